This design comes from an exercise in tuning for small area and a short achievable clock period on the open sky130 flow, not from production work. At most, simulation tests tie the RTL to the original design; equivalence was not proved. Runs are listed by start time; runs that overlapped did not see each other's results, and the first one shown may already differ from the original design. Not every run is shown, and edits may drop behaviour that the tests do not exercise. Only the layout flow was run in run 2; the RTL was not checked for function there. Power and IR drop assume default switching activity.

File: design.v
`timescale 1ns / 10ps
`timescale 1ns / 1ps
`timescale 1ns / 10ps
module pipelined_4stage(clk, rst, imem_addr, imem_data, aluout);
input clk;										
input rst;
output [9:0] imem_addr;			 
input [32-1:0] imem_data;	 
output [32-1:0] aluout;
wire [32-1:0]inst_addr;
wire [32-1:0] inst_out;
wire [32-1:0] inst_in;
assign imem_addr = inst_addr[9:0];
assign inst_out = imem_data;
datapath_mux DP(
	.clk(clk),
	.rst(rst),
	.inst(inst_out),
	.WB_aluout(aluout)
);
PC1 pc(
	.clk(clk),
	.rst(rst),
	.currPC(inst_addr),
	.nextPC(inst_addr)
);
IF_ID_stage IIS(
	.clk(clk),
	.rst(rst), 
	.instout(inst_out), 
	.instin(inst_in)
);
endmodule
`timescale 1ns / 10ps
`timescale 1ns / 1ps
module datapath_mux (
	clk,
	rst,
	inst,
	WB_aluout
);
input		  clk;
input		  rst;
input  [32-1:0] inst;
output  [32-1:0] WB_aluout;
wire [32-1:0] inst_out;
wire [2:0]	aluop_in;
wire [2:0]	aluop_out;
wire alusrc_in;
wire alusrc_out;
wire regDST;
wire wen;
wire [32-1:0] rdata1_in;
wire [32-1:0] rdata2_in;
wire [32-1:0] rdata1_out;
wire [32-1:0] rdata2_out;
wire [32-1:0] wdata_out;
wire [5-1:0] waddr_out;
wire [32-1:0] aluout;
wire [5-1:0] WB_muxout;
wire [32-1:0]rdata2_imm=alusrc_out ? {16'b0,inst_out[15:0]} : rdata2_out; 
wire [5-1:0]waddr_regDST=regDST ? inst[15:11] : inst[20:16]; 
control CO (
    .inst_cntrl(inst[31:26]),
    .wen_cntrl(wen),
    .alusrc_cntrl(alusrc_in),
    .regdst_cntrl(regDST),
    .aluop_cntrl(aluop_in)
);
regfile RFO (
    .clk(clk),
    .rst(rst),
    .wen(wen),
    .raddr1(inst[25:21]),
    .raddr2(inst[20:16]),
    .waddr(WB_muxout),
    .wdata(WB_aluout),
    .rdata1(rdata1_in),
    .rdata2(rdata2_in)
);
ID_EXE_stage IXS(
    .clk(clk),  
    .rst(rst), 
    .aluop_in(aluop_in), 
    .alusrc_in(alusrc_in), 
    .rdata1_in(rdata1_in), 
    .rdata2_in(rdata2_in),
    .inst_in(inst),
    .wregdst_in(waddr_regDST),
    .aluop_out(aluop_out),
    .alusrc_out(alusrc_out), 
    .rdata1_out(rdata1_out), 
    .rdata2_out(rdata2_out), 
    .inst_out(inst_out),
    .wregdst_out(waddr_out)
);
alu ALU0 (
    .a(rdata1_out),
    .b(rdata2_imm),
    .op(aluop_out),
    .out(aluout)
);
EXE_WBstage EWS(
	.clk(clk),
	.rst(rst),
	.aluin(aluout),
	.aluout(WB_aluout),
	.muxin(waddr_out),
	.muxout(WB_muxout)	
);
endmodule  
`timescale 1ns / 10ps
module PC1(clk,rst,nextPC,currPC);
		 input clk,rst;		 
		 input [32 - 1:0]nextPC;		  
		 output reg [32 - 1:0]currPC;
always @(posedge clk)
  begin
    if(rst)
      begin
	currPC <= 0;
      end
    else
      begin
        currPC <= nextPC + 1;
      end
  end
endmodule	
`timescale 1ns / 10ps
module IF_ID_stage (
	clk,  rst, instout, instin
);
input clk, rst;
input [32 - 1:0]instout;
output reg [32 - 1:0]instin;
always @(posedge clk)
  begin
    if(rst)
      begin
	instin <= 0;
      end
    else
      begin
        instin <= instout;
      end
  end
endmodule
`timescale 1ns / 10ps
module ID_EXE_stage (
	clk,  rst, aluop_in, alusrc_in, rdata1_in, rdata2_in, inst_in, wregdst_in,
	aluop_out, alusrc_out, rdata1_out, rdata2_out, inst_out, wregdst_out
);
input clk, rst, alusrc_in;
input [2:0] aluop_in;
input [32-1:0] rdata1_in;
input [32-1:0] rdata2_in;
input [32-1:0] inst_in;
input [5-1:0] wregdst_in;
output reg alusrc_out;
output reg[2:0] aluop_out;
output reg [32-1:0] rdata1_out;
output reg [32-1:0] rdata2_out;
output reg [32-1:0] inst_out;
output reg [5-1:0] wregdst_out;
always @(posedge clk)
  begin
    if(rst)
      begin
	aluop_out <= 0; 
	alusrc_out <= 0; 
	rdata1_out <= 0; 
	rdata2_out <= 0; 
	inst_out <= 0;
	wregdst_out <= 0;
      end
    else
      begin
        aluop_out <= aluop_in; 
	alusrc_out <= alusrc_in; 
	rdata1_out <= rdata1_in; 
	rdata2_out <= rdata2_in; 
	inst_out <= inst_in;
	wregdst_out <= wregdst_in;
      end
  end
endmodule
`timescale 1ns / 10ps
module EXE_WBstage (
	clk,  rst, aluin, aluout,
	muxin, muxout             
);
input clk, rst;
input [32-1:0]aluin;
input [5-1:0]muxin;
output reg[5-1:0]muxout;
output reg [32-1:0]aluout;
always @(posedge clk)
  begin
    if(rst)
      begin
	aluout <= 0;
	muxout <= 0;
      end
    else
      begin
        aluout <= aluin;
	muxout <= muxin;
      end
  end
endmodule
`timescale 1ns / 10ps
module alu(
   a,    
   b,    
   op,    
   out    
   );
   input [32-1:0] a, b;
   input [2:0] op;
   output reg [32-1:0] out;
always @(a or b or op )
begin
   case(op)
       6'b000000: out = a+b;
       6'b000001: out = a - b;
       6'b000010: out = a & b;
       6'b000011:  out = a^b;
       6'b000100: out = a<=b;
       6'b000101: out = a*b;
       6'b000110: out = a+b;
default: out = 0;  
   endcase
end
endmodule
`timescale 1ns / 10ps
module control(
  input [5:0] inst_cntrl, 
  output reg wen_cntrl,
  output reg alusrc_cntrl,
  output reg regdst_cntrl,
  output reg [2:0] aluop_cntrl
  );
  always@(inst_cntrl)
  begin
    case(inst_cntrl)
			6'b000000: begin
					wen_cntrl=1;
					alusrc_cntrl=0;
					regdst_cntrl=1;
					aluop_cntrl=inst_cntrl[2:0];
			end
        6'b000001: begin
                wen_cntrl=1;
					 alusrc_cntrl=0;
					 regdst_cntrl=1;
                aluop_cntrl=inst_cntrl[2:0];
        end
        6'b000010: begin
                wen_cntrl=1;
					 alusrc_cntrl=0;
					 regdst_cntrl=1;
                aluop_cntrl=inst_cntrl[2:0];
        end
        6'b000011: begin
                wen_cntrl=1;
					 alusrc_cntrl=0;
					 regdst_cntrl=1;
                aluop_cntrl=inst_cntrl[2:0];
        end
        6'b000100: begin
                wen_cntrl=1;
					 alusrc_cntrl=0;
					 regdst_cntrl=1;
                aluop_cntrl=inst_cntrl[2:0];
        end
        6'b000101: begin
                wen_cntrl=1;
					 alusrc_cntrl=0;
					 regdst_cntrl=1;
                aluop_cntrl=inst_cntrl[2:0];
			end
		6'b000110: begin
                wen_cntrl=1;
					 alusrc_cntrl=1;
					 regdst_cntrl=0;
                aluop_cntrl=inst_cntrl[2:0];
        end
		default: begin
				wen_cntrl=1; 
				alusrc_cntrl=0;
				regdst_cntrl=1;
				aluop_cntrl=inst_cntrl[2:0];
		end	
    endcase
  end
endmodule
`timescale 1ns / 10ps
`timescale 1ns / 1ps
module regfile (
	clk,
	rst,
	wen,
	raddr1, 
	raddr2, 
	waddr, 
	wdata, 
	rdata1,
	rdata2
	);
	input clk;
	input rst;
	input wen;
	input [5-1:0] raddr1; 
	input [5-1:0] raddr2; 
	input [5-1:0] waddr; 
	input [32-1:0] wdata; 
	output [32-1:0] rdata1;
	output [32-1:0] rdata2;
	reg [32-1:0] regdata [0:32-1];
integer i;
	always@(posedge clk)
		begin
			if(rst)
				begin
					for (i=0; i<32; i=i+1)
					regdata[i] <=0;
					regdata[8] <=5; 
					regdata[3] <=2;
				end
			else
				regdata[waddr] <= (wen == 1) ? wdata : regdata[waddr]; 
		end
	assign rdata1 = ((wen) && (waddr == raddr1)) ? wdata : regdata[raddr1]; 
	assign rdata2 = ((wen) && (waddr == raddr2)) ? wdata : regdata[raddr2];
endmodule 
File: run.sh
#!/bin/bash
# synth_recipe.tcl (not shown) runs the flow's synth.tcl, then flattens the netlist and writes it again
# the make line also repeats each setting of config.mk as NAME=value (left out here)
make -C /OpenROAD-flow-scripts/flow DESIGN_CONFIG=/design/flow/config.mk WORK_HOME=/design/flow/orfs CLKGATE_MAP_FILE= SYNTH_SCRIPT=/design/flow/synth_recipe.tcl finish
File: config.mk
export PLATFORM = sky130hd
export DESIGN_NAME = pipelined_4stage
export DESIGN_NICKNAME = pipelined_4stage
export VERILOG_FILES = /design/flow/design.v
export SDC_FILE = /design/flow/constraint.sdc
export NUM_CORES = 4
export LEC_CHECK = 0
export CAP_MARGIN = 20
export CORE_MARGIN = 2
export CORE_UTILIZATION = 40
export SLEW_MARGIN = 20
File: constraint.sdc
create_clock -name core_clock -period 8.0 [get_ports {clk}]
set_input_delay 1.6000 -clock core_clock [delete_from_list [all_inputs] [get_ports {clk}]]
set_output_delay 1.6000 -clock core_clock [all_outputs]
set_load 0.01 [all_outputs]
==> results of run 1 <==
==> synth_stat cells (all sizes together) (16+ instances only) <==
cell	n
a211oi	79
a21o	22
a21oi	89
a31oi	17
and2	277
buf	164
clkbuf	337
dfxtp	136
edfxtp	1024
fa	410
ha	188
inv	452
mux2i	97
mux4	641
nand2	304
nand2b	78
nand3	20
nor2	1210
nor2b	52
nor3	33
o21a	16
o21ai	64
o21bai	20
xnor2	92
xor2	32
==> sequential cells by signal, summed over array words and instances (netlist names) <==
register / flops
DP.EWS.aluout: 32
DP.EWS.muxout: 5
DP.IXS.aluop_out: 3
DP.IXS.alusrc_out: 1
DP.IXS.inst_out: 16
DP.IXS.rdata1_out: 32
DP.IXS.rdata2_out: 32
DP.IXS.wregdst_out: 5
DP.RFO.regdata: 1024
pc.currPC: 10
==> metal layers <==
| layer | global-route usage, % | vias to the layer above | routed length (um) | share of wire, % |
|---|---|---|---|---|
| met1 | 34.80 | 26650 | 95810 | 36 |
| met4 | 13.46 | 8 | 14840 | 5.6 |
| met2 | 45.46 | 3044 | 128700 | 48 |
| met3 | 4.862 | 681 | 25990 | 9.8 |
| li1 | - | 21300 | - | - |
| met5 | 0 | - | 47 | 0.018 |
==> worst min path at each step <==
stage                             endpoint  slack, ns  cells after the start
2_1_floorplan  DP.EWS.muxout[0]$_SDFF_PP0_       0.41                      1
5_1_grt        DP.EWS.muxout[1]$_SDFF_PP0_       0.46                      1
4_1_cts        DP.EWS.muxout[1]$_SDFF_PP0_       0.44                      1
3_5_place_dp   DP.EWS.muxout[3]$_SDFF_PP0_       0.42                      1
3_3_place_gp   DP.EWS.muxout[1]$_SDFF_PP0_       0.42                      1
6_report       DP.EWS.muxout[1]$_SDFF_PP0_       0.45                      1
==> final cells by class <==
| class | instances | area, um2 |
|---|---|---|
| diodes | 6 | 15.01 |
| clock buffers | 153 | 3292 |
| clock inverters | 68 | 654.4 |
| fillers | 17070 | 105100 |
| inverters | 454 | 1704 |
| multi-input cells | 3917 | 39340 |
| flip-flops and latches | 1160 | 33480 |
| well taps | 2511 | 3142 |
| repair buffers | 330 | 2894 |
==> kinds of logic after synthesis <==
logic type,Yosys count,share of synthesized area (%)
buf+inv,955,4.749
simple gates,2035,11.74
fa+ha+maj,598,13.88
xor+xnor,129,1.575
mux,744,20.35
flops,1160,43.99
compound gates,411,3.721
==> through the flow <==
stage	instance area [um2]	total power, mW
2_1_floorplan	76090	10.02
3_3_place_gp	80440	11.79
4_1_cts	84410	17.51
6_report	84520	17.52
3_5_place_dp	80450	11.81
5_1_grt	84510	18.12
==> power by group through the flow <==
| stage | clock network, mW | registers, mW | logic, mW |
|---|---|---|---|
| finish | 5.72 | 7.13 | 4.66 |
| global route | 5.97 | 7.16 | 4.99 |
| CTS | 5.77 | 7.13 | 4.61 |
| detailed placement | 0 | 7.26 | 4.56 |
| global placement | 0 | 7.24 | 4.55 |
| floorplan | 0 | 7.10 | 2.92 |
==> timing repair <==
item                                    in CTS  in global routing
gates resized for setup                      2                 19
pin swaps                                    0                  1
buffers inserted                             0                  3
endpoints found under the setup margin       4                 10
endpoints found under the hold margin        0                  0
==> impl_metrics.env, run 1 <==
export IMPL_drt_wirelength_per_cell_um=30.86
export IMPL_ys_flop_type="edfxtp_1"
export IMPL_fp_dieH_um=440.2
export IMPL_outcome="finished clean"
export IMPL_critPathLaunchType="register"
export IMPL_slowest_delay_ns=0.56
export IMPL_start_util_pct=40.14
export IMPL_fin_nets=6613
export IMPL_intPower_mw=11.95
export IMPL_hp_start="DP.IXS.wregdst_out[1]$_SDFF_PP0_"
export IMPL_grt_usage_pct=27.45
export IMPL_die_w_um=440.2
export IMPL_holdWs_ns=0.4468
export IMPL_ys_ff_latch=1160
export IMPL_synth_area_top_cells="edfxtp_1 40%, mux4_2 19%, fa_1 11%"
export IMPL_antenna_found_initial=8
export IMPL_final_util_pct=44.58
export IMPL_final_period_utilization_pct=96.09
export IMPL_setup_slack_ns=0.3129
export IMPL_clkLatencyLatePin_ns=0.77
export IMPL_pre_cts_slack_ns=-0.09886
export IMPL_wl_um=265400
export IMPL_power_share_sequential_pct=40.7
export IMPL_io_buffers=75
export IMPL_drc_errors=0
export IMPL_grt_max_degree=119
export IMPL_layout_common_cells="1,208 x nor2_1, 1,024 x edfxtp_1, 641 x mux4_2"
export IMPL_tns_ns=0
export IMPL_io_pins=76
export IMPL_clock_sinks=1160
export IMPL_hold_viol=0
export IMPL_critPathCaptureType="register"
export IMPL_drv_cap=0
export IMPL_ctsHoldBuffers=0
export IMPL_final_common_cell="nor2_1"
export IMPL_cp_arrival_ns=8.30
export IMPL_path_buf_inv=8
export IMPL_ant_nets=0
export IMPL_r2r_end="DP.EWS.aluout[29]$_SDFF_PP0_"
export IMPL_numCtsBuffers=118
export IMPL_cp_depth=26
export IMPL_synth_edff_count=1024
export IMPL_clock_path_buffers=3
export IMPL_setup_viol=0
export IMPL_placement_rows=160
export IMPL_cts_tree="yes"
export IMPL_async_flop_share_pct=0
export IMPL_crit_start="DP.IXS.alusrc_out$_SDFF_PP0_"
export IMPL_clock_fmax_mhz=130.1
export IMPL_crit_path_top_delay_cell="fa_1"
export IMPL_reg2reg_depth=26
export IMPL_fin_skew_ns=0.04838
export IMPL_htreeDepth=3
export IMPL_p_leak_nw=31.19
export IMPL_worst_pin_slew_ns=1.201
export IMPL_dr_pass1_iters=8
export IMPL_r2r_start="DP.IXS.alusrc_out$_SDFF_PP0_"
export IMPL_vias=51680
export IMPL_netlist_area_mm2=0.07609
export IMPL_cts_root_buf="clkbuf_16"
export IMPL_crit_type="reg2reg"
export IMPL_drive_above_1_share_pct=19.80
export IMPL_viasPerCell=6.010
export IMPL_synthCells=6032
export IMPL_gp_congestion=0.9879
export IMPL_first_iter_violations=6719
export IMPL_dieArea_mm2=0.1937
export IMPL_grt_pass1_wl_um=379600
export IMPL_dp_cells=8369
export IMPL_share_comb_of_total_power_pct=26.6
export IMPL_dp_hpwl_um=171400
export IMPL_power_density_mw_per_mm2=207.3
export IMPL_crit_path_max_fanout=18
export IMPL_power_switching_mw=5.570
export IMPL_drv_slew=0
export IMPL_p_clk_share_pct=32.7
export IMPL_cp_top_family="adder cells"
export IMPL_overflow=0
export IMPL_netlist_area_leader_share_pct=40.41
export IMPL_first_global_vias=53080
export IMPL_syn_avg_cell_area_um2=12.61
export IMPL_vdd_ir_drop_worst_uv=187.2
export IMPL_cp_endpoint="DP.EWS.aluout[29]$_SDFF_PP0_"
export IMPL_maxSlewHeadroom_pct=19.93
export IMPL_min_path_type="reg2reg"
export IMPL_area_growth_pct=11.07
export IMPL_yosysSeqAreaShare_pct=43.99
export IMPL_clk_pin_slew_ns=0.07
export IMPL_yosysTopAreaCell="edfxtp_1"
export IMPL_required_ns=8.61
export IMPL_r2r_slack_ns=0.31
export IMPL_stdcell_count=8599
export IMPL_min_period_ns=7.687
export IMPL_cpMostUsedCell="fa_1"
export IMPL_synth_cell_types=89
export IMPL_synth_warnings=7
export IMPL_placeableCoreArea_mm2=0.1896
export IMPL_p_sw_share_pct=31.80
==> run 2, diff against run 1 <==
==> design.v (replaced) <==
`timescale 1ns / 10ps
`timescale 1ns / 1ps
`timescale 1ns / 10ps
module pipelined_4stage(clk, rst, imem_addr, imem_data, aluout);
input clk;
input rst;
output [9:0] imem_addr;			 
input [32-1:0] imem_data;	 
output [32-1:0] aluout;
reg [9:0] pc;
always @(posedge clk)
  if (rst) pc <= 10'd0;
  else pc <= pc + 10'd1;
assign imem_addr = pc;
reg [31:0] regdata [0:31];    
reg [291-1:0] ex_r;          
reg [4:0] ex_waddr;
reg ex_valid;                 
reg [31:0] wb_x, wb_y;        
wire [31:0] wb_aluout = wb_x + wb_y;
reg [4:0] wb_waddr;
wire [31:0] wsel = 32'd1 << wb_waddr;
wire [31:0] wload = wsel | {32{rst}};
wire [31:0] wd0 = rst ? 32'd0 : wb_aluout;
wire [31:0] wd3 = rst ? 32'd2 : wb_aluout;
wire [31:0] wd8 = rst ? 32'd5 : wb_aluout;
genvar g, h;
generate
  for (g = 0; g < 32; g = g + 1) begin : RF
    wire [31:0] d = g == 8 ? wd8 : g == 3 ? wd3 : wd0;
    wire [31:0] next;
    for (h = 0; h < 32; h = h + 1) begin : B
      rf_hold H (.load(wload[g]), .hold(~wload[g]), .d(d[h]), .q(regdata[g][h]),
                 .next(next[h]));
    end
    always @(posedge clk)
      regdata[g] <= next;
  end
endgenerate
wire [5:0] opcode = imem_data[31:26];
wire [4:0] rs = imem_data[25:21];
wire [4:0] rt = imem_data[20:16];
wire [2:0] aluop = opcode[2:0];
wire alusrc = opcode == 6'b000110;
wire [4:0] waddr_id = alusrc ? rt : imem_data[15:11];
wire [31:0] sel1, sel2;
rf_dec DEC1 (.addr(rs), .keep(~wsel), .sel(sel1));
rf_dec DEC2 (.addr(rt), .keep(~wsel), .sel(sel2));
wire fwd1 = rs == wb_waddr;
wire fwd2 = rt == wb_waddr;
wire [1023:0] rflat;
generate
  for (g = 0; g < 32; g = g + 1) begin : RFLAT
    assign rflat[32*g +: 32] = regdata[g];
  end
endgenerate
wire [31:0] opa, opb;
rf_read RD1 (.sel({fwd1, sel1}), .d({wb_aluout, rflat}), .q(opa));
rf_read RD2 (.sel({fwd2, sel2}), .d({wb_aluout, rflat}), .q(opb));
wire [291-1:0] r_id;
alu_id ALUID (
  .a(opa), .b(opb), .imm(imem_data[15:0]), .alusrc(alusrc),
  .op_add(aluop == 3'd0 || aluop == 3'd6),
  .op_sub(aluop == 3'd1),
  .op_and(aluop == 3'd2),
  .op_xor(aluop == 3'd3),
  .op_com(aluop == 3'd4),
  .op_mul(aluop == 3'd5),
  .r(r_id)
);
always @(posedge clk) begin
  ex_r <= r_id;
  if (rst) begin
    ex_waddr <= 5'd0;
    ex_valid <= 1'b0;
  end else begin
    ex_waddr <= waddr_id;
    ex_valid <= 1'b1;
  end
end
wire [31:0] ex_x, ex_y;
alu_ex ALUEX (.r(ex_r), .x(ex_x), .y(ex_y));
always @(posedge clk)
  if (rst || !ex_valid) begin
    wb_x <= 32'd0;
    wb_y <= 32'd0;
    wb_waddr <= 5'd0;
  end else begin
    wb_x <= ex_x;
    wb_y <= ex_y;
    wb_waddr <= ex_waddr;
  end
assign aluout = wb_aluout;
endmodule
`timescale 1ns / 10ps
module alu_id (
  input  [31:0] a,
  input  [31:0] b,        
  input  [15:0] imm,
  input         alusrc,   
  input         op_add,   
  input         op_sub,
  input         op_and,
  input         op_xor,
  input         op_com,
  input         op_mul,
  output [290:0] r
);
  wire gt0_0, eq0_0;
  cmp_bit C0_0 (.a(a[0]), .b(b[0]), .gt(gt0_0), .eq(eq0_0));
  wire gt0_1, eq0_1;
  cmp_bit C0_1 (.a(a[1]), .b(b[1]), .gt(gt0_1), .eq(eq0_1));
  wire gt0_2, eq0_2;
  cmp_bit C0_2 (.a(a[2]), .b(b[2]), .gt(gt0_2), .eq(eq0_2));
  wire gt0_3, eq0_3;
  cmp_bit C0_3 (.a(a[3]), .b(b[3]), .gt(gt0_3), .eq(eq0_3));
  wire gt0_4, eq0_4;
  cmp_bit C0_4 (.a(a[4]), .b(b[4]), .gt(gt0_4), .eq(eq0_4));
  wire gt0_5, eq0_5;
  cmp_bit C0_5 (.a(a[5]), .b(b[5]), .gt(gt0_5), .eq(eq0_5));
  wire gt0_6, eq0_6;
  cmp_bit C0_6 (.a(a[6]), .b(b[6]), .gt(gt0_6), .eq(eq0_6));
  wire gt0_7, eq0_7;
  cmp_bit C0_7 (.a(a[7]), .b(b[7]), .gt(gt0_7), .eq(eq0_7));
  wire gt0_8, eq0_8;
  cmp_bit C0_8 (.a(a[8]), .b(b[8]), .gt(gt0_8), .eq(eq0_8));
  wire gt0_9, eq0_9;
  cmp_bit C0_9 (.a(a[9]), .b(b[9]), .gt(gt0_9), .eq(eq0_9));
  wire gt0_10, eq0_10;
  cmp_bit C0_10 (.a(a[10]), .b(b[10]), .gt(gt0_10), .eq(eq0_10));
  wire gt0_11, eq0_11;
  cmp_bit C0_11 (.a(a[11]), .b(b[11]), .gt(gt0_11), .eq(eq0_11));
  wire gt0_12, eq0_12;
  cmp_bit C0_12 (.a(a[12]), .b(b[12]), .gt(gt0_12), .eq(eq0_12));
  wire gt0_13, eq0_13;
  cmp_bit C0_13 (.a(a[13]), .b(b[13]), .gt(gt0_13), .eq(eq0_13));
  wire gt0_14, eq0_14;
  cmp_bit C0_14 (.a(a[14]), .b(b[14]), .gt(gt0_14), .eq(eq0_14));
  wire gt0_15, eq0_15;
  cmp_bit C0_15 (.a(a[15]), .b(b[15]), .gt(gt0_15), .eq(eq0_15));
  wire gt0_16, eq0_16;
  cmp_bit C0_16 (.a(a[16]), .b(b[16]), .gt(gt0_16), .eq(eq0_16));
  wire gt0_17, eq0_17;
  cmp_bit C0_17 (.a(a[17]), .b(b[17]), .gt(gt0_17), .eq(eq0_17));
  wire gt0_18, eq0_18;
  cmp_bit C0_18 (.a(a[18]), .b(b[18]), .gt(gt0_18), .eq(eq0_18));
  wire gt0_19, eq0_19;
  cmp_bit C0_19 (.a(a[19]), .b(b[19]), .gt(gt0_19), .eq(eq0_19));
  wire gt0_20, eq0_20;
  cmp_bit C0_20 (.a(a[20]), .b(b[20]), .gt(gt0_20), .eq(eq0_20));
  wire gt0_21, eq0_21;
  cmp_bit C0_21 (.a(a[21]), .b(b[21]), .gt(gt0_21), .eq(eq0_21));
  wire gt0_22, eq0_22;
  cmp_bit C0_22 (.a(a[22]), .b(b[22]), .gt(gt0_22), .eq(eq0_22));
  wire gt0_23, eq0_23;
  cmp_bit C0_23 (.a(a[23]), .b(b[23]), .gt(gt0_23), .eq(eq0_23));
  wire gt0_24, eq0_24;
  cmp_bit C0_24 (.a(a[24]), .b(b[24]), .gt(gt0_24), .eq(eq0_24));
  wire gt0_25, eq0_25;
  cmp_bit C0_25 (.a(a[25]), .b(b[25]), .gt(gt0_25), .eq(eq0_25));
  wire gt0_26, eq0_26;
  cmp_bit C0_26 (.a(a[26]), .b(b[26]), .gt(gt0_26), .eq(eq0_26));
  wire gt0_27, eq0_27;
  cmp_bit C0_27 (.a(a[27]), .b(b[27]), .gt(gt0_27), .eq(eq0_27));
  wire gt0_28, eq0_28;
  cmp_bit C0_28 (.a(a[28]), .b(b[28]), .gt(gt0_28), .eq(eq0_28));
  wire gt0_29, eq0_29;
  cmp_bit C0_29 (.a(a[29]), .b(b[29]), .gt(gt0_29), .eq(eq0_29));
  wire gt0_30, eq0_30;
  cmp_bit C0_30 (.a(a[30]), .b(b[30]), .gt(gt0_30), .eq(eq0_30));
  wire gt0_31, eq0_31;
  cmp_bit C0_31 (.a(a[31]), .b(b[31]), .gt(gt0_31), .eq(eq0_31));
  wire gt1_0, eq1_0;
  cmp_node C1_0 (.gh(gt0_1), .eh(eq0_1), .gl(gt0_0), .el(eq0_0), .g(gt1_0), .e(eq1_0));
  wire gt1_1, eq1_1;
  cmp_node C1_1 (.gh(gt0_3), .eh(eq0_3), .gl(gt0_2), .el(eq0_2), .g(gt1_1), .e(eq1_1));
  wire gt1_2, eq1_2;
  cmp_node C1_2 (.gh(gt0_5), .eh(eq0_5), .gl(gt0_4), .el(eq0_4), .g(gt1_2), .e(eq1_2));
  wire gt1_3, eq1_3;
  cmp_node C1_3 (.gh(gt0_7), .eh(eq0_7), .gl(gt0_6), .el(eq0_6), .g(gt1_3), .e(eq1_3));
  wire gt1_4, eq1_4;
  cmp_node C1_4 (.gh(gt0_9), .eh(eq0_9), .gl(gt0_8), .el(eq0_8), .g(gt1_4), .e(eq1_4));
  wire gt1_5, eq1_5;
  cmp_node C1_5 (.gh(gt0_11), .eh(eq0_11), .gl(gt0_10), .el(eq0_10), .g(gt1_5), .e(eq1_5));
  wire gt1_6, eq1_6;
  cmp_node C1_6 (.gh(gt0_13), .eh(eq0_13), .gl(gt0_12), .el(eq0_12), .g(gt1_6), .e(eq1_6));
  wire gt1_7, eq1_7;
  cmp_node C1_7 (.gh(gt0_15), .eh(eq0_15), .gl(gt0_14), .el(eq0_14), .g(gt1_7), .e(eq1_7));
  wire gt1_8, eq1_8;
  cmp_node C1_8 (.gh(gt0_17), .eh(eq0_17), .gl(gt0_16), .el(eq0_16), .g(gt1_8), .e(eq1_8));
  wire gt1_9, eq1_9;
  cmp_node C1_9 (.gh(gt0_19), .eh(eq0_19), .gl(gt0_18), .el(eq0_18), .g(gt1_9), .e(eq1_9));
  wire gt1_10, eq1_10;
  cmp_node C1_10 (.gh(gt0_21), .eh(eq0_21), .gl(gt0_20), .el(eq0_20), .g(gt1_10), .e(eq1_10));
  wire gt1_11, eq1_11;
  cmp_node C1_11 (.gh(gt0_23), .eh(eq0_23), .gl(gt0_22), .el(eq0_22), .g(gt1_11), .e(eq1_11));
  wire gt1_12, eq1_12;
  cmp_node C1_12 (.gh(gt0_25), .eh(eq0_25), .gl(gt0_24), .el(eq0_24), .g(gt1_12), .e(eq1_12));
  wire gt1_13, eq1_13;
  cmp_node C1_13 (.gh(gt0_27), .eh(eq0_27), .gl(gt0_26), .el(eq0_26), .g(gt1_13), .e(eq1_13));
  wire gt1_14, eq1_14;
  cmp_node C1_14 (.gh(gt0_29), .eh(eq0_29), .gl(gt0_28), .el(eq0_28), .g(gt1_14), .e(eq1_14));
  wire gt1_15, eq1_15;
  cmp_node C1_15 (.gh(gt0_31), .eh(eq0_31), .gl(gt0_30), .el(eq0_30), .g(gt1_15), .e(eq1_15));
  wire gt2_0, eq2_0;
  cmp_node C2_0 (.gh(gt1_1), .eh(eq1_1), .gl(gt1_0), .el(eq1_0), .g(gt2_0), .e(eq2_0));
  wire gt2_1, eq2_1;
  cmp_node C2_1 (.gh(gt1_3), .eh(eq1_3), .gl(gt1_2), .el(eq1_2), .g(gt2_1), .e(eq2_1));
  wire gt2_2, eq2_2;
  cmp_node C2_2 (.gh(gt1_5), .eh(eq1_5), .gl(gt1_4), .el(eq1_4), .g(gt2_2), .e(eq2_2));
  wire gt2_3, eq2_3;
  cmp_node C2_3 (.gh(gt1_7), .eh(eq1_7), .gl(gt1_6), .el(eq1_6), .g(gt2_3), .e(eq2_3));
  wire gt2_4, eq2_4;
  cmp_node C2_4 (.gh(gt1_9), .eh(eq1_9), .gl(gt1_8), .el(eq1_8), .g(gt2_4), .e(eq2_4));
  wire gt2_5, eq2_5;
  cmp_node C2_5 (.gh(gt1_11), .eh(eq1_11), .gl(gt1_10), .el(eq1_10), .g(gt2_5), .e(eq2_5));
  wire gt2_6, eq2_6;
  cmp_node C2_6 (.gh(gt1_13), .eh(eq1_13), .gl(gt1_12), .el(eq1_12), .g(gt2_6), .e(eq2_6));
  wire gt2_7, eq2_7;
  cmp_node C2_7 (.gh(gt1_15), .eh(eq1_15), .gl(gt1_14), .el(eq1_14), .g(gt2_7), .e(eq2_7));
  wire gt3_0, eq3_0;
  cmp_node C3_0 (.gh(gt2_1), .eh(eq2_1), .gl(gt2_0), .el(eq2_0), .g(gt3_0), .e(eq3_0));
  wire gt3_1, eq3_1;
  cmp_node C3_1 (.gh(gt2_3), .eh(eq2_3), .gl(gt2_2), .el(eq2_2), .g(gt3_1), .e(eq3_1));
  wire gt3_2, eq3_2;
  cmp_node C3_2 (.gh(gt2_5), .eh(eq2_5), .gl(gt2_4), .el(eq2_4), .g(gt3_2), .e(eq3_2));
  wire gt3_3, eq3_3;
  cmp_node C3_3 (.gh(gt2_7), .eh(eq2_7), .gl(gt2_6), .el(eq2_6), .g(gt3_3), .e(eq3_3));
  wire gt4_0, eq4_0;
  cmp_node C4_0 (.gh(gt3_1), .eh(eq3_1), .gl(gt3_0), .el(eq3_0), .g(gt4_0), .e(eq4_0));
  wire gt4_1, eq4_1;
  cmp_node C4_1 (.gh(gt3_3), .eh(eq3_3), .gl(gt3_2), .el(eq3_2), .g(gt4_1), .e(eq4_1));
  wire gt5_0;
  cmp_top C5_0 (.gh(gt4_1), .eh(eq4_1), .gl(gt4_0), .g(gt5_0));
  assign le = ~gt5_0;
  wire le;
  wire com = op_com & le;
  wire [31:0] b2 = alusrc ? {16'b0, imm} : b;
  wire [31:0] inj_x = ({32{op_add | op_sub}} & a)
                    | ({32{op_and}} & (a & b))
                    | ({32{op_xor}} & (a ^ b));
  wire [31:0] inj_y = ({32{op_add}} & b2) | ({32{op_sub}} & ~b);
  wire inj_c = op_sub;
  wire one0 = op_mul & (b[0] ^ 1'b0);
  wire two0 = op_mul & ((b[1] & ~b[0] & ~1'b0) | (~b[1] & b[0] & 1'b0));
  wire neg0 = op_mul & b[1];
  wire one1 = op_mul & (b[2] ^ b[1]);
  wire two1 = op_mul & ((b[3] & ~b[2] & ~b[1]) | (~b[3] & b[2] & b[1]));
  wire neg1 = op_mul & b[3];
  wire one2 = op_mul & (b[4] ^ b[3]);
  wire two2 = op_mul & ((b[5] & ~b[4] & ~b[3]) | (~b[5] & b[4] & b[3]));
  wire neg2 = op_mul & b[5];
  wire one3 = op_mul & (b[6] ^ b[5]);
  wire two3 = op_mul & ((b[7] & ~b[6] & ~b[5]) | (~b[7] & b[6] & b[5]));
  wire neg3 = op_mul & b[7];
  wire one4 = op_mul & (b[8] ^ b[7]);
  wire two4 = op_mul & ((b[9] & ~b[8] & ~b[7]) | (~b[9] & b[8] & b[7]));
  wire neg4 = op_mul & b[9];
  wire one5 = op_mul & (b[10] ^ b[9]);
  wire two5 = op_mul & ((b[11] & ~b[10] & ~b[9]) | (~b[11] & b[10] & b[9]));
  wire neg5 = op_mul & b[11];
  wire one6 = op_mul & (b[12] ^ b[11]);
  wire two6 = op_mul & ((b[13] & ~b[12] & ~b[11]) | (~b[13] & b[12] & b[11]));
  wire neg6 = op_mul & b[13];
  wire one7 = op_mul & (b[14] ^ b[13]);
  wire two7 = op_mul & ((b[15] & ~b[14] & ~b[13]) | (~b[15] & b[14] & b[13]));
  wire neg7 = op_mul & b[15];
  wire one8 = op_mul & (b[16] ^ b[15]);
  wire two8 = op_mul & ((b[17] & ~b[16] & ~b[15]) | (~b[17] & b[16] & b[15]));
  wire neg8 = op_mul & b[17];
  wire one9 = op_mul & (b[18] ^ b[17]);
  wire two9 = op_mul & ((b[19] & ~b[18] & ~b[17]) | (~b[19] & b[18] & b[17]));
  wire neg9 = op_mul & b[19];
  wire one10 = op_mul & (b[20] ^ b[19]);
  wire two10 = op_mul & ((b[21] & ~b[20] & ~b[19]) | (~b[21] & b[20] & b[19]));
  wire neg10 = op_mul & b[21];
  wire one11 = op_mul & (b[22] ^ b[21]);
  wire two11 = op_mul & ((b[23] & ~b[22] & ~b[21]) | (~b[23] & b[22] & b[21]));
  wire neg11 = op_mul & b[23];
  wire one12 = op_mul & (b[24] ^ b[23]);
  wire two12 = op_mul & ((b[25] & ~b[24] & ~b[23]) | (~b[25] & b[24] & b[23]));
  wire neg12 = op_mul & b[25];
  wire one13 = op_mul & (b[26] ^ b[25]);
  wire two13 = op_mul & ((b[27] & ~b[26] & ~b[25]) | (~b[27] & b[26] & b[25]));
  wire neg13 = op_mul & b[27];
  wire one14 = op_mul & (b[28] ^ b[27]);
  wire two14 = op_mul & ((b[29] & ~b[28] & ~b[27]) | (~b[29] & b[28] & b[27]));
  wire neg14 = op_mul & b[29];
  wire one15 = op_mul & (b[30] ^ b[29]);
  wire two15 = op_mul & ((b[31] & ~b[30] & ~b[29]) | (~b[31] & b[30] & b[29]));
  wire neg15 = op_mul & b[31];
  wire pp0_0;
  booth_ppi P0_0 (.one(one0), .two(two0), .neg(neg0), .a(a[0]), .am1(1'b0), .i(inj_x[0]), .pp(pp0_0));
  wire pp0_1;
  booth_ppi P0_1 (.one(one0), .two(two0), .neg(neg0), .a(a[1]), .am1(a[0]), .i(inj_x[1]), .pp(pp0_1));
  wire pp0_2;
  booth_ppi P0_2 (.one(one0), .two(two0), .neg(neg0), .a(a[2]), .am1(a[1]), .i(inj_x[2]), .pp(pp0_2));
  wire pp0_3;
  booth_ppi P0_3 (.one(one0), .two(two0), .neg(neg0), .a(a[3]), .am1(a[2]), .i(inj_x[3]), .pp(pp0_3));
  wire pp0_4;
  booth_ppi P0_4 (.one(one0), .two(two0), .neg(neg0), .a(a[4]), .am1(a[3]), .i(inj_x[4]), .pp(pp0_4));
  wire pp0_5;
  booth_ppi P0_5 (.one(one0), .two(two0), .neg(neg0), .a(a[5]), .am1(a[4]), .i(inj_x[5]), .pp(pp0_5));
  wire pp0_6;
  booth_ppi P0_6 (.one(one0), .two(two0), .neg(neg0), .a(a[6]), .am1(a[5]), .i(inj_x[6]), .pp(pp0_6));
  wire pp0_7;
  booth_ppi P0_7 (.one(one0), .two(two0), .neg(neg0), .a(a[7]), .am1(a[6]), .i(inj_x[7]), .pp(pp0_7));
  wire pp0_8;
  booth_ppi P0_8 (.one(one0), .two(two0), .neg(neg0), .a(a[8]), .am1(a[7]), .i(inj_x[8]), .pp(pp0_8));
  wire pp0_9;
  booth_ppi P0_9 (.one(one0), .two(two0), .neg(neg0), .a(a[9]), .am1(a[8]), .i(inj_x[9]), .pp(pp0_9));
  wire pp0_10;
  booth_ppi P0_10 (.one(one0), .two(two0), .neg(neg0), .a(a[10]), .am1(a[9]), .i(inj_x[10]), .pp(pp0_10));
  wire pp0_11;
  booth_ppi P0_11 (.one(one0), .two(two0), .neg(neg0), .a(a[11]), .am1(a[10]), .i(inj_x[11]), .pp(pp0_11));
  wire pp0_12;
  booth_ppi P0_12 (.one(one0), .two(two0), .neg(neg0), .a(a[12]), .am1(a[11]), .i(inj_x[12]), .pp(pp0_12));
  wire pp0_13;
  booth_ppi P0_13 (.one(one0), .two(two0), .neg(neg0), .a(a[13]), .am1(a[12]), .i(inj_x[13]), .pp(pp0_13));
  wire pp0_14;
  booth_ppi P0_14 (.one(one0), .two(two0), .neg(neg0), .a(a[14]), .am1(a[13]), .i(inj_x[14]), .pp(pp0_14));
  wire pp0_15;
  booth_ppi P0_15 (.one(one0), .two(two0), .neg(neg0), .a(a[15]), .am1(a[14]), .i(inj_x[15]), .pp(pp0_15));
  wire pp0_16;
  booth_ppi P0_16 (.one(one0), .two(two0), .neg(neg0), .a(a[16]), .am1(a[15]), .i(inj_x[16]), .pp(pp0_16));
  wire pp0_17;
  booth_ppi P0_17 (.one(one0), .two(two0), .neg(neg0), .a(a[17]), .am1(a[16]), .i(inj_x[17]), .pp(pp0_17));
  wire pp0_18;
  booth_ppi P0_18 (.one(one0), .two(two0), .neg(neg0), .a(a[18]), .am1(a[17]), .i(inj_x[18]), .pp(pp0_18));
  wire pp0_19;
  booth_ppi P0_19 (.one(one0), .two(two0), .neg(neg0), .a(a[19]), .am1(a[18]), .i(inj_x[19]), .pp(pp0_19));
  wire pp0_20;
  booth_ppi P0_20 (.one(one0), .two(two0), .neg(neg0), .a(a[20]), .am1(a[19]), .i(inj_x[20]), .pp(pp0_20));
  wire pp0_21;
  booth_ppi P0_21 (.one(one0), .two(two0), .neg(neg0), .a(a[21]), .am1(a[20]), .i(inj_x[21]), .pp(pp0_21));
  wire pp0_22;
  booth_ppi P0_22 (.one(one0), .two(two0), .neg(neg0), .a(a[22]), .am1(a[21]), .i(inj_x[22]), .pp(pp0_22));
  wire pp0_23;
  booth_ppi P0_23 (.one(one0), .two(two0), .neg(neg0), .a(a[23]), .am1(a[22]), .i(inj_x[23]), .pp(pp0_23));
  wire pp0_24;
  booth_ppi P0_24 (.one(one0), .two(two0), .neg(neg0), .a(a[24]), .am1(a[23]), .i(inj_x[24]), .pp(pp0_24));
  wire pp0_25;
  booth_ppi P0_25 (.one(one0), .two(two0), .neg(neg0), .a(a[25]), .am1(a[24]), .i(inj_x[25]), .pp(pp0_25));
  wire pp0_26;
  booth_ppi P0_26 (.one(one0), .two(two0), .neg(neg0), .a(a[26]), .am1(a[25]), .i(inj_x[26]), .pp(pp0_26));
  wire pp0_27;
  booth_ppi P0_27 (.one(one0), .two(two0), .neg(neg0), .a(a[27]), .am1(a[26]), .i(inj_x[27]), .pp(pp0_27));
  wire pp0_28;
  booth_ppi P0_28 (.one(one0), .two(two0), .neg(neg0), .a(a[28]), .am1(a[27]), .i(inj_x[28]), .pp(pp0_28));
  wire pp0_29;
  booth_ppi P0_29 (.one(one0), .two(two0), .neg(neg0), .a(a[29]), .am1(a[28]), .i(inj_x[29]), .pp(pp0_29));
  wire pp0_30;
  booth_ppi P0_30 (.one(one0), .two(two0), .neg(neg0), .a(a[30]), .am1(a[29]), .i(inj_x[30]), .pp(pp0_30));
  wire pp0_31;
  booth_ppi P0_31 (.one(one0), .two(two0), .neg(neg0), .a(a[31]), .am1(a[30]), .i(inj_x[31]), .pp(pp0_31));
  wire n0 = neg0 | inj_y[0];
  wire pp1_0;
  booth_ppi P1_0 (.one(one1), .two(two1), .neg(neg1), .a(a[0]), .am1(1'b0), .i(inj_y[2]), .pp(pp1_0));
  wire pp1_1;
  booth_ppi P1_1 (.one(one1), .two(two1), .neg(neg1), .a(a[1]), .am1(a[0]), .i(inj_y[3]), .pp(pp1_1));
  wire pp1_2;
  booth_ppi P1_2 (.one(one1), .two(two1), .neg(neg1), .a(a[2]), .am1(a[1]), .i(inj_y[4]), .pp(pp1_2));
  wire pp1_3;
  booth_ppi P1_3 (.one(one1), .two(two1), .neg(neg1), .a(a[3]), .am1(a[2]), .i(inj_y[5]), .pp(pp1_3));
  wire pp1_4;
  booth_ppi P1_4 (.one(one1), .two(two1), .neg(neg1), .a(a[4]), .am1(a[3]), .i(inj_y[6]), .pp(pp1_4));
  wire pp1_5;
  booth_ppi P1_5 (.one(one1), .two(two1), .neg(neg1), .a(a[5]), .am1(a[4]), .i(inj_y[7]), .pp(pp1_5));
  wire pp1_6;
  booth_ppi P1_6 (.one(one1), .two(two1), .neg(neg1), .a(a[6]), .am1(a[5]), .i(inj_y[8]), .pp(pp1_6));
  wire pp1_7;
  booth_ppi P1_7 (.one(one1), .two(two1), .neg(neg1), .a(a[7]), .am1(a[6]), .i(inj_y[9]), .pp(pp1_7));
  wire pp1_8;
  booth_ppi P1_8 (.one(one1), .two(two1), .neg(neg1), .a(a[8]), .am1(a[7]), .i(inj_y[10]), .pp(pp1_8));
  wire pp1_9;
  booth_ppi P1_9 (.one(one1), .two(two1), .neg(neg1), .a(a[9]), .am1(a[8]), .i(inj_y[11]), .pp(pp1_9));
  wire pp1_10;
  booth_ppi P1_10 (.one(one1), .two(two1), .neg(neg1), .a(a[10]), .am1(a[9]), .i(inj_y[12]), .pp(pp1_10));
  wire pp1_11;
  booth_ppi P1_11 (.one(one1), .two(two1), .neg(neg1), .a(a[11]), .am1(a[10]), .i(inj_y[13]), .pp(pp1_11));
  wire pp1_12;
  booth_ppi P1_12 (.one(one1), .two(two1), .neg(neg1), .a(a[12]), .am1(a[11]), .i(inj_y[14]), .pp(pp1_12));
  wire pp1_13;
  booth_ppi P1_13 (.one(one1), .two(two1), .neg(neg1), .a(a[13]), .am1(a[12]), .i(inj_y[15]), .pp(pp1_13));
  wire pp1_14;
  booth_ppi P1_14 (.one(one1), .two(two1), .neg(neg1), .a(a[14]), .am1(a[13]), .i(inj_y[16]), .pp(pp1_14));
  wire pp1_15;
  booth_ppi P1_15 (.one(one1), .two(two1), .neg(neg1), .a(a[15]), .am1(a[14]), .i(inj_y[17]), .pp(pp1_15));
  wire pp1_16;
  booth_ppi P1_16 (.one(one1), .two(two1), .neg(neg1), .a(a[16]), .am1(a[15]), .i(inj_y[18]), .pp(pp1_16));
  wire pp1_17;
  booth_ppi P1_17 (.one(one1), .two(two1), .neg(neg1), .a(a[17]), .am1(a[16]), .i(inj_y[19]), .pp(pp1_17));
  wire pp1_18;
  booth_ppi P1_18 (.one(one1), .two(two1), .neg(neg1), .a(a[18]), .am1(a[17]), .i(inj_y[20]), .pp(pp1_18));
  wire pp1_19;
  booth_ppi P1_19 (.one(one1), .two(two1), .neg(neg1), .a(a[19]), .am1(a[18]), .i(inj_y[21]), .pp(pp1_19));
  wire pp1_20;
  booth_ppi P1_20 (.one(one1), .two(two1), .neg(neg1), .a(a[20]), .am1(a[19]), .i(inj_y[22]), .pp(pp1_20));
  wire pp1_21;
  booth_ppi P1_21 (.one(one1), .two(two1), .neg(neg1), .a(a[21]), .am1(a[20]), .i(inj_y[23]), .pp(pp1_21));
  wire pp1_22;
  booth_ppi P1_22 (.one(one1), .two(two1), .neg(neg1), .a(a[22]), .am1(a[21]), .i(inj_y[24]), .pp(pp1_22));
  wire pp1_23;
  booth_ppi P1_23 (.one(one1), .two(two1), .neg(neg1), .a(a[23]), .am1(a[22]), .i(inj_y[25]), .pp(pp1_23));
  wire pp1_24;
  booth_ppi P1_24 (.one(one1), .two(two1), .neg(neg1), .a(a[24]), .am1(a[23]), .i(inj_y[26]), .pp(pp1_24));
  wire pp1_25;
  booth_ppi P1_25 (.one(one1), .two(two1), .neg(neg1), .a(a[25]), .am1(a[24]), .i(inj_y[27]), .pp(pp1_25));
  wire pp1_26;
  booth_ppi P1_26 (.one(one1), .two(two1), .neg(neg1), .a(a[26]), .am1(a[25]), .i(inj_y[28]), .pp(pp1_26));
  wire pp1_27;
  booth_ppi P1_27 (.one(one1), .two(two1), .neg(neg1), .a(a[27]), .am1(a[26]), .i(inj_y[29]), .pp(pp1_27));
  wire pp1_28;
  booth_ppi P1_28 (.one(one1), .two(two1), .neg(neg1), .a(a[28]), .am1(a[27]), .i(inj_y[30]), .pp(pp1_28));
  wire pp1_29;
  booth_ppi P1_29 (.one(one1), .two(two1), .neg(neg1), .a(a[29]), .am1(a[28]), .i(inj_y[31]), .pp(pp1_29));
  wire pp2_0;
  booth_pp P2_0 (.one(one2), .two(two2), .neg(neg2), .a(a[0]), .am1(1'b0), .pp(pp2_0));
  wire pp2_1;
  booth_pp P2_1 (.one(one2), .two(two2), .neg(neg2), .a(a[1]), .am1(a[0]), .pp(pp2_1));
  wire pp2_2;
  booth_pp P2_2 (.one(one2), .two(two2), .neg(neg2), .a(a[2]), .am1(a[1]), .pp(pp2_2));
  wire pp2_3;
  booth_pp P2_3 (.one(one2), .two(two2), .neg(neg2), .a(a[3]), .am1(a[2]), .pp(pp2_3));
  wire pp2_4;
  booth_pp P2_4 (.one(one2), .two(two2), .neg(neg2), .a(a[4]), .am1(a[3]), .pp(pp2_4));
  wire pp2_5;
  booth_pp P2_5 (.one(one2), .two(two2), .neg(neg2), .a(a[5]), .am1(a[4]), .pp(pp2_5));
  wire pp2_6;
  booth_pp P2_6 (.one(one2), .two(two2), .neg(neg2), .a(a[6]), .am1(a[5]), .pp(pp2_6));
  wire pp2_7;
  booth_pp P2_7 (.one(one2), .two(two2), .neg(neg2), .a(a[7]), .am1(a[6]), .pp(pp2_7));
  wire pp2_8;
  booth_pp P2_8 (.one(one2), .two(two2), .neg(neg2), .a(a[8]), .am1(a[7]), .pp(pp2_8));
  wire pp2_9;
  booth_pp P2_9 (.one(one2), .two(two2), .neg(neg2), .a(a[9]), .am1(a[8]), .pp(pp2_9));
  wire pp2_10;
  booth_pp P2_10 (.one(one2), .two(two2), .neg(neg2), .a(a[10]), .am1(a[9]), .pp(pp2_10));
  wire pp2_11;
  booth_pp P2_11 (.one(one2), .two(two2), .neg(neg2), .a(a[11]), .am1(a[10]), .pp(pp2_11));
  wire pp2_12;
  booth_pp P2_12 (.one(one2), .two(two2), .neg(neg2), .a(a[12]), .am1(a[11]), .pp(pp2_12));
  wire pp2_13;
  booth_pp P2_13 (.one(one2), .two(two2), .neg(neg2), .a(a[13]), .am1(a[12]), .pp(pp2_13));
  wire pp2_14;
  booth_pp P2_14 (.one(one2), .two(two2), .neg(neg2), .a(a[14]), .am1(a[13]), .pp(pp2_14));
  wire pp2_15;
  booth_pp P2_15 (.one(one2), .two(two2), .neg(neg2), .a(a[15]), .am1(a[14]), .pp(pp2_15));
  wire pp2_16;
  booth_pp P2_16 (.one(one2), .two(two2), .neg(neg2), .a(a[16]), .am1(a[15]), .pp(pp2_16));
  wire pp2_17;
  booth_pp P2_17 (.one(one2), .two(two2), .neg(neg2), .a(a[17]), .am1(a[16]), .pp(pp2_17));
  wire pp2_18;
  booth_pp P2_18 (.one(one2), .two(two2), .neg(neg2), .a(a[18]), .am1(a[17]), .pp(pp2_18));
  wire pp2_19;
  booth_pp P2_19 (.one(one2), .two(two2), .neg(neg2), .a(a[19]), .am1(a[18]), .pp(pp2_19));
  wire pp2_20;
  booth_pp P2_20 (.one(one2), .two(two2), .neg(neg2), .a(a[20]), .am1(a[19]), .pp(pp2_20));
  wire pp2_21;
  booth_pp P2_21 (.one(one2), .two(two2), .neg(neg2), .a(a[21]), .am1(a[20]), .pp(pp2_21));
  wire pp2_22;
  booth_pp P2_22 (.one(one2), .two(two2), .neg(neg2), .a(a[22]), .am1(a[21]), .pp(pp2_22));
  wire pp2_23;
  booth_pp P2_23 (.one(one2), .two(two2), .neg(neg2), .a(a[23]), .am1(a[22]), .pp(pp2_23));
  wire pp2_24;
  booth_pp P2_24 (.one(one2), .two(two2), .neg(neg2), .a(a[24]), .am1(a[23]), .pp(pp2_24));
  wire pp2_25;
  booth_pp P2_25 (.one(one2), .two(two2), .neg(neg2), .a(a[25]), .am1(a[24]), .pp(pp2_25));
  wire pp2_26;
  booth_pp P2_26 (.one(one2), .two(two2), .neg(neg2), .a(a[26]), .am1(a[25]), .pp(pp2_26));
  wire pp2_27;
  booth_pp P2_27 (.one(one2), .two(two2), .neg(neg2), .a(a[27]), .am1(a[26]), .pp(pp2_27));
  wire pp3_0;
  booth_pp P3_0 (.one(one3), .two(two3), .neg(neg3), .a(a[0]), .am1(1'b0), .pp(pp3_0));
  wire pp3_1;
  booth_pp P3_1 (.one(one3), .two(two3), .neg(neg3), .a(a[1]), .am1(a[0]), .pp(pp3_1));
  wire pp3_2;
  booth_pp P3_2 (.one(one3), .two(two3), .neg(neg3), .a(a[2]), .am1(a[1]), .pp(pp3_2));
  wire pp3_3;
  booth_pp P3_3 (.one(one3), .two(two3), .neg(neg3), .a(a[3]), .am1(a[2]), .pp(pp3_3));
  wire pp3_4;
  booth_pp P3_4 (.one(one3), .two(two3), .neg(neg3), .a(a[4]), .am1(a[3]), .pp(pp3_4));
  wire pp3_5;
  booth_pp P3_5 (.one(one3), .two(two3), .neg(neg3), .a(a[5]), .am1(a[4]), .pp(pp3_5));
  wire pp3_6;
  booth_pp P3_6 (.one(one3), .two(two3), .neg(neg3), .a(a[6]), .am1(a[5]), .pp(pp3_6));
  wire pp3_7;
  booth_pp P3_7 (.one(one3), .two(two3), .neg(neg3), .a(a[7]), .am1(a[6]), .pp(pp3_7));
  wire pp3_8;
  booth_pp P3_8 (.one(one3), .two(two3), .neg(neg3), .a(a[8]), .am1(a[7]), .pp(pp3_8));
  wire pp3_9;
  booth_pp P3_9 (.one(one3), .two(two3), .neg(neg3), .a(a[9]), .am1(a[8]), .pp(pp3_9));
  wire pp3_10;
  booth_pp P3_10 (.one(one3), .two(two3), .neg(neg3), .a(a[10]), .am1(a[9]), .pp(pp3_10));
  wire pp3_11;
  booth_pp P3_11 (.one(one3), .two(two3), .neg(neg3), .a(a[11]), .am1(a[10]), .pp(pp3_11));
  wire pp3_12;
  booth_pp P3_12 (.one(one3), .two(two3), .neg(neg3), .a(a[12]), .am1(a[11]), .pp(pp3_12));
  wire pp3_13;
  booth_pp P3_13 (.one(one3), .two(two3), .neg(neg3), .a(a[13]), .am1(a[12]), .pp(pp3_13));
  wire pp3_14;
  booth_pp P3_14 (.one(one3), .two(two3), .neg(neg3), .a(a[14]), .am1(a[13]), .pp(pp3_14));
  wire pp3_15;
  booth_pp P3_15 (.one(one3), .two(two3), .neg(neg3), .a(a[15]), .am1(a[14]), .pp(pp3_15));
  wire pp3_16;
  booth_pp P3_16 (.one(one3), .two(two3), .neg(neg3), .a(a[16]), .am1(a[15]), .pp(pp3_16));
  wire pp3_17;
  booth_pp P3_17 (.one(one3), .two(two3), .neg(neg3), .a(a[17]), .am1(a[16]), .pp(pp3_17));
  wire pp3_18;
  booth_pp P3_18 (.one(one3), .two(two3), .neg(neg3), .a(a[18]), .am1(a[17]), .pp(pp3_18));
  wire pp3_19;
  booth_pp P3_19 (.one(one3), .two(two3), .neg(neg3), .a(a[19]), .am1(a[18]), .pp(pp3_19));
  wire pp3_20;
  booth_pp P3_20 (.one(one3), .two(two3), .neg(neg3), .a(a[20]), .am1(a[19]), .pp(pp3_20));
  wire pp3_21;
  booth_pp P3_21 (.one(one3), .two(two3), .neg(neg3), .a(a[21]), .am1(a[20]), .pp(pp3_21));
  wire pp3_22;
  booth_pp P3_22 (.one(one3), .two(two3), .neg(neg3), .a(a[22]), .am1(a[21]), .pp(pp3_22));
  wire pp3_23;
  booth_pp P3_23 (.one(one3), .two(two3), .neg(neg3), .a(a[23]), .am1(a[22]), .pp(pp3_23));
  wire pp3_24;
  booth_pp P3_24 (.one(one3), .two(two3), .neg(neg3), .a(a[24]), .am1(a[23]), .pp(pp3_24));
  wire pp3_25;
  booth_pp P3_25 (.one(one3), .two(two3), .neg(neg3), .a(a[25]), .am1(a[24]), .pp(pp3_25));
  wire pp4_0;
  booth_pp P4_0 (.one(one4), .two(two4), .neg(neg4), .a(a[0]), .am1(1'b0), .pp(pp4_0));
  wire pp4_1;
  booth_pp P4_1 (.one(one4), .two(two4), .neg(neg4), .a(a[1]), .am1(a[0]), .pp(pp4_1));
  wire pp4_2;
  booth_pp P4_2 (.one(one4), .two(two4), .neg(neg4), .a(a[2]), .am1(a[1]), .pp(pp4_2));
  wire pp4_3;
  booth_pp P4_3 (.one(one4), .two(two4), .neg(neg4), .a(a[3]), .am1(a[2]), .pp(pp4_3));
  wire pp4_4;
  booth_pp P4_4 (.one(one4), .two(two4), .neg(neg4), .a(a[4]), .am1(a[3]), .pp(pp4_4));
  wire pp4_5;
  booth_pp P4_5 (.one(one4), .two(two4), .neg(neg4), .a(a[5]), .am1(a[4]), .pp(pp4_5));
  wire pp4_6;
  booth_pp P4_6 (.one(one4), .two(two4), .neg(neg4), .a(a[6]), .am1(a[5]), .pp(pp4_6));
  wire pp4_7;
  booth_pp P4_7 (.one(one4), .two(two4), .neg(neg4), .a(a[7]), .am1(a[6]), .pp(pp4_7));
  wire pp4_8;
  booth_pp P4_8 (.one(one4), .two(two4), .neg(neg4), .a(a[8]), .am1(a[7]), .pp(pp4_8));
  wire pp4_9;
  booth_pp P4_9 (.one(one4), .two(two4), .neg(neg4), .a(a[9]), .am1(a[8]), .pp(pp4_9));
  wire pp4_10;
  booth_pp P4_10 (.one(one4), .two(two4), .neg(neg4), .a(a[10]), .am1(a[9]), .pp(pp4_10));
  wire pp4_11;
  booth_pp P4_11 (.one(one4), .two(two4), .neg(neg4), .a(a[11]), .am1(a[10]), .pp(pp4_11));
  wire pp4_12;
  booth_pp P4_12 (.one(one4), .two(two4), .neg(neg4), .a(a[12]), .am1(a[11]), .pp(pp4_12));
  wire pp4_13;
  booth_pp P4_13 (.one(one4), .two(two4), .neg(neg4), .a(a[13]), .am1(a[12]), .pp(pp4_13));
  wire pp4_14;
  booth_pp P4_14 (.one(one4), .two(two4), .neg(neg4), .a(a[14]), .am1(a[13]), .pp(pp4_14));
  wire pp4_15;
  booth_pp P4_15 (.one(one4), .two(two4), .neg(neg4), .a(a[15]), .am1(a[14]), .pp(pp4_15));
  wire pp4_16;
  booth_pp P4_16 (.one(one4), .two(two4), .neg(neg4), .a(a[16]), .am1(a[15]), .pp(pp4_16));
  wire pp4_17;
  booth_pp P4_17 (.one(one4), .two(two4), .neg(neg4), .a(a[17]), .am1(a[16]), .pp(pp4_17));
  wire pp4_18;
  booth_pp P4_18 (.one(one4), .two(two4), .neg(neg4), .a(a[18]), .am1(a[17]), .pp(pp4_18));
  wire pp4_19;
  booth_pp P4_19 (.one(one4), .two(two4), .neg(neg4), .a(a[19]), .am1(a[18]), .pp(pp4_19));
  wire pp4_20;
  booth_pp P4_20 (.one(one4), .two(two4), .neg(neg4), .a(a[20]), .am1(a[19]), .pp(pp4_20));
  wire pp4_21;
  booth_pp P4_21 (.one(one4), .two(two4), .neg(neg4), .a(a[21]), .am1(a[20]), .pp(pp4_21));
  wire pp4_22;
  booth_pp P4_22 (.one(one4), .two(two4), .neg(neg4), .a(a[22]), .am1(a[21]), .pp(pp4_22));
  wire pp4_23;
  booth_pp P4_23 (.one(one4), .two(two4), .neg(neg4), .a(a[23]), .am1(a[22]), .pp(pp4_23));
  wire pp5_0;
  booth_pp P5_0 (.one(one5), .two(two5), .neg(neg5), .a(a[0]), .am1(1'b0), .pp(pp5_0));
  wire pp5_1;
  booth_pp P5_1 (.one(one5), .two(two5), .neg(neg5), .a(a[1]), .am1(a[0]), .pp(pp5_1));
  wire pp5_2;
  booth_pp P5_2 (.one(one5), .two(two5), .neg(neg5), .a(a[2]), .am1(a[1]), .pp(pp5_2));
  wire pp5_3;
  booth_pp P5_3 (.one(one5), .two(two5), .neg(neg5), .a(a[3]), .am1(a[2]), .pp(pp5_3));
  wire pp5_4;
  booth_pp P5_4 (.one(one5), .two(two5), .neg(neg5), .a(a[4]), .am1(a[3]), .pp(pp5_4));
  wire pp5_5;
  booth_pp P5_5 (.one(one5), .two(two5), .neg(neg5), .a(a[5]), .am1(a[4]), .pp(pp5_5));
  wire pp5_6;
  booth_pp P5_6 (.one(one5), .two(two5), .neg(neg5), .a(a[6]), .am1(a[5]), .pp(pp5_6));
  wire pp5_7;
  booth_pp P5_7 (.one(one5), .two(two5), .neg(neg5), .a(a[7]), .am1(a[6]), .pp(pp5_7));
  wire pp5_8;
  booth_pp P5_8 (.one(one5), .two(two5), .neg(neg5), .a(a[8]), .am1(a[7]), .pp(pp5_8));
  wire pp5_9;
  booth_pp P5_9 (.one(one5), .two(two5), .neg(neg5), .a(a[9]), .am1(a[8]), .pp(pp5_9));
  wire pp5_10;
  booth_pp P5_10 (.one(one5), .two(two5), .neg(neg5), .a(a[10]), .am1(a[9]), .pp(pp5_10));
  wire pp5_11;
  booth_pp P5_11 (.one(one5), .two(two5), .neg(neg5), .a(a[11]), .am1(a[10]), .pp(pp5_11));
  wire pp5_12;
  booth_pp P5_12 (.one(one5), .two(two5), .neg(neg5), .a(a[12]), .am1(a[11]), .pp(pp5_12));
  wire pp5_13;
  booth_pp P5_13 (.one(one5), .two(two5), .neg(neg5), .a(a[13]), .am1(a[12]), .pp(pp5_13));
  wire pp5_14;
  booth_pp P5_14 (.one(one5), .two(two5), .neg(neg5), .a(a[14]), .am1(a[13]), .pp(pp5_14));
  wire pp5_15;
  booth_pp P5_15 (.one(one5), .two(two5), .neg(neg5), .a(a[15]), .am1(a[14]), .pp(pp5_15));
  wire pp5_16;
  booth_pp P5_16 (.one(one5), .two(two5), .neg(neg5), .a(a[16]), .am1(a[15]), .pp(pp5_16));
  wire pp5_17;
  booth_pp P5_17 (.one(one5), .two(two5), .neg(neg5), .a(a[17]), .am1(a[16]), .pp(pp5_17));
  wire pp5_18;
  booth_pp P5_18 (.one(one5), .two(two5), .neg(neg5), .a(a[18]), .am1(a[17]), .pp(pp5_18));
  wire pp5_19;
  booth_pp P5_19 (.one(one5), .two(two5), .neg(neg5), .a(a[19]), .am1(a[18]), .pp(pp5_19));
  wire pp5_20;
  booth_pp P5_20 (.one(one5), .two(two5), .neg(neg5), .a(a[20]), .am1(a[19]), .pp(pp5_20));
  wire pp5_21;
  booth_pp P5_21 (.one(one5), .two(two5), .neg(neg5), .a(a[21]), .am1(a[20]), .pp(pp5_21));
  wire pp6_0;
  booth_pp P6_0 (.one(one6), .two(two6), .neg(neg6), .a(a[0]), .am1(1'b0), .pp(pp6_0));
  wire pp6_1;
  booth_pp P6_1 (.one(one6), .two(two6), .neg(neg6), .a(a[1]), .am1(a[0]), .pp(pp6_1));
  wire pp6_2;
  booth_pp P6_2 (.one(one6), .two(two6), .neg(neg6), .a(a[2]), .am1(a[1]), .pp(pp6_2));
  wire pp6_3;
  booth_pp P6_3 (.one(one6), .two(two6), .neg(neg6), .a(a[3]), .am1(a[2]), .pp(pp6_3));
  wire pp6_4;
  booth_pp P6_4 (.one(one6), .two(two6), .neg(neg6), .a(a[4]), .am1(a[3]), .pp(pp6_4));
  wire pp6_5;
  booth_pp P6_5 (.one(one6), .two(two6), .neg(neg6), .a(a[5]), .am1(a[4]), .pp(pp6_5));
  wire pp6_6;
  booth_pp P6_6 (.one(one6), .two(two6), .neg(neg6), .a(a[6]), .am1(a[5]), .pp(pp6_6));
  wire pp6_7;
  booth_pp P6_7 (.one(one6), .two(two6), .neg(neg6), .a(a[7]), .am1(a[6]), .pp(pp6_7));
  wire pp6_8;
  booth_pp P6_8 (.one(one6), .two(two6), .neg(neg6), .a(a[8]), .am1(a[7]), .pp(pp6_8));
  wire pp6_9;
  booth_pp P6_9 (.one(one6), .two(two6), .neg(neg6), .a(a[9]), .am1(a[8]), .pp(pp6_9));
  wire pp6_10;
  booth_pp P6_10 (.one(one6), .two(two6), .neg(neg6), .a(a[10]), .am1(a[9]), .pp(pp6_10));
  wire pp6_11;
  booth_pp P6_11 (.one(one6), .two(two6), .neg(neg6), .a(a[11]), .am1(a[10]), .pp(pp6_11));
  wire pp6_12;
  booth_pp P6_12 (.one(one6), .two(two6), .neg(neg6), .a(a[12]), .am1(a[11]), .pp(pp6_12));
  wire pp6_13;
  booth_pp P6_13 (.one(one6), .two(two6), .neg(neg6), .a(a[13]), .am1(a[12]), .pp(pp6_13));
  wire pp6_14;
  booth_pp P6_14 (.one(one6), .two(two6), .neg(neg6), .a(a[14]), .am1(a[13]), .pp(pp6_14));
  wire pp6_15;
  booth_pp P6_15 (.one(one6), .two(two6), .neg(neg6), .a(a[15]), .am1(a[14]), .pp(pp6_15));
  wire pp6_16;
  booth_pp P6_16 (.one(one6), .two(two6), .neg(neg6), .a(a[16]), .am1(a[15]), .pp(pp6_16));
  wire pp6_17;
  booth_pp P6_17 (.one(one6), .two(two6), .neg(neg6), .a(a[17]), .am1(a[16]), .pp(pp6_17));
  wire pp6_18;
  booth_pp P6_18 (.one(one6), .two(two6), .neg(neg6), .a(a[18]), .am1(a[17]), .pp(pp6_18));
  wire pp6_19;
  booth_pp P6_19 (.one(one6), .two(two6), .neg(neg6), .a(a[19]), .am1(a[18]), .pp(pp6_19));
  wire pp7_0;
  booth_pp P7_0 (.one(one7), .two(two7), .neg(neg7), .a(a[0]), .am1(1'b0), .pp(pp7_0));
  wire pp7_1;
  booth_pp P7_1 (.one(one7), .two(two7), .neg(neg7), .a(a[1]), .am1(a[0]), .pp(pp7_1));
  wire pp7_2;
  booth_pp P7_2 (.one(one7), .two(two7), .neg(neg7), .a(a[2]), .am1(a[1]), .pp(pp7_2));
  wire pp7_3;
  booth_pp P7_3 (.one(one7), .two(two7), .neg(neg7), .a(a[3]), .am1(a[2]), .pp(pp7_3));
  wire pp7_4;
  booth_pp P7_4 (.one(one7), .two(two7), .neg(neg7), .a(a[4]), .am1(a[3]), .pp(pp7_4));
  wire pp7_5;
  booth_pp P7_5 (.one(one7), .two(two7), .neg(neg7), .a(a[5]), .am1(a[4]), .pp(pp7_5));
  wire pp7_6;
  booth_pp P7_6 (.one(one7), .two(two7), .neg(neg7), .a(a[6]), .am1(a[5]), .pp(pp7_6));
  wire pp7_7;
  booth_pp P7_7 (.one(one7), .two(two7), .neg(neg7), .a(a[7]), .am1(a[6]), .pp(pp7_7));
  wire pp7_8;
  booth_pp P7_8 (.one(one7), .two(two7), .neg(neg7), .a(a[8]), .am1(a[7]), .pp(pp7_8));
  wire pp7_9;
  booth_pp P7_9 (.one(one7), .two(two7), .neg(neg7), .a(a[9]), .am1(a[8]), .pp(pp7_9));
  wire pp7_10;
  booth_pp P7_10 (.one(one7), .two(two7), .neg(neg7), .a(a[10]), .am1(a[9]), .pp(pp7_10));
  wire pp7_11;
  booth_pp P7_11 (.one(one7), .two(two7), .neg(neg7), .a(a[11]), .am1(a[10]), .pp(pp7_11));
  wire pp7_12;
  booth_pp P7_12 (.one(one7), .two(two7), .neg(neg7), .a(a[12]), .am1(a[11]), .pp(pp7_12));
  wire pp7_13;
  booth_pp P7_13 (.one(one7), .two(two7), .neg(neg7), .a(a[13]), .am1(a[12]), .pp(pp7_13));
  wire pp7_14;
  booth_pp P7_14 (.one(one7), .two(two7), .neg(neg7), .a(a[14]), .am1(a[13]), .pp(pp7_14));
  wire pp7_15;
  booth_pp P7_15 (.one(one7), .two(two7), .neg(neg7), .a(a[15]), .am1(a[14]), .pp(pp7_15));
  wire pp7_16;
  booth_pp P7_16 (.one(one7), .two(two7), .neg(neg7), .a(a[16]), .am1(a[15]), .pp(pp7_16));
  wire pp7_17;
  booth_pp P7_17 (.one(one7), .two(two7), .neg(neg7), .a(a[17]), .am1(a[16]), .pp(pp7_17));
  wire pp8_0;
  booth_pp P8_0 (.one(one8), .two(two8), .neg(neg8), .a(a[0]), .am1(1'b0), .pp(pp8_0));
  wire pp8_1;
  booth_pp P8_1 (.one(one8), .two(two8), .neg(neg8), .a(a[1]), .am1(a[0]), .pp(pp8_1));
  wire pp8_2;
  booth_pp P8_2 (.one(one8), .two(two8), .neg(neg8), .a(a[2]), .am1(a[1]), .pp(pp8_2));
  wire pp8_3;
  booth_pp P8_3 (.one(one8), .two(two8), .neg(neg8), .a(a[3]), .am1(a[2]), .pp(pp8_3));
  wire pp8_4;
  booth_pp P8_4 (.one(one8), .two(two8), .neg(neg8), .a(a[4]), .am1(a[3]), .pp(pp8_4));
  wire pp8_5;
  booth_pp P8_5 (.one(one8), .two(two8), .neg(neg8), .a(a[5]), .am1(a[4]), .pp(pp8_5));
  wire pp8_6;
  booth_pp P8_6 (.one(one8), .two(two8), .neg(neg8), .a(a[6]), .am1(a[5]), .pp(pp8_6));
  wire pp8_7;
  booth_pp P8_7 (.one(one8), .two(two8), .neg(neg8), .a(a[7]), .am1(a[6]), .pp(pp8_7));
  wire pp8_8;
  booth_pp P8_8 (.one(one8), .two(two8), .neg(neg8), .a(a[8]), .am1(a[7]), .pp(pp8_8));
  wire pp8_9;
  booth_pp P8_9 (.one(one8), .two(two8), .neg(neg8), .a(a[9]), .am1(a[8]), .pp(pp8_9));
  wire pp8_10;
  booth_pp P8_10 (.one(one8), .two(two8), .neg(neg8), .a(a[10]), .am1(a[9]), .pp(pp8_10));
  wire pp8_11;
  booth_pp P8_11 (.one(one8), .two(two8), .neg(neg8), .a(a[11]), .am1(a[10]), .pp(pp8_11));
  wire pp8_12;
  booth_pp P8_12 (.one(one8), .two(two8), .neg(neg8), .a(a[12]), .am1(a[11]), .pp(pp8_12));
  wire pp8_13;
  booth_pp P8_13 (.one(one8), .two(two8), .neg(neg8), .a(a[13]), .am1(a[12]), .pp(pp8_13));
  wire pp8_14;
  booth_pp P8_14 (.one(one8), .two(two8), .neg(neg8), .a(a[14]), .am1(a[13]), .pp(pp8_14));
  wire pp8_15;
  booth_pp P8_15 (.one(one8), .two(two8), .neg(neg8), .a(a[15]), .am1(a[14]), .pp(pp8_15));
  wire pp9_0;
  booth_pp P9_0 (.one(one9), .two(two9), .neg(neg9), .a(a[0]), .am1(1'b0), .pp(pp9_0));
  wire pp9_1;
  booth_pp P9_1 (.one(one9), .two(two9), .neg(neg9), .a(a[1]), .am1(a[0]), .pp(pp9_1));
  wire pp9_2;
  booth_pp P9_2 (.one(one9), .two(two9), .neg(neg9), .a(a[2]), .am1(a[1]), .pp(pp9_2));
  wire pp9_3;
  booth_pp P9_3 (.one(one9), .two(two9), .neg(neg9), .a(a[3]), .am1(a[2]), .pp(pp9_3));
  wire pp9_4;
  booth_pp P9_4 (.one(one9), .two(two9), .neg(neg9), .a(a[4]), .am1(a[3]), .pp(pp9_4));
  wire pp9_5;
  booth_pp P9_5 (.one(one9), .two(two9), .neg(neg9), .a(a[5]), .am1(a[4]), .pp(pp9_5));
  wire pp9_6;
  booth_pp P9_6 (.one(one9), .two(two9), .neg(neg9), .a(a[6]), .am1(a[5]), .pp(pp9_6));
  wire pp9_7;
  booth_pp P9_7 (.one(one9), .two(two9), .neg(neg9), .a(a[7]), .am1(a[6]), .pp(pp9_7));
  wire pp9_8;
  booth_pp P9_8 (.one(one9), .two(two9), .neg(neg9), .a(a[8]), .am1(a[7]), .pp(pp9_8));
  wire pp9_9;
  booth_pp P9_9 (.one(one9), .two(two9), .neg(neg9), .a(a[9]), .am1(a[8]), .pp(pp9_9));
  wire pp9_10;
  booth_pp P9_10 (.one(one9), .two(two9), .neg(neg9), .a(a[10]), .am1(a[9]), .pp(pp9_10));
  wire pp9_11;
  booth_pp P9_11 (.one(one9), .two(two9), .neg(neg9), .a(a[11]), .am1(a[10]), .pp(pp9_11));
  wire pp9_12;
  booth_pp P9_12 (.one(one9), .two(two9), .neg(neg9), .a(a[12]), .am1(a[11]), .pp(pp9_12));
  wire pp9_13;
  booth_pp P9_13 (.one(one9), .two(two9), .neg(neg9), .a(a[13]), .am1(a[12]), .pp(pp9_13));
  wire pp10_0;
  booth_pp P10_0 (.one(one10), .two(two10), .neg(neg10), .a(a[0]), .am1(1'b0), .pp(pp10_0));
  wire pp10_1;
  booth_pp P10_1 (.one(one10), .two(two10), .neg(neg10), .a(a[1]), .am1(a[0]), .pp(pp10_1));
  wire pp10_2;
  booth_pp P10_2 (.one(one10), .two(two10), .neg(neg10), .a(a[2]), .am1(a[1]), .pp(pp10_2));
  wire pp10_3;
  booth_pp P10_3 (.one(one10), .two(two10), .neg(neg10), .a(a[3]), .am1(a[2]), .pp(pp10_3));
  wire pp10_4;
  booth_pp P10_4 (.one(one10), .two(two10), .neg(neg10), .a(a[4]), .am1(a[3]), .pp(pp10_4));
  wire pp10_5;
  booth_pp P10_5 (.one(one10), .two(two10), .neg(neg10), .a(a[5]), .am1(a[4]), .pp(pp10_5));
  wire pp10_6;
  booth_pp P10_6 (.one(one10), .two(two10), .neg(neg10), .a(a[6]), .am1(a[5]), .pp(pp10_6));
  wire pp10_7;
  booth_pp P10_7 (.one(one10), .two(two10), .neg(neg10), .a(a[7]), .am1(a[6]), .pp(pp10_7));
  wire pp10_8;
  booth_pp P10_8 (.one(one10), .two(two10), .neg(neg10), .a(a[8]), .am1(a[7]), .pp(pp10_8));
  wire pp10_9;
  booth_pp P10_9 (.one(one10), .two(two10), .neg(neg10), .a(a[9]), .am1(a[8]), .pp(pp10_9));
  wire pp10_10;
  booth_pp P10_10 (.one(one10), .two(two10), .neg(neg10), .a(a[10]), .am1(a[9]), .pp(pp10_10));
  wire pp10_11;
  booth_pp P10_11 (.one(one10), .two(two10), .neg(neg10), .a(a[11]), .am1(a[10]), .pp(pp10_11));
  wire pp11_0;
  booth_pp P11_0 (.one(one11), .two(two11), .neg(neg11), .a(a[0]), .am1(1'b0), .pp(pp11_0));
  wire pp11_1;
  booth_pp P11_1 (.one(one11), .two(two11), .neg(neg11), .a(a[1]), .am1(a[0]), .pp(pp11_1));
  wire pp11_2;
  booth_pp P11_2 (.one(one11), .two(two11), .neg(neg11), .a(a[2]), .am1(a[1]), .pp(pp11_2));
  wire pp11_3;
  booth_pp P11_3 (.one(one11), .two(two11), .neg(neg11), .a(a[3]), .am1(a[2]), .pp(pp11_3));
  wire pp11_4;
  booth_pp P11_4 (.one(one11), .two(two11), .neg(neg11), .a(a[4]), .am1(a[3]), .pp(pp11_4));
  wire pp11_5;
  booth_pp P11_5 (.one(one11), .two(two11), .neg(neg11), .a(a[5]), .am1(a[4]), .pp(pp11_5));
  wire pp11_6;
  booth_pp P11_6 (.one(one11), .two(two11), .neg(neg11), .a(a[6]), .am1(a[5]), .pp(pp11_6));
  wire pp11_7;
  booth_pp P11_7 (.one(one11), .two(two11), .neg(neg11), .a(a[7]), .am1(a[6]), .pp(pp11_7));
  wire pp11_8;
  booth_pp P11_8 (.one(one11), .two(two11), .neg(neg11), .a(a[8]), .am1(a[7]), .pp(pp11_8));
  wire pp11_9;
  booth_pp P11_9 (.one(one11), .two(two11), .neg(neg11), .a(a[9]), .am1(a[8]), .pp(pp11_9));
  wire pp12_0;
  booth_pp P12_0 (.one(one12), .two(two12), .neg(neg12), .a(a[0]), .am1(1'b0), .pp(pp12_0));
  wire pp12_1;
  booth_pp P12_1 (.one(one12), .two(two12), .neg(neg12), .a(a[1]), .am1(a[0]), .pp(pp12_1));
  wire pp12_2;
  booth_pp P12_2 (.one(one12), .two(two12), .neg(neg12), .a(a[2]), .am1(a[1]), .pp(pp12_2));
  wire pp12_3;
  booth_pp P12_3 (.one(one12), .two(two12), .neg(neg12), .a(a[3]), .am1(a[2]), .pp(pp12_3));
  wire pp12_4;
  booth_pp P12_4 (.one(one12), .two(two12), .neg(neg12), .a(a[4]), .am1(a[3]), .pp(pp12_4));
  wire pp12_5;
  booth_pp P12_5 (.one(one12), .two(two12), .neg(neg12), .a(a[5]), .am1(a[4]), .pp(pp12_5));
  wire pp12_6;
  booth_pp P12_6 (.one(one12), .two(two12), .neg(neg12), .a(a[6]), .am1(a[5]), .pp(pp12_6));
  wire pp12_7;
  booth_pp P12_7 (.one(one12), .two(two12), .neg(neg12), .a(a[7]), .am1(a[6]), .pp(pp12_7));
  wire pp13_0;
  booth_pp P13_0 (.one(one13), .two(two13), .neg(neg13), .a(a[0]), .am1(1'b0), .pp(pp13_0));
  wire pp13_1;
  booth_pp P13_1 (.one(one13), .two(two13), .neg(neg13), .a(a[1]), .am1(a[0]), .pp(pp13_1));
  wire pp13_2;
  booth_pp P13_2 (.one(one13), .two(two13), .neg(neg13), .a(a[2]), .am1(a[1]), .pp(pp13_2));
  wire pp13_3;
  booth_pp P13_3 (.one(one13), .two(two13), .neg(neg13), .a(a[3]), .am1(a[2]), .pp(pp13_3));
  wire pp13_4;
  booth_pp P13_4 (.one(one13), .two(two13), .neg(neg13), .a(a[4]), .am1(a[3]), .pp(pp13_4));
  wire pp13_5;
  booth_pp P13_5 (.one(one13), .two(two13), .neg(neg13), .a(a[5]), .am1(a[4]), .pp(pp13_5));
  wire pp14_0;
  booth_pp P14_0 (.one(one14), .two(two14), .neg(neg14), .a(a[0]), .am1(1'b0), .pp(pp14_0));
  wire pp14_1;
  booth_pp P14_1 (.one(one14), .two(two14), .neg(neg14), .a(a[1]), .am1(a[0]), .pp(pp14_1));
  wire pp14_2;
  booth_pp P14_2 (.one(one14), .two(two14), .neg(neg14), .a(a[2]), .am1(a[1]), .pp(pp14_2));
  wire pp14_3;
  booth_pp P14_3 (.one(one14), .two(two14), .neg(neg14), .a(a[3]), .am1(a[2]), .pp(pp14_3));
  wire pp15_0;
  booth_pp P15_0 (.one(one15), .two(two15), .neg(neg15), .a(a[0]), .am1(1'b0), .pp(pp15_0));
  wire pp15_1;
  booth_pp P15_1 (.one(one15), .two(two15), .neg(neg15), .a(a[1]), .am1(a[0]), .pp(pp15_1));
  assign r[0] = inj_c;
  assign r[1] = com;
  assign r[2] = n0;
  assign r[3] = pp0_0;
  assign r[4] = inj_y[1];
  assign r[5] = pp0_1;
  assign r[6] = neg1;
  assign r[7] = pp0_2;
  assign r[8] = pp1_0;
  assign r[9] = pp0_3;
  assign r[10] = pp1_1;
  assign r[11] = neg2;
  assign r[12] = pp0_4;
  assign r[13] = pp1_2;
  assign r[14] = pp2_0;
  assign r[15] = pp0_5;
  assign r[16] = pp1_3;
  assign r[17] = pp2_1;
  assign r[18] = neg3;
  assign r[19] = pp0_6;
  assign r[20] = pp1_4;
  assign r[21] = pp2_2;
  assign r[22] = pp3_0;
  assign r[23] = pp0_7;
  assign r[24] = pp1_5;
  assign r[25] = pp2_3;
  assign r[26] = pp3_1;
  assign r[27] = neg4;
  assign r[28] = pp0_8;
  assign r[29] = pp1_6;
  assign r[30] = pp2_4;
  assign r[31] = pp3_2;
  assign r[32] = pp4_0;
  assign r[33] = pp0_9;
  assign r[34] = pp1_7;
  assign r[35] = pp2_5;
  assign r[36] = pp3_3;
  assign r[37] = pp4_1;
  assign r[38] = neg5;
  assign r[39] = pp0_10;
  assign r[40] = pp1_8;
  assign r[41] = pp2_6;
  assign r[42] = pp3_4;
  assign r[43] = pp4_2;
  assign r[44] = pp5_0;
  assign r[45] = pp0_11;
  assign r[46] = pp1_9;
  assign r[47] = pp2_7;
  assign r[48] = pp3_5;
  assign r[49] = pp4_3;
  assign r[50] = pp5_1;
  assign r[51] = neg6;
  assign r[52] = pp0_12;
  assign r[53] = pp1_10;
  assign r[54] = pp2_8;
  assign r[55] = pp3_6;
  assign r[56] = pp4_4;
  assign r[57] = pp5_2;
  assign r[58] = pp6_0;
  assign r[59] = pp0_13;
  assign r[60] = pp1_11;
  assign r[61] = pp2_9;
  assign r[62] = pp3_7;
  assign r[63] = pp4_5;
  assign r[64] = pp5_3;
  assign r[65] = pp6_1;
  assign r[66] = neg7;
  assign r[67] = pp0_14;
  assign r[68] = pp1_12;
  assign r[69] = pp2_10;
  assign r[70] = pp3_8;
  assign r[71] = pp4_6;
  assign r[72] = pp5_4;
  assign r[73] = pp6_2;
  assign r[74] = pp7_0;
  assign r[75] = pp0_15;
  assign r[76] = pp1_13;
  assign r[77] = pp2_11;
  assign r[78] = pp3_9;
  assign r[79] = pp4_7;
  assign r[80] = pp5_5;
  assign r[81] = pp6_3;
  assign r[82] = pp7_1;
  assign r[83] = neg8;
  assign r[84] = pp0_16;
  assign r[85] = pp1_14;
  assign r[86] = pp2_12;
  assign r[87] = pp3_10;
  assign r[88] = pp4_8;
  assign r[89] = pp5_6;
  assign r[90] = pp6_4;
  assign r[91] = pp7_2;
  assign r[92] = pp8_0;
  assign r[93] = pp0_17;
  assign r[94] = pp1_15;
  assign r[95] = pp2_13;
  assign r[96] = pp3_11;
  assign r[97] = pp4_9;
  assign r[98] = pp5_7;
  assign r[99] = pp6_5;
  assign r[100] = pp7_3;
  assign r[101] = pp8_1;
  assign r[102] = neg9;
  assign r[103] = pp0_18;
  assign r[104] = pp1_16;
  assign r[105] = pp2_14;
  assign r[106] = pp3_12;
  assign r[107] = pp4_10;
  assign r[108] = pp5_8;
  assign r[109] = pp6_6;
  assign r[110] = pp7_4;
  assign r[111] = pp8_2;
  assign r[112] = pp9_0;
  assign r[113] = pp0_19;
  assign r[114] = pp1_17;
  assign r[115] = pp2_15;
  assign r[116] = pp3_13;
  assign r[117] = pp4_11;
  assign r[118] = pp5_9;
  assign r[119] = pp6_7;
  assign r[120] = pp7_5;
  assign r[121] = pp8_3;
  assign r[122] = pp9_1;
  assign r[123] = neg10;
  assign r[124] = pp0_20;
  assign r[125] = pp1_18;
  assign r[126] = pp2_16;
  assign r[127] = pp3_14;
  assign r[128] = pp4_12;
  assign r[129] = pp5_10;
  assign r[130] = pp6_8;
  assign r[131] = pp7_6;
  assign r[132] = pp8_4;
  assign r[133] = pp9_2;
  assign r[134] = pp10_0;
  assign r[135] = pp0_21;
  assign r[136] = pp1_19;
  assign r[137] = pp2_17;
  assign r[138] = pp3_15;
  assign r[139] = pp4_13;
  assign r[140] = pp5_11;
  assign r[141] = pp6_9;
  assign r[142] = pp7_7;
  assign r[143] = pp8_5;
  assign r[144] = pp9_3;
  assign r[145] = pp10_1;
  assign r[146] = neg11;
  assign r[147] = pp0_22;
  assign r[148] = pp1_20;
  assign r[149] = pp2_18;
  assign r[150] = pp3_16;
  assign r[151] = pp4_14;
  assign r[152] = pp5_12;
  assign r[153] = pp6_10;
  assign r[154] = pp7_8;
  assign r[155] = pp8_6;
  assign r[156] = pp9_4;
  assign r[157] = pp10_2;
  assign r[158] = pp11_0;
  assign r[159] = pp0_23;
  assign r[160] = pp1_21;
  assign r[161] = pp2_19;
  assign r[162] = pp3_17;
  assign r[163] = pp4_15;
  assign r[164] = pp5_13;
  assign r[165] = pp6_11;
  assign r[166] = pp7_9;
  assign r[167] = pp8_7;
  assign r[168] = pp9_5;
  assign r[169] = pp10_3;
  assign r[170] = pp11_1;
  assign r[171] = neg12;
  assign r[172] = pp0_24;
  assign r[173] = pp1_22;
  assign r[174] = pp2_20;
  assign r[175] = pp3_18;
  assign r[176] = pp4_16;
  assign r[177] = pp5_14;
  assign r[178] = pp6_12;
  assign r[179] = pp7_10;
  assign r[180] = pp8_8;
  assign r[181] = pp9_6;
  assign r[182] = pp10_4;
  assign r[183] = pp11_2;
  assign r[184] = pp12_0;
  assign r[185] = pp0_25;
  assign r[186] = pp1_23;
  assign r[187] = pp2_21;
  assign r[188] = pp3_19;
  assign r[189] = pp4_17;
  assign r[190] = pp5_15;
  assign r[191] = pp6_13;
  assign r[192] = pp7_11;
  assign r[193] = pp8_9;
  assign r[194] = pp9_7;
  assign r[195] = pp10_5;
  assign r[196] = pp11_3;
  assign r[197] = pp12_1;
  assign r[198] = neg13;
  assign r[199] = pp0_26;
  assign r[200] = pp1_24;
  assign r[201] = pp2_22;
  assign r[202] = pp3_20;
  assign r[203] = pp4_18;
  assign r[204] = pp5_16;
  assign r[205] = pp6_14;
  assign r[206] = pp7_12;
  assign r[207] = pp8_10;
  assign r[208] = pp9_8;
  assign r[209] = pp10_6;
  assign r[210] = pp11_4;
  assign r[211] = pp12_2;
  assign r[212] = pp13_0;
  assign r[213] = pp0_27;
  assign r[214] = pp1_25;
  assign r[215] = pp2_23;
  assign r[216] = pp3_21;
  assign r[217] = pp4_19;
  assign r[218] = pp5_17;
  assign r[219] = pp6_15;
  assign r[220] = pp7_13;
  assign r[221] = pp8_11;
  assign r[222] = pp9_9;
  assign r[223] = pp10_7;
  assign r[224] = pp11_5;
  assign r[225] = pp12_3;
  assign r[226] = pp13_1;
  assign r[227] = neg14;
  assign r[228] = pp0_28;
  assign r[229] = pp1_26;
  assign r[230] = pp2_24;
  assign r[231] = pp3_22;
  assign r[232] = pp4_20;
  assign r[233] = pp5_18;
  assign r[234] = pp6_16;
  assign r[235] = pp7_14;
  assign r[236] = pp8_12;
  assign r[237] = pp9_10;
  assign r[238] = pp10_8;
  assign r[239] = pp11_6;
  assign r[240] = pp12_4;
  assign r[241] = pp13_2;
  assign r[242] = pp14_0;
  assign r[243] = pp0_29;
  assign r[244] = pp1_27;
  assign r[245] = pp2_25;
  assign r[246] = pp3_23;
  assign r[247] = pp4_21;
  assign r[248] = pp5_19;
  assign r[249] = pp6_17;
  assign r[250] = pp7_15;
  assign r[251] = pp8_13;
  assign r[252] = pp9_11;
  assign r[253] = pp10_9;
  assign r[254] = pp11_7;
  assign r[255] = pp12_5;
  assign r[256] = pp13_3;
  assign r[257] = pp14_1;
  assign r[258] = neg15;
  assign r[259] = pp0_30;
  assign r[260] = pp1_28;
  assign r[261] = pp2_26;
  assign r[262] = pp3_24;
  assign r[263] = pp4_22;
  assign r[264] = pp5_20;
  assign r[265] = pp6_18;
  assign r[266] = pp7_16;
  assign r[267] = pp8_14;
  assign r[268] = pp9_12;
  assign r[269] = pp10_10;
  assign r[270] = pp11_8;
  assign r[271] = pp12_6;
  assign r[272] = pp13_4;
  assign r[273] = pp14_2;
  assign r[274] = pp15_0;
  assign r[275] = pp0_31;
  assign r[276] = pp1_29;
  assign r[277] = pp2_27;
  assign r[278] = pp3_25;
  assign r[279] = pp4_23;
  assign r[280] = pp5_21;
  assign r[281] = pp6_19;
  assign r[282] = pp7_17;
  assign r[283] = pp8_15;
  assign r[284] = pp9_13;
  assign r[285] = pp10_11;
  assign r[286] = pp11_9;
  assign r[287] = pp12_7;
  assign r[288] = pp13_5;
  assign r[289] = pp14_3;
  assign r[290] = pp15_1;
endmodule
module alu_ex (
  input  [290:0] r,
  output [31:0] x,
  output [31:0] y
);
  wire se1, ce1;
  ha He1 (.a(r[171]), .b(r[172]), .s(se1), .co(ce1));
  wire se2, ce2;
  ha He2 (.a(r[185]), .b(r[186]), .s(se2), .co(ce2));
  wire se3, ce3;
  fa Fe3 (.a(r[198]), .b(r[199]), .c(r[200]), .s(se3), .co(ce3));
  wire se4, ce4;
  ha He4 (.a(r[201]), .b(r[202]), .s(se4), .co(ce4));
  wire se5, ce5;
  fa Fe5 (.a(r[213]), .b(r[214]), .c(r[215]), .s(se5), .co(ce5));
  wire se6, ce6;
  ha He6 (.a(r[216]), .b(r[217]), .s(se6), .co(ce6));
  wire se7, ce7;
  fa Fe7 (.a(r[227]), .b(r[228]), .c(r[229]), .s(se7), .co(ce7));
  wire se8, ce8;
  fa Fe8 (.a(r[230]), .b(r[231]), .c(r[232]), .s(se8), .co(ce8));
  wire se9, ce9;
  ha He9 (.a(r[233]), .b(r[234]), .s(se9), .co(ce9));
  wire se10, ce10;
  fa Fe10 (.a(r[243]), .b(r[244]), .c(r[245]), .s(se10), .co(ce10));
  wire se11, ce11;
  fa Fe11 (.a(r[246]), .b(r[247]), .c(r[248]), .s(se11), .co(ce11));
  wire se12, ce12;
  ha He12 (.a(r[249]), .b(r[250]), .s(se12), .co(ce12));
  wire se13, ce13;
  fa Fe13 (.a(r[258]), .b(r[259]), .c(r[260]), .s(se13), .co(ce13));
  wire se14, ce14;
  fa Fe14 (.a(r[261]), .b(r[262]), .c(r[263]), .s(se14), .co(ce14));
  wire se15, ce15;
  fa Fe15 (.a(r[264]), .b(r[265]), .c(r[266]), .s(se15), .co(ce15));
  wire se16, ce16;
  ha He16 (.a(r[267]), .b(r[268]), .s(se16), .co(ce16));
  wire se17, ce17;
  fa Fe17 (.a(r[275]), .b(r[276]), .c(r[277]), .s(se17), .co(ce17));
  wire se18, ce18;
  fa Fe18 (.a(r[278]), .b(r[279]), .c(r[280]), .s(se18), .co(ce18));
  wire se19, ce19;
  fa Fe19 (.a(r[281]), .b(r[282]), .c(r[283]), .s(se19), .co(ce19));
  wire se20, ce20;
  ha He20 (.a(r[284]), .b(r[285]), .s(se20), .co(ce20));
  wire se21, ce21;
  ha He21 (.a(r[83]), .b(r[84]), .s(se21), .co(ce21));
  wire se22, ce22;
  ha He22 (.a(r[93]), .b(r[94]), .s(se22), .co(ce22));
  wire se23, ce23;
  fa Fe23 (.a(r[102]), .b(r[103]), .c(r[104]), .s(se23), .co(ce23));
  wire se24, ce24;
  ha He24 (.a(r[105]), .b(r[106]), .s(se24), .co(ce24));
  wire se25, ce25;
  fa Fe25 (.a(r[113]), .b(r[114]), .c(r[115]), .s(se25), .co(ce25));
  wire se26, ce26;
  ha He26 (.a(r[116]), .b(r[117]), .s(se26), .co(ce26));
  wire se27, ce27;
  fa Fe27 (.a(r[123]), .b(r[124]), .c(r[125]), .s(se27), .co(ce27));
  wire se28, ce28;
  fa Fe28 (.a(r[126]), .b(r[127]), .c(r[128]), .s(se28), .co(ce28));
  wire se29, ce29;
  ha He29 (.a(r[129]), .b(r[130]), .s(se29), .co(ce29));
  wire se30, ce30;
  fa Fe30 (.a(r[135]), .b(r[136]), .c(r[137]), .s(se30), .co(ce30));
  wire se31, ce31;
  fa Fe31 (.a(r[138]), .b(r[139]), .c(r[140]), .s(se31), .co(ce31));
  wire se32, ce32;
  ha He32 (.a(r[141]), .b(r[142]), .s(se32), .co(ce32));
  wire se33, ce33;
  fa Fe33 (.a(r[146]), .b(r[147]), .c(r[148]), .s(se33), .co(ce33));
  wire se34, ce34;
  fa Fe34 (.a(r[149]), .b(r[150]), .c(r[151]), .s(se34), .co(ce34));
  wire se35, ce35;
  fa Fe35 (.a(r[152]), .b(r[153]), .c(r[154]), .s(se35), .co(ce35));
  wire se36, ce36;
  ha He36 (.a(r[155]), .b(r[156]), .s(se36), .co(ce36));
  wire se37, ce37;
  fa Fe37 (.a(r[159]), .b(r[160]), .c(r[161]), .s(se37), .co(ce37));
  wire se38, ce38;
  fa Fe38 (.a(r[162]), .b(r[163]), .c(r[164]), .s(se38), .co(ce38));
  wire se39, ce39;
  fa Fe39 (.a(r[165]), .b(r[166]), .c(r[167]), .s(se39), .co(ce39));
  wire se40, ce40;
  ha He40 (.a(r[168]), .b(r[169]), .s(se40), .co(ce40));
  wire se41, ce41;
  fa Fe41 (.a(r[173]), .b(r[174]), .c(r[175]), .s(se41), .co(ce41));
  wire se42, ce42;
  fa Fe42 (.a(r[176]), .b(r[177]), .c(r[178]), .s(se42), .co(ce42));
  wire se43, ce43;
  fa Fe43 (.a(r[179]), .b(r[180]), .c(r[181]), .s(se43), .co(ce43));
  wire se44, ce44;
  fa Fe44 (.a(r[182]), .b(r[183]), .c(r[184]), .s(se44), .co(ce44));
  wire se45, ce45;
  fa Fe45 (.a(r[187]), .b(r[188]), .c(r[189]), .s(se45), .co(ce45));
  wire se46, ce46;
  fa Fe46 (.a(r[190]), .b(r[191]), .c(r[192]), .s(se46), .co(ce46));
  wire se47, ce47;
  fa Fe47 (.a(r[193]), .b(r[194]), .c(r[195]), .s(se47), .co(ce47));
  wire se48, ce48;
  fa Fe48 (.a(r[196]), .b(r[197]), .c(ce1), .s(se48), .co(ce48));
  wire se49, ce49;
  fa Fe49 (.a(r[203]), .b(r[204]), .c(r[205]), .s(se49), .co(ce49));
  wire se50, ce50;
  fa Fe50 (.a(r[206]), .b(r[207]), .c(r[208]), .s(se50), .co(ce50));
  wire se51, ce51;
  fa Fe51 (.a(r[209]), .b(r[210]), .c(r[211]), .s(se51), .co(ce51));
  wire se52, ce52;
  fa Fe52 (.a(r[212]), .b(ce2), .c(se4), .s(se52), .co(ce52));
  wire se53, ce53;
  fa Fe53 (.a(r[218]), .b(r[219]), .c(r[220]), .s(se53), .co(ce53));
  wire se54, ce54;
  fa Fe54 (.a(r[221]), .b(r[222]), .c(r[223]), .s(se54), .co(ce54));
  wire se55, ce55;
  fa Fe55 (.a(r[224]), .b(r[225]), .c(r[226]), .s(se55), .co(ce55));
  wire se56, ce56;
  fa Fe56 (.a(ce4), .b(se6), .c(ce3), .s(se56), .co(ce56));
  wire se57, ce57;
  fa Fe57 (.a(r[235]), .b(r[236]), .c(r[237]), .s(se57), .co(ce57));
  wire se58, ce58;
  fa Fe58 (.a(r[238]), .b(r[239]), .c(r[240]), .s(se58), .co(ce58));
  wire se59, ce59;
  fa Fe59 (.a(r[241]), .b(r[242]), .c(ce6), .s(se59), .co(ce59));
  wire se60, ce60;
  fa Fe60 (.a(se9), .b(ce5), .c(se7), .s(se60), .co(ce60));
  wire se61, ce61;
  fa Fe61 (.a(r[251]), .b(r[252]), .c(r[253]), .s(se61), .co(ce61));
  wire se62, ce62;
  fa Fe62 (.a(r[254]), .b(r[255]), .c(r[256]), .s(se62), .co(ce62));
  wire se63, ce63;
  fa Fe63 (.a(r[257]), .b(ce9), .c(se12), .s(se63), .co(ce63));
  wire se64, ce64;
  fa Fe64 (.a(ce7), .b(ce8), .c(se10), .s(se64), .co(ce64));
  wire se65, ce65;
  fa Fe65 (.a(r[269]), .b(r[270]), .c(r[271]), .s(se65), .co(ce65));
  wire se66, ce66;
  fa Fe66 (.a(r[272]), .b(r[273]), .c(r[274]), .s(se66), .co(ce66));
  wire se67, ce67;
  fa Fe67 (.a(ce12), .b(se16), .c(ce10), .s(se67), .co(ce67));
  wire se68, ce68;
  fa Fe68 (.a(ce11), .b(se13), .c(se14), .s(se68), .co(ce68));
  wire se69, ce69;
  fa Fe69 (.a(r[286]), .b(r[287]), .c(r[288]), .s(se69), .co(ce69));
  wire se70, ce70;
  fa Fe70 (.a(r[289]), .b(r[290]), .c(ce16), .s(se70), .co(ce70));
  wire se71, ce71;
  fa Fe71 (.a(se20), .b(ce13), .c(ce14), .s(se71), .co(ce71));
  wire se72, ce72;
  fa Fe72 (.a(ce15), .b(se17), .c(se18), .s(se72), .co(ce72));
  wire se73, ce73;
  ha He73 (.a(r[38]), .b(r[39]), .s(se73), .co(ce73));
  wire se74, ce74;
  ha He74 (.a(r[45]), .b(r[46]), .s(se74), .co(ce74));
  wire se75, ce75;
  fa Fe75 (.a(r[51]), .b(r[52]), .c(r[53]), .s(se75), .co(ce75));
  wire se76, ce76;
  ha He76 (.a(r[54]), .b(r[55]), .s(se76), .co(ce76));
  wire se77, ce77;
  fa Fe77 (.a(r[59]), .b(r[60]), .c(r[61]), .s(se77), .co(ce77));
  wire se78, ce78;
  ha He78 (.a(r[62]), .b(r[63]), .s(se78), .co(ce78));
  wire se79, ce79;
  fa Fe79 (.a(r[66]), .b(r[67]), .c(r[68]), .s(se79), .co(ce79));
  wire se80, ce80;
  fa Fe80 (.a(r[69]), .b(r[70]), .c(r[71]), .s(se80), .co(ce80));
  wire se81, ce81;
  ha He81 (.a(r[72]), .b(r[73]), .s(se81), .co(ce81));
  wire se82, ce82;
  fa Fe82 (.a(r[75]), .b(r[76]), .c(r[77]), .s(se82), .co(ce82));
  wire se83, ce83;
  fa Fe83 (.a(r[78]), .b(r[79]), .c(r[80]), .s(se83), .co(ce83));
  wire se84, ce84;
  ha He84 (.a(r[81]), .b(r[82]), .s(se84), .co(ce84));
  wire se85, ce85;
  fa Fe85 (.a(r[85]), .b(r[86]), .c(r[87]), .s(se85), .co(ce85));
  wire se86, ce86;
  fa Fe86 (.a(r[88]), .b(r[89]), .c(r[90]), .s(se86), .co(ce86));
  wire se87, ce87;
  fa Fe87 (.a(r[91]), .b(r[92]), .c(se21), .s(se87), .co(ce87));
  wire se88, ce88;
  fa Fe88 (.a(r[95]), .b(r[96]), .c(r[97]), .s(se88), .co(ce88));
  wire se89, ce89;
  fa Fe89 (.a(r[98]), .b(r[99]), .c(r[100]), .s(se89), .co(ce89));
  wire se90, ce90;
  fa Fe90 (.a(r[101]), .b(ce21), .c(se22), .s(se90), .co(ce90));
  wire se91, ce91;
  fa Fe91 (.a(r[107]), .b(r[108]), .c(r[109]), .s(se91), .co(ce91));
  wire se92, ce92;
  fa Fe92 (.a(r[110]), .b(r[111]), .c(r[112]), .s(se92), .co(ce92));
  wire se93, ce93;
  fa Fe93 (.a(ce22), .b(se24), .c(se23), .s(se93), .co(ce93));
  wire se94, ce94;
  fa Fe94 (.a(r[118]), .b(r[119]), .c(r[120]), .s(se94), .co(ce94));
  wire se95, ce95;
  fa Fe95 (.a(r[121]), .b(r[122]), .c(ce24), .s(se95), .co(ce95));
  wire se96, ce96;
  fa Fe96 (.a(se26), .b(ce23), .c(se25), .s(se96), .co(ce96));
  wire se97, ce97;
  fa Fe97 (.a(r[131]), .b(r[132]), .c(r[133]), .s(se97), .co(ce97));
  wire se98, ce98;
  fa Fe98 (.a(r[134]), .b(ce26), .c(se29), .s(se98), .co(ce98));
  wire se99, ce99;
  fa Fe99 (.a(ce25), .b(se27), .c(se28), .s(se99), .co(ce99));
  wire se100, ce100;
  fa Fe100 (.a(r[143]), .b(r[144]), .c(r[145]), .s(se100), .co(ce100));
  wire se101, ce101;
  fa Fe101 (.a(ce29), .b(se32), .c(ce27), .s(se101), .co(ce101));
  wire se102, ce102;
  fa Fe102 (.a(ce28), .b(se30), .c(se31), .s(se102), .co(ce102));
  wire se103, ce103;
  fa Fe103 (.a(r[157]), .b(r[158]), .c(ce32), .s(se103), .co(ce103));
  wire se104, ce104;
  fa Fe104 (.a(se36), .b(ce30), .c(ce31), .s(se104), .co(ce104));
  wire se105, ce105;
  fa Fe105 (.a(se33), .b(se34), .c(se35), .s(se105), .co(ce105));
  wire se106, ce106;
  fa Fe106 (.a(r[170]), .b(ce36), .c(se40), .s(se106), .co(ce106));
  wire se107, ce107;
  fa Fe107 (.a(ce33), .b(ce34), .c(ce35), .s(se107), .co(ce107));
  wire se108, ce108;
  fa Fe108 (.a(se37), .b(se38), .c(se39), .s(se108), .co(ce108));
  wire se109, ce109;
  fa Fe109 (.a(ce40), .b(se1), .c(ce37), .s(se109), .co(ce109));
  wire se110, ce110;
  fa Fe110 (.a(ce38), .b(ce39), .c(se41), .s(se110), .co(ce110));
  wire se111, ce111;
  fa Fe111 (.a(se42), .b(se43), .c(se44), .s(se111), .co(ce111));
  wire se112, ce112;
  fa Fe112 (.a(se2), .b(ce41), .c(ce42), .s(se112), .co(ce112));
  wire se113, ce113;
  fa Fe113 (.a(ce43), .b(ce44), .c(se45), .s(se113), .co(ce113));
  wire se114, ce114;
  fa Fe114 (.a(se46), .b(se47), .c(se48), .s(se114), .co(ce114));
  wire se115, ce115;
  fa Fe115 (.a(ce45), .b(ce46), .c(ce47), .s(se115), .co(ce115));
  wire se116, ce116;
  fa Fe116 (.a(se49), .b(se50), .c(se51), .s(se116), .co(ce116));
  wire se117, ce117;
  fa Fe117 (.a(se3), .b(ce48), .c(se52), .s(se117), .co(ce117));
  wire se118, ce118;
  fa Fe118 (.a(ce49), .b(ce50), .c(ce51), .s(se118), .co(ce118));
  wire se119, ce119;
  fa Fe119 (.a(se53), .b(se54), .c(se55), .s(se119), .co(ce119));
  wire se120, ce120;
  fa Fe120 (.a(se5), .b(ce52), .c(se56), .s(se120), .co(ce120));
  wire se121, ce121;
  fa Fe121 (.a(ce53), .b(ce54), .c(ce55), .s(se121), .co(ce121));
  wire se122, ce122;
  fa Fe122 (.a(se57), .b(se58), .c(se8), .s(se122), .co(ce122));
  wire se123, ce123;
  fa Fe123 (.a(se59), .b(ce56), .c(se60), .s(se123), .co(ce123));
  wire se124, ce124;
  fa Fe124 (.a(ce57), .b(ce58), .c(se61), .s(se124), .co(ce124));
  wire se125, ce125;
  fa Fe125 (.a(se62), .b(se11), .c(ce59), .s(se125), .co(ce125));
  wire se126, ce126;
  fa Fe126 (.a(se63), .b(ce60), .c(se64), .s(se126), .co(ce126));
  wire se127, ce127;
  fa Fe127 (.a(ce61), .b(ce62), .c(se65), .s(se127), .co(ce127));
  wire se128, ce128;
  fa Fe128 (.a(se66), .b(se15), .c(ce63), .s(se128), .co(ce128));
  wire se129, ce129;
  fa Fe129 (.a(ce64), .b(se67), .c(se68), .s(se129), .co(ce129));
  wire se130, ce130;
  fa Fe130 (.a(ce65), .b(ce66), .c(se69), .s(se130), .co(ce130));
  wire se131, ce131;
  fa Fe131 (.a(se19), .b(se70), .c(ce67), .s(se131), .co(ce131));
  wire se132, ce132;
  fa Fe132 (.a(ce68), .b(se71), .c(se72), .s(se132), .co(ce132));
  wire se133, ce133;
  ha He133 (.a(r[18]), .b(r[19]), .s(se133), .co(ce133));
  wire se134, ce134;
  ha He134 (.a(r[23]), .b(r[24]), .s(se134), .co(ce134));
  wire se135, ce135;
  fa Fe135 (.a(r[27]), .b(r[28]), .c(r[29]), .s(se135), .co(ce135));
  wire se136, ce136;
  ha He136 (.a(r[30]), .b(r[31]), .s(se136), .co(ce136));
  wire se137, ce137;
  fa Fe137 (.a(r[33]), .b(r[34]), .c(r[35]), .s(se137), .co(ce137));
  wire se138, ce138;
  ha He138 (.a(r[36]), .b(r[37]), .s(se138), .co(ce138));
  wire se139, ce139;
  fa Fe139 (.a(r[40]), .b(r[41]), .c(r[42]), .s(se139), .co(ce139));
  wire se140, ce140;
  fa Fe140 (.a(r[43]), .b(r[44]), .c(se73), .s(se140), .co(ce140));
  wire se141, ce141;
  fa Fe141 (.a(r[47]), .b(r[48]), .c(r[49]), .s(se141), .co(ce141));
  wire se142, ce142;
  fa Fe142 (.a(r[50]), .b(ce73), .c(se74), .s(se142), .co(ce142));
  wire se143, ce143;
  fa Fe143 (.a(r[56]), .b(r[57]), .c(r[58]), .s(se143), .co(ce143));
  wire se144, ce144;
  fa Fe144 (.a(ce74), .b(se76), .c(se75), .s(se144), .co(ce144));
  wire se145, ce145;
  fa Fe145 (.a(r[64]), .b(r[65]), .c(ce76), .s(se145), .co(ce145));
  wire se146, ce146;
  fa Fe146 (.a(se78), .b(ce75), .c(se77), .s(se146), .co(ce146));
  wire se147, ce147;
  fa Fe147 (.a(r[74]), .b(ce78), .c(se81), .s(se147), .co(ce147));
  wire se148, ce148;
  fa Fe148 (.a(ce77), .b(se79), .c(se80), .s(se148), .co(ce148));
  wire se149, ce149;
  fa Fe149 (.a(ce81), .b(se84), .c(ce79), .s(se149), .co(ce149));
  wire se150, ce150;
  fa Fe150 (.a(ce80), .b(se82), .c(se83), .s(se150), .co(ce150));
  wire se151, ce151;
  fa Fe151 (.a(ce84), .b(ce82), .c(ce83), .s(se151), .co(ce151));
  wire se152, ce152;
  fa Fe152 (.a(se85), .b(se86), .c(se87), .s(se152), .co(ce152));
  wire se153, ce153;
  fa Fe153 (.a(ce85), .b(ce86), .c(se88), .s(se153), .co(ce153));
  wire se154, ce154;
  fa Fe154 (.a(se89), .b(ce87), .c(se90), .s(se154), .co(ce154));
  wire se155, ce155;
  fa Fe155 (.a(ce88), .b(ce89), .c(se91), .s(se155), .co(ce155));
  wire se156, ce156;
  fa Fe156 (.a(se92), .b(ce90), .c(se93), .s(se156), .co(ce156));
  wire se157, ce157;
  fa Fe157 (.a(ce91), .b(ce92), .c(se94), .s(se157), .co(ce157));
  wire se158, ce158;
  fa Fe158 (.a(se95), .b(ce93), .c(se96), .s(se158), .co(ce158));
  wire se159, ce159;
  fa Fe159 (.a(ce94), .b(se97), .c(ce95), .s(se159), .co(ce159));
  wire se160, ce160;
  fa Fe160 (.a(se98), .b(ce96), .c(se99), .s(se160), .co(ce160));
  wire se161, ce161;
  fa Fe161 (.a(ce97), .b(se100), .c(ce98), .s(se161), .co(ce161));
  wire se162, ce162;
  fa Fe162 (.a(ce99), .b(se101), .c(se102), .s(se162), .co(ce162));
  wire se163, ce163;
  fa Fe163 (.a(ce100), .b(se103), .c(ce101), .s(se163), .co(ce163));
  wire se164, ce164;
  fa Fe164 (.a(ce102), .b(se104), .c(se105), .s(se164), .co(ce164));
  wire se165, ce165;
  fa Fe165 (.a(ce103), .b(se106), .c(ce104), .s(se165), .co(ce165));
  wire se166, ce166;
  fa Fe166 (.a(ce105), .b(se107), .c(se108), .s(se166), .co(ce166));
  wire se167, ce167;
  fa Fe167 (.a(ce106), .b(ce107), .c(ce108), .s(se167), .co(ce167));
  wire se168, ce168;
  fa Fe168 (.a(se109), .b(se110), .c(se111), .s(se168), .co(ce168));
  wire se169, ce169;
  fa Fe169 (.a(ce109), .b(ce110), .c(ce111), .s(se169), .co(ce169));
  wire se170, ce170;
  fa Fe170 (.a(se112), .b(se113), .c(se114), .s(se170), .co(ce170));
  wire se171, ce171;
  fa Fe171 (.a(ce112), .b(ce113), .c(se115), .s(se171), .co(ce171));
  wire se172, ce172;
  fa Fe172 (.a(se116), .b(ce114), .c(se117), .s(se172), .co(ce172));
  wire se173, ce173;
  fa Fe173 (.a(ce115), .b(ce116), .c(se118), .s(se173), .co(ce173));
  wire se174, ce174;
  fa Fe174 (.a(se119), .b(ce117), .c(se120), .s(se174), .co(ce174));
  wire se175, ce175;
  fa Fe175 (.a(ce118), .b(ce119), .c(se121), .s(se175), .co(ce175));
  wire se176, ce176;
  fa Fe176 (.a(se122), .b(ce120), .c(se123), .s(se176), .co(ce176));
  wire se177, ce177;
  fa Fe177 (.a(ce121), .b(ce122), .c(se124), .s(se177), .co(ce177));
  wire se178, ce178;
  fa Fe178 (.a(se125), .b(ce123), .c(se126), .s(se178), .co(ce178));
  wire se179, ce179;
  fa Fe179 (.a(ce124), .b(se127), .c(ce125), .s(se179), .co(ce179));
  wire se180, ce180;
  fa Fe180 (.a(se128), .b(ce126), .c(se129), .s(se180), .co(ce180));
  wire se181, ce181;
  fa Fe181 (.a(ce127), .b(se130), .c(ce128), .s(se181), .co(ce181));
  wire se182, ce182;
  fa Fe182 (.a(se131), .b(ce129), .c(se132), .s(se182), .co(ce182));
  wire se183, ce183;
  ha He183 (.a(r[0]), .b(r[1]), .s(se183), .co(ce183));
  wire se184, ce184;
  ha He184 (.a(r[11]), .b(r[12]), .s(se184), .co(ce184));
  wire se185, ce185;
  ha He185 (.a(r[15]), .b(r[16]), .s(se185), .co(ce185));
  wire se186, ce186;
  fa Fe186 (.a(r[20]), .b(r[21]), .c(r[22]), .s(se186), .co(ce186));
  wire se187, ce187;
  fa Fe187 (.a(r[25]), .b(r[26]), .c(ce133), .s(se187), .co(ce187));
  wire se188, ce188;
  fa Fe188 (.a(r[32]), .b(ce134), .c(se136), .s(se188), .co(ce188));
  wire se189, ce189;
  fa Fe189 (.a(ce136), .b(se138), .c(ce135), .s(se189), .co(ce189));
  wire se190, ce190;
  fa Fe190 (.a(ce138), .b(ce137), .c(se139), .s(se190), .co(ce190));
  wire se191, ce191;
  fa Fe191 (.a(ce139), .b(se141), .c(ce140), .s(se191), .co(ce191));
  wire se192, ce192;
  fa Fe192 (.a(ce141), .b(se143), .c(ce142), .s(se192), .co(ce192));
  wire se193, ce193;
  fa Fe193 (.a(ce143), .b(se145), .c(ce144), .s(se193), .co(ce193));
  wire se194, ce194;
  fa Fe194 (.a(ce145), .b(se147), .c(ce146), .s(se194), .co(ce194));
  wire se195, ce195;
  fa Fe195 (.a(ce147), .b(ce148), .c(se149), .s(se195), .co(ce195));
  wire se196, ce196;
  fa Fe196 (.a(ce149), .b(ce150), .c(se151), .s(se196), .co(ce196));
  wire se197, ce197;
  fa Fe197 (.a(ce151), .b(se153), .c(ce152), .s(se197), .co(ce197));
  wire se198, ce198;
  fa Fe198 (.a(ce153), .b(se155), .c(ce154), .s(se198), .co(ce198));
  wire se199, ce199;
  fa Fe199 (.a(ce155), .b(se157), .c(ce156), .s(se199), .co(ce199));
  wire se200, ce200;
  fa Fe200 (.a(ce157), .b(se159), .c(ce158), .s(se200), .co(ce200));
  wire se201, ce201;
  fa Fe201 (.a(ce159), .b(se161), .c(ce160), .s(se201), .co(ce201));
  wire se202, ce202;
  fa Fe202 (.a(ce161), .b(se163), .c(ce162), .s(se202), .co(ce202));
  wire se203, ce203;
  fa Fe203 (.a(ce163), .b(se165), .c(ce164), .s(se203), .co(ce203));
  wire se204, ce204;
  fa Fe204 (.a(ce165), .b(ce166), .c(se167), .s(se204), .co(ce204));
  wire se205, ce205;
  fa Fe205 (.a(ce167), .b(ce168), .c(se169), .s(se205), .co(ce205));
  wire se206, ce206;
  fa Fe206 (.a(ce169), .b(se171), .c(ce170), .s(se206), .co(ce206));
  wire se207, ce207;
  fa Fe207 (.a(ce171), .b(se173), .c(ce172), .s(se207), .co(ce207));
  wire se208, ce208;
  fa Fe208 (.a(ce173), .b(se175), .c(ce174), .s(se208), .co(ce208));
  wire se209, ce209;
  fa Fe209 (.a(ce175), .b(se177), .c(ce176), .s(se209), .co(ce209));
  wire se210, ce210;
  fa Fe210 (.a(ce177), .b(se179), .c(ce178), .s(se210), .co(ce210));
  wire se211, ce211;
  fa Fe211 (.a(ce179), .b(se181), .c(ce180), .s(se211), .co(ce211));
  wire se212, ce212;
  ha He212 (.a(r[2]), .b(r[3]), .s(se212), .co(ce212));
  wire se213, ce213;
  fa Fe213 (.a(r[4]), .b(r[5]), .c(ce183), .s(se213), .co(ce213));
  wire se214, ce214;
  fa Fe214 (.a(r[6]), .b(r[7]), .c(r[8]), .s(se214), .co(ce214));
  wire se215, ce215;
  ha He215 (.a(r[9]), .b(r[10]), .s(se215), .co(ce215));
  wire se216, ce216;
  fa Fe216 (.a(r[13]), .b(r[14]), .c(se184), .s(se216), .co(ce216));
  wire se217, ce217;
  fa Fe217 (.a(r[17]), .b(ce184), .c(se185), .s(se217), .co(ce217));
  wire se218, ce218;
  fa Fe218 (.a(ce185), .b(se133), .c(se186), .s(se218), .co(ce218));
  wire se219, ce219;
  fa Fe219 (.a(se134), .b(ce186), .c(se187), .s(se219), .co(ce219));
  wire se220, ce220;
  fa Fe220 (.a(se135), .b(ce187), .c(se188), .s(se220), .co(ce220));
  wire se221, ce221;
  fa Fe221 (.a(se137), .b(ce188), .c(se189), .s(se221), .co(ce221));
  wire se222, ce222;
  fa Fe222 (.a(se140), .b(ce189), .c(se190), .s(se222), .co(ce222));
  wire se223, ce223;
  fa Fe223 (.a(se142), .b(ce190), .c(se191), .s(se223), .co(ce223));
  wire se224, ce224;
  fa Fe224 (.a(se144), .b(ce191), .c(se192), .s(se224), .co(ce224));
  wire se225, ce225;
  fa Fe225 (.a(se146), .b(ce192), .c(se193), .s(se225), .co(ce225));
  wire se226, ce226;
  fa Fe226 (.a(se148), .b(ce193), .c(se194), .s(se226), .co(ce226));
  wire se227, ce227;
  fa Fe227 (.a(se150), .b(ce194), .c(se195), .s(se227), .co(ce227));
  wire se228, ce228;
  fa Fe228 (.a(se152), .b(ce195), .c(se196), .s(se228), .co(ce228));
  wire se229, ce229;
  fa Fe229 (.a(se154), .b(ce196), .c(se197), .s(se229), .co(ce229));
  wire se230, ce230;
  fa Fe230 (.a(se156), .b(ce197), .c(se198), .s(se230), .co(ce230));
  wire se231, ce231;
  fa Fe231 (.a(se158), .b(ce198), .c(se199), .s(se231), .co(ce231));
  wire se232, ce232;
  fa Fe232 (.a(se160), .b(ce199), .c(se200), .s(se232), .co(ce232));
  wire se233, ce233;
  fa Fe233 (.a(se162), .b(ce200), .c(se201), .s(se233), .co(ce233));
  wire se234, ce234;
  fa Fe234 (.a(se164), .b(ce201), .c(se202), .s(se234), .co(ce234));
  wire se235, ce235;
  fa Fe235 (.a(se166), .b(ce202), .c(se203), .s(se235), .co(ce235));
  wire se236, ce236;
  fa Fe236 (.a(se168), .b(ce203), .c(se204), .s(se236), .co(ce236));
  wire se237, ce237;
  fa Fe237 (.a(se170), .b(ce204), .c(se205), .s(se237), .co(ce237));
  wire se238, ce238;
  fa Fe238 (.a(se172), .b(ce205), .c(se206), .s(se238), .co(ce238));
  wire se239, ce239;
  fa Fe239 (.a(se174), .b(ce206), .c(se207), .s(se239), .co(ce239));
  wire se240, ce240;
  fa Fe240 (.a(se176), .b(ce207), .c(se208), .s(se240), .co(ce240));
  wire se241, ce241;
  fa Fe241 (.a(se178), .b(ce208), .c(se209), .s(se241), .co(ce241));
  wire se242, ce242;
  fa Fe242 (.a(se180), .b(ce209), .c(se210), .s(se242), .co(ce242));
  wire se243, ce243;
  fa Fe243 (.a(se182), .b(ce210), .c(se211), .s(se243), .co(ce243));
  assign x[0] = se212;
  assign y[0] = se183;
  assign x[1] = ce212;
  assign y[1] = se213;
  assign x[2] = ce213;
  assign y[2] = se214;
  assign x[3] = ce214;
  assign y[3] = se215;
  assign x[4] = ce215;
  assign y[4] = se216;
  assign x[5] = ce216;
  assign y[5] = se217;
  assign x[6] = ce217;
  assign y[6] = se218;
  assign x[7] = ce218;
  assign y[7] = se219;
  assign x[8] = ce219;
  assign y[8] = se220;
  assign x[9] = ce220;
  assign y[9] = se221;
  assign x[10] = ce221;
  assign y[10] = se222;
  assign x[11] = ce222;
  assign y[11] = se223;
  assign x[12] = ce223;
  assign y[12] = se224;
  assign x[13] = ce224;
  assign y[13] = se225;
  assign x[14] = ce225;
  assign y[14] = se226;
  assign x[15] = ce226;
  assign y[15] = se227;
  assign x[16] = ce227;
  assign y[16] = se228;
  assign x[17] = ce228;
  assign y[17] = se229;
  assign x[18] = ce229;
  assign y[18] = se230;
  assign x[19] = ce230;
  assign y[19] = se231;
  assign x[20] = ce231;
  assign y[20] = se232;
  assign x[21] = ce232;
  assign y[21] = se233;
  assign x[22] = ce233;
  assign y[22] = se234;
  assign x[23] = ce234;
  assign y[23] = se235;
  assign x[24] = ce235;
  assign y[24] = se236;
  assign x[25] = ce236;
  assign y[25] = se237;
  assign x[26] = ce237;
  assign y[26] = se238;
  assign x[27] = ce238;
  assign y[27] = se239;
  assign x[28] = ce239;
  assign y[28] = se240;
  assign x[29] = ce240;
  assign y[29] = se241;
  assign x[30] = ce241;
  assign y[30] = se242;
  assign x[31] = ce242;
  assign y[31] = se243;
endmodule
module cmp_bit (
  input  a,
  input  b,
  output gt,
  output eq
);
  assign gt = a & ~b;
  assign eq = ~(a ^ b);
endmodule
module cmp_node (
  input  gh,
  input  eh,
  input  gl,
  input  el,
  output g,
  output e
);
  assign g = gh | (eh & gl);
  assign e = eh & el;
endmodule
module cmp_top (
  input  gh,
  input  eh,
  input  gl,
  output g
);
  assign g = gh | (eh & gl);
endmodule
module booth_ppi (
  input  one,
  input  two,
  input  neg,
  input  a,
  input  am1,
  input  i,
  output pp
);
  wire m;
  booth_seli S (.one(one), .two(two), .a(a), .am1(am1), .i(i), .m(m));
  bit_xor X (.a(m), .b(neg), .y(pp));
endmodule
module booth_seli (
  input  one,
  input  two,
  input  a,
  input  am1,
  input  i,
  output m
);
  assign m = (one & a) | (two & am1) | i;
endmodule
module fa (
  input  a,
  input  b,
  input  c,
  output s,
  output co
);
  assign s = a ^ b ^ c;
  assign co = (a & b) | (a & c) | (b & c);
endmodule
module ha (
  input  a,
  input  b,
  output s,
  output co
);
  assign s = a ^ b;
  assign co = a & b;
endmodule
module booth_pp (
  input  one,
  input  two,
  input  neg,
  input  a,
  input  am1,
  output pp
);
  wire m;
  booth_sel S (.one(one), .two(two), .a(a), .am1(am1), .m(m));
  bit_xor X (.a(m), .b(neg), .y(pp));
endmodule
module booth_sel (
  input  one,
  input  two,
  input  a,
  input  am1,
  output m
);
  assign m = (one & a) | (two & am1);
endmodule
module bit_xor (
  input  a,
  input  b,
  output y
);
  assign y = a ^ b;
endmodule
`timescale 1ns / 10ps
module rf_hold (
  input  load,
  input  hold,
  input  d,
  input  q,
  output next
);
  assign next = (load & d) | (hold & q);
endmodule
module rf_dec (
  input  [4:0]  addr,
  input  [31:0] keep,
  output [31:0] sel
);
  wire [3:0] lo = 4'd1 << addr[1:0];
  wire [7:0] hi = 8'd1 << addr[4:2];
  genvar i;
  generate
    for (i = 0; i < 32; i = i + 1) begin : S
      assign sel[i] = lo[i % 4] & hi[i / 4] & keep[i];
    end
  endgenerate
endmodule
module rf_read (
  input  [32:0]   sel,
  input  [1055:0] d,
  output [31:0]   q
);
  reg [31:0] r;
  integer i;
  always @(*) begin
    r = 32'b0;
    for (i = 0; i < 33; i = i + 1)
      r = r | ({32{sel[i]}} & d[32*i +: 32]);
  end
  assign q = r;
endmodule
--- a/config.mk
+++ b/config.mk
@@ -7,5 +7,8 @@
 export LEC_CHECK = 0
 export CAP_MARGIN = 20
 export CORE_MARGIN = 2
-export CORE_UTILIZATION = 40
+export CORE_UTILIZATION = 35
+export PLACE_DENSITY = 0.45
+export SETUP_SLACK_MARGIN = 3.4
 export SLEW_MARGIN = 20
+export SYNTH_HIERARCHICAL = 1
==> impl_metrics.env, run 2 <==
export IMPL_fillers=18210
export IMPL_cp_arrival_ns=3.56
export IMPL_regMostFlops="regdata"
export IMPL_dp_hpwl_um=227000
export IMPL_die_w_um=444
export IMPL_intPower_mw=12.26
export IMPL_dieArea_mm2=0.1971
export IMPL_dr_pass1_iters=11
export IMPL_htreeDepth=4
export IMPL_gp_congestion=0.9782
export IMPL_drive_above_1_share_pct=20.33
export IMPL_drv_cap=0
export IMPL_grt_pass1_wl_um=515300
export IMPL_power_share_sequential_pct=43.3
export IMPL_cpMostUsedCell="buf_6"
export IMPL_share_comb_of_total_power_pct=10.1
export IMPL_clock_fmax_mhz=193.7
export IMPL_power_switching_mw=4.709
export IMPL_worst_pin_slew_ns=1.145
export IMPL_critPathCaptureType="output pin"
export IMPL_vdd_ir_drop_worst_uv=208.4
export IMPL_placeableCoreArea_mm2=0.1924
export IMPL_p_sw_share_pct=27.75
export IMPL_stdcell_count=9154
export IMPL_first_global_vias=59340
export IMPL_met1_usage_pct=47.13
export IMPL_fp_dieH_um=444
export IMPL_clock_path_buffers=3
export IMPL_grt_usage_pct=37.56
export IMPL_final_util_pct=42.03
export IMPL_crit_type="reg2out"
export IMPL_p_clk_share_pct=46.6
export IMPL_seqCellArea_mm2=0.02803
export IMPL_gr_usage_met3_pct=14.09
export IMPL_p_leak_nw=33.78
export IMPL_post_dp_cell_area_mm2=0.07019
export IMPL_path_buf_inv=4
export IMPL_crit_chain="ha_2 > inv_2 > fa_2 > and2b_2 > o2111a_2 > o2111ai_2 > nor3b_4 > buf_6 > a311o_2 > xnor2_1 > buf_4 > buf_6"
export IMPL_drc_errors=0
export IMPL_fin_skew_ns=0.05041
export IMPL_numCtsBuffers=163
export IMPL_slowest_delay_ns=0.36
export IMPL_clkLatencyLatePin_ns=0.86
export IMPL_final_period_utilization_pct=64.54
export IMPL_vias=64210
export IMPL_final_common_cell="dfxtp_1"
export IMPL_io_buffers=75
export IMPL_drv_slew=0
export IMPL_outcome="finished clean"
export IMPL_fin_nets=6840
export IMPL_globalRouteMet2Util_pct=52.60
export IMPL_cts_tree="yes"
export IMPL_clk_pin_slew_ns=0.06
export IMPL_reg2reg_depth=22
export IMPL_setup_viol=0
export IMPL_maxSlewHeadroom_pct=23.66
export IMPL_min_path_type="reg2reg"
export IMPL_ant_nets=0
export IMPL_dp_cells=8581
export IMPL_min_period_ns=5.163
export IMPL_viasPerCell=7.014
export IMPL_hold_depth=1
export IMPL_antenna_found_initial=41
export IMPL_io_pins=76
export IMPL_netlist_area_mm2=0.06776
export IMPL_multi_input_area_mm2=0.03833
export IMPL_tns_ns=0
export IMPL_syn_avg_cell_area_um2=10.75
export IMPL_reg_top3="regdata x1024, ex_r x291"
export IMPL_cp_depth=12
export IMPL_synthCells=6305
export IMPL_final_area_mm2=0.08085
export IMPL_crit_path_top_delay_cell="a311o_2"
export IMPL_area_growth_pct=19.32
export IMPL_top_usage_layer="met2"
export IMPL_first_iter_violations=10770
export IMPL_cp_top_family="compound AO/OA/AOI/OAI gates"
export IMPL_cts_root_buf="clkbuf_16"
export IMPL_power_density_mw_per_mm2=209.9
export IMPL_synth_warnings=10
export IMPL_crit_path_max_fanout=3
export IMPL_overflow=0
export IMPL_start_util_pct=35.22
export IMPL_layout_common_cells="1,395 x dfxtp_1, 1,234 x a22o_1, 969 x a22oi_1"
export IMPL_hold_viol=0
export IMPL_wl_um=390100
export IMPL_clock_sinks=1400
export IMPL_holdWs_ns=0.4240
export IMPL_required_ns=6.40
export IMPL_grt_max_degree=70
export IMPL_drt_wirelength_per_cell_um=42.62
export IMPL_critPathLaunchType="register"
export IMPL_largest_register_ffs=1024
export IMPL_rsz0062_at_grt="true"
export IMPL_placement_rows=161
[run 2: area by class of cell]
class | instances | area share, %
tap | 2526 | 3.909
antenna | 32 | 0.09904
timing repair buffer | 582 | 6.704
clock buffer | 237 | 5.953
inverter | 76 | 0.3621
sequential | 1400 | 34.67
clock inverter | 58 | 0.8898
multi-input combinational | 4243 | 47.41
[run 2: through the flow]
stage | worst slack, ns | power (mW)
global route | 2.735 | 17.23
floorplan | 3.408 | 8.170
finish | 2.837 | 16.97
global placement | 1.361 | 8.935
CTS | 2.802 | 16.81
detailed placement | 1.340 | 8.937
[run 2: worst paths after layout]
| check | startpoint | endpoint | slack (ns) |
|---|---|---|---|
| setup reg to reg | wb_y[0]$_SDFF_PP0_ | ex_r[250]$_DFF_P_ | 2.98 |
| hold / removal | ex_waddr[2]$_SDFF_PP0_ | wb_waddr[2]$_SDFF_PP0_ | 0.42 |
| setup / recovery | wb_y[0]$_SDFF_PP0_ | aluout[28] | 2.84 |
| hold reg to reg | ex_waddr[2]$_SDFF_PP0_ | wb_waddr[2]$_SDFF_PP0_ | 0.42 |
[run 2: power by group through the flow]
stage	Sequential [mW]	Clock [mW]	Combinational, mW
3_5_place_dp	7.49	0	1.45
6_report	7.35	7.91	1.71
4_1_cts	7.34	7.92	1.55
3_3_place_gp	7.49	0	1.44
2_1_floorplan	7.44	0	0.731
5_1_grt	7.37	8.18	1.69
[run 2: layer usage]
metal	routed length [um]	part of all wire [%]
met5	736	0.19
met4	33630	8.6
met3	51710	13
met2	155500	40
met1	148500	38
[run 2: repair_timing]
action | 4_1_cts | 5_1_grt
gates cloned | 12 | 10
resized for setup | 547 | 219
endpoints found under the setup margin | 313 | 296
pin swaps | 106 | 93
hold buffers | 0 | 0
setup buffers | 152 | 72
==> run 3, diff against run 2 <==
--- a/design.v
+++ b/design.v
@@ -16,8 +16,13 @@
 reg [291-1:0] ex_r;          
 reg [4:0] ex_waddr;
 reg ex_valid;                 
-reg [31:0] wb_x, wb_y;        
-wire [31:0] wb_aluout = wb_x + wb_y;
+reg [20-1:0] wb_lo;         
+reg wb_c;                     
+reg [12-1:0] wb_xh, wb_yh;  
+wire [12-1:0] hi_out, hi_int;
+add12 ADDO (.a(wb_xh), .b(wb_yh), .ci(wb_c), .s(hi_out), .co());
+add12 ADDI (.a(wb_xh), .b(wb_yh), .ci(wb_c), .s(hi_int), .co());
+wire [31:0] wb_aluout = {hi_int, wb_lo};
 reg [4:0] wb_waddr;
 wire [31:0] wsel = 32'd1 << wb_waddr;
 wire [31:0] wload = wsel | {32{rst}};
@@ -78,19 +83,25 @@
     ex_valid <= 1'b1;
   end
 end
-wire [31:0] ex_x, ex_y;
-alu_ex ALUEX (.r(ex_r), .x(ex_x), .y(ex_y));
+wire [20-1:0] ex_lo;
+wire ex_c;
+wire [12-1:0] ex_xh, ex_yh;
+alu_ex ALUEX (.r(ex_r), .lo(ex_lo), .clo(ex_c), .xh(ex_xh), .yh(ex_yh));
 always @(posedge clk)
   if (rst || !ex_valid) begin
-    wb_x <= 32'd0;
-    wb_y <= 32'd0;
+    wb_lo <= 0;
+    wb_c <= 1'b0;
+    wb_xh <= 0;
+    wb_yh <= 0;
     wb_waddr <= 5'd0;
   end else begin
-    wb_x <= ex_x;
-    wb_y <= ex_y;
+    wb_lo <= ex_lo;
+    wb_c <= ex_c;
+    wb_xh <= ex_xh;
+    wb_yh <= ex_yh;
     wb_waddr <= ex_waddr;
   end
-assign aluout = wb_aluout;
+assign aluout = {hi_out, wb_lo};
 endmodule
 `timescale 1ns / 10ps
 module alu_id (
@@ -1128,8 +1139,10 @@
 endmodule
 module alu_ex (
   input  [290:0] r,
-  output [31:0] x,
-  output [31:0] y
+  output [19:0] lo,      
+  output        clo,     
+  output [11:0] xh,      
+  output [11:0] yh
 );
   wire se1, ce1;
   ha He1 (.a(r[171]), .b(r[172]), .s(se1), .co(ce1));
@@ -1617,6 +1630,7 @@
   fa Fe242 (.a(se180), .b(ce209), .c(se210), .s(se242), .co(ce242));
   wire se243, ce243;
   fa Fe243 (.a(se182), .b(ce210), .c(se211), .s(se243), .co(ce243));
+  wire [31:0] x, y;
   assign x[0] = se212;
   assign y[0] = se183;
   assign x[1] = ce212;
@@ -1681,6 +1695,350 @@
   assign y[30] = se242;
   assign x[31] = ce242;
   assign y[31] = se243;
+  add20 ADDLO (.a(x[19:0]), .b(y[19:0]), .ci(1'b0), .s(lo), .co(clo));
+  assign xh = x[31:20];
+  assign yh = y[31:20];
+endmodule
+module add20 (
+  input  [19:0] a,
+  input  [19:0] b,
+  input  ci,
+  output [19:0] s,
+  output co
+);
+  wire g0_0, p0_0;
+  ha B0 (.a(a[0]), .b(b[0]), .s(p0_0), .co(g0_0));
+  wire g0_1, p0_1;
+  ha B1 (.a(a[1]), .b(b[1]), .s(p0_1), .co(g0_1));
+  wire g0_2, p0_2;
+  ha B2 (.a(a[2]), .b(b[2]), .s(p0_2), .co(g0_2));
+  wire g0_3, p0_3;
+  ha B3 (.a(a[3]), .b(b[3]), .s(p0_3), .co(g0_3));
+  wire g0_4, p0_4;
+  ha B4 (.a(a[4]), .b(b[4]), .s(p0_4), .co(g0_4));
+  wire g0_5, p0_5;
+  ha B5 (.a(a[5]), .b(b[5]), .s(p0_5), .co(g0_5));
+  wire g0_6, p0_6;
+  ha B6 (.a(a[6]), .b(b[6]), .s(p0_6), .co(g0_6));
+  wire g0_7, p0_7;
+  ha B7 (.a(a[7]), .b(b[7]), .s(p0_7), .co(g0_7));
+  wire g0_8, p0_8;
+  ha B8 (.a(a[8]), .b(b[8]), .s(p0_8), .co(g0_8));
+  wire g0_9, p0_9;
+  ha B9 (.a(a[9]), .b(b[9]), .s(p0_9), .co(g0_9));
+  wire g0_10, p0_10;
+  ha B10 (.a(a[10]), .b(b[10]), .s(p0_10), .co(g0_10));
+  wire g0_11, p0_11;
+  ha B11 (.a(a[11]), .b(b[11]), .s(p0_11), .co(g0_11));
+  wire g0_12, p0_12;
+  ha B12 (.a(a[12]), .b(b[12]), .s(p0_12), .co(g0_12));
+  wire g0_13, p0_13;
+  ha B13 (.a(a[13]), .b(b[13]), .s(p0_13), .co(g0_13));
+  wire g0_14, p0_14;
+  ha B14 (.a(a[14]), .b(b[14]), .s(p0_14), .co(g0_14));
+  wire g0_15, p0_15;
+  ha B15 (.a(a[15]), .b(b[15]), .s(p0_15), .co(g0_15));
+  wire g0_16, p0_16;
+  ha B16 (.a(a[16]), .b(b[16]), .s(p0_16), .co(g0_16));
+  wire g0_17, p0_17;
+  ha B17 (.a(a[17]), .b(b[17]), .s(p0_17), .co(g0_17));
+  wire g0_18, p0_18;
+  ha B18 (.a(a[18]), .b(b[18]), .s(p0_18), .co(g0_18));
+  wire g0_19, p0_19;
+  ha B19 (.a(a[19]), .b(b[19]), .s(p0_19), .co(g0_19));
+  wire gc_0;
+  pfx_g C0 (.gh(g0_0), .ph(p0_0), .gl(ci), .g(gc_0));
+  wire g1_1;
+  pfx_g X1_1 (.gh(g0_1), .ph(p0_1), .gl(gc_0), .g(g1_1));
+  wire g1_2, p1_2;
+  pfx X1_2 (.gh(g0_2), .ph(p0_2), .gl(g0_1), .pl(p0_1), .g(g1_2), .p(p1_2));
+  wire g1_3, p1_3;
+  pfx X1_3 (.gh(g0_3), .ph(p0_3), .gl(g0_2), .pl(p0_2), .g(g1_3), .p(p1_3));
+  wire g1_4, p1_4;
+  pfx X1_4 (.gh(g0_4), .ph(p0_4), .gl(g0_3), .pl(p0_3), .g(g1_4), .p(p1_4));
+  wire g1_5, p1_5;
+  pfx X1_5 (.gh(g0_5), .ph(p0_5), .gl(g0_4), .pl(p0_4), .g(g1_5), .p(p1_5));
+  wire g1_6, p1_6;
+  pfx X1_6 (.gh(g0_6), .ph(p0_6), .gl(g0_5), .pl(p0_5), .g(g1_6), .p(p1_6));
+  wire g1_7, p1_7;
+  pfx X1_7 (.gh(g0_7), .ph(p0_7), .gl(g0_6), .pl(p0_6), .g(g1_7), .p(p1_7));
+  wire g1_8, p1_8;
+  pfx X1_8 (.gh(g0_8), .ph(p0_8), .gl(g0_7), .pl(p0_7), .g(g1_8), .p(p1_8));
+  wire g1_9, p1_9;
+  pfx X1_9 (.gh(g0_9), .ph(p0_9), .gl(g0_8), .pl(p0_8), .g(g1_9), .p(p1_9));
+  wire g1_10, p1_10;
+  pfx X1_10 (.gh(g0_10), .ph(p0_10), .gl(g0_9), .pl(p0_9), .g(g1_10), .p(p1_10));
+  wire g1_11, p1_11;
+  pfx X1_11 (.gh(g0_11), .ph(p0_11), .gl(g0_10), .pl(p0_10), .g(g1_11), .p(p1_11));
+  wire g1_12, p1_12;
+  pfx X1_12 (.gh(g0_12), .ph(p0_12), .gl(g0_11), .pl(p0_11), .g(g1_12), .p(p1_12));
+  wire g1_13, p1_13;
+  pfx X1_13 (.gh(g0_13), .ph(p0_13), .gl(g0_12), .pl(p0_12), .g(g1_13), .p(p1_13));
+  wire g1_14, p1_14;
+  pfx X1_14 (.gh(g0_14), .ph(p0_14), .gl(g0_13), .pl(p0_13), .g(g1_14), .p(p1_14));
+  wire g1_15, p1_15;
+  pfx X1_15 (.gh(g0_15), .ph(p0_15), .gl(g0_14), .pl(p0_14), .g(g1_15), .p(p1_15));
+  wire g1_16, p1_16;
+  pfx X1_16 (.gh(g0_16), .ph(p0_16), .gl(g0_15), .pl(p0_15), .g(g1_16), .p(p1_16));
+  wire g1_17, p1_17;
+  pfx X1_17 (.gh(g0_17), .ph(p0_17), .gl(g0_16), .pl(p0_16), .g(g1_17), .p(p1_17));
+  wire g1_18, p1_18;
+  pfx X1_18 (.gh(g0_18), .ph(p0_18), .gl(g0_17), .pl(p0_17), .g(g1_18), .p(p1_18));
+  wire g1_19, p1_19;
+  pfx X1_19 (.gh(g0_19), .ph(p0_19), .gl(g0_18), .pl(p0_18), .g(g1_19), .p(p1_19));
+  wire g2_2;
+  pfx_g X2_2 (.gh(g1_2), .ph(p1_2), .gl(gc_0), .g(g2_2));
+  wire g2_3;
+  pfx_g X2_3 (.gh(g1_3), .ph(p1_3), .gl(g1_1), .g(g2_3));
+  wire g2_4, p2_4;
+  pfx X2_4 (.gh(g1_4), .ph(p1_4), .gl(g1_2), .pl(p1_2), .g(g2_4), .p(p2_4));
+  wire g2_5, p2_5;
+  pfx X2_5 (.gh(g1_5), .ph(p1_5), .gl(g1_3), .pl(p1_3), .g(g2_5), .p(p2_5));
+  wire g2_6, p2_6;
+  pfx X2_6 (.gh(g1_6), .ph(p1_6), .gl(g1_4), .pl(p1_4), .g(g2_6), .p(p2_6));
+  wire g2_7, p2_7;
+  pfx X2_7 (.gh(g1_7), .ph(p1_7), .gl(g1_5), .pl(p1_5), .g(g2_7), .p(p2_7));
+  wire g2_8, p2_8;
+  pfx X2_8 (.gh(g1_8), .ph(p1_8), .gl(g1_6), .pl(p1_6), .g(g2_8), .p(p2_8));
+  wire g2_9, p2_9;
+  pfx X2_9 (.gh(g1_9), .ph(p1_9), .gl(g1_7), .pl(p1_7), .g(g2_9), .p(p2_9));
+  wire g2_10, p2_10;
+  pfx X2_10 (.gh(g1_10), .ph(p1_10), .gl(g1_8), .pl(p1_8), .g(g2_10), .p(p2_10));
+  wire g2_11, p2_11;
+  pfx X2_11 (.gh(g1_11), .ph(p1_11), .gl(g1_9), .pl(p1_9), .g(g2_11), .p(p2_11));
+  wire g2_12, p2_12;
+  pfx X2_12 (.gh(g1_12), .ph(p1_12), .gl(g1_10), .pl(p1_10), .g(g2_12), .p(p2_12));
+  wire g2_13, p2_13;
+  pfx X2_13 (.gh(g1_13), .ph(p1_13), .gl(g1_11), .pl(p1_11), .g(g2_13), .p(p2_13));
+  wire g2_14, p2_14;
+  pfx X2_14 (.gh(g1_14), .ph(p1_14), .gl(g1_12), .pl(p1_12), .g(g2_14), .p(p2_14));
+  wire g2_15, p2_15;
+  pfx X2_15 (.gh(g1_15), .ph(p1_15), .gl(g1_13), .pl(p1_13), .g(g2_15), .p(p2_15));
+  wire g2_16, p2_16;
+  pfx X2_16 (.gh(g1_16), .ph(p1_16), .gl(g1_14), .pl(p1_14), .g(g2_16), .p(p2_16));
+  wire g2_17, p2_17;
+  pfx X2_17 (.gh(g1_17), .ph(p1_17), .gl(g1_15), .pl(p1_15), .g(g2_17), .p(p2_17));
+  wire g2_18, p2_18;
+  pfx X2_18 (.gh(g1_18), .ph(p1_18), .gl(g1_16), .pl(p1_16), .g(g2_18), .p(p2_18));
+  wire g2_19, p2_19;
+  pfx X2_19 (.gh(g1_19), .ph(p1_19), .gl(g1_17), .pl(p1_17), .g(g2_19), .p(p2_19));
+  wire g3_4;
+  pfx_g X3_4 (.gh(g2_4), .ph(p2_4), .gl(gc_0), .g(g3_4));
+  wire g3_5;
+  pfx_g X3_5 (.gh(g2_5), .ph(p2_5), .gl(g1_1), .g(g3_5));
+  wire g3_6;
+  pfx_g X3_6 (.gh(g2_6), .ph(p2_6), .gl(g2_2), .g(g3_6));
+  wire g3_7;
+  pfx_g X3_7 (.gh(g2_7), .ph(p2_7), .gl(g2_3), .g(g3_7));
+  wire g3_8, p3_8;
+  pfx X3_8 (.gh(g2_8), .ph(p2_8), .gl(g2_4), .pl(p2_4), .g(g3_8), .p(p3_8));
+  wire g3_9, p3_9;
+  pfx X3_9 (.gh(g2_9), .ph(p2_9), .gl(g2_5), .pl(p2_5), .g(g3_9), .p(p3_9));
+  wire g3_10, p3_10;
+  pfx X3_10 (.gh(g2_10), .ph(p2_10), .gl(g2_6), .pl(p2_6), .g(g3_10), .p(p3_10));
+  wire g3_11, p3_11;
+  pfx X3_11 (.gh(g2_11), .ph(p2_11), .gl(g2_7), .pl(p2_7), .g(g3_11), .p(p3_11));
+  wire g3_12, p3_12;
+  pfx X3_12 (.gh(g2_12), .ph(p2_12), .gl(g2_8), .pl(p2_8), .g(g3_12), .p(p3_12));
+  wire g3_13, p3_13;
+  pfx X3_13 (.gh(g2_13), .ph(p2_13), .gl(g2_9), .pl(p2_9), .g(g3_13), .p(p3_13));
+  wire g3_14, p3_14;
+  pfx X3_14 (.gh(g2_14), .ph(p2_14), .gl(g2_10), .pl(p2_10), .g(g3_14), .p(p3_14));
+  wire g3_15, p3_15;
+  pfx X3_15 (.gh(g2_15), .ph(p2_15), .gl(g2_11), .pl(p2_11), .g(g3_15), .p(p3_15));
+  wire g3_16, p3_16;
+  pfx X3_16 (.gh(g2_16), .ph(p2_16), .gl(g2_12), .pl(p2_12), .g(g3_16), .p(p3_16));
+  wire g3_17, p3_17;
+  pfx X3_17 (.gh(g2_17), .ph(p2_17), .gl(g2_13), .pl(p2_13), .g(g3_17), .p(p3_17));
+  wire g3_18, p3_18;
+  pfx X3_18 (.gh(g2_18), .ph(p2_18), .gl(g2_14), .pl(p2_14), .g(g3_18), .p(p3_18));
+  wire g3_19, p3_19;
+  pfx X3_19 (.gh(g2_19), .ph(p2_19), .gl(g2_15), .pl(p2_15), .g(g3_19), .p(p3_19));
+  wire g4_8;
+  pfx_g X4_8 (.gh(g3_8), .ph(p3_8), .gl(gc_0), .g(g4_8));
+  wire g4_9;
+  pfx_g X4_9 (.gh(g3_9), .ph(p3_9), .gl(g1_1), .g(g4_9));
+  wire g4_10;
+  pfx_g X4_10 (.gh(g3_10), .ph(p3_10), .gl(g2_2), .g(g4_10));
+  wire g4_11;
+  pfx_g X4_11 (.gh(g3_11), .ph(p3_11), .gl(g2_3), .g(g4_11));
+  wire g4_12;
+  pfx_g X4_12 (.gh(g3_12), .ph(p3_12), .gl(g3_4), .g(g4_12));
+  wire g4_13;
+  pfx_g X4_13 (.gh(g3_13), .ph(p3_13), .gl(g3_5), .g(g4_13));
+  wire g4_14;
+  pfx_g X4_14 (.gh(g3_14), .ph(p3_14), .gl(g3_6), .g(g4_14));
+  wire g4_15;
+  pfx_g X4_15 (.gh(g3_15), .ph(p3_15), .gl(g3_7), .g(g4_15));
+  wire g4_16, p4_16;
+  pfx X4_16 (.gh(g3_16), .ph(p3_16), .gl(g3_8), .pl(p3_8), .g(g4_16), .p(p4_16));
+  wire g4_17, p4_17;
+  pfx X4_17 (.gh(g3_17), .ph(p3_17), .gl(g3_9), .pl(p3_9), .g(g4_17), .p(p4_17));
+  wire g4_18, p4_18;
+  pfx X4_18 (.gh(g3_18), .ph(p3_18), .gl(g3_10), .pl(p3_10), .g(g4_18), .p(p4_18));
+  wire g4_19, p4_19;
+  pfx X4_19 (.gh(g3_19), .ph(p3_19), .gl(g3_11), .pl(p3_11), .g(g4_19), .p(p4_19));
+  wire g5_16;
+  pfx_g X5_16 (.gh(g4_16), .ph(p4_16), .gl(gc_0), .g(g5_16));
+  wire g5_17;
+  pfx_g X5_17 (.gh(g4_17), .ph(p4_17), .gl(g1_1), .g(g5_17));
+  wire g5_18;
+  pfx_g X5_18 (.gh(g4_18), .ph(p4_18), .gl(g2_2), .g(g5_18));
+  wire g5_19;
+  pfx_g X5_19 (.gh(g4_19), .ph(p4_19), .gl(g2_3), .g(g5_19));
+  bit_xor S0 (.a(p0_0), .b(ci), .y(s[0]));
+  bit_xor S1 (.a(p0_1), .b(gc_0), .y(s[1]));
+  bit_xor S2 (.a(p0_2), .b(g1_1), .y(s[2]));
+  bit_xor S3 (.a(p0_3), .b(g2_2), .y(s[3]));
+  bit_xor S4 (.a(p0_4), .b(g2_3), .y(s[4]));
+  bit_xor S5 (.a(p0_5), .b(g3_4), .y(s[5]));
+  bit_xor S6 (.a(p0_6), .b(g3_5), .y(s[6]));
+  bit_xor S7 (.a(p0_7), .b(g3_6), .y(s[7]));
+  bit_xor S8 (.a(p0_8), .b(g3_7), .y(s[8]));
+  bit_xor S9 (.a(p0_9), .b(g4_8), .y(s[9]));
+  bit_xor S10 (.a(p0_10), .b(g4_9), .y(s[10]));
+  bit_xor S11 (.a(p0_11), .b(g4_10), .y(s[11]));
+  bit_xor S12 (.a(p0_12), .b(g4_11), .y(s[12]));
+  bit_xor S13 (.a(p0_13), .b(g4_12), .y(s[13]));
+  bit_xor S14 (.a(p0_14), .b(g4_13), .y(s[14]));
+  bit_xor S15 (.a(p0_15), .b(g4_14), .y(s[15]));
+  bit_xor S16 (.a(p0_16), .b(g4_15), .y(s[16]));
+  bit_xor S17 (.a(p0_17), .b(g5_16), .y(s[17]));
+  bit_xor S18 (.a(p0_18), .b(g5_17), .y(s[18]));
+  bit_xor S19 (.a(p0_19), .b(g5_18), .y(s[19]));
+  assign co = g5_19;
+endmodule
+module add12 (
+  input  [11:0] a,
+  input  [11:0] b,
+  input  ci,
+  output [11:0] s,
+  output co
+);
+  wire g0_0, p0_0;
+  ha B0 (.a(a[0]), .b(b[0]), .s(p0_0), .co(g0_0));
+  wire g0_1, p0_1;
+  ha B1 (.a(a[1]), .b(b[1]), .s(p0_1), .co(g0_1));
+  wire g0_2, p0_2;
+  ha B2 (.a(a[2]), .b(b[2]), .s(p0_2), .co(g0_2));
+  wire g0_3, p0_3;
+  ha B3 (.a(a[3]), .b(b[3]), .s(p0_3), .co(g0_3));
+  wire g0_4, p0_4;
+  ha B4 (.a(a[4]), .b(b[4]), .s(p0_4), .co(g0_4));
+  wire g0_5, p0_5;
+  ha B5 (.a(a[5]), .b(b[5]), .s(p0_5), .co(g0_5));
+  wire g0_6, p0_6;
+  ha B6 (.a(a[6]), .b(b[6]), .s(p0_6), .co(g0_6));
+  wire g0_7, p0_7;
+  ha B7 (.a(a[7]), .b(b[7]), .s(p0_7), .co(g0_7));
+  wire g0_8, p0_8;
+  ha B8 (.a(a[8]), .b(b[8]), .s(p0_8), .co(g0_8));
+  wire g0_9, p0_9;
+  ha B9 (.a(a[9]), .b(b[9]), .s(p0_9), .co(g0_9));
+  wire g0_10, p0_10;
+  ha B10 (.a(a[10]), .b(b[10]), .s(p0_10), .co(g0_10));
+  wire g0_11, p0_11;
+  ha B11 (.a(a[11]), .b(b[11]), .s(p0_11), .co(g0_11));
+  wire gc_0;
+  pfx_g C0 (.gh(g0_0), .ph(p0_0), .gl(ci), .g(gc_0));
+  wire g1_1;
+  pfx_g X1_1 (.gh(g0_1), .ph(p0_1), .gl(gc_0), .g(g1_1));
+  wire g1_2, p1_2;
+  pfx X1_2 (.gh(g0_2), .ph(p0_2), .gl(g0_1), .pl(p0_1), .g(g1_2), .p(p1_2));
+  wire g1_3, p1_3;
+  pfx X1_3 (.gh(g0_3), .ph(p0_3), .gl(g0_2), .pl(p0_2), .g(g1_3), .p(p1_3));
+  wire g1_4, p1_4;
+  pfx X1_4 (.gh(g0_4), .ph(p0_4), .gl(g0_3), .pl(p0_3), .g(g1_4), .p(p1_4));
+  wire g1_5, p1_5;
+  pfx X1_5 (.gh(g0_5), .ph(p0_5), .gl(g0_4), .pl(p0_4), .g(g1_5), .p(p1_5));
+  wire g1_6, p1_6;
+  pfx X1_6 (.gh(g0_6), .ph(p0_6), .gl(g0_5), .pl(p0_5), .g(g1_6), .p(p1_6));
+  wire g1_7, p1_7;
+  pfx X1_7 (.gh(g0_7), .ph(p0_7), .gl(g0_6), .pl(p0_6), .g(g1_7), .p(p1_7));
+  wire g1_8, p1_8;
+  pfx X1_8 (.gh(g0_8), .ph(p0_8), .gl(g0_7), .pl(p0_7), .g(g1_8), .p(p1_8));
+  wire g1_9, p1_9;
+  pfx X1_9 (.gh(g0_9), .ph(p0_9), .gl(g0_8), .pl(p0_8), .g(g1_9), .p(p1_9));
+  wire g1_10, p1_10;
+  pfx X1_10 (.gh(g0_10), .ph(p0_10), .gl(g0_9), .pl(p0_9), .g(g1_10), .p(p1_10));
+  wire g1_11, p1_11;
+  pfx X1_11 (.gh(g0_11), .ph(p0_11), .gl(g0_10), .pl(p0_10), .g(g1_11), .p(p1_11));
+  wire g2_2;
+  pfx_g X2_2 (.gh(g1_2), .ph(p1_2), .gl(gc_0), .g(g2_2));
+  wire g2_3;
+  pfx_g X2_3 (.gh(g1_3), .ph(p1_3), .gl(g1_1), .g(g2_3));
+  wire g2_4, p2_4;
+  pfx X2_4 (.gh(g1_4), .ph(p1_4), .gl(g1_2), .pl(p1_2), .g(g2_4), .p(p2_4));
+  wire g2_5, p2_5;
+  pfx X2_5 (.gh(g1_5), .ph(p1_5), .gl(g1_3), .pl(p1_3), .g(g2_5), .p(p2_5));
+  wire g2_6, p2_6;
+  pfx X2_6 (.gh(g1_6), .ph(p1_6), .gl(g1_4), .pl(p1_4), .g(g2_6), .p(p2_6));
+  wire g2_7, p2_7;
+  pfx X2_7 (.gh(g1_7), .ph(p1_7), .gl(g1_5), .pl(p1_5), .g(g2_7), .p(p2_7));
+  wire g2_8, p2_8;
+  pfx X2_8 (.gh(g1_8), .ph(p1_8), .gl(g1_6), .pl(p1_6), .g(g2_8), .p(p2_8));
+  wire g2_9, p2_9;
+  pfx X2_9 (.gh(g1_9), .ph(p1_9), .gl(g1_7), .pl(p1_7), .g(g2_9), .p(p2_9));
+  wire g2_10, p2_10;
+  pfx X2_10 (.gh(g1_10), .ph(p1_10), .gl(g1_8), .pl(p1_8), .g(g2_10), .p(p2_10));
+  wire g2_11, p2_11;
+  pfx X2_11 (.gh(g1_11), .ph(p1_11), .gl(g1_9), .pl(p1_9), .g(g2_11), .p(p2_11));
+  wire g3_4;
+  pfx_g X3_4 (.gh(g2_4), .ph(p2_4), .gl(gc_0), .g(g3_4));
+  wire g3_5;
+  pfx_g X3_5 (.gh(g2_5), .ph(p2_5), .gl(g1_1), .g(g3_5));
+  wire g3_6;
+  pfx_g X3_6 (.gh(g2_6), .ph(p2_6), .gl(g2_2), .g(g3_6));
+  wire g3_7;
+  pfx_g X3_7 (.gh(g2_7), .ph(p2_7), .gl(g2_3), .g(g3_7));
+  wire g3_8, p3_8;
+  pfx X3_8 (.gh(g2_8), .ph(p2_8), .gl(g2_4), .pl(p2_4), .g(g3_8), .p(p3_8));
+  wire g3_9, p3_9;
+  pfx X3_9 (.gh(g2_9), .ph(p2_9), .gl(g2_5), .pl(p2_5), .g(g3_9), .p(p3_9));
+  wire g3_10, p3_10;
+  pfx X3_10 (.gh(g2_10), .ph(p2_10), .gl(g2_6), .pl(p2_6), .g(g3_10), .p(p3_10));
+  wire g3_11, p3_11;
+  pfx X3_11 (.gh(g2_11), .ph(p2_11), .gl(g2_7), .pl(p2_7), .g(g3_11), .p(p3_11));
+  wire g4_8;
+  pfx_g X4_8 (.gh(g3_8), .ph(p3_8), .gl(gc_0), .g(g4_8));
+  wire g4_9;
+  pfx_g X4_9 (.gh(g3_9), .ph(p3_9), .gl(g1_1), .g(g4_9));
+  wire g4_10;
+  pfx_g X4_10 (.gh(g3_10), .ph(p3_10), .gl(g2_2), .g(g4_10));
+  wire g4_11;
+  pfx_g X4_11 (.gh(g3_11), .ph(p3_11), .gl(g2_3), .g(g4_11));
+  bit_xor S0 (.a(p0_0), .b(ci), .y(s[0]));
+  bit_xor S1 (.a(p0_1), .b(gc_0), .y(s[1]));
+  bit_xor S2 (.a(p0_2), .b(g1_1), .y(s[2]));
+  bit_xor S3 (.a(p0_3), .b(g2_2), .y(s[3]));
+  bit_xor S4 (.a(p0_4), .b(g2_3), .y(s[4]));
+  bit_xor S5 (.a(p0_5), .b(g3_4), .y(s[5]));
+  bit_xor S6 (.a(p0_6), .b(g3_5), .y(s[6]));
+  bit_xor S7 (.a(p0_7), .b(g3_6), .y(s[7]));
+  bit_xor S8 (.a(p0_8), .b(g3_7), .y(s[8]));
+  bit_xor S9 (.a(p0_9), .b(g4_8), .y(s[9]));
+  bit_xor S10 (.a(p0_10), .b(g4_9), .y(s[10]));
+  bit_xor S11 (.a(p0_11), .b(g4_10), .y(s[11]));
+  assign co = g4_11;
+endmodule
+module pfx (
+  input  gh,
+  input  ph,
+  input  gl,
+  input  pl,
+  output g,
+  output p
+);
+  assign g = gh | (ph & gl);
+  assign p = ph & pl;
+endmodule
+module pfx_g (
+  input  gh,
+  input  ph,
+  input  gl,
+  output g
+);
+  assign g = gh | (ph & gl);
 endmodule
 module cmp_bit (
   input  a,
--- a/config.mk
+++ b/config.mk
@@ -9,6 +9,6 @@
 export CORE_MARGIN = 2
 export CORE_UTILIZATION = 35
 export PLACE_DENSITY = 0.45
-export SETUP_SLACK_MARGIN = 3.4
+export SETUP_SLACK_MARGIN = 3.6
 export SLEW_MARGIN = 20
 export SYNTH_HIERARCHICAL = 1
==> impl_metrics.env, run 3 <==
export IMPL_final_period_utilization_pct=57.83
export IMPL_syn_avg_cell_area_um2=10.82
export IMPL_p_sw_share_pct=28.26
export IMPL_r2r_start="wb_waddr[3]$_SDFF_PP0_"
export IMPL_ant_nets=0
export IMPL_vdd_ir_drop_worst_uv=254.5
export IMPL_synthCells=6237
export IMPL_power_switching_mw=4.755
export IMPL_io_pins=76
export IMPL_overflow=0
export IMPL_p_leak_nw=35.20
export IMPL_required_ns=8.76
export IMPL_drc_errors=0
export IMPL_fin_skew_ns=0.05502
export IMPL_numCtsBuffers=162
export IMPL_crit_path_max_fanout=17
export IMPL_drive_above_1_share_pct=19.26
export IMPL_htreeDepth=4
export IMPL_start_util_pct=35.15
export IMPL_share_comb_of_total_power_pct=10.8
export IMPL_largest_register_ffs=1024
export IMPL_wl_um=400900
export IMPL_critPathCaptureType="register"
export IMPL_dr_pass1_iters=12
export IMPL_cpMostUsedCell="a21o_1"
export IMPL_pre_cts_slack_ns=1.391
export IMPL_drv_slew=0
export IMPL_crit_chain="nor2b_2 > buf_8 > nand2_2 > and3_4 > buf_12 > a22oi_2 > nand4_1 > nor4_4 > nand2_1 > buf_6 > ha_1 > a21o_1 > a21o_1 > a21o_1 > a21o_1 > a21o_1 > nor2b_1"
export IMPL_critPathLaunchType="register"
export IMPL_first_iter_violations=12350
export IMPL_grt_max_degree=51
export IMPL_final_common_cell="dfxtp_1"
export IMPL_intPower_mw=12.07
export IMPL_cts_tree="yes"
export IMPL_grt_usage_pct=39.17
export IMPL_fin_nets=6890
export IMPL_area_growth_pct=20.11
export IMPL_cts_root_buf="clkbuf_16"
export IMPL_min_period_ns=4.626
export IMPL_min_path_type="reg2reg"
export IMPL_grt_pass1_wl_um=532900
export IMPL_reg_top3="regdata x1024, ex_r x291, wb_lo x20"
export IMPL_regMostFlops="regdata"
export IMPL_rsz0062_at_grt="true"
export IMPL_outcome="finished clean"
export IMPL_maxSlewHeadroom_pct=10.33
export IMPL_setup_slack_ns=3.374
export IMPL_drt_wirelength_per_cell_um=43.64
export IMPL_clock_sinks=1381
export IMPL_setup_viol=0
export IMPL_drv_cap=0
export IMPL_hp_start="ex_waddr[3]$_SDFF_PP0_"
export IMPL_clock_path_buffers=3
export IMPL_clk_pin_slew_ns=0.06
export IMPL_first_global_vias=60500
export IMPL_vias=65100
export IMPL_crit_start="wb_waddr[3]$_SDFF_PP0_"
export IMPL_crit_type="reg2reg"
export IMPL_io_buffers=75
export IMPL_slowest_delay_ns=0.74
export IMPL_dieArea_mm2=0.1963
export IMPL_placeableCoreArea_mm2=0.1920
export IMPL_fp_dieH_um=443.1
export IMPL_cp_arrival_ns=5.38
export IMPL_gp_congestion=0.9384
export IMPL_p_clk_share_pct=45.8
export IMPL_antenna_found_initial=42
export IMPL_hold_viol=0
export IMPL_die_w_um=443.1
export IMPL_power_density_mw_per_mm2=207.6
export IMPL_power_share_sequential_pct=43.4
export IMPL_tns_ns=0
export IMPL_dp_hpwl_um=215300
export IMPL_viasPerCell=7.087
export IMPL_crit_path_top_delay_cell="nor4_4"
export IMPL_synth_warnings=10
export IMPL_netlist_area_mm2=0.06748
export IMPL_clock_fmax_mhz=216.2
export IMPL_worst_pin_slew_ns=1.339
export IMPL_layout_common_cells="1,370 x dfxtp_1, 1,234 x a22o_1, 969 x a22oi_1"
export IMPL_placement_rows=161
export IMPL_clkLatencyLatePin_ns=0.86
==> run 3: changes by cell type in the layout (fill, tap and decap cells not counted), sizes merged, moves of 28 or more <==
cell | previous run | this run
and2 | 150 | 200
nor2 | 53 | 14
nand2 | 207 | 134
a21o | 39 | 165
buf | 526 | 554
xor2 | 306 | 338
==> run 3: metrics by stage <==
step	hold WS [ns]	std cells	total power, mW	utilization, %	cell area, um2
2_1_floorplan	0.4057	6253	8.134	-	67700
3_3_place_gp	0.4116	8540	8.978	36.78	70610
3_5_place_dp	0.4142	8540	8.983	36.78	70620
4_1_cts	0.4290	9027	16.64	41.06	78830
5_1_grt	0.4481	9167	17.10	42.20	81010
6_report	0.4268	9186	16.83	42.22	81060
==> run 3: layout make-up <==
cell class	instances	area (um2)
fill	18210	110900
multi-input combinational	4271	38530
sequential	1381	27670
timing repair buffer	623	5995
clock buffer	236	4770
tap	2526	3161
clock inverter	56	623.1
inverter	65	247.7
antenna	28	70.07
==> run 3: what timing repair did <==
action / 4_1_cts / 5_1_grt
resized for setup: 300 / 207
buffers inserted: 166 / 122
pin swaps: 35 / 75
setup endpoints to repair: 298 / 262
hold buffers: 0 / 0
cloned: 29 / 7
==> run 3: final timing paths <==
kind         cells past startpoint  slack [ns]                     end
min                              1        0.43  wb_waddr[3]$_SDFF_PP0_
max                             17        3.37         ex_r[1]$_DFF_P_
max reg2reg                     17        3.37         ex_r[1]$_DFF_P_
min reg2reg                      1        0.43  wb_waddr[3]$_SDFF_PP0_
==> run 3: routing by layer <==
metal | global-route usage (%) | wire, um | vias to the layer above
met5 | 1.465 | 674 | -
met4 | 28.84 | 37000 | 28
met3 | 16.80 | 57520 | 1891
met2 | 52.73 | 154600 | 5945
met1 | 49.09 | 151100 | 32150
li1 | - | - | 25090
==> run 3: power by group through the flow <==
stage	registers [mW]	clock network (mW)	logic, mW
finish	7.30	7.71	1.82
global route	7.32	7.99	1.79
CTS	7.29	7.71	1.64
detailed placement	7.43	0	1.55
global placement	7.44	0	1.54
floorplan	7.37	0	0.764
==> run 3: critical path: cells and delay by family (launching register included) <==
kind | cells | cell delay [ns]
flops | 1 | 0.44
buf+inv | 3 | 0.59
compound gates | 6 | 0.98
fa+ha+maj | 1 | 0.29
simple gates | 7 | 2.17
==> run 4: too many edits to list; what changed since run 3 <==
design.v: 2178 -> 2171 lines; modules unchanged: 15
  pipelined_4stage: edited, 102 -> 112 lines
  alu_id: edited, 1033 -> 887 lines, not shown
  alu_ex: edited, 562 -> 700 lines, shown in part
  add20: edited, 209 -> 206 lines
  addpg12: new, 93 lines
  booth_enc: new, 14 lines
  removed: add12
==> module pipelined_4stage, changes in run 4 <==
@@ -10,15 +10,16 @@
   else pc <= pc + 10'd1;
 assign imem_addr = pc;
 reg [31:0] regdata [0:31];    
-reg [291-1:0] ex_r;          
+reg [290-1:0] ex_r;          
 reg [4:0] ex_waddr;
 reg ex_valid;                 
+reg ex_com;                   
 reg [20-1:0] wb_lo;         
 reg wb_c;                     
-reg [12-1:0] wb_xh, wb_yh;  
+reg [12-1:0] wb_ph, wb_gh;  
 wire [12-1:0] hi_out, hi_int;
-add12 ADDO (.a(wb_xh), .b(wb_yh), .ci(wb_c), .s(hi_out), .co());
-add12 ADDI (.a(wb_xh), .b(wb_yh), .ci(wb_c), .s(hi_int), .co());
+addpg12 ADDOUT (.p(wb_ph), .g(wb_gh), .ci(wb_c), .s(hi_out));
+addpg12 ADDINT (.p(wb_ph), .g(wb_gh), .ci(wb_c), .s(hi_int));
 wire [31:0] wb_aluout = {hi_int, wb_lo};
 reg [4:0] wb_waddr;
 wire [31:0] wsel = 32'd1 << wb_waddr;
@@ -59,7 +60,7 @@
 wire [31:0] opa, opb;
 rf_read RD1 (.sel({fwd1, sel1}), .d({wb_aluout, rflat}), .q(opa));
 rf_read RD2 (.sel({fwd2, sel2}), .d({wb_aluout, rflat}), .q(opb));
-wire [291-1:0] r_id;
+wire [290-1:0] r_id;
 alu_id ALUID (
   .a(opa), .b(opb), .imm(imem_data[15:0]), .alusrc(alusrc),
   .op_add(aluop == 3'd0 || aluop == 3'd6),
@@ -75,27 +76,36 @@
   if (rst) begin
     ex_waddr <= 5'd0;
     ex_valid <= 1'b0;
+    ex_com <= 1'b0;
   end else begin
     ex_waddr <= waddr_id;
     ex_valid <= 1'b1;
+    ex_com <= aluop == 3'd4;
   end
 end
 wire [20-1:0] ex_lo;
 wire ex_c;
-wire [12-1:0] ex_xh, ex_yh;
-alu_ex ALUEX (.r(ex_r), .lo(ex_lo), .clo(ex_c), .xh(ex_xh), .yh(ex_yh));
+wire [12-1:0] ex_ph, ex_gh;
+wire ex_le;
+alu_ex ALUEX (.r(ex_r), .lo(ex_lo), .clo(ex_c), .ph(ex_ph), .gh(ex_gh), .le(ex_le));
 always @(posedge clk)
   if (rst || !ex_valid) begin
     wb_lo <= 0;
     wb_c <= 1'b0;
-    wb_xh <= 0;
-    wb_yh <= 0;
+    wb_ph <= 0;
+    wb_gh <= 0;
     wb_waddr <= 5'd0;
+  end else if (ex_com) begin
+    wb_lo <= {{(20-1){1'b0}}, ex_le};
+    wb_c <= 1'b0;
+    wb_ph <= 0;
+    wb_gh <= 0;
+    wb_waddr <= ex_waddr;
   end else begin
     wb_lo <= ex_lo;
     wb_c <= ex_c;
-    wb_xh <= ex_xh;
-    wb_yh <= ex_yh;
+    wb_ph <= ex_ph;
+    wb_gh <= ex_gh;
     wb_waddr <= ex_waddr;
   end
 assign aluout = {hi_out, wb_lo};
==> module alu_ex, changes in run 4, first 44 of 828 lines <==
@@ -1,222 +1,223 @@
 module alu_ex (
-  input  [290:0] r,
+  input  [289:0] r,
   output [19:0] lo,      
   output        clo,     
-  output [11:0] xh,      
-  output [11:0] yh
+  output [11:0] ph,      
+  output [11:0] gh,      
+  output        le       
 );
   wire se1, ce1;
-  ha He1 (.a(r[171]), .b(r[172]), .s(se1), .co(ce1));
+  ha He1 (.a(r[170]), .b(r[171]), .s(se1), .co(ce1));
   wire se2, ce2;
-  ha He2 (.a(r[185]), .b(r[186]), .s(se2), .co(ce2));
+  ha He2 (.a(r[184]), .b(r[185]), .s(se2), .co(ce2));
   wire se3, ce3;
-  fa Fe3 (.a(r[198]), .b(r[199]), .c(r[200]), .s(se3), .co(ce3));
+  fa Fe3 (.a(r[197]), .b(r[198]), .c(r[199]), .s(se3), .co(ce3));
   wire se4, ce4;
-  ha He4 (.a(r[201]), .b(r[202]), .s(se4), .co(ce4));
+  ha He4 (.a(r[200]), .b(r[201]), .s(se4), .co(ce4));
   wire se5, ce5;
-  fa Fe5 (.a(r[213]), .b(r[214]), .c(r[215]), .s(se5), .co(ce5));
+  fa Fe5 (.a(r[212]), .b(r[213]), .c(r[214]), .s(se5), .co(ce5));
   wire se6, ce6;
-  ha He6 (.a(r[216]), .b(r[217]), .s(se6), .co(ce6));
+  ha He6 (.a(r[215]), .b(r[216]), .s(se6), .co(ce6));
   wire se7, ce7;
-  fa Fe7 (.a(r[227]), .b(r[228]), .c(r[229]), .s(se7), .co(ce7));
+  fa Fe7 (.a(r[226]), .b(r[227]), .c(r[228]), .s(se7), .co(ce7));
   wire se8, ce8;
-  fa Fe8 (.a(r[230]), .b(r[231]), .c(r[232]), .s(se8), .co(ce8));
+  fa Fe8 (.a(r[229]), .b(r[230]), .c(r[231]), .s(se8), .co(ce8));
   wire se9, ce9;
-  ha He9 (.a(r[233]), .b(r[234]), .s(se9), .co(ce9));
+  ha He9 (.a(r[232]), .b(r[233]), .s(se9), .co(ce9));
   wire se10, ce10;
-  fa Fe10 (.a(r[243]), .b(r[244]), .c(r[245]), .s(se10), .co(ce10));
+  fa Fe10 (.a(r[242]), .b(r[243]), .c(r[244]), .s(se10), .co(ce10));
   wire se11, ce11;
-  fa Fe11 (.a(r[246]), .b(r[247]), .c(r[248]), .s(se11), .co(ce11));
==> module add20, changes in run 4 <==
@@ -1,7 +1,6 @@
 module add20 (
   input  [19:0] a,
   input  [19:0] b,
-  input  ci,
   output [19:0] s,
   output co
 );
@@ -45,10 +44,8 @@
   ha B18 (.a(a[18]), .b(b[18]), .s(p0_18), .co(g0_18));
   wire g0_19, p0_19;
   ha B19 (.a(a[19]), .b(b[19]), .s(p0_19), .co(g0_19));
-  wire gc_0;
-  pfx_g C0 (.gh(g0_0), .ph(p0_0), .gl(ci), .g(gc_0));
   wire g1_1;
-  pfx_g X1_1 (.gh(g0_1), .ph(p0_1), .gl(gc_0), .g(g1_1));
+  pfx_g X1_1 (.gh(g0_1), .ph(p0_1), .gl(g0_0), .g(g1_1));
   wire g1_2, p1_2;
   pfx X1_2 (.gh(g0_2), .ph(p0_2), .gl(g0_1), .pl(p0_1), .g(g1_2), .p(p1_2));
   wire g1_3, p1_3;
@@ -86,7 +83,7 @@
   wire g1_19, p1_19;
   pfx X1_19 (.gh(g0_19), .ph(p0_19), .gl(g0_18), .pl(p0_18), .g(g1_19), .p(p1_19));
   wire g2_2;
-  pfx_g X2_2 (.gh(g1_2), .ph(p1_2), .gl(gc_0), .g(g2_2));
+  pfx_g X2_2 (.gh(g1_2), .ph(p1_2), .gl(g0_0), .g(g2_2));
   wire g2_3;
   pfx_g X2_3 (.gh(g1_3), .ph(p1_3), .gl(g1_1), .g(g2_3));
   wire g2_4, p2_4;
@@ -122,7 +119,7 @@
   wire g2_19, p2_19;
   pfx X2_19 (.gh(g1_19), .ph(p1_19), .gl(g1_17), .pl(p1_17), .g(g2_19), .p(p2_19));
   wire g3_4;
-  pfx_g X3_4 (.gh(g2_4), .ph(p2_4), .gl(gc_0), .g(g3_4));
+  pfx_g X3_4 (.gh(g2_4), .ph(p2_4), .gl(g0_0), .g(g3_4));
   wire g3_5;
   pfx_g X3_5 (.gh(g2_5), .ph(p2_5), .gl(g1_1), .g(g3_5));
   wire g3_6;
@@ -154,7 +151,7 @@
   wire g3_19, p3_19;
   pfx X3_19 (.gh(g2_19), .ph(p2_19), .gl(g2_15), .pl(p2_15), .g(g3_19), .p(p3_19));
   wire g4_8;
-  pfx_g X4_8 (.gh(g3_8), .ph(p3_8), .gl(gc_0), .g(g4_8));
+  pfx_g X4_8 (.gh(g3_8), .ph(p3_8), .gl(g0_0), .g(g4_8));
   wire g4_9;
   pfx_g X4_9 (.gh(g3_9), .ph(p3_9), .gl(g1_1), .g(g4_9));
   wire g4_10;
@@ -178,15 +175,15 @@
   wire g4_19, p4_19;
   pfx X4_19 (.gh(g3_19), .ph(p3_19), .gl(g3_11), .pl(p3_11), .g(g4_19), .p(p4_19));
   wire g5_16;
-  pfx_g X5_16 (.gh(g4_16), .ph(p4_16), .gl(gc_0), .g(g5_16));
+  pfx_g X5_16 (.gh(g4_16), .ph(p4_16), .gl(g0_0), .g(g5_16));
   wire g5_17;
   pfx_g X5_17 (.gh(g4_17), .ph(p4_17), .gl(g1_1), .g(g5_17));
   wire g5_18;
   pfx_g X5_18 (.gh(g4_18), .ph(p4_18), .gl(g2_2), .g(g5_18));
   wire g5_19;
   pfx_g X5_19 (.gh(g4_19), .ph(p4_19), .gl(g2_3), .g(g5_19));
-  bit_xor S0 (.a(p0_0), .b(ci), .y(s[0]));
-  bit_xor S1 (.a(p0_1), .b(gc_0), .y(s[1]));
+  assign s[0] = p0_0;
+  bit_xor S1 (.a(p0_1), .b(g0_0), .y(s[1]));
   bit_xor S2 (.a(p0_2), .b(g1_1), .y(s[2]));
   bit_xor S3 (.a(p0_3), .b(g2_2), .y(s[3]));
   bit_xor S4 (.a(p0_4), .b(g2_3), .y(s[4]));
==> module addpg12 as of run 4 <==
module addpg12 (
  input  [11:0] p,
  input  [11:0] g,
  input  ci,
  output [11:0] s
);
  wire g1_1;
  pfx_g X1_1 (.gh(g[0]), .ph(p[0]), .gl(ci), .g(g1_1));
  wire g1_2, p1_2;
  pfx X1_2 (.gh(g[1]), .ph(p[1]), .gl(g[0]), .pl(p[0]), .g(g1_2), .p(p1_2));
  wire g1_3, p1_3;
  pfx X1_3 (.gh(g[2]), .ph(p[2]), .gl(g[1]), .pl(p[1]), .g(g1_3), .p(p1_3));
  wire g1_4, p1_4;
  pfx X1_4 (.gh(g[3]), .ph(p[3]), .gl(g[2]), .pl(p[2]), .g(g1_4), .p(p1_4));
  wire g1_5, p1_5;
  pfx X1_5 (.gh(g[4]), .ph(p[4]), .gl(g[3]), .pl(p[3]), .g(g1_5), .p(p1_5));
  wire g1_6, p1_6;
  pfx X1_6 (.gh(g[5]), .ph(p[5]), .gl(g[4]), .pl(p[4]), .g(g1_6), .p(p1_6));
  wire g1_7, p1_7;
  pfx X1_7 (.gh(g[6]), .ph(p[6]), .gl(g[5]), .pl(p[5]), .g(g1_7), .p(p1_7));
  wire g1_8, p1_8;
  pfx X1_8 (.gh(g[7]), .ph(p[7]), .gl(g[6]), .pl(p[6]), .g(g1_8), .p(p1_8));
  wire g1_9, p1_9;
  pfx X1_9 (.gh(g[8]), .ph(p[8]), .gl(g[7]), .pl(p[7]), .g(g1_9), .p(p1_9));
  wire g1_10, p1_10;
  pfx X1_10 (.gh(g[9]), .ph(p[9]), .gl(g[8]), .pl(p[8]), .g(g1_10), .p(p1_10));
  wire g1_11, p1_11;
  pfx X1_11 (.gh(g[10]), .ph(p[10]), .gl(g[9]), .pl(p[9]), .g(g1_11), .p(p1_11));
  wire g1_12, p1_12;
  pfx X1_12 (.gh(g[11]), .ph(p[11]), .gl(g[10]), .pl(p[10]), .g(g1_12), .p(p1_12));
  wire g2_2;
  pfx_g X2_2 (.gh(g1_2), .ph(p1_2), .gl(ci), .g(g2_2));
  wire g2_3;
  pfx_g X2_3 (.gh(g1_3), .ph(p1_3), .gl(g1_1), .g(g2_3));
  wire g2_4, p2_4;
  pfx X2_4 (.gh(g1_4), .ph(p1_4), .gl(g1_2), .pl(p1_2), .g(g2_4), .p(p2_4));
  wire g2_5, p2_5;
  pfx X2_5 (.gh(g1_5), .ph(p1_5), .gl(g1_3), .pl(p1_3), .g(g2_5), .p(p2_5));
  wire g2_6, p2_6;
  pfx X2_6 (.gh(g1_6), .ph(p1_6), .gl(g1_4), .pl(p1_4), .g(g2_6), .p(p2_6));
  wire g2_7, p2_7;
  pfx X2_7 (.gh(g1_7), .ph(p1_7), .gl(g1_5), .pl(p1_5), .g(g2_7), .p(p2_7));
  wire g2_8, p2_8;
  pfx X2_8 (.gh(g1_8), .ph(p1_8), .gl(g1_6), .pl(p1_6), .g(g2_8), .p(p2_8));
  wire g2_9, p2_9;
  pfx X2_9 (.gh(g1_9), .ph(p1_9), .gl(g1_7), .pl(p1_7), .g(g2_9), .p(p2_9));
  wire g2_10, p2_10;
  pfx X2_10 (.gh(g1_10), .ph(p1_10), .gl(g1_8), .pl(p1_8), .g(g2_10), .p(p2_10));
  wire g2_11, p2_11;
  pfx X2_11 (.gh(g1_11), .ph(p1_11), .gl(g1_9), .pl(p1_9), .g(g2_11), .p(p2_11));
  wire g2_12, p2_12;
  pfx X2_12 (.gh(g1_12), .ph(p1_12), .gl(g1_10), .pl(p1_10), .g(g2_12), .p(p2_12));
  wire g3_4;
  pfx_g X3_4 (.gh(g2_4), .ph(p2_4), .gl(ci), .g(g3_4));
  wire g3_5;
  pfx_g X3_5 (.gh(g2_5), .ph(p2_5), .gl(g1_1), .g(g3_5));
  wire g3_6;
  pfx_g X3_6 (.gh(g2_6), .ph(p2_6), .gl(g2_2), .g(g3_6));
  wire g3_7;
  pfx_g X3_7 (.gh(g2_7), .ph(p2_7), .gl(g2_3), .g(g3_7));
  wire g3_8, p3_8;
  pfx X3_8 (.gh(g2_8), .ph(p2_8), .gl(g2_4), .pl(p2_4), .g(g3_8), .p(p3_8));
  wire g3_9, p3_9;
  pfx X3_9 (.gh(g2_9), .ph(p2_9), .gl(g2_5), .pl(p2_5), .g(g3_9), .p(p3_9));
  wire g3_10, p3_10;
  pfx X3_10 (.gh(g2_10), .ph(p2_10), .gl(g2_6), .pl(p2_6), .g(g3_10), .p(p3_10));
  wire g3_11, p3_11;
  pfx X3_11 (.gh(g2_11), .ph(p2_11), .gl(g2_7), .pl(p2_7), .g(g3_11), .p(p3_11));
  wire g3_12, p3_12;
  pfx X3_12 (.gh(g2_12), .ph(p2_12), .gl(g2_8), .pl(p2_8), .g(g3_12), .p(p3_12));
  wire g4_8;
  pfx_g X4_8 (.gh(g3_8), .ph(p3_8), .gl(ci), .g(g4_8));
  wire g4_9;
  pfx_g X4_9 (.gh(g3_9), .ph(p3_9), .gl(g1_1), .g(g4_9));
  wire g4_10;
  pfx_g X4_10 (.gh(g3_10), .ph(p3_10), .gl(g2_2), .g(g4_10));
  wire g4_11;
  pfx_g X4_11 (.gh(g3_11), .ph(p3_11), .gl(g2_3), .g(g4_11));
  wire g4_12;
  pfx_g X4_12 (.gh(g3_12), .ph(p3_12), .gl(g3_4), .g(g4_12));
  bit_xor S0 (.a(p[0]), .b(ci), .y(s[0]));
  bit_xor S1 (.a(p[1]), .b(g1_1), .y(s[1]));
  bit_xor S2 (.a(p[2]), .b(g2_2), .y(s[2]));
  bit_xor S3 (.a(p[3]), .b(g2_3), .y(s[3]));
  bit_xor S4 (.a(p[4]), .b(g3_4), .y(s[4]));
  bit_xor S5 (.a(p[5]), .b(g3_5), .y(s[5]));
  bit_xor S6 (.a(p[6]), .b(g3_6), .y(s[6]));
  bit_xor S7 (.a(p[7]), .b(g3_7), .y(s[7]));
  bit_xor S8 (.a(p[8]), .b(g4_8), .y(s[8]));
  bit_xor S9 (.a(p[9]), .b(g4_9), .y(s[9]));
  bit_xor S10 (.a(p[10]), .b(g4_10), .y(s[10]));
  bit_xor S11 (.a(p[11]), .b(g4_11), .y(s[11]));
endmodule
==> module booth_enc as of run 4 <==
module booth_enc (
  input  b1,
  input  b0,
  input  bm1,
  input  mul,
  output one,
  output two,
  output neg
);
  wire x0 = b0 ^ bm1;
  assign one = mul & x0;
  assign two = mul & ~x0 & (b1 ^ b0);
  assign neg = mul & b1;
endmodule
--- a/config.mk
+++ b/config.mk
@@ -8,6 +8,8 @@
 export CAP_MARGIN = 20
 export CORE_MARGIN = 2
 export CORE_UTILIZATION = 35
+export CTS_CLUSTER_DIAMETER = 90
+export CTS_CLUSTER_SIZE = 20
 export PLACE_DENSITY = 0.45
 export SETUP_SLACK_MARGIN = 3.6
 export SLEW_MARGIN = 20
==> impl_metrics.env, run 4 <==
export IMPL_outcome="finished clean"
export IMPL_rsz0062_at_grt="true"
export IMPL_clk_pin_slew_ns=0.08
export IMPL_fillers=18280
export IMPL_drv_cap=0
export IMPL_drive_above_1_share_pct=15.81
export IMPL_worst_pin_slew_ns=1.223
export IMPL_power_total_mw=14.16
export IMPL_start_util_pct=35.21
export IMPL_r2r_start="wb_waddr[4]$_SDFF_PP0_"
export IMPL_min_period_ns=4.483
export IMPL_critPathCaptureType="register"
export IMPL_r2r_slack_ns=3.59
export IMPL_dieArea_mm2=0.1948
export IMPL_grt_pass1_wl_um=508700
export IMPL_cts_root_buf="clkbuf_16"
export IMPL_io_buffers=75
export IMPL_power_density_mw_per_mm2=184.1
export IMPL_dp_cells=8554
export IMPL_placement_rows=160
export IMPL_grt_usage_pct=37.65
export IMPL_htreeDepth=3
export IMPL_r2r_end="ex_r[6]$_DFF_P_"
export IMPL_fin_skew_ns=0.05780
export IMPL_clock_fmax_mhz=223.1
export IMPL_clock_sinks=1380
export IMPL_area_growth_pct=14.84
export IMPL_fp_dieH_um=441.4
export IMPL_min_path_type="reg2reg"
export IMPL_vdd_ir_drop_worst_uv=150.2
export IMPL_cp_arrival_ns=5.10
export IMPL_clkLatencyLatePin_ns=0.79
export IMPL_grt_max_degree=44
export IMPL_final_common_cell="dfxtp_1"
export IMPL_p_leak_nw=33.48
export IMPL_layout_common_cells="1,367 x dfxtp_1, 1,234 x a22o_1, 952 x a22oi_1"
export IMPL_setup_viol=0
export IMPL_dp_hpwl_um=230700
export IMPL_vias=62540
export IMPL_hold_viol=0
export IMPL_hold_depth=1
export IMPL_synthCells=6193
export IMPL_regMostFlops="regdata"
export IMPL_clock_path_buffers=3
export IMPL_drc_errors=0
export IMPL_drt_wirelength_per_cell_um=43.06
export IMPL_reg_top3="regdata x1024, ex_r x290, wb_lo x20"
export IMPL_gp_congestion=0.9541
export IMPL_stdcell_count=8893
export IMPL_wl_um=382900
export IMPL_ant_nets=0
export IMPL_required_ns=8.62
export IMPL_dr_pass1_iters=10
export IMPL_whs_endpoint="wb_waddr[0]$_SDFF_PP0_"
export IMPL_crit_type="in2reg"
export IMPL_numCtsBuffers=90
export IMPL_hp_start="ex_waddr[0]$_SDFF_PP0_"
export IMPL_synth_warnings=10
export IMPL_first_global_vias=57970
export IMPL_syn_avg_cell_area_um2=10.81
export IMPL_placeableCoreArea_mm2=0.1902
export IMPL_fin_nets=6687
export IMPL_netlist_area_mm2=0.06696
export IMPL_first_iter_violations=10580
export IMPL_cts_tree="yes"
export IMPL_antenna_found_initial=21
export IMPL_largest_register_ffs=1024
export IMPL_overflow=0
export IMPL_viasPerCell=7.032
export IMPL_reg2reg_depth=14
export IMPL_die_w_um=441.4
export IMPL_final_period_utilization_pct=56.04
export IMPL_maxSlewHeadroom_pct=18.44
export IMPL_critPathLaunchType="input port"
export IMPL_tns_ns=0
export IMPL_drv_slew=0
export IMPL_io_pins=76
export IMPL_crit_path_max_fanout=16
run 4: changes by cell type in the layout (fill, tap and decap cells not counted), moves of 22 or more:
cell,change
o21ai_0,-27
clkinv_2,-28
buf_4,-59
clkbuf_8,-25
clkbuf_16,-80
clkbuf_1,-35
a222oi_1,+32
inv_1,+43
nand2_1,-22
and3_4,-27
run 4: layout make-up:
type                            instances  area (um2)  area share (%)
Inverter                              113       439.2          0.5711
Clock inverter                         36       476.7          0.6199
Timing Repair Buffer                  535        4992           6.492
Antenna cell                           24       60.06         0.07810
Sequential cell                      1380       27650           35.96
Tap cell                             2511        3142           4.086
Clock buffer                          100        2381           3.096
Multi-Input combinational cell       4194       37750           49.10
run 4: worst max-delay path by stage:
| stage | start | slack (ns) | cells after the start | end |
|---|---|---|---|---|
| after detailed placement | imem_data[18] | 1.23 | 12 | ex_r[139]$_DFF_P_ |
| after CTS | wb_ph[3]$_SDFF_PP0_ | 3.57 | 5 | aluout[24] |
| after global routing | imem_data[18] | 3.57 | 14 | ex_r[171]$_DFF_P_ |
| after global placement | imem_data[18] | 1.28 | 12 | ex_r[176]$_DFF_P_ |
| after floorplan | rst | 3.54 | 5 | regdata[27][0]$_DFF_P_ |
| final | imem_data[21] | 3.52 | 14 | ex_r[6]$_DFF_P_ |
run 4: worst max-delay path, cell delays in order:
cell      delay [ns]
clkbuf_4        0.18
nor2b_2         0.23
and3_4          0.26
buf_4           0.28
a22oi_2         0.22
nand4_1         0.17
nor4_4          0.76
nand2_4         0.11
buf_12          0.21
ha_1            0.30
a222oi_1        0.25
inv_1           0.07
a221o_1         0.28
xor2_1          0.14
run 4: repair_timing:
item / in CTS / in global routing
pin swaps: 74 / 59
gates cloned: 9 / 5
setup endpoints to repair: 298 / 272
hold buffers: 0 / 0
setup buffers: 110 / 54
resized for setup: 330 / 122
run 4: power breakdown:
part,internal [mW],total [mW],leakage [nW],switching (mW)
clock,2.35,5.16,1.40,2.81
sequential,7.07,7.28,11.2,0.206
combinational,0.478,1.71,20.9,1.23
run 4: per-stage QoR:
stage | setup WS [ns] | hold slack, ns | util (%) | cell area [um2]
floorplan | 3.536 | 0.4057 | - | 67170
global placement | 1.276 | 0.4130 | 37.08 | 70520
detailed placement | 1.233 | 0.4147 | 37.09 | 70540
CTS | 3.566 | 0.4439 | 39.83 | 75750
global route | 3.566 | 0.4662 | 40.40 | 76840
finish | 3.517 | 0.4453 | 40.43 | 76900
run 4: per-layer routing:
layer | routed length (um) | vias to the layer above | part of all wire (%) | track usage (%)
met5 | 198 | - | 0.052 | 0
met4 | 33780 | 14 | 8.8 | 25.90
met3 | 46430 | 1604 | 12 | 11.90
met2 | 159500 | 5130 | 42 | 55.65
met1 | 143000 | 31220 | 37 | 46.60
li1 | - | 24580 | - | -
==> run 5, diff against run 4 <==
--- a/config.mk
+++ b/config.mk
@@ -11,6 +11,6 @@
 export CTS_CLUSTER_DIAMETER = 90
 export CTS_CLUSTER_SIZE = 20
 export PLACE_DENSITY = 0.45
-export SETUP_SLACK_MARGIN = 3.6
+export SETUP_SLACK_MARGIN = 3.3
 export SLEW_MARGIN = 20
 export SYNTH_HIERARCHICAL = 1
==> impl_metrics.env, run 5 <==
export IMPL_outcome="finished clean"
export IMPL_drv_slew=0
export IMPL_multi_input_area_mm2=0.03694
export IMPL_dp_cells=8566
export IMPL_dr_pass1_iters=12
export IMPL_area_growth_pct=12.13
export IMPL_largest_register_ffs=1024
export IMPL_intPower_mw=9.819
export IMPL_rsz0062_at_grt="false"
export IMPL_setup_viol=0
export IMPL_io_buffers=75
export IMPL_die_w_um=441.4
export IMPL_fin_nets=6608
export IMPL_seqCellArea_mm2=0.02763
export IMPL_fp_dieH_um=441.4
export IMPL_clock_fmax_mhz=210.3
export IMPL_synth_warnings=10
export IMPL_final_area_mm2=0.07508
export IMPL_p_leak_nw=32.74
export IMPL_critPathLaunchType="input port"
export IMPL_highest_signal_layer="met5"
export IMPL_wl_met3_um=43540
export IMPL_drv_cap=0
export IMPL_wl_met2_um=159700
export IMPL_hold_viol=0
export IMPL_wl_um=376500
export IMPL_crit_path_max_fanout=17
export IMPL_stdcell_count=8804
export IMPL_io_pins=76
export IMPL_pre_cts_slack_ns=1.272
export IMPL_post_dp_cell_area_mm2=0.07073
export IMPL_regMostFlops="regdata"
export IMPL_overflow=0
export IMPL_first_iter_violations=10010
export IMPL_viasPerCell=6.986
export IMPL_clk_pin_slew_ns=0.09
export IMPL_drt_met1_wl_um=142200
export IMPL_netlist_area_mm2=0.06696
export IMPL_cp_arrival_ns=5.39
export IMPL_grt_pass1_wl_um=504100
export IMPL_clkLatencyLatePin_ns=0.80
export IMPL_cts_root_buf="clkbuf_16"
export IMPL_min_period_ns=4.756
export IMPL_drive_above_1_share_pct=13.30
export IMPL_antenna_found_initial=20
export IMPL_ant_nets=0
export IMPL_grt_usage_pct=37.16
export IMPL_worst_pin_slew_ns=1.247
export IMPL_gp_congestion=0.9572
export IMPL_placeableCoreArea_mm2=0.1902
export IMPL_grt_max_degree=49
export IMPL_vias=61510
export IMPL_fillers=18440
export IMPL_drt_wirelength_per_cell_um=42.77
export IMPL_first_global_vias=58180
export IMPL_tns_ns=0
export IMPL_final_common_cell="dfxtp_1"
export IMPL_cts_tree="yes"
export IMPL_clock_sinks=1380
export IMPL_power_share_sequential_pct=52.0
export IMPL_required_ns=8.64
export IMPL_syn_avg_cell_area_um2=10.81
export IMPL_dp_hpwl_um=235500
export IMPL_crit_type="in2reg"
export IMPL_placement_rows=160
export IMPL_clock_path_buffers=3
export IMPL_layout_common_cells="1,374 x dfxtp_1, 1,234 x a22o_1, 956 x a22oi_1"
export IMPL_reg_top3="regdata x1024, ex_r x290, wb_lo x20"
export IMPL_setup_slack_ns=3.244
export IMPL_min_path_type="reg2reg"
export IMPL_htreeDepth=3
export IMPL_power_density_mw_per_mm2=186.4
export IMPL_synthCells=6193
export IMPL_fin_skew_ns=0.05730
export IMPL_share_comb_of_total_power_pct=11.8
export IMPL_dieArea_mm2=0.1948
export IMPL_p_sw_share_pct=29.83
export IMPL_start_util_pct=35.21
export IMPL_critPathCaptureType="register"
export IMPL_power_switching_mw=4.174
export IMPL_maxSlewHeadroom_pct=16.86
export IMPL_vdd_ir_drop_worst_uv=166.2
export IMPL_drc_errors=0
export IMPL_numCtsBuffers=88
export IMPL_p_clk_share_pct=36.2
export IMPL_final_period_utilization_pct=59.45
[run 5: changes by cell type in the layout (fill, tap and decap cells not counted), sizes merged, moves of 5 or more]
cell / change
and3: -9
buf: -69
clkbuf: +6
clkdlybuf4s50: +5
diode: -10
dlygate4sd2: -5
inv: -7
[run 5: what timing repair did]
| item | in CTS | in global routing |
|---|---|---|
| pin swaps | 27 | 21 |
| hold endpoints to repair | 0 | 0 |
| endpoints found under the setup margin | 283 | 235 |
| gates resized for setup | 144 | 80 |
| buffers inserted | 60 | 27 |
| hold buffers | 0 | 0 |
| cloned | 0 | 3 |
[run 5: path summary, 6_finish.rpt]
path	start	slack, ns	end	cells after the start
setup reg to reg	wb_waddr[0]$_SDFF_PP0_	3.39	ex_r[92]$_DFF_P_	15
hold / removal	ex_waddr[1]$_SDFF_PP0_	0.45	wb_waddr[1]$_SDFF_PP0_	1
hold reg to reg	ex_waddr[1]$_SDFF_PP0_	0.45	wb_waddr[1]$_SDFF_PP0_	1
setup / recovery	imem_data[23]	3.24	ex_r[92]$_DFF_P_	14
[run 5: layout make-up]
type | instances | share of cell area [%]
Clock inverter | 31 | 0.4833
Antenna cell | 14 | 0.04666
Multi-Input combinational cell | 4183 | 49.20
Timing Repair Buffer | 469 | 5.511
Clock buffer | 103 | 3.186
Inverter | 113 | 0.5849
Sequential cell | 1380 | 36.81
Tap cell | 2511 | 4.185
[run 5: through the flow]
step | hold WS (ns) | util, % | power [mW]
after detailed placement | 0.4135 | 37.19 | 8.949
after CTS | 0.4457 | 39.20 | 13.89
after floorplan | 0.4057 | - | 8.085
after global placement | 0.4136 | 37.18 | 8.948
after global routing | 0.4728 | 39.46 | 14.26
final | 0.4471 | 39.48 | 13.99
[run 5: power by group through the flow]
stage               logic [mW]  registers [mW]  clock network (mW)
floorplan                0.727            7.36                   0
global placement          1.52            7.43                   0
detailed placement        1.52            7.43                   0
CTS                       1.55            7.27                5.08
global route              1.65            7.30                5.31
finish                    1.65            7.28                5.07
[run 5: critical path, stage by stage]
cell      delay, ns
buf_2          0.22
and3b_1        0.27
and3_4         0.33
buf_6          0.26
a22oi_1        0.19
nand4_1        0.27
nor4_4         0.72
nand2_1        0.21
buf_12         0.22
ha_1           0.29
a222oi_1       0.27
inv_1          0.07
a221o_1        0.27
xor2_1         0.14
[run 5: per-layer routing]
layer | up-vias | GRT usage, %
li1 | 24370 | -
met1 | 31110 | 45.73
met2 | 4578 | 56.01
met3 | 1430 | 11.80
met4 | 22 | 23.60
met5 | - | 0.8309
==> run 6, diff against run 5 <==
--- a/design.v
+++ b/design.v
@@ -49,20 +49,23 @@
 wire [2:0] aluop = opcode[2:0];
 wire alusrc = opcode == 6'b000110;
 wire [4:0] waddr_id = alusrc ? rt : imem_data[15:11];
-wire [31:0] sel1, sel2;
-rf_dec DEC1 (.addr(rs), .keep(~wsel), .sel(sel1));
-rf_dec DEC2 (.addr(rt), .keep(~wsel), .sel(sel2));
-wire fwd1 = rs == wb_waddr;
-wire fwd2 = rt == wb_waddr;
-wire [1023:0] rflat;
+wire [31:0] opa, opb;
+genvar hf;
 generate
-  for (g = 0; g < 32; g = g + 1) begin : RFLAT
-    assign rflat[32*g +: 32] = regdata[g];
+  for (hf = 0; hf < 2; hf = hf + 1) begin : RD
+    wire [31:0] sel1, sel2;
+    wire fwd1, fwd2;
+    rf_dec DEC1 (.addr(rs), .keep(~wsel), .waddr(wb_waddr), .sel(sel1), .fwd(fwd1));
+    rf_dec DEC2 (.addr(rt), .keep(~wsel), .waddr(wb_waddr), .sel(sel2), .fwd(fwd2));
+    wire [527:0] d;
+    assign d[16*32 +: 16] = wb_aluout[16*hf +: 16];
+    for (g = 0; g < 32; g = g + 1) begin : D
+      assign d[16*g +: 16] = regdata[g][16*hf +: 16];
+    end
+    rf_read16 RD1 (.sel({fwd1, sel1}), .d(d), .q(opa[16*hf +: 16]));
+    rf_read16 RD2 (.sel({fwd2, sel2}), .d(d), .q(opb[16*hf +: 16]));
   end
 endgenerate
-wire [31:0] opa, opb;
-rf_read RD1 (.sel({fwd1, sel1}), .d({wb_aluout, rflat}), .q(opa));
-rf_read RD2 (.sel({fwd2, sel2}), .d({wb_aluout, rflat}), .q(opb));
 wire [290-1:0] r_id;
 alu_id ALUID (
   .a(opa), .b(opb), .imm(imem_data[15:0]), .alusrc(alusrc),
@@ -2144,8 +2147,11 @@
 module rf_dec (
   input  [4:0]  addr,
   input  [31:0] keep,
-  output [31:0] sel
+  input  [4:0]  waddr,
+  output [31:0] sel,
+  output        fwd
 );
+  assign fwd = addr == waddr;
   wire [3:0] lo = 4'd1 << addr[1:0];
   wire [7:0] hi = 8'd1 << addr[4:2];
   genvar i;
@@ -2155,17 +2161,17 @@
     end
   endgenerate
 endmodule
-module rf_read (
-  input  [32:0]   sel,
-  input  [1055:0] d,
-  output [31:0]   q
+module rf_read16 (
+  input  [32:0]  sel,
+  input  [527:0] d,
+  output [15:0]  q
 );
-  reg [31:0] r;
+  reg [15:0] r;
   integer i;
   always @(*) begin
-    r = 32'b0;
+    r = 16'b0;
     for (i = 0; i < 33; i = i + 1)
-      r = r | ({32{sel[i]}} & d[32*i +: 32]);
+      r = r | ({16{sel[i]}} & d[16*i +: 16]);
   end
   assign q = r;
 endmodule
--- a/config.mk
+++ b/config.mk
@@ -11,6 +11,6 @@
 export CTS_CLUSTER_DIAMETER = 90
 export CTS_CLUSTER_SIZE = 20
 export PLACE_DENSITY = 0.45
-export SETUP_SLACK_MARGIN = 3.3
+export SETUP_SLACK_MARGIN = 3.6
 export SLEW_MARGIN = 20
 export SYNTH_HIERARCHICAL = 1
==> impl_metrics.env, run 6 <==
export IMPL_ant_nets=0
export IMPL_fp_dieH_um=449.3
export IMPL_drv_slew=0
export IMPL_synthCells=6388
export IMPL_clkLatencyLatePin_ns=0.78
export IMPL_holdWs_ns=0.4404
export IMPL_synth_warnings=10
export IMPL_seqCellArea_mm2=0.02765
export IMPL_first_global_vias=57470
export IMPL_final_common_cell="dfxtp_1"
export IMPL_critPathCaptureType="register"
export IMPL_first_iter_violations=8946
export IMPL_antenna_found_initial=15
export IMPL_area_growth_pct=12.16
export IMPL_dp_hpwl_um=234400
export IMPL_min_path_type="reg2reg"
export IMPL_clk_pin_slew_ns=0.08
export IMPL_r2r_start="wb_waddr[4]$_SDFF_PP0_"
export IMPL_largest_register_ffs=1024
export IMPL_io_buffers=75
export IMPL_clock_sinks=1380
export IMPL_min_period_ns=4.526
export IMPL_maxSlewHeadroom_pct=17.49
export IMPL_fin_nets=6761
export IMPL_crit_start="imem_data[25]"
export IMPL_reg2reg_depth=14
export IMPL_syn_avg_cell_area_um2=10.86
export IMPL_clock_path_buffers=3
export IMPL_wl_met2_um=156400
export IMPL_cts_tree="yes"
export IMPL_crit_type="in2reg"
export IMPL_start_util_pct=35.19
export IMPL_drive_above_1_share_pct=16.57
export IMPL_final_period_utilization_pct=56.57
export IMPL_r2r_slack_ns=3.51
export IMPL_wl_um=363200
export IMPL_io_pins=76
export IMPL_dr_pass1_iters=14
export IMPL_placeableCoreArea_mm2=0.1972
export IMPL_placement_rows=163
export IMPL_post_dp_cell_area_mm2=0.07207
export IMPL_netlist_area_mm2=0.06940
export IMPL_highest_signal_layer="met5"
export IMPL_vdd_ir_drop_worst_uv=167.0
export IMPL_outcome="finished clean"
export IMPL_hold_viol=0
export IMPL_layout_common_cells="1,369 x dfxtp_1, 1,234 x a22o_1, 896 x a22oi_1"
export IMPL_drt_met1_wl_um=146500
export IMPL_setup_slack_ns=3.474
export IMPL_fillers=19140
export IMPL_drc_errors=0
export IMPL_grt_pass1_wl_um=487200
export IMPL_die_w_um=449.3
export IMPL_multi_input_area_mm2=0.03874
export IMPL_crit_path_max_fanout=5
export IMPL_reg_top3="regdata x1024, ex_r x290, wb_lo x20"
export IMPL_stdcell_count=9085
export IMPL_p_leak_nw=33.83
export IMPL_setup_viol=0
export IMPL_clock_fmax_mhz=221.0
export IMPL_tns_ns=0
export IMPL_ctsHoldBuffers=0
export IMPL_pre_cts_slack_ns=0.9751
export IMPL_power_density_mw_per_mm2=180.0
export IMPL_grt_max_degree=35
export IMPL_critPathLaunchType="input port"
export IMPL_fin_skew_ns=0.05090
export IMPL_cts_root_buf="clkbuf_16"
export IMPL_wl_met3_um=40840
export IMPL_drv_cap=0
export IMPL_numCtsBuffers=89
export IMPL_dieArea_mm2=0.2019
export IMPL_overflow=0
export IMPL_rsz0062_at_grt="true"
export IMPL_cp_arrival_ns=5.16
export IMPL_worst_pin_slew_ns=1.236
export IMPL_gp_congestion=0.9980
export IMPL_r2r_end="ex_r[11]$_DFF_P_"
export IMPL_htreeDepth=3
export IMPL_regMostFlops="regdata"
export IMPL_dp_cells=8819
export IMPL_viasPerCell=6.715
export IMPL_final_area_mm2=0.07784
export IMPL_required_ns=8.63
export IMPL_vias=61010
export IMPL_drt_wirelength_per_cell_um=39.98
export IMPL_cp_endpoint="ex_r[11]$_DFF_P_"
export IMPL_grt_usage_pct=34.03
[run 6: metrics by stage]
stage          util, %  total power [mW]
3_3_place_gp     36.50             8.913
2_1_floorplan        -             8.157
6_report         39.47             14.01
3_5_place_dp     36.54             8.919
5_1_grt          39.46             14.33
4_1_cts          38.42             13.92
[run 6: what timing repair did]
item / in CTS / in global routing
buffers inserted: 16 / 85
hold endpoints to repair: 0 / 0
setup endpoints to repair: 292 / 265
gates cloned: 4 / 13
resized for setup: 281 / 269
pin swaps: 42 / 104
[run 6: final cells by class]
cell class	count	share of cell area [%]
multi-input cells	4286	49.77
flip-flops and latches	1380	35.53
repair buffers	517	6.267
well taps	2640	4.244
clock buffers	100	2.993
clock inverters	35	0.5867
inverters	114	0.5674
diodes	13	0.04179
[run 6: worst max-delay path: stages]
cell       delay [ns]
clkbuf_16        0.14
and3b_2          0.24
and3_4           0.23
buf_4            0.16
a22oi_1          0.19
nand4_1          0.42
nor4_2           0.99
nand2_4          0.16
ha_4             0.20
a222oi_1         0.30
inv_1            0.07
a221o_1          0.27
xor2_1           0.16
[run 6: power by group]
part / switching [mW] / internal (mW)
sequential: 0.209 / 7.07
clock: 2.79 / 2.30
combinational: 1.14 / 0.499
[run 6: worst min path at each step]
stage                                start                endpoint  slack (ns)  cells past startpoint
floorplan           ex_waddr[0]$_SDFF_PP0_  wb_waddr[0]$_SDFF_PP0_        0.41                      1
global placement    ex_waddr[0]$_SDFF_PP0_  wb_waddr[0]$_SDFF_PP0_        0.41                      1
detailed placement  ex_waddr[0]$_SDFF_PP0_  wb_waddr[0]$_SDFF_PP0_        0.42                      1
CTS                 ex_waddr[3]$_SDFF_PP0_  wb_waddr[3]$_SDFF_PP0_        0.44                      1
global route        ex_waddr[0]$_SDFF_PP0_  wb_waddr[0]$_SDFF_PP0_        0.47                      1
finish              ex_waddr[3]$_SDFF_PP0_  wb_waddr[3]$_SDFF_PP0_        0.44                      1
[run 6: layer usage]
metal	up-vias	GRT usage, %
li1	24860	-
met1	31010	44.76
met2	4114	51.40
met3	1011	9.826
met4	8	15.35
met5	-	0
==> run 7, diff against run 6 <==
--- a/config.mk
+++ b/config.mk
@@ -11,6 +11,6 @@
 export CTS_CLUSTER_DIAMETER = 90
 export CTS_CLUSTER_SIZE = 20
 export PLACE_DENSITY = 0.45
-export SETUP_SLACK_MARGIN = 3.6
+export SETUP_SLACK_MARGIN = 3.8
 export SLEW_MARGIN = 20
 export SYNTH_HIERARCHICAL = 1
==> impl_metrics.env, run 7 <==
export IMPL_cts_root_buf="clkbuf_16"
export IMPL_io_pins=76
export IMPL_cp_arrival_ns=5.13
export IMPL_grt_max_degree=44
export IMPL_fin_nets=7005
export IMPL_synthCells=6388
export IMPL_post_dp_cell_area_mm2=0.07252
export IMPL_syn_avg_cell_area_um2=10.86
export IMPL_r2r_slack_ns=3.63
export IMPL_io_buffers=75
export IMPL_clock_path_buffers=3
export IMPL_fin_skew_ns=0.05318
export IMPL_vdd_ir_drop_worst_uv=177.0
export IMPL_clk_pin_slew_ns=0.09
export IMPL_start_util_pct=35.19
export IMPL_maxSlewHeadroom_pct=19.77
export IMPL_clock_fmax_mhz=223.2
export IMPL_htreeDepth=3
export IMPL_largest_register_ffs=1024
export IMPL_placement_rows=163
export IMPL_cts_tree="yes"
export IMPL_dr_pass1_iters=9
export IMPL_crit_type="in2reg"
export IMPL_gp_congestion=0.9953
export IMPL_clock_sinks=1380
export IMPL_overflow=0
export IMPL_power_density_mw_per_mm2=174.1
export IMPL_layout_common_cells="1,359 x dfxtp_1, 1,234 x a22o_1, 796 x a22oi_1"
export IMPL_viasPerCell=6.696
export IMPL_critPathCaptureType="register"
export IMPL_ctsHoldBuffers=0
export IMPL_p_leak_nw=35.31
export IMPL_final_period_utilization_pct=56.00
export IMPL_rsz0062_at_grt="true"
export IMPL_first_iter_violations=9324
export IMPL_critPathLaunchType="input port"
export IMPL_placeableCoreArea_mm2=0.1972
export IMPL_fp_dieH_um=449.3
export IMPL_grt_usage_pct=34.58
export IMPL_worst_pin_slew_ns=1.203
export IMPL_required_ns=8.65
export IMPL_drive_above_1_share_pct=22.51
export IMPL_dieArea_mm2=0.2019
export IMPL_fillers=18860
export IMPL_numCtsBuffers=89
export IMPL_dp_hpwl_um=232600
export IMPL_netlist_area_mm2=0.06940
export IMPL_drv_cap=0
export IMPL_hold_viol=0
export IMPL_wl_um=370000
export IMPL_area_growth_pct=17.78
export IMPL_setup_viol=0
export IMPL_min_period_ns=4.480
export IMPL_final_util_pct=41.45
export IMPL_crit_path_max_fanout=5
export IMPL_regMostFlops="regdata"
export IMPL_drc_errors=0
export IMPL_vias=62420
export IMPL_clkLatencyLatePin_ns=0.77
export IMPL_grt_pass1_wl_um=494800
export IMPL_antenna_found_initial=15
export IMPL_min_path_type="reg2reg"
export IMPL_reg_top3="regdata x1024, ex_r x290, wb_lo x20"
export IMPL_final_area_mm2=0.08174
export IMPL_synth_warnings=10
export IMPL_ant_nets=0
export IMPL_tns_ns=0
export IMPL_die_w_um=449.3
export IMPL_drt_wirelength_per_cell_um=39.69
export IMPL_outcome="finished clean"
export IMPL_final_common_cell="dfxtp_1"
export IMPL_first_global_vias=58020
export IMPL_drv_slew=0
## run 7: cell types whose count changed in the layout (fill, tap and decap cells not counted), moves of 18 or more
| cell | before | now |
|---|---|---|
| buf_12 | 25 | 57 |
| a22oi_2 | 64 | 164 |
| buf_4 | 361 | 502 |
| and3_4 | 72 | 90 |
| and3_1 | 39 | 17 |
| buf_6 | 37 | 76 |
| a22oi_1 | 896 | 796 |
| and2_4 | 12 | 34 |
## run 7: critical path: stages
cell      delay (ns)
buf_16          0.10
buf_12          0.12
and3b_2         0.23
and3_4          0.19
buf_4           0.15
a22oi_2         0.18
nand4_1         0.49
nor4_4          0.83
nand2_4         0.15
ha_4            0.24
a222oi_1        0.31
inv_1           0.07
a221o_1         0.28
xor2_1          0.16
## run 7: final timing paths
kind	start	end	cells past startpoint
hold reg to reg	ex_waddr[3]$_SDFF_PP0_	wb_waddr[3]$_SDFF_PP0_	1
setup reg to reg	wb_waddr[2]$_SDFF_PP0_	ex_r[41]$_DFF_P_	16
hold / removal	ex_waddr[3]$_SDFF_PP0_	wb_waddr[3]$_SDFF_PP0_	1
setup / recovery	imem_data[25]	ex_r[83]$_DFF_P_	14
## run 7: per-layer routing
metal | track usage (%) | up-vias | routed length (um)
met1 | 45.26 | 31680 | 147600
met3 | 10.23 | 1026 | 42850
met5 | 0 | - | 79
met2 | 51.39 | 4351 | 157200
li1 | - | 25350 | -
met4 | 17.64 | 14 | 22350
## run 7: power by group
| part | switching, mW | internal [mW] |
|---|---|---|
| Clock | 2.79 | 2.41 |
| Combinational | 1.18 | 0.565 |
| Sequential | 0.211 | 7.07 |
| Total | 4.18 | 10.1 |
## run 7: what timing repair did
action	4_1_cts	5_1_grt
buffers inserted	123	185
cloned	23	25
endpoints found under the hold margin	0	0
pin swaps	131	274
setup endpoints to repair	300	280
resized for setup	519	287
## run 7: through the flow
step / hold WS, ns / worst slack, ns / instances / power (mW)
floorplan: 0.4057 / 3.528 / 6406 / 8.171
global placement: 0.4211 / 0.9823 / 8823 / 8.921
detailed placement: 0.4200 / 1.199 / 8824 / 8.925
CTS: 0.4470 / 3.645 / 9103 / 14.09
global route: 0.4670 / 3.475 / 9320 / 14.53
finish: 0.4471 / 3.520 / 9322 / 14.23
## run 7: cell type report
type	count	area [um2]	share of cell area, %
clock inverters	32	451.7	0.5526
diodes	8	20.02	0.02449
clock buffers	101	2397	2.933
flip-flops and latches	1380	27670	33.85
multi-input cells	4300	40040	48.98
repair buffers	746	7396	9.048
inverters	114	455.4	0.5572
well taps	2640	3303	4.041
repair inverters	1	7.507	0.009185
## Run 8: large edit since run 7, in outline
design.v: 2177 -> 2752 lines; modules unchanged: 16
  pipelined_4stage: edited, 115 -> 115 lines
  alu_id: edited, 887 -> 920 lines, not shown
  alu_ex: edited, 700 -> 1245 lines, shown in part
  rf_dec: edited, 17 -> 14 lines
  rf_read: new, 14 lines
  removed: rf_read16
==> module pipelined_4stage, changes in run 8 <==
@@ -11,6 +11,7 @@
 assign imem_addr = pc;
 reg [31:0] regdata [0:31];    
 reg [290-1:0] ex_r;          
+reg [32-1:0] ex_ng;         
 reg [4:0] ex_waddr;
 reg ex_valid;                 
 reg ex_com;                   
@@ -46,24 +47,22 @@
 wire [2:0] aluop = opcode[2:0];
 wire alusrc = opcode == 6'b000110;
 wire [4:0] waddr_id = alusrc ? rt : imem_data[15:11];
-wire [31:0] opa, opb;
-genvar hf;
+wire [31:0] sel1, sel2;
+rf_dec DEC1 (.addr(rs), .keep(~wsel), .sel(sel1));
+rf_dec DEC2 (.addr(rt), .keep(~wsel), .sel(sel2));
+wire fwd1 = rs == wb_waddr;
+wire fwd2 = rt == wb_waddr;
+wire [1023:0] rflat;
 generate
-  for (hf = 0; hf < 2; hf = hf + 1) begin : RD
-    wire [31:0] sel1, sel2;
-    wire fwd1, fwd2;
-    rf_dec DEC1 (.addr(rs), .keep(~wsel), .waddr(wb_waddr), .sel(sel1), .fwd(fwd1));
-    rf_dec DEC2 (.addr(rt), .keep(~wsel), .waddr(wb_waddr), .sel(sel2), .fwd(fwd2));
-    wire [527:0] d;
-    assign d[16*32 +: 16] = wb_aluout[16*hf +: 16];
-    for (g = 0; g < 32; g = g + 1) begin : D
-      assign d[16*g +: 16] = regdata[g][16*hf +: 16];
-    end
-    rf_read16 RD1 (.sel({fwd1, sel1}), .d(d), .q(opa[16*hf +: 16]));
-    rf_read16 RD2 (.sel({fwd2, sel2}), .d(d), .q(opb[16*hf +: 16]));
+  for (g = 0; g < 32; g = g + 1) begin : RFLAT
+    assign rflat[32*g +: 32] = regdata[g];
   end
 endgenerate
+wire [31:0] opa, opb;
+rf_read RD1 (.sel({fwd1, sel1}), .d({wb_aluout, rflat}), .q(opa));
+rf_read RD2 (.sel({fwd2, sel2}), .d({wb_aluout, rflat}), .q(opb));
 wire [290-1:0] r_id;
+wire [32-1:0] ng_id;
 alu_id ALUID (
   .a(opa), .b(opb), .imm(imem_data[15:0]), .alusrc(alusrc),
   .op_add(aluop == 3'd0 || aluop == 3'd6),
@@ -72,10 +71,11 @@
   .op_xor(aluop == 3'd3),
   .op_com(aluop == 3'd4),
   .op_mul(aluop == 3'd5),
-  .r(r_id)
+  .r(r_id), .ng(ng_id)
 );
 always @(posedge clk) begin
   ex_r <= r_id;
+  ex_ng <= ng_id;
   if (rst) begin
     ex_waddr <= 5'd0;
     ex_valid <= 1'b0;
@@ -90,7 +90,7 @@
 wire ex_c;
 wire [12-1:0] ex_ph, ex_gh;
 wire ex_le;
-alu_ex ALUEX (.r(ex_r), .lo(ex_lo), .clo(ex_c), .ph(ex_ph), .gh(ex_gh), .le(ex_le));
+alu_ex ALUEX (.r(ex_r), .ng(ex_ng), .lo(ex_lo), .clo(ex_c), .ph(ex_ph), .gh(ex_gh), .le(ex_le));
 always @(posedge clk)
   if (rst || !ex_valid) begin
     wb_lo <= 0;
==> module alu_ex, changes in run 8, first 58 of 961 lines <==
@@ -1,223 +1,768 @@
 module alu_ex (
   input  [289:0] r,
+  input  [31:0] ng,
   output [19:0] lo,      
   output        clo,     
   output [11:0] ph,      
   output [11:0] gh,      
   output        le       
 );
+  wire pp0_0;
+  bit_xor X0_0 (.a(r[2]), .b(ng[0]), .y(pp0_0));
+  wire pp0_1;
+  bit_xor X0_1 (.a(r[4]), .b(ng[0]), .y(pp0_1));
+  wire pp0_2;
+  bit_xor X0_2 (.a(r[6]), .b(ng[0]), .y(pp0_2));
+  wire pp1_0;
+  bit_xor X1_0 (.a(r[7]), .b(ng[2]), .y(pp1_0));
+  wire pp0_3;
+  bit_xor X0_3 (.a(r[8]), .b(ng[0]), .y(pp0_3));
+  wire pp1_1;
+  bit_xor X1_1 (.a(r[9]), .b(ng[2]), .y(pp1_1));
+  wire pp0_4;
+  bit_xor X0_4 (.a(r[11]), .b(ng[0]), .y(pp0_4));
+  wire pp1_2;
+  bit_xor X1_2 (.a(r[12]), .b(ng[2]), .y(pp1_2));
+  wire pp2_0;
+  bit_xor X2_0 (.a(r[13]), .b(ng[4]), .y(pp2_0));
+  wire pp0_5;
+  bit_xor X0_5 (.a(r[14]), .b(ng[0]), .y(pp0_5));
+  wire pp1_3;
+  bit_xor X1_3 (.a(r[15]), .b(ng[2]), .y(pp1_3));
+  wire pp2_1;
+  bit_xor X2_1 (.a(r[16]), .b(ng[4]), .y(pp2_1));
+  wire pp0_6;
+  bit_xor X0_6 (.a(r[18]), .b(ng[0]), .y(pp0_6));
+  wire pp1_4;
+  bit_xor X1_4 (.a(r[19]), .b(ng[2]), .y(pp1_4));
+  wire pp2_2;
+  bit_xor X2_2 (.a(r[20]), .b(ng[4]), .y(pp2_2));
+  wire pp3_0;
+  bit_xor X3_0 (.a(r[21]), .b(ng[6]), .y(pp3_0));
+  wire pp0_7;
+  bit_xor X0_7 (.a(r[22]), .b(ng[0]), .y(pp0_7));
+  wire pp1_5;
+  bit_xor X1_5 (.a(r[23]), .b(ng[2]), .y(pp1_5));
+  wire pp2_3;
+  bit_xor X2_3 (.a(r[24]), .b(ng[4]), .y(pp2_3));
+  wire pp3_1;
+  bit_xor X3_1 (.a(r[25]), .b(ng[6]), .y(pp3_1));
+  wire pp0_8;
+  bit_xor X0_8 (.a(r[27]), .b(ng[0]), .y(pp0_8));
+  wire pp1_6;
+  bit_xor X1_6 (.a(r[28]), .b(ng[2]), .y(pp1_6));
+  wire pp2_4;
+  bit_xor X2_4 (.a(r[29]), .b(ng[4]), .y(pp2_4));
+  wire pp3_2;
+  bit_xor X3_2 (.a(r[30]), .b(ng[6]), .y(pp3_2));
==> module rf_dec as of run 8 <==
module rf_dec (
  input  [4:0]  addr,
  input  [31:0] keep,
  output [31:0] sel
);
  wire [3:0] lo = 4'd1 << addr[1:0];
  wire [7:0] hi = 8'd1 << addr[4:2];
  genvar i;
  generate
    for (i = 0; i < 32; i = i + 1) begin : S
      assign sel[i] = lo[i % 4] & hi[i / 4] & keep[i];
    end
  endgenerate
endmodule
==> module rf_read as of run 8 <==
module rf_read (
  input  [32:0]   sel,
  input  [1055:0] d,
  output [31:0]   q
);
  reg [31:0] r;
  integer i;
  always @(*) begin
    r = 32'b0;
    for (i = 0; i < 33; i = i + 1)
      r = r | ({32{sel[i]}} & d[32*i +: 32]);
  end
  assign q = r;
endmodule
--- a/config.mk
+++ b/config.mk
@@ -11,6 +11,6 @@
 export CTS_CLUSTER_DIAMETER = 90
 export CTS_CLUSTER_SIZE = 20
 export PLACE_DENSITY = 0.45
-export SETUP_SLACK_MARGIN = 3.8
+export SETUP_SLACK_MARGIN = 3.6
 export SLEW_MARGIN = 20
 export SYNTH_HIERARCHICAL = 1
==> impl_metrics.env, run 8 <==
export IMPL_outcome="finished clean"
export IMPL_tns_ns=0
export IMPL_reg_top3="regdata x1024, ex_r x290, ex_ng x32"
export IMPL_r2r_slack_ns=3.57
export IMPL_drv_cap=0
export IMPL_drv_slew=0
export IMPL_hold_viol=0
export IMPL_setup_viol=0
export IMPL_synth_warnings=10
export IMPL_critPathCaptureType="register"
export IMPL_clkLatencyLatePin_ns=0.82
export IMPL_fillers=18660
export IMPL_viasPerCell=6.978
export IMPL_drive_above_1_share_pct=15.35
export IMPL_io_buffers=75
export IMPL_syn_avg_cell_area_um2=10.84
export IMPL_grt_max_degree=49
export IMPL_p_leak_nw=33.30
export IMPL_gp_congestion=0.9920
export IMPL_setup_slack_ns=3.517
export IMPL_final_common_cell="dfxtp_1"
export IMPL_cp_endpoint="ex_r[92]$_DFF_P_"
export IMPL_min_path_type="reg2reg"
export IMPL_clk_pin_slew_ns=0.09
export IMPL_cts_tree="yes"
export IMPL_rsz0062_at_grt="true"
export IMPL_fp_dieH_um=444.3
export IMPL_r2r_start="ex_ng[1]$_DFF_P_"
export IMPL_cp_arrival_ns=5.17
export IMPL_ant_nets=0
export IMPL_io_pins=76
export IMPL_clock_fmax_mhz=223.1
export IMPL_multi_input_area_mm2=0.03755
export IMPL_dieArea_mm2=0.1974
export IMPL_power_density_mw_per_mm2=189.0
export IMPL_clock_path_buffers=3
export IMPL_min_period_ns=4.483
export IMPL_area_growth_pct=12.97
export IMPL_fin_nets=6667
export IMPL_seqCellArea_mm2=0.02834
export IMPL_cts_root_buf="clkbuf_16"
export IMPL_maxSlewHeadroom_pct=16.36
export IMPL_critPathLaunchType="input port"
export IMPL_placement_rows=161
export IMPL_numCtsBuffers=94
export IMPL_required_ns=8.69
export IMPL_fin_skew_ns=0.07241
export IMPL_clock_sinks=1412
export IMPL_drc_errors=0
export IMPL_crit_path_max_fanout=14
export IMPL_placeableCoreArea_mm2=0.1926
export IMPL_largest_register_ffs=1024
export IMPL_drt_wirelength_per_cell_um=43.34
export IMPL_reg2reg_depth=15
export IMPL_crit_type="in2reg"
export IMPL_r2r_end="wb_lo[19]$_SDFF_PP0_"
export IMPL_netlist_area_mm2=0.06784
export IMPL_first_global_vias=58250
export IMPL_worst_pin_slew_ns=1.252
export IMPL_pre_cts_slack_ns=1.506
export IMPL_dr_pass1_iters=10
export IMPL_dp_hpwl_um=249200
export IMPL_htreeDepth=3
export IMPL_start_util_pct=35.23
export IMPL_regMostFlops="regdata"
export IMPL_antenna_found_initial=37
export IMPL_grt_usage_pct=37.65
export IMPL_vias=61980
export IMPL_holdWs_ns=0.4318
export IMPL_wl_um=384900
export IMPL_layout_common_cells="1,378 x dfxtp_1, 1,234 x a22o_1, 956 x a22oi_1"
export IMPL_die_w_um=444.3
export IMPL_overflow=0
export IMPL_first_iter_violations=10100
export IMPL_final_period_utilization_pct=56.04
export IMPL_crit_start="imem_data[18]"
export IMPL_power_total_mw=14.49
export IMPL_vdd_ir_drop_worst_uv=186.3
export IMPL_synthCells=6257
export IMPL_grt_pass1_wl_um=517200
==> run 8: layout make-up <==
| class | count | share of cell area (%) |
|---|---|---|
| well taps | 2526 | 4.124 |
| clock inverters | 41 | 0.6922 |
| diodes | 16 | 0.05224 |
| inverters | 113 | 0.5567 |
| clock buffers | 100 | 3.179 |
| repair buffers | 489 | 5.419 |
| flip-flops and latches | 1412 | 36.98 |
| multi-input cells | 4184 | 49.00 |
==> run 8: worst min path at each step <==
stage                            from                     end  slack, ns  depth (start not counted)
2_1_floorplan  ex_waddr[0]$_SDFF_PP0_  wb_waddr[0]$_SDFF_PP0_       0.41                          1
3_3_place_gp   ex_waddr[3]$_SDFF_PP0_  wb_waddr[3]$_SDFF_PP0_       0.41                          1
3_5_place_dp   ex_waddr[3]$_SDFF_PP0_  wb_waddr[3]$_SDFF_PP0_       0.41                          1
4_1_cts        ex_waddr[3]$_SDFF_PP0_  wb_waddr[3]$_SDFF_PP0_       0.43                          1
5_1_grt        ex_waddr[1]$_SDFF_PP0_  wb_waddr[1]$_SDFF_PP0_       0.44                          1
6_report       ex_waddr[3]$_SDFF_PP0_  wb_waddr[3]$_SDFF_PP0_       0.43                          1
==> run 8: what timing repair did <==
| action | 4_1_cts | 5_1_grt |
|---|---|---|
| hold endpoints to repair | 0 | 0 |
| hold buffers | 0 | 0 |
| gates resized for setup | 290 | 106 |
| gates cloned | 3 | 0 |
| setup buffers | 44 | 48 |
| setup endpoints to repair | 334 | 206 |
| pin swaps | 57 | 58 |
==> run 8: where the power goes <==
part	internal [mW]	switching, mW	total [mW]
clock	2.42	2.93	5.35
combinational	0.472	1.22	1.69
sequential	7.22	0.228	7.45
==> run 8: per-stage QoR <==
| stage | instance area, um2 | instances | util [%] |
|---|---|---|---|
| floorplan | 67980 | 6275 | - |
| global placement | 71300 | 8628 | 37.02 |
| detailed placement | 71350 | 8629 | 37.05 |
| CTS | 75820 | 8817 | 39.37 |
| global route | 76610 | 8871 | 39.78 |
| finish | 76640 | 8881 | 39.80 |
==> run 8: per-layer routing <==
| metal | track usage [%] | part of all wire (%) |
|---|---|---|
| met1 | 46.92 | 38 |
| met2 | 55.65 | 42 |
| met3 | 12.20 | 12 |
| met4 | 24.48 | 8.0 |
| met5 | 0.1465 | 0.050 |
==> run 8: critical path, stage by stage <==
cell and delay, ns:
buf_2 0.22, and3b_1 0.26, and3_4 0.35, buf_4 0.33
a22oi_1 0.22, nand4_1 0.17, nor4_2 0.61, nand2_2 0.34
ha_1 0.37, a222oi_1 0.32, inv_1 0.07, a221o_1 0.25
==> run 9: too many edits to list; what changed since run 8 <==
design.v: 2752 -> 1809 lines; modules unchanged: 16
  pipelined_4stage: edited, 115 -> 115 lines
  alu_id: edited, 920 -> 24 lines
  alu_ex: edited, 1245 -> 1258 lines, shown in part
  add18: new, 128 lines, not shown
  addpg14: new, 111 lines
  removed: add20, addpg12
==> module pipelined_4stage as of run 9 <==
module pipelined_4stage(clk, rst, imem_addr, imem_data, aluout);
input clk;
input rst;
output [9:0] imem_addr;			 
input [32-1:0] imem_data;	 
output [32-1:0] aluout;
reg [9:0] pc;
always @(posedge clk)
  if (rst) pc <= 10'd0;
  else pc <= pc + 10'd1;
assign imem_addr = pc;
reg [31:0] regdata [0:31];    
reg [31:0] ex_a, ex_b;        
reg [15:0] ex_one, ex_two, ex_neg;   
reg ex_add, ex_sub, ex_and, ex_xor;
reg [4:0] ex_waddr;
reg ex_valid;                 
reg ex_com;                   
reg [18-1:0] wb_lo;         
reg wb_c;                     
reg [14-1:0] wb_ph, wb_gh;  
wire [14-1:0] hi_out, hi_int;
addpg14 ADDOUT (.p(wb_ph), .g(wb_gh), .ci(wb_c), .s(hi_out));
addpg14 ADDINT (.p(wb_ph), .g(wb_gh), .ci(wb_c), .s(hi_int));
wire [31:0] wb_aluout = {hi_int, wb_lo};
reg [4:0] wb_waddr;
wire [31:0] wsel = 32'd1 << wb_waddr;
wire [31:0] wload = wsel | {32{rst}};
wire [31:0] wd0 = rst ? 32'd0 : wb_aluout;
wire [31:0] wd3 = rst ? 32'd2 : wb_aluout;
wire [31:0] wd8 = rst ? 32'd5 : wb_aluout;
genvar g, h;
generate
  for (g = 0; g < 32; g = g + 1) begin : RF
    wire [31:0] d = g == 8 ? wd8 : g == 3 ? wd3 : wd0;
    wire [31:0] next;
    for (h = 0; h < 32; h = h + 1) begin : B
      rf_hold H (.load(wload[g]), .hold(~wload[g]), .d(d[h]), .q(regdata[g][h]),
                 .next(next[h]));
    end
    always @(posedge clk)
      regdata[g] <= next;
  end
endgenerate
wire [5:0] opcode = imem_data[31:26];
wire [4:0] rs = imem_data[25:21];
wire [4:0] rt = imem_data[20:16];
wire [2:0] aluop = opcode[2:0];
wire alusrc = opcode == 6'b000110;
wire [4:0] waddr_id = alusrc ? rt : imem_data[15:11];
wire [31:0] sel1, sel2;
rf_dec DEC1 (.addr(rs), .keep(~wsel), .sel(sel1));
rf_dec DEC2 (.addr(rt), .keep(~wsel), .sel(sel2));
wire fwd1 = rs == wb_waddr;
wire fwd2 = rt == wb_waddr;
wire [1023:0] rflat;
generate
  for (g = 0; g < 32; g = g + 1) begin : RFLAT
    assign rflat[32*g +: 32] = regdata[g];
  end
endgenerate
wire [31:0] opa, opb;
rf_read RD1 (.sel({fwd1, sel1}), .d({wb_aluout, rflat}), .q(opa));
rf_read RD2 (.sel({fwd2, sel2}), .d({wb_aluout, rflat}), .q(opb));
wire [15:0] one_id, two_id, neg_id;
alu_id ALUID (.b(opb), .op_mul(aluop == 3'd5), .one(one_id), .two(two_id), .neg(neg_id));
always @(posedge clk) begin
  ex_a <= opa;
  ex_b <= alusrc ? {16'b0, imem_data[15:0]} : opb;
  ex_one <= one_id;
  ex_two <= two_id;
  ex_neg <= neg_id;
  ex_add <= aluop == 3'd0 || aluop == 3'd6;
  ex_sub <= aluop == 3'd1;
  ex_and <= aluop == 3'd2;
  ex_xor <= aluop == 3'd3;
  if (rst) begin
    ex_waddr <= 5'd0;
    ex_valid <= 1'b0;
    ex_com <= 1'b0;
  end else begin
    ex_waddr <= waddr_id;
    ex_valid <= 1'b1;
    ex_com <= aluop == 3'd4;
  end
end
wire [18-1:0] ex_lo;
wire ex_c;
wire [14-1:0] ex_ph, ex_gh;
wire ex_le;
alu_ex ALUEX (.a(ex_a), .b(ex_b), .one(ex_one), .two(ex_two), .neg(ex_neg),
  .op_add(ex_add), .op_sub(ex_sub), .op_and(ex_and), .op_xor(ex_xor), .op_com(ex_com),
  .lo(ex_lo), .clo(ex_c), .ph(ex_ph), .gh(ex_gh), .le(ex_le));
always @(posedge clk)
  if (rst || !ex_valid) begin
    wb_lo <= 0;
    wb_c <= 1'b0;
    wb_ph <= 0;
    wb_gh <= 0;
    wb_waddr <= 5'd0;
  end else if (ex_com) begin
    wb_lo <= {{(18-1){1'b0}}, ex_le};
    wb_c <= 1'b0;
    wb_ph <= 0;
    wb_gh <= 0;
    wb_waddr <= ex_waddr;
  end else begin
    wb_lo <= ex_lo;
    wb_c <= ex_c;
    wb_ph <= ex_ph;
    wb_gh <= ex_gh;
    wb_waddr <= ex_waddr;
  end
assign aluout = {hi_out, wb_lo};
endmodule
==> module alu_id as of run 9 <==
module alu_id (
  input  [31:0] b,
  input         op_mul,
  output [15:0] one,
  output [15:0] two,
  output [15:0] neg
);
  booth_enc E0 (.b1(b[1]), .b0(b[0]), .bm1(1'b0), .mul(op_mul), .one(one[0]), .two(two[0]), .neg(neg[0]));
  booth_enc E1 (.b1(b[3]), .b0(b[2]), .bm1(b[1]), .mul(op_mul), .one(one[1]), .two(two[1]), .neg(neg[1]));
  booth_enc E2 (.b1(b[5]), .b0(b[4]), .bm1(b[3]), .mul(op_mul), .one(one[2]), .two(two[2]), .neg(neg[2]));
  booth_enc E3 (.b1(b[7]), .b0(b[6]), .bm1(b[5]), .mul(op_mul), .one(one[3]), .two(two[3]), .neg(neg[3]));
  booth_enc E4 (.b1(b[9]), .b0(b[8]), .bm1(b[7]), .mul(op_mul), .one(one[4]), .two(two[4]), .neg(neg[4]));
  booth_enc E5 (.b1(b[11]), .b0(b[10]), .bm1(b[9]), .mul(op_mul), .one(one[5]), .two(two[5]), .neg(neg[5]));
  booth_enc E6 (.b1(b[13]), .b0(b[12]), .bm1(b[11]), .mul(op_mul), .one(one[6]), .two(two[6]), .neg(neg[6]));
  booth_enc E7 (.b1(b[15]), .b0(b[14]), .bm1(b[13]), .mul(op_mul), .one(one[7]), .two(two[7]), .neg(neg[7]));
  booth_enc E8 (.b1(b[17]), .b0(b[16]), .bm1(b[15]), .mul(op_mul), .one(one[8]), .two(two[8]), .neg(neg[8]));
  booth_enc E9 (.b1(b[19]), .b0(b[18]), .bm1(b[17]), .mul(op_mul), .one(one[9]), .two(two[9]), .neg(neg[9]));
  booth_enc E10 (.b1(b[21]), .b0(b[20]), .bm1(b[19]), .mul(op_mul), .one(one[10]), .two(two[10]), .neg(neg[10]));
  booth_enc E11 (.b1(b[23]), .b0(b[22]), .bm1(b[21]), .mul(op_mul), .one(one[11]), .two(two[11]), .neg(neg[11]));
  booth_enc E12 (.b1(b[25]), .b0(b[24]), .bm1(b[23]), .mul(op_mul), .one(one[12]), .two(two[12]), .neg(neg[12]));
  booth_enc E13 (.b1(b[27]), .b0(b[26]), .bm1(b[25]), .mul(op_mul), .one(one[13]), .two(two[13]), .neg(neg[13]));
  booth_enc E14 (.b1(b[29]), .b0(b[28]), .bm1(b[27]), .mul(op_mul), .one(one[14]), .two(two[14]), .neg(neg[14]));
  booth_enc E15 (.b1(b[31]), .b0(b[30]), .bm1(b[29]), .mul(op_mul), .one(one[15]), .two(two[15]), .neg(neg[15]));
endmodule
==> module alu_ex, changes in run 9, first 49 of 1233 lines <==
@@ -1,562 +1,575 @@
 module alu_ex (
-  input  [289:0] r,
-  input  [31:0] ng,
-  output [19:0] lo,      
+  input  [31:0] a,
+  input  [31:0] b,        
+  input  [15:0] one,
+  input  [15:0] two,
+  input  [15:0] neg,
+  input         op_add,   
+  input         op_sub,
+  input         op_and,
+  input         op_xor,
+  input         op_com,
+  output [17:0] lo,      
   output        clo,     
-  output [11:0] ph,      
-  output [11:0] gh,      
+  output [13:0] ph,      
+  output [13:0] gh,      
   output        le       
 );
+  wire [31:0] inj_x = ({32{op_add | op_sub}} & a)
+                    | ({32{op_and}} & (a & b))
+                    | ({32{op_xor}} & (a ^ b));
+  wire [31:0] inj_y = ({32{op_add}} & b) | ({32{op_sub}} & ~b);
   wire pp0_0;
-  bit_xor X0_0 (.a(r[2]), .b(ng[0]), .y(pp0_0));
+  booth_ppi P0_0 (.one(one[0]), .two(two[0]), .neg(neg[0]), .a(a[0]), .am1(1'b0), .i(inj_x[0]), .pp(pp0_0));
   wire pp0_1;
-  bit_xor X0_1 (.a(r[4]), .b(ng[0]), .y(pp0_1));
+  booth_ppi P0_1 (.one(one[0]), .two(two[0]), .neg(neg[0]), .a(a[1]), .am1(a[0]), .i(inj_x[1]), .pp(pp0_1));
   wire pp0_2;
-  bit_xor X0_2 (.a(r[6]), .b(ng[0]), .y(pp0_2));
-  wire pp1_0;
-  bit_xor X1_0 (.a(r[7]), .b(ng[2]), .y(pp1_0));
+  booth_ppi P0_2 (.one(one[0]), .two(two[0]), .neg(neg[0]), .a(a[2]), .am1(a[1]), .i(inj_x[2]), .pp(pp0_2));
   wire pp0_3;
-  bit_xor X0_3 (.a(r[8]), .b(ng[0]), .y(pp0_3));
-  wire pp1_1;
-  bit_xor X1_1 (.a(r[9]), .b(ng[2]), .y(pp1_1));
+  booth_ppi P0_3 (.one(one[0]), .two(two[0]), .neg(neg[0]), .a(a[3]), .am1(a[2]), .i(inj_x[3]), .pp(pp0_3));
   wire pp0_4;
-  bit_xor X0_4 (.a(r[11]), .b(ng[0]), .y(pp0_4));
-  wire pp1_2;
-  bit_xor X1_2 (.a(r[12]), .b(ng[2]), .y(pp1_2));
-  wire pp2_0;
-  bit_xor X2_0 (.a(r[13]), .b(ng[4]), .y(pp2_0));
==> module addpg14 as of run 9 <==
module addpg14 (
  input  [13:0] p,
  input  [13:0] g,
  input  ci,
  output [13:0] s
);
  wire g1_1;
  pfx_g X1_1 (.gh(g[0]), .ph(p[0]), .gl(ci), .g(g1_1));
  wire g1_2, p1_2;
  pfx X1_2 (.gh(g[1]), .ph(p[1]), .gl(g[0]), .pl(p[0]), .g(g1_2), .p(p1_2));
  wire g1_3, p1_3;
  pfx X1_3 (.gh(g[2]), .ph(p[2]), .gl(g[1]), .pl(p[1]), .g(g1_3), .p(p1_3));
  wire g1_4, p1_4;
  pfx X1_4 (.gh(g[3]), .ph(p[3]), .gl(g[2]), .pl(p[2]), .g(g1_4), .p(p1_4));
  wire g1_5, p1_5;
  pfx X1_5 (.gh(g[4]), .ph(p[4]), .gl(g[3]), .pl(p[3]), .g(g1_5), .p(p1_5));
  wire g1_6, p1_6;
  pfx X1_6 (.gh(g[5]), .ph(p[5]), .gl(g[4]), .pl(p[4]), .g(g1_6), .p(p1_6));
  wire g1_7, p1_7;
  pfx X1_7 (.gh(g[6]), .ph(p[6]), .gl(g[5]), .pl(p[5]), .g(g1_7), .p(p1_7));
  wire g1_8, p1_8;
  pfx X1_8 (.gh(g[7]), .ph(p[7]), .gl(g[6]), .pl(p[6]), .g(g1_8), .p(p1_8));
  wire g1_9, p1_9;
  pfx X1_9 (.gh(g[8]), .ph(p[8]), .gl(g[7]), .pl(p[7]), .g(g1_9), .p(p1_9));
  wire g1_10, p1_10;
  pfx X1_10 (.gh(g[9]), .ph(p[9]), .gl(g[8]), .pl(p[8]), .g(g1_10), .p(p1_10));
  wire g1_11, p1_11;
  pfx X1_11 (.gh(g[10]), .ph(p[10]), .gl(g[9]), .pl(p[9]), .g(g1_11), .p(p1_11));
  wire g1_12, p1_12;
  pfx X1_12 (.gh(g[11]), .ph(p[11]), .gl(g[10]), .pl(p[10]), .g(g1_12), .p(p1_12));
  wire g1_13, p1_13;
  pfx X1_13 (.gh(g[12]), .ph(p[12]), .gl(g[11]), .pl(p[11]), .g(g1_13), .p(p1_13));
  wire g1_14, p1_14;
  pfx X1_14 (.gh(g[13]), .ph(p[13]), .gl(g[12]), .pl(p[12]), .g(g1_14), .p(p1_14));
  wire g2_2;
  pfx_g X2_2 (.gh(g1_2), .ph(p1_2), .gl(ci), .g(g2_2));
  wire g2_3;
  pfx_g X2_3 (.gh(g1_3), .ph(p1_3), .gl(g1_1), .g(g2_3));
  wire g2_4, p2_4;
  pfx X2_4 (.gh(g1_4), .ph(p1_4), .gl(g1_2), .pl(p1_2), .g(g2_4), .p(p2_4));
  wire g2_5, p2_5;
  pfx X2_5 (.gh(g1_5), .ph(p1_5), .gl(g1_3), .pl(p1_3), .g(g2_5), .p(p2_5));
  wire g2_6, p2_6;
  pfx X2_6 (.gh(g1_6), .ph(p1_6), .gl(g1_4), .pl(p1_4), .g(g2_6), .p(p2_6));
  wire g2_7, p2_7;
  pfx X2_7 (.gh(g1_7), .ph(p1_7), .gl(g1_5), .pl(p1_5), .g(g2_7), .p(p2_7));
  wire g2_8, p2_8;
  pfx X2_8 (.gh(g1_8), .ph(p1_8), .gl(g1_6), .pl(p1_6), .g(g2_8), .p(p2_8));
  wire g2_9, p2_9;
  pfx X2_9 (.gh(g1_9), .ph(p1_9), .gl(g1_7), .pl(p1_7), .g(g2_9), .p(p2_9));
  wire g2_10, p2_10;
  pfx X2_10 (.gh(g1_10), .ph(p1_10), .gl(g1_8), .pl(p1_8), .g(g2_10), .p(p2_10));
  wire g2_11, p2_11;
  pfx X2_11 (.gh(g1_11), .ph(p1_11), .gl(g1_9), .pl(p1_9), .g(g2_11), .p(p2_11));
  wire g2_12, p2_12;
  pfx X2_12 (.gh(g1_12), .ph(p1_12), .gl(g1_10), .pl(p1_10), .g(g2_12), .p(p2_12));
  wire g2_13, p2_13;
  pfx X2_13 (.gh(g1_13), .ph(p1_13), .gl(g1_11), .pl(p1_11), .g(g2_13), .p(p2_13));
  wire g2_14, p2_14;
  pfx X2_14 (.gh(g1_14), .ph(p1_14), .gl(g1_12), .pl(p1_12), .g(g2_14), .p(p2_14));
  wire g3_4;
  pfx_g X3_4 (.gh(g2_4), .ph(p2_4), .gl(ci), .g(g3_4));
  wire g3_5;
  pfx_g X3_5 (.gh(g2_5), .ph(p2_5), .gl(g1_1), .g(g3_5));
  wire g3_6;
  pfx_g X3_6 (.gh(g2_6), .ph(p2_6), .gl(g2_2), .g(g3_6));
  wire g3_7;
  pfx_g X3_7 (.gh(g2_7), .ph(p2_7), .gl(g2_3), .g(g3_7));
  wire g3_8, p3_8;
  pfx X3_8 (.gh(g2_8), .ph(p2_8), .gl(g2_4), .pl(p2_4), .g(g3_8), .p(p3_8));
  wire g3_9, p3_9;
  pfx X3_9 (.gh(g2_9), .ph(p2_9), .gl(g2_5), .pl(p2_5), .g(g3_9), .p(p3_9));
  wire g3_10, p3_10;
  pfx X3_10 (.gh(g2_10), .ph(p2_10), .gl(g2_6), .pl(p2_6), .g(g3_10), .p(p3_10));
  wire g3_11, p3_11;
  pfx X3_11 (.gh(g2_11), .ph(p2_11), .gl(g2_7), .pl(p2_7), .g(g3_11), .p(p3_11));
  wire g3_12, p3_12;
  pfx X3_12 (.gh(g2_12), .ph(p2_12), .gl(g2_8), .pl(p2_8), .g(g3_12), .p(p3_12));
  wire g3_13, p3_13;
  pfx X3_13 (.gh(g2_13), .ph(p2_13), .gl(g2_9), .pl(p2_9), .g(g3_13), .p(p3_13));
  wire g3_14, p3_14;
  pfx X3_14 (.gh(g2_14), .ph(p2_14), .gl(g2_10), .pl(p2_10), .g(g3_14), .p(p3_14));
  wire g4_8;
  pfx_g X4_8 (.gh(g3_8), .ph(p3_8), .gl(ci), .g(g4_8));
  wire g4_9;
  pfx_g X4_9 (.gh(g3_9), .ph(p3_9), .gl(g1_1), .g(g4_9));
  wire g4_10;
  pfx_g X4_10 (.gh(g3_10), .ph(p3_10), .gl(g2_2), .g(g4_10));
  wire g4_11;
  pfx_g X4_11 (.gh(g3_11), .ph(p3_11), .gl(g2_3), .g(g4_11));
  wire g4_12;
  pfx_g X4_12 (.gh(g3_12), .ph(p3_12), .gl(g3_4), .g(g4_12));
  wire g4_13;
  pfx_g X4_13 (.gh(g3_13), .ph(p3_13), .gl(g3_5), .g(g4_13));
  wire g4_14;
  pfx_g X4_14 (.gh(g3_14), .ph(p3_14), .gl(g3_6), .g(g4_14));
  bit_xor S0 (.a(p[0]), .b(ci), .y(s[0]));
  bit_xor S1 (.a(p[1]), .b(g1_1), .y(s[1]));
  bit_xor S2 (.a(p[2]), .b(g2_2), .y(s[2]));
  bit_xor S3 (.a(p[3]), .b(g2_3), .y(s[3]));
  bit_xor S4 (.a(p[4]), .b(g3_4), .y(s[4]));
  bit_xor S5 (.a(p[5]), .b(g3_5), .y(s[5]));
  bit_xor S6 (.a(p[6]), .b(g3_6), .y(s[6]));
  bit_xor S7 (.a(p[7]), .b(g3_7), .y(s[7]));
  bit_xor S8 (.a(p[8]), .b(g4_8), .y(s[8]));
  bit_xor S9 (.a(p[9]), .b(g4_9), .y(s[9]));
  bit_xor S10 (.a(p[10]), .b(g4_10), .y(s[10]));
  bit_xor S11 (.a(p[11]), .b(g4_11), .y(s[11]));
  bit_xor S12 (.a(p[12]), .b(g4_12), .y(s[12]));
  bit_xor S13 (.a(p[13]), .b(g4_13), .y(s[13]));
endmodule
==> impl_metrics.env, run 9 <==
export IMPL_drv_slew=0
export IMPL_synth_warnings=10
export IMPL_fin_skew_ns=0.06165
export IMPL_p_leak_nw=30.56
export IMPL_ant_nets=0
export IMPL_gp_congestion=0.9640
export IMPL_syn_avg_cell_area_um2=10.74
export IMPL_cp_top_family="adder cells"
export IMPL_start_util_pct=35.31
export IMPL_maxSlewHeadroom_pct=14.24
export IMPL_setup_viol=0
export IMPL_outcome="finished clean"
export IMPL_post_dp_cell_area_mm2=0.06666
export IMPL_p_clk_share_pct=36.4
export IMPL_tns_ns=0
export IMPL_synthCells=5725
export IMPL_fp_dieH_um=423.2
export IMPL_setup_slack_ns=3.395
export IMPL_reg_top3="regdata x1024, ex_a x32, ex_b x32"
export IMPL_placement_rows=153
export IMPL_final_common_cell="a22o_1"
export IMPL_grt_usage_pct=39.41
export IMPL_placeableCoreArea_mm2=0.1742
export IMPL_netlist_area_mm2=0.06151
export IMPL_overflow=0
export IMPL_pre_cts_slack_ns=2.387
export IMPL_min_path_type="reg2reg"
export IMPL_cts_root_buf="clkbuf_16"
export IMPL_vias=60340
export IMPL_share_comb_of_total_power_pct=12.4
export IMPL_io_pins=76
export IMPL_clk_pin_slew_ns=0.09
export IMPL_grt_pass1_wl_um=493800
export IMPL_first_global_vias=56710
export IMPL_critPathLaunchType="register"
export IMPL_rsz0062_at_grt="true"
export IMPL_crit_path_top_delay_cell="fa_1"
export IMPL_area_growth_pct=15.12
export IMPL_fin_nets=6357
export IMPL_power_density_mw_per_mm2=175.7
export IMPL_first_iter_violations=9613
export IMPL_viasPerCell=7.218
export IMPL_hold_viol=0
export IMPL_htreeDepth=3
export IMPL_crit_path_max_fanout=7
export IMPL_final_period_utilization_pct=57.57
export IMPL_largest_register_ffs=1024
export IMPL_grt_max_degree=52
export IMPL_clock_path_buffers=3
export IMPL_dr_pass1_iters=7
export IMPL_clock_sinks=1208
export IMPL_crit_chain="buf_12 > buf_12 > o21ai_2 > nand2_1 > a221o_1 > xor2_1 > fa_1 > fa_1 > fa_1 > fa_2 > fa_1 > fa_1 > ha_2 > and2_1"
export IMPL_cts_tree="yes"
export IMPL_final_area_mm2=0.07081
export IMPL_ctsHoldBuffers=0
export IMPL_critPathCaptureType="register"
export IMPL_drc_errors=0
export IMPL_drive_above_1_share_pct=14.38
export IMPL_crit_type="reg2reg"
export IMPL_clock_fmax_mhz=217.1
export IMPL_vdd_ir_drop_worst_uv=154.3
export IMPL_cpMostUsedCell="fa_1"
export IMPL_io_buffers=75
export IMPL_layout_common_cells="1,234 x a22o_1, 1,161 x dfxtp_1, 986 x a22oi_1"
export IMPL_wl_um=368100
export IMPL_drv_cap=0
export IMPL_power_share_sequential_pct=51.2
export IMPL_dp_hpwl_um=224200
export IMPL_final_util_pct=40.65
export IMPL_power_switching_mw=3.822
export IMPL_die_w_um=423.2
export IMPL_p_sw_share_pct=30.72
export IMPL_min_period_ns=4.605
export IMPL_drt_wirelength_per_cell_um=44.04
export IMPL_clkLatencyLatePin_ns=0.78
export IMPL_worst_pin_slew_ns=1.282
export IMPL_antenna_found_initial=23
export IMPL_path_buf_inv=2
export IMPL_cp_arrival_ns=5.23
export IMPL_regMostFlops="regdata"
export IMPL_numCtsBuffers=80
export IMPL_dieArea_mm2=0.1791
export IMPL_slowest_delay_ns=0.52
export IMPL_intPower_mw=8.620
export IMPL_required_ns=8.63
==> run 9: metrics by stage <==
stage | hold slack, ns | instances | power [mW]
6_report | 0.4352 | 8359 | 12.44
5_1_grt | 0.4464 | 8350 | 12.66
4_1_cts | 0.4359 | 8338 | 12.34
3_5_place_dp | 0.4105 | 8171 | 7.879
3_3_place_gp | 0.4083 | 8170 | 7.875
2_1_floorplan | 0.4057 | 5742 | 7.056
==> run 9: final timing paths <==
path,start,cells after the start,slack [ns],to
worst max-delay path,ex_sub$_DFF_P_,14,3.39,wb_ph[12]$_SDFF_PP0_
worst min-delay path,ex_waddr[1]$_SDFF_PP0_,1,0.44,wb_waddr[1]$_SDFF_PP0_
worst max register to register,ex_sub$_DFF_P_,14,3.39,wb_ph[12]$_SDFF_PP0_
worst min register to register,ex_waddr[1]$_SDFF_PP0_,1,0.44,wb_waddr[1]$_SDFF_PP0_
==> run 9: power by group through the flow <==
stage | clock network [mW] | registers, mW | logic [mW]
floorplan | 0 | 6.45 | 0.604
global placement | 0 | 6.53 | 1.34
detailed placement | 0 | 6.53 | 1.35
CTS | 4.54 | 6.37 | 1.44
global route | 4.74 | 6.39 | 1.53
finish | 4.53 | 6.37 | 1.54
==> run 9: worst register-to-register path: stages, from the launching register on <==
cell     delay, ns
dfxtp_4       0.40
buf_12        0.17
buf_12        0.14
o21ai_2       0.11
nand2_1       0.05
a221o_1       0.27
xor2_1        0.18
fa_1          0.48
fa_1          0.52
fa_1          0.45
fa_2          0.36
fa_1          0.48
fa_1          0.51
ha_2          0.26
and2_1        0.13
==> run 9: layout make-up <==
type / instances / area (um2)
Sequential cell: 1208 / 24300
Clock buffer: 91 / 2073
Antenna cell: 10 / 25.02
Fill cell: 16830 / 103400
Inverter: 79 / 300.3
Clock inverter: 31 / 406.6
Multi-Input combinational cell: 4203 / 37040
Tap cell: 2325 / 2909
Timing Repair Buffer: 412 / 3751
==> run 9: metal layers <==
metal / share of wire (%) / GRT usage, %
met5: 0.054 / 0
met4: 8.9 / 28.21
met3: 12 / 12.25
met2: 42 / 58.32
met1: 37 / 48.35
==> run 9: what timing repair did <==
item,in CTS,in global routing
setup endpoints to repair,90,90
setup buffers,43,8
gates resized for setup,160,102
cloned,2,3
pin swaps,32,36
==> run 10, diff against run 9 <==
--- a/design.v
+++ b/design.v
@@ -19,12 +19,12 @@
 reg [4:0] ex_waddr;
 reg ex_valid;                 
 reg ex_com;                   
-reg [18-1:0] wb_lo;         
+reg [25-1:0] wb_lo;         
 reg wb_c;                     
-reg [14-1:0] wb_ph, wb_gh;  
-wire [14-1:0] hi_out, hi_int;
-addpg14 ADDOUT (.p(wb_ph), .g(wb_gh), .ci(wb_c), .s(hi_out));
-addpg14 ADDINT (.p(wb_ph), .g(wb_gh), .ci(wb_c), .s(hi_int));
+reg [7-1:0] wb_ph, wb_gh;  
+wire [7-1:0] hi_out, hi_int;
+addpg7 ADDOUT (.p(wb_ph), .g(wb_gh), .ci(wb_c), .s(hi_out));
+addpg7 ADDINT (.p(wb_ph), .g(wb_gh), .ci(wb_c), .s(hi_int));
 wire [31:0] wb_aluout = {hi_int, wb_lo};
 reg [4:0] wb_waddr;
 wire [31:0] wsel = 32'd1 << wb_waddr;
@@ -87,9 +87,9 @@
     ex_com <= aluop == 3'd4;
   end
 end
-wire [18-1:0] ex_lo;
+wire [25-1:0] ex_lo;
 wire ex_c;
-wire [14-1:0] ex_ph, ex_gh;
+wire [7-1:0] ex_ph, ex_gh;
 wire ex_le;
 alu_ex ALUEX (.a(ex_a), .b(ex_b), .one(ex_one), .two(ex_two), .neg(ex_neg),
   .op_add(ex_add), .op_sub(ex_sub), .op_and(ex_and), .op_xor(ex_xor), .op_com(ex_com),
@@ -102,7 +102,7 @@
     wb_gh <= 0;
     wb_waddr <= 5'd0;
   end else if (ex_com) begin
-    wb_lo <= {{(18-1){1'b0}}, ex_le};
+    wb_lo <= {{(25-1){1'b0}}, ex_le};
     wb_c <= 1'b0;
     wb_ph <= 0;
     wb_gh <= 0;
@@ -152,10 +152,10 @@
   input         op_and,
   input         op_xor,
   input         op_com,
-  output [17:0] lo,      
+  output [24:0] lo,      
   output        clo,     
-  output [13:0] ph,      
-  output [13:0] gh,      
+  output [6:0] ph,      
+  output [6:0] gh,      
   output        le       
 );
   wire [31:0] inj_x = ({32{op_add | op_sub}} & a)
@@ -1383,26 +1383,19 @@
   wire gt5_0;
   cmp_top C5_0 (.gh(gt4_1), .eh(eq4_1), .gl(gt4_0), .g(gt5_0));
   assign le = ~gt5_0;
-  add18 ADDLO (.a(x[17:0]), .b(y[17:0]), .s(lo), .co(clo));
-  ha HP18 (.a(x[18]), .b(y[18]), .s(ph[0]), .co(gh[0]));
-  ha HP19 (.a(x[19]), .b(y[19]), .s(ph[1]), .co(gh[1]));
-  ha HP20 (.a(x[20]), .b(y[20]), .s(ph[2]), .co(gh[2]));
-  ha HP21 (.a(x[21]), .b(y[21]), .s(ph[3]), .co(gh[3]));
-  ha HP22 (.a(x[22]), .b(y[22]), .s(ph[4]), .co(gh[4]));
-  ha HP23 (.a(x[23]), .b(y[23]), .s(ph[5]), .co(gh[5]));
-  ha HP24 (.a(x[24]), .b(y[24]), .s(ph[6]), .co(gh[6]));
-  ha HP25 (.a(x[25]), .b(y[25]), .s(ph[7]), .co(gh[7]));
-  ha HP26 (.a(x[26]), .b(y[26]), .s(ph[8]), .co(gh[8]));
-  ha HP27 (.a(x[27]), .b(y[27]), .s(ph[9]), .co(gh[9]));
-  ha HP28 (.a(x[28]), .b(y[28]), .s(ph[10]), .co(gh[10]));
-  ha HP29 (.a(x[29]), .b(y[29]), .s(ph[11]), .co(gh[11]));
-  ha HP30 (.a(x[30]), .b(y[30]), .s(ph[12]), .co(gh[12]));
-  ha HP31 (.a(x[31]), .b(y[31]), .s(ph[13]), .co(gh[13]));
+  add25 ADDLO (.a(x[24:0]), .b(y[24:0]), .s(lo), .co(clo));
+  ha HP25 (.a(x[25]), .b(y[25]), .s(ph[0]), .co(gh[0]));
+  ha HP26 (.a(x[26]), .b(y[26]), .s(ph[1]), .co(gh[1]));
+  ha HP27 (.a(x[27]), .b(y[27]), .s(ph[2]), .co(gh[2]));
+  ha HP28 (.a(x[28]), .b(y[28]), .s(ph[3]), .co(gh[3]));
+  ha HP29 (.a(x[29]), .b(y[29]), .s(ph[4]), .co(gh[4]));
+  ha HP30 (.a(x[30]), .b(y[30]), .s(ph[5]), .co(gh[5]));
+  ha HP31 (.a(x[31]), .b(y[31]), .s(ph[6]), .co(gh[6]));
 endmodule
-module add18 (
-  input  [17:0] a,
-  input  [17:0] b,
-  output [17:0] s,
+module add25 (
+  input  [24:0] a,
+  input  [24:0] b,
+  output [24:0] s,
   output co
 );
   wire g_0_0, p_0_0;
@@ -1441,6 +1434,20 @@
   ha B16 (.a(a[16]), .b(b[16]), .s(p_16_16), .co(g_16_16));
   wire g_17_17, p_17_17;
   ha B17 (.a(a[17]), .b(b[17]), .s(p_17_17), .co(g_17_17));
+  wire g_18_18, p_18_18;
+  ha B18 (.a(a[18]), .b(b[18]), .s(p_18_18), .co(g_18_18));
+  wire g_19_19, p_19_19;
+  ha B19 (.a(a[19]), .b(b[19]), .s(p_19_19), .co(g_19_19));
+  wire g_20_20, p_20_20;
+  ha B20 (.a(a[20]), .b(b[20]), .s(p_20_20), .co(g_20_20));
+  wire g_21_21, p_21_21;
+  ha B21 (.a(a[21]), .b(b[21]), .s(p_21_21), .co(g_21_21));
+  wire g_22_22, p_22_22;
+  ha B22 (.a(a[22]), .b(b[22]), .s(p_22_22), .co(g_22_22));
+  wire g_23_23, p_23_23;
+  ha B23 (.a(a[23]), .b(b[23]), .s(p_23_23), .co(g_23_23));
+  wire g_24_24, p_24_24;
+  ha B24 (.a(a[24]), .b(b[24]), .s(p_24_24), .co(g_24_24));
   wire g_0_1;
   pfx_g X0_1 (.gh(g_1_1), .ph(p_1_1), .gl(g_0_0), .g(g_0_1));
   wire g_0_2;
@@ -1507,6 +1514,48 @@
   pfx X15_17 (.gh(g_17_17), .ph(p_17_17), .gl(g_15_16), .pl(p_15_16), .g(g_15_17), .p(p_15_17));
   wire g_0_17;
   pfx_g X0_17 (.gh(g_15_17), .ph(p_15_17), .gl(g_0_14), .g(g_0_17));
+  wire g_17_18, p_17_18;
+  pfx X17_18 (.gh(g_18_18), .ph(p_18_18), .gl(g_17_17), .pl(p_17_17), .g(g_17_18), .p(p_17_18));
+  wire g_0_18;
+  pfx_g X0_18 (.gh(g_17_18), .ph(p_17_18), .gl(g_0_16), .g(g_0_18));
+  wire g_17_19, p_17_19;
+  pfx X17_19 (.gh(g_19_19), .ph(p_19_19), .gl(g_17_18), .pl(p_17_18), .g(g_17_19), .p(p_17_19));
+  wire g_0_19;
+  pfx_g X0_19 (.gh(g_17_19), .ph(p_17_19), .gl(g_0_16), .g(g_0_19));
+  wire g_19_20, p_19_20;
+  pfx X19_20 (.gh(g_20_20), .ph(p_20_20), .gl(g_19_19), .pl(p_19_19), .g(g_19_20), .p(p_19_20));
+  wire g_17_20, p_17_20;
+  pfx X17_20 (.gh(g_19_20), .ph(p_19_20), .gl(g_17_18), .pl(p_17_18), .g(g_17_20), .p(p_17_20));
+  wire g_0_20;
+  pfx_g X0_20 (.gh(g_17_20), .ph(p_17_20), .gl(g_0_16), .g(g_0_20));
+  wire g_20_21, p_20_21;
+  pfx X20_21 (.gh(g_21_21), .ph(p_21_21), .gl(g_20_20), .pl(p_20_20), .g(g_20_21), .p(p_20_21));
+  wire g_18_19, p_18_19;
+  pfx X18_19 (.gh(g_19_19), .ph(p_19_19), .gl(g_18_18), .pl(p_18_18), .g(g_18_19), .p(p_18_19));
+  wire g_18_21, p_18_21;
+  pfx X18_21 (.gh(g_20_21), .ph(p_20_21), .gl(g_18_19), .pl(p_18_19), .g(g_18_21), .p(p_18_21));
+  wire g_0_21;
+  pfx_g X0_21 (.gh(g_18_21), .ph(p_18_21), .gl(g_0_17), .g(g_0_21));
+  wire g_21_22, p_21_22;
+  pfx X21_22 (.gh(g_22_22), .ph(p_22_22), .gl(g_21_21), .pl(p_21_21), .g(g_21_22), .p(p_21_22));
+  wire g_19_22, p_19_22;
+  pfx X19_22 (.gh(g_21_22), .ph(p_21_22), .gl(g_19_20), .pl(p_19_20), .g(g_19_22), .p(p_19_22));
+  wire g_0_22;
+  pfx_g X0_22 (.gh(g_19_22), .ph(p_19_22), .gl(g_0_18), .g(g_0_22));
+  wire g_22_23, p_22_23;
+  pfx X22_23 (.gh(g_23_23), .ph(p_23_23), .gl(g_22_22), .pl(p_22_22), .g(g_22_23), .p(p_22_23));
+  wire g_20_23, p_20_23;
+  pfx X20_23 (.gh(g_22_23), .ph(p_22_23), .gl(g_20_21), .pl(p_20_21), .g(g_20_23), .p(p_20_23));
+  wire g_0_23;
+  pfx_g X0_23 (.gh(g_20_23), .ph(p_20_23), .gl(g_0_19), .g(g_0_23));
+  wire g_23_24, p_23_24;
+  pfx X23_24 (.gh(g_24_24), .ph(p_24_24), .gl(g_23_23), .pl(p_23_23), .g(g_23_24), .p(p_23_24));
+  wire g_21_24, p_21_24;
+  pfx X21_24 (.gh(g_23_24), .ph(p_23_24), .gl(g_21_22), .pl(p_21_22), .g(g_21_24), .p(p_21_24));
+  wire g_17_24, p_17_24;
+  pfx X17_24 (.gh(g_21_24), .ph(p_21_24), .gl(g_17_20), .pl(p_17_20), .g(g_17_24), .p(p_17_24));
+  wire g_0_24;
+  pfx_g X0_24 (.gh(g_17_24), .ph(p_17_24), .gl(g_0_16), .g(g_0_24));
   assign s[0] = p_0_0;
   bit_xor S1 (.a(p_1_1), .b(g_0_0), .y(s[1]));
   bit_xor S2 (.a(p_2_2), .b(g_0_1), .y(s[2]));
@@ -1525,13 +1574,20 @@
   bit_xor S15 (.a(p_15_15), .b(g_0_14), .y(s[15]));
   bit_xor S16 (.a(p_16_16), .b(g_0_15), .y(s[16]));
   bit_xor S17 (.a(p_17_17), .b(g_0_16), .y(s[17]));
-  assign co = g_0_17;
+  bit_xor S18 (.a(p_18_18), .b(g_0_17), .y(s[18]));
+  bit_xor S19 (.a(p_19_19), .b(g_0_18), .y(s[19]));
+  bit_xor S20 (.a(p_20_20), .b(g_0_19), .y(s[20]));
+  bit_xor S21 (.a(p_21_21), .b(g_0_20), .y(s[21]));
+  bit_xor S22 (.a(p_22_22), .b(g_0_21), .y(s[22]));
+  bit_xor S23 (.a(p_23_23), .b(g_0_22), .y(s[23]));
+  bit_xor S24 (.a(p_24_24), .b(g_0_23), .y(s[24]));
+  assign co = g_0_24;
 endmodule
-module addpg14 (
-  input  [13:0] p,
-  input  [13:0] g,
+module addpg7 (
+  input  [6:0] p,
+  input  [6:0] g,
   input  ci,
-  output [13:0] s
+  output [6:0] s
 );
   wire g1_1;
   pfx_g X1_1 (.gh(g[0]), .ph(p[0]), .gl(ci), .g(g1_1));
@@ -1547,20 +1603,6 @@
   pfx X1_6 (.gh(g[5]), .ph(p[5]), .gl(g[4]), .pl(p[4]), .g(g1_6), .p(p1_6));
   wire g1_7, p1_7;
   pfx X1_7 (.gh(g[6]), .ph(p[6]), .gl(g[5]), .pl(p[5]), .g(g1_7), .p(p1_7));
-  wire g1_8, p1_8;
-  pfx X1_8 (.gh(g[7]), .ph(p[7]), .gl(g[6]), .pl(p[6]), .g(g1_8), .p(p1_8));
-  wire g1_9, p1_9;
-  pfx X1_9 (.gh(g[8]), .ph(p[8]), .gl(g[7]), .pl(p[7]), .g(g1_9), .p(p1_9));
-  wire g1_10, p1_10;
-  pfx X1_10 (.gh(g[9]), .ph(p[9]), .gl(g[8]), .pl(p[8]), .g(g1_10), .p(p1_10));
-  wire g1_11, p1_11;
-  pfx X1_11 (.gh(g[10]), .ph(p[10]), .gl(g[9]), .pl(p[9]), .g(g1_11), .p(p1_11));
-  wire g1_12, p1_12;
-  pfx X1_12 (.gh(g[11]), .ph(p[11]), .gl(g[10]), .pl(p[10]), .g(g1_12), .p(p1_12));
-  wire g1_13, p1_13;
-  pfx X1_13 (.gh(g[12]), .ph(p[12]), .gl(g[11]), .pl(p[11]), .g(g1_13), .p(p1_13));
-  wire g1_14, p1_14;
-  pfx X1_14 (.gh(g[13]), .ph(p[13]), .gl(g[12]), .pl(p[12]), .g(g1_14), .p(p1_14));
   wire g2_2;
   pfx_g X2_2 (.gh(g1_2), .ph(p1_2), .gl(ci), .g(g2_2));
   wire g2_3;
@@ -1573,20 +1615,6 @@
   pfx X2_6 (.gh(g1_6), .ph(p1_6), .gl(g1_4), .pl(p1_4), .g(g2_6), .p(p2_6));
   wire g2_7, p2_7;
   pfx X2_7 (.gh(g1_7), .ph(p1_7), .gl(g1_5), .pl(p1_5), .g(g2_7), .p(p2_7));
-  wire g2_8, p2_8;
-  pfx X2_8 (.gh(g1_8), .ph(p1_8), .gl(g1_6), .pl(p1_6), .g(g2_8), .p(p2_8));
-  wire g2_9, p2_9;
-  pfx X2_9 (.gh(g1_9), .ph(p1_9), .gl(g1_7), .pl(p1_7), .g(g2_9), .p(p2_9));
-  wire g2_10, p2_10;
-  pfx X2_10 (.gh(g1_10), .ph(p1_10), .gl(g1_8), .pl(p1_8), .g(g2_10), .p(p2_10));
-  wire g2_11, p2_11;
-  pfx X2_11 (.gh(g1_11), .ph(p1_11), .gl(g1_9), .pl(p1_9), .g(g2_11), .p(p2_11));
-  wire g2_12, p2_12;
-  pfx X2_12 (.gh(g1_12), .ph(p1_12), .gl(g1_10), .pl(p1_10), .g(g2_12), .p(p2_12));
-  wire g2_13, p2_13;
-  pfx X2_13 (.gh(g1_13), .ph(p1_13), .gl(g1_11), .pl(p1_11), .g(g2_13), .p(p2_13));
-  wire g2_14, p2_14;
-  pfx X2_14 (.gh(g1_14), .ph(p1_14), .gl(g1_12), .pl(p1_12), .g(g2_14), .p(p2_14));
   wire g3_4;
   pfx_g X3_4 (.gh(g2_4), .ph(p2_4), .gl(ci), .g(g3_4));
   wire g3_5;
@@ -1595,34 +1623,6 @@
   pfx_g X3_6 (.gh(g2_6), .ph(p2_6), .gl(g2_2), .g(g3_6));
   wire g3_7;
   pfx_g X3_7 (.gh(g2_7), .ph(p2_7), .gl(g2_3), .g(g3_7));
-  wire g3_8, p3_8;
-  pfx X3_8 (.gh(g2_8), .ph(p2_8), .gl(g2_4), .pl(p2_4), .g(g3_8), .p(p3_8));
-  wire g3_9, p3_9;
-  pfx X3_9 (.gh(g2_9), .ph(p2_9), .gl(g2_5), .pl(p2_5), .g(g3_9), .p(p3_9));
-  wire g3_10, p3_10;
-  pfx X3_10 (.gh(g2_10), .ph(p2_10), .gl(g2_6), .pl(p2_6), .g(g3_10), .p(p3_10));
-  wire g3_11, p3_11;
-  pfx X3_11 (.gh(g2_11), .ph(p2_11), .gl(g2_7), .pl(p2_7), .g(g3_11), .p(p3_11));
-  wire g3_12, p3_12;
-  pfx X3_12 (.gh(g2_12), .ph(p2_12), .gl(g2_8), .pl(p2_8), .g(g3_12), .p(p3_12));
-  wire g3_13, p3_13;
-  pfx X3_13 (.gh(g2_13), .ph(p2_13), .gl(g2_9), .pl(p2_9), .g(g3_13), .p(p3_13));
-  wire g3_14, p3_14;
-  pfx X3_14 (.gh(g2_14), .ph(p2_14), .gl(g2_10), .pl(p2_10), .g(g3_14), .p(p3_14));
-  wire g4_8;
-  pfx_g X4_8 (.gh(g3_8), .ph(p3_8), .gl(ci), .g(g4_8));
-  wire g4_9;
-  pfx_g X4_9 (.gh(g3_9), .ph(p3_9), .gl(g1_1), .g(g4_9));
-  wire g4_10;
-  pfx_g X4_10 (.gh(g3_10), .ph(p3_10), .gl(g2_2), .g(g4_10));
-  wire g4_11;
-  pfx_g X4_11 (.gh(g3_11), .ph(p3_11), .gl(g2_3), .g(g4_11));
-  wire g4_12;
-  pfx_g X4_12 (.gh(g3_12), .ph(p3_12), .gl(g3_4), .g(g4_12));
-  wire g4_13;
-  pfx_g X4_13 (.gh(g3_13), .ph(p3_13), .gl(g3_5), .g(g4_13));
-  wire g4_14;
-  pfx_g X4_14 (.gh(g3_14), .ph(p3_14), .gl(g3_6), .g(g4_14));
   bit_xor S0 (.a(p[0]), .b(ci), .y(s[0]));
   bit_xor S1 (.a(p[1]), .b(g1_1), .y(s[1]));
   bit_xor S2 (.a(p[2]), .b(g2_2), .y(s[2]));
@@ -1630,13 +1630,6 @@
   bit_xor S4 (.a(p[4]), .b(g3_4), .y(s[4]));
   bit_xor S5 (.a(p[5]), .b(g3_5), .y(s[5]));
   bit_xor S6 (.a(p[6]), .b(g3_6), .y(s[6]));
-  bit_xor S7 (.a(p[7]), .b(g3_7), .y(s[7]));
-  bit_xor S8 (.a(p[8]), .b(g4_8), .y(s[8]));
-  bit_xor S9 (.a(p[9]), .b(g4_9), .y(s[9]));
-  bit_xor S10 (.a(p[10]), .b(g4_10), .y(s[10]));
-  bit_xor S11 (.a(p[11]), .b(g4_11), .y(s[11]));
-  bit_xor S12 (.a(p[12]), .b(g4_12), .y(s[12]));
-  bit_xor S13 (.a(p[13]), .b(g4_13), .y(s[13]));
 endmodule
 module pfx (
   input  gh,
==> impl_metrics.env, run 10 <==
export IMPL_outcome="finished clean"
export IMPL_pre_cts_slack_ns=2.310
export IMPL_gp_congestion=0.9306
export IMPL_largest_register_ffs=1024
export IMPL_rsz0062_at_grt="true"
export IMPL_overflow=0
export IMPL_placement_rows=153
export IMPL_fin_skew_ns=0.05541
export IMPL_ctsHoldBuffers=0
export IMPL_slowest_delay_ns=0.56
export IMPL_grt_max_degree=66
export IMPL_fin_nets=6267
export IMPL_first_iter_violations=11090
export IMPL_power_total_mw=12.26
export IMPL_final_area_mm2=0.07015
export IMPL_min_path_type="reg2reg"
export IMPL_crit_path_top_delay_cell="fa_1"
export IMPL_drc_errors=0
export IMPL_regMostFlops="regdata"
export IMPL_critPathCaptureType="register"
export IMPL_power_switching_mw=3.769
export IMPL_critPathLaunchType="register"
export IMPL_clock_fmax_mhz=204.1
export IMPL_setup_slack_ns=3.100
export IMPL_htreeDepth=3
export IMPL_wl_um=370900
export IMPL_power_density_mw_per_mm2=174.8
export IMPL_die_w_um=421.0
export IMPL_synthCells=5645
export IMPL_worst_pin_slew_ns=1.237
export IMPL_netlist_area_mm2=0.06085
export IMPL_crit_type="reg2reg"
export IMPL_hold_viol=0
export IMPL_vdd_ir_drop_worst_uv=160.5
export IMPL_share_comb_of_total_power_pct=12.9
export IMPL_dieArea_mm2=0.1772
export IMPL_dp_cells=8054
export IMPL_final_common_cell="a22o_1"
export IMPL_reg_top3="regdata x1024, ex_a x32, ex_b x32"
export IMPL_required_ns=8.62
export IMPL_area_growth_pct=15.27
export IMPL_fp_dieH_um=421.0
export IMPL_cpMostUsedCell="fa_1"
export IMPL_io_buffers=75
export IMPL_crit_chain="ha_1 > a22oi_1 > nand2_1 > a221o_1 > xor2_1 > fa_1 > fa_1 > fa_1 > fa_1 > fa_1 > ha_4 > and2_4 > and2_1 > a21o_1 > xor2_1 > and2_1"
export IMPL_drv_cap=0
export IMPL_drt_wirelength_per_cell_um=44.89
export IMPL_cp_arrival_ns=5.52
export IMPL_cts_root_buf="clkbuf_16"
export IMPL_drive_above_1_share_pct=14.56
export IMPL_io_pins=76
export IMPL_antenna_found_initial=28
export IMPL_dp_hpwl_um=213800
export IMPL_grt_usage_pct=39.89
export IMPL_final_period_utilization_pct=61.25
export IMPL_start_util_pct=35.13
export IMPL_holdWs_ns=0.4895
export IMPL_numCtsBuffers=77
export IMPL_viasPerCell=7.327
export IMPL_p_clk_share_pct=35.4
export IMPL_crit_path_max_fanout=4
export IMPL_final_util_pct=40.49
export IMPL_cts_tree="yes"
export IMPL_power_share_sequential_pct=51.7
export IMPL_tns_ns=0
export IMPL_min_period_ns=4.900
export IMPL_cp_top_family="adder cells"
export IMPL_synth_warnings=10
export IMPL_path_buf_inv=0
export IMPL_maxSlewHeadroom_pct=17.54
export IMPL_grt_pass1_wl_um=494500
export IMPL_layout_common_cells="1,234 x a22o_1, 1,140 x dfxtp_1, 985 x a22oi_1"
export IMPL_clock_path_buffers=3
export IMPL_fillers=16690
export IMPL_vias=60550
export IMPL_p_sw_share_pct=30.74
export IMPL_drv_slew=0
export IMPL_clkLatencyLatePin_ns=0.76
export IMPL_ant_nets=0
export IMPL_clk_pin_slew_ns=0.09
export IMPL_intPower_mw=8.493
export IMPL_syn_avg_cell_area_um2=10.78
export IMPL_setup_viol=0
export IMPL_placeableCoreArea_mm2=0.1732
export IMPL_stdcell_count=8263
export IMPL_first_global_vias=56280
export IMPL_clock_sinks=1201
export IMPL_post_dp_cell_area_mm2=0.06600
export IMPL_p_leak_nw=29.78
export IMPL_dr_pass1_iters=8
==> run 10: repair_timing <==
item,in CTS,in global routing
gates resized for setup,116,99
setup endpoints to repair,90,75
endpoints found under the hold margin,0,0
setup buffers,61,17
cloned,4,4
pin swaps,21,45
==> run 10: routing by layer <==
| layer | routed length (um) | share of wire [%] | track usage (%) | vias up |
|---|---|---|---|---|
| met4 | 30220 | 8.1 | 25.97 | 16 |
| met5 | 121 | 0.033 | 0 | - |
| li1 | - | - | - | 23310 |
| met3 | 49800 | 13 | 13.75 | 1552 |
| met1 | 140800 | 38 | 50.66 | 30230 |
| met2 | 150000 | 40 | 57.17 | 5438 |
==> run 10: layout make-up <==
| class | count | area (um2) | area share, % |
|---|---|---|---|
| Multi-Input combinational cell | 4130 | 36670 | 52.28 |
| Sequential cell | 1201 | 24210 | 34.51 |
| Timing Repair Buffer | 405 | 3709 | 5.287 |
| Tap cell | 2325 | 2909 | 4.147 |
| Clock buffer | 90 | 2059 | 2.936 |
| Inverter | 79 | 302.8 | 0.4316 |
| Clock inverter | 21 | 261.5 | 0.3728 |
| Antenna cell | 12 | 30.03 | 0.04281 |
==> run 10: power by group through the flow <==
| stage | Sequential (mW) | Combinational (mW) | Clock [mW] |
|---|---|---|---|
| final | 6.33 | 1.58 | 4.34 |
| after CTS | 6.33 | 1.47 | 4.34 |
| after detailed placement | 6.50 | 1.36 | 0 |
| after floorplan | 6.41 | 0.630 | 0 |
| after global placement | 6.50 | 1.36 | 0 |
| after global routing | 6.35 | 1.57 | 4.54 |
==> run 10: path summary, 6_finish.rpt <==
kind / start / end / slack [ns] / depth (start not counted)
setup / recovery: ex_a[21]$_DFF_P_ / wb_lo[23]$_SDFF_PP0_ / 3.10 / 16
hold / removal: pc[9]$_SDFF_PP0_ / pc[9]$_SDFF_PP0_ / 0.49 / 2
setup reg to reg: ex_a[21]$_DFF_P_ / wb_lo[23]$_SDFF_PP0_ / 3.10 / 16
hold reg to reg: pc[9]$_SDFF_PP0_ / pc[9]$_SDFF_PP0_ / 0.49 / 2
==> run 10: worst reg2reg max path, delay by kind of cell (launching register included) <==
family | cells | cell delay [ns]
flops | 1 | 0.39
simple gates | 4 | 0.51
compound gates | 3 | 0.63
fa+ha+maj | 7 | 2.95
xor+xnor | 2 | 0.33
==> run 11, diff against run 10 <==
--- a/design.v
+++ b/design.v
@@ -19,12 +19,12 @@
 reg [4:0] ex_waddr;
 reg ex_valid;                 
 reg ex_com;                   
-reg [25-1:0] wb_lo;         
+reg [18-1:0] wb_lo;         
 reg wb_c;                     
-reg [7-1:0] wb_ph, wb_gh;  
-wire [7-1:0] hi_out, hi_int;
-addpg7 ADDOUT (.p(wb_ph), .g(wb_gh), .ci(wb_c), .s(hi_out));
-addpg7 ADDINT (.p(wb_ph), .g(wb_gh), .ci(wb_c), .s(hi_int));
+reg [14-1:0] wb_ph, wb_gh;  
+wire [14-1:0] hi_out, hi_int;
+addpg14 ADDOUT (.p(wb_ph), .g(wb_gh), .ci(wb_c), .s(hi_out));
+addpg14 ADDINT (.p(wb_ph), .g(wb_gh), .ci(wb_c), .s(hi_int));
 wire [31:0] wb_aluout = {hi_int, wb_lo};
 reg [4:0] wb_waddr;
 wire [31:0] wsel = 32'd1 << wb_waddr;
@@ -51,20 +51,23 @@
 wire [2:0] aluop = opcode[2:0];
 wire alusrc = opcode == 6'b000110;
 wire [4:0] waddr_id = alusrc ? rt : imem_data[15:11];
-wire [31:0] sel1, sel2;
-rf_dec DEC1 (.addr(rs), .keep(~wsel), .sel(sel1));
-rf_dec DEC2 (.addr(rt), .keep(~wsel), .sel(sel2));
-wire fwd1 = rs == wb_waddr;
-wire fwd2 = rt == wb_waddr;
-wire [1023:0] rflat;
+wire [31:0] opa, opb;
+genvar hf;
 generate
-  for (g = 0; g < 32; g = g + 1) begin : RFLAT
-    assign rflat[32*g +: 32] = regdata[g];
+  for (hf = 0; hf < 2; hf = hf + 1) begin : RD
+    wire [31:0] sel1, sel2;
+    wire fwd1, fwd2;
+    rf_dec DEC1 (.addr(rs), .keep(~wsel), .waddr(wb_waddr), .sel(sel1), .fwd(fwd1));
+    rf_dec DEC2 (.addr(rt), .keep(~wsel), .waddr(wb_waddr), .sel(sel2), .fwd(fwd2));
+    wire [527:0] d;
+    assign d[16*32 +: 16] = wb_aluout[16*hf +: 16];
+    for (g = 0; g < 32; g = g + 1) begin : D
+      assign d[16*g +: 16] = regdata[g][16*hf +: 16];
+    end
+    rf_read16 RD1 (.sel({fwd1, sel1}), .d(d), .q(opa[16*hf +: 16]));
+    rf_read16 RD2 (.sel({fwd2, sel2}), .d(d), .q(opb[16*hf +: 16]));
   end
 endgenerate
-wire [31:0] opa, opb;
-rf_read RD1 (.sel({fwd1, sel1}), .d({wb_aluout, rflat}), .q(opa));
-rf_read RD2 (.sel({fwd2, sel2}), .d({wb_aluout, rflat}), .q(opb));
 wire [15:0] one_id, two_id, neg_id;
 alu_id ALUID (.b(opb), .op_mul(aluop == 3'd5), .one(one_id), .two(two_id), .neg(neg_id));
 always @(posedge clk) begin
@@ -87,9 +90,9 @@
     ex_com <= aluop == 3'd4;
   end
 end
-wire [25-1:0] ex_lo;
+wire [18-1:0] ex_lo;
 wire ex_c;
-wire [7-1:0] ex_ph, ex_gh;
+wire [14-1:0] ex_ph, ex_gh;
 wire ex_le;
 alu_ex ALUEX (.a(ex_a), .b(ex_b), .one(ex_one), .two(ex_two), .neg(ex_neg),
   .op_add(ex_add), .op_sub(ex_sub), .op_and(ex_and), .op_xor(ex_xor), .op_com(ex_com),
@@ -102,7 +105,7 @@
     wb_gh <= 0;
     wb_waddr <= 5'd0;
   end else if (ex_com) begin
-    wb_lo <= {{(25-1){1'b0}}, ex_le};
+    wb_lo <= {{(18-1){1'b0}}, ex_le};
     wb_c <= 1'b0;
     wb_ph <= 0;
     wb_gh <= 0;
@@ -152,10 +155,10 @@
   input         op_and,
   input         op_xor,
   input         op_com,
-  output [24:0] lo,      
+  output [17:0] lo,      
   output        clo,     
-  output [6:0] ph,      
-  output [6:0] gh,      
+  output [13:0] ph,      
+  output [13:0] gh,      
   output        le       
 );
   wire [31:0] inj_x = ({32{op_add | op_sub}} & a)
@@ -708,307 +711,307 @@
   wire pp15_1;
   booth_pp P15_1 (.one(one[15]), .two(two[15]), .neg(neg[15]), .a(a[1]), .am1(a[0]), .pp(pp15_1));
   wire se1, ce1;
-  ha He1 (.a(neg[12]), .b(pp0_24), .s(se1), .co(ce1));
+  ha He1 (.a(neg[12]), .b(pp2_20), .s(se1), .co(ce1));
   wire se2, ce2;
-  ha He2 (.a(pp0_25), .b(pp1_23), .s(se2), .co(ce2));
+  ha He2 (.a(pp2_21), .b(pp3_19), .s(se2), .co(ce2));
   wire se3, ce3;
-  fa Fe3 (.a(neg[13]), .b(pp0_26), .c(pp1_24), .s(se3), .co(ce3));
+  fa Fe3 (.a(neg[13]), .b(pp2_22), .c(pp3_20), .s(se3), .co(ce3));
   wire se4, ce4;
-  ha He4 (.a(pp2_22), .b(pp3_20), .s(se4), .co(ce4));
+  ha He4 (.a(pp4_18), .b(pp5_16), .s(se4), .co(ce4));
   wire se5, ce5;
-  fa Fe5 (.a(pp0_27), .b(pp1_25), .c(pp2_23), .s(se5), .co(ce5));
+  fa Fe5 (.a(pp2_23), .b(pp3_21), .c(pp4_19), .s(se5), .co(ce5));
   wire se6, ce6;
-  ha He6 (.a(pp3_21), .b(pp4_19), .s(se6), .co(ce6));
+  ha He6 (.a(pp5_17), .b(pp6_15), .s(se6), .co(ce6));
   wire se7, ce7;
-  fa Fe7 (.a(neg[14]), .b(pp0_28), .c(pp1_26), .s(se7), .co(ce7));
+  fa Fe7 (.a(neg[14]), .b(pp2_24), .c(pp3_22), .s(se7), .co(ce7));
   wire se8, ce8;
-  fa Fe8 (.a(pp2_24), .b(pp3_22), .c(pp4_20), .s(se8), .co(ce8));
+  fa Fe8 (.a(pp4_20), .b(pp5_18), .c(pp6_16), .s(se8), .co(ce8));
   wire se9, ce9;
-  ha He9 (.a(pp5_18), .b(pp6_16), .s(se9), .co(ce9));
+  ha He9 (.a(pp7_14), .b(pp8_12), .s(se9), .co(ce9));
   wire se10, ce10;
-  fa Fe10 (.a(pp0_29), .b(pp1_27), .c(pp2_25), .s(se10), .co(ce10));
+  fa Fe10 (.a(pp2_25), .b(pp3_23), .c(pp4_21), .s(se10), .co(ce10));
   wire se11, ce11;
-  fa Fe11 (.a(pp3_23), .b(pp4_21), .c(pp5_19), .s(se11), .co(ce11));
+  fa Fe11 (.a(pp5_19), .b(pp6_17), .c(pp7_15), .s(se11), .co(ce11));
   wire se12, ce12;
-  ha He12 (.a(pp6_17), .b(pp7_15), .s(se12), .co(ce12));
+  ha He12 (.a(pp8_13), .b(pp9_11), .s(se12), .co(ce12));
   wire se13, ce13;
-  fa Fe13 (.a(neg[15]), .b(pp0_30), .c(pp1_28), .s(se13), .co(ce13));
+  fa Fe13 (.a(neg[15]), .b(pp2_26), .c(pp3_24), .s(se13), .co(ce13));
   wire se14, ce14;
-  fa Fe14 (.a(pp2_26), .b(pp3_24), .c(pp4_22), .s(se14), .co(ce14));
+  fa Fe14 (.a(pp4_22), .b(pp5_20), .c(pp6_18), .s(se14), .co(ce14));
   wire se15, ce15;
-  fa Fe15 (.a(pp5_20), .b(pp6_18), .c(pp7_16), .s(se15), .co(ce15));
+  fa Fe15 (.a(pp7_16), .b(pp8_14), .c(pp9_12), .s(se15), .co(ce15));
   wire se16, ce16;
-  ha He16 (.a(pp8_14), .b(pp9_12), .s(se16), .co(ce16));
+  ha He16 (.a(pp10_10), .b(pp11_8), .s(se16), .co(ce16));
   wire se17, ce17;
-  fa Fe17 (.a(pp0_31), .b(pp1_29), .c(pp2_27), .s(se17), .co(ce17));
+  fa Fe17 (.a(pp2_27), .b(pp3_25), .c(pp4_23), .s(se17), .co(ce17));
   wire se18, ce18;
-  fa Fe18 (.a(pp3_25), .b(pp4_23), .c(pp5_21), .s(se18), .co(ce18));
+  fa Fe18 (.a(pp5_21), .b(pp6_19), .c(pp7_17), .s(se18), .co(ce18));
   wire se19, ce19;
-  fa Fe19 (.a(pp6_19), .b(pp7_17), .c(pp8_15), .s(se19), .co(ce19));
+  fa Fe19 (.a(pp8_15), .b(pp9_13), .c(pp10_11), .s(se19), .co(ce19));
   wire se20, ce20;
-  ha He20 (.a(pp9_13), .b(pp10_11), .s(se20), .co(ce20));
+  ha He20 (.a(pp11_9), .b(pp12_7), .s(se20), .co(ce20));
   wire se21, ce21;
-  ha He21 (.a(neg[8]), .b(pp0_16), .s(se21), .co(ce21));
+  ha He21 (.a(neg[8]), .b(pp2_12), .s(se21), .co(ce21));
   wire se22, ce22;
-  ha He22 (.a(pp0_17), .b(pp1_15), .s(se22), .co(ce22));
+  ha He22 (.a(pp2_13), .b(pp3_11), .s(se22), .co(ce22));
   wire se23, ce23;
-  fa Fe23 (.a(neg[9]), .b(pp0_18), .c(pp1_16), .s(se23), .co(ce23));
+  fa Fe23 (.a(neg[9]), .b(pp2_14), .c(pp3_12), .s(se23), .co(ce23));
   wire se24, ce24;
-  ha He24 (.a(pp2_14), .b(pp3_12), .s(se24), .co(ce24));
+  ha He24 (.a(pp4_10), .b(pp5_8), .s(se24), .co(ce24));
   wire se25, ce25;
-  fa Fe25 (.a(pp0_19), .b(pp1_17), .c(pp2_15), .s(se25), .co(ce25));
+  fa Fe25 (.a(pp2_15), .b(pp3_13), .c(pp4_11), .s(se25), .co(ce25));
   wire se26, ce26;
-  ha He26 (.a(pp3_13), .b(pp4_11), .s(se26), .co(ce26));
+  ha He26 (.a(pp5_9), .b(pp6_7), .s(se26), .co(ce26));
   wire se27, ce27;
-  fa Fe27 (.a(neg[10]), .b(pp0_20), .c(pp1_18), .s(se27), .co(ce27));
+  fa Fe27 (.a(neg[10]), .b(pp2_16), .c(pp3_14), .s(se27), .co(ce27));
   wire se28, ce28;
-  fa Fe28 (.a(pp2_16), .b(pp3_14), .c(pp4_12), .s(se28), .co(ce28));
+  fa Fe28 (.a(pp4_12), .b(pp5_10), .c(pp6_8), .s(se28), .co(ce28));
   wire se29, ce29;
-  ha He29 (.a(pp5_10), .b(pp6_8), .s(se29), .co(ce29));
+  ha He29 (.a(pp7_6), .b(pp8_4), .s(se29), .co(ce29));
   wire se30, ce30;
-  fa Fe30 (.a(pp0_21), .b(pp1_19), .c(pp2_17), .s(se30), .co(ce30));
+  fa Fe30 (.a(pp2_17), .b(pp3_15), .c(pp4_13), .s(se30), .co(ce30));
   wire se31, ce31;
-  fa Fe31 (.a(pp3_15), .b(pp4_13), .c(pp5_11), .s(se31), .co(ce31));
+  fa Fe31 (.a(pp5_11), .b(pp6_9), .c(pp7_7), .s(se31), .co(ce31));
   wire se32, ce32;
-  ha He32 (.a(pp6_9), .b(pp7_7), .s(se32), .co(ce32));
+  ha He32 (.a(pp8_5), .b(pp9_3), .s(se32), .co(ce32));
   wire se33, ce33;
-  fa Fe33 (.a(neg[11]), .b(pp0_22), .c(pp1_20), .s(se33), .co(ce33));
+  fa Fe33 (.a(neg[11]), .b(pp2_18), .c(pp3_16), .s(se33), .co(ce33));
   wire se34, ce34;
-  fa Fe34 (.a(pp2_18), .b(pp3_16), .c(pp4_14), .s(se34), .co(ce34));
+  fa Fe34 (.a(pp4_14), .b(pp5_12), .c(pp6_10), .s(se34), .co(ce34));
   wire se35, ce35;
-  fa Fe35 (.a(pp5_12), .b(pp6_10), .c(pp7_8), .s(se35), .co(ce35));
+  fa Fe35 (.a(pp7_8), .b(pp8_6), .c(pp9_4), .s(se35), .co(ce35));
   wire se36, ce36;
-  ha He36 (.a(pp8_6), .b(pp9_4), .s(se36), .co(ce36));
+  ha He36 (.a(pp10_2), .b(pp11_0), .s(se36), .co(ce36));
   wire se37, ce37;
-  fa Fe37 (.a(pp0_23), .b(pp1_21), .c(pp2_19), .s(se37), .co(ce37));
+  fa Fe37 (.a(pp2_19), .b(pp3_17), .c(pp4_15), .s(se37), .co(ce37));
   wire se38, ce38;
-  fa Fe38 (.a(pp3_17), .b(pp4_15), .c(pp5_13), .s(se38), .co(ce38));
+  fa Fe38 (.a(pp5_13), .b(pp6_11), .c(pp7_9), .s(se38), .co(ce38));
   wire se39, ce39;
-  fa Fe39 (.a(pp6_11), .b(pp7_9), .c(pp8_7), .s(se39), .co(ce39));
+  fa Fe39 (.a(pp8_7), .b(pp9_5), .c(pp10_3), .s(se39), .co(ce39));
   wire se40, ce40;
-  ha He40 (.a(pp9_5), .b(pp10_3), .s(se40), .co(ce40));
+  ha He40 (.a(pp11_1), .b(pp0_23), .s(se40), .co(ce40));
   wire se41, ce41;
-  fa Fe41 (.a(pp1_22), .b(pp2_20), .c(pp3_18), .s(se41), .co(ce41));
+  fa Fe41 (.a(pp3_18), .b(pp4_16), .c(pp5_14), .s(se41), .co(ce41));
   wire se42, ce42;
-  fa Fe42 (.a(pp4_16), .b(pp5_14), .c(pp6_12), .s(se42), .co(ce42));
+  fa Fe42 (.a(pp6_12), .b(pp7_10), .c(pp8_8), .s(se42), .co(ce42));
   wire se43, ce43;
-  fa Fe43 (.a(pp7_10), .b(pp8_8), .c(pp9_6), .s(se43), .co(ce43));
+  fa Fe43 (.a(pp9_6), .b(pp10_4), .c(pp11_2), .s(se43), .co(ce43));
   wire se44, ce44;
-  fa Fe44 (.a(pp10_4), .b(pp11_2), .c(pp12_0), .s(se44), .co(ce44));
+  fa Fe44 (.a(pp12_0), .b(pp0_24), .c(pp1_22), .s(se44), .co(ce44));
   wire se45, ce45;
-  fa Fe45 (.a(pp2_21), .b(pp3_19), .c(pp4_17), .s(se45), .co(ce45));
+  fa Fe45 (.a(pp4_17), .b(pp5_15), .c(pp6_13), .s(se45), .co(ce45));
   wire se46, ce46;
-  fa Fe46 (.a(pp5_15), .b(pp6_13), .c(pp7_11), .s(se46), .co(ce46));
+  fa Fe46 (.a(pp7_11), .b(pp8_9), .c(pp9_7), .s(se46), .co(ce46));
   wire se47, ce47;
-  fa Fe47 (.a(pp8_9), .b(pp9_7), .c(pp10_5), .s(se47), .co(ce47));
+  fa Fe47 (.a(pp10_5), .b(pp11_3), .c(pp12_1), .s(se47), .co(ce47));
   wire se48, ce48;
-  fa Fe48 (.a(pp11_3), .b(pp12_1), .c(ce1), .s(se48), .co(ce48));
+  fa Fe48 (.a(pp0_25), .b(pp1_23), .c(ce1), .s(se48), .co(ce48));
   wire se49, ce49;
-  fa Fe49 (.a(pp4_18), .b(pp5_16), .c(pp6_14), .s(se49), .co(ce49));
+  fa Fe49 (.a(pp6_14), .b(pp7_12), .c(pp8_10), .s(se49), .co(ce49));
   wire se50, ce50;
-  fa Fe50 (.a(pp7_12), .b(pp8_10), .c(pp9_8), .s(se50), .co(ce50));
+  fa Fe50 (.a(pp9_8), .b(pp10_6), .c(pp11_4), .s(se50), .co(ce50));
   wire se51, ce51;
-  fa Fe51 (.a(pp10_6), .b(pp11_4), .c(pp12_2), .s(se51), .co(ce51));
+  fa Fe51 (.a(pp12_2), .b(pp13_0), .c(pp0_26), .s(se51), .co(ce51));
   wire se52, ce52;
-  fa Fe52 (.a(pp13_0), .b(ce2), .c(se4), .s(se52), .co(ce52));
+  fa Fe52 (.a(pp1_24), .b(ce2), .c(se4), .s(se52), .co(ce52));
   wire se53, ce53;
-  fa Fe53 (.a(pp5_17), .b(pp6_15), .c(pp7_13), .s(se53), .co(ce53));
+  fa Fe53 (.a(pp7_13), .b(pp8_11), .c(pp9_9), .s(se53), .co(ce53));
   wire se54, ce54;
-  fa Fe54 (.a(pp8_11), .b(pp9_9), .c(pp10_7), .s(se54), .co(ce54));
+  fa Fe54 (.a(pp10_7), .b(pp11_5), .c(pp12_3), .s(se54), .co(ce54));
   wire se55, ce55;
-  fa Fe55 (.a(pp11_5), .b(pp12_3), .c(pp13_1), .s(se55), .co(ce55));
+  fa Fe55 (.a(pp13_1), .b(pp0_27), .c(pp1_25), .s(se55), .co(ce55));
   wire se56, ce56;
   fa Fe56 (.a(ce4), .b(se6), .c(ce3), .s(se56), .co(ce56));
   wire se57, ce57;
-  fa Fe57 (.a(pp7_14), .b(pp8_12), .c(pp9_10), .s(se57), .co(ce57));
+  fa Fe57 (.a(pp9_10), .b(pp10_8), .c(pp11_6), .s(se57), .co(ce57));
   wire se58, ce58;
-  fa Fe58 (.a(pp10_8), .b(pp11_6), .c(pp12_4), .s(se58), .co(ce58));
+  fa Fe58 (.a(pp12_4), .b(pp13_2), .c(pp14_0), .s(se58), .co(ce58));
   wire se59, ce59;
-  fa Fe59 (.a(pp13_2), .b(pp14_0), .c(ce6), .s(se59), .co(ce59));
+  fa Fe59 (.a(pp0_28), .b(pp1_26), .c(ce6), .s(se59), .co(ce59));
   wire se60, ce60;
   fa Fe60 (.a(se9), .b(ce5), .c(se7), .s(se60), .co(ce60));
   wire se61, ce61;
-  fa Fe61 (.a(pp8_13), .b(pp9_11), .c(pp10_9), .s(se61), .co(ce61));
+  fa Fe61 (.a(pp10_9), .b(pp11_7), .c(pp12_5), .s(se61), .co(ce61));
   wire se62, ce62;
-  fa Fe62 (.a(pp11_7), .b(pp12_5), .c(pp13_3), .s(se62), .co(ce62));
+  fa Fe62 (.a(pp13_3), .b(pp14_1), .c(pp0_29), .s(se62), .co(ce62));
   wire se63, ce63;
-  fa Fe63 (.a(pp14_1), .b(ce9), .c(se12), .s(se63), .co(ce63));
+  fa Fe63 (.a(pp1_27), .b(ce9), .c(se12), .s(se63), .co(ce63));
   wire se64, ce64;
   fa Fe64 (.a(ce7), .b(ce8), .c(se10), .s(se64), .co(ce64));
   wire se65, ce65;
-  fa Fe65 (.a(pp10_10), .b(pp11_8), .c(pp12_6), .s(se65), .co(ce65));
+  fa Fe65 (.a(pp12_6), .b(pp13_4), .c(pp14_2), .s(se65), .co(ce65));
   wire se66, ce66;
-  fa Fe66 (.a(pp13_4), .b(pp14_2), .c(pp15_0), .s(se66), .co(ce66));
+  fa Fe66 (.a(pp15_0), .b(pp0_30), .c(pp1_28), .s(se66), .co(ce66));
   wire se67, ce67;
   fa Fe67 (.a(ce12), .b(se16), .c(ce10), .s(se67), .co(ce67));
   wire se68, ce68;
   fa Fe68 (.a(ce11), .b(se13), .c(se14), .s(se68), .co(ce68));
   wire se69, ce69;
-  fa Fe69 (.a(pp11_9), .b(pp12_7), .c(pp13_5), .s(se69), .co(ce69));
+  fa Fe69 (.a(pp13_5), .b(pp14_3), .c(pp15_1), .s(se69), .co(ce69));
   wire se70, ce70;
-  fa Fe70 (.a(pp14_3), .b(pp15_1), .c(ce16), .s(se70), .co(ce70));
+  fa Fe70 (.a(pp0_31), .b(pp1_29), .c(ce16), .s(se70), .co(ce70));
   wire se71, ce71;
   fa Fe71 (.a(se20), .b(ce13), .c(ce14), .s(se71), .co(ce71));
   wire se72, ce72;
   fa Fe72 (.a(ce15), .b(se17), .c(se18), .s(se72), .co(ce72));
   wire se73, ce73;
-  ha He73 (.a(neg[5]), .b(pp0_10), .s(se73), .co(ce73));
+  ha He73 (.a(neg[5]), .b(pp2_6), .s(se73), .co(ce73));
   wire se74, ce74;
-  ha He74 (.a(pp0_11), .b(pp1_9), .s(se74), .co(ce74));
+  ha He74 (.a(pp2_7), .b(pp3_5), .s(se74), .co(ce74));
   wire se75, ce75;
-  fa Fe75 (.a(neg[6]), .b(pp0_12), .c(pp1_10), .s(se75), .co(ce75));
+  fa Fe75 (.a(neg[6]), .b(pp2_8), .c(pp3_6), .s(se75), .co(ce75));
   wire se76, ce76;
-  ha He76 (.a(pp2_8), .b(pp3_6), .s(se76), .co(ce76));
+  ha He76 (.a(pp4_4), .b(pp5_2), .s(se76), .co(ce76));
   wire se77, ce77;
-  fa Fe77 (.a(pp0_13), .b(pp1_11), .c(pp2_9), .s(se77), .co(ce77));
+  fa Fe77 (.a(pp2_9), .b(pp3_7), .c(pp4_5), .s(se77), .co(ce77));
   wire se78, ce78;
-  ha He78 (.a(pp3_7), .b(pp4_5), .s(se78), .co(ce78));
+  ha He78 (.a(pp5_3), .b(pp6_1), .s(se78), .co(ce78));
   wire se79, ce79;
-  fa Fe79 (.a(neg[7]), .b(pp0_14), .c(pp1_12), .s(se79), .co(ce79));
+  fa Fe79 (.a(neg[7]), .b(pp2_10), .c(pp3_8), .s(se79), .co(ce79));
   wire se80, ce80;
-  fa Fe80 (.a(pp2_10), .b(pp3_8), .c(pp4_6), .s(se80), .co(ce80));
+  fa Fe80 (.a(pp4_6), .b(pp5_4), .c(pp6_2), .s(se80), .co(ce80));
   wire se81, ce81;
-  ha He81 (.a(pp5_4), .b(pp6_2), .s(se81), .co(ce81));
+  ha He81 (.a(pp7_0), .b(pp0_14), .s(se81), .co(ce81));
   wire se82, ce82;
-  fa Fe82 (.a(pp0_15), .b(pp1_13), .c(pp2_11), .s(se82), .co(ce82));
+  fa Fe82 (.a(pp2_11), .b(pp3_9), .c(pp4_7), .s(se82), .co(ce82));
   wire se83, ce83;
-  fa Fe83 (.a(pp3_9), .b(pp4_7), .c(pp5_5), .s(se83), .co(ce83));
+  fa Fe83 (.a(pp5_5), .b(pp6_3), .c(pp7_1), .s(se83), .co(ce83));
   wire se84, ce84;
-  ha He84 (.a(pp6_3), .b(pp7_1), .s(se84), .co(ce84));
+  ha He84 (.a(pp0_15), .b(pp1_13), .s(se84), .co(ce84));
   wire se85, ce85;
-  fa Fe85 (.a(pp1_14), .b(pp2_12), .c(pp3_10), .s(se85), .co(ce85));
+  fa Fe85 (.a(pp3_10), .b(pp4_8), .c(pp5_6), .s(se85), .co(ce85));
   wire se86, ce86;
-  fa Fe86 (.a(pp4_8), .b(pp5_6), .c(pp6_4), .s(se86), .co(ce86));
+  fa Fe86 (.a(pp6_4), .b(pp7_2), .c(pp8_0), .s(se86), .co(ce86));
   wire se87, ce87;
-  fa Fe87 (.a(pp7_2), .b(pp8_0), .c(se21), .s(se87), .co(ce87));
+  fa Fe87 (.a(pp0_16), .b(pp1_14), .c(se21), .s(se87), .co(ce87));
   wire se88, ce88;
-  fa Fe88 (.a(pp2_13), .b(pp3_11), .c(pp4_9), .s(se88), .co(ce88));
+  fa Fe88 (.a(pp4_9), .b(pp5_7), .c(pp6_5), .s(se88), .co(ce88));
   wire se89, ce89;
-  fa Fe89 (.a(pp5_7), .b(pp6_5), .c(pp7_3), .s(se89), .co(ce89));
+  fa Fe89 (.a(pp7_3), .b(pp8_1), .c(pp0_17), .s(se89), .co(ce89));
   wire se90, ce90;
-  fa Fe90 (.a(pp8_1), .b(ce21), .c(se22), .s(se90), .co(ce90));
+  fa Fe90 (.a(pp1_15), .b(ce21), .c(se22), .s(se90), .co(ce90));
   wire se91, ce91;
-  fa Fe91 (.a(pp4_10), .b(pp5_8), .c(pp6_6), .s(se91), .co(ce91));
+  fa Fe91 (.a(pp6_6), .b(pp7_4), .c(pp8_2), .s(se91), .co(ce91));
   wire se92, ce92;
-  fa Fe92 (.a(pp7_4), .b(pp8_2), .c(pp9_0), .s(se92), .co(ce92));
+  fa Fe92 (.a(pp9_0), .b(pp0_18), .c(pp1_16), .s(se92), .co(ce92));
   wire se93, ce93;
   fa Fe93 (.a(ce22), .b(se24), .c(se23), .s(se93), .co(ce93));
   wire se94, ce94;
-  fa Fe94 (.a(pp5_9), .b(pp6_7), .c(pp7_5), .s(se94), .co(ce94));
+  fa Fe94 (.a(pp7_5), .b(pp8_3), .c(pp9_1), .s(se94), .co(ce94));
   wire se95, ce95;
-  fa Fe95 (.a(pp8_3), .b(pp9_1), .c(ce24), .s(se95), .co(ce95));
+  fa Fe95 (.a(pp0_19), .b(pp1_17), .c(ce24), .s(se95), .co(ce95));
   wire se96, ce96;
   fa Fe96 (.a(se26), .b(ce23), .c(se25), .s(se96), .co(ce96));
   wire se97, ce97;
-  fa Fe97 (.a(pp7_6), .b(pp8_4), .c(pp9_2), .s(se97), .co(ce97));
+  fa Fe97 (.a(pp9_2), .b(pp10_0), .c(pp0_20), .s(se97), .co(ce97));
   wire se98, ce98;
-  fa Fe98 (.a(pp10_0), .b(ce26), .c(se29), .s(se98), .co(ce98));
+  fa Fe98 (.a(pp1_18), .b(ce26), .c(se29), .s(se98), .co(ce98));
   wire se99, ce99;
   fa Fe99 (.a(ce25), .b(se27), .c(se28), .s(se99), .co(ce99));
   wire se100, ce100;
-  fa Fe100 (.a(pp8_5), .b(pp9_3), .c(pp10_1), .s(se100), .co(ce100));
+  fa Fe100 (.a(pp10_1), .b(pp0_21), .c(pp1_19), .s(se100), .co(ce100));
   wire se101, ce101;
   fa Fe101 (.a(ce29), .b(se32), .c(ce27), .s(se101), .co(ce101));
   wire se102, ce102;
   fa Fe102 (.a(ce28), .b(se30), .c(se31), .s(se102), .co(ce102));
   wire se103, ce103;
-  fa Fe103 (.a(pp10_2), .b(pp11_0), .c(ce32), .s(se103), .co(ce103));
+  fa Fe103 (.a(pp0_22), .b(pp1_20), .c(ce32), .s(se103), .co(ce103));
   wire se104, ce104;
   fa Fe104 (.a(se36), .b(ce30), .c(ce31), .s(se104), .co(ce104));
   wire se105, ce105;
   fa Fe105 (.a(se33), .b(se34), .c(se35), .s(se105), .co(ce105));
   wire se106, ce106;
-  fa Fe106 (.a(pp11_1), .b(ce36), .c(se40), .s(se106), .co(ce106));
+  fa Fe106 (.a(pp1_21), .b(ce36), .c(ce33), .s(se106), .co(ce106));
   wire se107, ce107;
-  fa Fe107 (.a(ce33), .b(ce34), .c(ce35), .s(se107), .co(ce107));
+  fa Fe107 (.a(ce34), .b(ce35), .c(se40), .s(se107), .co(ce107));
   wire se108, ce108;
   fa Fe108 (.a(se37), .b(se38), .c(se39), .s(se108), .co(ce108));
   wire se109, ce109;
-  fa Fe109 (.a(ce40), .b(se1), .c(ce37), .s(se109), .co(ce109));
+  fa Fe109 (.a(se1), .b(ce37), .c(ce38), .s(se109), .co(ce109));
   wire se110, ce110;
-  fa Fe110 (.a(ce38), .b(ce39), .c(se41), .s(se110), .co(ce110));
+  fa Fe110 (.a(ce39), .b(ce40), .c(se41), .s(se110), .co(ce110));
   wire se111, ce111;
   fa Fe111 (.a(se42), .b(se43), .c(se44), .s(se111), .co(ce111));
   wire se112, ce112;
   fa Fe112 (.a(se2), .b(ce41), .c(ce42), .s(se112), .co(ce112));
   wire se113, ce113;
-  fa Fe113 (.a(ce43), .b(ce44), .c(se45), .s(se113), .co(ce113));
+  fa Fe113 (.a(ce43), .b(se45), .c(se46), .s(se113), .co(ce113));
   wire se114, ce114;
-  fa Fe114 (.a(se46), .b(se47), .c(se48), .s(se114), .co(ce114));
+  fa Fe114 (.a(se47), .b(ce44), .c(se48), .s(se114), .co(ce114));
   wire se115, ce115;
   fa Fe115 (.a(ce45), .b(ce46), .c(ce47), .s(se115), .co(ce115));
   wire se116, ce116;
-  fa Fe116 (.a(se49), .b(se50), .c(se51), .s(se116), .co(ce116));
+  fa Fe116 (.a(se49), .b(se50), .c(se3), .s(se116), .co(ce116));
   wire se117, ce117;
-  fa Fe117 (.a(se3), .b(ce48), .c(se52), .s(se117), .co(ce117));
+  fa Fe117 (.a(se51), .b(ce48), .c(se52), .s(se117), .co(ce117));
   wire se118, ce118;
-  fa Fe118 (.a(ce49), .b(ce50), .c(ce51), .s(se118), .co(ce118));
+  fa Fe118 (.a(ce49), .b(ce50), .c(se53), .s(se118), .co(ce118));
   wire se119, ce119;
-  fa Fe119 (.a(se53), .b(se54), .c(se55), .s(se119), .co(ce119));
+  fa Fe119 (.a(se54), .b(se5), .c(ce51), .s(se119), .co(ce119));
   wire se120, ce120;
-  fa Fe120 (.a(se5), .b(ce52), .c(se56), .s(se120), .co(ce120));
+  fa Fe120 (.a(se55), .b(ce52), .c(se56), .s(se120), .co(ce120));
   wire se121, ce121;
-  fa Fe121 (.a(ce53), .b(ce54), .c(ce55), .s(se121), .co(ce121));
+  fa Fe121 (.a(ce53), .b(ce54), .c(se57), .s(se121), .co(ce121));
   wire se122, ce122;
-  fa Fe122 (.a(se57), .b(se58), .c(se8), .s(se122), .co(ce122));
+  fa Fe122 (.a(se58), .b(se8), .c(ce55), .s(se122), .co(ce122));
   wire se123, ce123;
   fa Fe123 (.a(se59), .b(ce56), .c(se60), .s(se123), .co(ce123));
   wire se124, ce124;
   fa Fe124 (.a(ce57), .b(ce58), .c(se61), .s(se124), .co(ce124));
   wire se125, ce125;
-  fa Fe125 (.a(se62), .b(se11), .c(ce59), .s(se125), .co(ce125));
+  fa Fe125 (.a(se11), .b(se62), .c(ce59), .s(se125), .co(ce125));
   wire se126, ce126;
   fa Fe126 (.a(se63), .b(ce60), .c(se64), .s(se126), .co(ce126));
   wire se127, ce127;
-  fa Fe127 (.a(ce61), .b(ce62), .c(se65), .s(se127), .co(ce127));
+  fa Fe127 (.a(ce61), .b(se65), .c(se15), .s(se127), .co(ce127));
   wire se128, ce128;
-  fa Fe128 (.a(se66), .b(se15), .c(ce63), .s(se128), .co(ce128));
+  fa Fe128 (.a(ce62), .b(se66), .c(ce63), .s(se128), .co(ce128));
   wire se129, ce129;
   fa Fe129 (.a(ce64), .b(se67), .c(se68), .s(se129), .co(ce129));
   wire se130, ce130;
-  fa Fe130 (.a(ce65), .b(ce66), .c(se69), .s(se130), .co(ce130));
+  fa Fe130 (.a(ce65), .b(se69), .c(se19), .s(se130), .co(ce130));
   wire se131, ce131;
-  fa Fe131 (.a(se19), .b(se70), .c(ce67), .s(se131), .co(ce131));
+  fa Fe131 (.a(ce66), .b(se70), .c(ce67), .s(se131), .co(ce131));
   wire se132, ce132;
   fa Fe132 (.a(ce68), .b(se71), .c(se72), .s(se132), .co(ce132));
   wire se133, ce133;
-  ha He133 (.a(neg[3]), .b(pp0_6), .s(se133), .co(ce133));
+  ha He133 (.a(neg[3]), .b(pp2_2), .s(se133), .co(ce133));
   wire se134, ce134;
-  ha He134 (.a(pp0_7), .b(pp1_5), .s(se134), .co(ce134));
+  ha He134 (.a(pp2_3), .b(pp3_1), .s(se134), .co(ce134));
   wire se135, ce135;
-  fa Fe135 (.a(neg[4]), .b(pp0_8), .c(pp1_6), .s(se135), .co(ce135));
+  fa Fe135 (.a(neg[4]), .b(pp2_4), .c(pp3_2), .s(se135), .co(ce135));
   wire se136, ce136;
-  ha He136 (.a(pp2_4), .b(pp3_2), .s(se136), .co(ce136));
+  ha He136 (.a(pp4_0), .b(pp0_8), .s(se136), .co(ce136));
   wire se137, ce137;
-  fa Fe137 (.a(pp0_9), .b(pp1_7), .c(pp2_5), .s(se137), .co(ce137));
+  fa Fe137 (.a(pp2_5), .b(pp3_3), .c(pp4_1), .s(se137), .co(ce137));
   wire se138, ce138;
-  ha He138 (.a(pp3_3), .b(pp4_1), .s(se138), .co(ce138));
+  ha He138 (.a(pp0_9), .b(pp1_7), .s(se138), .co(ce138));
   wire se139, ce139;
-  fa Fe139 (.a(pp1_8), .b(pp2_6), .c(pp3_4), .s(se139), .co(ce139));
+  fa Fe139 (.a(pp3_4), .b(pp4_2), .c(pp5_0), .s(se139), .co(ce139));
   wire se140, ce140;
-  fa Fe140 (.a(pp4_2), .b(pp5_0), .c(se73), .s(se140), .co(ce140));
+  fa Fe140 (.a(pp0_10), .b(pp1_8), .c(se73), .s(se140), .co(ce140));
   wire se141, ce141;
-  fa Fe141 (.a(pp2_7), .b(pp3_5), .c(pp4_3), .s(se141), .co(ce141));
+  fa Fe141 (.a(pp4_3), .b(pp5_1), .c(pp0_11), .s(se141), .co(ce141));
   wire se142, ce142;
-  fa Fe142 (.a(pp5_1), .b(ce73), .c(se74), .s(se142), .co(ce142));
+  fa Fe142 (.a(pp1_9), .b(ce73), .c(se74), .s(se142), .co(ce142));
   wire se143, ce143;
-  fa Fe143 (.a(pp4_4), .b(pp5_2), .c(pp6_0), .s(se143), .co(ce143));
+  fa Fe143 (.a(pp6_0), .b(pp0_12), .c(pp1_10), .s(se143), .co(ce143));
   wire se144, ce144;
   fa Fe144 (.a(ce74), .b(se76), .c(se75), .s(se144), .co(ce144));
   wire se145, ce145;
-  fa Fe145 (.a(pp5_3), .b(pp6_1), .c(ce76), .s(se145), .co(ce145));
+  fa Fe145 (.a(pp0_13), .b(pp1_11), .c(ce76), .s(se145), .co(ce145));
   wire se146, ce146;
   fa Fe146 (.a(se78), .b(ce75), .c(se77), .s(se146), .co(ce146));
   wire se147, ce147;
-  fa Fe147 (.a(pp7_0), .b(ce78), .c(se81), .s(se147), .co(ce147));
+  fa Fe147 (.a(pp1_12), .b(ce78), .c(ce77), .s(se147), .co(ce147));
   wire se148, ce148;
-  fa Fe148 (.a(ce77), .b(se79), .c(se80), .s(se148), .co(ce148));
+  fa Fe148 (.a(se81), .b(se79), .c(se80), .s(se148), .co(ce148));
   wire se149, ce149;
-  fa Fe149 (.a(ce81), .b(se84), .c(ce79), .s(se149), .co(ce149));
+  fa Fe149 (.a(ce79), .b(ce80), .c(ce81), .s(se149), .co(ce149));
   wire se150, ce150;
-  fa Fe150 (.a(ce80), .b(se82), .c(se83), .s(se150), .co(ce150));
+  fa Fe150 (.a(se84), .b(se82), .c(se83), .s(se150), .co(ce150));
   wire se151, ce151;
-  fa Fe151 (.a(ce84), .b(ce82), .c(ce83), .s(se151), .co(ce151));
+  fa Fe151 (.a(ce82), .b(ce83), .c(ce84), .s(se151), .co(ce151));
   wire se152, ce152;
   fa Fe152 (.a(se85), .b(se86), .c(se87), .s(se152), .co(ce152));
   wire se153, ce153;
@@ -1016,11 +1019,11 @@
   wire se154, ce154;
   fa Fe154 (.a(se89), .b(ce87), .c(se90), .s(se154), .co(ce154));
   wire se155, ce155;
-  fa Fe155 (.a(ce88), .b(ce89), .c(se91), .s(se155), .co(ce155));
+  fa Fe155 (.a(ce88), .b(se91), .c(ce89), .s(se155), .co(ce155));
   wire se156, ce156;
   fa Fe156 (.a(se92), .b(ce90), .c(se93), .s(se156), .co(ce156));
   wire se157, ce157;
-  fa Fe157 (.a(ce91), .b(ce92), .c(se94), .s(se157), .co(ce157));
+  fa Fe157 (.a(ce91), .b(se94), .c(ce92), .s(se157), .co(ce157));
   wire se158, ce158;
   fa Fe158 (.a(se95), .b(ce93), .c(se96), .s(se158), .co(ce158));
   wire se159, ce159;
@@ -1036,17 +1039,17 @@
   wire se164, ce164;
   fa Fe164 (.a(ce102), .b(se104), .c(se105), .s(se164), .co(ce164));
   wire se165, ce165;
-  fa Fe165 (.a(ce103), .b(se106), .c(ce104), .s(se165), .co(ce165));
+  fa Fe165 (.a(ce103), .b(ce104), .c(ce105), .s(se165), .co(ce165));
   wire se166, ce166;
-  fa Fe166 (.a(ce105), .b(se107), .c(se108), .s(se166), .co(ce166));
+  fa Fe166 (.a(se106), .b(se107), .c(se108), .s(se166), .co(ce166));
   wire se167, ce167;
   fa Fe167 (.a(ce106), .b(ce107), .c(ce108), .s(se167), .co(ce167));
   wire se168, ce168;
   fa Fe168 (.a(se109), .b(se110), .c(se111), .s(se168), .co(ce168));
   wire se169, ce169;
-  fa Fe169 (.a(ce109), .b(ce110), .c(ce111), .s(se169), .co(ce169));
+  fa Fe169 (.a(ce109), .b(ce110), .c(se112), .s(se169), .co(ce169));
   wire se170, ce170;
-  fa Fe170 (.a(se112), .b(se113), .c(se114), .s(se170), .co(ce170));
+  fa Fe170 (.a(se113), .b(ce111), .c(se114), .s(se170), .co(ce170));
   wire se171, ce171;
   fa Fe171 (.a(ce112), .b(ce113), .c(se115), .s(se171), .co(ce171));
   wire se172, ce172;
@@ -1056,11 +1059,11 @@
   wire se174, ce174;
   fa Fe174 (.a(se119), .b(ce117), .c(se120), .s(se174), .co(ce174));
   wire se175, ce175;
-  fa Fe175 (.a(ce118), .b(ce119), .c(se121), .s(se175), .co(ce175));
+  fa Fe175 (.a(ce118), .b(se121), .c(ce119), .s(se175), .co(ce175));
   wire se176, ce176;
   fa Fe176 (.a(se122), .b(ce120), .c(se123), .s(se176), .co(ce176));
   wire se177, ce177;
-  fa Fe177 (.a(ce121), .b(ce122), .c(se124), .s(se177), .co(ce177));
+  fa Fe177 (.a(ce121), .b(se124), .c(ce122), .s(se177), .co(ce177));
   wire se178, ce178;
   fa Fe178 (.a(se125), .b(ce123), .c(se126), .s(se178), .co(ce178));
   wire se179, ce179;
@@ -1072,19 +1075,19 @@
   wire se182, ce182;
   fa Fe182 (.a(se131), .b(ce129), .c(se132), .s(se182), .co(ce182));
   wire se183, ce183;
-  ha He183 (.a(neg[2]), .b(pp0_4), .s(se183), .co(ce183));
+  ha He183 (.a(neg[2]), .b(pp2_0), .s(se183), .co(ce183));
   wire se184, ce184;
-  ha He184 (.a(pp0_5), .b(pp1_3), .s(se184), .co(ce184));
+  ha He184 (.a(pp2_1), .b(pp0_5), .s(se184), .co(ce184));
   wire se185, ce185;
-  fa Fe185 (.a(pp1_4), .b(pp2_2), .c(pp3_0), .s(se185), .co(ce185));
+  fa Fe185 (.a(pp3_0), .b(pp0_6), .c(pp1_4), .s(se185), .co(ce185));
   wire se186, ce186;
-  fa Fe186 (.a(pp2_3), .b(pp3_1), .c(ce133), .s(se186), .co(ce186));
+  fa Fe186 (.a(pp0_7), .b(pp1_5), .c(ce133), .s(se186), .co(ce186));
   wire se187, ce187;
-  fa Fe187 (.a(pp4_0), .b(ce134), .c(se136), .s(se187), .co(ce187));
+  fa Fe187 (.a(pp1_6), .b(ce134), .c(se136), .s(se187), .co(ce187));
   wire se188, ce188;
-  fa Fe188 (.a(ce136), .b(se138), .c(ce135), .s(se188), .co(ce188));
+  fa Fe188 (.a(ce135), .b(ce136), .c(se138), .s(se188), .co(ce188));
   wire se189, ce189;
-  fa Fe189 (.a(ce138), .b(ce137), .c(se139), .s(se189), .co(ce189));
+  fa Fe189 (.a(ce137), .b(ce138), .c(se139), .s(se189), .co(ce189));
   wire se190, ce190;
   fa Fe190 (.a(ce139), .b(se141), .c(ce140), .s(se190), .co(ce190));
   wire se191, ce191;
@@ -1092,7 +1095,7 @@
   wire se192, ce192;
   fa Fe192 (.a(ce143), .b(se145), .c(ce144), .s(se192), .co(ce192));
   wire se193, ce193;
-  fa Fe193 (.a(ce145), .b(se147), .c(ce146), .s(se193), .co(ce193));
+  fa Fe193 (.a(ce145), .b(ce146), .c(se147), .s(se193), .co(ce193));
   wire se194, ce194;
   fa Fe194 (.a(ce147), .b(ce148), .c(se149), .s(se194), .co(ce194));
   wire se195, ce195;
@@ -1110,11 +1113,11 @@
   wire se201, ce201;
   fa Fe201 (.a(ce161), .b(se163), .c(ce162), .s(se201), .co(ce201));
   wire se202, ce202;
-  fa Fe202 (.a(ce163), .b(se165), .c(ce164), .s(se202), .co(ce202));
+  fa Fe202 (.a(ce163), .b(ce164), .c(se165), .s(se202), .co(ce202));
   wire se203, ce203;
   fa Fe203 (.a(ce165), .b(ce166), .c(se167), .s(se203), .co(ce203));
   wire se204, ce204;
-  fa Fe204 (.a(ce167), .b(ce168), .c(se169), .s(se204), .co(ce204));
+  fa Fe204 (.a(ce167), .b(se169), .c(ce168), .s(se204), .co(ce204));
   wire se205, ce205;
   fa Fe205 (.a(ce169), .b(se171), .c(ce170), .s(se205), .co(ce205));
   wire se206, ce206;
@@ -1136,11 +1139,11 @@
   wire se214, ce214;
   ha He214 (.a(pp0_3), .b(pp1_1), .s(se214), .co(ce214));
   wire se215, ce215;
-  fa Fe215 (.a(pp1_2), .b(pp2_0), .c(se183), .s(se215), .co(ce215));
+  fa Fe215 (.a(pp0_4), .b(pp1_2), .c(se183), .s(se215), .co(ce215));
   wire se216, ce216;
-  fa Fe216 (.a(pp2_1), .b(ce183), .c(se184), .s(se216), .co(ce216));
+  fa Fe216 (.a(pp1_3), .b(ce183), .c(se184), .s(se216), .co(ce216));
   wire se217, ce217;
-  fa Fe217 (.a(ce184), .b(se133), .c(se185), .s(se217), .co(ce217));
+  fa Fe217 (.a(se133), .b(ce184), .c(se185), .s(se217), .co(ce217));
   wire se218, ce218;
   fa Fe218 (.a(se134), .b(ce185), .c(se186), .s(se218), .co(ce218));
   wire se219, ce219;
@@ -1383,19 +1386,26 @@
   wire gt5_0;
   cmp_top C5_0 (.gh(gt4_1), .eh(eq4_1), .gl(gt4_0), .g(gt5_0));
   assign le = ~gt5_0;
-  add25 ADDLO (.a(x[24:0]), .b(y[24:0]), .s(lo), .co(clo));
-  ha HP25 (.a(x[25]), .b(y[25]), .s(ph[0]), .co(gh[0]));
-  ha HP26 (.a(x[26]), .b(y[26]), .s(ph[1]), .co(gh[1]));
-  ha HP27 (.a(x[27]), .b(y[27]), .s(ph[2]), .co(gh[2]));
-  ha HP28 (.a(x[28]), .b(y[28]), .s(ph[3]), .co(gh[3]));
-  ha HP29 (.a(x[29]), .b(y[29]), .s(ph[4]), .co(gh[4]));
-  ha HP30 (.a(x[30]), .b(y[30]), .s(ph[5]), .co(gh[5]));
-  ha HP31 (.a(x[31]), .b(y[31]), .s(ph[6]), .co(gh[6]));
-endmodule
-module add25 (
-  input  [24:0] a,
-  input  [24:0] b,
-  output [24:0] s,
+  add18 ADDLO (.a(x[17:0]), .b(y[17:0]), .s(lo), .co(clo));
+  ha HP18 (.a(x[18]), .b(y[18]), .s(ph[0]), .co(gh[0]));
+  ha HP19 (.a(x[19]), .b(y[19]), .s(ph[1]), .co(gh[1]));
+  ha HP20 (.a(x[20]), .b(y[20]), .s(ph[2]), .co(gh[2]));
+  ha HP21 (.a(x[21]), .b(y[21]), .s(ph[3]), .co(gh[3]));
+  ha HP22 (.a(x[22]), .b(y[22]), .s(ph[4]), .co(gh[4]));
+  ha HP23 (.a(x[23]), .b(y[23]), .s(ph[5]), .co(gh[5]));
+  ha HP24 (.a(x[24]), .b(y[24]), .s(ph[6]), .co(gh[6]));
+  ha HP25 (.a(x[25]), .b(y[25]), .s(ph[7]), .co(gh[7]));
+  ha HP26 (.a(x[26]), .b(y[26]), .s(ph[8]), .co(gh[8]));
+  ha HP27 (.a(x[27]), .b(y[27]), .s(ph[9]), .co(gh[9]));
+  ha HP28 (.a(x[28]), .b(y[28]), .s(ph[10]), .co(gh[10]));
+  ha HP29 (.a(x[29]), .b(y[29]), .s(ph[11]), .co(gh[11]));
+  ha HP30 (.a(x[30]), .b(y[30]), .s(ph[12]), .co(gh[12]));
+  ha HP31 (.a(x[31]), .b(y[31]), .s(ph[13]), .co(gh[13]));
+endmodule
+module add18 (
+  input  [17:0] a,
+  input  [17:0] b,
+  output [17:0] s,
   output co
 );
   wire g_0_0, p_0_0;
@@ -1434,20 +1444,6 @@
   ha B16 (.a(a[16]), .b(b[16]), .s(p_16_16), .co(g_16_16));
   wire g_17_17, p_17_17;
   ha B17 (.a(a[17]), .b(b[17]), .s(p_17_17), .co(g_17_17));
-  wire g_18_18, p_18_18;
-  ha B18 (.a(a[18]), .b(b[18]), .s(p_18_18), .co(g_18_18));
-  wire g_19_19, p_19_19;
-  ha B19 (.a(a[19]), .b(b[19]), .s(p_19_19), .co(g_19_19));
-  wire g_20_20, p_20_20;
-  ha B20 (.a(a[20]), .b(b[20]), .s(p_20_20), .co(g_20_20));
-  wire g_21_21, p_21_21;
-  ha B21 (.a(a[21]), .b(b[21]), .s(p_21_21), .co(g_21_21));
-  wire g_22_22, p_22_22;
-  ha B22 (.a(a[22]), .b(b[22]), .s(p_22_22), .co(g_22_22));
-  wire g_23_23, p_23_23;
-  ha B23 (.a(a[23]), .b(b[23]), .s(p_23_23), .co(g_23_23));
-  wire g_24_24, p_24_24;
-  ha B24 (.a(a[24]), .b(b[24]), .s(p_24_24), .co(g_24_24));
   wire g_0_1;
   pfx_g X0_1 (.gh(g_1_1), .ph(p_1_1), .gl(g_0_0), .g(g_0_1));
   wire g_0_2;
@@ -1456,8 +1452,10 @@
   pfx X2_3 (.gh(g_3_3), .ph(p_3_3), .gl(g_2_2), .pl(p_2_2), .g(g_2_3), .p(p_2_3));
   wire g_0_3;
   pfx_g X0_3 (.gh(g_2_3), .ph(p_2_3), .gl(g_0_1), .g(g_0_3));
+  wire g_3_4, p_3_4;
+  pfx X3_4 (.gh(g_4_4), .ph(p_4_4), .gl(g_3_3), .pl(p_3_3), .g(g_3_4), .p(p_3_4));
   wire g_0_4;
-  pfx_g X0_4 (.gh(g_4_4), .ph(p_4_4), .gl(g_0_3), .g(g_0_4));
+  pfx_g X0_4 (.gh(g_3_4), .ph(p_3_4), .gl(g_0_2), .g(g_0_4));
   wire g_4_5, p_4_5;
   pfx X4_5 (.gh(g_5_5), .ph(p_5_5), .gl(g_4_4), .pl(p_4_4), .g(g_4_5), .p(p_4_5));
   wire g_0_5;
@@ -1466,8 +1464,10 @@
   pfx X5_6 (.gh(g_6_6), .ph(p_6_6), .gl(g_5_5), .pl(p_5_5), .g(g_5_6), .p(p_5_6));
   wire g_0_6;
   pfx_g X0_6 (.gh(g_5_6), .ph(p_5_6), .gl(g_0_4), .g(g_0_6));
+  wire g_6_7, p_6_7;
+  pfx X6_7 (.gh(g_7_7), .ph(p_7_7), .gl(g_6_6), .pl(p_6_6), .g(g_6_7), .p(p_6_7));
   wire g_0_7;
-  pfx_g X0_7 (.gh(g_7_7), .ph(p_7_7), .gl(g_0_6), .g(g_0_7));
+  pfx_g X0_7 (.gh(g_6_7), .ph(p_6_7), .gl(g_0_5), .g(g_0_7));
   wire g_7_8, p_7_8;
   pfx X7_8 (.gh(g_8_8), .ph(p_8_8), .gl(g_7_7), .pl(p_7_7), .g(g_7_8), .p(p_7_8));
   wire g_0_8;
@@ -1476,10 +1476,12 @@
   pfx X8_9 (.gh(g_9_9), .ph(p_9_9), .gl(g_8_8), .pl(p_8_8), .g(g_8_9), .p(p_8_9));
   wire g_0_9;
   pfx_g X0_9 (.gh(g_8_9), .ph(p_8_9), .gl(g_0_7), .g(g_0_9));
+  wire g_8_10, p_8_10;
+  pfx X8_10 (.gh(g_10_10), .ph(p_10_10), .gl(g_8_9), .pl(p_8_9), .g(g_8_10), .p(p_8_10));
+  wire g_0_10;
+  pfx_g X0_10 (.gh(g_8_10), .ph(p_8_10), .gl(g_0_7), .g(g_0_10));
   wire g_9_10, p_9_10;
   pfx X9_10 (.gh(g_10_10), .ph(p_10_10), .gl(g_9_9), .pl(p_9_9), .g(g_9_10), .p(p_9_10));
-  wire g_0_10;
-  pfx_g X0_10 (.gh(g_9_10), .ph(p_9_10), .gl(g_0_8), .g(g_0_10));
   wire g_9_11, p_9_11;
   pfx X9_11 (.gh(g_11_11), .ph(p_11_11), .gl(g_9_10), .pl(p_9_10), .g(g_9_11), .p(p_9_11));
   wire g_0_11;
@@ -1494,8 +1496,10 @@
   pfx_g X0_13 (.gh(g_11_13), .ph(p_11_13), .gl(g_0_10), .g(g_0_13));
   wire g_13_14, p_13_14;
   pfx X13_14 (.gh(g_14_14), .ph(p_14_14), .gl(g_13_13), .pl(p_13_13), .g(g_13_14), .p(p_13_14));
+  wire g_11_14, p_11_14;
+  pfx X11_14 (.gh(g_13_14), .ph(p_13_14), .gl(g_11_12), .pl(p_11_12), .g(g_11_14), .p(p_11_14));
   wire g_0_14;
-  pfx_g X0_14 (.gh(g_13_14), .ph(p_13_14), .gl(g_0_12), .g(g_0_14));
+  pfx_g X0_14 (.gh(g_11_14), .ph(p_11_14), .gl(g_0_10), .g(g_0_14));
   wire g_14_15, p_14_15;
   pfx X14_15 (.gh(g_15_15), .ph(p_15_15), .gl(g_14_14), .pl(p_14_14), .g(g_14_15), .p(p_14_15));
   wire g_12_13, p_12_13;
@@ -1510,52 +1514,10 @@
   pfx X13_16 (.gh(g_15_16), .ph(p_15_16), .gl(g_13_14), .pl(p_13_14), .g(g_13_16), .p(p_13_16));
   wire g_0_16;
   pfx_g X0_16 (.gh(g_13_16), .ph(p_13_16), .gl(g_0_12), .g(g_0_16));
-  wire g_15_17, p_15_17;
-  pfx X15_17 (.gh(g_17_17), .ph(p_17_17), .gl(g_15_16), .pl(p_15_16), .g(g_15_17), .p(p_15_17));
+  wire g_13_17, p_13_17;
+  pfx X13_17 (.gh(g_17_17), .ph(p_17_17), .gl(g_13_16), .pl(p_13_16), .g(g_13_17), .p(p_13_17));
   wire g_0_17;
-  pfx_g X0_17 (.gh(g_15_17), .ph(p_15_17), .gl(g_0_14), .g(g_0_17));
-  wire g_17_18, p_17_18;
-  pfx X17_18 (.gh(g_18_18), .ph(p_18_18), .gl(g_17_17), .pl(p_17_17), .g(g_17_18), .p(p_17_18));
-  wire g_0_18;
-  pfx_g X0_18 (.gh(g_17_18), .ph(p_17_18), .gl(g_0_16), .g(g_0_18));
-  wire g_17_19, p_17_19;
-  pfx X17_19 (.gh(g_19_19), .ph(p_19_19), .gl(g_17_18), .pl(p_17_18), .g(g_17_19), .p(p_17_19));
-  wire g_0_19;
-  pfx_g X0_19 (.gh(g_17_19), .ph(p_17_19), .gl(g_0_16), .g(g_0_19));
-  wire g_19_20, p_19_20;
-  pfx X19_20 (.gh(g_20_20), .ph(p_20_20), .gl(g_19_19), .pl(p_19_19), .g(g_19_20), .p(p_19_20));
-  wire g_17_20, p_17_20;
-  pfx X17_20 (.gh(g_19_20), .ph(p_19_20), .gl(g_17_18), .pl(p_17_18), .g(g_17_20), .p(p_17_20));
-  wire g_0_20;
-  pfx_g X0_20 (.gh(g_17_20), .ph(p_17_20), .gl(g_0_16), .g(g_0_20));
-  wire g_20_21, p_20_21;
-  pfx X20_21 (.gh(g_21_21), .ph(p_21_21), .gl(g_20_20), .pl(p_20_20), .g(g_20_21), .p(p_20_21));
-  wire g_18_19, p_18_19;
-  pfx X18_19 (.gh(g_19_19), .ph(p_19_19), .gl(g_18_18), .pl(p_18_18), .g(g_18_19), .p(p_18_19));
-  wire g_18_21, p_18_21;
-  pfx X18_21 (.gh(g_20_21), .ph(p_20_21), .gl(g_18_19), .pl(p_18_19), .g(g_18_21), .p(p_18_21));
-  wire g_0_21;
-  pfx_g X0_21 (.gh(g_18_21), .ph(p_18_21), .gl(g_0_17), .g(g_0_21));
-  wire g_21_22, p_21_22;
-  pfx X21_22 (.gh(g_22_22), .ph(p_22_22), .gl(g_21_21), .pl(p_21_21), .g(g_21_22), .p(p_21_22));
-  wire g_19_22, p_19_22;
-  pfx X19_22 (.gh(g_21_22), .ph(p_21_22), .gl(g_19_20), .pl(p_19_20), .g(g_19_22), .p(p_19_22));
-  wire g_0_22;
-  pfx_g X0_22 (.gh(g_19_22), .ph(p_19_22), .gl(g_0_18), .g(g_0_22));
-  wire g_22_23, p_22_23;
-  pfx X22_23 (.gh(g_23_23), .ph(p_23_23), .gl(g_22_22), .pl(p_22_22), .g(g_22_23), .p(p_22_23));
-  wire g_20_23, p_20_23;
-  pfx X20_23 (.gh(g_22_23), .ph(p_22_23), .gl(g_20_21), .pl(p_20_21), .g(g_20_23), .p(p_20_23));
-  wire g_0_23;
-  pfx_g X0_23 (.gh(g_20_23), .ph(p_20_23), .gl(g_0_19), .g(g_0_23));
-  wire g_23_24, p_23_24;
-  pfx X23_24 (.gh(g_24_24), .ph(p_24_24), .gl(g_23_23), .pl(p_23_23), .g(g_23_24), .p(p_23_24));
-  wire g_21_24, p_21_24;
-  pfx X21_24 (.gh(g_23_24), .ph(p_23_24), .gl(g_21_22), .pl(p_21_22), .g(g_21_24), .p(p_21_24));
-  wire g_17_24, p_17_24;
-  pfx X17_24 (.gh(g_21_24), .ph(p_21_24), .gl(g_17_20), .pl(p_17_20), .g(g_17_24), .p(p_17_24));
-  wire g_0_24;
-  pfx_g X0_24 (.gh(g_17_24), .ph(p_17_24), .gl(g_0_16), .g(g_0_24));
+  pfx_g X0_17 (.gh(g_13_17), .ph(p_13_17), .gl(g_0_12), .g(g_0_17));
   assign s[0] = p_0_0;
   bit_xor S1 (.a(p_1_1), .b(g_0_0), .y(s[1]));
   bit_xor S2 (.a(p_2_2), .b(g_0_1), .y(s[2]));
@@ -1574,20 +1536,13 @@
   bit_xor S15 (.a(p_15_15), .b(g_0_14), .y(s[15]));
   bit_xor S16 (.a(p_16_16), .b(g_0_15), .y(s[16]));
   bit_xor S17 (.a(p_17_17), .b(g_0_16), .y(s[17]));
-  bit_xor S18 (.a(p_18_18), .b(g_0_17), .y(s[18]));
-  bit_xor S19 (.a(p_19_19), .b(g_0_18), .y(s[19]));
-  bit_xor S20 (.a(p_20_20), .b(g_0_19), .y(s[20]));
-  bit_xor S21 (.a(p_21_21), .b(g_0_20), .y(s[21]));
-  bit_xor S22 (.a(p_22_22), .b(g_0_21), .y(s[22]));
-  bit_xor S23 (.a(p_23_23), .b(g_0_22), .y(s[23]));
-  bit_xor S24 (.a(p_24_24), .b(g_0_23), .y(s[24]));
-  assign co = g_0_24;
-endmodule
-module addpg7 (
-  input  [6:0] p,
-  input  [6:0] g,
+  assign co = g_0_17;
+endmodule
+module addpg14 (
+  input  [13:0] p,
+  input  [13:0] g,
   input  ci,
-  output [6:0] s
+  output [13:0] s
 );
   wire g1_1;
   pfx_g X1_1 (.gh(g[0]), .ph(p[0]), .gl(ci), .g(g1_1));
@@ -1603,6 +1558,20 @@
   pfx X1_6 (.gh(g[5]), .ph(p[5]), .gl(g[4]), .pl(p[4]), .g(g1_6), .p(p1_6));
   wire g1_7, p1_7;
   pfx X1_7 (.gh(g[6]), .ph(p[6]), .gl(g[5]), .pl(p[5]), .g(g1_7), .p(p1_7));
+  wire g1_8, p1_8;
+  pfx X1_8 (.gh(g[7]), .ph(p[7]), .gl(g[6]), .pl(p[6]), .g(g1_8), .p(p1_8));
+  wire g1_9, p1_9;
+  pfx X1_9 (.gh(g[8]), .ph(p[8]), .gl(g[7]), .pl(p[7]), .g(g1_9), .p(p1_9));
+  wire g1_10, p1_10;
+  pfx X1_10 (.gh(g[9]), .ph(p[9]), .gl(g[8]), .pl(p[8]), .g(g1_10), .p(p1_10));
+  wire g1_11, p1_11;
+  pfx X1_11 (.gh(g[10]), .ph(p[10]), .gl(g[9]), .pl(p[9]), .g(g1_11), .p(p1_11));
+  wire g1_12, p1_12;
+  pfx X1_12 (.gh(g[11]), .ph(p[11]), .gl(g[10]), .pl(p[10]), .g(g1_12), .p(p1_12));
+  wire g1_13, p1_13;
+  pfx X1_13 (.gh(g[12]), .ph(p[12]), .gl(g[11]), .pl(p[11]), .g(g1_13), .p(p1_13));
+  wire g1_14, p1_14;
+  pfx X1_14 (.gh(g[13]), .ph(p[13]), .gl(g[12]), .pl(p[12]), .g(g1_14), .p(p1_14));
   wire g2_2;
   pfx_g X2_2 (.gh(g1_2), .ph(p1_2), .gl(ci), .g(g2_2));
   wire g2_3;
@@ -1615,6 +1584,20 @@
   pfx X2_6 (.gh(g1_6), .ph(p1_6), .gl(g1_4), .pl(p1_4), .g(g2_6), .p(p2_6));
   wire g2_7, p2_7;
   pfx X2_7 (.gh(g1_7), .ph(p1_7), .gl(g1_5), .pl(p1_5), .g(g2_7), .p(p2_7));
+  wire g2_8, p2_8;
+  pfx X2_8 (.gh(g1_8), .ph(p1_8), .gl(g1_6), .pl(p1_6), .g(g2_8), .p(p2_8));
+  wire g2_9, p2_9;
+  pfx X2_9 (.gh(g1_9), .ph(p1_9), .gl(g1_7), .pl(p1_7), .g(g2_9), .p(p2_9));
+  wire g2_10, p2_10;
+  pfx X2_10 (.gh(g1_10), .ph(p1_10), .gl(g1_8), .pl(p1_8), .g(g2_10), .p(p2_10));
+  wire g2_11, p2_11;
+  pfx X2_11 (.gh(g1_11), .ph(p1_11), .gl(g1_9), .pl(p1_9), .g(g2_11), .p(p2_11));
+  wire g2_12, p2_12;
+  pfx X2_12 (.gh(g1_12), .ph(p1_12), .gl(g1_10), .pl(p1_10), .g(g2_12), .p(p2_12));
+  wire g2_13, p2_13;
+  pfx X2_13 (.gh(g1_13), .ph(p1_13), .gl(g1_11), .pl(p1_11), .g(g2_13), .p(p2_13));
+  wire g2_14, p2_14;
+  pfx X2_14 (.gh(g1_14), .ph(p1_14), .gl(g1_12), .pl(p1_12), .g(g2_14), .p(p2_14));
   wire g3_4;
   pfx_g X3_4 (.gh(g2_4), .ph(p2_4), .gl(ci), .g(g3_4));
   wire g3_5;
@@ -1623,6 +1606,34 @@
   pfx_g X3_6 (.gh(g2_6), .ph(p2_6), .gl(g2_2), .g(g3_6));
   wire g3_7;
   pfx_g X3_7 (.gh(g2_7), .ph(p2_7), .gl(g2_3), .g(g3_7));
+  wire g3_8, p3_8;
+  pfx X3_8 (.gh(g2_8), .ph(p2_8), .gl(g2_4), .pl(p2_4), .g(g3_8), .p(p3_8));
+  wire g3_9, p3_9;
+  pfx X3_9 (.gh(g2_9), .ph(p2_9), .gl(g2_5), .pl(p2_5), .g(g3_9), .p(p3_9));
+  wire g3_10, p3_10;
+  pfx X3_10 (.gh(g2_10), .ph(p2_10), .gl(g2_6), .pl(p2_6), .g(g3_10), .p(p3_10));
+  wire g3_11, p3_11;
+  pfx X3_11 (.gh(g2_11), .ph(p2_11), .gl(g2_7), .pl(p2_7), .g(g3_11), .p(p3_11));
+  wire g3_12, p3_12;
+  pfx X3_12 (.gh(g2_12), .ph(p2_12), .gl(g2_8), .pl(p2_8), .g(g3_12), .p(p3_12));
+  wire g3_13, p3_13;
+  pfx X3_13 (.gh(g2_13), .ph(p2_13), .gl(g2_9), .pl(p2_9), .g(g3_13), .p(p3_13));
+  wire g3_14, p3_14;
+  pfx X3_14 (.gh(g2_14), .ph(p2_14), .gl(g2_10), .pl(p2_10), .g(g3_14), .p(p3_14));
+  wire g4_8;
+  pfx_g X4_8 (.gh(g3_8), .ph(p3_8), .gl(ci), .g(g4_8));
+  wire g4_9;
+  pfx_g X4_9 (.gh(g3_9), .ph(p3_9), .gl(g1_1), .g(g4_9));
+  wire g4_10;
+  pfx_g X4_10 (.gh(g3_10), .ph(p3_10), .gl(g2_2), .g(g4_10));
+  wire g4_11;
+  pfx_g X4_11 (.gh(g3_11), .ph(p3_11), .gl(g2_3), .g(g4_11));
+  wire g4_12;
+  pfx_g X4_12 (.gh(g3_12), .ph(p3_12), .gl(g3_4), .g(g4_12));
+  wire g4_13;
+  pfx_g X4_13 (.gh(g3_13), .ph(p3_13), .gl(g3_5), .g(g4_13));
+  wire g4_14;
+  pfx_g X4_14 (.gh(g3_14), .ph(p3_14), .gl(g3_6), .g(g4_14));
   bit_xor S0 (.a(p[0]), .b(ci), .y(s[0]));
   bit_xor S1 (.a(p[1]), .b(g1_1), .y(s[1]));
   bit_xor S2 (.a(p[2]), .b(g2_2), .y(s[2]));
@@ -1630,6 +1641,13 @@
   bit_xor S4 (.a(p[4]), .b(g3_4), .y(s[4]));
   bit_xor S5 (.a(p[5]), .b(g3_5), .y(s[5]));
   bit_xor S6 (.a(p[6]), .b(g3_6), .y(s[6]));
+  bit_xor S7 (.a(p[7]), .b(g3_7), .y(s[7]));
+  bit_xor S8 (.a(p[8]), .b(g4_8), .y(s[8]));
+  bit_xor S9 (.a(p[9]), .b(g4_9), .y(s[9]));
+  bit_xor S10 (.a(p[10]), .b(g4_10), .y(s[10]));
+  bit_xor S11 (.a(p[11]), .b(g4_11), .y(s[11]));
+  bit_xor S12 (.a(p[12]), .b(g4_12), .y(s[12]));
+  bit_xor S13 (.a(p[13]), .b(g4_13), .y(s[13]));
 endmodule
 module pfx (
   input  gh,
@@ -1701,19 +1719,17 @@
   input  i,
   output pp
 );
-  wire m;
-  booth_seli S (.one(one), .two(two), .a(a), .am1(am1), .i(i), .m(m));
-  bit_xor X (.a(m), .b(neg), .y(pp));
+  wire m, t;
+  booth_sel S (.one(one), .two(two), .a(a), .am1(am1), .m(m));
+  bit_xor X (.a(m), .b(neg), .y(t));
+  bit_or O (.a(t), .b(i), .y(pp));
 endmodule
-module booth_seli (
-  input  one,
-  input  two,
+module bit_or (
   input  a,
-  input  am1,
-  input  i,
-  output m
+  input  b,
+  output y
 );
-  assign m = (one & a) | (two & am1) | i;
+  assign y = a | b;
 endmodule
 module fa (
   input  a,
@@ -1775,8 +1791,11 @@
 module rf_dec (
   input  [4:0]  addr,
   input  [31:0] keep,
-  output [31:0] sel
+  input  [4:0]  waddr,
+  output [31:0] sel,
+  output        fwd
 );
+  assign fwd = addr == waddr;
   wire [3:0] lo = 4'd1 << addr[1:0];
   wire [7:0] hi = 8'd1 << addr[4:2];
   genvar i;
@@ -1786,17 +1805,17 @@
     end
   endgenerate
 endmodule
-module rf_read (
-  input  [32:0]   sel,
-  input  [1055:0] d,
-  output [31:0]   q
+module rf_read16 (
+  input  [32:0]  sel,
+  input  [527:0] d,
+  output [15:0]  q
 );
-  reg [31:0] r;
+  reg [15:0] r;
   integer i;
   always @(*) begin
-    r = 32'b0;
+    r = 16'b0;
     for (i = 0; i < 33; i = i + 1)
-      r = r | ({32{sel[i]}} & d[32*i +: 32]);
+      r = r | ({16{sel[i]}} & d[16*i +: 16]);
   end
   assign q = r;
 endmodule
==> impl_metrics.env, run 11 <==
export IMPL_tns_ns=0
export IMPL_min_period_ns=4.515
export IMPL_drv_slew=0
export IMPL_drc_errors=0
export IMPL_area_growth_pct=11.45
export IMPL_overflow=0
export IMPL_crit_start="imem_data[20]"
export IMPL_hold_depth=1
export IMPL_grt_max_degree=65
export IMPL_reg_top3="regdata x1024, ex_a x32, ex_b x32"
export IMPL_clock_path_buffers=3
export IMPL_final_common_cell="a22o_1"
export IMPL_ant_nets=0
export IMPL_final_period_utilization_pct=56.44
export IMPL_viasPerCell=6.852
export IMPL_power_total_mw=12.33
export IMPL_critPathLaunchType="input port"
export IMPL_dieArea_mm2=0.1871
export IMPL_drt_met1_wl_um=142100
export IMPL_crit_type="in2reg"
export IMPL_drt_wirelength_per_cell_um=40.59
export IMPL_placeableCoreArea_mm2=0.1829
export IMPL_rsz0062_at_grt="true"
export IMPL_gp_congestion=1.030
export IMPL_clock_sinks=1208
export IMPL_reg2reg_depth=10
export IMPL_grt_usage_pct=36.00
export IMPL_antenna_found_initial=19
export IMPL_largest_register_ffs=1024
export IMPL_r2r_start="wb_waddr[0]$_SDFF_PP0_"
export IMPL_vdd_ir_drop_worst_uv=168.7
export IMPL_fp_dieH_um=432.6
export IMPL_hp_start="ex_waddr[4]$_SDFF_PP0_"
export IMPL_htreeDepth=3
export IMPL_holdWs_ns=0.4334
export IMPL_setup_viol=0
export IMPL_fin_skew_ns=0.05851
export IMPL_regMostFlops="regdata"
export IMPL_synthCells=5988
export IMPL_required_ns=8.62
export IMPL_synth_warnings=10
export IMPL_fin_nets=6508
export IMPL_min_path_type="reg2reg"
export IMPL_dp_hpwl_um=229600
export IMPL_seqCellArea_mm2=0.02431
export IMPL_netlist_area_mm2=0.06429
export IMPL_p_leak_nw=31.62
export IMPL_io_pins=76
export IMPL_worst_pin_slew_ns=1.281
export IMPL_drv_cap=0
export IMPL_die_w_um=432.6
export IMPL_crit_path_max_fanout=19
export IMPL_numCtsBuffers=82
export IMPL_vias=59220
export IMPL_post_dp_cell_area_mm2=0.06814
export IMPL_multi_input_area_mm2=0.03782
export IMPL_wl_met3_um=43890
export IMPL_dr_pass1_iters=9
export IMPL_cts_root_buf="clkbuf_16"
export IMPL_grt_pass1_wl_um=474600
export IMPL_wl_um=350800
export IMPL_outcome="finished clean"
export IMPL_dp_cells=8504
export IMPL_cts_tree="yes"
export IMPL_syn_avg_cell_area_um2=10.74
export IMPL_fillers=17910
export IMPL_critPathCaptureType="register"
export IMPL_clk_pin_slew_ns=0.08
export IMPL_final_area_mm2=0.07165
export IMPL_start_util_pct=35.15
export IMPL_layout_common_cells="1,296 x a22o_1, 1,155 x dfxtp_1, 979 x a22oi_1"
export IMPL_stdcell_count=8643
export IMPL_clkLatencyLatePin_ns=0.77
export IMPL_highest_signal_layer="met5"
export IMPL_first_iter_violations=8568
export IMPL_placement_rows=157
export IMPL_cp_arrival_ns=5.14
export IMPL_drive_above_1_share_pct=11.96
export IMPL_power_density_mw_per_mm2=172.1
export IMPL_clock_fmax_mhz=221.5
export IMPL_maxSlewHeadroom_pct=14.62
export IMPL_first_global_vias=55900
export IMPL_wl_met2_um=146300
export IMPL_hold_viol=0
export IMPL_io_buffers=75
run 11: repair_timing:
action,CTS,global route
resized for setup,126,96
buffers inserted,1,3
endpoints found under the setup margin,117,77
pin swaps,5,23
cloned,1,5
hold buffers,0,0
run 11: worst paths after layout:
kind                                          endpoint  slack [ns]
worst max register to register       ex_one[2]$_DFF_P_        3.62
worst min register to register  wb_waddr[4]$_SDFF_PP0_        0.43
worst max-delay path                 ex_one[9]$_DFF_P_        3.48
worst min-delay path            wb_waddr[4]$_SDFF_PP0_        0.43
run 11: layout make-up:
cell class                      instances  area share (%)
Sequential cell                      1208           33.93
Inverter                               80          0.4191
Multi-Input combinational cell       4371           52.79
Timing Repair Buffer                  392           4.986
Clock inverter                         35          0.6374
Tap cell                             2464           4.303
Antenna cell                            7         0.02445
Clock buffer                           86           2.915
run 11: per-stage QoR:
| stage | setup slack (ns) | utilization (%) |
|---|---|---|
| floorplan | 3.527 | - |
| global placement | 1.838 | 37.22 |
| finish | 3.485 | 39.18 |
| detailed placement | 1.865 | 37.26 |
| global route | 3.518 | 39.17 |
| CTS | 3.557 | 38.89 |
run 11: critical path, cell delays in order:
cell and delay [ns]:
clkdlybuf4s50_1 0.50, buf_12 0.20, and3b_1 0.23, and3_1 0.36, buf_4 0.33, a22oi_1 0.27
nand4_1 0.49, nor4_2 0.34, buf_4 0.25, nand2_1 0.17, xor2_1 0.19, and2_1 0.16
run 11: per-layer routing:
metal	track usage, %	vias to the layer above
met3	12.27	960
met5	0	-
met2	52.54	4240
met1	47.70	29920
met4	16.16	12
li1	-	24090
run 11: report_power, final:
part	switching, mW	internal [mW]	leakage [nW]
logic	0.986	0.394	20.6
registers	0.216	6.18	9.79
clock network	2.51	2.05	1.24
total	3.71	8.62	31.6
==> run 12, diff against run 11 <==
--- a/config.mk
+++ b/config.mk
@@ -11,6 +11,6 @@
 export CTS_CLUSTER_DIAMETER = 90
 export CTS_CLUSTER_SIZE = 20
 export PLACE_DENSITY = 0.45
-export SETUP_SLACK_MARGIN = 3.6
+export SETUP_SLACK_MARGIN = 3.8
 export SLEW_MARGIN = 20
 export SYNTH_HIERARCHICAL = 1
==> impl_metrics.env, run 12 <==
export IMPL_reg_top3="regdata x1024, ex_a x32, ex_b x32"
export IMPL_setup_viol=0
export IMPL_critPathCaptureType="register"
export IMPL_maxSlewHeadroom_pct=16.83
export IMPL_holdWs_ns=0.4338
export IMPL_path_buf_inv=4
export IMPL_final_util_pct=39.71
export IMPL_drc_errors=0
export IMPL_grt_max_degree=65
export IMPL_fin_skew_ns=0.05699
export IMPL_post_dp_cell_area_mm2=0.06795
export IMPL_clock_sinks=1208
export IMPL_io_pins=76
export IMPL_cp_top_family="simple AND/OR/NAND/NOR gates"
export IMPL_r2r_end="wb_ph[13]$_SDFF_PP0_"
export IMPL_required_ns=8.64
export IMPL_ctsHoldBuffers=0
export IMPL_outcome="finished clean"
export IMPL_hold_depth=1
export IMPL_reg2reg_depth=11
export IMPL_gp_congestion=0.9728
export IMPL_crit_type="in2reg"
export IMPL_p_leak_nw=31.89
export IMPL_cpMostUsedCell="buf_4"
export IMPL_dp_cells=8478
export IMPL_min_path_type="reg2reg"
export IMPL_viasPerCell=6.831
export IMPL_synthCells=5988
export IMPL_power_share_sequential_pct=52.0
export IMPL_clock_path_buffers=3
export IMPL_tns_ns=0
export IMPL_first_global_vias=55990
export IMPL_cp_arrival_ns=4.98
export IMPL_area_growth_pct=12.96
export IMPL_final_period_utilization_pct=54.22
export IMPL_synth_warnings=10
export IMPL_slowest_delay_ns=0.54
export IMPL_final_common_cell="a22o_1"
export IMPL_grt_usage_pct=35.86
export IMPL_fillers=17730
export IMPL_syn_avg_cell_area_um2=10.74
export IMPL_ant_nets=0
export IMPL_clock_fmax_mhz=230.6
export IMPL_largest_register_ffs=1024
export IMPL_fp_dieH_um=432.6
export IMPL_worst_pin_slew_ns=1.248
export IMPL_intPower_mw=8.583
export IMPL_share_comb_of_total_power_pct=11.4
export IMPL_drive_above_1_share_pct=14.25
export IMPL_crit_chain="clkdlybuf4s50_1 > buf_12 > buf_4 > nor3b_2 > and3_1 > buf_4 > a22oi_1 > nand4_1 > nor4_4 > nand2_1 > xor2_1 > and2_1"
export IMPL_dr_pass1_iters=9
export IMPL_hold_viol=0
export IMPL_crit_path_top_delay_cell="nor4_4"
export IMPL_die_w_um=432.6
export IMPL_rsz0062_at_grt="true"
export IMPL_drv_cap=0
export IMPL_placeableCoreArea_mm2=0.1829
export IMPL_numCtsBuffers=80
export IMPL_vias=59390
export IMPL_min_period_ns=4.337
export IMPL_cts_root_buf="clkbuf_16"
export IMPL_power_switching_mw=3.692
export IMPL_start_util_pct=35.15
export IMPL_critPathLaunchType="input port"
export IMPL_pre_cts_slack_ns=1.923
export IMPL_r2r_start="ex_one[3]$_DFF_P_"
export IMPL_final_area_mm2=0.07262
export IMPL_clk_pin_slew_ns=0.08
export IMPL_whs_endpoint="wb_waddr[1]$_SDFF_PP0_"
export IMPL_drt_wirelength_per_cell_um=40.33
export IMPL_stdcell_count=8693
export IMPL_p_clk_share_pct=36.6
export IMPL_p_sw_share_pct=30.08
export IMPL_antenna_found_initial=28
export IMPL_layout_common_cells="1,295 x a22o_1, 1,136 x dfxtp_1, 970 x a22oi_1"
export IMPL_overflow=0
export IMPL_netlist_area_mm2=0.06429
export IMPL_cts_tree="yes"
export IMPL_power_density_mw_per_mm2=169.0
export IMPL_drv_slew=0
export IMPL_power_total_mw=12.28
export IMPL_wl_um=350600
export IMPL_grt_pass1_wl_um=473100
export IMPL_dp_hpwl_um=223500
export IMPL_dieArea_mm2=0.1871
export IMPL_r2r_slack_ns=3.71
export IMPL_placement_rows=157
export IMPL_regMostFlops="regdata"
export IMPL_setup_slack_ns=3.663
export IMPL_clkLatencyLatePin_ns=0.78
export IMPL_io_buffers=75
export IMPL_htreeDepth=3
export IMPL_vdd_ir_drop_worst_uv=176.4
export IMPL_fin_nets=6556
export IMPL_crit_path_max_fanout=16
export IMPL_hp_start="ex_waddr[1]$_SDFF_PP0_"
export IMPL_first_iter_violations=8642
-- run 12: changes by cell type in the layout (fill, tap and decap cells not counted), moves of 15 or more --
cell / change
buf_4: +23
ha_1: -15
fa_2: +19
fa_1: -19
and3_1: -19
dfxtp_1: -19
-- run 12: how the worst max path moves through the flow --
stage	startpoint	endpoint	slack (ns)	cells past startpoint
6_report	imem_data[18]	ex_one[9]$_DFF_P_	3.66	12
5_1_grt	ex_two[5]$_DFF_P_	wb_ph[13]$_SDFF_PP0_	3.61	11
4_1_cts	ex_one[3]$_DFF_P_	wb_ph[13]$_SDFF_PP0_	3.65	11
3_5_place_dp	imem_data[20]	ex_one[5]$_DFF_P_	1.92	10
3_3_place_gp	imem_data[20]	ex_one[5]$_DFF_P_	1.88	10
2_1_floorplan	rst	regdata[24][0]$_DFF_P_	3.53	5
-- run 12: per-layer routing --
layer | GRT usage (%) | part of all wire (%) | vias up
met4 | 16.94 | 5.5 | 26
met5 | 0.7286 | 0.096 | -
li1 | - | - | 24190
met1 | 47.16 | 41 | 29930
met3 | 12.09 | 12 | 1032
met2 | 52.44 | 42 | 4209
-- run 12: final cells by class --
| cell class | count | area (um2) | area share (%) |
|---|---|---|---|
| antenna | 11 | 27.53 | 0.03790 |
| clock buffer | 86 | 2076 | 2.858 |
| clock inverter | 31 | 396.6 | 0.5462 |
| inverter | 80 | 300.3 | 0.4135 |
| multi-input combinational | 4371 | 38210 | 52.62 |
| sequential | 1208 | 24370 | 33.56 |
| tap | 2464 | 3083 | 4.245 |
| timing repair buffer | 442 | 4156 | 5.724 |
-- run 12: timing repair --
item,4_1_cts,5_1_grt
pin swaps,32,51
setup endpoints to repair,140,73
hold endpoints to repair,0,0
buffers inserted,31,47
cloned,4,3
resized for setup,220,152
-- run 12: power groups by stage --
| stage | logic (mW) | clock network, mW | registers, mW |
|---|---|---|---|
| 2_1_floorplan | 0.647 | 0 | 6.45 |
| 3_3_place_gp | 1.27 | 0 | 6.53 |
| 3_5_place_dp | 1.28 | 0 | 6.53 |
| 4_1_cts | 1.32 | 4.52 | 6.38 |
| 5_1_grt | 1.43 | 4.72 | 6.40 |
| 6_report | 1.40 | 4.49 | 6.38 |
==> run 13, diff against run 12 <==
--- a/config.mk
+++ b/config.mk
@@ -11,6 +11,6 @@
 export CTS_CLUSTER_DIAMETER = 90
 export CTS_CLUSTER_SIZE = 20
 export PLACE_DENSITY = 0.45
-export SETUP_SLACK_MARGIN = 3.8
+export SETUP_SLACK_MARGIN = 4.0
 export SLEW_MARGIN = 20
 export SYNTH_HIERARCHICAL = 1
==> impl_metrics.env, run 13 <==
export IMPL_outcome="finished clean"
export IMPL_layout_common_cells="1,296 x a22o_1, 1,125 x dfxtp_1, 974 x a22oi_1"
export IMPL_syn_avg_cell_area_um2=10.74
export IMPL_dieArea_mm2=0.1871
export IMPL_fillers=17690
export IMPL_fp_dieH_um=432.6
export IMPL_clock_fmax_mhz=231.2
export IMPL_hold_viol=0
export IMPL_placeableCoreArea_mm2=0.1829
export IMPL_rsz0062_at_grt="true"
export IMPL_io_pins=76
export IMPL_power_density_mw_per_mm2=171.0
export IMPL_ant_nets=0
export IMPL_top_usage_layer="met2"
export IMPL_largest_register_ffs=1024
export IMPL_critPathLaunchType="register"
export IMPL_wl_um=353900
export IMPL_placement_rows=157
export IMPL_min_path_type="reg2reg"
export IMPL_gp_congestion=0.9897
export IMPL_numCtsBuffers=83
export IMPL_holdWs_ns=0.4277
export IMPL_power_switching_mw=3.739
export IMPL_clock_path_buffers=3
export IMPL_setup_viol=0
export IMPL_vdd_ir_drop_worst_uv=174.5
export IMPL_tns_ns=0
export IMPL_cts_root_buf="clkbuf_16"
export IMPL_overflow=0
export IMPL_first_global_vias=55740
export IMPL_maxSlewHeadroom_pct=13.59
export IMPL_final_common_cell="a22o_1"
export IMPL_clkLatencyLatePin_ns=0.77
export IMPL_grt_pass1_wl_um=476100
export IMPL_required_ns=8.65
export IMPL_htreeDepth=3
export IMPL_drv_slew=0
export IMPL_dp_hpwl_um=222900
export IMPL_drv_cap=0
export IMPL_cts_tree="yes"
export IMPL_critPathCaptureType="register"
export IMPL_netlist_area_mm2=0.06429
export IMPL_die_w_um=432.6
export IMPL_regMostFlops="regdata"
export IMPL_share_comb_of_total_power_pct=11.2
export IMPL_ctsHoldBuffers=0
export IMPL_grt_usage_pct=36.25
export IMPL_fin_skew_ns=0.04890
export IMPL_power_total_mw=12.50
export IMPL_power_share_sequential_pct=51.1
export IMPL_reg_top3="regdata x1024, ex_a x32, ex_b x32"
export IMPL_viasPerCell=6.863
export IMPL_cp_arrival_ns=4.97
export IMPL_drive_above_1_share_pct=14.96
export IMPL_met1_usage_pct=48.26
export IMPL_synth_warnings=10
export IMPL_antenna_found_initial=21
export IMPL_min_period_ns=4.324
export IMPL_clk_pin_slew_ns=0.09
export IMPL_gr_usage_met3_pct=10.10
export IMPL_p_sw_share_pct=29.91
export IMPL_intPower_mw=8.763
export IMPL_worst_pin_slew_ns=1.296
export IMPL_final_period_utilization_pct=54.06
export IMPL_vias=59810
export IMPL_fin_nets=6568
export IMPL_globalRouteMet2Util_pct=53.25
export IMPL_drc_errors=0
export IMPL_io_buffers=75
export IMPL_multi_input_area_mm2=0.03825
export IMPL_grt_max_degree=66
export IMPL_seqCellArea_mm2=0.02441
export IMPL_area_growth_pct=13.72
export IMPL_crit_path_max_fanout=32
export IMPL_drt_wirelength_per_cell_um=40.61
export IMPL_dr_pass1_iters=9
export IMPL_start_util_pct=35.15
export IMPL_crit_type="reg2reg"
export IMPL_synthCells=5988
export IMPL_p_clk_share_pct=37.7
export IMPL_first_iter_violations=8726
export IMPL_p_leak_nw=32.10
export IMPL_clock_sinks=1208
==> run 13: worst max-delay path: stages (launching register included) <==
cell	delay (ns)
dfxtp_2	0.34
buf_12	0.16
a22o_1	0.27
xor2_1	0.13
or2_1	0.23
ha_1	0.33
fa_1	0.45
fa_1	0.48
fa_1	0.59
ha_4	0.23
and2_1	0.16
a21o_1	0.18
a21o_1	0.18
a21o_2	0.26
and2_1	0.16
==> run 13: final cells by class <==
| type | instances | share of cell area, % |
|---|---|---|
| antenna | 8 | 0.02738 |
| clock buffer | 94 | 3.012 |
| clock inverter | 39 | 0.6811 |
| inverter | 80 | 0.4107 |
| multi-input combinational | 4371 | 52.32 |
| sequential | 1208 | 33.39 |
| tap | 2464 | 4.217 |
| timing repair buffer | 451 | 5.942 |
==> run 13: worst paths after layout <==
kind | startpoint | endpoint | slack, ns | cells past startpoint
worst min-delay path | ex_waddr[1]$_SDFF_PP0_ | wb_waddr[1]$_SDFF_PP0_ | 0.43 | 1
worst min register to register | ex_waddr[1]$_SDFF_PP0_ | wb_waddr[1]$_SDFF_PP0_ | 0.43 | 1
worst max register to register | ex_one[0]$_DFF_P_ | wb_c$_SDFF_PP0_ | 3.68 | 14
worst max-delay path | ex_one[0]$_DFF_P_ | wb_c$_SDFF_PP0_ | 3.68 | 14
==> run 13: power by group through the flow <==
stage	logic (mW)	clock network (mW)	registers, mW
finish	1.40	4.72	6.38
global route	1.42	4.95	6.40
CTS	1.32	4.74	6.38
detailed placement	1.26	0	6.54
global placement	1.25	0	6.55
floorplan	0.647	0	6.45
==> run 13: per-layer routing <==
metal,share of wire [%],wire [um],vias up
li1,-,-,24270
met1,41,145200,30400
met2,42,148700,4126
met3,11,38660,997
met4,6.0,21130,18
met5,0.079,280,-
==> run 13: metrics by stage <==
| step | std cells | setup WS (ns) | util [%] | area [um2] |
|---|---|---|---|---|
| 3_3_place_gp | 8454 | 1.757 | 37.09 | 67840 |
| 2_1_floorplan | 6005 | 3.527 | - | 64440 |
| 5_1_grt | 8710 | 3.614 | 39.97 | 73100 |
| 4_1_cts | 8664 | 3.715 | 39.46 | 72160 |
| 3_5_place_dp | 8455 | 1.701 | 37.10 | 67860 |
| 6_report | 8715 | 3.676 | 39.98 | 73110 |
==> run 13: timing repair <==
| item | CTS | global route |
|---|---|---|
| setup buffers | 75 | 39 |
| cloned | 1 | 3 |
| gates resized for setup | 226 | 105 |
| setup endpoints to repair | 162 | 108 |
| pin swaps | 16 | 34 |
==> run 14, diff against run 13 <==
--- a/config.mk
+++ b/config.mk
@@ -7,10 +7,10 @@
 export LEC_CHECK = 0
 export CAP_MARGIN = 20
 export CORE_MARGIN = 2
-export CORE_UTILIZATION = 35
+export CORE_UTILIZATION = 40
 export CTS_CLUSTER_DIAMETER = 90
 export CTS_CLUSTER_SIZE = 20
-export PLACE_DENSITY = 0.45
-export SETUP_SLACK_MARGIN = 4.0
+export PLACE_DENSITY = 0.55
+export SETUP_SLACK_MARGIN = 3.8
 export SLEW_MARGIN = 20
 export SYNTH_HIERARCHICAL = 1
==> impl_metrics.env, run 14 <==
export IMPL_outcome="finished clean"
export IMPL_hold_viol=0
export IMPL_final_area_mm2=0.07178
export IMPL_vdd_ir_drop_worst_uv=185.1
export IMPL_layout_common_cells="1,296 x a22o_1, 1,133 x dfxtp_1, 975 x a22oi_1"
export IMPL_pre_cts_slack_ns=2.075
export IMPL_grt_pass1_wl_um=455100
export IMPL_wl_um=335600
export IMPL_fillers=15030
export IMPL_holdWs_ns=0.4312
export IMPL_rsz0062_at_grt="true"
export IMPL_seqCellArea_mm2=0.02439
export IMPL_final_common_cell="a22o_1"
export IMPL_first_global_vias=56550
export IMPL_reg_top3="regdata x1024, ex_a x32, ex_b x32"
export IMPL_fin_nets=6559
export IMPL_fin_skew_ns=0.05137
export IMPL_grt_max_degree=65
export IMPL_ant_nets=0
export IMPL_critPathCaptureType="register"
export IMPL_start_util_pct=40.18
export IMPL_crit_type="in2reg"
export IMPL_power_density_mw_per_mm2=166.6
export IMPL_synthCells=5988
export IMPL_netlist_area_mm2=0.06429
export IMPL_gp_congestion=1.028
export IMPL_viasPerCell=7.264
export IMPL_overflow=0
export IMPL_crit_path_top_delay_cell="dlygate4sd2_1"
export IMPL_setup_slack_ns=3.648
export IMPL_multi_input_area_mm2=0.03810
export IMPL_p_leak_nw=31.72
export IMPL_drive_above_1_share_pct=13.81
export IMPL_clock_fmax_mhz=229.8
export IMPL_critPathLaunchType="input port"
export IMPL_maxSlewHeadroom_pct=12.28
export IMPL_share_comb_of_total_power_pct=11.6
export IMPL_numCtsBuffers=76
export IMPL_area_growth_pct=11.66
export IMPL_dp_hpwl_um=212700
export IMPL_htreeDepth=3
export IMPL_io_buffers=75
export IMPL_min_period_ns=4.352
export IMPL_p_sw_share_pct=29.44
export IMPL_dp_cells=8101
export IMPL_post_dp_cell_area_mm2=0.06737
export IMPL_clock_sinks=1208
export IMPL_cts_tree="yes"
export IMPL_clk_pin_slew_ns=0.08
export IMPL_power_switching_mw=3.522
export IMPL_syn_avg_cell_area_um2=10.74
export IMPL_power_total_mw=11.96
export IMPL_grt_usage_pct=39.16
export IMPL_p_clk_share_pct=35.0
export IMPL_antenna_found_initial=18
export IMPL_crit_path_max_fanout=18
export IMPL_clock_path_buffers=3
export IMPL_fp_dieH_um=404.9
export IMPL_drv_cap=0
export IMPL_drc_errors=0
export IMPL_placement_rows=147
export IMPL_tns_ns=0
export IMPL_die_w_um=404.9
export IMPL_crit_chain="dlygate4sd2_1 > nor3b_2 > and3_1 > buf_4 > a22oi_1 > nand4_1 > nor4_2 > nand2_1"
export IMPL_clkLatencyLatePin_ns=0.74
export IMPL_synth_warnings=10
export IMPL_worst_pin_slew_ns=1.316
export IMPL_intPower_mw=8.441
export IMPL_placeableCoreArea_mm2=0.1600
export IMPL_largest_register_ffs=1024
export IMPL_cp_arrival_ns=4.90
export IMPL_required_ns=8.55
export IMPL_drt_wirelength_per_cell_um=40.44
export IMPL_stdcell_count=8299
export IMPL_setup_viol=0
export IMPL_min_path_type="reg2reg"
export IMPL_first_iter_violations=9860
export IMPL_final_util_pct=44.86
export IMPL_regMostFlops="regdata"
export IMPL_io_pins=76
export IMPL_dr_pass1_iters=11
export IMPL_drv_slew=0
export IMPL_power_share_sequential_pct=53.4
export IMPL_dieArea_mm2=0.1639
export IMPL_vias=60290
export IMPL_final_period_utilization_pct=54.40
export IMPL_slowest_delay_ns=0.85
export IMPL_cts_root_buf="clkbuf_16"
-- run 14: cell count changes in the layout (fill, tap and decap cells not counted), moves of 9 or more --
cell    change
buf_4      +14
and3_2     -10
nor4_4      -9
buf_16      -9
buf_12     -13
nor4_1     +14
and3_1     +15
-- run 14: what timing repair did --
item	CTS	global route
gates resized for setup	200	150
endpoints found under the setup margin	157	104
buffers inserted	36	47
gates cloned	5	5
hold buffers	0	0
pin swaps	12	68
hold endpoints to repair	0	0
-- run 14: path summary, 6_finish.rpt --
kind,slack [ns],cells after the start,start,endpoint
max,3.65,8,imem_data[24],ex_a[20]$_DFF_P_
min,0.43,1,ex_waddr[2]$_SDFF_PP0_,wb_waddr[2]$_SDFF_PP0_
max reg2reg,3.69,10,ex_a[19]$_DFF_P_,wb_ph[13]$_SDFF_PP0_
min reg2reg,0.43,1,ex_waddr[2]$_SDFF_PP0_,wb_waddr[2]$_SDFF_PP0_
-- run 14: per-layer routing --
metal	up-vias	part of all wire, %	track usage (%)
li1	24160	-	-
met3	1217	14	15.08
met5	-	0.041	0
met2	4842	40	55.20
met1	30040	39	51.61
met4	22	6.6	19.94
-- run 14: worst max-delay path: cells and delay by family --
kind | cells | cell delay [ns]
and+or+nand+nor | 5 | 1.89
buffers and inverters | 2 | 1.19
AOI/OAI and AO/OA | 1 | 0.21
-- run 14: final cells by class --
class | instances | share of cell area (%)
clock buffers | 81 | 2.719
multi-input cells | 4371 | 53.08
flip-flops and latches | 1208 | 33.97
inverters | 80 | 0.4288
clock inverters | 18 | 0.3782
repair buffers | 449 | 5.766
well taps | 2086 | 3.636
diodes | 6 | 0.02092
-- run 14: power by group through the flow --
stage	clock [mW]	combinational, mW	sequential [mW]
after floorplan	0	0.647	6.45
after global placement	0	1.23	6.53
after detailed placement	0	1.24	6.53
after CTS	4.16	1.28	6.38
after global routing	4.39	1.40	6.41
final	4.19	1.39	6.39
==> run 15, diff against run 14 <==
--- a/config.mk
+++ b/config.mk
@@ -11,6 +11,6 @@
 export CTS_CLUSTER_DIAMETER = 90
 export CTS_CLUSTER_SIZE = 20
 export PLACE_DENSITY = 0.55
-export SETUP_SLACK_MARGIN = 3.8
+export SETUP_SLACK_MARGIN = 4.2
 export SLEW_MARGIN = 20
 export SYNTH_HIERARCHICAL = 1
==> impl_metrics.env, run 15 <==
export IMPL_outcome="finished clean"
export IMPL_drv_slew=0
export IMPL_overflow=0
export IMPL_cpMostUsedCell="fa_1"
export IMPL_required_ns=8.60
export IMPL_ctsHoldBuffers=0
export IMPL_power_switching_mw=3.550
export IMPL_synth_warnings=10
export IMPL_start_util_pct=40.18
export IMPL_maxSlewHeadroom_pct=19.54
export IMPL_hold_depth=1
export IMPL_clkLatencyLatePin_ns=0.73
export IMPL_placement_rows=147
export IMPL_setup_slack_ns=3.729
export IMPL_crit_path_top_delay_cell="fa_1"
export IMPL_cts_tree="yes"
export IMPL_fin_skew_ns=0.05071
export IMPL_first_iter_violations=9916
export IMPL_hold_viol=0
export IMPL_power_share_sequential_pct=52.9
export IMPL_min_path_type="reg2reg"
export IMPL_fillers=14790
export IMPL_critPathCaptureType="register"
export IMPL_ant_nets=0
export IMPL_grt_usage_pct=40.30
export IMPL_multi_input_area_mm2=0.03871
export IMPL_p_sw_share_pct=29.40
export IMPL_htreeDepth=3
export IMPL_fp_dieH_um=404.9
export IMPL_drt_wirelength_per_cell_um=40.99
export IMPL_tns_ns=0
export IMPL_slowest_delay_ns=0.52
export IMPL_cp_top_family="adder cells"
export IMPL_area_growth_pct=14.54
export IMPL_rsz0062_at_grt="true"
export IMPL_grt_max_degree=66
export IMPL_dp_hpwl_um=214300
export IMPL_power_density_mw_per_mm2=164.0
export IMPL_numCtsBuffers=76
export IMPL_clock_fmax_mhz=234.2
export IMPL_drive_above_1_share_pct=17.25
export IMPL_io_pins=76
export IMPL_r2r_start="ex_one[3]$_DFF_P_"
export IMPL_hp_start="ex_waddr[4]$_SDFF_PP0_"
export IMPL_crit_type="reg2reg"
export IMPL_drv_cap=0
export IMPL_min_period_ns=4.271
export IMPL_fin_nets=6662
export IMPL_seqCellArea_mm2=0.02445
export IMPL_pre_cts_slack_ns=1.877
export IMPL_wl_um=345000
export IMPL_first_global_vias=56860
export IMPL_crit_chain="buf_12 > a22o_1 > xor2_1 > fa_1 > fa_1 > fa_1 > fa_2 > fa_1 > fa_1 > ha_1 > and2_1"
export IMPL_dieArea_mm2=0.1639
export IMPL_vdd_ir_drop_worst_uv=150.8
export IMPL_layout_common_cells="1,291 x a22o_1, 1,120 x dfxtp_1, 960 x a22oi_1"
export IMPL_die_w_um=404.9
export IMPL_path_buf_inv=1
export IMPL_p_leak_nw=32.43
export IMPL_final_period_utilization_pct=53.38
export IMPL_grt_pass1_wl_um=466900
export IMPL_vias=61230
export IMPL_setup_viol=0
export IMPL_antenna_found_initial=22
export IMPL_largest_register_ffs=1024
export IMPL_critPathLaunchType="register"
export IMPL_netlist_area_mm2=0.06429
export IMPL_share_comb_of_total_power_pct=12.0
export IMPL_clk_pin_slew_ns=0.09
export IMPL_clock_path_buffers=3
export IMPL_intPower_mw=8.525
export IMPL_whs_endpoint="wb_waddr[4]$_SDFF_PP0_"
export IMPL_syn_avg_cell_area_um2=10.74
export IMPL_cts_root_buf="clkbuf_16"
export IMPL_reg_top3="regdata x1024, ex_a x32, ex_b x32"
export IMPL_r2r_slack_ns=3.73
export IMPL_p_clk_share_pct=35.1
export IMPL_io_buffers=75
export IMPL_regMostFlops="regdata"
export IMPL_r2r_end="wb_ph[12]$_SDFF_PP0_"
export IMPL_final_common_cell="a22o_1"
export IMPL_cp_arrival_ns=4.87
export IMPL_synthCells=5988
export IMPL_reg2reg_depth=11
export IMPL_worst_pin_slew_ns=1.206
export IMPL_gp_congestion=1.020
export IMPL_crit_path_max_fanout=7
export IMPL_dr_pass1_iters=9
export IMPL_drc_errors=0
export IMPL_clock_sinks=1208
export IMPL_placeableCoreArea_mm2=0.1600
export IMPL_viasPerCell=7.275
==> run 15: how the worst max path moves through the flow <==
stage | from | to | slack (ns) | depth (start not counted)
finish | ex_one[3]$_DFF_P_ | wb_ph[12]$_SDFF_PP0_ | 3.73 | 11
global route | ex_one[3]$_DFF_P_ | wb_lo[17]$_SDFF_PP0_ | 3.69 | 13
CTS | ex_one[2]$_DFF_P_ | wb_ph[13]$_SDFF_PP0_ | 3.79 | 11
detailed placement | imem_data[19] | ex_one[7]$_DFF_P_ | 1.88 | 10
global placement | imem_data[18] | ex_one[9]$_DFF_P_ | 1.71 | 9
floorplan | rst | regdata[24][0]$_DFF_P_ | 3.53 | 5
==> run 15: per-stage QoR <==
stage | util [%] | cell area (um2) | cells | hold WS (ns) | power, mW
global route | 46.00 | 73600 | 8405 | 0.4499 | 12.31
floorplan | - | 64620 | 6005 | 0.4057 | 7.096
detailed placement | 42.15 | 67440 | 8074 | 0.4171 | 7.769
CTS | 45.14 | 72230 | 8332 | 0.4401 | 11.95
finish | 46.02 | 73630 | 8416 | 0.4329 | 12.07
global placement | 42.14 | 67430 | 8074 | 0.4190 | 7.765
==> run 15: what timing repair did <==
action / in CTS / in global routing
pin swaps: 63 / 91
cloned: 1 / 1
endpoints found under the hold margin: 0 / 0
buffers inserted: 149 / 70
gates resized for setup: 289 / 182
setup endpoints to repair: 163 / 119
==> run 15: cell type report <==
| type | instances | share of cell area (%) |
|---|---|---|
| inverter | 80 | 0.4078 |
| clock inverter | 19 | 0.3602 |
| timing repair buffer | 552 | 7.123 |
| tap | 2086 | 3.545 |
| sequential | 1208 | 33.20 |
| antenna | 11 | 0.03738 |
| clock buffer | 89 | 2.749 |
| multi-input combinational | 4371 | 52.57 |
==> run 15: metal layers <==
| metal | share of wire, % | routed length, um | track usage [%] |
|---|---|---|---|
| met4 | 6.8 | 23370 | 22.19 |
| met1 | 39 | 134600 | 52.60 |
| met5 | 0.041 | 141 | 0.2379 |
| met2 | 40 | 138900 | 56.79 |
| met3 | 14 | 47940 | 15.29 |
==> run 15: power groups by stage <==
| stage | sequential [mW] | combinational, mW | clock, mW |
|---|---|---|---|
| after floorplan | 6.44 | 0.653 | 0 |
| after global placement | 6.56 | 1.21 | 0 |
| after detailed placement | 6.55 | 1.22 | 0 |
| after CTS | 6.38 | 1.33 | 4.24 |
| after global routing | 6.41 | 1.46 | 4.44 |
| final | 6.39 | 1.45 | 4.24 |
==> run 16, diff against run 15 <==
--- a/config.mk
+++ b/config.mk
@@ -11,6 +11,6 @@
 export CTS_CLUSTER_DIAMETER = 90
 export CTS_CLUSTER_SIZE = 20
 export PLACE_DENSITY = 0.55
-export SETUP_SLACK_MARGIN = 4.2
+export SETUP_SLACK_MARGIN = 4.0
 export SLEW_MARGIN = 20
 export SYNTH_HIERARCHICAL = 1
==> impl_metrics.env, run 16 <==
export IMPL_cp_arrival_ns=5.00
export IMPL_power_density_mw_per_mm2=167.3
export IMPL_outcome="finished clean"
export IMPL_fin_skew_ns=0.06383
export IMPL_viasPerCell=7.260
export IMPL_io_buffers=75
export IMPL_crit_path_max_fanout=35
export IMPL_cts_root_buf="clkbuf_16"
export IMPL_setup_slack_ns=3.650
export IMPL_critPathCaptureType="register"
export IMPL_drv_slew=0
export IMPL_critPathLaunchType="register"
export IMPL_setup_viol=0
export IMPL_htreeDepth=3
export IMPL_clk_pin_slew_ns=0.08
export IMPL_power_total_mw=12.09
export IMPL_dieArea_mm2=0.1639
export IMPL_reg2reg_depth=13
export IMPL_ant_nets=0
export IMPL_rsz0062_at_grt="true"
export IMPL_crit_start="ex_a[0]$_DFF_P_"
export IMPL_ctsHoldBuffers=0
export IMPL_final_period_utilization_pct=54.37
export IMPL_cp_endpoint="wb_lo[17]$_SDFF_PP0_"
export IMPL_required_ns=8.65
export IMPL_gp_congestion=1.019
export IMPL_dp_hpwl_um=203900
export IMPL_vias=60420
export IMPL_vdd_ir_drop_worst_uv=148.3
export IMPL_min_period_ns=4.350
export IMPL_reg_top3="regdata x1024, ex_a x32, ex_b x32"
export IMPL_antenna_found_initial=19
export IMPL_drt_wirelength_per_cell_um=39.79
export IMPL_overflow=0
export IMPL_first_global_vias=56700
export IMPL_dr_pass1_iters=10
export IMPL_clkLatencyLatePin_ns=0.75
export IMPL_fillers=14890
export IMPL_tns_ns=0
export IMPL_crit_type="reg2reg"
export IMPL_p_leak_nw=31.96
export IMPL_regMostFlops="regdata"
export IMPL_grt_max_degree=65
export IMPL_io_pins=76
export IMPL_final_common_cell="a22o_1"
export IMPL_netlist_area_mm2=0.06429
export IMPL_grt_pass1_wl_um=452400
export IMPL_layout_common_cells="1,293 x a22o_1, 1,128 x dfxtp_1, 977 x a22oi_1"
export IMPL_maxSlewHeadroom_pct=21.06
export IMPL_r2r_start="ex_a[0]$_DFF_P_"
export IMPL_numCtsBuffers=78
export IMPL_syn_avg_cell_area_um2=10.74
export IMPL_drive_above_1_share_pct=14.47
export IMPL_drc_errors=0
export IMPL_fin_nets=6577
export IMPL_start_util_pct=40.18
export IMPL_clock_path_buffers=3
export IMPL_synth_warnings=10
export IMPL_wl_um=331200
export IMPL_pre_cts_slack_ns=2.048
export IMPL_die_w_um=404.9
export IMPL_synthCells=5988
export IMPL_placement_rows=147
export IMPL_first_iter_violations=9742
export IMPL_drv_cap=0
export IMPL_grt_usage_pct=38.66
export IMPL_r2r_slack_ns=3.65
export IMPL_hold_viol=0
export IMPL_clock_fmax_mhz=229.9
export IMPL_clock_sinks=1208
export IMPL_placeableCoreArea_mm2=0.1600
export IMPL_fp_dieH_um=404.9
export IMPL_r2r_end="wb_lo[17]$_SDFF_PP0_"
export IMPL_min_path_type="reg2reg"
export IMPL_worst_pin_slew_ns=1.184
export IMPL_cts_tree="yes"
export IMPL_area_growth_pct=12.44
export IMPL_largest_register_ffs=1024
-- run 16: how the worst min path moves through the flow --
stage,to,cells past startpoint,slack (ns),start
2_1_floorplan,wb_waddr[0]$_SDFF_PP0_,1,0.41,ex_waddr[0]$_SDFF_PP0_
3_5_place_dp,wb_waddr[4]$_SDFF_PP0_,1,0.41,ex_waddr[4]$_SDFF_PP0_
4_1_cts,wb_waddr[4]$_SDFF_PP0_,1,0.45,ex_waddr[4]$_SDFF_PP0_
6_report,wb_waddr[4]$_SDFF_PP0_,1,0.44,ex_waddr[4]$_SDFF_PP0_
5_1_grt,wb_waddr[3]$_SDFF_PP0_,1,0.47,ex_waddr[3]$_SDFF_PP0_
3_3_place_gp,wb_waddr[3]$_SDFF_PP0_,1,0.41,ex_waddr[3]$_SDFF_PP0_
-- run 16: through the flow --
stage / cells / cell area [um2] / utilization [%] / hold slack, ns
2_1_floorplan: 6005 / 64440 / - / 0.4057
3_3_place_gp: 8072 / 67230 / 42.02 / 0.4101
3_5_place_dp: 8072 / 67250 / 42.03 / 0.4149
4_1_cts: 8277 / 71310 / 44.56 / 0.4454
5_1_grt: 8319 / 72270 / 45.17 / 0.4651
6_report: 8323 / 72280 / 45.17 / 0.4414
-- run 16: final cells by class --
class	count	area, um2	share of cell area (%)
repair buffers	465	4395	6.081
clock inverters	23	320.3	0.4431
diodes	4	10.01	0.01385
inverters	80	300.3	0.4154
well taps	2086	2610	3.611
flip-flops and latches	1208	24400	33.75
clock buffers	86	2034	2.815
multi-input cells	4371	38210	52.87
-- run 16: timing repair --
item,CTS,global route
gates cloned,4,4
setup endpoints to repair,154,96
pin swaps,39,50
resized for setup,207,113
buffers inserted,92,38
-- run 16: metal layers --
metal | global-route usage (%) | share of wire [%] | up-vias
li1 | - | - | 24210
met1 | 49.72 | 38 | 29750
met2 | 54.79 | 40 | 5052
met3 | 14.78 | 14 | 1381
met4 | 22.20 | 7.4 | 34
met5 | 1.249 | 0.10 | -
-- run 16: critical path, stage by stage (launching register included) --
cell	delay, ns
dfxtp_2	0.35
buf_12	0.22
a22o_1	0.19
xor2_1	0.21
fa_2	0.49
fa_2	0.38
fa_1	0.48
fa_1	0.55
ha_4	0.22
and2_1	0.17
and2_1	0.16
a21o_1	0.24
xor2_4	0.33
and2_4	0.21
-- run 16: where the power goes --
group | internal, mW | total, mW | leakage, nW | switching, mW
logic | 0.419 | 1.39 | 21.0 | 0.971
registers | 6.17 | 6.39 | 9.81 | 0.215
clock network | 1.91 | 4.32 | 1.14 | 2.40
==> run 17, diff against run 16 <==
--- a/design.v
+++ b/design.v
@@ -19,12 +19,12 @@
 reg [4:0] ex_waddr;
 reg ex_valid;                 
 reg ex_com;                   
-reg [18-1:0] wb_lo;         
+reg [16-1:0] wb_lo;         
 reg wb_c;                     
-reg [14-1:0] wb_ph, wb_gh;  
-wire [14-1:0] hi_out, hi_int;
-addpg14 ADDOUT (.p(wb_ph), .g(wb_gh), .ci(wb_c), .s(hi_out));
-addpg14 ADDINT (.p(wb_ph), .g(wb_gh), .ci(wb_c), .s(hi_int));
+reg [16-1:0] wb_ph, wb_gh;  
+wire [16-1:0] hi_out, hi_int;
+addpg16 ADDOUT (.p(wb_ph), .g(wb_gh), .ci(wb_c), .s(hi_out));
+addpg16 ADDINT (.p(wb_ph), .g(wb_gh), .ci(wb_c), .s(hi_int));
 wire [31:0] wb_aluout = {hi_int, wb_lo};
 reg [4:0] wb_waddr;
 wire [31:0] wsel = 32'd1 << wb_waddr;
@@ -90,9 +90,9 @@
     ex_com <= aluop == 3'd4;
   end
 end
-wire [18-1:0] ex_lo;
+wire [16-1:0] ex_lo;
 wire ex_c;
-wire [14-1:0] ex_ph, ex_gh;
+wire [16-1:0] ex_ph, ex_gh;
 wire ex_le;
 alu_ex ALUEX (.a(ex_a), .b(ex_b), .one(ex_one), .two(ex_two), .neg(ex_neg),
   .op_add(ex_add), .op_sub(ex_sub), .op_and(ex_and), .op_xor(ex_xor), .op_com(ex_com),
@@ -105,7 +105,7 @@
     wb_gh <= 0;
     wb_waddr <= 5'd0;
   end else if (ex_com) begin
-    wb_lo <= {{(18-1){1'b0}}, ex_le};
+    wb_lo <= {{(16-1){1'b0}}, ex_le};
     wb_c <= 1'b0;
     wb_ph <= 0;
     wb_gh <= 0;
@@ -155,10 +155,10 @@
   input         op_and,
   input         op_xor,
   input         op_com,
-  output [17:0] lo,      
+  output [15:0] lo,      
   output        clo,     
-  output [13:0] ph,      
-  output [13:0] gh,      
+  output [15:0] ph,      
+  output [15:0] gh,      
   output        le       
 );
   wire [31:0] inj_x = ({32{op_add | op_sub}} & a)
@@ -1386,26 +1386,28 @@
   wire gt5_0;
   cmp_top C5_0 (.gh(gt4_1), .eh(eq4_1), .gl(gt4_0), .g(gt5_0));
   assign le = ~gt5_0;
-  add18 ADDLO (.a(x[17:0]), .b(y[17:0]), .s(lo), .co(clo));
-  ha HP18 (.a(x[18]), .b(y[18]), .s(ph[0]), .co(gh[0]));
-  ha HP19 (.a(x[19]), .b(y[19]), .s(ph[1]), .co(gh[1]));
-  ha HP20 (.a(x[20]), .b(y[20]), .s(ph[2]), .co(gh[2]));
-  ha HP21 (.a(x[21]), .b(y[21]), .s(ph[3]), .co(gh[3]));
-  ha HP22 (.a(x[22]), .b(y[22]), .s(ph[4]), .co(gh[4]));
-  ha HP23 (.a(x[23]), .b(y[23]), .s(ph[5]), .co(gh[5]));
-  ha HP24 (.a(x[24]), .b(y[24]), .s(ph[6]), .co(gh[6]));
-  ha HP25 (.a(x[25]), .b(y[25]), .s(ph[7]), .co(gh[7]));
-  ha HP26 (.a(x[26]), .b(y[26]), .s(ph[8]), .co(gh[8]));
-  ha HP27 (.a(x[27]), .b(y[27]), .s(ph[9]), .co(gh[9]));
-  ha HP28 (.a(x[28]), .b(y[28]), .s(ph[10]), .co(gh[10]));
-  ha HP29 (.a(x[29]), .b(y[29]), .s(ph[11]), .co(gh[11]));
-  ha HP30 (.a(x[30]), .b(y[30]), .s(ph[12]), .co(gh[12]));
-  ha HP31 (.a(x[31]), .b(y[31]), .s(ph[13]), .co(gh[13]));
+  add16 ADDLO (.a(x[15:0]), .b(y[15:0]), .s(lo), .co(clo));
+  ha HP16 (.a(x[16]), .b(y[16]), .s(ph[0]), .co(gh[0]));
+  ha HP17 (.a(x[17]), .b(y[17]), .s(ph[1]), .co(gh[1]));
+  ha HP18 (.a(x[18]), .b(y[18]), .s(ph[2]), .co(gh[2]));
+  ha HP19 (.a(x[19]), .b(y[19]), .s(ph[3]), .co(gh[3]));
+  ha HP20 (.a(x[20]), .b(y[20]), .s(ph[4]), .co(gh[4]));
+  ha HP21 (.a(x[21]), .b(y[21]), .s(ph[5]), .co(gh[5]));
+  ha HP22 (.a(x[22]), .b(y[22]), .s(ph[6]), .co(gh[6]));
+  ha HP23 (.a(x[23]), .b(y[23]), .s(ph[7]), .co(gh[7]));
+  ha HP24 (.a(x[24]), .b(y[24]), .s(ph[8]), .co(gh[8]));
+  ha HP25 (.a(x[25]), .b(y[25]), .s(ph[9]), .co(gh[9]));
+  ha HP26 (.a(x[26]), .b(y[26]), .s(ph[10]), .co(gh[10]));
+  ha HP27 (.a(x[27]), .b(y[27]), .s(ph[11]), .co(gh[11]));
+  ha HP28 (.a(x[28]), .b(y[28]), .s(ph[12]), .co(gh[12]));
+  ha HP29 (.a(x[29]), .b(y[29]), .s(ph[13]), .co(gh[13]));
+  ha HP30 (.a(x[30]), .b(y[30]), .s(ph[14]), .co(gh[14]));
+  ha HP31 (.a(x[31]), .b(y[31]), .s(ph[15]), .co(gh[15]));
 endmodule
-module add18 (
-  input  [17:0] a,
-  input  [17:0] b,
-  output [17:0] s,
+module add16 (
+  input  [15:0] a,
+  input  [15:0] b,
+  output [15:0] s,
   output co
 );
   wire g_0_0, p_0_0;
@@ -1440,10 +1442,6 @@
   ha B14 (.a(a[14]), .b(b[14]), .s(p_14_14), .co(g_14_14));
   wire g_15_15, p_15_15;
   ha B15 (.a(a[15]), .b(b[15]), .s(p_15_15), .co(g_15_15));
-  wire g_16_16, p_16_16;
-  ha B16 (.a(a[16]), .b(b[16]), .s(p_16_16), .co(g_16_16));
-  wire g_17_17, p_17_17;
-  ha B17 (.a(a[17]), .b(b[17]), .s(p_17_17), .co(g_17_17));
   wire g_0_1;
   pfx_g X0_1 (.gh(g_1_1), .ph(p_1_1), .gl(g_0_0), .g(g_0_1));
   wire g_0_2;
@@ -1508,16 +1506,6 @@
   pfx X12_15 (.gh(g_14_15), .ph(p_14_15), .gl(g_12_13), .pl(p_12_13), .g(g_12_15), .p(p_12_15));
   wire g_0_15;
   pfx_g X0_15 (.gh(g_12_15), .ph(p_12_15), .gl(g_0_11), .g(g_0_15));
-  wire g_15_16, p_15_16;
-  pfx X15_16 (.gh(g_16_16), .ph(p_16_16), .gl(g_15_15), .pl(p_15_15), .g(g_15_16), .p(p_15_16));
-  wire g_13_16, p_13_16;
-  pfx X13_16 (.gh(g_15_16), .ph(p_15_16), .gl(g_13_14), .pl(p_13_14), .g(g_13_16), .p(p_13_16));
-  wire g_0_16;
-  pfx_g X0_16 (.gh(g_13_16), .ph(p_13_16), .gl(g_0_12), .g(g_0_16));
-  wire g_13_17, p_13_17;
-  pfx X13_17 (.gh(g_17_17), .ph(p_17_17), .gl(g_13_16), .pl(p_13_16), .g(g_13_17), .p(p_13_17));
-  wire g_0_17;
-  pfx_g X0_17 (.gh(g_13_17), .ph(p_13_17), .gl(g_0_12), .g(g_0_17));
   assign s[0] = p_0_0;
   bit_xor S1 (.a(p_1_1), .b(g_0_0), .y(s[1]));
   bit_xor S2 (.a(p_2_2), .b(g_0_1), .y(s[2]));
@@ -1534,15 +1522,13 @@
   bit_xor S13 (.a(p_13_13), .b(g_0_12), .y(s[13]));
   bit_xor S14 (.a(p_14_14), .b(g_0_13), .y(s[14]));
   bit_xor S15 (.a(p_15_15), .b(g_0_14), .y(s[15]));
-  bit_xor S16 (.a(p_16_16), .b(g_0_15), .y(s[16]));
-  bit_xor S17 (.a(p_17_17), .b(g_0_16), .y(s[17]));
-  assign co = g_0_17;
+  assign co = g_0_15;
 endmodule
-module addpg14 (
-  input  [13:0] p,
-  input  [13:0] g,
+module addpg16 (
+  input  [15:0] p,
+  input  [15:0] g,
   input  ci,
-  output [13:0] s
+  output [15:0] s
 );
   wire g1_1;
   pfx_g X1_1 (.gh(g[0]), .ph(p[0]), .gl(ci), .g(g1_1));
@@ -1572,6 +1558,10 @@
   pfx X1_13 (.gh(g[12]), .ph(p[12]), .gl(g[11]), .pl(p[11]), .g(g1_13), .p(p1_13));
   wire g1_14, p1_14;
   pfx X1_14 (.gh(g[13]), .ph(p[13]), .gl(g[12]), .pl(p[12]), .g(g1_14), .p(p1_14));
+  wire g1_15, p1_15;
+  pfx X1_15 (.gh(g[14]), .ph(p[14]), .gl(g[13]), .pl(p[13]), .g(g1_15), .p(p1_15));
+  wire g1_16, p1_16;
+  pfx X1_16 (.gh(g[15]), .ph(p[15]), .gl(g[14]), .pl(p[14]), .g(g1_16), .p(p1_16));
   wire g2_2;
   pfx_g X2_2 (.gh(g1_2), .ph(p1_2), .gl(ci), .g(g2_2));
   wire g2_3;
@@ -1598,6 +1588,10 @@
   pfx X2_13 (.gh(g1_13), .ph(p1_13), .gl(g1_11), .pl(p1_11), .g(g2_13), .p(p2_13));
   wire g2_14, p2_14;
   pfx X2_14 (.gh(g1_14), .ph(p1_14), .gl(g1_12), .pl(p1_12), .g(g2_14), .p(p2_14));
+  wire g2_15, p2_15;
+  pfx X2_15 (.gh(g1_15), .ph(p1_15), .gl(g1_13), .pl(p1_13), .g(g2_15), .p(p2_15));
+  wire g2_16, p2_16;
+  pfx X2_16 (.gh(g1_16), .ph(p1_16), .gl(g1_14), .pl(p1_14), .g(g2_16), .p(p2_16));
   wire g3_4;
   pfx_g X3_4 (.gh(g2_4), .ph(p2_4), .gl(ci), .g(g3_4));
   wire g3_5;
@@ -1620,6 +1614,10 @@
   pfx X3_13 (.gh(g2_13), .ph(p2_13), .gl(g2_9), .pl(p2_9), .g(g3_13), .p(p3_13));
   wire g3_14, p3_14;
   pfx X3_14 (.gh(g2_14), .ph(p2_14), .gl(g2_10), .pl(p2_10), .g(g3_14), .p(p3_14));
+  wire g3_15, p3_15;
+  pfx X3_15 (.gh(g2_15), .ph(p2_15), .gl(g2_11), .pl(p2_11), .g(g3_15), .p(p3_15));
+  wire g3_16, p3_16;
+  pfx X3_16 (.gh(g2_16), .ph(p2_16), .gl(g2_12), .pl(p2_12), .g(g3_16), .p(p3_16));
   wire g4_8;
   pfx_g X4_8 (.gh(g3_8), .ph(p3_8), .gl(ci), .g(g4_8));
   wire g4_9;
@@ -1634,6 +1632,12 @@
   pfx_g X4_13 (.gh(g3_13), .ph(p3_13), .gl(g3_5), .g(g4_13));
   wire g4_14;
   pfx_g X4_14 (.gh(g3_14), .ph(p3_14), .gl(g3_6), .g(g4_14));
+  wire g4_15;
+  pfx_g X4_15 (.gh(g3_15), .ph(p3_15), .gl(g3_7), .g(g4_15));
+  wire g4_16, p4_16;
+  pfx X4_16 (.gh(g3_16), .ph(p3_16), .gl(g3_8), .pl(p3_8), .g(g4_16), .p(p4_16));
+  wire g5_16;
+  pfx_g X5_16 (.gh(g4_16), .ph(p4_16), .gl(ci), .g(g5_16));
   bit_xor S0 (.a(p[0]), .b(ci), .y(s[0]));
   bit_xor S1 (.a(p[1]), .b(g1_1), .y(s[1]));
   bit_xor S2 (.a(p[2]), .b(g2_2), .y(s[2]));
@@ -1648,6 +1652,8 @@
   bit_xor S11 (.a(p[11]), .b(g4_11), .y(s[11]));
   bit_xor S12 (.a(p[12]), .b(g4_12), .y(s[12]));
   bit_xor S13 (.a(p[13]), .b(g4_13), .y(s[13]));
+  bit_xor S14 (.a(p[14]), .b(g4_14), .y(s[14]));
+  bit_xor S15 (.a(p[15]), .b(g4_15), .y(s[15]));
 endmodule
 module pfx (
   input  gh,
==> impl_metrics.env, run 17 <==
export IMPL_dieArea_mm2=0.1644
export IMPL_required_ns=8.60
export IMPL_holdWs_ns=0.4312
export IMPL_io_buffers=75
export IMPL_stdcell_count=8381
export IMPL_min_path_type="reg2reg"
export IMPL_fin_skew_ns=0.05046
export IMPL_grt_max_degree=65
export IMPL_numCtsBuffers=75
export IMPL_cp_arrival_ns=4.84
export IMPL_htreeDepth=3
export IMPL_power_total_mw=11.98
export IMPL_drc_errors=0
export IMPL_cts_root_buf="clkbuf_16"
export IMPL_worst_pin_slew_ns=1.160
export IMPL_final_period_utilization_pct=53.04
export IMPL_cts_tree="yes"
export IMPL_drive_above_1_share_pct=14.01
export IMPL_start_util_pct=40.21
export IMPL_crit_start="ex_one[2]$_DFF_P_"
export IMPL_synthCells=6013
export IMPL_outcome="finished clean"
export IMPL_antenna_found_initial=19
export IMPL_syn_avg_cell_area_um2=10.72
export IMPL_netlist_area_mm2=0.06448
export IMPL_critPathLaunchType="register"
export IMPL_min_period_ns=4.243
export IMPL_placement_rows=147
export IMPL_area_growth_pct=11.47
export IMPL_regMostFlops="regdata"
export IMPL_viasPerCell=7.178
export IMPL_synth_warnings=10
export IMPL_clock_sinks=1210
export IMPL_drv_cap=0
export IMPL_power_density_mw_per_mm2=166.6
export IMPL_r2r_start="ex_one[2]$_DFF_P_"
export IMPL_p_leak_nw=31.81
export IMPL_final_common_cell="a22o_1"
export IMPL_die_w_um=405.5
export IMPL_clkLatencyLatePin_ns=0.75
export IMPL_dp_cells=8194
export IMPL_clk_pin_slew_ns=0.09
export IMPL_tns_ns=0
export IMPL_grt_pass1_wl_um=455200
export IMPL_clock_path_buffers=3
export IMPL_hp_start="ex_waddr[4]$_SDFF_PP0_"
export IMPL_fillers=14980
export IMPL_io_pins=76
export IMPL_ant_nets=0
export IMPL_multi_input_area_mm2=0.03827
export IMPL_maxSlewHeadroom_pct=22.35
export IMPL_grt_usage_pct=38.92
export IMPL_dr_pass1_iters=9
export IMPL_fin_nets=6567
export IMPL_vias=60160
export IMPL_layout_common_cells="1,294 x a22o_1, 1,127 x dfxtp_1, 977 x a22oi_1"
export IMPL_reg_top3="regdata x1024, ex_a x32, ex_b x32"
export IMPL_rsz0062_at_grt="true"
export IMPL_dp_hpwl_um=207500
export IMPL_clock_fmax_mhz=235.7
export IMPL_drv_slew=0
export IMPL_crit_type="reg2reg"
export IMPL_first_global_vias=57190
export IMPL_hold_viol=0
export IMPL_largest_register_ffs=1024
export IMPL_ctsHoldBuffers=0
export IMPL_critPathCaptureType="register"
export IMPL_fp_dieH_um=405.5
export IMPL_seqCellArea_mm2=0.02446
export IMPL_gp_congestion=1.006
export IMPL_wl_um=331700
export IMPL_crit_path_max_fanout=5
export IMPL_final_util_pct=44.82
export IMPL_overflow=0
export IMPL_placeableCoreArea_mm2=0.1604
export IMPL_first_iter_violations=10040
export IMPL_drt_wirelength_per_cell_um=39.57
export IMPL_vdd_ir_drop_worst_uv=148.4
export IMPL_setup_viol=0
==> run 17: cell count changes in the layout (fill, tap and decap cells not counted), sizes merged, moves of 4 or more <==
cell,before,now
buf,390,361
a21o,154,165
and2,189,200
clkdlybuf4s50,56,52
clkdlybuf4s15,5,1
inv,91,84
==> run 17: final cells by class <==
cell class	count	share of cell area [%]
clock buffers	82	2.733
repair buffers	432	5.391
clock inverters	18	0.3969
well taps	2160	3.760
flip-flops and latches	1210	34.02
multi-input cells	4395	53.25
inverters	80	0.4334
diodes	4	0.01393
==> run 17: path summary, 6_finish.rpt <==
| kind | to | slack (ns) | depth (start not counted) |
|---|---|---|---|
| max | wb_ph[14]$_SDFF_PP0_ | 3.76 | 11 |
| min | wb_waddr[4]$_SDFF_PP0_ | 0.43 | 1 |
| max reg2reg | wb_ph[14]$_SDFF_PP0_ | 3.76 | 11 |
| min reg2reg | wb_waddr[4]$_SDFF_PP0_ | 0.43 | 1 |
==> run 17: layer usage <==
layer  GRT usage, %  vias up  part of all wire (%)
li1               -    24190                     -
met1          50.12    29920                    38
met2          55.75     4764                    41
met3          14.65     1261                    14
met4          21.43       16                   6.6
met5         0.7434        -                 0.078
==> run 17: per-stage QoR <==
stage	setup slack [ns]	instance area, um2
3_5_place_dp	2.089	67700
4_1_cts	3.766	71350
3_3_place_gp	2.133	67670
5_1_grt	3.672	71870
6_report	3.757	71880
2_1_floorplan	3.527	64640
==> run 17: power breakdown <==
group	internal, mW	switching (mW)
registers	6.18	0.212
logic	0.403	0.964
clock network	1.87	2.35
total	8.45	3.52
==> run 17: timing repair <==
| item | in CTS | in global routing |
|---|---|---|
| gates resized for setup | 247 | 94 |
| pin swaps | 52 | 67 |
| endpoints found under the setup margin | 205 | 122 |
| setup buffers | 57 | 26 |
==> run 17: worst max-delay path, cell delays in order (launching register included) <==
cell and delay [ns]:
dfxtp_4 0.37, buf_12 0.14, a22o_1 0.23, xor2_1 0.16
fa_1 0.57, fa_1 0.43, fa_1 0.49, fa_2 0.36
fa_1 0.46, fa_1 0.51, ha_2 0.27, and2_1 0.14
==> run 18, diff against run 17 <==
--- a/design.v
+++ b/design.v
@@ -19,12 +19,12 @@
 reg [4:0] ex_waddr;
 reg ex_valid;                 
 reg ex_com;                   
-reg [16-1:0] wb_lo;         
+reg [12-1:0] wb_lo;         
 reg wb_c;                     
-reg [16-1:0] wb_ph, wb_gh;  
-wire [16-1:0] hi_out, hi_int;
-addpg16 ADDOUT (.p(wb_ph), .g(wb_gh), .ci(wb_c), .s(hi_out));
-addpg16 ADDINT (.p(wb_ph), .g(wb_gh), .ci(wb_c), .s(hi_int));
+reg [20-1:0] wb_xh, wb_yh;  
+wire [20-1:0] hi_out, hi_int;
+addxy20 ADDOUT (.a(wb_xh), .b(wb_yh), .ci(wb_c), .s(hi_out));
+addxy20 ADDINT (.a(wb_xh), .b(wb_yh), .ci(wb_c), .s(hi_int));
 wire [31:0] wb_aluout = {hi_int, wb_lo};
 reg [4:0] wb_waddr;
 wire [31:0] wsel = 32'd1 << wb_waddr;
@@ -90,31 +90,31 @@
     ex_com <= aluop == 3'd4;
   end
 end
-wire [16-1:0] ex_lo;
+wire [12-1:0] ex_lo;
 wire ex_c;
-wire [16-1:0] ex_ph, ex_gh;
+wire [20-1:0] ex_xh, ex_yh;
 wire ex_le;
 alu_ex ALUEX (.a(ex_a), .b(ex_b), .one(ex_one), .two(ex_two), .neg(ex_neg),
   .op_add(ex_add), .op_sub(ex_sub), .op_and(ex_and), .op_xor(ex_xor), .op_com(ex_com),
-  .lo(ex_lo), .clo(ex_c), .ph(ex_ph), .gh(ex_gh), .le(ex_le));
+  .lo(ex_lo), .clo(ex_c), .xh(ex_xh), .yh(ex_yh), .le(ex_le));
 always @(posedge clk)
   if (rst || !ex_valid) begin
     wb_lo <= 0;
     wb_c <= 1'b0;
-    wb_ph <= 0;
-    wb_gh <= 0;
+    wb_xh <= 0;
+    wb_yh <= 0;
     wb_waddr <= 5'd0;
   end else if (ex_com) begin
-    wb_lo <= {{(16-1){1'b0}}, ex_le};
+    wb_lo <= {{(12-1){1'b0}}, ex_le};
     wb_c <= 1'b0;
-    wb_ph <= 0;
-    wb_gh <= 0;
+    wb_xh <= 0;
+    wb_yh <= 0;
     wb_waddr <= ex_waddr;
   end else begin
     wb_lo <= ex_lo;
     wb_c <= ex_c;
-    wb_ph <= ex_ph;
-    wb_gh <= ex_gh;
+    wb_xh <= ex_xh;
+    wb_yh <= ex_yh;
     wb_waddr <= ex_waddr;
   end
 assign aluout = {hi_out, wb_lo};
@@ -155,10 +155,10 @@
   input         op_and,
   input         op_xor,
   input         op_com,
-  output [15:0] lo,      
+  output [11:0] lo,      
   output        clo,     
-  output [15:0] ph,      
-  output [15:0] gh,      
+  output [19:0] xh,      
+  output [19:0] yh,
   output        le       
 );
   wire [31:0] inj_x = ({32{op_add | op_sub}} & a)
@@ -1386,28 +1386,52 @@
   wire gt5_0;
   cmp_top C5_0 (.gh(gt4_1), .eh(eq4_1), .gl(gt4_0), .g(gt5_0));
   assign le = ~gt5_0;
-  add16 ADDLO (.a(x[15:0]), .b(y[15:0]), .s(lo), .co(clo));
-  ha HP16 (.a(x[16]), .b(y[16]), .s(ph[0]), .co(gh[0]));
-  ha HP17 (.a(x[17]), .b(y[17]), .s(ph[1]), .co(gh[1]));
-  ha HP18 (.a(x[18]), .b(y[18]), .s(ph[2]), .co(gh[2]));
-  ha HP19 (.a(x[19]), .b(y[19]), .s(ph[3]), .co(gh[3]));
-  ha HP20 (.a(x[20]), .b(y[20]), .s(ph[4]), .co(gh[4]));
-  ha HP21 (.a(x[21]), .b(y[21]), .s(ph[5]), .co(gh[5]));
-  ha HP22 (.a(x[22]), .b(y[22]), .s(ph[6]), .co(gh[6]));
-  ha HP23 (.a(x[23]), .b(y[23]), .s(ph[7]), .co(gh[7]));
-  ha HP24 (.a(x[24]), .b(y[24]), .s(ph[8]), .co(gh[8]));
-  ha HP25 (.a(x[25]), .b(y[25]), .s(ph[9]), .co(gh[9]));
-  ha HP26 (.a(x[26]), .b(y[26]), .s(ph[10]), .co(gh[10]));
-  ha HP27 (.a(x[27]), .b(y[27]), .s(ph[11]), .co(gh[11]));
-  ha HP28 (.a(x[28]), .b(y[28]), .s(ph[12]), .co(gh[12]));
-  ha HP29 (.a(x[29]), .b(y[29]), .s(ph[13]), .co(gh[13]));
-  ha HP30 (.a(x[30]), .b(y[30]), .s(ph[14]), .co(gh[14]));
-  ha HP31 (.a(x[31]), .b(y[31]), .s(ph[15]), .co(gh[15]));
+  add12 ADDLO (.a(x[11:0]), .b(y[11:0]), .s(lo), .co(clo));
+  assign xh[0] = x[12];
+  assign yh[0] = y[12];
+  assign xh[1] = x[13];
+  assign yh[1] = y[13];
+  assign xh[2] = x[14];
+  assign yh[2] = y[14];
+  assign xh[3] = x[15];
+  assign yh[3] = y[15];
+  assign xh[4] = x[16];
+  assign yh[4] = y[16];
+  assign xh[5] = x[17];
+  assign yh[5] = y[17];
+  assign xh[6] = x[18];
+  assign yh[6] = y[18];
+  assign xh[7] = x[19];
+  assign yh[7] = y[19];
+  assign xh[8] = x[20];
+  assign yh[8] = y[20];
+  assign xh[9] = x[21];
+  assign yh[9] = y[21];
+  assign xh[10] = x[22];
+  assign yh[10] = y[22];
+  assign xh[11] = x[23];
+  assign yh[11] = y[23];
+  assign xh[12] = x[24];
+  assign yh[12] = y[24];
+  assign xh[13] = x[25];
+  assign yh[13] = y[25];
+  assign xh[14] = x[26];
+  assign yh[14] = y[26];
+  assign xh[15] = x[27];
+  assign yh[15] = y[27];
+  assign xh[16] = x[28];
+  assign yh[16] = y[28];
+  assign xh[17] = x[29];
+  assign yh[17] = y[29];
+  assign xh[18] = x[30];
+  assign yh[18] = y[30];
+  assign xh[19] = x[31];
+  assign yh[19] = y[31];
 endmodule
-module add16 (
-  input  [15:0] a,
-  input  [15:0] b,
-  output [15:0] s,
+module add12 (
+  input  [11:0] a,
+  input  [11:0] b,
+  output [11:0] s,
   output co
 );
   wire g_0_0, p_0_0;
@@ -1434,14 +1458,6 @@
   ha B10 (.a(a[10]), .b(b[10]), .s(p_10_10), .co(g_10_10));
   wire g_11_11, p_11_11;
   ha B11 (.a(a[11]), .b(b[11]), .s(p_11_11), .co(g_11_11));
-  wire g_12_12, p_12_12;
-  ha B12 (.a(a[12]), .b(b[12]), .s(p_12_12), .co(g_12_12));
-  wire g_13_13, p_13_13;
-  ha B13 (.a(a[13]), .b(b[13]), .s(p_13_13), .co(g_13_13));
-  wire g_14_14, p_14_14;
-  ha B14 (.a(a[14]), .b(b[14]), .s(p_14_14), .co(g_14_14));
-  wire g_15_15, p_15_15;
-  ha B15 (.a(a[15]), .b(b[15]), .s(p_15_15), .co(g_15_15));
   wire g_0_1;
   pfx_g X0_1 (.gh(g_1_1), .ph(p_1_1), .gl(g_0_0), .g(g_0_1));
   wire g_0_2;
@@ -1484,28 +1500,6 @@
   pfx X9_11 (.gh(g_11_11), .ph(p_11_11), .gl(g_9_10), .pl(p_9_10), .g(g_9_11), .p(p_9_11));
   wire g_0_11;
   pfx_g X0_11 (.gh(g_9_11), .ph(p_9_11), .gl(g_0_8), .g(g_0_11));
-  wire g_11_12, p_11_12;
-  pfx X11_12 (.gh(g_12_12), .ph(p_12_12), .gl(g_11_11), .pl(p_11_11), .g(g_11_12), .p(p_11_12));
-  wire g_0_12;
-  pfx_g X0_12 (.gh(g_11_12), .ph(p_11_12), .gl(g_0_10), .g(g_0_12));
-  wire g_11_13, p_11_13;
-  pfx X11_13 (.gh(g_13_13), .ph(p_13_13), .gl(g_11_12), .pl(p_11_12), .g(g_11_13), .p(p_11_13));
-  wire g_0_13;
-  pfx_g X0_13 (.gh(g_11_13), .ph(p_11_13), .gl(g_0_10), .g(g_0_13));
-  wire g_13_14, p_13_14;
-  pfx X13_14 (.gh(g_14_14), .ph(p_14_14), .gl(g_13_13), .pl(p_13_13), .g(g_13_14), .p(p_13_14));
-  wire g_11_14, p_11_14;
-  pfx X11_14 (.gh(g_13_14), .ph(p_13_14), .gl(g_11_12), .pl(p_11_12), .g(g_11_14), .p(p_11_14));
-  wire g_0_14;
-  pfx_g X0_14 (.gh(g_11_14), .ph(p_11_14), .gl(g_0_10), .g(g_0_14));
-  wire g_14_15, p_14_15;
-  pfx X14_15 (.gh(g_15_15), .ph(p_15_15), .gl(g_14_14), .pl(p_14_14), .g(g_14_15), .p(p_14_15));
-  wire g_12_13, p_12_13;
-  pfx X12_13 (.gh(g_13_13), .ph(p_13_13), .gl(g_12_12), .pl(p_12_12), .g(g_12_13), .p(p_12_13));
-  wire g_12_15, p_12_15;
-  pfx X12_15 (.gh(g_14_15), .ph(p_14_15), .gl(g_12_13), .pl(p_12_13), .g(g_12_15), .p(p_12_15));
-  wire g_0_15;
-  pfx_g X0_15 (.gh(g_12_15), .ph(p_12_15), .gl(g_0_11), .g(g_0_15));
   assign s[0] = p_0_0;
   bit_xor S1 (.a(p_1_1), .b(g_0_0), .y(s[1]));
   bit_xor S2 (.a(p_2_2), .b(g_0_1), .y(s[2]));
@@ -1518,17 +1512,13 @@
   bit_xor S9 (.a(p_9_9), .b(g_0_8), .y(s[9]));
   bit_xor S10 (.a(p_10_10), .b(g_0_9), .y(s[10]));
   bit_xor S11 (.a(p_11_11), .b(g_0_10), .y(s[11]));
-  bit_xor S12 (.a(p_12_12), .b(g_0_11), .y(s[12]));
-  bit_xor S13 (.a(p_13_13), .b(g_0_12), .y(s[13]));
-  bit_xor S14 (.a(p_14_14), .b(g_0_13), .y(s[14]));
-  bit_xor S15 (.a(p_15_15), .b(g_0_14), .y(s[15]));
-  assign co = g_0_15;
+  assign co = g_0_11;
 endmodule
-module addpg16 (
-  input  [15:0] p,
-  input  [15:0] g,
+module addpg20 (
+  input  [19:0] p,
+  input  [19:0] g,
   input  ci,
-  output [15:0] s
+  output [19:0] s
 );
   wire g1_1;
   pfx_g X1_1 (.gh(g[0]), .ph(p[0]), .gl(ci), .g(g1_1));
@@ -1562,6 +1552,14 @@
   pfx X1_15 (.gh(g[14]), .ph(p[14]), .gl(g[13]), .pl(p[13]), .g(g1_15), .p(p1_15));
   wire g1_16, p1_16;
   pfx X1_16 (.gh(g[15]), .ph(p[15]), .gl(g[14]), .pl(p[14]), .g(g1_16), .p(p1_16));
+  wire g1_17, p1_17;
+  pfx X1_17 (.gh(g[16]), .ph(p[16]), .gl(g[15]), .pl(p[15]), .g(g1_17), .p(p1_17));
+  wire g1_18, p1_18;
+  pfx X1_18 (.gh(g[17]), .ph(p[17]), .gl(g[16]), .pl(p[16]), .g(g1_18), .p(p1_18));
+  wire g1_19, p1_19;
+  pfx X1_19 (.gh(g[18]), .ph(p[18]), .gl(g[17]), .pl(p[17]), .g(g1_19), .p(p1_19));
+  wire g1_20, p1_20;
+  pfx X1_20 (.gh(g[19]), .ph(p[19]), .gl(g[18]), .pl(p[18]), .g(g1_20), .p(p1_20));
   wire g2_2;
   pfx_g X2_2 (.gh(g1_2), .ph(p1_2), .gl(ci), .g(g2_2));
   wire g2_3;
@@ -1592,6 +1590,14 @@
   pfx X2_15 (.gh(g1_15), .ph(p1_15), .gl(g1_13), .pl(p1_13), .g(g2_15), .p(p2_15));
   wire g2_16, p2_16;
   pfx X2_16 (.gh(g1_16), .ph(p1_16), .gl(g1_14), .pl(p1_14), .g(g2_16), .p(p2_16));
+  wire g2_17, p2_17;
+  pfx X2_17 (.gh(g1_17), .ph(p1_17), .gl(g1_15), .pl(p1_15), .g(g2_17), .p(p2_17));
+  wire g2_18, p2_18;
+  pfx X2_18 (.gh(g1_18), .ph(p1_18), .gl(g1_16), .pl(p1_16), .g(g2_18), .p(p2_18));
+  wire g2_19, p2_19;
+  pfx X2_19 (.gh(g1_19), .ph(p1_19), .gl(g1_17), .pl(p1_17), .g(g2_19), .p(p2_19));
+  wire g2_20, p2_20;
+  pfx X2_20 (.gh(g1_20), .ph(p1_20), .gl(g1_18), .pl(p1_18), .g(g2_20), .p(p2_20));
   wire g3_4;
   pfx_g X3_4 (.gh(g2_4), .ph(p2_4), .gl(ci), .g(g3_4));
   wire g3_5;
@@ -1618,6 +1624,14 @@
   pfx X3_15 (.gh(g2_15), .ph(p2_15), .gl(g2_11), .pl(p2_11), .g(g3_15), .p(p3_15));
   wire g3_16, p3_16;
   pfx X3_16 (.gh(g2_16), .ph(p2_16), .gl(g2_12), .pl(p2_12), .g(g3_16), .p(p3_16));
+  wire g3_17, p3_17;
+  pfx X3_17 (.gh(g2_17), .ph(p2_17), .gl(g2_13), .pl(p2_13), .g(g3_17), .p(p3_17));
+  wire g3_18, p3_18;
+  pfx X3_18 (.gh(g2_18), .ph(p2_18), .gl(g2_14), .pl(p2_14), .g(g3_18), .p(p3_18));
+  wire g3_19, p3_19;
+  pfx X3_19 (.gh(g2_19), .ph(p2_19), .gl(g2_15), .pl(p2_15), .g(g3_19), .p(p3_19));
+  wire g3_20, p3_20;
+  pfx X3_20 (.gh(g2_20), .ph(p2_20), .gl(g2_16), .pl(p2_16), .g(g3_20), .p(p3_20));
   wire g4_8;
   pfx_g X4_8 (.gh(g3_8), .ph(p3_8), .gl(ci), .g(g4_8));
   wire g4_9;
@@ -1636,8 +1650,24 @@
   pfx_g X4_15 (.gh(g3_15), .ph(p3_15), .gl(g3_7), .g(g4_15));
   wire g4_16, p4_16;
   pfx X4_16 (.gh(g3_16), .ph(p3_16), .gl(g3_8), .pl(p3_8), .g(g4_16), .p(p4_16));
+  wire g4_17, p4_17;
+  pfx X4_17 (.gh(g3_17), .ph(p3_17), .gl(g3_9), .pl(p3_9), .g(g4_17), .p(p4_17));
+  wire g4_18, p4_18;
+  pfx X4_18 (.gh(g3_18), .ph(p3_18), .gl(g3_10), .pl(p3_10), .g(g4_18), .p(p4_18));
+  wire g4_19, p4_19;
+  pfx X4_19 (.gh(g3_19), .ph(p3_19), .gl(g3_11), .pl(p3_11), .g(g4_19), .p(p4_19));
+  wire g4_20, p4_20;
+  pfx X4_20 (.gh(g3_20), .ph(p3_20), .gl(g3_12), .pl(p3_12), .g(g4_20), .p(p4_20));
   wire g5_16;
   pfx_g X5_16 (.gh(g4_16), .ph(p4_16), .gl(ci), .g(g5_16));
+  wire g5_17;
+  pfx_g X5_17 (.gh(g4_17), .ph(p4_17), .gl(g1_1), .g(g5_17));
+  wire g5_18;
+  pfx_g X5_18 (.gh(g4_18), .ph(p4_18), .gl(g2_2), .g(g5_18));
+  wire g5_19;
+  pfx_g X5_19 (.gh(g4_19), .ph(p4_19), .gl(g2_3), .g(g5_19));
+  wire g5_20;
+  pfx_g X5_20 (.gh(g4_20), .ph(p4_20), .gl(g3_4), .g(g5_20));
   bit_xor S0 (.a(p[0]), .b(ci), .y(s[0]));
   bit_xor S1 (.a(p[1]), .b(g1_1), .y(s[1]));
   bit_xor S2 (.a(p[2]), .b(g2_2), .y(s[2]));
@@ -1654,6 +1684,25 @@
   bit_xor S13 (.a(p[13]), .b(g4_13), .y(s[13]));
   bit_xor S14 (.a(p[14]), .b(g4_14), .y(s[14]));
   bit_xor S15 (.a(p[15]), .b(g4_15), .y(s[15]));
+  bit_xor S16 (.a(p[16]), .b(g5_16), .y(s[16]));
+  bit_xor S17 (.a(p[17]), .b(g5_17), .y(s[17]));
+  bit_xor S18 (.a(p[18]), .b(g5_18), .y(s[18]));
+  bit_xor S19 (.a(p[19]), .b(g5_19), .y(s[19]));
+endmodule
+module addxy20 (
+  input  [20-1:0] a,
+  input  [20-1:0] b,
+  input  ci,
+  output [20-1:0] s
+);
+  wire [20-1:0] p, g;
+  genvar i;
+  generate
+    for (i = 0; i < 20; i = i + 1) begin : B
+      ha H (.a(a[i]), .b(b[i]), .s(p[i]), .co(g[i]));
+    end
+  endgenerate
+  addpg20 A (.p(p), .g(g), .ci(ci), .s(s));
 endmodule
 module pfx (
   input  gh,
==> impl_metrics.env, run 18 <==
export IMPL_fillers=15220
export IMPL_overflow=0
export IMPL_netlist_area_mm2=0.06555
export IMPL_layout_common_cells="1,296 x a22o_1, 1,134 x dfxtp_1, 974 x a22oi_1"
export IMPL_min_path_type="reg2reg"
export IMPL_drv_cap=0
export IMPL_final_period_utilization_pct=53.39
export IMPL_drt_wirelength_per_cell_um=38.47
export IMPL_final_common_cell="a22o_1"
export IMPL_fin_nets=6628
export IMPL_regMostFlops="regdata"
export IMPL_cts_root_buf="clkbuf_16"
export IMPL_htreeDepth=3
export IMPL_placeableCoreArea_mm2=0.1628
export IMPL_power_total_mw=11.87
export IMPL_drc_errors=0
export IMPL_fp_dieH_um=408.8
export IMPL_crit_path_max_fanout=18
export IMPL_grt_max_degree=65
export IMPL_synth_warnings=10
export IMPL_fin_skew_ns=0.06545
export IMPL_setup_viol=0
export IMPL_vias=60700
export IMPL_viasPerCell=7.196
export IMPL_dieArea_mm2=0.1671
export IMPL_power_density_mw_per_mm2=164.4
export IMPL_final_area_mm2=0.07222
export IMPL_reg_top3="regdata x1024, ex_a x32, ex_b x32"
export IMPL_io_pins=76
export IMPL_dp_cells=8288
export IMPL_wl_um=324500
export IMPL_antenna_found_initial=12
export IMPL_largest_register_ffs=1024
export IMPL_cts_tree="yes"
export IMPL_maxSlewHeadroom_pct=14.56
export IMPL_start_util_pct=40.27
export IMPL_clkLatencyLatePin_ns=0.75
export IMPL_die_w_um=408.8
export IMPL_final_util_pct=44.37
export IMPL_grt_pass1_wl_um=449700
export IMPL_cp_arrival_ns=4.85
export IMPL_drive_above_1_share_pct=13.18
export IMPL_first_global_vias=57630
export IMPL_crit_type="in2reg"
export IMPL_stdcell_count=8435
export IMPL_min_period_ns=4.271
export IMPL_rsz0062_at_grt="true"
export IMPL_gp_congestion=1.037
export IMPL_critPathLaunchType="input port"
export IMPL_dr_pass1_iters=9
export IMPL_first_iter_violations=10160
export IMPL_p_leak_nw=32.37
export IMPL_clock_fmax_mhz=234.1
export IMPL_syn_avg_cell_area_um2=10.68
export IMPL_io_buffers=75
export IMPL_vdd_ir_drop_worst_uv=171.2
export IMPL_outcome="finished clean"
export IMPL_required_ns=8.57
export IMPL_drv_slew=0
export IMPL_synthCells=6137
export IMPL_tns_ns=0
export IMPL_clock_sinks=1215
export IMPL_grt_usage_pct=37.21
export IMPL_post_dp_cell_area_mm2=0.06841
export IMPL_critPathCaptureType="register"
export IMPL_dp_hpwl_um=208300
export IMPL_clk_pin_slew_ns=0.09
export IMPL_clock_path_buffers=3
export IMPL_hold_viol=0
export IMPL_ant_nets=0
export IMPL_area_growth_pct=10.19
export IMPL_worst_pin_slew_ns=1.282
export IMPL_placement_rows=148
export IMPL_numCtsBuffers=75
## run 18: timing repair
item | in CTS | in global routing
hold buffers | 0 | 0
gates cloned | 0 | 1
setup endpoints to repair | 156 | 157
pin swaps | 55 | 35
endpoints found under the hold margin | 0 | 0
setup buffers | 22 | 18
resized for setup | 333 | 73
## run 18: per-layer routing
metal | track usage [%] | part of all wire [%] | vias up
met5 | 1.092 | 0.093 | -
met3 | 15.25 | 15 | 1234
met2 | 52.56 | 41 | 5124
li1 | - | - | 24420
met4 | 20.38 | 6.4 | 12
met1 | 47.73 | 38 | 29910
## run 18: critical path, cell delays in order
cell	delay, ns
clkdlybuf4s15_2	0.55
and3b_1	0.30
and3_1	0.61
a22oi_1	0.35
nand4_1	0.54
nor4_1	0.48
buf_4	0.25
nand2_1	0.13
## run 18: path summary, 6_finish.rpt
kind / startpoint / end / slack [ns] / cells past startpoint
worst max-delay path: imem_data[25] / ex_a[31]$_DFF_P_ / 3.73 / 8
worst min-delay path: ex_waddr[4]$_SDFF_PP0_ / wb_waddr[4]$_SDFF_PP0_ / 0.43 / 1
worst max register to register: ex_one[2]$_DFF_P_ / wb_yh[19]$_SDFF_PP0_ / 3.91 / 10
worst min register to register: ex_waddr[4]$_SDFF_PP0_ / wb_waddr[4]$_SDFF_PP0_ / 0.43 / 1
## run 18: final cells by class
| cell class | instances | area, um2 | share of cell area (%) |
|---|---|---|---|
| Timing Repair Buffer | 385 | 3283 | 4.546 |
| Tap cell | 2175 | 2721 | 3.768 |
| Antenna cell | 7 | 17.52 | 0.02425 |
| Inverter | 80 | 304.0 | 0.4210 |
| Clock inverter | 18 | 272.8 | 0.3777 |
| Multi-Input combinational cell | 4478 | 39190 | 54.26 |
| Sequential cell | 1215 | 24530 | 33.96 |
| Clock buffer | 77 | 1906 | 2.639 |
## run 18: where the power goes
| group | leakage, nW | switching, mW | internal (mW) |
|---|---|---|---|
| Clock | 1.07 | 2.33 | 1.80 |
| Sequential | 9.87 | 0.198 | 6.21 |
| Combinational | 21.4 | 0.953 | 0.386 |
| Total | 32.4 | 3.48 | 8.39 |
## run 18: metrics by stage
step / hold WS [ns] / setup slack (ns)
2_1_floorplan: 0.4057 / 3.527
3_3_place_gp: 0.4172 / 2.113
4_1_cts: 0.4362 / 3.693
6_report: 0.4339 / 3.729
3_5_place_dp: 0.4159 / 2.138
5_1_grt: 0.4562 / 3.676
==> run 19, diff against run 18 <==
--- a/design.v
+++ b/design.v
@@ -19,12 +19,12 @@
 reg [4:0] ex_waddr;
 reg ex_valid;                 
 reg ex_com;                   
-reg [12-1:0] wb_lo;         
+reg [14-1:0] wb_lo;         
 reg wb_c;                     
-reg [20-1:0] wb_xh, wb_yh;  
-wire [20-1:0] hi_out, hi_int;
-addxy20 ADDOUT (.a(wb_xh), .b(wb_yh), .ci(wb_c), .s(hi_out));
-addxy20 ADDINT (.a(wb_xh), .b(wb_yh), .ci(wb_c), .s(hi_int));
+reg [18-1:0] wb_xh, wb_yh;  
+wire [18-1:0] hi_out, hi_int;
+addxy18 ADDOUT (.a(wb_xh), .b(wb_yh), .ci(wb_c), .s(hi_out));
+addxy18 ADDINT (.a(wb_xh), .b(wb_yh), .ci(wb_c), .s(hi_int));
 wire [31:0] wb_aluout = {hi_int, wb_lo};
 reg [4:0] wb_waddr;
 wire [31:0] wsel = 32'd1 << wb_waddr;
@@ -90,9 +90,9 @@
     ex_com <= aluop == 3'd4;
   end
 end
-wire [12-1:0] ex_lo;
+wire [14-1:0] ex_lo;
 wire ex_c;
-wire [20-1:0] ex_xh, ex_yh;
+wire [18-1:0] ex_xh, ex_yh;
 wire ex_le;
 alu_ex ALUEX (.a(ex_a), .b(ex_b), .one(ex_one), .two(ex_two), .neg(ex_neg),
   .op_add(ex_add), .op_sub(ex_sub), .op_and(ex_and), .op_xor(ex_xor), .op_com(ex_com),
@@ -105,7 +105,7 @@
     wb_yh <= 0;
     wb_waddr <= 5'd0;
   end else if (ex_com) begin
-    wb_lo <= {{(12-1){1'b0}}, ex_le};
+    wb_lo <= {{(14-1){1'b0}}, ex_le};
     wb_c <= 1'b0;
     wb_xh <= 0;
     wb_yh <= 0;
@@ -155,10 +155,10 @@
   input         op_and,
   input         op_xor,
   input         op_com,
-  output [11:0] lo,      
+  output [13:0] lo,      
   output        clo,     
-  output [19:0] xh,      
-  output [19:0] yh,
+  output [17:0] xh,      
+  output [17:0] yh,
   output        le       
 );
   wire [31:0] inj_x = ({32{op_add | op_sub}} & a)
@@ -1386,52 +1386,48 @@
   wire gt5_0;
   cmp_top C5_0 (.gh(gt4_1), .eh(eq4_1), .gl(gt4_0), .g(gt5_0));
   assign le = ~gt5_0;
-  add12 ADDLO (.a(x[11:0]), .b(y[11:0]), .s(lo), .co(clo));
-  assign xh[0] = x[12];
-  assign yh[0] = y[12];
-  assign xh[1] = x[13];
-  assign yh[1] = y[13];
-  assign xh[2] = x[14];
-  assign yh[2] = y[14];
-  assign xh[3] = x[15];
-  assign yh[3] = y[15];
-  assign xh[4] = x[16];
-  assign yh[4] = y[16];
-  assign xh[5] = x[17];
-  assign yh[5] = y[17];
-  assign xh[6] = x[18];
-  assign yh[6] = y[18];
-  assign xh[7] = x[19];
-  assign yh[7] = y[19];
-  assign xh[8] = x[20];
-  assign yh[8] = y[20];
-  assign xh[9] = x[21];
-  assign yh[9] = y[21];
-  assign xh[10] = x[22];
-  assign yh[10] = y[22];
-  assign xh[11] = x[23];
-  assign yh[11] = y[23];
-  assign xh[12] = x[24];
-  assign yh[12] = y[24];
-  assign xh[13] = x[25];
-  assign yh[13] = y[25];
-  assign xh[14] = x[26];
-  assign yh[14] = y[26];
-  assign xh[15] = x[27];
-  assign yh[15] = y[27];
-  assign xh[16] = x[28];
-  assign yh[16] = y[28];
-  assign xh[17] = x[29];
-  assign yh[17] = y[29];
-  assign xh[18] = x[30];
-  assign yh[18] = y[30];
-  assign xh[19] = x[31];
-  assign yh[19] = y[31];
+  add14 ADDLO (.a(x[13:0]), .b(y[13:0]), .s(lo), .co(clo));
+  assign xh[0] = x[14];
+  assign yh[0] = y[14];
+  assign xh[1] = x[15];
+  assign yh[1] = y[15];
+  assign xh[2] = x[16];
+  assign yh[2] = y[16];
+  assign xh[3] = x[17];
+  assign yh[3] = y[17];
+  assign xh[4] = x[18];
+  assign yh[4] = y[18];
+  assign xh[5] = x[19];
+  assign yh[5] = y[19];
+  assign xh[6] = x[20];
+  assign yh[6] = y[20];
+  assign xh[7] = x[21];
+  assign yh[7] = y[21];
+  assign xh[8] = x[22];
+  assign yh[8] = y[22];
+  assign xh[9] = x[23];
+  assign yh[9] = y[23];
+  assign xh[10] = x[24];
+  assign yh[10] = y[24];
+  assign xh[11] = x[25];
+  assign yh[11] = y[25];
+  assign xh[12] = x[26];
+  assign yh[12] = y[26];
+  assign xh[13] = x[27];
+  assign yh[13] = y[27];
+  assign xh[14] = x[28];
+  assign yh[14] = y[28];
+  assign xh[15] = x[29];
+  assign yh[15] = y[29];
+  assign xh[16] = x[30];
+  assign yh[16] = y[30];
+  assign xh[17] = x[31];
+  assign yh[17] = y[31];
 endmodule
-module add12 (
-  input  [11:0] a,
-  input  [11:0] b,
-  output [11:0] s,
+module add14 (
+  input  [13:0] a,
+  input  [13:0] b,
+  output [13:0] s,
   output co
 );
   wire g_0_0, p_0_0;
@@ -1458,6 +1454,10 @@
   ha B10 (.a(a[10]), .b(b[10]), .s(p_10_10), .co(g_10_10));
   wire g_11_11, p_11_11;
   ha B11 (.a(a[11]), .b(b[11]), .s(p_11_11), .co(g_11_11));
+  wire g_12_12, p_12_12;
+  ha B12 (.a(a[12]), .b(b[12]), .s(p_12_12), .co(g_12_12));
+  wire g_13_13, p_13_13;
+  ha B13 (.a(a[13]), .b(b[13]), .s(p_13_13), .co(g_13_13));
   wire g_0_1;
   pfx_g X0_1 (.gh(g_1_1), .ph(p_1_1), .gl(g_0_0), .g(g_0_1));
   wire g_0_2;
@@ -1500,6 +1500,14 @@
   pfx X9_11 (.gh(g_11_11), .ph(p_11_11), .gl(g_9_10), .pl(p_9_10), .g(g_9_11), .p(p_9_11));
   wire g_0_11;
   pfx_g X0_11 (.gh(g_9_11), .ph(p_9_11), .gl(g_0_8), .g(g_0_11));
+  wire g_11_12, p_11_12;
+  pfx X11_12 (.gh(g_12_12), .ph(p_12_12), .gl(g_11_11), .pl(p_11_11), .g(g_11_12), .p(p_11_12));
+  wire g_0_12;
+  pfx_g X0_12 (.gh(g_11_12), .ph(p_11_12), .gl(g_0_10), .g(g_0_12));
+  wire g_11_13, p_11_13;
+  pfx X11_13 (.gh(g_13_13), .ph(p_13_13), .gl(g_11_12), .pl(p_11_12), .g(g_11_13), .p(p_11_13));
+  wire g_0_13;
+  pfx_g X0_13 (.gh(g_11_13), .ph(p_11_13), .gl(g_0_10), .g(g_0_13));
   assign s[0] = p_0_0;
   bit_xor S1 (.a(p_1_1), .b(g_0_0), .y(s[1]));
   bit_xor S2 (.a(p_2_2), .b(g_0_1), .y(s[2]));
@@ -1512,13 +1520,15 @@
   bit_xor S9 (.a(p_9_9), .b(g_0_8), .y(s[9]));
   bit_xor S10 (.a(p_10_10), .b(g_0_9), .y(s[10]));
   bit_xor S11 (.a(p_11_11), .b(g_0_10), .y(s[11]));
-  assign co = g_0_11;
+  bit_xor S12 (.a(p_12_12), .b(g_0_11), .y(s[12]));
+  bit_xor S13 (.a(p_13_13), .b(g_0_12), .y(s[13]));
+  assign co = g_0_13;
 endmodule
-module addpg20 (
-  input  [19:0] p,
-  input  [19:0] g,
+module addpg18 (
+  input  [17:0] p,
+  input  [17:0] g,
   input  ci,
-  output [19:0] s
+  output [17:0] s
 );
   wire g1_1;
   pfx_g X1_1 (.gh(g[0]), .ph(p[0]), .gl(ci), .g(g1_1));
@@ -1556,10 +1566,6 @@
   pfx X1_17 (.gh(g[16]), .ph(p[16]), .gl(g[15]), .pl(p[15]), .g(g1_17), .p(p1_17));
   wire g1_18, p1_18;
   pfx X1_18 (.gh(g[17]), .ph(p[17]), .gl(g[16]), .pl(p[16]), .g(g1_18), .p(p1_18));
-  wire g1_19, p1_19;
-  pfx X1_19 (.gh(g[18]), .ph(p[18]), .gl(g[17]), .pl(p[17]), .g(g1_19), .p(p1_19));
-  wire g1_20, p1_20;
-  pfx X1_20 (.gh(g[19]), .ph(p[19]), .gl(g[18]), .pl(p[18]), .g(g1_20), .p(p1_20));
   wire g2_2;
   pfx_g X2_2 (.gh(g1_2), .ph(p1_2), .gl(ci), .g(g2_2));
   wire g2_3;
@@ -1594,10 +1600,6 @@
   pfx X2_17 (.gh(g1_17), .ph(p1_17), .gl(g1_15), .pl(p1_15), .g(g2_17), .p(p2_17));
   wire g2_18, p2_18;
   pfx X2_18 (.gh(g1_18), .ph(p1_18), .gl(g1_16), .pl(p1_16), .g(g2_18), .p(p2_18));
-  wire g2_19, p2_19;
-  pfx X2_19 (.gh(g1_19), .ph(p1_19), .gl(g1_17), .pl(p1_17), .g(g2_19), .p(p2_19));
-  wire g2_20, p2_20;
-  pfx X2_20 (.gh(g1_20), .ph(p1_20), .gl(g1_18), .pl(p1_18), .g(g2_20), .p(p2_20));
   wire g3_4;
   pfx_g X3_4 (.gh(g2_4), .ph(p2_4), .gl(ci), .g(g3_4));
   wire g3_5;
@@ -1628,10 +1630,6 @@
   pfx X3_17 (.gh(g2_17), .ph(p2_17), .gl(g2_13), .pl(p2_13), .g(g3_17), .p(p3_17));
   wire g3_18, p3_18;
   pfx X3_18 (.gh(g2_18), .ph(p2_18), .gl(g2_14), .pl(p2_14), .g(g3_18), .p(p3_18));
-  wire g3_19, p3_19;
-  pfx X3_19 (.gh(g2_19), .ph(p2_19), .gl(g2_15), .pl(p2_15), .g(g3_19), .p(p3_19));
-  wire g3_20, p3_20;
-  pfx X3_20 (.gh(g2_20), .ph(p2_20), .gl(g2_16), .pl(p2_16), .g(g3_20), .p(p3_20));
   wire g4_8;
   pfx_g X4_8 (.gh(g3_8), .ph(p3_8), .gl(ci), .g(g4_8));
   wire g4_9;
@@ -1654,20 +1652,12 @@
   pfx X4_17 (.gh(g3_17), .ph(p3_17), .gl(g3_9), .pl(p3_9), .g(g4_17), .p(p4_17));
   wire g4_18, p4_18;
   pfx X4_18 (.gh(g3_18), .ph(p3_18), .gl(g3_10), .pl(p3_10), .g(g4_18), .p(p4_18));
-  wire g4_19, p4_19;
-  pfx X4_19 (.gh(g3_19), .ph(p3_19), .gl(g3_11), .pl(p3_11), .g(g4_19), .p(p4_19));
-  wire g4_20, p4_20;
-  pfx X4_20 (.gh(g3_20), .ph(p3_20), .gl(g3_12), .pl(p3_12), .g(g4_20), .p(p4_20));
   wire g5_16;
   pfx_g X5_16 (.gh(g4_16), .ph(p4_16), .gl(ci), .g(g5_16));
   wire g5_17;
   pfx_g X5_17 (.gh(g4_17), .ph(p4_17), .gl(g1_1), .g(g5_17));
   wire g5_18;
   pfx_g X5_18 (.gh(g4_18), .ph(p4_18), .gl(g2_2), .g(g5_18));
-  wire g5_19;
-  pfx_g X5_19 (.gh(g4_19), .ph(p4_19), .gl(g2_3), .g(g5_19));
-  wire g5_20;
-  pfx_g X5_20 (.gh(g4_20), .ph(p4_20), .gl(g3_4), .g(g5_20));
   bit_xor S0 (.a(p[0]), .b(ci), .y(s[0]));
   bit_xor S1 (.a(p[1]), .b(g1_1), .y(s[1]));
   bit_xor S2 (.a(p[2]), .b(g2_2), .y(s[2]));
@@ -1686,23 +1676,21 @@
   bit_xor S15 (.a(p[15]), .b(g4_15), .y(s[15]));
   bit_xor S16 (.a(p[16]), .b(g5_16), .y(s[16]));
   bit_xor S17 (.a(p[17]), .b(g5_17), .y(s[17]));
-  bit_xor S18 (.a(p[18]), .b(g5_18), .y(s[18]));
-  bit_xor S19 (.a(p[19]), .b(g5_19), .y(s[19]));
 endmodule
-module addxy20 (
-  input  [20-1:0] a,
-  input  [20-1:0] b,
+module addxy18 (
+  input  [18-1:0] a,
+  input  [18-1:0] b,
   input  ci,
-  output [20-1:0] s
+  output [18-1:0] s
 );
-  wire [20-1:0] p, g;
+  wire [18-1:0] p, g;
   genvar i;
   generate
-    for (i = 0; i < 20; i = i + 1) begin : B
+    for (i = 0; i < 18; i = i + 1) begin : B
       ha H (.a(a[i]), .b(b[i]), .s(p[i]), .co(g[i]));
     end
   endgenerate
-  addpg20 A (.p(p), .g(g), .ci(ci), .s(s));
+  addpg18 A (.p(p), .g(g), .ci(ci), .s(s));
 endmodule
 module pfx (
   input  gh,
==> impl_metrics.env, run 19 <==
export IMPL_outcome="finished clean"
export IMPL_slowest_delay_ns=0.34
export IMPL_grt_pass1_wl_um=451800
export IMPL_clock_path_buffers=3
export IMPL_overflow=0
export IMPL_p_clk_share_pct=35.3
export IMPL_start_util_pct=40.16
export IMPL_final_util_pct=44.56
export IMPL_first_global_vias=56550
export IMPL_setup_viol=0
export IMPL_crit_path_top_delay_cell="dfxtp_2"
export IMPL_cpMostUsedCell="a21o_1"
export IMPL_viasPerCell=7.172
export IMPL_dieArea_mm2=0.1663
export IMPL_setup_slack_ns=3.859
export IMPL_clk_pin_slew_ns=0.09
export IMPL_placeableCoreArea_mm2=0.1624
export IMPL_synthCells=6097
export IMPL_numCtsBuffers=77
export IMPL_worst_pin_slew_ns=1.231
export IMPL_io_pins=76
export IMPL_dp_hpwl_um=210200
export IMPL_min_period_ns=4.141
export IMPL_tns_ns=0
export IMPL_drive_above_1_share_pct=13.72
export IMPL_io_buffers=75
export IMPL_grt_usage_pct=37.58
export IMPL_fp_dieH_um=407.8
export IMPL_required_ns=6.40
export IMPL_drt_wirelength_per_cell_um=38.90
export IMPL_intPower_mw=8.481
export IMPL_crit_path_max_fanout=4
export IMPL_critPathCaptureType="output pin"
export IMPL_hold_viol=0
export IMPL_drv_cap=0
export IMPL_gp_congestion=1.037
export IMPL_regMostFlops="regdata"
export IMPL_clock_sinks=1213
export IMPL_antenna_found_initial=15
export IMPL_drv_slew=0
export IMPL_vias=60530
export IMPL_syn_avg_cell_area_um2=10.70
export IMPL_fin_nets=6630
export IMPL_min_path_type="reg2reg"
export IMPL_pre_cts_slack_ns=2.037
export IMPL_layout_common_cells="1,296 x a22o_1, 1,124 x dfxtp_1, 972 x a22oi_1"
export IMPL_synth_warnings=10
export IMPL_power_share_sequential_pct=53.5
export IMPL_rsz0062_at_grt="true"
export IMPL_cts_tree="yes"
export IMPL_path_buf_inv=1
export IMPL_placement_rows=148
export IMPL_wl_um=328200
export IMPL_largest_register_ffs=1024
export IMPL_dr_pass1_iters=10
export IMPL_power_density_mw_per_mm2=165.4
export IMPL_clkLatencyLatePin_ns=0.75
export IMPL_holdWs_ns=0.4411
export IMPL_area_growth_pct=10.95
export IMPL_clock_fmax_mhz=241.5
export IMPL_critPathLaunchType="register"
export IMPL_crit_chain="ha_4 > a21o_1 > a21o_1 > a21o_1 > a21o_1 > a21o_1 > xor2_1 > buf_2"
export IMPL_htreeDepth=3
export IMPL_p_leak_nw=32.34
export IMPL_final_common_cell="a22o_1"
export IMPL_share_comb_of_total_power_pct=11.2
export IMPL_first_iter_violations=10370
export IMPL_cp_arrival_ns=2.54
export IMPL_reg_top3="regdata x1024, ex_a x32, ex_b x32"
export IMPL_power_switching_mw=3.491
export IMPL_fin_skew_ns=0.05763
export IMPL_ant_nets=0
export IMPL_grt_max_degree=65
export IMPL_netlist_area_mm2=0.06523
export IMPL_final_period_utilization_pct=51.76
export IMPL_maxSlewHeadroom_pct=17.84
export IMPL_cp_top_family="compound AO/OA/AOI/OAI gates"
export IMPL_drc_errors=0
export IMPL_vdd_ir_drop_worst_uv=166.4
export IMPL_crit_type="reg2out"
export IMPL_cts_root_buf="clkbuf_16"
export IMPL_p_sw_share_pct=29.16
export IMPL_die_w_um=407.8
run 19: routing by layer:
layer	up-vias	share of wire, %	global-route usage (%)
li1	24400	-	-
met1	29890	39	49.51
met2	5060	41	54.05
met3	1159	14	13.41
met4	14	6.3	18.72
met5	-	0.028	0.08621
run 19: through the flow:
step	instances	cell area [um2]	total power, mW
2_1_floorplan	6114	65320	7.138
4_1_cts	8406	71740	11.86
6_report	8439	72370	11.97
5_1_grt	8437	72360	12.19
3_5_place_dp	8256	68110	7.773
3_3_place_gp	8256	68100	7.765
run 19: area by class of cell:
class | count | area (um2)
Inverter | 80 | 300.3
Antenna cell | 2 | 5.005
Clock inverter | 18 | 269.0
Clock buffer | 84 | 1994
Multi-Input combinational cell | 4442 | 38830
Timing Repair Buffer | 425 | 3736
Fill cell | 15260 | 90030
Tap cell | 2175 | 2721
Sequential cell | 1213 | 24510
run 19: timing repair:
item / in CTS / in global routing
endpoints found under the setup margin: 158 / 95
buffers inserted: 47 / 27
cloned: 1 / 2
pin swaps: 45 / 42
hold buffers: 0 / 0
gates resized for setup: 279 / 113
run 19: power by group through the flow:
stage | Combinational [mW] | Sequential (mW) | Clock, mW
2_1_floorplan | 0.667 | 6.47 | 0
3_3_place_gp | 1.22 | 6.54 | 0
3_5_place_dp | 1.23 | 6.54 | 0
4_1_cts | 1.26 | 6.39 | 4.21
5_1_grt | 1.35 | 6.42 | 4.42
6_report | 1.34 | 6.40 | 4.22
run 19: final timing paths:
| check | startpoint | end | slack (ns) | cells past startpoint |
|---|---|---|---|---|
| max | wb_yh[5]$_SDFF_PP0_ | aluout[30] | 3.86 | 8 |
| min | ex_waddr[2]$_SDFF_PP0_ | wb_waddr[2]$_SDFF_PP0_ | 0.44 | 1 |
| max reg2reg | ex_one[3]$_DFF_P_ | wb_c$_SDFF_PP0_ | 4.01 | 14 |
| min reg2reg | ex_waddr[2]$_SDFF_PP0_ | wb_waddr[2]$_SDFF_PP0_ | 0.44 | 1 |
==> run 20, diff against run 19 <==
--- a/config.mk
+++ b/config.mk
@@ -11,6 +11,6 @@
 export CTS_CLUSTER_DIAMETER = 90
 export CTS_CLUSTER_SIZE = 20
 export PLACE_DENSITY = 0.55
-export SETUP_SLACK_MARGIN = 4.0
+export SETUP_SLACK_MARGIN = 4.2
 export SLEW_MARGIN = 20
 export SYNTH_HIERARCHICAL = 1
==> impl_metrics.env, run 20 <==
export IMPL_outcome="finished clean"
export IMPL_viasPerCell=7.180
export IMPL_largest_register_ffs=1024
export IMPL_vias=61190
export IMPL_fin_nets=6703
export IMPL_p_clk_share_pct=34.6
export IMPL_required_ns=6.40
export IMPL_wl_um=329600
export IMPL_p_sw_share_pct=29.52
export IMPL_min_period_ns=4.187
export IMPL_fin_skew_ns=0.05936
export IMPL_numCtsBuffers=76
export IMPL_power_switching_mw=3.513
export IMPL_io_buffers=75
export IMPL_clock_path_buffers=3
export IMPL_antenna_found_initial=25
export IMPL_setup_viol=0
export IMPL_final_common_cell="a22o_1"
export IMPL_netlist_area_mm2=0.06523
export IMPL_drv_cap=0
export IMPL_dieArea_mm2=0.1663
export IMPL_layout_common_cells="1,295 x a22o_1, 1,109 x dfxtp_1, 958 x a22oi_1"
export IMPL_power_share_sequential_pct=53.8
export IMPL_crit_path_top_delay_cell="dfxtp_4"
export IMPL_clock_sinks=1213
export IMPL_placement_rows=148
export IMPL_critPathCaptureType="output pin"
export IMPL_slowest_delay_ns=0.37
export IMPL_final_util_pct=45.55
export IMPL_vdd_ir_drop_worst_uv=154.7
export IMPL_drv_slew=0
export IMPL_drt_wirelength_per_cell_um=38.67
export IMPL_clock_fmax_mhz=238.8
export IMPL_ant_nets=0
export IMPL_tns_ns=0
export IMPL_fp_dieH_um=407.8
export IMPL_regMostFlops="regdata"
export IMPL_cts_root_buf="clkbuf_16"
export IMPL_first_iter_violations=10530
export IMPL_gp_congestion=1.036
export IMPL_reg_top3="regdata x1024, ex_a x32, ex_b x32"
export IMPL_cp_arrival_ns=2.59
export IMPL_final_period_utilization_pct=52.34
export IMPL_ctsHoldBuffers=0
export IMPL_cpMostUsedCell="a21o_1"
export IMPL_area_growth_pct=13.41
export IMPL_cp_top_family="compound AO/OA/AOI/OAI gates"
export IMPL_clkLatencyLatePin_ns=0.76
export IMPL_path_buf_inv=2
export IMPL_synthCells=6097
export IMPL_io_pins=76
export IMPL_placeableCoreArea_mm2=0.1624
export IMPL_crit_path_max_fanout=4
export IMPL_worst_pin_slew_ns=1.217
export IMPL_crit_chain="ha_4 > a21o_1 > buf_6 > a21o_1 > a21o_1 > a21o_1 > xor2_2 > buf_2"
export IMPL_crit_type="reg2out"
export IMPL_intPower_mw=8.389
export IMPL_rsz0062_at_grt="true"
export IMPL_power_density_mw_per_mm2=160.9
export IMPL_p_leak_nw=32.74
export IMPL_dp_cells=8222
export IMPL_synth_warnings=10
export IMPL_grt_usage_pct=37.73
export IMPL_grt_max_degree=66
export IMPL_die_w_um=407.8
export IMPL_dr_pass1_iters=10
export IMPL_stdcell_count=8522
export IMPL_overflow=0
export IMPL_cts_tree="yes"
export IMPL_first_global_vias=57310
export IMPL_hold_viol=0
export IMPL_maxSlewHeadroom_pct=18.51
export IMPL_start_util_pct=40.16
export IMPL_min_path_type="reg2reg"
export IMPL_clk_pin_slew_ns=0.09
export IMPL_dp_hpwl_um=204500
export IMPL_critPathLaunchType="register"
export IMPL_syn_avg_cell_area_um2=10.70
export IMPL_drc_errors=0
export IMPL_htreeDepth=3
export IMPL_share_comb_of_total_power_pct=11.6
export IMPL_grt_pass1_wl_um=453500
export IMPL_drive_above_1_share_pct=16.93
[run 20: power by group through the flow]
stage	Combinational [mW]	Sequential, mW	Clock (mW)
6_report	1.38	6.40	4.12
5_1_grt	1.39	6.41	4.32
4_1_cts	1.28	6.39	4.11
3_5_place_dp	1.21	6.55	0
3_3_place_gp	1.19	6.55	0
2_1_floorplan	0.667	6.47	0
[run 20: stage by stage]
stage / area (um2) / worst slack [ns] / hold slack [ns] / total power, mW
floorplan: 65400 / 3.527 / 0.4057 / 7.135
global placement: 67930 / 2.051 / 0.4162 / 7.744
detailed placement: 67940 / 1.995 / 0.4140 / 7.758
global route: 73950 / 3.716 / 0.4575 / 12.12
finish: 73970 / 3.813 / 0.4333 / 11.90
CTS: 72740 / 3.778 / 0.4309 / 11.78
[run 20: area by class of cell]
class	count	area [um2]
antenna	10	25.02
clock inverter	21	280.3
tap	2175	2721
fill	15060	88430
timing repair buffer	499	4646
multi-input combinational	4442	39480
clock buffer	82	1934
inverter	80	307.8
sequential	1213	24580
[run 20: worst paths after layout]
kind	startpoint	to	slack, ns	depth (start not counted)
worst max-delay path	wb_yh[4]$_SDFF_PP0_	aluout[29]	3.81	8
worst min-delay path	ex_waddr[2]$_SDFF_PP0_	wb_waddr[2]$_SDFF_PP0_	0.43	1
worst max register to register	ex_one[7]$_DFF_P_	wb_yh[17]$_SDFF_PP0_	4.00	9
worst min register to register	ex_waddr[2]$_SDFF_PP0_	wb_waddr[2]$_SDFF_PP0_	0.43	1
[run 20: layer usage]
| metal | vias to the layer above | GRT usage, % | wire length, um |
|---|---|---|---|
| met4 | 30 | 20.78 | 22550 |
| li1 | 24550 | - | - |
| met5 | - | 0.2299 | 380 |
| met2 | 5261 | 54.04 | 134400 |
| met3 | 1332 | 14.68 | 47340 |
| met1 | 30020 | 48.36 | 124900 |
[run 20: repair_timing]
item	in CTS	in global routing
buffers inserted	117	67
gates cloned	2	1
gates resized for setup	423	171
endpoints found under the setup margin	158	199
pin swaps	100	132
==> run 21, diff against run 20 <==
--- a/config.mk
+++ b/config.mk
@@ -7,10 +7,10 @@
 export LEC_CHECK = 0
 export CAP_MARGIN = 20
 export CORE_MARGIN = 2
-export CORE_UTILIZATION = 40
+export CORE_UTILIZATION = 45
 export CTS_CLUSTER_DIAMETER = 90
 export CTS_CLUSTER_SIZE = 20
-export PLACE_DENSITY = 0.55
-export SETUP_SLACK_MARGIN = 4.2
+export PLACE_DENSITY = 0.6
+export SETUP_SLACK_MARGIN = 4.0
 export SLEW_MARGIN = 20
 export SYNTH_HIERARCHICAL = 1
==> impl_metrics.env, run 21 <==
export IMPL_first_iter_violations=10300
export IMPL_final_common_cell="a22o_1"
export IMPL_netlist_area_mm2=0.06523
export IMPL_r2r_end="ex_a[28]$_DFF_P_"
export IMPL_fin_skew_ns=0.06503
export IMPL_final_period_utilization_pct=51.96
export IMPL_layout_common_cells="1,296 x a22o_1, 1,124 x dfxtp_1, 970 x a22oi_1"
export IMPL_tns_ns=0
export IMPL_largest_register_ffs=1024
export IMPL_drv_slew=0
export IMPL_cp_arrival_ns=4.70
export IMPL_placeableCoreArea_mm2=0.1438
export IMPL_clkLatencyLatePin_ns=0.76
export IMPL_viasPerCell=7.481
export IMPL_hold_viol=0
export IMPL_setup_slack_ns=3.843
export IMPL_syn_avg_cell_area_um2=10.70
export IMPL_vdd_ir_drop_worst_uv=171.7
export IMPL_clock_path_buffers=3
export IMPL_dp_hpwl_um=208800
export IMPL_reg2reg_depth=8
export IMPL_drv_cap=0
export IMPL_fp_dieH_um=384.7
export IMPL_start_util_pct=45.35
export IMPL_r2r_start="wb_waddr[3]$_SDFF_PP0_"
export IMPL_die_w_um=384.7
export IMPL_dr_pass1_iters=10
export IMPL_regMostFlops="regdata"
export IMPL_reg_top3="regdata x1024, ex_a x32, ex_b x32"
export IMPL_synth_warnings=10
export IMPL_maxSlewHeadroom_pct=14.18
export IMPL_placement_rows=139
export IMPL_first_global_vias=56630
export IMPL_crit_type="in2reg"
export IMPL_crit_path_max_fanout=10
export IMPL_dp_cells=7992
export IMPL_post_dp_cell_area_mm2=0.06781
export IMPL_dieArea_mm2=0.1480
export IMPL_clock_sinks=1213
export IMPL_power_total_mw=11.97
export IMPL_ant_nets=0
export IMPL_seqCellArea_mm2=0.02450
export IMPL_io_pins=76
export IMPL_overflow=0
export IMPL_power_density_mw_per_mm2=167.2
export IMPL_grt_usage_pct=42.63
export IMPL_worst_pin_slew_ns=1.276
export IMPL_drive_above_1_share_pct=12.99
export IMPL_required_ns=8.54
export IMPL_fillers=13070
export IMPL_critPathLaunchType="input port"
export IMPL_gp_congestion=1.054
export IMPL_min_period_ns=4.157
export IMPL_pre_cts_slack_ns=1.967
export IMPL_clock_fmax_mhz=240.6
export IMPL_min_path_type="reg2reg"
export IMPL_setup_viol=0
export IMPL_cts_tree="yes"
export IMPL_final_area_mm2=0.07159
export IMPL_drt_wirelength_per_cell_um=40.39
export IMPL_outcome="finished clean"
export IMPL_grt_pass1_wl_um=449300
export IMPL_r2r_slack_ns=3.94
export IMPL_synthCells=6097
export IMPL_htreeDepth=3
export IMPL_crit_start="imem_data[21]"
export IMPL_stdcell_count=8143
export IMPL_multi_input_area_mm2=0.03867
export IMPL_io_buffers=75
export IMPL_area_growth_pct=9.756
export IMPL_rsz0062_at_grt="true"
export IMPL_wl_um=328900
export IMPL_vias=60920
export IMPL_fin_nets=6597
export IMPL_grt_max_degree=66
export IMPL_numCtsBuffers=77
export IMPL_cp_endpoint="ex_a[17]$_DFF_P_"
export IMPL_antenna_found_initial=28
export IMPL_p_leak_nw=32.15
export IMPL_critPathCaptureType="register"
export IMPL_clk_pin_slew_ns=0.08
export IMPL_cts_root_buf="clkbuf_16"
export IMPL_drc_errors=0
run 21: per-stage QoR:
step                      utilization [%]  hold slack [ns]
after floorplan                         -           0.4057
after global placement              47.14           0.4128
after detailed placement            47.15           0.4141
after CTS                           49.34           0.4401
after global routing                49.76           0.4594
final                               49.78           0.4438
run 21: layout make-up:
| class | count | area share, % |
|---|---|---|
| clock buffers | 83 | 2.809 |
| well taps | 1903 | 3.326 |
| inverters | 80 | 0.4247 |
| multi-input cells | 4442 | 54.01 |
| flip-flops and latches | 1213 | 34.23 |
| repair buffers | 392 | 4.815 |
| diodes | 11 | 0.03845 |
| clock inverters | 19 | 0.3513 |
run 21: worst max-delay path, stage by stage:
cell	delay, ns
clkdlybuf4s15_1	0.47
and2_4	0.38
and3_1	0.39
buf_4	0.30
a22oi_1	0.17
nand4_1	0.28
nor4_1	0.76
nand2_1	0.33
run 21: how the worst min path moves through the flow:
stage,startpoint,to,slack [ns],depth (start not counted)
after global placement,ex_waddr[2]$_SDFF_PP0_,wb_waddr[2]$_SDFF_PP0_,0.41,1
after floorplan,ex_waddr[0]$_SDFF_PP0_,wb_waddr[0]$_SDFF_PP0_,0.41,1
after global routing,ex_waddr[0]$_SDFF_PP0_,wb_waddr[0]$_SDFF_PP0_,0.46,1
final,ex_waddr[0]$_SDFF_PP0_,wb_waddr[0]$_SDFF_PP0_,0.44,1
after detailed placement,ex_waddr[0]$_SDFF_PP0_,wb_waddr[0]$_SDFF_PP0_,0.41,1
after CTS,ex_waddr[0]$_SDFF_PP0_,wb_waddr[0]$_SDFF_PP0_,0.44,1
run 21: timing repair:
item                                   CTS  global route
resized for setup                      262           117
setup buffers                           22             8
hold buffers                             0             0
pin swaps                               32            34
endpoints found under the hold margin    0             0
setup endpoints to repair              161           112
gates cloned                             1             5
run 21: power breakdown:
part	switching, mW	internal, mW
Combinational	0.965	0.390
Sequential	0.207	6.20
Clock	2.34	1.87
Total	3.51	8.46
run 21: per-layer routing:
layer / wire length [um] / vias to the layer above / track usage, %
met5: 250 / - / 0
met4: 21080 / 24 / 20.79
met3: 49600 / 1234 / 18.59
met2: 131700 / 5252 / 60.24
met1: 126200 / 30050 / 55.15
li1: - / 24360 / -

[static timing again, ports no longer ideal]
In the flow no input, the clock included, has a driving cell. The finished layouts below were timed again as built, in two steps.
Step 1 (the two cells are an assumption about what drives the block):
set clk [get_ports {clk}]
set_driving_cell -lib_cell sky130_fd_sc_hd__clkbuf_16 $clk
set_driving_cell -lib_cell sky130_fd_sc_hd__buf_2 [delete_from_list [all_inputs] $clk]
Step 2 also shifts input and output timing later by t, the mid clock arrival at the registers, as if the neighbouring blocks saw the same clock.
Slacks: ideal ports / drivers / drivers and shift; pairs: ideal ports / drivers.
| run | t (ns) | setup slack, ns | hold slack, ns | worst data-port slew with drivers (ns) |
|---|---|---|---|---|
| run 1 | 0.827 | 0.313 / 0.313 / 0.313 | 0.447 / 0.447 / 0.447 | 0.07 |
| run 2 | 0.932 | 2.837 / 2.739 / 2.167 | 0.424 / 0.424 / 0.424 | 0.05 |
| run 3 | 0.928 | 3.374 / 3.374 / 2.505 | 0.427 / 0.427 / 0.427 | 0.12 |
| run 4 | 0.845 | 3.517 / 3.459 / 2.615 | 0.445 / 0.445 / 0.445 | 0.21 |
| run 5 | 0.856 | 3.244 / 3.314 / 2.458 | 0.447 / 0.447 / 0.447 | 0.14 |
| run 6 | 0.840 | 3.474 / 3.321 / 2.481 | 0.440 / 0.440 / 0.440 | 0.35 |
| run 7 | 0.828 | 3.520 / 3.364 / 2.536 | 0.447 / 0.447 / 0.447 | 0.30 |
| run 8 | 0.880 | 3.517 / 3.568 / 2.692 | 0.432 / 0.432 / 0.432 | 0.06 |
| run 9 | 0.847 | 3.395 / 3.395 / 2.754 | 0.435 / 0.435 / 0.435 | 0.07 |
| run 10 | 0.826 | 3.100 / 3.100 / 2.668 | 0.490 / 0.490 / 0.490 | 0.07 |
| run 11 | 0.831 | 3.485 / 3.515 / 2.684 | 0.433 / 0.433 / 0.433 | 0.16 |
| run 12 | 0.851 | 3.663 / 3.598 / 2.747 | 0.434 / 0.434 / 0.434 | 0.16 |
| run 13 | 0.837 | 3.676 / 3.676 / 3.036 | 0.428 / 0.428 / 0.428 | 0.15 |
| run 14 | 0.809 | 3.648 / 3.691 / 2.881 | 0.431 / 0.431 / 0.431 | 0.14 |
| run 15 | 0.803 | 3.729 / 3.729 / 3.281 | 0.433 / 0.433 / 0.433 | 0.11 |
| run 16 | 0.814 | 3.650 / 3.650 / 3.111 | 0.441 / 0.441 / 0.441 | 0.10 |
| run 17 | 0.803 | 3.757 / 3.757 / 3.164 | 0.431 / 0.431 / 0.431 | 0.08 |
| run 18 | 0.807 | 3.729 / 3.702 / 2.992 | 0.434 / 0.434 / 0.434 | 0.05 |
| run 19 | 0.800 | 3.859 / 3.775 / 3.133 | 0.441 / 0.441 / 0.441 | 0.09 |
| run 20 | 0.821 | 3.813 / 3.727 / 3.250 | 0.433 / 0.433 / 0.433 | 0.07 |
| run 21 | 0.804 | 3.843 / 3.812 / 3.098 | 0.444 / 0.444 / 0.444 | 0.12 |
After both steps every run listed still meets setup and hold. The setup slack of run 6, which loses most, moves by -0.153 ns with the drivers and by -0.993 ns with both steps.
